Background: an optimization exercise with open tools, aiming at small area and a short achievable clock period. Do not read the settings as production practice. In this exercise RTL edits were held to simulation tests only and were not proved equivalent to the original. The runs stand in the order in which they began. Some may have run side by side, so a run need not build on the results above it, and the first need not be the original design. Some runs may be left out. An edit can pass the tests and still lose a function that they never use. Power is estimated from default activity; no workload was simulated.

<file path="design/flow/constraint.sdc">
create_clock -name core_clock -period 12.0 [get_ports {clk}]
set_input_delay 2.4000 -clock core_clock [delete_from_list [all_inputs] [get_ports {clk}]]
set_output_delay 2.4000 -clock core_clock [all_outputs]
set_load 0.01 [all_outputs]
</file>
<file path="design/flow/run.sh">
#!/bin/bash
# synth_recipe.tcl (not shown) runs the flow's synth.tcl, then flattens the netlist and writes it again
# the make line also repeats each setting of config.mk as NAME=value (left out here)
make -C /OpenROAD-flow-scripts/flow DESIGN_CONFIG=/design/flow/config.mk WORK_HOME=/design/flow/orfs CLKGATE_MAP_FILE= SYNTH_SCRIPT=/design/flow/synth_recipe.tcl finish
</file>
<file path="design/flow/design.v">
module top_32bit(
    input                           clk,                             
    input                           we,                              
    input                           reset,                           
    input       [31:0]              data,                            
    input       [1:0]               p_sel,
    input       [31:0]              P0,
    input       [31:0]              P1,
    output      [31:0]              P0_out,
    output      [31:0]              P1_out,
    output      [31:0]              data_out
  );
  wire          [4:0]               addr,addr_reg;
  wire          [31:0]              instr,instr_reg;
  wire          [3:0]               op;
  wire          [2:0]               rs,rA,rB;
  wire                              jz;
  wire          [4:0]               start,end_addr;
  wire          [31:0]              out_ALU,out_A,out_B;
  AddrGen  U1(
             .clk(clk),
             .reset(reset),
             .jz(1'b0),
             .start(5'd0),
             .end_addr(5'd31),
             .count(addr)
           );
  register_5bit  U2 (
                   .clk(clk),
                   .rst(reset),
                   .din(addr),
                   .en(1'b1),
                   .dout(addr_reg)
                 );
  ProgramMem  U3(
                .clk(clk),
                .we(we),
                .data(data),
                .addr(addr_reg),
                .data_out(instr)
              );
  register_32bit  U4 (
                    .clk(clk),
                    .reset(reset),
                    .enable(1'b1),
                    .data_in(instr),
                    .data_out(instr_reg)
                  );
  inst_fetch  U5 (
                .instr(instr_reg),
                .op(op),
                .rs(rs),
                .rA(rA),
                .rB(rB),
                .jz(jz),
                .start(start),
                .end_addr(end_addr)
              );
  RegBank  U7 (
             .clk(clk),
             .reset(reset),
             .data_in(out_ALU),
             .p_sel(p_sel),
             .sel(rs),
             .sel_A(rA),
             .sel_B(rB),
             .P0(P0),
             .P1(P1),
             .out_A(out_A),
             .out_B(out_B),
             .P0_out(P0_out),
             .P1_out(P1_out)
           );
  ALU_32bit  U6 (
               .A(out_A),
               .B(out_B),
               .opcode(op),
               .result(out_ALU)
             );
  assign data_out = out_ALU;
endmodule
module ProgramMem (
    input                           clk,                             
    input                           we,                              
    input [31:0]                    data,                            
    input [4:0]                     addr,                            
    output [31:0]                   data_out                         
  );
  reg [31:0] memory [31:0];                                          
  reg [4:0] addr_reg;
  always @(posedge clk)
  begin
    if(we)
      memory[addr] <= data;
    addr_reg <= addr;
  end
  assign data_out = memory[addr_reg];
endmodule
module AddrGen (
    input clk,                                                       
    input reset,                                                     
    input jz,
    input [4:0]start,
    input [4:0]end_addr,
    output [4:0] count                                               
  );
  reg [4:0] counter;
  reg [4:0] R0;
  reg [4:0] R1;
  always @(posedge clk)
  begin
    if (reset)
      counter <= 5'b00000;
    else
      counter <= counter + 5'd1;
    if (reset)
    begin
      R0 <= end_addr;
      R1 <= start;
    end
    else if(jz)
    begin
      counter <= start;
      R0 <= end_addr;
      R1 <= counter;
    end
    if(counter == R0)
    begin
      counter <= R1;
    end
  end
  assign count = counter;
endmodule
module register_5bit(
    input clk,        
    input rst,        
    input [4:0] din,  
    input en,         
    output [4:0] dout  
  );
  reg [4:0] reg_data;
  always @(posedge clk or posedge rst)
  begin
    if (rst)
    begin
      reg_data <= 5'd0;  
    end
    else if (en)
    begin
      reg_data <= din;  
    end
  end
  assign dout = reg_data;
endmodule
module register_32bit (
    input wire clk,          
    input wire reset,        
    input wire enable,       
    input wire [31:0] data_in,  
    output [31:0] data_out  
  );
  reg [31:0] reg_data;
  always @(posedge clk or posedge reset)
  begin
    if (reset)
    begin
      reg_data <= 32'b0;
    end
    else if (enable)
    begin
      reg_data <= data_in;
    end
  end
  assign data_out = reg_data;
endmodule
module inst_fetch(
    input [31:0] instr,
    output [3:0] op,
    output [2:0] rs, rA, rB,
    output jz,
    output [4:0] start, end_addr
  );
  assign op = instr[31:28];
  assign rs = instr[27:25];
  assign rA = instr[24:22];
  assign rB = instr[21:19];
  assign jz = instr[0];
  assign start = instr[5:1];
  assign end_addr = instr[10:6];
endmodule
module ALU_32bit(
    input [31:0] A,                
    input [31:0] B,                
    input [3:0] opcode,
    output reg [31:0] result
  );
  wire [31:0] w2;
  vedic_multiplier_16bit n0(
              .A(A[15:0]),
              .B(B[15:0]),
              .product(w2)
  );
  always @(*)
  begin
    case(opcode)
      4'b0000:
        result = A + B;
      4'b0001:
        result = A - B;
      4'b0010:
        result = w2;
      4'b0011:
        result = A & B;
      4'b0100:
        result = A | B;
      4'b0101:
        result = A ^ B;
      4'b0110:
        result = (A>B)?1:0;
      4'b0111:
        result = (A<B)?1:0;
      4'b1001:
        result = A;
      default:
        result = 32'd0;
    endcase
  end
endmodule
module RegBank(
    input clk,
    input reset,
    input [31:0] data_in,     
    input [1:0] p_sel,
    input [2:0] sel,
    input [2:0] sel_A,
    input [2:0] sel_B,
    input [31:0] P0,
    input [31:0] P1,
    output [31:0] out_A,      
    output [31:0] out_B,      
    output [31:0] P0_out,    
    output [31:0] P1_out    
  );
  wire [31:0]w0,w1,w2,w3,w4,w5,w6,w7,w0_p0,w1_p1;   
  wire [7:
        0]Reg_EN;
  decoder_3to8  decoder_3to8_inst (
                  .input_A(sel),
                  .y(Reg_EN)
                );
  assign w0_p0 = p_sel[0] ? data_in : P0;
  assign w1_p1 = p_sel[1] ? data_in : P1;
  register_32bit  R0 (
                    .clk(clk),
                    .reset(reset),
                    .enable(Reg_EN[0]),
                    .data_in(w0_p0),
                    .data_out(w0)
                  );
  register_32bit  R1 (
                    .clk(clk),
                    .reset(reset),
                    .enable(Reg_EN[1]),
                    .data_in(w1_p1),
                    .data_out(w1)
                  );
  register_32bit  R2 (
                    .clk(clk),
                    .reset(reset),
                    .enable(Reg_EN[2]),
                    .data_in(data_in),
                    .data_out(w2)
                  );
  register_32bit  R3 (
                    .clk(clk),
                    .reset(reset),
                    .enable(Reg_EN[3]),
                    .data_in(data_in),
                    .data_out(w3)
                  );
  register_32bit  R4 (
                    .clk(clk),
                    .reset(reset),
                    .enable(Reg_EN[4]),
                    .data_in(data_in),
                    .data_out(w4)
                  );
  register_32bit  R5 (
                    .clk(clk),
                    .reset(reset),
                    .enable(Reg_EN[5]),
                    .data_in(data_in),
                    .data_out(w5)
                  );
  register_32bit  R6 (
                    .clk(clk),
                    .reset(reset),
                    .enable(Reg_EN[6]),
                    .data_in(data_in),
                    .data_out(w6)
                  );
  register_32bit  R7 (
                    .clk(clk),
                    .reset(reset),
                    .enable(Reg_EN[7]),
                    .data_in(data_in),
                    .data_out(w7)
                  );
  mux_8to1  U0 (
              .input_0(w0),
              .input_1(w1),
              .input_2(w2),
              .input_3(w3),
              .input_4(w4),
              .input_5(w5),
              .input_6(w6),
              .input_7(w7),
              .select(sel_A),
              .output_Y(out_A)
            );
  mux_8to1  U1 (
              .input_0(w0),
              .input_1(w1),
              .input_2(w2),
              .input_3(w3),
              .input_4(w4),
              .input_5(w5),
              .input_6(w6),
              .input_7(w7),
              .select(sel_B),
              .output_Y(out_B)
            );
  assign P0_out = w0;
  assign P1_out = w1;
endmodule
module mux_8to1 (
    input [31:0] input_0,
    input [31:0] input_1,
    input [31:0] input_2,
    input [31:0] input_3,
    input [31:0] input_4,
    input [31:0] input_5,
    input [31:0] input_6,
    input [31:0] input_7,
    input [2:0] select,
    output reg [31:0] output_Y
  );
  always @*
  begin
    case(select)
      3'b000:
        output_Y = input_0;
      3'b001:
        output_Y = input_1;
      3'b010:
        output_Y = input_2;
      3'b011:
        output_Y = input_3;
      3'b100:
        output_Y = input_4;
      3'b101:
        output_Y = input_5;
      3'b110:
        output_Y = input_6;
      3'b111:
        output_Y = input_7;
      default:
        output_Y = 8'b0;
    endcase
  end
endmodule
module decoder_3to8 (
    input wire [2:0] input_A,          
    output reg [7:0] y                 
  );
  always @*
  begin
    case(input_A)
      3'b000:
        y = 8'b00000001;
      3'b001:
        y = 8'b00000010;
      3'b010:
        y = 8'b00000100;
      3'b011:
        y = 8'b00001000;
      3'b100:
        y = 8'b00010000;
      3'b101:
        y = 8'b00100000;
      3'b110:
        y = 8'b01000000;
      3'b111:
        y = 8'b10000000;
      default:
        y = 8'b00000000;  
    endcase
  end
endmodule
module Reg_16_bit (
    input clk,                       
    input reset,                     
    input enable,                    
    input [15:0] data_in,            
    output [15:0] data_out           
  );
  reg [15:
       0] reg_data;               
  always @(posedge clk or posedge reset)
  begin
    if (reset)
      reg_data <= 16'd0;   
    else if (enable)
      reg_data <= data_in;
  end
  assign data_out = reg_data;
endmodule
module vedic_multiplier_16bit(
    input [15:0] A,  
    input [15:0] B,  
    output [31:0] product  
);
    wire [15:0] p0, p1, p2, p3;
    wire [7:0] A1, A0, B1, B0;
    assign A1 = A[15:8];
    assign A0 = A[7:0];
    assign B1 = B[15:8];
    assign B0 = B[7:0];
    vedic_multiplier_8bit VM0 (.A(A0), .B(B0), .product(p0));
    vedic_multiplier_8bit VM1 (.A(A1), .B(B0), .product(p1));
    vedic_multiplier_8bit VM2 (.A(A0), .B(B1), .product(p2));
    vedic_multiplier_8bit VM3 (.A(A1), .B(B1), .product(p3));
    wire [31:0] sum1, sum2, sum3;
    assign sum1 = {8'b0, p0[15:0]};
    assign sum2 = {p1[15:0], 8'b0} + {p2[15:0], 8'b0};
    assign sum3 = {p3[15:0], 16'b0};
    assign product = sum1 + sum2 + sum3;
endmodule
module vedic_multiplier_8bit(
    input [7:0] A,  
    input [7:0] B,  
    output [15:0] product  
);
    wire [7:0] p0, p1, p2, p3;
    wire [3:0] A1, A0, B1, B0;
    assign A1 = A[7:4];
    assign A0 = A[3:0];
    assign B1 = B[7:4];
    assign B0 = B[3:0];
    vedic_multiplier_4bit VM0 (.A(A0), .B(B0), .product(p0));
    vedic_multiplier_4bit VM1 (.A(A1), .B(B0), .product(p1));
    vedic_multiplier_4bit VM2 (.A(A0), .B(B1), .product(p2));
    vedic_multiplier_4bit VM3 (.A(A1), .B(B1), .product(p3));
    wire [15:0] sum1, sum2, sum3;
    assign sum1 = {4'b0, p0[7:0]};
    assign sum2 = {p1[7:0], 4'b0} + {p2[7:0], 4'b0};
    assign sum3 = {p3[7:0], 8'b0};
    assign product = sum1 + sum2 + sum3;
endmodule
module vedic_multiplier_4bit(
    input [3:0] A,  
    input [3:0] B,  
    output [7:0] product  
);
    wire [3:0] p0, p1, p2, p3;
    wire [1:0] A1, A0, B1, B0;
    assign A1 = A[3:2];
    assign A0 = A[1:0];
    assign B1 = B[3:2];
    assign B0 = B[1:0];
    vedic_multiplier_2bit VM0 (.A(A0), .B(B0), .product(p0));
    vedic_multiplier_2bit VM1 (.A(A1), .B(B0), .product(p1));
    vedic_multiplier_2bit VM2 (.A(A0), .B(B1), .product(p2));
    vedic_multiplier_2bit VM3 (.A(A1), .B(B1), .product(p3));
    wire [7:0] sum1, sum2, sum3;
    assign sum1 = {2'b0, p0[3:0]};
    assign sum2 = {p1[3:0], 2'b0} + {p2[3:0], 2'b0};
    assign sum3 = {p3[3:0], 4'b0};
    assign product = sum1 + sum2 + sum3;
endmodule
module vedic_multiplier_2bit(
    input [1:0] A,  
    input [1:0] B,  
    output [3:0] product  
);
    assign product = A * B;  
endmodule
</file>
<file path="design/flow/config.mk">
export PLATFORM = sky130hd
export DESIGN_NAME = top_32bit
export DESIGN_NICKNAME = top_32bit
export VERILOG_FILES = /design/flow/design.v
export SDC_FILE = /design/flow/constraint.sdc
export NUM_CORES = 4
export LEC_CHECK = 0
export CAP_MARGIN = 20
export CORE_MARGIN = 2
export CORE_UTILIZATION = 40
export SLEW_MARGIN = 20
</file>
==> results.toml, run 1 <==
[critical_path]
crit_type = "flip-flop to output port"
reg2reg_slack_ns = 3.01
cp_common_cell = "inv_1"
crit_fanout = 8
worst_setup_path_end_kind = "output port"
critPathArrivalTime_ns = 9.45
crit_slowest_cell = "dfrtp_4"
startpoint_type = "flip-flop"
critPathMaxStageDelay_ns = 0.58
worstPathRequired_ns = 9.60

[cells_and_area]
largest_register_ffs = 416
regMostFlops = "U3.memory"
instances_no_fill = 6379
drive_gt1_share_pct = 17.8
fillers = 10700
area_growth_pct = 18.7
layout.nets = 5398

[grt]
grt_antenna_before_repair = 3
grt_overflow = 0
grt_pass1_vias = 35600
grt_pass1_wl_mm = 231
grt_max_degree = 175
globalRouteTotalUtil_pct = 25.3

[route]
wl_per_cell_um = 24.6
drcViolationCount = 0
drt_iter0_drc = 3652
routed_wl_mm = 157
drt-pass1-iter-count = 6
via_count = 36900
antenna_left = 0
avgViaCountPerCell = 5.79

[clock_network]
numCtsBuffers = 74
cts_tree = "yes"
path_clk_slew_ns = 0.06
clk_path_buf_depth = 3
htreeDepth = 3
clock_latency_ns = 0.67
cts_root_buf = "clkbuf_16"
cts-hold-fix-buffers = 0
clock-sinks = 700

[floorplan]
dieArea_um2 = 121000
die_y_um = 348
io_pins = 197
die_x_um = 348
initial_core_util_pct = 40.2
rows = 126
coreArea_um2 = 118000

[timing]
hold_viol_final = 0
post-route-period-util_pct = 98.7
max_slew_margin_pct = 21.3
fmax_ghz = 0.0844
finalClockSkew_ns = 0.0593
rsz0062_at_grt = "yes"
worstMarginPinSlew_ns = 1.18
slew_violations = 0
min_period_ns = 11.85
setup_viol = 0

[logic_synthesis]
ys_ff_latch = 700
synthesis.area_um2 = 47400
yosys.area.top_type = "edfxtp_1"
yosysSeqAreaShare_pct = 41.3
yosysUniqueCellTypes = 94
yosys_warnings = 7
synthTopCellsByArea = "edfxtp_1, dfrtp_1, ha_1"
async_flop_share_pct = 39.1
synth_common_cells = "nor2_1, inv_1, edfxtp_1"
synthFlopType = "edfxtp_1"
synth_top_area_share_pct = 26.4
yosysMostFrequentCell = "nor2_1"
synth_edf_count = 416
syn_area_per_cell_um2 = 10.6
syn_inst = 4487

[worst_hold_path]
hold_class = "flip-flop to flip-flop"

[place]
dpl.hpwl_mm = 111
placed_cells = 6156
port-buffer-count = 177
gp_congestion = 0.974

[run]
cap_violations = 0

[outcome]
outcome = "finished clean"
-- kinds of logic after synthesis --
| logic type | Yosys count | synth area share (%) |
|---|---|---|
| flip-flops | 700 | 41.3 |
| buffers and inverters | 738 | 5.99 |
| XOR/XNOR | 124 | 2.29 |
| multiplexers | 273 | 10.3 |
| AND/OR/NAND/NOR | 1029 | 9.67 |
| AO/OA/AOI/OAI | 1110 | 15.0 |
| adder cells (fa/ha/maj) | 513 | 15.5 |
-- path summary, 6_finish.rpt --
kind                                  from                 end  depth (start not counted)
setup / recovery           U4.reg_data[21]        data_out[26]                         44
hold / removal               U1.counter[4]      U2.reg_data[4]                          0
setup reg to reg           U4.reg_data[21]  U7.R5.reg_data[29]                         43
hold reg to reg              U1.counter[4]      U2.reg_data[4]                          0
max in group asynchronous            reset     U4.reg_data[19]                          3
min in group asynchronous            reset      U2.reg_data[3]                          2
-- critical path: cells and delay by family, from the launching register on --
family	cells	cell delay (ns)
adder cells (fa/ha/maj)	10	3.21
buffers and inverters	15	1.86
AO/OA/AOI/OAI	9	1.66
AND/OR/NAND/NOR	7	0.96
flip-flops	1	0.58
XOR/XNOR	3	0.55
-- per-layer routing --
| metal | part of all wire (%) | vias to the layer above | track usage (%) |
|---|---|---|---|
| li1 | - | 16700 | - |
| met1 | 44 | 18500 | 36.4 |
| met4 | 3.7 | 2 | 9.04 |
| met2 | 45 | 1472 | 38.8 |
| met5 | 0.0083 | - | 0 |
| met3 | 7.5 | 264 | 3.58 |
-- cell type report --
type	instances	area, um^2	share of cell area (%)
diodes	1	2.50	0.00445
flip-flops and latches	700	19600	34.8
inverters	480	1820	3.23
clock buffers	96	1990	3.55
well taps	1536	1920	3.42
clock inverters	38	470	0.836
repair buffers	479	4510	8.02
multi-input cells	3049	25900	46.1
-- placed cells by master (no fill, tap or decap), drive strengths merged, types with 44 or more instances in the layout --
master,instances
xor2,44
nand2,276
fa,123
a21o,69
edfxtp,416
mux4,167
a21oi,310
a211oi,46
ha,390
mux2i,75
dfrtp,274
clkdlybuf4s50,153
inv,477
nor2,488
buf,307
xnor2,80
clkbuf,102
o21ai,313
-- through the flow --
step / utilization (%) / hold WS, ns / TNS, ns / area, um^2 / setup WS (ns)
floorplan: - / 0.336 / 0 / 47400 / 0.563
global placement: 44.2 / 0.346 / -0.0802 / 52000 / -0.0802
detailed placement: 44.2 / 0.350 / -0.209 / 52000 / -0.0975
CTS: 47.0 / 0.359 / 0 / 55400 / 0.0102
global route: 47.8 / 0.365 / -0.511 / 56200 / -0.169
finish: 47.8 / 0.359 / 0 / 56200 / 0.151
-- timing repair --
item                       in CTS  in global routing
cloned                          3                  3
pin swaps                      23                 50
setup buffers                  34                 46
gates resized for setup       112                120
setup endpoints to repair      16                 16
Power of run 1 is not shown: default switching activity piles up to over one toggle a cycle in this logic, so the estimate is an artifact.
==> run 2, diff against run 1 <==
==> design/flow/design.v (replaced) <==
module top_32bit(
    input               clk,
    input               we,
    input               reset,
    input      [31:0]   data,
    input      [1:0]    p_sel,
    input      [31:0]   P0,
    input      [31:0]   P1,
    output     [31:0]   P0_out,
    output     [31:0]   P1_out,
    output     [31:0]   data_out
  );
  localparam [2:0] OP_ADD = 3'd0, OP_SUB = 3'd1, OP_MUL = 3'd2, OP_AND = 3'd3,
                   OP_OR  = 3'd4, OP_XOR = 3'd5, OP_LT  = 3'd6;
  reg  [4:0]  a1;
  reg         first;
  always @(posedge clk or posedge reset)
    if (reset) a1 <= 5'd0;
    else       a1 <= first ? 5'd0 : a1 + 5'd1;
  always @(posedge clk)
    first <= reset;
  wire [3:0] d_op = data[31:28];
  wire [2:0] d_rs = data[27:25];
  wire [2:0] d_rA = data[24:22];
  wire [2:0] d_rB = data[21:19];
  reg  [2:0] e_op, e_A, e_B;
  always @* begin
    e_A = d_rA;
    e_B = d_rB;
    case (d_op)
      4'b0000: e_op = OP_ADD;
      4'b0001: e_op = OP_SUB;
      4'b0010: e_op = OP_MUL;
      4'b0011: e_op = OP_AND;
      4'b0100: e_op = OP_OR;
      4'b0101: e_op = OP_XOR;
      4'b0110: begin e_op = OP_LT; e_A = d_rB; e_B = d_rA; end
      4'b0111: e_op = OP_LT;
      4'b1001: begin e_op = OP_AND; e_B = d_rA; end
      default: begin e_op = OP_XOR; e_B = d_rA; end
    endcase
  end
  wire [11:0] enc = {e_op, d_rs, e_A, e_B};
  reg  [11:0] mem [0:31];
  always @(posedge clk)
    if (we) mem[a1] <= enc;
  reg  [11:0] J;
  always @(posedge clk)
    J <= we ? enc : mem[a1];
  wire [2:0] j_op = J[11:9];
  wire [2:0] j_rs = J[8:6];
  wire [2:0] j_A  = J[5:3];
  wire [2:0] j_B  = J[2:0];
  reg  [255:0] R;
  reg  [2:0]   rs_cur;    
  reg  [31:0]  Y;         
  wire [31:0] wb0 = p_sel[0] ? Y : P0;
  wire [31:0] wb1 = p_sel[1] ? Y : P1;
  wire [31:0] wb  = (rs_cur == 3'd0) ? wb0 : (rs_cur == 3'd1) ? wb1 : Y;
  genvar k;
  generate
    for (k = 0; k < 8; k = k + 1) begin : g_reg
      always @(posedge clk or posedge reset)
        if (reset)
          R[32*k +: 32] <= 32'd0;
        else if (rs_cur == k)
          R[32*k +: 32] <= (k == 0) ? wb0 : (k == 1) ? wb1 : Y;
    end
  endgenerate
  wire [31:0] rA_val = R[32*j_A +: 32];
  wire [31:0] rB_val = R[32*j_B +: 32];
  wire [31:0] A = (j_A == rs_cur) ? wb : rA_val;
  wire [31:0] B = (j_B == rs_cur) ? wb : rB_val;
  wire        sub  = (j_op == OP_SUB) | (j_op == OP_LT);
  wire [32:0] sum  = {1'b0, A} + {1'b0, B ^ {32{sub}}} + {32'd0, sub};
  wire [31:0] prod;
  mul16 u_mul (.a(A[15:0]), .b(B[15:0]), .p(prod));
  reg  [31:0] alu;
  always @* begin
    case (j_op)
      OP_ADD, OP_SUB: alu = sum[31:0];
      OP_MUL:         alu = prod;
      OP_OR:          alu = A | B;
      OP_XOR:         alu = A ^ B;
      OP_LT:          alu = {31'd0, ~sum[32]};
      default:        alu = A & B;
    endcase
  end
  always @(posedge clk or posedge reset)
    if (reset) begin
      Y      <= 32'd0;
      rs_cur <= 3'd0;
    end else begin
      Y      <= alu;
      rs_cur <= j_rs;
    end
  assign P0_out   = R[31:0];
  assign P1_out   = R[63:32];
  assign data_out = Y;
endmodule
module mul16(input [15:0] a, input [15:0] b, output [31:0] p);
  wire one1;
  wire two2;
  wire neg3;
  wire pp4;
  wire pp5;
  wire pp6;
  wire pp7;
  wire pp8;
  wire pp9;
  wire pp10;
  wire pp11;
  wire pp12;
  wire pp13;
  wire pp14;
  wire pp15;
  wire pp16;
  wire pp17;
  wire pp18;
  wire pp19;
  wire pp20;
  wire ns21;
  wire one22;
  wire two23;
  wire neg24;
  wire pp25;
  wire pp26;
  wire pp27;
  wire pp28;
  wire pp29;
  wire pp30;
  wire pp31;
  wire pp32;
  wire pp33;
  wire pp34;
  wire pp35;
  wire pp36;
  wire pp37;
  wire pp38;
  wire pp39;
  wire pp40;
  wire pp41;
  wire ns42;
  wire one43;
  wire two44;
  wire neg45;
  wire pp46;
  wire pp47;
  wire pp48;
  wire pp49;
  wire pp50;
  wire pp51;
  wire pp52;
  wire pp53;
  wire pp54;
  wire pp55;
  wire pp56;
  wire pp57;
  wire pp58;
  wire pp59;
  wire pp60;
  wire pp61;
  wire pp62;
  wire ns63;
  wire one64;
  wire two65;
  wire neg66;
  wire pp67;
  wire pp68;
  wire pp69;
  wire pp70;
  wire pp71;
  wire pp72;
  wire pp73;
  wire pp74;
  wire pp75;
  wire pp76;
  wire pp77;
  wire pp78;
  wire pp79;
  wire pp80;
  wire pp81;
  wire pp82;
  wire pp83;
  wire ns84;
  wire one85;
  wire two86;
  wire neg87;
  wire pp88;
  wire pp89;
  wire pp90;
  wire pp91;
  wire pp92;
  wire pp93;
  wire pp94;
  wire pp95;
  wire pp96;
  wire pp97;
  wire pp98;
  wire pp99;
  wire pp100;
  wire pp101;
  wire pp102;
  wire pp103;
  wire pp104;
  wire ns105;
  wire one106;
  wire two107;
  wire neg108;
  wire pp109;
  wire pp110;
  wire pp111;
  wire pp112;
  wire pp113;
  wire pp114;
  wire pp115;
  wire pp116;
  wire pp117;
  wire pp118;
  wire pp119;
  wire pp120;
  wire pp121;
  wire pp122;
  wire pp123;
  wire pp124;
  wire pp125;
  wire ns126;
  wire one127;
  wire two128;
  wire neg129;
  wire pp130;
  wire pp131;
  wire pp132;
  wire pp133;
  wire pp134;
  wire pp135;
  wire pp136;
  wire pp137;
  wire pp138;
  wire pp139;
  wire pp140;
  wire pp141;
  wire pp142;
  wire pp143;
  wire pp144;
  wire pp145;
  wire pp146;
  wire ns147;
  wire one148;
  wire two149;
  wire neg150;
  wire pp151;
  wire pp152;
  wire pp153;
  wire pp154;
  wire pp155;
  wire pp156;
  wire pp157;
  wire pp158;
  wire pp159;
  wire pp160;
  wire pp161;
  wire pp162;
  wire pp163;
  wire pp164;
  wire pp165;
  wire pp166;
  wire pp167;
  wire ns168;
  wire one169;
  wire two170;
  wire neg171;
  wire pp172;
  wire pp173;
  wire pp174;
  wire pp175;
  wire pp176;
  wire pp177;
  wire pp178;
  wire pp179;
  wire pp180;
  wire pp181;
  wire pp182;
  wire pp183;
  wire pp184;
  wire pp185;
  wire pp186;
  wire pp187;
  wire s188;
  wire c189;
  wire s190;
  wire c191;
  wire s192;
  wire c193;
  wire s194;
  wire c195;
  wire s196;
  wire c197;
  wire s198;
  wire c199;
  wire s200;
  wire c201;
  wire s202;
  wire c203;
  wire s204;
  wire c205;
  wire s206;
  wire c207;
  wire s208;
  wire c209;
  wire s210;
  wire c211;
  wire s212;
  wire c213;
  wire s214;
  wire c215;
  wire s216;
  wire c217;
  wire s218;
  wire c219;
  wire s220;
  wire c221;
  wire s222;
  wire c223;
  wire s224;
  wire c225;
  wire s226;
  wire c227;
  wire s228;
  wire c229;
  wire s230;
  wire c231;
  wire s232;
  wire c233;
  wire s234;
  wire c235;
  wire s236;
  wire c237;
  wire s238;
  wire c239;
  wire s240;
  wire c241;
  wire s242;
  wire c243;
  wire s244;
  wire c245;
  wire s246;
  wire c247;
  wire s248;
  wire c249;
  wire s250;
  wire c251;
  wire s252;
  wire c253;
  wire s254;
  wire c255;
  wire s256;
  wire c257;
  wire s258;
  wire c259;
  wire s260;
  wire c261;
  wire s262;
  wire c263;
  wire s264;
  wire c265;
  wire s266;
  wire c267;
  wire s268;
  wire c269;
  wire s270;
  wire c271;
  wire s272;
  wire c273;
  wire s274;
  wire c275;
  wire s276;
  wire c277;
  wire s278;
  wire c279;
  wire s280;
  wire c281;
  wire s282;
  wire c283;
  wire s284;
  wire c285;
  wire s286;
  wire c287;
  wire s288;
  wire c289;
  wire s290;
  wire c291;
  wire s292;
  wire c293;
  wire s294;
  wire c295;
  wire s296;
  wire c297;
  wire s298;
  wire c299;
  wire s300;
  wire c301;
  wire s302;
  wire c303;
  wire s304;
  wire c305;
  wire s306;
  wire c307;
  wire s308;
  wire c309;
  wire s310;
  wire c311;
  wire s312;
  wire c313;
  wire s314;
  wire c315;
  wire s316;
  wire c317;
  wire s318;
  wire c319;
  wire s320;
  wire c321;
  wire s322;
  wire c323;
  wire s324;
  wire c325;
  wire s326;
  wire c327;
  wire s328;
  wire c329;
  wire s330;
  wire c331;
  wire s332;
  wire c333;
  wire s334;
  wire c335;
  wire s336;
  wire c337;
  wire s338;
  wire c339;
  wire s340;
  wire c341;
  wire s342;
  wire c343;
  wire s344;
  wire c345;
  wire s346;
  wire c347;
  wire s348;
  wire c349;
  wire s350;
  wire c351;
  wire s352;
  wire c353;
  wire s354;
  wire c355;
  wire s356;
  wire c357;
  wire s358;
  wire c359;
  wire s360;
  wire c361;
  wire s362;
  wire c363;
  wire s364;
  wire c365;
  wire s366;
  wire c367;
  wire s368;
  wire c369;
  wire s370;
  wire c371;
  wire s372;
  wire c373;
  wire s374;
  wire c375;
  wire s376;
  wire c377;
  wire s378;
  wire c379;
  wire s380;
  wire c381;
  wire s382;
  wire c383;
  wire s384;
  wire c385;
  wire s386;
  wire c387;
  wire s388;
  wire c389;
  wire s390;
  wire c391;
  wire s392;
  wire c393;
  wire s394;
  wire c395;
  wire s396;
  wire c397;
  wire s398;
  wire c399;
  wire s400;
  wire c401;
  wire s402;
  wire c403;
  wire s404;
  wire c405;
  wire s406;
  wire c407;
  wire s408;
  wire c409;
  wire s410;
  wire c411;
  wire s412;
  wire c413;
  wire s414;
  wire c415;
  wire s416;
  wire c417;
  wire s418;
  wire c419;
  wire s420;
  wire c421;
  wire s422;
  wire c423;
  wire s424;
  wire c425;
  wire s426;
  wire c427;
  wire s428;
  wire c429;
  wire s430;
  wire c431;
  wire s432;
  wire c433;
  wire s434;
  wire c435;
  wire s436;
  wire c437;
  wire s438;
  wire c439;
  wire s440;
  wire c441;
  wire s442;
  wire c443;
  wire s444;
  wire c445;
  wire s446;
  wire c447;
  wire s448;
  wire c449;
  wire s450;
  wire c451;
  assign one1 = b[0] ^ 1'b0;
  assign two2 = (b[1] & ~b[0] & ~1'b0) | (~b[1] & b[0] & 1'b0);
  assign neg3 = b[1];
  assign pp4 = ((one1 & a[0]) | (two2 & 1'b0)) ^ neg3;
  assign pp5 = ((one1 & a[1]) | (two2 & a[0])) ^ neg3;
  assign pp6 = ((one1 & a[2]) | (two2 & a[1])) ^ neg3;
  assign pp7 = ((one1 & a[3]) | (two2 & a[2])) ^ neg3;
  assign pp8 = ((one1 & a[4]) | (two2 & a[3])) ^ neg3;
  assign pp9 = ((one1 & a[5]) | (two2 & a[4])) ^ neg3;
  assign pp10 = ((one1 & a[6]) | (two2 & a[5])) ^ neg3;
  assign pp11 = ((one1 & a[7]) | (two2 & a[6])) ^ neg3;
  assign pp12 = ((one1 & a[8]) | (two2 & a[7])) ^ neg3;
  assign pp13 = ((one1 & a[9]) | (two2 & a[8])) ^ neg3;
  assign pp14 = ((one1 & a[10]) | (two2 & a[9])) ^ neg3;
  assign pp15 = ((one1 & a[11]) | (two2 & a[10])) ^ neg3;
  assign pp16 = ((one1 & a[12]) | (two2 & a[11])) ^ neg3;
  assign pp17 = ((one1 & a[13]) | (two2 & a[12])) ^ neg3;
  assign pp18 = ((one1 & a[14]) | (two2 & a[13])) ^ neg3;
  assign pp19 = ((one1 & a[15]) | (two2 & a[14])) ^ neg3;
  assign pp20 = ((one1 & 1'b0) | (two2 & a[15])) ^ neg3;
  assign ns21 = ~neg3;
  assign one22 = b[2] ^ b[1];
  assign two23 = (b[3] & ~b[2] & ~b[1]) | (~b[3] & b[2] & b[1]);
  assign neg24 = b[3];
  assign pp25 = ((one22 & a[0]) | (two23 & 1'b0)) ^ neg24;
  assign pp26 = ((one22 & a[1]) | (two23 & a[0])) ^ neg24;
  assign pp27 = ((one22 & a[2]) | (two23 & a[1])) ^ neg24;
  assign pp28 = ((one22 & a[3]) | (two23 & a[2])) ^ neg24;
  assign pp29 = ((one22 & a[4]) | (two23 & a[3])) ^ neg24;
  assign pp30 = ((one22 & a[5]) | (two23 & a[4])) ^ neg24;
  assign pp31 = ((one22 & a[6]) | (two23 & a[5])) ^ neg24;
  assign pp32 = ((one22 & a[7]) | (two23 & a[6])) ^ neg24;
  assign pp33 = ((one22 & a[8]) | (two23 & a[7])) ^ neg24;
  assign pp34 = ((one22 & a[9]) | (two23 & a[8])) ^ neg24;
  assign pp35 = ((one22 & a[10]) | (two23 & a[9])) ^ neg24;
  assign pp36 = ((one22 & a[11]) | (two23 & a[10])) ^ neg24;
  assign pp37 = ((one22 & a[12]) | (two23 & a[11])) ^ neg24;
  assign pp38 = ((one22 & a[13]) | (two23 & a[12])) ^ neg24;
  assign pp39 = ((one22 & a[14]) | (two23 & a[13])) ^ neg24;
  assign pp40 = ((one22 & a[15]) | (two23 & a[14])) ^ neg24;
  assign pp41 = ((one22 & 1'b0) | (two23 & a[15])) ^ neg24;
  assign ns42 = ~neg24;
  assign one43 = b[4] ^ b[3];
  assign two44 = (b[5] & ~b[4] & ~b[3]) | (~b[5] & b[4] & b[3]);
  assign neg45 = b[5];
  assign pp46 = ((one43 & a[0]) | (two44 & 1'b0)) ^ neg45;
  assign pp47 = ((one43 & a[1]) | (two44 & a[0])) ^ neg45;
  assign pp48 = ((one43 & a[2]) | (two44 & a[1])) ^ neg45;
  assign pp49 = ((one43 & a[3]) | (two44 & a[2])) ^ neg45;
  assign pp50 = ((one43 & a[4]) | (two44 & a[3])) ^ neg45;
  assign pp51 = ((one43 & a[5]) | (two44 & a[4])) ^ neg45;
  assign pp52 = ((one43 & a[6]) | (two44 & a[5])) ^ neg45;
  assign pp53 = ((one43 & a[7]) | (two44 & a[6])) ^ neg45;
  assign pp54 = ((one43 & a[8]) | (two44 & a[7])) ^ neg45;
  assign pp55 = ((one43 & a[9]) | (two44 & a[8])) ^ neg45;
  assign pp56 = ((one43 & a[10]) | (two44 & a[9])) ^ neg45;
  assign pp57 = ((one43 & a[11]) | (two44 & a[10])) ^ neg45;
  assign pp58 = ((one43 & a[12]) | (two44 & a[11])) ^ neg45;
  assign pp59 = ((one43 & a[13]) | (two44 & a[12])) ^ neg45;
  assign pp60 = ((one43 & a[14]) | (two44 & a[13])) ^ neg45;
  assign pp61 = ((one43 & a[15]) | (two44 & a[14])) ^ neg45;
  assign pp62 = ((one43 & 1'b0) | (two44 & a[15])) ^ neg45;
  assign ns63 = ~neg45;
  assign one64 = b[6] ^ b[5];
  assign two65 = (b[7] & ~b[6] & ~b[5]) | (~b[7] & b[6] & b[5]);
  assign neg66 = b[7];
  assign pp67 = ((one64 & a[0]) | (two65 & 1'b0)) ^ neg66;
  assign pp68 = ((one64 & a[1]) | (two65 & a[0])) ^ neg66;
  assign pp69 = ((one64 & a[2]) | (two65 & a[1])) ^ neg66;
  assign pp70 = ((one64 & a[3]) | (two65 & a[2])) ^ neg66;
  assign pp71 = ((one64 & a[4]) | (two65 & a[3])) ^ neg66;
  assign pp72 = ((one64 & a[5]) | (two65 & a[4])) ^ neg66;
  assign pp73 = ((one64 & a[6]) | (two65 & a[5])) ^ neg66;
  assign pp74 = ((one64 & a[7]) | (two65 & a[6])) ^ neg66;
  assign pp75 = ((one64 & a[8]) | (two65 & a[7])) ^ neg66;
  assign pp76 = ((one64 & a[9]) | (two65 & a[8])) ^ neg66;
  assign pp77 = ((one64 & a[10]) | (two65 & a[9])) ^ neg66;
  assign pp78 = ((one64 & a[11]) | (two65 & a[10])) ^ neg66;
  assign pp79 = ((one64 & a[12]) | (two65 & a[11])) ^ neg66;
  assign pp80 = ((one64 & a[13]) | (two65 & a[12])) ^ neg66;
  assign pp81 = ((one64 & a[14]) | (two65 & a[13])) ^ neg66;
  assign pp82 = ((one64 & a[15]) | (two65 & a[14])) ^ neg66;
  assign pp83 = ((one64 & 1'b0) | (two65 & a[15])) ^ neg66;
  assign ns84 = ~neg66;
  assign one85 = b[8] ^ b[7];
  assign two86 = (b[9] & ~b[8] & ~b[7]) | (~b[9] & b[8] & b[7]);
  assign neg87 = b[9];
  assign pp88 = ((one85 & a[0]) | (two86 & 1'b0)) ^ neg87;
  assign pp89 = ((one85 & a[1]) | (two86 & a[0])) ^ neg87;
  assign pp90 = ((one85 & a[2]) | (two86 & a[1])) ^ neg87;
  assign pp91 = ((one85 & a[3]) | (two86 & a[2])) ^ neg87;
  assign pp92 = ((one85 & a[4]) | (two86 & a[3])) ^ neg87;
  assign pp93 = ((one85 & a[5]) | (two86 & a[4])) ^ neg87;
  assign pp94 = ((one85 & a[6]) | (two86 & a[5])) ^ neg87;
  assign pp95 = ((one85 & a[7]) | (two86 & a[6])) ^ neg87;
  assign pp96 = ((one85 & a[8]) | (two86 & a[7])) ^ neg87;
  assign pp97 = ((one85 & a[9]) | (two86 & a[8])) ^ neg87;
  assign pp98 = ((one85 & a[10]) | (two86 & a[9])) ^ neg87;
  assign pp99 = ((one85 & a[11]) | (two86 & a[10])) ^ neg87;
  assign pp100 = ((one85 & a[12]) | (two86 & a[11])) ^ neg87;
  assign pp101 = ((one85 & a[13]) | (two86 & a[12])) ^ neg87;
  assign pp102 = ((one85 & a[14]) | (two86 & a[13])) ^ neg87;
  assign pp103 = ((one85 & a[15]) | (two86 & a[14])) ^ neg87;
  assign pp104 = ((one85 & 1'b0) | (two86 & a[15])) ^ neg87;
  assign ns105 = ~neg87;
  assign one106 = b[10] ^ b[9];
  assign two107 = (b[11] & ~b[10] & ~b[9]) | (~b[11] & b[10] & b[9]);
  assign neg108 = b[11];
  assign pp109 = ((one106 & a[0]) | (two107 & 1'b0)) ^ neg108;
  assign pp110 = ((one106 & a[1]) | (two107 & a[0])) ^ neg108;
  assign pp111 = ((one106 & a[2]) | (two107 & a[1])) ^ neg108;
  assign pp112 = ((one106 & a[3]) | (two107 & a[2])) ^ neg108;
  assign pp113 = ((one106 & a[4]) | (two107 & a[3])) ^ neg108;
  assign pp114 = ((one106 & a[5]) | (two107 & a[4])) ^ neg108;
  assign pp115 = ((one106 & a[6]) | (two107 & a[5])) ^ neg108;
  assign pp116 = ((one106 & a[7]) | (two107 & a[6])) ^ neg108;
  assign pp117 = ((one106 & a[8]) | (two107 & a[7])) ^ neg108;
  assign pp118 = ((one106 & a[9]) | (two107 & a[8])) ^ neg108;
  assign pp119 = ((one106 & a[10]) | (two107 & a[9])) ^ neg108;
  assign pp120 = ((one106 & a[11]) | (two107 & a[10])) ^ neg108;
  assign pp121 = ((one106 & a[12]) | (two107 & a[11])) ^ neg108;
  assign pp122 = ((one106 & a[13]) | (two107 & a[12])) ^ neg108;
  assign pp123 = ((one106 & a[14]) | (two107 & a[13])) ^ neg108;
  assign pp124 = ((one106 & a[15]) | (two107 & a[14])) ^ neg108;
  assign pp125 = ((one106 & 1'b0) | (two107 & a[15])) ^ neg108;
  assign ns126 = ~neg108;
  assign one127 = b[12] ^ b[11];
  assign two128 = (b[13] & ~b[12] & ~b[11]) | (~b[13] & b[12] & b[11]);
  assign neg129 = b[13];
  assign pp130 = ((one127 & a[0]) | (two128 & 1'b0)) ^ neg129;
  assign pp131 = ((one127 & a[1]) | (two128 & a[0])) ^ neg129;
  assign pp132 = ((one127 & a[2]) | (two128 & a[1])) ^ neg129;
  assign pp133 = ((one127 & a[3]) | (two128 & a[2])) ^ neg129;
  assign pp134 = ((one127 & a[4]) | (two128 & a[3])) ^ neg129;
  assign pp135 = ((one127 & a[5]) | (two128 & a[4])) ^ neg129;
  assign pp136 = ((one127 & a[6]) | (two128 & a[5])) ^ neg129;
  assign pp137 = ((one127 & a[7]) | (two128 & a[6])) ^ neg129;
  assign pp138 = ((one127 & a[8]) | (two128 & a[7])) ^ neg129;
  assign pp139 = ((one127 & a[9]) | (two128 & a[8])) ^ neg129;
  assign pp140 = ((one127 & a[10]) | (two128 & a[9])) ^ neg129;
  assign pp141 = ((one127 & a[11]) | (two128 & a[10])) ^ neg129;
  assign pp142 = ((one127 & a[12]) | (two128 & a[11])) ^ neg129;
  assign pp143 = ((one127 & a[13]) | (two128 & a[12])) ^ neg129;
  assign pp144 = ((one127 & a[14]) | (two128 & a[13])) ^ neg129;
  assign pp145 = ((one127 & a[15]) | (two128 & a[14])) ^ neg129;
  assign pp146 = ((one127 & 1'b0) | (two128 & a[15])) ^ neg129;
  assign ns147 = ~neg129;
  assign one148 = b[14] ^ b[13];
  assign two149 = (b[15] & ~b[14] & ~b[13]) | (~b[15] & b[14] & b[13]);
  assign neg150 = b[15];
  assign pp151 = ((one148 & a[0]) | (two149 & 1'b0)) ^ neg150;
  assign pp152 = ((one148 & a[1]) | (two149 & a[0])) ^ neg150;
  assign pp153 = ((one148 & a[2]) | (two149 & a[1])) ^ neg150;
  assign pp154 = ((one148 & a[3]) | (two149 & a[2])) ^ neg150;
  assign pp155 = ((one148 & a[4]) | (two149 & a[3])) ^ neg150;
  assign pp156 = ((one148 & a[5]) | (two149 & a[4])) ^ neg150;
  assign pp157 = ((one148 & a[6]) | (two149 & a[5])) ^ neg150;
  assign pp158 = ((one148 & a[7]) | (two149 & a[6])) ^ neg150;
  assign pp159 = ((one148 & a[8]) | (two149 & a[7])) ^ neg150;
  assign pp160 = ((one148 & a[9]) | (two149 & a[8])) ^ neg150;
  assign pp161 = ((one148 & a[10]) | (two149 & a[9])) ^ neg150;
  assign pp162 = ((one148 & a[11]) | (two149 & a[10])) ^ neg150;
  assign pp163 = ((one148 & a[12]) | (two149 & a[11])) ^ neg150;
  assign pp164 = ((one148 & a[13]) | (two149 & a[12])) ^ neg150;
  assign pp165 = ((one148 & a[14]) | (two149 & a[13])) ^ neg150;
  assign pp166 = ((one148 & a[15]) | (two149 & a[14])) ^ neg150;
  assign pp167 = ((one148 & 1'b0) | (two149 & a[15])) ^ neg150;
  assign ns168 = ~neg150;
  assign one169 = 1'b0 ^ b[15];
  assign two170 = (1'b0 & ~1'b0 & ~b[15]) | (~1'b0 & 1'b0 & b[15]);
  assign neg171 = 1'b0;
  assign pp172 = one169 & a[0];
  assign pp173 = one169 & a[1];
  assign pp174 = one169 & a[2];
  assign pp175 = one169 & a[3];
  assign pp176 = one169 & a[4];
  assign pp177 = one169 & a[5];
  assign pp178 = one169 & a[6];
  assign pp179 = one169 & a[7];
  assign pp180 = one169 & a[8];
  assign pp181 = one169 & a[9];
  assign pp182 = one169 & a[10];
  assign pp183 = one169 & a[11];
  assign pp184 = one169 & a[12];
  assign pp185 = one169 & a[13];
  assign pp186 = one169 & a[14];
  assign pp187 = one169 & a[15];
  assign {c189,s188} = pp14 + pp33;
  assign {c191,s190} = pp15 + pp34;
  assign {c193,s192} = pp16 + pp35 + pp54;
  assign {c195,s194} = pp73 + pp92;
  assign {c197,s196} = pp17 + pp36 + pp55;
  assign {c199,s198} = pp74 + pp93;
  assign {c201,s200} = pp18 + pp37 + pp56;
  assign {c203,s202} = pp75 + pp94 + pp113;
  assign {c205,s204} = pp132 + pp151;
  assign {c207,s206} = pp19 + pp38 + pp57;
  assign {c209,s208} = pp76 + pp95 + pp114;
  assign {c211,s210} = pp133 + pp152;
  assign {c213,s212} = pp20 + pp39 + pp58;
  assign {c215,s214} = pp77 + pp96 + pp115;
  assign {c217,s216} = pp134 + pp153 + pp172;
  assign {c219,s218} = neg3 + pp40 + pp59;
  assign {c221,s220} = pp78 + pp97 + pp116;
  assign {c223,s222} = pp135 + pp154 + pp173;
  assign {c225,s224} = neg3 + pp41 + pp60;
  assign {c227,s226} = pp79 + pp98 + pp117;
  assign {c229,s228} = pp136 + pp155 + pp174;
  assign {c231,s230} = ns21 + ns42 + pp61;
  assign {c233,s232} = pp80 + pp99 + pp118;
  assign {c235,s234} = pp137 + pp156 + pp175;
  assign {c237,s236} = 1'b1 + pp62 + pp81;
  assign {c239,s238} = pp100 + pp119 + pp138;
  assign {c241,s240} = pp157 + pp176;
  assign {c243,s242} = ns63 + pp82 + pp101;
  assign {c245,s244} = pp120 + pp139 + pp158;
  assign {c247,s246} = 1'b1 + pp83 + pp102;
  assign {c249,s248} = pp121 + pp140;
  assign {c251,s250} = ns84 + pp103 + pp122;
  assign {c253,s252} = 1'b1 + pp104;
  assign {c255,s254} = pp10 + pp29;
  assign {c257,s256} = pp11 + pp30;
  assign {c259,s258} = pp12 + pp31 + pp50;
  assign {c261,s260} = pp69 + pp88;
  assign {c263,s262} = pp13 + pp32 + pp51;
  assign {c265,s264} = pp70 + pp89;
  assign {c267,s266} = s188 + pp52 + pp71;
  assign {c269,s268} = pp90 + pp109 + neg108;
  assign {c271,s270} = c189 + s190 + pp53;
  assign {c273,s272} = pp72 + pp91 + pp110;
  assign {c275,s274} = c191 + s192 + s194;
  assign {c277,s276} = pp111 + pp130 + neg129;
  assign {c279,s278} = c193 + c195 + s196;
  assign {c281,s280} = s198 + pp112 + pp131;
  assign {c283,s282} = c197 + c199 + s200;
  assign {c285,s284} = s202 + s204 + neg150;
  assign {c287,s286} = c201 + c203 + c205;
  assign {c289,s288} = s206 + s208 + s210;
  assign {c291,s290} = c207 + c209 + c211;
  assign {c293,s292} = s212 + s214 + s216;
  assign {c295,s294} = c213 + c215 + c217;
  assign {c297,s296} = s218 + s220 + s222;
  assign {c299,s298} = c219 + c221 + c223;
  assign {c301,s300} = s224 + s226 + s228;
  assign {c303,s302} = c225 + c227 + c229;
  assign {c305,s304} = s230 + s232 + s234;
  assign {c307,s306} = c231 + c233 + c235;
  assign {c309,s308} = s236 + s238 + s240;
  assign {c311,s310} = c237 + c239 + c241;
  assign {c313,s312} = s242 + s244 + pp177;
  assign {c315,s314} = c243 + c245 + s246;
  assign {c317,s316} = s248 + pp159 + pp178;
  assign {c319,s318} = c247 + c249 + s250;
  assign {c321,s320} = pp141 + pp160 + pp179;
  assign {c323,s322} = c251 + s252 + pp123;
  assign {c325,s324} = pp142 + pp161 + pp180;
  assign {c327,s326} = c253 + ns105 + pp124;
  assign {c329,s328} = pp143 + pp162 + pp181;
  assign {c331,s330} = 1'b1 + pp125 + pp144;
  assign {c333,s332} = pp163 + pp182;
  assign {c335,s334} = ns126 + pp145 + pp164;
  assign {c337,s336} = 1'b1 + pp146;
  assign {c339,s338} = pp8 + pp27;
  assign {c341,s340} = pp9 + pp28;
  assign {c343,s342} = s254 + pp48 + pp67;
  assign {c345,s344} = c255 + s256 + pp49;
  assign {c347,s346} = c257 + s258 + s260;
  assign {c349,s348} = c259 + c261 + s262;
  assign {c351,s350} = c263 + c265 + s266;
  assign {c353,s352} = c267 + c269 + s270;
  assign {c355,s354} = c271 + c273 + s274;
  assign {c357,s356} = c275 + c277 + s278;
  assign {c359,s358} = c279 + c281 + s282;
  assign {c361,s360} = c283 + c285 + s286;
  assign {c363,s362} = c287 + c289 + s290;
  assign {c365,s364} = c291 + c293 + s294;
  assign {c367,s366} = c295 + c297 + s298;
  assign {c369,s368} = c299 + c301 + s302;
  assign {c371,s370} = c303 + c305 + s306;
  assign {c373,s372} = c307 + c309 + s310;
  assign {c375,s374} = c311 + c313 + s314;
  assign {c377,s376} = c315 + c317 + s318;
  assign {c379,s378} = c319 + c321 + s322;
  assign {c381,s380} = c323 + c325 + s326;
  assign {c383,s382} = c327 + c329 + s330;
  assign {c385,s384} = c331 + c333 + s334;
  assign {c387,s386} = c335 + s336 + pp165;
  assign {c389,s388} = c337 + ns147 + pp166;
  assign {c391,s390} = 1'b1 + pp167;
  assign {c393,s392} = pp6 + pp25;
  assign {c395,s394} = pp7 + pp26;
  assign {c397,s396} = s338 + pp46 + neg45;
  assign {c399,s398} = c339 + s340 + pp47;
  assign {c401,s400} = c341 + s342 + neg66;
  assign {c403,s402} = c343 + s344 + pp68;
  assign {c405,s404} = c345 + s346 + neg87;
  assign {c407,s406} = c347 + s348 + s264;
  assign {c409,s408} = c349 + s350 + s268;
  assign {c411,s410} = c351 + s352 + s272;
  assign {c413,s412} = c353 + s354 + s276;
  assign {c415,s414} = c355 + s356 + s280;
  assign {c417,s416} = c357 + s358 + s284;
  assign {c419,s418} = c359 + s360 + s288;
  assign {c421,s420} = c361 + s362 + s292;
  assign {c423,s422} = c363 + s364 + s296;
  assign {c425,s424} = c365 + s366 + s300;
  assign {c427,s426} = c367 + s368 + s304;
  assign {c429,s428} = c369 + s370 + s308;
  assign {c431,s430} = c371 + s372 + s312;
  assign {c433,s432} = c373 + s374 + s316;
  assign {c435,s434} = c375 + s376 + s320;
  assign {c437,s436} = c377 + s378 + s324;
  assign {c439,s438} = c379 + s380 + s328;
  assign {c441,s440} = c381 + s382 + s332;
  assign {c443,s442} = c383 + s384 + pp183;
  assign {c445,s444} = c385 + s386 + pp184;
  assign {c447,s446} = c387 + s388 + pp185;
  assign {c449,s448} = c389 + s390 + pp186;
  assign {c451,s450} = c391 + ns168 + pp187;
  wire [31:0] ra = {c449, c447, c445, c443, c441, c439, c437, c435, c433, c431, c429, c427, c425, c423, c421, c419, c417, c415, c413, c411, c409, c407, c405, c403, c401, c399, c397, c395, c393, s392, pp5, pp4};
  wire [31:0] rb = {s450, s448, s446, s444, s442, s440, s438, s436, s434, s432, s430, s428, s426, s424, s422, s420, s418, s416, s414, s412, s410, s408, s406, s404, s402, s400, s398, s396, s394, neg24, 1'b0, neg3};
  assign p = ra + rb;
endmodule
==> run 2 against run 1 <==
Against the previous run: still clean; utilization shrank 2.8 points; synthesized area down 4.7%; critical path depth decreased by 10; sequential cell count is 14 lower; fmax increased by 14%; die area shrank 4.7%; global-route usage rose by 0.52 points; non-clock buffer count shrank 136; worst setup slack better by 1.4 ns; hold slack gained 0.10 ns; cell area is 10% lower; cell count is 4.7% lower; critical path type is now flip-flop to flip-flop; critical endpoint is now Y[26]; highest routed layer unchanged.
==> results.toml, run 2 <==
[logic_synthesis]
synthTopCellsByArea = "edfxtp_1, dfrtp_1, nand2_1"
synthesis.area_um2 = 45100
synth_simple_gate_area_share_pct = 13.3
yosys_warnings = 1
synth_xor_xnor_area_share_pct = 2.08
synthFlopType = "edfxtp_1"
async_flop_share_pct = 43.1
synth_common_cells = "nand2_1, edfxtp_1, nor2_1"
yosysSeqAreaShare_pct = 42.2
synthMuxAreaShare_pct = 12.5
synth_top_family_by_area = "compound AO/OA/AOI/OAI gates"
yosysUniqueCellTypes = 88
synth_compound_gate_area_share_pct = 14.8
yosysMostFrequentCell = "nand2_1"
ys_ff_latch = 686
synth_top_area_share_pct = 25.5
yosys.area.top_type = "edfxtp_1"
syn_inst = 4568
syn_area_per_cell_um2 = 9.88
synth_edf_count = 384
synthAdderAreaFrac_pct = 8.87

[cells_and_area]
largest_register_ffs = 384
instances_no_fill = 6078
layout_commonest_cell = "nand2_1"
fillers = 10500
regMostFlops = "mem"
final_cell_mix = "nand2_1, edfxtp_1, nor2_1"
final_util_pct = 44.9
diodes = 0
largestRegisters = "mem: 384 flops, R: 256 flops, Y: 32 flops"
layout.nets = 4884
area_growth_pct = 11.7
drive_gt1_share_pct = 13.7

[place]
gp_congestion = 0.952
dpl.hpwl_mm = 101
placed_cells = 5954
port-buffer-count = 177

[floorplan]
die_x_um = 340
rows = 123
coreArea_um2 = 112000
dieArea_um2 = 116000
die_y_um = 340
initial_core_util_pct = 40.2
io_pins = 197

[run]
cap_violations = 0

[clock_network]
cts_root_buf = "clkbuf_16"
clock_latency_ns = 0.65
cts_tree = "yes"
path_clk_slew_ns = 0.06
clock-sinks = 686
numCtsBuffers = 72
cts-hold-fix-buffers = 0
htreeDepth = 3
cts_setup_buffers = 0
cts-resized-gates = 0
clk_path_buf_depth = 3

[timing]
rsz0062_at_grt = "no"
max_slew_margin_pct = 19.9
setup_viol = 0
post-route-period-util_pct = 86.9
hold_viol_final = 0
min_period_ns = 10.43
finalClockSkew_ns = 0.0273
fmax_ghz = 0.0959
slew_violations = 0
worstMarginPinSlew_ns = 1.20
finalSetupTns_ns = 0

[grt]
globalRouteTotalUtil_pct = 25.8
grt_pass1_wl_mm = 227
grt_overflow = 0
grt_pass1_vias = 34600
grt_max_degree = 143
grt_antenna_before_repair = 1

[critical_path]
crit_type = "flip-flop to flip-flop"
worstPathRequired_ns = 12.53
critPathArrivalTime_ns = 10.96
worst_setup_path_end_kind = "flip-flop"
startpoint_type = "flip-flop"
crit_fanout = 52
critPathMaxStageDelay_ns = 0.74
crit_slowest_cell = "a211oi_1"

[route]
wl_per_cell_um = 25.1
antenna_left = 0
via_count = 36400
avgViaCountPerCell = 5.99
drt-pass1-iter-count = 9
drt_iter0_drc = 3893
routed_wl_mm = 152
drcViolationCount = 0

[worst_hold_path]
hold_class = "flip-flop to flip-flop"

[outcome]
outcome = "finished clean"
[run 2: changes by cell type after synthesis, sizes merged, moves of 68 or more]
cell	before	now
o22ai	37	120
o21ai	313	245
clkbuf	194	311
buf	64	146
nand3	19	278
inv	475	184
mux2	31	211
nor2	488	324
nand2	276	650
mux4	167	92
ha	390	151
[run 2: cell families (layout without fill, tap and decap cells)]
logic type | after synthesis | after routing
fa+ha+maj | 258 | 258
flops | 686 | 686
xor+xnor | 107 | 107
simple gates | 1390 | 1390
compound gates | 1066 | 1066
mux | 416 | 416
buf+inv | 645 | 655
[run 2: cell type report]
cell class / instances / area, um^2 / area share, %
inverter: 188 / 713 / 1.41
clock inverter: 23 / 303 / 0.601
tap: 1500 / 1880 / 3.72
timing repair buffer: 343 / 3040 / 6.04
sequential: 686 / 19100 / 37.8
multi-input combinational: 3237 / 23400 / 46.4
clock buffer: 101 / 2000 / 3.97
[run 2: path summary, 6_finish.rpt]
path / from / slack [ns] / endpoint / cells after the start
worst max-delay path: flip-flop / 1.57 / Y[26] / 34
worst min-delay path: a1[1] / 0.46 / flip-flop / 0
worst max register to register: flip-flop / 1.57 / Y[26] / 34
worst min register to register: a1[1] / 0.46 / flip-flop / 0
max in group asynchronous: reset / 8.29 / Y[18] / 3
min in group asynchronous: reset / 2.32 / R[1] / 2
[run 2: critical path, delay by kind of cell (launching register included)]
family | cells | cell delay (ns)
and+or+nand+nor | 8 | 2.11
xor gates and xnor gates | 1 | 0.18
DFF | 1 | 0.48
buffers and inverters | 5 | 1.02
adders and majority gates | 5 | 2.51
AOI/OAI and AO/OA | 15 | 3.97
[run 2: layer usage]
layer | routed length [um] | vias up | GRT usage, % | part of all wire [%]
li1 | - | 16300 | - | -
met1 | 61200 | 17900 | 34.5 | 40
met5 | 10 | - | 0 | 0.0066
met4 | 6960 | 2 | 10.7 | 4.6
met3 | 14600 | 314 | 5.59 | 9.6
met2 | 69700 | 1853 | 40.6 | 46
[run 2: metrics by stage]
| stage | setup slack [ns] | instance area, um^2 | hold WS (ns) |
|---|---|---|---|
| after CTS | 1.65 | 50400 | 0.451 |
| after floorplan | 1.42 | 45100 | 0.345 |
| after global placement | 1.23 | 48100 | 0.434 |
| after global routing | 1.00 | 50400 | 0.475 |
| after detailed placement | 1.19 | 48100 | 0.437 |
| final | 1.57 | 50400 | 0.460 |
Power of run 2 is left out for the same reason.
==> run 3, diff against run 2 <==
--- a/design/flow/config.mk
+++ b/design/flow/config.mk
@@ -5,7 +5,9 @@
 export SDC_FILE = /design/flow/constraint.sdc
 export NUM_CORES = 4
 export LEC_CHECK = 0
+export ABC_CLOCK_PERIOD_IN_PS = 6000
 export CAP_MARGIN = 20
 export CORE_MARGIN = 2
 export CORE_UTILIZATION = 40
+export SETUP_SLACK_MARGIN = 5
 export SLEW_MARGIN = 20
==> run 3 against run 2 <==
Against the previous run: critical path type is now primary input to flip-flop; critical path depth is the same; cell count grew 5.1%; highest routed layer unchanged; first-iteration DRC count grew 27%; synthesized area is the same; hold slack gained 0.016 ns; critical endpoint is now Y[30]; worst setup slack gained 2.1 ns; utilization grew 5.1 points; register-to-register slack gained 2.1 ns; sequential share of layout area shrank 3.9 points; still clean on timing, DRC and antenna; fmax grew 25%.
==> results.toml, run 3 <==
[outcome]
outcome = "finished clean"

[critical_path]
critPathTopFamily = "compound AO/OA/AOI/OAI gates"
worstPathRequired_ns = 12.52
r2r_cells = 39
startpoint_type = "primary input"
critPathMaxStageDelay_ns = 0.60
reg2reg_slack_ns = 3.68
crit_fanout = 16
critPathArrivalTime_ns = 8.88
critical_path.n_buffers_inverters = 8
worst_setup_path_end_kind = "flip-flop"
crit_type = "primary input to flip-flop"
r2r_end = "Y[30]"
crit_slowest_cell = "fa_1"

[clock_network]
numCtsBuffers = 72
htreeDepth = 3
clock_latency_ns = 0.66
cts_tree = "yes"
clk_path_buf_depth = 3
clock-sinks = 686
path_clk_slew_ns = 0.06
cts_root_buf = "clkbuf_16"

[cells_and_area]
multi_input_area_um2 = 25400
area_growth_pct = 24.4
layout_commonest_cell = "nand2_1"
regMostFlops = "mem"
largest_register_ffs = 384
largestRegisters = "mem: 384 flops, R: 256 flops, Y: 32 flops"
fillers = 9887
area.sequential_um2 = 19100
final_cell_mix = "nand2_1, edfxtp_1, buf_4"
layout.nets = 5190
drive_gt1_share_pct = 25.3

[timing]
post-route-period-util_pct = 69.7
hold_viol_final = 0
finalClockSkew_ns = 0.0328
finalSetupTns_ns = 0
max_slew_margin_pct = 30.2
slew_violations = 0
min_period_ns = 8.37
worstMarginPinSlew_ns = 1.04
setup_viol = 0
rsz0062_at_grt = "yes"
fmax_ghz = 0.120

[grt]
grt_antenna_before_repair = 5
grt_overflow = 0
grt_pass1_vias = 37700
grt_max_degree = 61
globalRouteTotalUtil_pct = 28.8
grt_pass1_wl_mm = 251

[logic_synthesis]
yosys_warnings = 1
synth_edf_count = 384
async_flop_share_pct = 43.1
synthesis.area_um2 = 45100
synth_common_cells = "nand2_1, edfxtp_1, nor2_1"
syn_inst = 4568
synthTopCellsByArea = "edfxtp_1, dfrtp_1, nand2_1"
ys_ff_latch = 686
synth_top_area_share_pct = 25.5
yosysMostFrequentCell = "nand2_1"
yosys.area.top_type = "edfxtp_1"
synthFlopType = "edfxtp_1"
yosysUniqueCellTypes = 88
yosysSeqAreaShare_pct = 42.2
syn_area_per_cell_um2 = 9.88

[route]
antenna_left = 0
highest_layer = "met5"
avgViaCountPerCell = 6.17
drcViolationCount = 0
via_count = 39400
wl_met3_mm = 18.1
wl_met1_mm = 65.9
drt_iter0_drc = 4951
wl_met2_mm = 77.7
drt-pass1-iter-count = 6
wl_per_cell_um = 27.0
routed_wl_mm = 173

[floorplan]
io_pins = 197
initial_core_util_pct = 40.2
rows = 123
dieArea_um2 = 116000
die_y_um = 340
coreArea_um2 = 112000
die_x_um = 340

[run]
cap_violations = 0

[place]
port-buffer-count = 177
dpl.hpwl_mm = 104
gp_congestion = 0.970

[worst_hold_path]
hold_depth = 0
hold_path_startpoint = "a1[1]"
hold_class = "flip-flop to flip-flop"
[run 3: changes by cell type in the layout (fill, tap and decap cells not counted), sizes merged]
cell,before,now
clkinv,17,15
a31o,2,3
inv,189,173
nand2,650,651
clkinvlp,2,18
dlygate4sd2,0,1
or4,4,12
diode,0,2
nor2b,10,11
bufbuf,0,12
clkbuf,101,113
bufinv,3,4
clkdlybuf4s50,172,171
buf,171,445
[run 3: how the worst max path moves through the flow]
stage,slack [ns],cells past startpoint,end,from
after floorplan,3.72,31,Y[26],p_sel[1]
after global placement,1.91,30,Y[26],flip-flop
after detailed placement,1.89,30,Y[26],flip-flop
after CTS,3.83,33,Y[26],p_sel[0]
after global routing,3.49,39,Y[30],flip-flop
final,3.63,34,Y[30],p_sel[1]
[run 3: worst reg2reg max path, delay by kind of cell, from the launching register on]
family / cells / cell delay [ns]
compound gates: 13 / 2.18
xor+xnor: 3 / 0.56
fa+ha+maj: 5 / 2.25
buf+inv: 11 / 1.47
flops: 1 / 0.42
mux: 1 / 0.55
simple gates: 6 / 0.77
[run 3: layout make-up]
| type | count | area share [%] |
|---|---|---|
| inverters | 188 | 1.40 |
| multi-input cells | 3248 | 45.3 |
| flip-flops and latches | 686 | 34.0 |
| repair buffers | 635 | 11.8 |
| clock inverters | 19 | 0.506 |
| repair inverters | 3 | 0.0356 |
| well taps | 1500 | 3.34 |
| diodes | 2 | 0.00891 |
| clock buffers | 107 | 3.66 |
[run 3: layer usage]
metal / vias up / GRT usage [%]
li1: 17000 / -
met1: 19400 / 37.6
met2: 2450 / 45.0
met3: 540 / 6.28
met4: 6 / 14.9
met5: - / 0
[run 3: cell families after synthesis]
family | count (synthesis) | share of synthesized area, %
buffers and inverters | 645 | 6.26
AO/OA/AOI/OAI | 1066 | 14.8
flip-flops | 686 | 42.2
XOR/XNOR | 107 | 2.08
multiplexers | 416 | 12.5
adder cells (fa/ha/maj) | 258 | 8.87
AND/OR/NAND/NOR | 1390 | 13.3
[run 3: timing repair]
| action | in CTS | in global routing |
|---|---|---|
| setup endpoints to repair | 30 | 27 |
| cloned | 29 | 8 |
| pin swaps | 116 | 113 |
| resized for setup | 433 | 145 |
| hold buffers | 0 | 0 |
| setup buffers | 210 | 66 |
[run 3: stage by stage]
| stage | area, um^2 | utilization (%) | cells | hold slack [ns] | setup slack [ns] |
|---|---|---|---|---|---|
| 6_report | 56200 | 50.1 | 6388 | 0.475 | 3.63 |
| 5_1_grt | 56200 | 50.1 | 6386 | 0.515 | 3.49 |
| 4_1_cts | 54800 | 48.9 | 6310 | 0.474 | 3.83 |
| 3_5_place_dp | 48200 | 43.0 | 5945 | 0.461 | 1.89 |
| 3_3_place_gp | 48200 | 43.0 | 5945 | 0.445 | 1.91 |
| 2_1_floorplan | 45500 | - | 4568 | 0.345 | 3.72 |
Power of run 3 is left out for the same reason.
--- run 4: outline of the changes from run 3 ---
design/flow/design.v: 875 -> 1133 lines; modules unchanged: 0
  top_32bit: edited, 100 -> 239 lines, not shown
  mulfront: new, 712 lines, shown in part
  csaback: new, 182 lines, not shown
  removed: mul16
==> module mulfront as of run 4, first 130 of 712 lines <==
module mulfront(input [15:0] a, input [15:0] b, output [114:0] t);
  wire one1;
  wire two2;
  wire neg3;
  wire pp4;
  wire pp5;
  wire pp6;
  wire pp7;
  wire pp8;
  wire pp9;
  wire pp10;
  wire pp11;
  wire pp12;
  wire pp13;
  wire pp14;
  wire pp15;
  wire pp16;
  wire pp17;
  wire pp18;
  wire pp19;
  wire pp20;
  wire ns21;
  wire one22;
  wire two23;
  wire neg24;
  wire pp25;
  wire pp26;
  wire pp27;
  wire pp28;
  wire pp29;
  wire pp30;
  wire pp31;
  wire pp32;
  wire pp33;
  wire pp34;
  wire pp35;
  wire pp36;
  wire pp37;
  wire pp38;
  wire pp39;
  wire pp40;
  wire pp41;
  wire ns42;
  wire one43;
  wire two44;
  wire neg45;
  wire pp46;
  wire pp47;
  wire pp48;
  wire pp49;
  wire pp50;
  wire pp51;
  wire pp52;
  wire pp53;
  wire pp54;
  wire pp55;
  wire pp56;
  wire pp57;
  wire pp58;
  wire pp59;
  wire pp60;
  wire pp61;
  wire pp62;
  wire ns63;
  wire one64;
  wire two65;
  wire neg66;
  wire pp67;
  wire pp68;
  wire pp69;
  wire pp70;
  wire pp71;
  wire pp72;
  wire pp73;
  wire pp74;
  wire pp75;
  wire pp76;
  wire pp77;
  wire pp78;
  wire pp79;
  wire pp80;
  wire pp81;
  wire pp82;
  wire pp83;
  wire ns84;
  wire one85;
  wire two86;
  wire neg87;
  wire pp88;
  wire pp89;
  wire pp90;
  wire pp91;
  wire pp92;
  wire pp93;
  wire pp94;
  wire pp95;
  wire pp96;
  wire pp97;
  wire pp98;
  wire pp99;
  wire pp100;
  wire pp101;
  wire pp102;
  wire pp103;
  wire pp104;
  wire ns105;
  wire one106;
  wire two107;
  wire neg108;
  wire pp109;
  wire pp110;
  wire pp111;
  wire pp112;
  wire pp113;
  wire pp114;
  wire pp115;
  wire pp116;
  wire pp117;
  wire pp118;
  wire pp119;
  wire pp120;
  wire pp121;
  wire pp122;
  wire pp123;
  wire pp124;
  wire pp125;
  wire ns126;
  wire one127;
  wire two128;
  wire neg129;
--- a/design/flow/config.mk
+++ b/design/flow/config.mk
@@ -5,9 +5,9 @@
 export SDC_FILE = /design/flow/constraint.sdc
 export NUM_CORES = 4
 export LEC_CHECK = 0
-export ABC_CLOCK_PERIOD_IN_PS = 6000
 export CAP_MARGIN = 20
 export CORE_MARGIN = 2
 export CORE_UTILIZATION = 40
 export SETUP_SLACK_MARGIN = 5
 export SLEW_MARGIN = 20
+export SYNTH_HIERARCHICAL = 1
==> run 4 against run 3 <==
Against the previous run: still clean; hold slack worse by 0.022 ns; register-to-register slack better by 1.5 ns; routed wire length down 17%; die area up 5.1%; non-clock buffer count down 285; first-iteration DRC count down 39%; clock skew up 0.030 ns; fmax up 20%; utilization down 4.3 points; clock-buffer cell count up 15; worst setup slack better by 1.4 ns; synthesized cell count down 11%; critical endpoint is now data_out[24]; largest cell class unchanged; highest routed layer is now met4.
==> results.toml, run 4 <==
[grt]
grt_pass1_vias = 32300
grt_max_degree = 154
globalRouteTotalUtil_pct = 22.8
grt_pass1_wl_mm = 210
grt_overflow = 0
grt_antenna_before_repair = 1

[logic_synthesis]
async_flop_share_pct = 25.2
yosys_warnings = 7
yosysSeqAreaShare_pct = 47.0
synthAdderAreaFrac_pct = 8.65
yosysUniqueCellTypes = 86
synth_xor_xnor_area_share_pct = 1.88
yosysMostFrequentCell = "edfxtp_1"
synth_compound_gate_area_share_pct = 14.7
synth_edf_count = 576
syn_area_per_cell_um2 = 11.6
synth_simple_gate_area_share_pct = 6.85
synthTopCellsByArea = "edfxtp_1, dfrtp_1, mux2i_1"
synthesis.area_um2 = 47400
synth_common_cells = "edfxtp_1, a21oi_1, nor2_1"
ys_ff_latch = 778
synthFlopType = "edfxtp_1"
synth_top_family_by_area = "compound AO/OA/AOI/OAI gates"
synth_top_area_share_pct = 36.5
yosys.area.top_type = "edfxtp_1"
syn_inst = 4083
synthMuxAreaShare_pct = 14.5

[cells_and_area]
layout_commonest_cell = "edfxtp_1"
layout.nets = 4443
multi_input_area_um2 = 22700
largest_register_ffs = 384
largestRegisters = "mem: 384 flops, Rh: 192 flops, mid: 118 flops"
drive_gt1_share_pct = 19.3
final_cell_mix = "edfxtp_1, a21oi_1, nor2_1"
regMostFlops = "mem"
area.sequential_um2 = 22300
fillers = 10600
area_growth_pct = 13.7

[timing]
rsz0062_at_grt = "yes"
slew_violations = 0
setup_viol = 0
hold_viol_final = 0
finalClockSkew_ns = 0.0631
max_slew_margin_pct = 26.8
worstMarginPinSlew_ns = 1.10
fmax_ghz = 0.144
min_period_ns = 6.95
finalSetupTns_ns = 0
post-route-period-util_pct = 57.9

[floorplan]
io_pins = 197
dieArea_um2 = 121000
die_x_um = 348
rows = 126
die_y_um = 348
coreArea_um2 = 118000
initial_core_util_pct = 40.2

[outcome]
outcome = "finished clean"

[clock_network]
clock_latency_ns = 0.71
clk_path_buf_depth = 3
clock-sinks = 778
cts-hold-fix-buffers = 0
numCtsBuffers = 87
htreeDepth = 3
cts_tree = "yes"
path_clk_slew_ns = 0.06
cts_root_buf = "clkbuf_16"

[critical_path]
reg2reg_slack_ns = 5.22
crit_fanout = 4
worstPathRequired_ns = 9.60
critPathArrivalTime_ns = 4.55
crit_type = "flip-flop to output port"
worst_setup_path_end_kind = "output port"
startpoint_type = "flip-flop"

[route]
drcViolationCount = 0
routed_wl_mm = 143
drt_iter0_drc = 3029
via_count = 33300
avgViaCountPerCell = 5.85
drt-pass1-iter-count = 5
wl_per_cell_um = 25.1
antenna_left = 0

[place]
port-buffer-count = 177
dpl.hpwl_mm = 91.7
gp_congestion = 0.926

[worst_hold_path]
hold_class = "flip-flop to flip-flop"

[run]
cap_violations = 0
## run 4: cell count changes after synthesis, moves of 115 or more
cell,before,now
nand2_1,650,193
nand3_1,278,22
edfxtp_1,384,576
mux2i_1,113,254
o21ai_0,237,106
clkbuf_1,311,182
a21oi_1,319,434
## run 4: worst paths after layout
kind                       startpoint           end  cells after the start
max reg2reg                 flip-flop       mid[69]                     22
min in group asynchronous       reset         a1[1]                      2
max in group asynchronous       reset       mid[80]                      4
max                           mid[18]  data_out[24]                     15
min                             a1[1]     flip-flop                      0
min reg2reg                     a1[1]     flip-flop                      0
## run 4: cell families after synthesis
group	Yosys count
simple gates	733
xor+xnor	102
flops	778
buf+inv	603
compound gates	1075
mux	527
fa+ha+maj	265
## run 4: area by class of cell
| type | instances | share of cell area [%] |
|---|---|---|
| Inverter | 162 | 1.20 |
| Timing Repair inverter | 2 | 0.0186 |
| Timing Repair Buffer | 350 | 6.24 |
| Clock inverter | 36 | 0.972 |
| Antenna cell | 2 | 0.00928 |
| Clock buffer | 122 | 4.54 |
| Sequential cell | 778 | 41.4 |
| Tap cell | 1536 | 3.56 |
| Multi-Input combinational cell | 2702 | 42.1 |
## run 4: critical path: stages, from the launching register on
cell and delay (ns):
dfrtp_1 0.38, fa_1 0.56, inv_2 0.06, fa_1 0.49, inv_2 0.05, ha_4 0.23, a21o_1 0.18, a21oi_4 0.25
o21ai_4 0.15, a21oi_4 0.22, a31oi_4 0.14, a31oi_4 0.21, buf_4 0.14, xnor2_1 0.10, buf_4 0.16, clkdlybuf4s50_1 0.54
## run 4: stage by stage
step | instances | instance area, um^2 | utilization, % | hold WS, ns | worst slack, ns
2_1_floorplan | 4083 | 47400 | - | 0.345 | 5.38
3_3_place_gp | 5470 | 49900 | 42.3 | 0.440 | 3.73
3_5_place_dp | 5470 | 49900 | 42.3 | 0.444 | 3.63
4_1_cts | 5646 | 53300 | 45.2 | 0.458 | 4.90
5_1_grt | 5689 | 53900 | 45.7 | 0.471 | 4.90
6_report | 5690 | 53900 | 45.7 | 0.453 | 5.05
## run 4: repair_timing
| item | 4_1_cts | 5_1_grt |
|---|---|---|
| endpoints found under the setup margin | 107 | 58 |
| gates cloned | 1 | 4 |
| resized for setup | 73 | 73 |
| setup buffers | 17 | 38 |
| pin swaps | 11 | 14 |
## run 4: routing by layer
metal | GRT usage [%] | share of wire (%) | vias up
met1 | 30.1 | 42 | 16700
met3 | 3.26 | 6.1 | 248
met5 | 0 | 0 | -
met2 | 38.2 | 48 | 1297
li1 | - | - | 15000
met4 | 8.65 | 3.7 | 0
## run 4: per-module statistics from Yosys (local to each module, per instance)
module | cells | area (um^2)
mulfront | 986 | 6520
csaback | 301 | 2810
top_32bit | 2796 | 38100
Power of run 4 is not shown: the default activity estimate is doubtful for this run.
==> run 5, diff against run 4 <==
--- a/design/flow/config.mk
+++ b/design/flow/config.mk
@@ -10,4 +10,3 @@
 export CORE_UTILIZATION = 40
 export SETUP_SLACK_MARGIN = 5
 export SLEW_MARGIN = 20
-export SYNTH_HIERARCHICAL = 1
==> run 5 against run 4 <==
Against the previous run: still clean; synthesized cell count down 2.3%; fmax is 2.5% lower; via count grew 6.0%; non-clock buffer count rose by 41.
==> results.toml, run 5 <==
[logic_synthesis]
synth_common_cells = "edfxtp_1, mux2i_1, o21ai_0"
synth_top_family_by_area = "multiplexers"
synth_simple_gate_area_share_pct = 6.68
yosysUniqueCellTypes = 96
synth_top_area_share_pct = 37.0
synthAdderAreaFrac_pct = 8.98
synthFlopType = "edfxtp_1"
syn_inst = 3988
ys_ff_latch = 778
synthesis.area_um2 = 46800
yosys_warnings = 1
yosysMostFrequentCell = "edfxtp_1"
synthTopCellsByArea = "edfxtp_1, dfrtp_1, mux2i_1"
syn_area_per_cell_um2 = 11.7
synth_compound_gate_area_share_pct = 15.0
synthMuxAreaShare_pct = 15.3
yosysSeqAreaShare_pct = 47.7
async_flop_share_pct = 25.2
synth_xor_xnor_area_share_pct = 1.16
yosys.area.top_type = "edfxtp_1"
synth_edf_count = 576

[grt]
grt_max_degree = 70
grt_antenna_before_repair = 4
grt_overflow = 0
grt_pass1_wl_mm = 238
grt_pass1_vias = 34000
globalRouteTotalUtil_pct = 26.9

[critical_path]
critPathArrivalTime_ns = 4.72
cp_cell_sequence = "fa_1, fa_1, ha_4, and3_1, nand4_1, o21ai_4, and3_4, o211ai_1, buf_4, a2111oi_2, or3_4, clkinvlp_4, buf_6"
crit_fanout = 9
worstPathRequired_ns = 9.60
worst_setup_path_end_kind = "output port"
crit_type = "flip-flop to output port"
cp_common_cell = "fa_1"
critPathMaxStageDelay_ns = 0.56
crit_slowest_cell = "fa_1"
startpoint_type = "flip-flop"

[worst_hold_path]
hold_class = "flip-flop to flip-flop"

[clock_network]
numCtsBuffers = 82
htreeDepth = 3
clk_path_buf_depth = 3
clock_latency_ns = 0.69
clock-sinks = 778
cts-hold-fix-buffers = 0
cts_tree = "yes"
path_clk_slew_ns = 0.07
cts_root_buf = "clkbuf_16"

[route]
drt_iter0_drc = 4500
avgViaCountPerCell = 6.21
via_count = 35300
routed_wl_mm = 166
antenna_left = 0
wl_per_cell_um = 29.2
drcViolationCount = 0
drt-pass1-iter-count = 7

[floorplan]
coreArea_um2 = 116000
dieArea_um2 = 120000
rows = 125
die_y_um = 346
initial_core_util_pct = 40.3
io_pins = 197
die_x_um = 346

[timing]
slew_violations = 0
post-route-period-util_pct = 59.4
fmax_ghz = 0.140
worstMarginPinSlew_ns = 1.12
rsz0062_at_grt = "yes"
max_slew_margin_pct = 24.8
min_period_ns = 7.12
finalSetupTns_ns = 0
hold_viol_final = 0
setup_viol = 0
finalClockSkew_ns = 0.0491

[outcome]
outcome = "finished clean"

[cells_and_area]
largest_register_ffs = 384
layout.nets = 4451
largestRegisters = "mem: 384 flops, Rh: 192 flops, mid: 118 flops"
area_growth_pct = 15.5
regMostFlops = "mem"
layout_commonest_cell = "edfxtp_1"
drive_gt1_share_pct = 17.6
final_cell_mix = "edfxtp_1, mux2i_1, o21ai_0"

[place]
port-buffer-count = 177
dpl.hpwl_mm = 109
gp_congestion = 0.946

[run]
cap_violations = 0
run 5: cell count changes after synthesis, sizes merged, moves of 33 or more:
cell	previous run	this run
a21oi	437	258
mux2i	258	407
o21ai	154	273
nor2	346	251
mux2	160	90
buf	259	207
nand2	193	236
and3	54	14
a211oi	78	39
nand3	23	57
a22oi	55	88
run 5: worst max-delay path, delay by kind of cell (launching register included):
family	cells	cell delay (ns)
buffers and inverters	3	0.60
AOI/OAI and AO/OA	3	0.74
and+or+nand+nor	4	0.92
DFF	1	0.38
adders and majority gates	3	1.42
run 5: final timing paths:
kind                       cells after the start      endpoint    start  slack [ns]
min in group asynchronous                      2         a1[3]    reset        2.07
setup / recovery                              13  data_out[31]  mid[37]        4.88
hold reg to reg                                0     flip-flop    a1[1]        0.46
hold / removal                                 0     flip-flop    a1[1]        0.46
setup reg to reg                              25       mid[66]  mid[17]        4.99
max in group asynchronous                      4      mid[109]    reset        7.82
run 5: area by class of cell:
cell class	instances	area (um^2)
Timing Repair Buffer	391	3580
Fill cell	10400	62000
Multi-Input combinational cell	2693	22800
Inverter	136	558
Antenna cell	2	5.00
Clock inverter	46	551
Timing Repair inverter	8	45.0
Clock buffer	104	2190
Tap cell	1524	1910
Sequential cell	778	22300
run 5: metrics by stage:
step | util [%] | hold WS [ns] | instances | instance area [um^2] | setup slack (ns)
3_3_place_gp | 42.9 | 0.453 | 5447 | 49800 | 3.73
4_1_cts | 46.1 | 0.472 | 5640 | 53500 | 4.76
6_report | 46.5 | 0.458 | 5682 | 54000 | 4.88
3_5_place_dp | 42.9 | 0.450 | 5447 | 49800 | 3.76
2_1_floorplan | - | 0.345 | 3988 | 46800 | 5.77
5_1_grt | 46.5 | 0.508 | 5680 | 54000 | 4.78
run 5: repair_timing:
action                     in CTS  in global routing
pin swaps                      25                 27
setup buffers                  35                 35
setup endpoints to repair      95                 69
gates cloned                    8                  5
gates resized for setup       157                 61
run 5: cells by family (layout without fill, tap and decap cells):
logic type / after synthesis / in the layout
compound gates: 1064 / 1064
flops: 778 / 778
simple gates: 704 / 704
mux: 587 / 589
buf+inv: 519 / 685
fa+ha+maj: 274 / 274
xor+xnor: 62 / 62
other cells: 0 / 2
run 5: metal layers:
layer,wire [um],vias to the layer above,GRT usage [%]
met5,30,-,0
met4,7490,6,10.7
met3,16500,376,6.11
met2,76000,1940,42.8
met1,65700,17700,35.4
li1,-,15200,-
Power of run 5 is not shown: the default activity estimate is doubtful for this run.
==> run 6, diff against run 5 <==
==> design/flow/flow/run.sh (new file) <==
#!/bin/bash
set -euo pipefail
bash standard.sh SETUP_SLACK_MARGIN=7 finish > layout_make.log 2>&1
==> design/flow/standard.sh (new file) <==
#!/bin/bash
# synth_recipe.tcl (not shown) runs the flow's synth.tcl, then flattens the netlist and writes it again
# the make line also repeats each setting of config.mk as NAME=value (left out here)
make -C /OpenROAD-flow-scripts/flow DESIGN_CONFIG=/design/flow/config.mk WORK_HOME=/design/flow/orfs CLKGATE_MAP_FILE= SYNTH_SCRIPT=/design/flow/synth_recipe.tcl "${@:-finish}"
--- a/design/flow/config.mk
+++ b/design/flow/config.mk
@@ -8,5 +8,5 @@
 export CAP_MARGIN = 20
 export CORE_MARGIN = 2
 export CORE_UTILIZATION = 40
-export SETUP_SLACK_MARGIN = 5
 export SLEW_MARGIN = 20
+export SYNTH_HIERARCHICAL = 1
removed: design/flow/run.sh
==> run 6 against run 5 <==
Against the previous run: still clean; die area increased by 1.5%; first-iteration DRC count decreased by 11%; clock-buffer cell count increased by 19; cell area increased by 11%; sequential share of layout area decreased by 4.2 points; via count increased by 1.9%; cell count increased by 4.7%; non-clock buffer count increased by 206; synthesized cell count increased by 2.4%; routed wire length decreased by 0.50%; hold slack about the same; register-to-register slack improved by 0.21 ns; critical path type unchanged; largest cell class unchanged; highest routed layer unchanged.
==> results.toml, run 6 <==
[place]
dpl.hpwl_mm = 93.7
port-buffer-count = 177
gp_congestion = 0.906

[clock_network]
htreeDepth = 3
clk_path_buf_depth = 3
cts_root_buf = "clkbuf_16"
numCtsBuffers = 87
cts_tree = "yes"
clock_latency_ns = 0.70
cts-hold-fix-buffers = 0
path_clk_slew_ns = 0.06
clock-sinks = 778

[timing]
setup_viol = 0
post-route-period-util_pct = 57.1
min_period_ns = 6.85
finalClockSkew_ns = 0.0543
rsz0062_at_grt = "yes"
max_slew_margin_pct = 27.2
worstMarginPinSlew_ns = 1.09
fmax_ghz = 0.146
finalSetupTns_ns = 0
slew_violations = 0
hold_viol_final = 0

[grt]
grt_pass1_wl_mm = 234
grt_overflow = 0
grt_antenna_before_repair = 5
grt_pass1_vias = 34300
grt_util_met3_pct = 4.27
grt_busiest_layer = "met2"
use_met2_pct = 43.5
grt_max_degree = 153
met1_usage_pct = 34.1
globalRouteTotalUtil_pct = 26.0

[route]
drt_iter0_drc = 4025
via_count = 35900
wl_per_cell_um = 27.7
antenna_left = 0
drt-pass1-iter-count = 6
routed_wl_mm = 165
drcViolationCount = 0
avgViaCountPerCell = 6.04

[logic_synthesis]
ys_ff_latch = 778
synth_edf_count = 576
syn_area_per_cell_um2 = 11.6
yosysUniqueCellTypes = 86
yosysMostFrequentCell = "edfxtp_1"
yosys_warnings = 7
yosysSeqAreaShare_pct = 47.0
synth_top_area_share_pct = 36.5
yosys.area.top_type = "edfxtp_1"
synthFlopType = "edfxtp_1"
synthTopCellsByArea = "edfxtp_1, dfrtp_1, mux2i_1"
async_flop_share_pct = 25.2
syn_inst = 4083
synth_common_cells = "edfxtp_1, a21oi_1, nor2_1"
synthesis.area_um2 = 47400

[critical_path]
r2r_end = "mid[85]"
critical_path.n_buffers_inverters = 3
cp_cell_sequence = "fa_1, fa_1, ha_2, a21oi_4, o21bai_1, a21o_1, and3_1, a31oi_4, buf_6, nor4b_4, nor4_4, xnor2_4, buf_12, buf_6"
critPathMaxStageDelay_ns = 0.57
critPathTopFamily = "adder cells"
timing.rr.start = "mid[17]"
crit_fanout = 6
worst_setup_path_end_kind = "output port"
reg2reg_slack_ns = 5.20
crit_slowest_cell = "fa_1"
worstPathRequired_ns = 9.60
crit_type = "flip-flop to output port"
startpoint_type = "flip-flop"
r2r_cells = 38
critPathArrivalTime_ns = 4.45

[floorplan]
die_y_um = 348
rows = 126
coreArea_um2 = 118000
io_pins = 197
dieArea_um2 = 121000
initial_core_util_pct = 40.2
die_x_um = 348

[worst_hold_path]
hold_path_startpoint = "a1[1]"
hold_depth = 0
hold_class = "flip-flop to flip-flop"

[cells_and_area]
largestRegisters = "mem: 384 flops, Rh: 192 flops, mid: 118 flops"
layout_commonest_cell = "edfxtp_1"
regMostFlops = "mem"
drive_gt1_share_pct = 32.4
final_cell_mix = "edfxtp_1, a21oi_1, nor2_1"
layout.nets = 4694
fillers = 10000
largest_register_ffs = 384
area_growth_pct = 26.6

[run]
cap_violations = 0

[outcome]
outcome = "finished clean"
## run 6: changes by cell type after synthesis, sizes merged, moves of 40 or more
| cell | before | now |
|---|---|---|
| mux2 | 90 | 160 |
| o21ai | 273 | 154 |
| mux2i | 407 | 258 |
| a21oi | 258 | 437 |
| nand2 | 236 | 193 |
| and3 | 14 | 54 |
| buf | 207 | 259 |
| nor2 | 251 | 346 |
## run 6: repair_timing
action | CTS | global route
gates resized for setup | 529 | 231
cloned | 34 | 10
endpoints found under the setup margin | 148 | 135
setup buffers | 237 | 62
pin swaps | 129 | 118
## run 6: worst max path at each step
stage	start	to	slack [ns]	depth (start not counted)
floorplan	p_sel[0]	mid[56]	6.11	16
detailed placement	flip-flop	mid[0]	3.66	20
CTS	mid[19]	data_out[30]	5.06	16
global route	mid[17]	mid[85]	5.01	38
global placement	flip-flop	mid[0]	3.69	20
finish	mid[37]	data_out[30]	5.15	14
## run 6: cell type report
type / count / area [um^2] / area share [%]
Timing Repair inverter: 5 / 42.5 / 0.0708
Tap cell: 1536 / 1920 / 3.20
Timing Repair Buffer: 597 / 6900 / 11.5
Antenna cell: 2 / 5.00 / 0.00833
Clock inverter: 41 / 594 / 0.989
Inverter: 162 / 726 / 1.21
Multi-Input combinational cell: 2703 / 25100 / 41.8
Clock buffer: 123 / 2420 / 4.03
Sequential cell: 778 / 22300 / 37.2
## run 6: per-stage QoR
step / hold WS, ns / cells / util [%] / setup WS (ns) / instance area [um^2]
after floorplan: 0.345 / 4083 / - / 6.11 / 48700
after global placement: 0.439 / 5438 / 42.9 / 3.69 / 50600
after detailed placement: 0.444 / 5438 / 42.9 / 3.66 / 50600
after CTS: 0.458 / 5873 / 49.5 / 5.06 / 58400
after global routing: 0.482 / 5945 / 50.9 / 5.01 / 60100
final: 0.458 / 5947 / 51.0 / 5.15 / 60100
## run 6: per-module statistics from Yosys (local to each module, per instance)
module	flops+latches	area, um^2
csaback	0	2810
mulfront	0	6520
top_32bit	778	38100
## run 6: worst register-to-register path, delay by kind of cell (launching register included)
family	cells	cell delay [ns]
flip-flops	1	0.38
AND/OR/NAND/NOR	4	0.59
AO/OA/AOI/OAI	11	1.46
adder cells (fa/ha/maj)	5	2.11
XOR/XNOR	1	0.15
buffers and inverters	16	1.82
multiplexers	1	0.12
## run 6: metal layers
layer / up-vias / part of all wire, % / wire length [um]
li1: 15600 / - / -
met1: 18200 / 40 / 65400
met2: 1745 / 47 / 78300
met3: 419 / 8.1 / 13300
met4: 2 / 4.8 / 7860
met5: - / 0.012 / 20
## run 6: logic make-up after synthesis
family | Yosys count | synth area share [%]
flops | 778 | 47.0
mux | 527 | 14.5
compound gates | 1075 | 14.7
fa+ha+maj | 265 | 8.65
simple gates | 733 | 6.85
buf+inv | 603 | 6.36
xor+xnor | 102 | 1.88
Power of run 6 is left out: the tool's default activity adds up to more than one toggle a clock period on the data nets, which glitch-free logic cannot reach.
==> run 7: too many edits to list; what changed since run 6 <==
design/flow/design.v: 1133 -> 1429 lines; modules unchanged: 0
  top_32bit: edited, 239 -> 119 lines, not shown
  opmux: new, 4 lines
  ltcmp: new, 3 lines
  mulfront: edited, 712 -> 941 lines, shown in part
  csaback: edited, 182 -> 359 lines, not shown
  xo2: new, 3 lines
==> module opmux as of run 7 <==
module opmux(input [31:0] alu, input [31:0] p0, input [31:0] p1, input [31:0] r,
             input gy, input gp0, input gp1, output [31:0] y);
  assign y = ({32{gy}} & alu) | ({32{gp0}} & p0) | ({32{gp1}} & p1) | r;
endmodule
==> module ltcmp as of run 7 <==
module ltcmp(input [31:0] a, input [31:0] b, output lt);
  assign lt = a < b;
endmodule
==> module mulfront, changes in run 7, first 115 of 883 lines <==
@@ -1,4 +1,5 @@
-module mulfront(input [15:0] a, input [15:0] b, output [114:0] t);
+module mulfront(input [15:0] a, input [15:0] b, input is_mul, input [31:0] ox,
+                input [31:0] oy, input ocin, output [117:0] m);
   wire one1;
   wire two2;
   wire neg3;
@@ -186,154 +187,229 @@
   wire pp185;
   wire s186;
   wire c187;
-  wire s188;
-  wire c189;
-  wire s190;
-  wire c191;
-  wire s192;
-  wire c193;
-  wire s194;
-  wire c195;
-  wire s196;
-  wire c197;
-  wire s198;
-  wire c199;
-  wire s200;
-  wire c201;
-  wire s202;
-  wire c203;
-  wire s204;
-  wire c205;
-  wire s206;
-  wire c207;
+  wire x188;
+  wire s189;
+  wire c190;
+  wire x191;
+  wire x192;
+  wire s193;
+  wire c194;
+  wire s195;
+  wire c196;
+  wire x197;
+  wire x198;
+  wire s199;
+  wire c200;
+  wire s201;
+  wire c202;
+  wire x203;
+  wire x204;
+  wire s205;
+  wire c206;
+  wire x207;
   wire s208;
   wire c209;
   wire s210;
   wire c211;
-  wire s212;
-  wire c213;
+  wire x212;
+  wire x213;
   wire s214;
   wire c215;
-  wire s216;
-  wire c217;
-  wire s218;
-  wire c219;
-  wire s220;
-  wire c221;
-  wire s222;
-  wire c223;
-  wire s224;
-  wire c225;
+  wire x216;
+  wire s217;
+  wire c218;
+  wire s219;
+  wire c220;
+  wire x221;
+  wire x222;
+  wire s223;
+  wire c224;
+  wire x225;
   wire s226;
   wire c227;
-  wire s228;
-  wire c229;
-  wire s230;
-  wire c231;
-  wire s232;
-  wire c233;
-  wire s234;
-  wire c235;
-  wire s236;
-  wire c237;
+  wire x228;
+  wire s229;
+  wire c230;
+  wire s231;
+  wire c232;
+  wire x233;
+  wire x234;
+  wire s235;
+  wire c236;
+  wire x237;
   wire s238;
   wire c239;
-  wire s240;
-  wire c241;
-  wire s242;
-  wire c243;
-  wire s244;
-  wire c245;
-  wire s246;
-  wire c247;
-  wire s248;
-  wire c249;
==> module xo2 as of run 7 <==
module xo2(input a, input b, output y);
  assign y = a ^ b;
endmodule
removed: design/flow/flow/run.sh
removed: design/flow/standard.sh
==> design/flow/run.sh (new file) <==
#!/bin/bash
# synth_recipe.tcl (not shown) runs the flow's synth.tcl, then flattens the netlist and writes it again
# the make line also repeats each setting of config.mk as NAME=value (left out here)
make -C /OpenROAD-flow-scripts/flow DESIGN_CONFIG=/design/flow/config.mk WORK_HOME=/design/flow/orfs CLKGATE_MAP_FILE= SYNTH_SCRIPT=/design/flow/synth_recipe.tcl finish
--- a/design/flow/config.mk
+++ b/design/flow/config.mk
@@ -8,5 +8,6 @@
 export CAP_MARGIN = 20
 export CORE_MARGIN = 2
 export CORE_UTILIZATION = 40
+export SETUP_SLACK_MARGIN = 5
 export SLEW_MARGIN = 20
 export SYNTH_HIERARCHICAL = 1
==> run 7 against run 6 <==
Against the previous run: cell area decreased by 3.9%; global-route usage increased by 0.73 points; via count increased by 12%; clock-buffer cell count decreased by 11; register-to-register slack got worse by 0.05 ns; critical endpoint unchanged; still clean; non-clock buffer count decreased by 217; largest cell class unchanged; sequential cell count unchanged.
==> results.toml, run 7 <==
[logic_synthesis]
synthFlopType = "edfxtp_1"
synth_common_cells = "edfxtp_1, nor2_1, nand2_1"
synth_top_area_share_pct = 34.3
yosys_warnings = 7
synth_edf_count = 576
async_flop_share_pct = 9.64
synthesis.area_um2 = 50500
yosysMostFrequentCell = "edfxtp_1"
synthTopCellsByArea = "edfxtp_1, dfxtp_1, mux4_2"
yosysSeqAreaShare_pct = 43.0
syn_area_per_cell_um2 = 10.7
yosysUniqueCellTypes = 112
syn_inst = 4724
yosys.area.top_type = "edfxtp_1"
ys_ff_latch = 778

[timing]
max_slew_margin_pct = 23.8
fmax_ghz = 0.144
min_period_ns = 6.94
worstMarginPinSlew_ns = 1.14
rsz0062_at_grt = "yes"
post-route-period-util_pct = 57.8
finalClockSkew_ns = 0.0513
slew_violations = 0
finalSetupTns_ns = 0
hold_viol_final = 0
setup_viol = 0

[floorplan]
dieArea_um2 = 129000
coreArea_um2 = 125000
initial_core_util_pct = 40.3
die_x_um = 359
die_y_um = 359
io_pins = 197
rows = 130

[cells_and_area]
regMostFlops = "mem"
area_growth_pct = 14.3
fillers = 11400
diodes = 0
final_cell_mix = "edfxtp_1, nor2_1, nand2_1, o211ai_1, a21oi_1"
layout.nets = 4922
largest_register_ffs = 384
largestRegisters = "mem: 384 flops, Rh: 192 flops, mid: 118 flops"
layout_commonest_cell = "edfxtp_1"
drive_gt1_share_pct = 20.1

[grt]
grt_antenna_before_repair = 5
grt_overflow = 0
grt_pass1_vias = 38300
grt_max_degree = 126
met1_usage_pct = 35.7
grt_busiest_layer = "met2"
grt_util_met3_pct = 6.40
grt_pass1_wl_mm = 259
globalRouteTotalUtil_pct = 26.7
use_met2_pct = 41.5

[worst_hold_path]
hold_depth = 1
hold_path_startpoint = "valid[7]"
whs_endpoint = "valid[7]"
hold_class = "flip-flop to flip-flop"

[critical_path]
crit_fanout = 7
worst_setup_path_end_kind = "output port"
startpoint = "mid[14]"
crit_type = "flip-flop to output port"
r2r_cells = 22
critPathArrivalTime_ns = 4.54
crit_slowest_cell = "clkdlybuf4s50_1"
critPathMaxStageDelay_ns = 0.55
reg2reg_slack_ns = 5.15
startpoint_type = "flip-flop"
cp_cell_sequence = "xor2_2, mux2_2, xor2_2, nor2_1, a21oi_1, ha_4, a211o_2, a21oi_2, o21a_4, a21oi_4, a21oi_2, xnor2_1, buf_4, clkdlybuf4s50_1"
critical_path.n_buffers_inverters = 2
critPathTopFamily = "compound AO/OA/AOI/OAI gates"
crit_cells = 14
worstPathRequired_ns = 9.60
r2r_end = "mid[58]"

[place]
gp_congestion = 0.935
dpl.hpwl_mm = 112
port-buffer-count = 177

[clock_network]
clock-sinks = 778
path_clk_slew_ns = 0.06
clock_latency_ns = 0.73
cts_tree = "yes"
numCtsBuffers = 88
clk_path_buf_depth = 3
htreeDepth = 3
cts-hold-fix-buffers = 0
cts_root_buf = "clkbuf_16"

[route]
wl_per_cell_um = 27.8
routed_wl_mm = 178
avgViaCountPerCell = 6.29
via_count = 40300
drt_iter0_drc = 5262
drt-pass1-iter-count = 6
antenna_left = 0
drcViolationCount = 0

[run]
cap_violations = 0

[outcome]
outcome = "finished clean"
run 7: changes by cell type in the layout (fill, tap and decap cells not counted), moves of 111 or more:
cell,before,now
xor2_1,13,138
dfrtp_1,196,75
nand2_1,165,276
dfxtp_1,2,119
inv_1,91,209
o211ai_1,21,276
mux2i_1,248,88
o41ai_1,0,132
run 7: kinds of logic after synthesis:
| family | count (synthesis) | share of synthesized area [%] |
|---|---|---|
| compound gates | 1402 | 20.6 |
| xor+xnor | 305 | 5.32 |
| fa+ha+maj | 180 | 4.23 |
| buf+inv | 731 | 7.10 |
| flops | 778 | 43.0 |
| mux | 384 | 10.9 |
| simple gates | 944 | 8.91 |
run 7: worst max path at each step:
stage                   end  slack (ns)
6_report       data_out[30]        5.06
5_1_grt        data_out[31]        4.90
4_1_cts        data_out[23]        5.00
3_5_place_dp        mid[83]        3.27
3_3_place_gp        mid[83]        3.33
2_1_floorplan       mid[83]        5.40
run 7: Yosys stat by module, one instance, submodules excluded:
module     area [um^2]  times used  flip-flops and latches
ltcmp              798           1                       0
mulfront          8220           1                       0
top_32bit        36000           1                     778
xo2               8.76         134                       0
opmux              603           2                       0
csaback           3140           1                       0
run 7: cell type report:
| class | instances | area, um^2 | area share (%) |
|---|---|---|---|
| clock buffers | 112 | 2410 | 4.18 |
| clock inverters | 50 | 597 | 1.03 |
| inverters | 222 | 846 | 1.47 |
| multi-input cells | 3220 | 26300 | 45.6 |
| flip-flops and latches | 778 | 21700 | 37.7 |
| well taps | 1650 | 2060 | 3.58 |
| repair buffers | 380 | 3720 | 6.45 |
run 7: worst register-to-register path, delay by kind of cell, from the launching register on:
family	cells	cell delay [ns]
AOI/OAI and AO/OA	9	1.94
buffers and inverters	6	1.77
and+or+nand+nor	3	1.23
xor gates and xnor gates	3	0.92
DFF	1	0.49
muxes	1	0.32
run 7: per-layer routing:
layer / up-vias / wire length, um
met5: - / 35
met4: 6 / 8110
met3: 407 / 18200
met2: 2137 / 79500
met1: 20000 / 72100
li1: 17800 / -
run 7: per-stage QoR:
step | hold slack (ns) | cell area (um^2) | utilization [%] | setup WS [ns] | instances
after floorplan | 0.345 | 50500 | - | 5.40 | 4724
after detailed placement | 0.458 | 53100 | 42.4 | 3.27 | 6203
after global placement | 0.446 | 53100 | 42.4 | 3.33 | 6203
final | 0.485 | 57700 | 46.0 | 5.06 | 6412
after global routing | 0.480 | 57700 | 46.0 | 4.90 | 6412
after CTS | 0.473 | 57100 | 45.5 | 5.00 | 6396
run 7: timing repair:
| action | 4_1_cts | 5_1_grt |
|---|---|---|
| buffers inserted | 23 | 15 |
| gates cloned | 8 | 0 |
| setup endpoints to repair | 122 | 49 |
| pin swaps | 21 | 21 |
| resized for setup | 116 | 93 |
Power of run 7 is not shown: the default activity estimate is doubtful for this run.
==> run 8, diff against run 7 <==
==> design/flow/flow/run.sh (new file) <==
#!/bin/bash
set -euo pipefail
bash standard.sh SETUP_SLACK_MARGIN=6.5 finish > layout_make.log 2>&1
==> design/flow/standard.sh (new file) <==
#!/bin/bash
# synth_recipe.tcl (not shown) runs the flow's synth.tcl, then flattens the netlist and writes it again
# the make line also repeats each setting of config.mk as NAME=value (left out here)
make -C /OpenROAD-flow-scripts/flow DESIGN_CONFIG=/design/flow/config.mk WORK_HOME=/design/flow/orfs CLKGATE_MAP_FILE= SYNTH_SCRIPT=/design/flow/synth_recipe.tcl "${@:-finish}"
--- a/design/flow/config.mk
+++ b/design/flow/config.mk
@@ -8,6 +8,5 @@
 export CAP_MARGIN = 20
 export CORE_MARGIN = 2
 export CORE_UTILIZATION = 40
-export SETUP_SLACK_MARGIN = 5
 export SLEW_MARGIN = 20
 export SYNTH_HIERARCHICAL = 1
removed: design/flow/run.sh
==> run 8 against run 7 <==
Against the previous run: clock-buffer cell count grew 5; cell count grew 9.1%; synthesized area is the same; non-clock buffer count grew 575; worst setup slack gained 0.32 ns; first-iteration DRC count grew 24%; routed wire length grew 20%; largest cell class unchanged.
==> results.toml, run 8 <==
[outcome]
outcome = "finished clean"

[cells_and_area]
layout_commonest_cell = "edfxtp_1"
largest_register_ffs = 384
regMostFlops = "mem"
area_growth_pct = 35.7
multi_input_area_um2 = 29800
fin_area_um2 = 68500
instances_no_fill = 6995
area.sequential_um2 = 21800
layout.nets = 5501
fillers = 10000
largestRegisters = "mem: 384 flops, Rh: 192 flops, mid: 118 flops"
final_cell_mix = "edfxtp_1, buf_4, nor2_1"
drive_gt1_share_pct = 37.1

[worst_hold_path]
hold_class = "flip-flop to flip-flop"

[timing]
fmax_ghz = 0.151
max_slew_margin_pct = 20.0
finalSetupTns_ns = 0
setup_viol = 0
rsz0062_at_grt = "yes"
post-route-period-util_pct = 55.2
hold_viol_final = 0
finalClockSkew_ns = 0.0553
slew_violations = 0
worstMarginPinSlew_ns = 1.20
min_period_ns = 6.62

[floorplan]
die_x_um = 359
die_y_um = 359
io_pins = 197
initial_core_util_pct = 40.3
dieArea_um2 = 129000
coreArea_um2 = 125000
rows = 130

[route]
routed_wl_mm = 213
drt_iter0_drc = 6500
antenna_left = 0
drt-pass1-iter-count = 6
wl_per_cell_um = 30.5
drcViolationCount = 0
via_count = 45500
avgViaCountPerCell = 6.50

[critical_path]
critical_path.n_buffers_inverters = 5
crit_fanout = 4
worstPathRequired_ns = 9.60
worst_setup_path_end_kind = "output port"
critPathTopFamily = "XOR/XNOR gates"
cp_cell_sequence = "xor2_2, xnor2_1, a21oi_2, ha_4, buf_4, buf_6, and3_4, o211ai_1, a21o_1, buf_4, o21ai_2, xor2_2, buf_6, clkdlybuf4s15_2"
critPathMaxStageDelay_ns = 0.63
crit_type = "flip-flop to output port"
startpoint_type = "flip-flop"
critPathArrivalTime_ns = 4.22
crit_slowest_cell = "xnor2_1"

[grt]
grt_pass1_vias = 42100
grt_pass1_wl_mm = 291
grt_overflow = 0
grt_antenna_before_repair = 7
grt_max_degree = 87
globalRouteTotalUtil_pct = 30.3

[logic_synthesis]
synthTopCellsByArea = "edfxtp_1, dfxtp_1, mux4_2"
async_flop_share_pct = 9.64
synthFlopType = "edfxtp_1"
syn_inst = 4724
ys_ff_latch = 778
yosysMostFrequentCell = "edfxtp_1"
synthesis.area_um2 = 50500
syn_area_per_cell_um2 = 10.7
yosys_warnings = 7
yosysSeqAreaShare_pct = 43.0
synth_edf_count = 576
synth_top_area_share_pct = 34.3
synth_common_cells = "edfxtp_1, nor2_1, nand2_1"
yosysUniqueCellTypes = 112
yosys.area.top_type = "edfxtp_1"

[place]
placed_cells = 6197
port-buffer-count = 177
gp_congestion = 0.930
dpl.hpwl_mm = 111
postPlaceCellArea_um2 = 53200

[clock_network]
clock-sinks = 778
clk_path_buf_depth = 3
cts_tree = "yes"
htreeDepth = 3
cts-hold-fix-buffers = 0
cts_root_buf = "clkbuf_16"
path_clk_slew_ns = 0.06
clock_latency_ns = 0.73
numCtsBuffers = 86

[run]
cap_violations = 0
-- run 8: cell type report --
type / count / share of cell area [%]
multi-input combinational: 3226 / 43.5
inverter: 222 / 1.31
tap: 1650 / 3.01
timing repair buffer: 955 / 16.1
clock buffer: 117 / 3.52
clock inverter: 45 / 0.827
antenna: 2 / 0.00731
sequential: 778 / 31.8
-- run 8: final timing paths --
check	depth (start not counted)	to	slack, ns	from
max	14	data_out[29]	5.38	mid[22]
min	1	a1[0]	0.49	first
max reg2reg	27	mid[0]	5.96	mid[22]
min reg2reg	1	a1[0]	0.49	first
max in group asynchronous	3	R0[23]	8.26	reset
min in group asynchronous	2	R1[5]	2.49	reset
-- run 8: per-module statistics from Yosys, one instance, submodules excluded --
module	cells	flip-flops and latches	area [um^2]
ltcmp	110	0	798
mulfront	1353	0	8220
top_32bit	2483	778	36000
opmux	105	0	603
xo2	1	0	8.76
csaback	434	0	3140
-- run 8: logic make-up after synthesis --
| logic type | Yosys count | share of synthesized area [%] |
|---|---|---|
| buffers and inverters | 731 | 7.10 |
| muxes | 384 | 10.9 |
| AOI/OAI and AO/OA | 1402 | 20.6 |
| and+or+nand+nor | 944 | 8.91 |
| xor gates and xnor gates | 305 | 5.32 |
| DFF | 778 | 43.0 |
| adders and majority gates | 180 | 4.23 |
-- run 8: through the flow --
stage / util (%) / hold WS (ns) / setup WS, ns
final: 54.6 / 0.490 / 5.38
after global routing: 54.6 / 0.493 / 5.34
after CTS: 51.8 / 0.470 / 5.52
after detailed placement: 42.4 / 0.454 / 3.15
after global placement: 42.4 / 0.454 / 3.22
after floorplan: - / 0.345 / 6.22
-- run 8: routing by layer --
metal / GRT usage, % / routed length (um) / share of wire, % / vias to the layer above
met5: 0 / 68 / 0.032 / -
met4: 18.2 / 17100 / 8.0 / 10
met3: 9.41 / 27800 / 13 / 922
met2: 45.4 / 91300 / 43 / 3387
met1: 38.3 / 76800 / 36 / 22200
li1: - / - / - / 19000
-- run 8: repair_timing --
item / in CTS / in global routing
setup endpoints to repair: 145 / 99
pin swaps: 254 / 275
cloned: 58 / 20
setup buffers: 386 / 170
gates resized for setup: 921 / 384
Power of run 8 is not shown: the default activity estimate is doubtful for this run.
==> run 9, diff against run 8 <==
==> design/flow/design.v: back to that of run 4 <==
==> design/flow/run.sh (new file) <==
#!/bin/bash
# synth_recipe.tcl (not shown) runs the flow's synth.tcl, then flattens the netlist and writes it again
# the make line also repeats each setting of config.mk as NAME=value (left out here)
make -C /OpenROAD-flow-scripts/flow DESIGN_CONFIG=/design/flow/config.mk WORK_HOME=/design/flow/orfs CLKGATE_MAP_FILE= SYNTH_SCRIPT=/design/flow/synth_recipe.tcl finish
--- a/design/flow/config.mk
+++ b/design/flow/config.mk
@@ -7,6 +7,7 @@
 export LEC_CHECK = 0
 export CAP_MARGIN = 20
 export CORE_MARGIN = 2
-export CORE_UTILIZATION = 40
+export CORE_UTILIZATION = 60
+export SETUP_SLACK_MARGIN = 5
 export SLEW_MARGIN = 20
 export SYNTH_HIERARCHICAL = 1
removed: design/flow/flow/run.sh
removed: design/flow/standard.sh
==> run 9 against run 8 <==
Against the previous run: synthesized cell count down 14%; cell count fell by 26%; synthesized area down 6.0%; cell area is 23% lower; worst setup slack got worse by 0.28 ns; clock skew decreased by 0.013 ns.
==> results.toml, run 9 <==
[cells_and_area]
final_cell_mix = "edfxtp_1, a21oi_1, nor2_1"
final_util_pct = 67.2
layout.nets = 4426
largest_register_ffs = 384
diodes = 0
drive_gt1_share_pct = 18.3
largestRegisters = "mem: 384 flops, Rh: 192 flops, mid: 118 flops"
regMostFlops = "mem"
layout_commonest_cell = "edfxtp_1"
area_growth_pct = 11.4

[clock_network]
cts_tree = "yes"
clk_path_buf_depth = 3
htreeDepth = 3
clock-sinks = 778
cts_root_buf = "clkbuf_16"
path_clk_slew_ns = 0.06
clock_latency_ns = 0.66
numCtsBuffers = 86

[timing]
fmax_ghz = 0.145
setup_viol = 0
slew_violations = 0
finalSetupTns_ns = 0
hold_viol_final = 0
rsz0062_at_grt = "yes"
min_period_ns = 6.90
finalClockSkew_ns = 0.0421
post-route-period-util_pct = 57.5
max_slew_margin_pct = 31.7
worstMarginPinSlew_ns = 1.02

[grt]
grt_max_degree = 89
grt_pass1_wl_mm = 214
globalRouteTotalUtil_pct = 35.1
grt_overflow = 0
grt_antenna_before_repair = 2
grt_pass1_vias = 33900

[logic_synthesis]
synth_common_cells = "edfxtp_1, a21oi_1, nor2_1"
synthFlopType = "edfxtp_1"
yosysMostFrequentCell = "edfxtp_1"
synth_top_family_by_area = "compound AO/OA/AOI/OAI gates"
synthesis.area_um2 = 47400
synth_edf_count = 576
synth_xor_xnor_area_share_pct = 1.88
yosysSeqAreaShare_pct = 47.0
yosys.area.top_type = "edfxtp_1"
synth_simple_gate_area_share_pct = 6.85
yosys_warnings = 7
async_flop_share_pct = 25.2
synthTopCellsByArea = "edfxtp_1, dfrtp_1, mux2i_1"
synth_compound_gate_area_share_pct = 14.7
yosysUniqueCellTypes = 86
syn_area_per_cell_um2 = 11.6
synthMuxAreaShare_pct = 14.5
ys_ff_latch = 778
syn_inst = 4083
synth_top_area_share_pct = 36.5
synthAdderAreaFrac_pct = 8.65

[worst_hold_path]
hold_path_startpoint = "a1[1]"
hold_depth = 0
hold_class = "flip-flop to flip-flop"

[floorplan]
die_x_um = 285
rows = 103
initial_core_util_pct = 60.4
dieArea_um2 = 81300
coreArea_um2 = 78600
io_pins = 197
die_y_um = 285

[outcome]
outcome = "finished clean"

[route]
routed_wl_mm = 144
via_count = 34600
drt_iter0_drc = 4251
antenna_left = 0
avgViaCountPerCell = 6.66
drcViolationCount = 0
wl_per_cell_um = 27.8
drt-pass1-iter-count = 6

[critical_path]
worst_setup_path_end_kind = "output port"
worstPathRequired_ns = 9.60
r2r_end = "mid[77]"
startpoint_type = "flip-flop"
timing.rr.start = "mid[17]"
reg2reg_slack_ns = 5.21
r2r_cells = 31
critPathArrivalTime_ns = 4.50
crit_type = "flip-flop to output port"
crit_fanout = 10

[place]
port-buffer-count = 177
dpl.hpwl_mm = 92.8
gp_congestion = 0.881

[run]
cap_violations = 0
[run 9: worst max path at each step]
| stage | startpoint | endpoint | slack, ns |
|---|---|---|---|
| floorplan | p_sel[0] | mid[53] | 5.38 |
| global placement | flip-flop | mid[49] | 3.02 |
| detailed placement | flip-flop | mid[49] | 2.89 |
| CTS | mid[17] | data_out[25] | 4.88 |
| global route | mid[17] | mid[77] | 4.96 |
| finish | mid[17] | data_out[31] | 5.10 |
[run 9: per-stage QoR]
stage          setup WS (ns)  cells  instance area (um^2)  hold WS, ns
2_1_floorplan           5.38   4083                 47400        0.345
5_1_grt                 4.96   5187                 52900        0.484
4_1_cts                 4.88   5169                 52500        0.466
6_report                5.10   5187                 52900        0.466
3_3_place_gp            3.02   4987                 49200        0.431
3_5_place_dp            2.89   4987                 49200        0.453
[run 9: worst max-delay path: stages (launching register included)]
cell and delay, ns:
dfrtp_1 0.38, fa_1 0.55, inv_1 0.05, fa_1 0.48, inv_1 0.07, ha_4 0.29
a21o_1 0.13, a21oi_2 0.07, buf_4 0.14, o21ai_1 0.17, a21oi_2 0.08, buf_4 0.18
a211oi_4 0.30, o22ai_2 0.13, o31ai_2 0.24, xnor2_1 0.15, buf_4 0.22, clkbuf_2 0.19
[run 9: what timing repair did]
action | in CTS | in global routing
pin swaps | 13 | 8
gates cloned | 4 | 1
gates resized for setup | 77 | 42
hold buffers | 0 | 0
endpoints found under the setup margin | 121 | 54
buffers inserted | 19 | 17
[run 9: area by class of cell]
| type | instances | area [um^2] |
|---|---|---|
| repair buffers | 334 | 3180 |
| multi-input cells | 2702 | 22600 |
| flip-flops and latches | 778 | 22300 |
| repair inverters | 2 | 10.0 |
| well taps | 1050 | 1310 |
| clock buffers | 108 | 2260 |
| clock inverters | 51 | 500 |
| inverters | 162 | 643 |
| fillers | 5733 | 25800 |
[run 9: logic make-up (layout without fill, tap and decap cells)]
| group | count (synthesis) | count (layout) |
|---|---|---|
| buffers and inverters | 603 | 657 |
| AO/OA/AOI/OAI | 1075 | 1075 |
| adder cells (fa/ha/maj) | 265 | 265 |
| XOR/XNOR | 102 | 102 |
| AND/OR/NAND/NOR | 733 | 733 |
| multiplexers | 527 | 527 |
| flip-flops | 778 | 778 |
[run 9: layer usage]
layer	wire, um	track usage (%)	up-vias
met5	25	0	-
met4	3870	10.6	4
met3	14400	5.84	271
met2	65000	53.7	1941
met1	60700	51.8	17400
li1	-	-	15000
[run 9: per-module statistics from Yosys (local to each module, per instance)]
| module | copies in the design | cells | flops+latches |
|---|---|---|---|
| mulfront | 1 | 986 | 0 |
| top_32bit | 1 | 2796 | 778 |
| csaback | 1 | 301 | 0 |
Power of run 9 is not shown: the default activity estimate is doubtful for this run.
==> run 10, diff against run 9 <==
--- a/design/flow/design.v
+++ b/design/flow/design.v
@@ -80,164 +80,52 @@
   wire        fwdB = (j_B == rs_cur);
   wire [31:0] rA_val = Rall[32*j_A +: 32];
   wire [31:0] rB_val = Rall[32*j_B +: 32];
-  wire [31:0] A_reg = vall[j_A] ? rA_val : 32'd0;
-  wire [31:0] B_reg = vall[j_B] ? rB_val : 32'd0;
+  wire [31:0] A_reg = (~fwdA & vall[j_A]) ? rA_val : 32'd0;
+  wire [31:0] B_reg = (~fwdB & vall[j_B]) ? rB_val : 32'd0;
   wire        sP0 = (rs_cur == 3'd0) & ~p_sel[0];
   wire        sP1 = (rs_cur == 3'd1) & ~p_sel[1];
-  wire [31:0] wbv = sP0 ? P0 : sP1 ? P1 : alu;
-  wire [31:0] A = fwdA ? wbv : A_reg;
-  wire [31:0] B = fwdB ? wbv : B_reg;
-  wire        is_mul = (j_op == OP_MUL);
-  wire        is_add = (j_op == OP_ADD);
-  wire        is_sub = (j_op == OP_SUB);
-  reg  [31:0] ox;
-  always @* begin
-    case (j_op)
-      OP_ADD, OP_SUB: ox = A;
-      OP_OR:          ox = A | B;
-      OP_XOR:         ox = A ^ B;
-      OP_LT:          ox = {31'd0, A < B};
-      default:        ox = A & B;
-    endcase
-  end
-  wire [31:0] oy   = is_add ? B : is_sub ? ~B : 32'd0;
-  wire        ocin = is_sub;
+  wire [31:0] A, B;
+  opmux u_opA (.alu(alu), .p0(P0), .p1(P1), .r(A_reg),
+               .gy(fwdA & ~sP0 & ~sP1), .gp0(fwdA & sP0), .gp1(fwdA & sP1), .y(A));
+  opmux u_opB (.alu(alu), .p0(P0), .p1(P1), .r(B_reg),
+               .gy(fwdB & ~sP0 & ~sP1), .gp0(fwdB & sP0), .gp1(fwdB & sP1), .y(B));
+  wire        nr    = ~reset;
+  wire        s_mul = nr & (j_op == OP_MUL);
+  wire        s_add = nr & (j_op == OP_ADD);
+  wire        s_sub = nr & (j_op == OP_SUB);
+  wire        s_or  = nr & (j_op == OP_OR);
+  wire        s_xor = nr & (j_op == OP_XOR);
+  wire        s_lt  = nr & (j_op == OP_LT);
+  wire        s_and = nr & (j_op == OP_AND | j_op == 3'd7);
+  wire        lt;
+  ltcmp u_lt (.a(A), .b(B), .lt(lt));
+  wire [31:0] ox = ({32{s_add | s_sub}} & A) | ({32{s_or}} & (A | B)) |
+                   ({32{s_xor}} & (A ^ B)) | ({32{s_and}} & (A & B)) |
+                   {31'd0, s_lt & lt};
+  wire [31:0] oy = ({32{s_add}} & B) | ({32{s_sub}} & ~B);
+  wire        ocin = s_sub;
   wire [117:0] mid_next;
   reg  [117:0] mid;
-  wire [114:0] t;
-  assign mid_next[0] = is_mul ? t[0] : ox[0];
-  assign mid_next[1] = is_mul ? t[1] : oy[0];
-  assign mid_next[2] = is_mul ? 1'b0 : ocin;
-  assign mid_next[3] = is_mul ? t[2] : ox[1];
-  assign mid_next[4] = is_mul ? 1'b0 : oy[1];
-  assign mid_next[5] = is_mul ? t[3] : ox[2];
-  assign mid_next[6] = is_mul ? t[4] : oy[2];
-  assign mid_next[7] = is_mul ? t[5] : 1'b0;
-  assign mid_next[8] = is_mul ? t[6] : ox[3];
-  assign mid_next[9] = is_mul ? t[7] : oy[3];
-  assign mid_next[10] = is_mul ? t[8] : ox[4];
-  assign mid_next[11] = is_mul ? t[9] : oy[4];
-  assign mid_next[12] = is_mul ? t[10] : 1'b0;
-  assign mid_next[13] = is_mul ? t[11] : 1'b0;
-  assign mid_next[14] = is_mul ? t[12] : ox[5];
-  assign mid_next[15] = is_mul ? t[13] : oy[5];
-  assign mid_next[16] = is_mul ? t[14] : 1'b0;
-  assign mid_next[17] = is_mul ? t[15] : ox[6];
-  assign mid_next[18] = is_mul ? t[16] : oy[6];
-  assign mid_next[19] = is_mul ? t[17] : 1'b0;
-  assign mid_next[20] = is_mul ? t[18] : 1'b0;
-  assign mid_next[21] = is_mul ? t[19] : ox[7];
-  assign mid_next[22] = is_mul ? t[20] : oy[7];
-  assign mid_next[23] = is_mul ? t[21] : 1'b0;
-  assign mid_next[24] = is_mul ? t[22] : 1'b0;
-  assign mid_next[25] = is_mul ? t[23] : ox[8];
-  assign mid_next[26] = is_mul ? t[24] : oy[8];
-  assign mid_next[27] = is_mul ? t[25] : 1'b0;
-  assign mid_next[28] = is_mul ? t[26] : 1'b0;
-  assign mid_next[29] = is_mul ? t[27] : ox[9];
-  assign mid_next[30] = is_mul ? t[28] : oy[9];
-  assign mid_next[31] = is_mul ? t[29] : 1'b0;
-  assign mid_next[32] = is_mul ? t[30] : 1'b0;
-  assign mid_next[33] = is_mul ? t[31] : ox[10];
-  assign mid_next[34] = is_mul ? t[32] : oy[10];
-  assign mid_next[35] = is_mul ? t[33] : 1'b0;
-  assign mid_next[36] = is_mul ? t[34] : 1'b0;
-  assign mid_next[37] = is_mul ? t[35] : ox[11];
-  assign mid_next[38] = is_mul ? t[36] : oy[11];
-  assign mid_next[39] = is_mul ? t[37] : 1'b0;
-  assign mid_next[40] = is_mul ? t[38] : 1'b0;
-  assign mid_next[41] = is_mul ? t[39] : ox[12];
-  assign mid_next[42] = is_mul ? t[40] : oy[12];
-  assign mid_next[43] = is_mul ? t[41] : 1'b0;
-  assign mid_next[44] = is_mul ? t[42] : 1'b0;
-  assign mid_next[45] = is_mul ? t[43] : ox[13];
-  assign mid_next[46] = is_mul ? t[44] : oy[13];
-  assign mid_next[47] = is_mul ? t[45] : 1'b0;
-  assign mid_next[48] = is_mul ? t[46] : 1'b0;
-  assign mid_next[49] = is_mul ? t[47] : ox[14];
-  assign mid_next[50] = is_mul ? t[48] : oy[14];
-  assign mid_next[51] = is_mul ? t[49] : 1'b0;
-  assign mid_next[52] = is_mul ? t[50] : 1'b0;
-  assign mid_next[53] = is_mul ? t[51] : ox[15];
-  assign mid_next[54] = is_mul ? t[52] : oy[15];
-  assign mid_next[55] = is_mul ? t[53] : 1'b0;
-  assign mid_next[56] = is_mul ? t[54] : 1'b0;
-  assign mid_next[57] = is_mul ? t[55] : ox[16];
-  assign mid_next[58] = is_mul ? t[56] : oy[16];
-  assign mid_next[59] = is_mul ? t[57] : 1'b0;
-  assign mid_next[60] = is_mul ? t[58] : 1'b0;
-  assign mid_next[61] = is_mul ? t[59] : ox[17];
-  assign mid_next[62] = is_mul ? t[60] : oy[17];
-  assign mid_next[63] = is_mul ? t[61] : 1'b0;
-  assign mid_next[64] = is_mul ? t[62] : 1'b0;
-  assign mid_next[65] = is_mul ? t[63] : ox[18];
-  assign mid_next[66] = is_mul ? t[64] : oy[18];
-  assign mid_next[67] = is_mul ? t[65] : 1'b0;
-  assign mid_next[68] = is_mul ? t[66] : 1'b0;
-  assign mid_next[69] = is_mul ? t[67] : ox[19];
-  assign mid_next[70] = is_mul ? t[68] : oy[19];
-  assign mid_next[71] = is_mul ? t[69] : 1'b0;
-  assign mid_next[72] = is_mul ? t[70] : 1'b0;
-  assign mid_next[73] = is_mul ? t[71] : ox[20];
-  assign mid_next[74] = is_mul ? t[72] : oy[20];
-  assign mid_next[75] = is_mul ? t[73] : 1'b0;
-  assign mid_next[76] = is_mul ? t[74] : 1'b0;
-  assign mid_next[77] = is_mul ? t[75] : ox[21];
-  assign mid_next[78] = is_mul ? t[76] : oy[21];
-  assign mid_next[79] = is_mul ? t[77] : 1'b0;
-  assign mid_next[80] = is_mul ? t[78] : 1'b0;
-  assign mid_next[81] = is_mul ? t[79] : ox[22];
-  assign mid_next[82] = is_mul ? t[80] : oy[22];
-  assign mid_next[83] = is_mul ? t[81] : 1'b0;
-  assign mid_next[84] = is_mul ? t[82] : 1'b0;
-  assign mid_next[85] = is_mul ? t[83] : ox[23];
-  assign mid_next[86] = is_mul ? t[84] : oy[23];
-  assign mid_next[87] = is_mul ? t[85] : 1'b0;
-  assign mid_next[88] = is_mul ? t[86] : 1'b0;
-  assign mid_next[89] = is_mul ? t[87] : ox[24];
-  assign mid_next[90] = is_mul ? t[88] : oy[24];
-  assign mid_next[91] = is_mul ? t[89] : 1'b0;
-  assign mid_next[92] = is_mul ? t[90] : 1'b0;
-  assign mid_next[93] = is_mul ? t[91] : ox[25];
-  assign mid_next[94] = is_mul ? t[92] : oy[25];
-  assign mid_next[95] = is_mul ? t[93] : 1'b0;
-  assign mid_next[96] = is_mul ? t[94] : 1'b0;
-  assign mid_next[97] = is_mul ? t[95] : ox[26];
-  assign mid_next[98] = is_mul ? t[96] : oy[26];
-  assign mid_next[99] = is_mul ? t[97] : 1'b0;
-  assign mid_next[100] = is_mul ? t[98] : 1'b0;
-  assign mid_next[101] = is_mul ? t[99] : ox[27];
-  assign mid_next[102] = is_mul ? t[100] : oy[27];
-  assign mid_next[103] = is_mul ? t[101] : 1'b0;
-  assign mid_next[104] = is_mul ? t[102] : 1'b0;
-  assign mid_next[105] = is_mul ? t[103] : ox[28];
-  assign mid_next[106] = is_mul ? t[104] : oy[28];
-  assign mid_next[107] = is_mul ? t[105] : 1'b0;
-  assign mid_next[108] = is_mul ? t[106] : 1'b0;
-  assign mid_next[109] = is_mul ? t[107] : ox[29];
-  assign mid_next[110] = is_mul ? t[108] : oy[29];
-  assign mid_next[111] = is_mul ? t[109] : 1'b0;
-  assign mid_next[112] = is_mul ? t[110] : 1'b0;
-  assign mid_next[113] = is_mul ? 1'b1 : ox[30];
-  assign mid_next[114] = is_mul ? t[111] : oy[30];
-  assign mid_next[115] = is_mul ? t[112] : 1'b0;
-  assign mid_next[116] = is_mul ? t[113] : ox[31];
-  assign mid_next[117] = is_mul ? t[114] : oy[31];
-  mulfront u_front (.a(A[15:0]), .b(B[15:0]), .t(t));
-  always @(posedge clk or posedge reset)
-    if (reset) begin
-      mid    <= 0;
-      rs_cur <= 3'd0;
-    end else begin
-      mid    <= mid_next;
-      rs_cur <= j_rs;
-    end
+  mulfront u_front (.a(A[15:0]), .b(B[15:0]), .is_mul(s_mul), .ox(ox), .oy(oy),
+                    .ocin(ocin), .m(mid_next));
+  always @(posedge clk) begin
+    mid    <= mid_next;
+    rs_cur <= reset ? 3'd0 : j_rs;
+  end
   csaback u_back (.m(mid), .s(alu));
   assign P0_out   = R0;
   assign P1_out   = R1;
   assign data_out = alu;
 endmodule
-module mulfront(input [15:0] a, input [15:0] b, output [114:0] t);
+module opmux(input [31:0] alu, input [31:0] p0, input [31:0] p1, input [31:0] r,
+             input gy, input gp0, input gp1, output [31:0] y);
+  assign y = ({32{gy}} & alu) | ({32{gp0}} & p0) | ({32{gp1}} & p1) | r;
+endmodule
+module ltcmp(input [31:0] a, input [31:0] b, output lt);
+  assign lt = a < b;
+endmodule
+module mulfront(input [15:0] a, input [15:0] b, input is_mul, input [31:0] ox,
+                input [31:0] oy, input ocin, output [117:0] m);
   wire one1;
   wire two2;
   wire neg3;
@@ -758,196 +646,199 @@
   assign pp183 = one169 & a[13];
   assign pp184 = one169 & a[14];
   assign pp185 = one169 & a[15];
-  assign {c187,s186} = pp14 + pp33;
-  assign {c189,s188} = pp15 + pp34;
-  assign {c191,s190} = pp16 + pp35 + pp54;
-  assign {c193,s192} = pp73 + pp92;
-  assign {c195,s194} = pp17 + pp36 + pp55;
-  assign {c197,s196} = pp74 + pp93;
-  assign {c199,s198} = pp18 + pp37 + pp56;
-  assign {c201,s200} = pp75 + pp94 + pp113;
-  assign {c203,s202} = pp132 + pp151;
-  assign {c205,s204} = pp19 + pp38 + pp57;
-  assign {c207,s206} = pp76 + pp95 + pp114;
-  assign {c209,s208} = pp133 + pp152;
-  assign {c211,s210} = pp20 + pp39 + pp58;
-  assign {c213,s212} = pp77 + pp96 + pp115;
-  assign {c215,s214} = pp134 + pp153 + pp170;
-  assign {c217,s216} = neg3 + pp40 + pp59;
-  assign {c219,s218} = pp78 + pp97 + pp116;
-  assign {c221,s220} = pp135 + pp154 + pp171;
-  assign {c223,s222} = neg3 + pp41 + pp60;
-  assign {c225,s224} = pp79 + pp98 + pp117;
-  assign {c227,s226} = pp136 + pp155 + pp172;
-  assign {c229,s228} = ns21 + ns42 + pp61;
-  assign {c231,s230} = pp80 + pp99 + pp118;
-  assign {c233,s232} = pp137 + pp156 + pp173;
-  assign {c235,s234} = 1'b1 + pp62 + pp81;
-  assign {c237,s236} = pp100 + pp119 + pp138;
-  assign {c239,s238} = pp157 + pp174;
-  assign {c241,s240} = ns63 + pp82 + pp101;
-  assign {c243,s242} = pp120 + pp139 + pp158;
-  assign {c245,s244} = 1'b1 + pp83 + pp102;
-  assign {c247,s246} = pp121 + pp140;
-  assign {c249,s248} = ns84 + pp103 + pp122;
-  assign {c251,s250} = 1'b1 + pp104;
-  assign {c253,s252} = pp10 + pp29;
-  assign {c255,s254} = pp11 + pp30;
-  assign {c257,s256} = pp12 + pp31 + pp50;
-  assign {c259,s258} = pp69 + pp88;
-  assign {c261,s260} = pp13 + pp32 + pp51;
-  assign {c263,s262} = pp70 + pp89;
-  assign {c265,s264} = s186 + pp52 + pp71;
-  assign {c267,s266} = pp90 + pp109 + neg108;
-  assign {c269,s268} = c187 + s188 + pp53;
-  assign {c271,s270} = pp72 + pp91 + pp110;
-  assign {c273,s272} = c189 + s190 + s192;
-  assign {c275,s274} = pp111 + pp130 + neg129;
-  assign {c277,s276} = c191 + c193 + s194;
-  assign {c279,s278} = s196 + pp112 + pp131;
-  assign {c281,s280} = c195 + c197 + s198;
-  assign {c283,s282} = s200 + s202 + neg150;
-  assign {c285,s284} = c199 + c201 + c203;
-  assign {c287,s286} = s204 + s206 + s208;
-  assign {c289,s288} = c205 + c207 + c209;
-  assign {c291,s290} = s210 + s212 + s214;
-  assign {c293,s292} = c211 + c213 + c215;
-  assign {c295,s294} = s216 + s218 + s220;
-  assign {c297,s296} = c217 + c219 + c221;
-  assign {c299,s298} = s222 + s224 + s226;
-  assign {c301,s300} = c223 + c225 + c227;
-  assign {c303,s302} = s228 + s230 + s232;
-  assign {c305,s304} = c229 + c231 + c233;
-  assign {c307,s306} = s234 + s236 + s238;
-  assign {c309,s308} = c235 + c237 + c239;
-  assign {c311,s310} = s240 + s242 + pp175;
-  assign {c313,s312} = c241 + c243 + s244;
-  assign {c315,s314} = s246 + pp159 + pp176;
-  assign {c317,s316} = c245 + c247 + s248;
-  assign {c319,s318} = pp141 + pp160 + pp177;
-  assign {c321,s320} = c249 + s250 + pp123;
-  assign {c323,s322} = pp142 + pp161 + pp178;
-  assign {c325,s324} = c251 + ns105 + pp124;
-  assign {c327,s326} = pp143 + pp162 + pp179;
-  assign {c329,s328} = 1'b1 + pp125 + pp144;
+  assign {c187,s186} = neg66 + pp10;
+  assign {c189,s188} = pp11 + pp30;
+  assign {c191,s190} = neg87 + pp12 + pp31;
+  assign {c193,s192} = pp50 + pp69;
+  assign {c195,s194} = pp13 + pp32 + pp51;
+  assign {c197,s196} = pp70 + pp89;
+  assign {c199,s198} = neg108 + pp14 + pp33;
+  assign {c201,s200} = pp52 + pp71 + pp90;
+  assign {c203,s202} = pp109 + c197;
+  assign {c205,s204} = pp15 + pp34 + pp53;
+  assign {c207,s206} = pp72 + pp91 + pp110;
+  assign {c209,s208} = c199 + c201;
+  assign {c211,s210} = neg129 + pp16 + pp35;
+  assign {c213,s212} = pp54 + pp73 + pp92;
+  assign {c215,s214} = pp111 + pp130 + c205;
+  assign {c217,s216} = c207 + s210;
+  assign {c219,s218} = pp17 + pp36 + pp55;
+  assign {c221,s220} = pp74 + pp93 + pp112;
+  assign {c223,s222} = pp131 + c211 + c213;
+  assign {c225,s224} = s218 + s220;
+  assign {c227,s226} = neg150 + pp18 + pp37;
+  assign {c229,s228} = pp56 + pp75 + pp94;
+  assign {c231,s230} = pp113 + pp132 + pp151;
+  assign {c233,s232} = c219 + c221 + s226;
+  assign {c235,s234} = s228 + s230;
+  assign {c237,s236} = pp19 + pp38 + pp57;
+  assign {c239,s238} = pp76 + pp95 + pp114;
+  assign {c241,s240} = pp133 + pp152 + c227;
+  assign {c243,s242} = c229 + c231 + s236;
+  assign {c245,s244} = s238 + c235;
+  assign {c247,s246} = pp20 + pp39 + pp58;
+  assign {c249,s248} = pp77 + pp96 + pp115;
+  assign {c251,s250} = pp134 + pp153 + pp170;
+  assign {c253,s252} = c237 + c239 + s246;
+  assign {c255,s254} = s248 + s250 + c241;
+  assign {c257,s256} = neg3 + pp40 + pp59;
+  assign {c259,s258} = pp78 + pp97 + pp116;
+  assign {c261,s260} = pp135 + pp154 + pp171;
+  assign {c263,s262} = c247 + c249 + c251;
+  assign {c265,s264} = s256 + s258 + s260;
+  assign {c267,s266} = neg3 + pp41 + pp60;
+  assign {c269,s268} = pp79 + pp98 + pp117;
+  assign {c271,s270} = pp136 + pp155 + pp172;
+  assign {c273,s272} = c257 + c259 + c261;
+  assign {c275,s274} = s266 + s268 + s270;
+  assign {c277,s276} = ns21 + ns42 + pp61;
+  assign {c279,s278} = pp80 + pp99 + pp118;
+  assign {c281,s280} = pp137 + pp156 + pp173;
+  assign {c283,s282} = c267 + c269 + c271;
+  assign {c285,s284} = s276 + s278 + s280;
+  assign {c287,s286} = pp62 + pp81 + 1'b1;
+  assign {c289,s288} = pp100 + pp119 + pp138;
+  assign {c291,s290} = pp157 + pp174 + c277;
+  assign {c293,s292} = c279 + c281 + s286;
+  assign {c295,s294} = s288 + c283;
+  assign {c297,s296} = ns63 + pp82 + pp101;
+  assign {c299,s298} = pp120 + pp139 + pp158;
+  assign {c301,s300} = pp175 + c287 + c289;
+  assign {c303,s302} = s296 + s298 + c291;
+  assign {c305,s304} = pp83 + pp102 + 1'b1;
+  assign {c307,s306} = pp121 + pp140 + pp159;
+  assign {c309,s308} = pp176 + c297 + c299;
+  assign {c311,s310} = s304 + s306;
+  assign {c313,s312} = ns84 + pp103 + pp122;
+  assign {c315,s314} = pp141 + pp160 + pp177;
+  assign {c317,s316} = c305 + c307 + s312;
+  assign {c319,s318} = pp104 + pp123 + 1'b1;
+  assign {c321,s320} = pp142 + pp161 + pp178;
+  assign {c323,s322} = c313 + c315;
+  assign {c325,s324} = ns105 + pp124 + pp143;
+  assign {c327,s326} = pp162 + pp179 + c319;
+  assign {c329,s328} = pp125 + pp144 + 1'b1;
   assign {c331,s330} = pp163 + pp180;
   assign {c333,s332} = ns126 + pp145 + pp164;
-  assign {c335,s334} = 1'b1 + pp146;
-  assign t[0] = pp4;
-  assign t[1] = neg3;
-  assign t[2] = pp5;
-  assign t[3] = pp6;
-  assign t[4] = pp25;
-  assign t[5] = neg24;
-  assign t[6] = pp7;
-  assign t[7] = pp26;
-  assign t[8] = pp8;
-  assign t[9] = pp27;
-  assign t[10] = pp46;
-  assign t[11] = neg45;
-  assign t[12] = pp9;
-  assign t[13] = pp28;
-  assign t[14] = pp47;
-  assign t[15] = s252;
-  assign t[16] = pp48;
-  assign t[17] = pp67;
-  assign t[18] = neg66;
-  assign t[19] = c253;
-  assign t[20] = s254;
-  assign t[21] = pp49;
-  assign t[22] = pp68;
-  assign t[23] = c255;
-  assign t[24] = s256;
-  assign t[25] = s258;
-  assign t[26] = neg87;
-  assign t[27] = c257;
-  assign t[28] = c259;
-  assign t[29] = s260;
-  assign t[30] = s262;
-  assign t[31] = c261;
-  assign t[32] = c263;
-  assign t[33] = s264;
-  assign t[34] = s266;
-  assign t[35] = c265;
-  assign t[36] = c267;
-  assign t[37] = s268;
-  assign t[38] = s270;
-  assign t[39] = c269;
-  assign t[40] = c271;
-  assign t[41] = s272;
-  assign t[42] = s274;
-  assign t[43] = c273;
-  assign t[44] = c275;
-  assign t[45] = s276;
-  assign t[46] = s278;
-  assign t[47] = c277;
-  assign t[48] = c279;
-  assign t[49] = s280;
-  assign t[50] = s282;
-  assign t[51] = c281;
-  assign t[52] = c283;
-  assign t[53] = s284;
-  assign t[54] = s286;
-  assign t[55] = c285;
-  assign t[56] = c287;
-  assign t[57] = s288;
-  assign t[58] = s290;
-  assign t[59] = c289;
-  assign t[60] = c291;
-  assign t[61] = s292;
-  assign t[62] = s294;
-  assign t[63] = c293;
-  assign t[64] = c295;
-  assign t[65] = s296;
-  assign t[66] = s298;
-  assign t[67] = c297;
-  assign t[68] = c299;
-  assign t[69] = s300;
-  assign t[70] = s302;
-  assign t[71] = c301;
-  assign t[72] = c303;
-  assign t[73] = s304;
-  assign t[74] = s306;
-  assign t[75] = c305;
-  assign t[76] = c307;
-  assign t[77] = s308;
-  assign t[78] = s310;
-  assign t[79] = c309;
-  assign t[80] = c311;
-  assign t[81] = s312;
-  assign t[82] = s314;
-  assign t[83] = c313;
-  assign t[84] = c315;
-  assign t[85] = s316;
-  assign t[86] = s318;
-  assign t[87] = c317;
-  assign t[88] = c319;
-  assign t[89] = s320;
-  assign t[90] = s322;
-  assign t[91] = c321;
-  assign t[92] = c323;
-  assign t[93] = s324;
-  assign t[94] = s326;
-  assign t[95] = c325;
-  assign t[96] = c327;
-  assign t[97] = s328;
-  assign t[98] = s330;
-  assign t[99] = c329;
-  assign t[100] = c331;
-  assign t[101] = s332;
-  assign t[102] = pp181;
-  assign t[103] = c333;
-  assign t[104] = s334;
-  assign t[105] = pp165;
-  assign t[106] = pp182;
-  assign t[107] = c335;
-  assign t[108] = ns147;
-  assign t[109] = pp166;
-  assign t[110] = pp183;
-  assign t[111] = pp167;
-  assign t[112] = pp184;
-  assign t[113] = ns168;
-  assign t[114] = pp185;
+  assign {c335,s334} = pp146 + pp165;
+  assign m[0] = is_mul ? pp4 : ox[0];
+  assign m[1] = is_mul ? neg3 : oy[0];
+  assign m[2] = ~is_mul & ocin;
+  assign m[3] = is_mul ? pp5 : ox[1];
+  assign m[4] = ~is_mul & oy[1];
+  assign m[5] = is_mul ? pp6 : ox[2];
+  assign m[6] = is_mul ? pp25 : oy[2];
+  assign m[7] = is_mul & neg24;
+  assign m[8] = is_mul ? pp7 : ox[3];
+  assign m[9] = is_mul ? pp26 : oy[3];
+  assign m[10] = is_mul ? pp8 : ox[4];
+  assign m[11] = is_mul ? pp27 : oy[4];
+  assign m[12] = is_mul & pp46;
+  assign m[13] = is_mul & neg45;
+  assign m[14] = is_mul ? pp9 : ox[5];
+  assign m[15] = is_mul ? pp28 : oy[5];
+  assign m[16] = is_mul & pp47;
+  assign m[17] = is_mul ? pp29 : ox[6];
+  assign m[18] = is_mul ? pp48 : oy[6];
+  assign m[19] = is_mul & pp67;
+  assign m[20] = is_mul & s186;
+  assign m[21] = is_mul ? pp49 : ox[7];
+  assign m[22] = is_mul ? pp68 : oy[7];
+  assign m[23] = is_mul & c187;
+  assign m[24] = is_mul & s188;
+  assign m[25] = is_mul ? pp88 : ox[8];
+  assign m[26] = is_mul ? c189 : oy[8];
+  assign m[27] = is_mul & s190;
+  assign m[28] = is_mul & s192;
+  assign m[29] = is_mul ? c193 : ox[9];
+  assign m[30] = is_mul ? c191 : oy[9];
+  assign m[31] = is_mul & s194;
+  assign m[32] = is_mul & s196;
+  assign m[33] = is_mul ? c195 : ox[10];
+  assign m[34] = is_mul ? s198 : oy[10];
+  assign m[35] = is_mul & s200;
+  assign m[36] = is_mul & s202;
+  assign m[37] = is_mul ? s204 : ox[11];
+  assign m[38] = is_mul ? s206 : oy[11];
+  assign m[39] = is_mul & c203;
+  assign m[40] = is_mul & s208;
+  assign m[41] = is_mul ? s212 : ox[12];
+  assign m[42] = is_mul ? c209 : oy[12];
+  assign m[43] = is_mul & s214;
+  assign m[44] = is_mul & s216;
+  assign m[45] = is_mul ? c217 : ox[13];
+  assign m[46] = is_mul ? c215 : oy[13];
+  assign m[47] = is_mul & s222;
+  assign m[48] = is_mul & s224;
+  assign m[49] = is_mul ? c225 : ox[14];
+  assign m[50] = is_mul ? c223 : oy[14];
+  assign m[51] = is_mul & s232;
+  assign m[52] = is_mul & s234;
+  assign m[53] = is_mul ? c233 : ox[15];
+  assign m[54] = is_mul ? s240 : oy[15];
+  assign m[55] = is_mul & s242;
+  assign m[56] = is_mul & s244;
+  assign m[57] = is_mul ? c243 : ox[16];
+  assign m[58] = is_mul ? s252 : oy[16];
+  assign m[59] = is_mul & c245;
+  assign m[60] = is_mul & s254;
+  assign m[61] = is_mul ? c253 : ox[17];
+  assign m[62] = is_mul ? s262 : oy[17];
+  assign m[63] = is_mul & c255;
+  assign m[64] = is_mul & s264;
+  assign m[65] = is_mul ? c263 : ox[18];
+  assign m[66] = is_mul ? c265 : oy[18];
+  assign m[67] = is_mul & s272;
+  assign m[68] = is_mul & s274;
+  assign m[69] = is_mul ? c273 : ox[19];
+  assign m[70] = is_mul ? c275 : oy[19];
+  assign m[71] = is_mul & s282;
+  assign m[72] = is_mul & s284;
+  assign m[73] = is_mul ? c285 : ox[20];
+  assign m[74] = is_mul ? s290 : oy[20];
+  assign m[75] = is_mul & s292;
+  assign m[76] = is_mul & s294;
+  assign m[77] = is_mul ? c293 : ox[21];
+  assign m[78] = is_mul ? s300 : oy[21];
+  assign m[79] = is_mul & c295;
+  assign m[80] = is_mul & s302;
+  assign m[81] = is_mul ? c301 : ox[22];
+  assign m[82] = is_mul ? s308 : oy[22];
+  assign m[83] = is_mul & c303;
+  assign m[84] = is_mul & s310;
+  assign m[85] = is_mul ? s314 : ox[23];
+  assign m[86] = is_mul ? c311 : oy[23];
+  assign m[87] = is_mul & c309;
+  assign m[88] = is_mul & s316;
+  assign m[89] = is_mul ? s318 : ox[24];
+  assign m[90] = is_mul ? s320 : oy[24];
+  assign m[91] = is_mul & c317;
+  assign m[92] = is_mul & s322;
+  assign m[93] = is_mul ? c321 : ox[25];
+  assign m[94] = is_mul ? s324 : oy[25];
+  assign m[95] = is_mul & c323;
+  assign m[96] = is_mul & s326;
+  assign m[97] = is_mul ? c325 : ox[26];
+  assign m[98] = is_mul ? s328 : oy[26];
+  assign m[99] = is_mul & c327;
+  assign m[100] = is_mul & s330;
+  assign m[101] = is_mul ? pp181 : ox[27];
+  assign m[102] = is_mul ? c331 : oy[27];
+  assign m[103] = is_mul & c329;
+  assign m[104] = is_mul & s332;
+  assign m[105] = is_mul ? 1'b1 : ox[28];
+  assign m[106] = is_mul ? pp182 : oy[28];
+  assign m[107] = is_mul & c333;
+  assign m[108] = is_mul & s334;
+  assign m[109] = is_mul ? ns147 : ox[29];
+  assign m[110] = is_mul ? pp166 : oy[29];
+  assign m[111] = is_mul & pp183;
+  assign m[112] = is_mul & c335;
+  assign m[113] = is_mul ? pp167 : ox[30];
+  assign m[114] = is_mul ? pp184 : oy[30];
+  assign m[115] = is_mul & 1'b1;
+  assign m[116] = is_mul ? ns168 : ox[31];
+  assign m[117] = is_mul ? pp185 : oy[31];
 endmodule
 module csaback(input [117:0] m, output [31:0] s);
   wire s1;
@@ -1068,66 +959,69 @@
   wire c116;
   wire s117;
   wire c118;
-  assign {c2,s1} = m[10] + m[11];
-  assign {c4,s3} = m[14] + m[15];
-  assign {c6,s5} = m[17] + m[18] + m[19];
-  assign {c8,s7} = m[21] + m[22] + m[23];
-  assign {c10,s9} = m[25] + m[26] + m[27];
-  assign {c12,s11} = m[29] + m[30] + m[31];
-  assign {c14,s13} = m[33] + m[34] + m[35];
-  assign {c16,s15} = m[37] + m[38] + m[39];
-  assign {c18,s17} = m[41] + m[42] + m[43];
-  assign {c20,s19} = m[45] + m[46] + m[47];
-  assign {c22,s21} = m[49] + m[50] + m[51];
-  assign {c24,s23} = m[53] + m[54] + m[55];
-  assign {c26,s25} = m[57] + m[58] + m[59];
-  assign {c28,s27} = m[61] + m[62] + m[63];
-  assign {c30,s29} = m[65] + m[66] + m[67];
-  assign {c32,s31} = m[69] + m[70] + m[71];
-  assign {c34,s33} = m[73] + m[74] + m[75];
-  assign {c36,s35} = m[77] + m[78] + m[79];
-  assign {c38,s37} = m[81] + m[82] + m[83];
-  assign {c40,s39} = m[85] + m[86] + m[87];
-  assign {c42,s41} = m[89] + m[90] + m[91];
-  assign {c44,s43} = m[93] + m[94] + m[95];
-  assign {c46,s45} = m[97] + m[98] + m[99];
-  assign {c48,s47} = m[101] + m[102] + m[103];
-  assign {c50,s49} = m[105] + m[106] + m[107];
-  assign {c52,s51} = m[109] + m[110] + m[111];
-  assign {c54,s53} = m[113] + m[114];
-  assign {c56,s55} = m[0] + m[1];
-  assign {c58,s57} = m[3] + m[4];
-  assign {c60,s59} = m[5] + m[6] + m[7];
-  assign {c62,s61} = m[8] + m[9];
-  assign {c64,s63} = s1 + m[12] + m[13];
-  assign {c66,s65} = c2 + s3 + m[16];
-  assign {c68,s67} = c4 + s5 + m[20];
-  assign {c70,s69} = c6 + s7 + m[24];
-  assign {c72,s71} = c8 + s9 + m[28];
-  assign {c74,s73} = c10 + s11 + m[32];
-  assign {c76,s75} = c12 + s13 + m[36];
-  assign {c78,s77} = c14 + s15 + m[40];
-  assign {c80,s79} = c16 + s17 + m[44];
-  assign {c82,s81} = c18 + s19 + m[48];
-  assign {c84,s83} = c20 + s21 + m[52];
-  assign {c86,s85} = c22 + s23 + m[56];
-  assign {c88,s87} = c24 + s25 + m[60];
-  assign {c90,s89} = c26 + s27 + m[64];
-  assign {c92,s91} = c28 + s29 + m[68];
-  assign {c94,s93} = c30 + s31 + m[72];
-  assign {c96,s95} = c32 + s33 + m[76];
-  assign {c98,s97} = c34 + s35 + m[80];
-  assign {c100,s99} = c36 + s37 + m[84];
-  assign {c102,s101} = c38 + s39 + m[88];
-  assign {c104,s103} = c40 + s41 + m[92];
-  assign {c106,s105} = c42 + s43 + m[96];
-  assign {c108,s107} = c44 + s45 + m[100];
-  assign {c110,s109} = c46 + s47 + m[104];
-  assign {c112,s111} = c48 + s49 + m[108];
-  assign {c114,s113} = c50 + s51 + m[112];
-  assign {c116,s115} = c52 + s53 + m[115];
-  assign {c118,s117} = c54 + m[116] + m[117];
-  wire [31:0] ra = {c116, c114, c112, c110, c108, c106, c104, c102, c100, c98, c96, c94, c92, c90, c88, c86, c84, c82, c80, c78, c76, c74, c72, c70, c68, c66, c64, c62, c60, c58, c56, s55};
-  wire [31:0] rb = {s117, s115, s113, s111, s109, s107, s105, s103, s101, s99, s97, s95, s93, s91, s89, s87, s85, s83, s81, s79, s77, s75, s73, s71, s69, s67, s65, s63, s61, s59, s57, m[2]};
+  assign {c2,s1} = m[0] + m[1];
+  assign {c4,s3} = m[3] + m[4];
+  assign {c6,s5} = m[5] + m[6] + m[7];
+  assign {c8,s7} = m[8] + m[9];
+  assign {c10,s9} = m[10] + m[11] + m[12];
+  assign {c12,s11} = m[13] + c8;
+  assign {c14,s13} = m[14] + m[15] + m[16];
+  assign {c16,s15} = c10 + s13;
+  assign {c18,s17} = m[17] + m[18] + m[19];
+  assign {c20,s19} = m[20] + c14 + s17;
+  assign {c22,s21} = m[21] + m[22] + m[23];
+  assign {c24,s23} = m[24] + c18 + s21;
+  assign {c26,s25} = m[25] + m[26] + m[27];
+  assign {c28,s27} = m[28] + c22 + s25;
+  assign {c30,s29} = m[29] + m[30] + m[31];
+  assign {c32,s31} = m[32] + c26 + s29;
+  assign {c34,s33} = m[33] + m[34] + m[35];
+  assign {c36,s35} = m[36] + c30 + s33;
+  assign {c38,s37} = m[37] + m[38] + m[39];
+  assign {c40,s39} = m[40] + c34 + s37;
+  assign {c42,s41} = m[41] + m[42] + m[43];
+  assign {c44,s43} = m[44] + c38 + s41;
+  assign {c46,s45} = m[45] + m[46] + m[47];
+  assign {c48,s47} = m[48] + c42 + s45;
+  assign {c50,s49} = m[49] + m[50] + m[51];
+  assign {c52,s51} = m[52] + c46 + s49;
+  assign {c54,s53} = m[53] + m[54] + m[55];
+  assign {c56,s55} = m[56] + c50 + s53;
+  assign {c58,s57} = m[57] + m[58] + m[59];
+  assign {c60,s59} = m[60] + c54 + s57;
+  assign {c62,s61} = m[61] + m[62] + m[63];
+  assign {c64,s63} = m[64] + c58 + s61;
+  assign {c66,s65} = m[65] + m[66] + m[67];
+  assign {c68,s67} = m[68] + c62 + s65;
+  assign {c70,s69} = m[69] + m[70] + m[71];
+  assign {c72,s71} = m[72] + c66 + s69;
+  assign {c74,s73} = m[73] + m[74] + m[75];
+  assign {c76,s75} = m[76] + c70 + s73;
+  assign {c78,s77} = m[77] + m[78] + m[79];
+  assign {c80,s79} = m[80] + c74 + s77;
+  assign {c82,s81} = m[81] + m[82] + m[83];
+  assign {c84,s83} = m[84] + c78 + s81;
+  assign {c86,s85} = m[85] + m[86] + m[87];
+  assign {c88,s87} = m[88] + c82 + s85;
+  assign {c90,s89} = m[89] + m[90] + m[91];
+  assign {c92,s91} = m[92] + c86 + s89;
+  assign {c94,s93} = m[93] + m[94] + m[95];
+  assign {c96,s95} = m[96] + c90 + s93;
+  assign {c98,s97} = m[97] + m[98] + m[99];
+  assign {c100,s99} = m[100] + c94 + s97;
+  assign {c102,s101} = m[101] + m[102] + m[103];
+  assign {c104,s103} = m[104] + c98 + s101;
+  assign {c106,s105} = m[105] + m[106] + m[107];
+  assign {c108,s107} = m[108] + c102 + s105;
+  assign {c110,s109} = m[109] + m[110] + m[111];
+  assign {c112,s111} = m[112] + c106 + s109;
+  assign {c114,s113} = m[113] + m[114] + m[115];
+  assign {c116,s115} = c110 + s113;
+  assign {c118,s117} = m[116] + m[117] + c114;
+  wire [31:0] ra = {c116, c112, c108, c104, c100, c96, c92, c88, c84, c80, c76, c72, c68, c64, c60, c56, c52, c48, c44, c40, c36, c32, c28, c24, c20, c16, c12, s9, c6, c4, c2, m[2]};
+  wire [31:0] rb = {s117, s115, s111, s107, s103, s99, s95, s91, s87, s83, s79, s75, s71, s67, s63, s59, s55, s51, s47, s43, s39, s35, s31, s27, s23, s19, s15, s11, s7, s5, s3, s1};
   assign s = ra + rb;
 endmodule
+module xo2(input a, input b, output y);
+  assign y = a ^ b;
+endmodule
==> run 10 against run 9 <==
Against the previous run: now fails the layout checks on antenna violations; first-iteration DRC count up 16%; synthesized area up 4.3%; worst setup slack worse by 0.086 ns; critical path type unchanged; critical endpoint unchanged; largest cell class unchanged; highest routed layer unchanged.
==> results.toml, run 10 <==
[critical_path]
startpoint_type = "flip-flop"
worst_setup_path_end_kind = "output port"
crit_type = "flip-flop to output port"
critPathArrivalTime_ns = 4.58
reg2reg_slack_ns = 5.22
crit_fanout = 11
worstPathRequired_ns = 9.60

[cells_and_area]
final_cell_mix = "edfxtp_1, nand2_1, o211ai_1"
largest_register_ffs = 384
regMostFlops = "mem"
layout_commonest_cell = "edfxtp_1"
largestRegisters = "mem: 384 flops, Rh: 192 flops, mid: 118 flops"
layout.nets = 4708
area_growth_pct = 11.3
drive_gt1_share_pct = 19.6

[logic_synthesis]
async_flop_share_pct = 9.64
ys_ff_latch = 778
syn_area_per_cell_um2 = 11.3
yosysSeqAreaShare_pct = 43.9
synthTopCellsByArea = "edfxtp_1, dfxtp_1, mux4_2"
yosys.area.top_type = "edfxtp_1"
synthesis.area_um2 = 49500
synthFlopType = "edfxtp_1"
yosys_warnings = 7
yosysMostFrequentCell = "edfxtp_1"
synth_edf_count = 576
yosysUniqueCellTypes = 101
synth_top_area_share_pct = 35.0
synth_common_cells = "edfxtp_1, nand2_1, nor2_1, o211ai_1, inv_1"
syn_inst = 4374

[timing]
slew_violations = 0
setup_ws_ns = 5.02
finalSetupTns_ns = 0
finalClockSkew_ns = 0.0397
fmax_ghz = 0.143
min_period_ns = 6.98
hold_viol_final = 0
setup_viol = 0
max_slew_margin_pct = 28.3
post-route-period-util_pct = 58.2
worstMarginPinSlew_ns = 1.08
rsz0062_at_grt = "yes"

[power_and_ir_drop]
p_per_area_nw_per_um2 = 255
ir_drop_mv = 0.147
p_leak_nw = 19.7

[clock_network]
clk_path_buf_depth = 3
numCtsBuffers = 85
htreeDepth = 3
clock_latency_ns = 0.66
clock-sinks = 778
cts_root_buf = "clkbuf_16"
path_clk_slew_ns = 0.06
cts_tree = "yes"

[outcome]
outcome = "failed layout checks"
so.violations = "antenna violations"

[place]
port-buffer-count = 177
dp_worst_setup_slack_ns = 3.39
gp_congestion = 0.935
dpl.hpwl_mm = 105

[floorplan]
io_pins = 197
initial_core_util_pct = 60.5
dieArea_um2 = 84800
coreArea_um2 = 81800
die_y_um = 291
rows = 105
die_x_um = 291

[grt]
grt_pass1_wl_mm = 243
globalRouteTotalUtil_pct = 38.2
grt_max_degree = 130
grt_pass1_vias = 36300
grt_overflow = 0
grt_antenna_before_repair = 4

[route]
antenna_left = 1
avgViaCountPerCell = 7.01
wl_per_cell_um = 30.2
via_count = 38500
routed_wl_mm = 166
drt-pass1-iter-count = 6
drcViolationCount = 0
drt_iter0_drc = 4929

[worst_hold_path]
hold_class = "flip-flop to flip-flop"

[run]
cap_violations = 0
run 10: cell count changes after synthesis, sizes merged, moves of 38 or more:
cell,previous run,this run
buf,259,307
inv,160,240
mux2i,258,80
nor2,346,240
o41ai,0,134
dfrtp,196,75
o22a,40,2
nand2,193,289
maj3,6,49
o211ai,23,267
a21oi,437,232
a2111oi,1,65
dfxtp,6,127
run 10: routing by layer:
layer  vias to the layer above  routed length (um)  track usage (%)
met2                      2506               75100             59.2
met3                       489               18100             8.49
met4                         8                7590             15.6
met5                         -                  54                0
li1                      16600                   -                -
met1                     18900               64700             52.3
run 10: worst max-delay path: stages, from the launching register on:
cell	delay [ns]
dfxtp_1	0.32
fa_1	0.61
inv_1	0.08
fa_1	0.39
inv_1	0.07
ha_2	0.32
and4_1	0.27
and3_4	0.18
a211o_4	0.35
nor3_4	0.24
o311a_2	0.46
clkdlybuf4s50_1	0.62
run 10: path summary, 6_finish.rpt:
path                       depth (start not counted)           end  startpoint
max reg2reg                                       24        mid[0]   flip-flop
min in group asynchronous                          2         a1[4]       reset
max                                               11  data_out[31]     mid[33]
min reg2reg                                        0     flip-flop       a1[1]
min                                                0     flip-flop       a1[1]
max in group asynchronous                          3        R0[16]       reset
run 10: cell type report:
| class | count | area, um^2 |
|---|---|---|
| Timing Repair inverter | 1 | 5.00 |
| Inverter | 241 | 913 |
| Clock inverter | 48 | 504 |
| Multi-Input combinational cell | 2862 | 24900 |
| Clock buffer | 103 | 2210 |
| Timing Repair Buffer | 374 | 3460 |
| Sequential cell | 778 | 21700 |
| Fill cell | 6261 | 26800 |
| Antenna cell | 6 | 15.0 |
| Tap cell | 1070 | 1340 |
run 10: logic make-up after synthesis:
logic type / share of synthesized area, %
flops: 43.9
simple gates: 7.49
fa+ha+maj: 9.33
buf+inv: 7.28
xor+xnor: 1.52
mux: 10.7
compound gates: 19.8
run 10: power breakdown:
group | internal (W) | switching, W
clock network | 0.00146 | 0.00113
registers | 0.00337 | 0.000240
logic | 0.00295 | 0.00487
run 10: metrics by stage:
step / std cells / area [um^2] / total power (W) / utilization, % / hold slack (ns)
floorplan: 4374 / 49500 / 0.00846 / - / 0.345
global placement: 5290 / 51400 / 0.0109 / 62.8 / 0.448
detailed placement: 5290 / 51400 / 0.0110 / 62.8 / 0.451
CTS: 5454 / 54600 / 0.0137 / 66.7 / 0.478
global route: 5477 / 55000 / 0.0148 / 67.2 / 0.509
finish: 5483 / 55100 / 0.0140 / 67.3 / 0.478
run 10: timing repair:
action / 4_1_cts / 5_1_grt
setup endpoints to repair: 121 / 63
gates cloned: 2 / 2
resized for setup: 77 / 65
hold buffers: 0 / 0
setup buffers: 11 / 21
endpoints found under the hold margin: 0 / 0
pin swaps: 5 / 7
run 10: Yosys stat by module (local to each module, per instance):
module | flops+latches | cells
top_32bit | 778 | 2486
ltcmp | 0 | 110
csaback | 0 | 345
opmux | 0 | 105
mulfront | 0 | 1223
## Run 11: large edit since run 10, in outline
design/flow/design.v: 1027 -> 1440 lines; modules unchanged: 2
  top_32bit: edited, 119 -> 138 lines, not shown
  opmux: edited, 4 -> 4 lines
  mulfront: edited, 716 -> 925 lines, shown in part
  csaback: edited, 182 -> 359 lines, not shown
  benc: new, 5 lines
  bsel: new, 3 lines
==> module opmux as of run 11 <==
module opmux(input [31:0] wb0, input [31:0] wb1, input [31:0] alu, input [31:0] r,
             input g0, input g1, input gy, output [31:0] y);
  assign y = ({32{g0}} & wb0) | ({32{g1}} & wb1) | ({32{gy}} & alu) | r;
endmodule
==> module mulfront, changes in run 11, first 127 of 1134 lines <==
@@ -187,321 +187,380 @@
   wire pp185;
   wire s186;
   wire c187;
-  wire s188;
-  wire c189;
-  wire s190;
-  wire c191;
-  wire s192;
-  wire c193;
-  wire s194;
-  wire c195;
-  wire s196;
-  wire c197;
-  wire s198;
-  wire c199;
-  wire s200;
-  wire c201;
-  wire s202;
-  wire c203;
-  wire s204;
-  wire c205;
-  wire s206;
-  wire c207;
+  wire x188;
+  wire s189;
+  wire c190;
+  wire x191;
+  wire x192;
+  wire s193;
+  wire c194;
+  wire s195;
+  wire c196;
+  wire x197;
+  wire x198;
+  wire s199;
+  wire c200;
+  wire s201;
+  wire c202;
+  wire x203;
+  wire x204;
+  wire s205;
+  wire c206;
+  wire x207;
   wire s208;
   wire c209;
   wire s210;
   wire c211;
-  wire s212;
-  wire c213;
+  wire x212;
+  wire x213;
   wire s214;
   wire c215;
-  wire s216;
-  wire c217;
-  wire s218;
-  wire c219;
-  wire s220;
-  wire c221;
-  wire s222;
-  wire c223;
-  wire s224;
-  wire c225;
+  wire x216;
+  wire s217;
+  wire c218;
+  wire s219;
+  wire c220;
+  wire x221;
+  wire x222;
+  wire s223;
+  wire c224;
+  wire x225;
   wire s226;
   wire c227;
-  wire s228;
-  wire c229;
-  wire s230;
-  wire c231;
-  wire s232;
-  wire c233;
-  wire s234;
-  wire c235;
-  wire s236;
-  wire c237;
+  wire x228;
+  wire s229;
+  wire c230;
+  wire s231;
+  wire c232;
+  wire x233;
+  wire x234;
+  wire s235;
+  wire c236;
+  wire x237;
   wire s238;
   wire c239;
-  wire s240;
-  wire c241;
-  wire s242;
-  wire c243;
-  wire s244;
-  wire c245;
-  wire s246;
-  wire c247;
-  wire s248;
-  wire c249;
+  wire x240;
+  wire s241;
+  wire c242;
+  wire s243;
+  wire c244;
+  wire x245;
+  wire x246;
+  wire s247;
+  wire c248;
+  wire x249;
   wire s250;
   wire c251;
-  wire s252;
-  wire c253;
-  wire s254;
-  wire c255;
+  wire x252;
+  wire s253;
+  wire c254;
==> module benc as of run 11 <==
module benc(input x2, input x1, input x0, output one, output two, output neg);
  assign one = x1 ^ x0;
  assign two = (x2 & ~x1 & ~x0) | (~x2 & x1 & x0);
  assign neg = x2;
endmodule
==> module bsel as of run 11 <==
module bsel(input one, input two, input neg, input a1, input a0, output pp);
  assign pp = ((one & a1) | (two & a0)) ^ neg;
endmodule
removed: design/flow/run.sh
==> design/flow/flow/run.sh (new file) <==
#!/bin/bash
set -euo pipefail
bash standard.sh SETUP_SLACK_MARGIN=6.5 finish > layout_make.log 2>&1
==> design/flow/standard.sh (new file) <==
#!/bin/bash
# synth_recipe.tcl (not shown) runs the flow's synth.tcl, then flattens the netlist and writes it again
# the make line also repeats each setting of config.mk as NAME=value (left out here)
make -C /OpenROAD-flow-scripts/flow DESIGN_CONFIG=/design/flow/config.mk WORK_HOME=/design/flow/orfs CLKGATE_MAP_FILE= SYNTH_SCRIPT=/design/flow/synth_recipe.tcl "${@:-finish}"
--- a/design/flow/config.mk
+++ b/design/flow/config.mk
@@ -8,6 +8,5 @@
 export CAP_MARGIN = 20
 export CORE_MARGIN = 2
 export CORE_UTILIZATION = 60
-export SETUP_SLACK_MARGIN = 5
 export SLEW_MARGIN = 20
 export SYNTH_HIERARCHICAL = 1
==> run 11 against run 10 <==
Against the previous run: now clean on timing, DRC and antenna; cell area is 3.0% higher; hold slack worse by 0.025 ns; critical path depth is 4 higher; clock power is 6% higher; sequential power is 6.1% higher; routed wire length is 0.56% lower; combinational power is 29% higher; sequential share of layout area is 0.28 points lower; power is 19% higher; global-route usage is 2.9 points higher; die area is 8.5% lower; synthesized area is 8.7% lower; critical path type unchanged; critical endpoint is now data_out[27].
==> results.toml, run 11 <==
[route]
avgViaCountPerCell = 6.95
drcViolationCount = 0
antenna_left = 0
via_count = 36000
drt_iter0_drc = 4912
wl_per_cell_um = 31.8
routed_wl_mm = 165
drt-pass1-iter-count = 9

[logic_synthesis]
async_flop_share_pct = 9.36
syn_area_per_cell_um2 = 12.1
syn_inst = 3724
yosysSeqAreaShare_pct = 49.1
synthFlopType = "edfxtp_1"
yosys.area.top_type = "edfxtp_1"
yosysMostFrequentCell = "edfxtp_1"
synth_common_cells = "edfxtp_1, a22oi_1, xnor2_1"
synth_edf_count = 576
synthTopCellsByArea = "edfxtp_1, dfxtp_1, a22oi_1"
synth_top_area_share_pct = 38.3
yosysUniqueCellTypes = 113
yosys_warnings = 7
ys_ff_latch = 801
synthesis.area_um2 = 45200

[critical_path]
timing.rr.start = "mid[17]"
startpoint_type = "flip-flop"
worst_setup_path_end_kind = "output port"
crit_type = "flip-flop to output port"
critPathMaxStageDelay_ns = 0.45
worstPathRequired_ns = 9.60
crit_fanout = 3
critPathTopFamily = "compound AO/OA/AOI/OAI gates"
critical_path.n_buffers_inverters = 3
r2r_end = "mid[62]"
reg2reg_slack_ns = 5.55
critPathArrivalTime_ns = 4.23
cp_cell_sequence = "xor2_2, mux2_4, xor2_4, nor2_2, a21oi_2, ha_4, a21o_1, a21o_1, a221o_2, buf_6, o211ai_1, buf_4, a21oi_2, a211oi_4, buf_2"
r2r_cells = 30
crit_slowest_cell = "a221o_2"

[grt]
grt_pass1_wl_mm = 233
grt_antenna_before_repair = 3
globalRouteTotalUtil_pct = 41.1
grt_pass1_vias = 35400
grt_overflow = 0
grt_max_degree = 66

[floorplan]
initial_core_util_pct = 60.6
coreArea_um2 = 74600
dieArea_um2 = 77500
die_x_um = 278
die_y_um = 278
rows = 100
io_pins = 197

[power_and_ir_drop]
switchingPower_w = 0.00717
swShare_pct = 43.0
p_total_w = 0.0167
p_leak_nw = 20.6
p_per_area_nw_per_um2 = 294
ir_drop_mv = 0.201
combPwrFrac_pct = 60.5
p_int_w = 0.00949
p_clk_share_pct = 16.5
power_frac_seq_pct = 23.0

[cells_and_area]
fillers = 4644
instances_no_fill = 5175
layout_commonest_cell = "edfxtp_1"
layout.nets = 4369
largest_register_ffs = 384
regMostFlops = "mem"
area_growth_pct = 25.4
final_cell_mix = "edfxtp_1, a22oi_1, buf_4"
drive_gt1_share_pct = 34.8
diodes = 0
largestRegisters = "mem: 384 flops, Rh: 192 flops, mid: 118 flops"

[clock_network]
cts_root_buf = "clkbuf_16"
cts-hold-fix-buffers = 0
numCtsBuffers = 84
clock_latency_ns = 0.68
path_clk_slew_ns = 0.06
htreeDepth = 3
clock-sinks = 801
clk_path_buf_depth = 3
cts_tree = "yes"

[timing]
worstMarginPinSlew_ns = 1.20
slew_violations = 0
finalSetupTns_ns = 0
max_slew_margin_pct = 19.7
min_period_ns = 6.63
rsz0062_at_grt = "yes"
finalClockSkew_ns = 0.0396
fmax_ghz = 0.151
hold_viol_final = 0
setup_viol = 0
post-route-period-util_pct = 55.2

[worst_hold_path]
hold_class = "flip-flop to flip-flop"
hold_depth = 1
hold_path_startpoint = "valid[2]"
whs_endpoint = "valid[2]"

[place]
gp_congestion = 0.931
port-buffer-count = 177
dpl.hpwl_mm = 97.5
placed_cells = 4752

[run]
cap_violations = 0

[outcome]
outcome = "finished clean"
==> run 11: final cells by class <==
class / instances / area [um^2] / share of cell area [%]
clock inverter: 39 / 562 / 0.991
tap: 969 / 1210 / 2.14
clock buffer: 116 / 2350 / 4.15
sequential: 801 / 22200 / 39.2
timing repair buffer: 554 / 5160 / 9.11
multi-input combinational: 2551 / 24600 / 43.4
inverter: 145 / 548 / 0.967
==> run 11: how the worst max path moves through the flow <==
stage | from | to | slack (ns) | cells past startpoint
after floorplan | p_sel[0] | mid[74] | 6.32 | 16
after global placement | mid[14] | mid[58] | 4.75 | 22
after CTS | mid[17] | data_out[12] | 5.49 | 12
after detailed placement | mid[14] | mid[58] | 4.60 | 22
after global routing | mid[17] | data_out[27] | 5.24 | 15
final | mid[17] | data_out[27] | 5.37 | 15
==> run 11: per-module statistics from Yosys (local to each module, per instance) <==
module,flops+latches,area (um^2),times used
bsel,0,21.3,136
opmux,0,603,2
mulfront,0,2370,1
top_32bit,801,33300,1
csaback,0,3140,1
benc,0,38.8,8
xo2,0,8.76,134
ltcmp,0,798,1
==> run 11: logic make-up after synthesis <==
kind of cell,share of synthesized area [%]
and+or+nand+nor,7.71
buffers and inverters,4.61
adders and majority gates,3.64
other,0.00830
muxes,10.4
xor gates and xnor gates,8.50
AOI/OAI and AO/OA,16.1
DFF,49.1
==> run 11: metal layers <==
metal	wire length [um]	global-route usage [%]	part of all wire, %	up-vias
met5	0	0	0	-
met4	12700	25.9	7.7	0
met3	19700	10.1	12	624
met2	73500	63.5	45	2665
met1	58800	52.3	36	17800
li1	-	-	-	14900
==> run 11: what timing repair did <==
action,4_1_cts,5_1_grt
endpoints found under the hold margin,0,0
pin swaps,135,170
gates cloned,8,0
endpoints found under the setup margin,106,100
gates resized for setup,480,259
buffers inserted,177,83
==> run 11: worst reg2reg max path, delay by kind of cell, from the launching register on <==
kind,cells,cell delay (ns)
AND/OR/NAND/NOR,4,0.66
AO/OA/AOI/OAI,8,1.81
flip-flops,1,0.34
adder cells (fa/ha/maj),1,0.25
multiplexers,2,0.64
XOR/XNOR,8,1.72
buffers and inverters,7,0.93
==> run 11: power by group through the flow <==
stage / sequential [W] / combinational (W) / clock, W
2_1_floorplan: 0.00373 / 0.00470 / 0
4_1_cts: 0.00381 / 0.00860 / 0.00275
6_report: 0.00383 / 0.0101 / 0.00275
3_3_place_gp: 0.00383 / 0.00677 / 0
5_1_grt: 0.00385 / 0.0104 / 0.00286
3_5_place_dp: 0.00385 / 0.00694 / 0
==> run 11: metrics by stage <==
stage	hold slack, ns	worst slack (ns)	util [%]	area, um^2
after detailed placement	0.431	4.60	64.7	48300
final	0.454	5.37	76.0	56700
after floorplan	0.416	6.32	-	46000
after global placement	0.430	4.75	64.7	48200
after CTS	0.460	5.49	73.5	54800
after global routing	0.470	5.24	76.0	56700
==> run 12: too many edits to list; what changed since run 11 <==
design/flow/design.v: 1440 -> 1339 lines; modules unchanged: 4
  top_32bit: edited, 138 -> 142 lines
  opmux: edited, 4 -> 4 lines
  mulfront: edited, 925 -> 700 lines, shown in part
  csaback: edited, 359 -> 182 lines, not shown
  cpa32: new, 294 lines, not shown
  ao21: new, 3 lines
==> module top_32bit, changes in run 12 <==
@@ -106,8 +106,12 @@
     end
   end
   wire [31:0] A, B;
-  opmux u_opA (.wb0(wb0), .wb1(wb1), .alu(alu), .r(A_reg), .g0(gA0), .g1(gA1), .gy(gAY), .y(A));
-  opmux u_opB (.wb0(wb0), .wb1(wb1), .alu(alu), .r(B_reg), .g0(gB0), .g1(gB1), .gy(gBY), .y(B));
+  opmux u_opA (.alu(alu), .p0(P0), .p1(P1), .r(A_reg),
+               .ga(gAY | (gA0 & p_sel[0]) | (gA1 & p_sel[1])),
+               .gp0(gA0 & ~p_sel[0]), .gp1(gA1 & ~p_sel[1]), .y(A));
+  opmux u_opB (.alu(alu), .p0(P0), .p1(P1), .r(B_reg),
+               .ga(gBY | (gB0 & p_sel[0]) | (gB1 & p_sel[1])),
+               .gp0(gB0 & ~p_sel[0]), .gp1(gB1 & ~p_sel[1]), .y(B));
   wire        nr    = ~reset;
   wire        s_mul = nr & (j_op == OP_MUL);
   wire        s_add = nr & (j_op == OP_ADD);
==> module opmux as of run 12 <==
module opmux(input [31:0] alu, input [31:0] p0, input [31:0] p1, input [31:0] r,
             input ga, input gp0, input gp1, output [31:0] y);
  assign y = ({32{ga}} & alu) | ({32{gp0}} & p0) | ({32{gp1}} & p1) | r;
endmodule
==> module mulfront, changes in run 12, first 127 of 879 lines <==
@@ -187,229 +187,154 @@
   wire pp185;
   wire s186;
   wire c187;
-  wire x188;
-  wire s189;
-  wire c190;
-  wire x191;
-  wire x192;
-  wire s193;
-  wire c194;
-  wire s195;
-  wire c196;
-  wire x197;
-  wire x198;
-  wire s199;
-  wire c200;
-  wire s201;
-  wire c202;
-  wire x203;
-  wire x204;
-  wire s205;
-  wire c206;
-  wire x207;
+  wire s188;
+  wire c189;
+  wire s190;
+  wire c191;
+  wire s192;
+  wire c193;
+  wire s194;
+  wire c195;
+  wire s196;
+  wire c197;
+  wire s198;
+  wire c199;
+  wire s200;
+  wire c201;
+  wire s202;
+  wire c203;
+  wire s204;
+  wire c205;
+  wire s206;
+  wire c207;
   wire s208;
   wire c209;
   wire s210;
   wire c211;
-  wire x212;
-  wire x213;
+  wire s212;
+  wire c213;
   wire s214;
   wire c215;
-  wire x216;
-  wire s217;
-  wire c218;
-  wire s219;
-  wire c220;
-  wire x221;
-  wire x222;
-  wire s223;
-  wire c224;
-  wire x225;
+  wire s216;
+  wire c217;
+  wire s218;
+  wire c219;
+  wire s220;
+  wire c221;
+  wire s222;
+  wire c223;
+  wire s224;
+  wire c225;
   wire s226;
   wire c227;
-  wire x228;
-  wire s229;
-  wire c230;
-  wire s231;
-  wire c232;
-  wire x233;
-  wire x234;
-  wire s235;
-  wire c236;
-  wire x237;
+  wire s228;
+  wire c229;
+  wire s230;
+  wire c231;
+  wire s232;
+  wire c233;
+  wire s234;
+  wire c235;
+  wire s236;
+  wire c237;
   wire s238;
   wire c239;
-  wire x240;
-  wire s241;
-  wire c242;
-  wire s243;
-  wire c244;
-  wire x245;
-  wire x246;
-  wire s247;
-  wire c248;
-  wire x249;
+  wire s240;
+  wire c241;
+  wire s242;
+  wire c243;
+  wire s244;
+  wire c245;
+  wire s246;
+  wire c247;
+  wire s248;
+  wire c249;
   wire s250;
   wire c251;
-  wire x252;
-  wire s253;
-  wire c254;
-  wire x255;
+  wire s252;
+  wire c253;
+  wire s254;
==> module ao21 as of run 12 <==
module ao21(input a, input b, input c, output y);
  assign y = (a & b) | c;
endmodule
==> run 12 against run 11 <==
Against the previous run: synthesized area fell by 2.2%; fmax rose by 0.50%; register-to-register slack improved by 0.39 ns; critical path depth fell by 3; non-clock buffer count fell by 63; sequential share of layout area rose by 1.8 points; clock-buffer cell count fell by 1; routed wire length fell by 6.3%; cell count fell by 3.2%; largest cell class is now sequential cells.
==> results.toml, run 12 <==
[clock_network]
clk_path_buf_depth = 3
cts_tree = "yes"
clock-sinks = 801
numCtsBuffers = 85
clock_latency_ns = 0.68
path_clk_slew_ns = 0.06
cts_root_buf = "clkbuf_16"
cts-hold-fix-buffers = 0
htreeDepth = 3

[critical_path]
timing.rr.start = "mid[27]"
critPathMaxStageDelay_ns = 0.60
worst_setup_path_end_kind = "output port"
startpoint = "mid[39]"
startpoint_type = "flip-flop"
cp_common_cell = "fa_1"
crit_type = "flip-flop to output port"
crit_fanout = 4
critPathArrivalTime_ns = 4.19
worstPathRequired_ns = 9.60
crit_slowest_cell = "fa_1"
cp_cell_sequence = "fa_1, fa_1, ha_4, and3_4, nand4_1, o221a_4, o21ai_4, a41oi_4, buf_6, o21bai_4, xor2_4, buf_2"
critical_path.n_buffers_inverters = 2
reg2reg_slack_ns = 5.94
critPathTopFamily = "adder cells"

[cells_and_area]
largestRegisters = "mem: 384 flops, Rh: 192 flops, mid: 118 flops"
regMostFlops = "mem"
multi_input_area_um2 = 22200
area.sequential_um2 = 22200
area_growth_pct = 22.6
layout_commonest_cell = "edfxtp_1"
largest_register_ffs = 384
fillers = 4662
final_cell_mix = "edfxtp_1, a22oi_1, inv_1"
layout.nets = 4342
instances_no_fill = 5011
fin_area_um2 = 54200
drive_gt1_share_pct = 25.4

[logic_synthesis]
syn_inst = 3555
synthesis.area_um2 = 44200
yosysSeqAreaShare_pct = 50.2
yosysUniqueCellTypes = 99
syn_area_per_cell_um2 = 12.4
yosysMostFrequentCell = "edfxtp_1"
yosys_warnings = 7
synthFlopType = "edfxtp_1"
synthTopCellsByArea = "edfxtp_1, dfxtp_1, a22oi_1"
ys_ff_latch = 801
synth_top_area_share_pct = 39.1
async_flop_share_pct = 9.36
synth_common_cells = "edfxtp_1, a22oi_1, inv_1"
synth_edf_count = 576
yosys.area.top_type = "edfxtp_1"

[floorplan]
coreArea_um2 = 73000
io_pins = 197
dieArea_um2 = 75900
initial_core_util_pct = 60.6
rows = 99
die_x_um = 275
die_y_um = 275

[worst_hold_path]
hold_path_startpoint = "valid[3]"
hold_class = "flip-flop to flip-flop"

[timing]
max_slew_margin_pct = 30.1
hold_viol_final = 0
rsz0062_at_grt = "yes"
slew_violations = 0
finalClockSkew_ns = 0.0795
worst_hold_slack_ns = 0.455
worstMarginPinSlew_ns = 1.05
setup_viol = 0
post-route-period-util_pct = 54.9
min_period_ns = 6.59
fmax_ghz = 0.152
finalSetupTns_ns = 0

[run]
cap_violations = 0

[route]
drcViolationCount = 0
routed_wl_mm = 154
drt-pass1-iter-count = 6
wl_per_cell_um = 30.8
avgViaCountPerCell = 6.74
antenna_left = 0
via_count = 33800
drt_iter0_drc = 3952

[place]
port-buffer-count = 177
dpl.hpwl_mm = 90.7
gp_congestion = 0.955
placed_cells = 4621
postPlaceCellArea_um2 = 47500

[grt]
grt_max_degree = 77
grt_pass1_vias = 34100
globalRouteTotalUtil_pct = 40.2
grt_overflow = 0
grt_antenna_before_repair = 7
grt_pass1_wl_mm = 221

[outcome]
outcome = "finished clean"
run 12: cell types whose count changed after synthesis, sizes merged, moves of 63 or more:
cell,delta
xor2,-168
a21o,+121
mux2i,+63
inv,+109
mux2,-209
fa,+108
run 12: routing by layer:
layer  global-route usage, %  part of all wire [%]  vias up
met5                       0                 0.031        -
met4                    26.4                   7.3        8
met3                    8.60                    10      622
met2                    65.4                    47     2229
met1                    48.8                    35    16800
li1                        -                     -    14100
run 12: final timing paths:
check                                to  cells after the start
min                            valid[3]                      2
max in group asynchronous         R0[7]                      4
min in group asynchronous         R0[3]                      3
max                        data_out[30]                     12
max reg2reg                     mid[64]                     29
min reg2reg                    valid[3]                      2
run 12: worst reg2reg max path: cells and delay by family, from the launching register on:
family,cells,cell delay (ns)
buf+inv,13,1.48
fa+ha+maj,5,2.34
compound gates,8,1.42
flops,1,0.32
xor+xnor,2,0.31
simple gates,1,0.07
run 12: kinds of logic (layout without fill, tap and decap cells):
| family | after synthesis | count (layout) | synth area share, % |
|---|---|---|---|
| muxes | 207 | 207 | 6.86 |
| adders and majority gates | 264 | 264 | 9.32 |
| AOI/OAI and AO/OA | 968 | 968 | 17.2 |
| and+or+nand+nor | 613 | 622 | 6.90 |
| DFF | 801 | 801 | 50.2 |
| xor gates and xnor gates | 212 | 212 | 4.23 |
| other | 1 | 75 | 0.00848 |
| buffers and inverters | 489 | 903 | 5.30 |
run 12: area by class of cell:
class,count,area share [%]
diodes,4,0.0185
multi-input cells,2344,40.9
inverters,254,1.78
repair buffers,491,8.84
flip-flops and latches,801,40.9
clock buffers,115,4.34
clock inverters,43,0.963
well taps,959,2.21
run 12: Yosys stat by module (local to each module, per instance), a selection:
module,copies in the design,cell area (um^2),flip-flops and latches,cells inside
ltcmp,1,798,0,110
ao21,114,7.51,0,1
bsel,136,21.3,0,2
csaback,1,1180,0,69
cpa32,1,1740,0,242
opmux,2,603,0,105
benc,8,38.8,0,5
top_32bit,1,33300,801,2274
run 12: metrics by stage:
stage	util [%]	setup WS, ns
after detailed placement	65.2	4.27
final	74.3	5.41
after floorplan	-	6.22
after global placement	65.1	4.30
after global routing	74.3	5.41
after CTS	73.1	5.43
run 12: what timing repair did:
| action | CTS | global route |
|---|---|---|
| setup endpoints to repair | 129 | 82 |
| pin swaps | 119 | 84 |
| buffers inserted | 161 | 54 |
| resized for setup | 365 | 113 |
| cloned | 11 | 1 |
Power of run 12 is not shown: the default activity estimate is doubtful for this run.
==> run 13: too many edits to list; what changed since run 12 <==
design/flow/design.v: 1339 -> 1741 lines; modules unchanged: 8
  mulfront: edited, 700 -> 925 lines, shown in part
  csaback: edited, 182 -> 359 lines, not shown
==> module mulfront, changes in run 13, first 127 of 823 lines <==
@@ -187,154 +187,229 @@
   wire pp185;
   wire s186;
   wire c187;
-  wire s188;
-  wire c189;
-  wire s190;
-  wire c191;
-  wire s192;
-  wire c193;
-  wire s194;
-  wire c195;
-  wire s196;
-  wire c197;
-  wire s198;
-  wire c199;
-  wire s200;
-  wire c201;
-  wire s202;
-  wire c203;
-  wire s204;
-  wire c205;
-  wire s206;
-  wire c207;
+  wire x188;
+  wire s189;
+  wire c190;
+  wire x191;
+  wire x192;
+  wire s193;
+  wire c194;
+  wire s195;
+  wire c196;
+  wire x197;
+  wire x198;
+  wire s199;
+  wire c200;
+  wire s201;
+  wire c202;
+  wire x203;
+  wire x204;
+  wire s205;
+  wire c206;
+  wire x207;
   wire s208;
   wire c209;
   wire s210;
   wire c211;
-  wire s212;
-  wire c213;
+  wire x212;
+  wire x213;
   wire s214;
   wire c215;
-  wire s216;
-  wire c217;
-  wire s218;
-  wire c219;
-  wire s220;
-  wire c221;
-  wire s222;
-  wire c223;
-  wire s224;
-  wire c225;
+  wire x216;
+  wire s217;
+  wire c218;
+  wire s219;
+  wire c220;
+  wire x221;
+  wire x222;
+  wire s223;
+  wire c224;
+  wire x225;
   wire s226;
   wire c227;
-  wire s228;
-  wire c229;
-  wire s230;
-  wire c231;
-  wire s232;
-  wire c233;
-  wire s234;
-  wire c235;
-  wire s236;
-  wire c237;
+  wire x228;
+  wire s229;
+  wire c230;
+  wire s231;
+  wire c232;
+  wire x233;
+  wire x234;
+  wire s235;
+  wire c236;
+  wire x237;
   wire s238;
   wire c239;
-  wire s240;
-  wire c241;
-  wire s242;
-  wire c243;
-  wire s244;
-  wire c245;
-  wire s246;
-  wire c247;
-  wire s248;
-  wire c249;
+  wire x240;
+  wire s241;
+  wire c242;
+  wire s243;
+  wire c244;
+  wire x245;
+  wire x246;
+  wire s247;
+  wire c248;
+  wire x249;
   wire s250;
   wire c251;
-  wire s252;
-  wire c253;
-  wire s254;
-  wire c255;
+  wire x252;
+  wire s253;
+  wire c254;
==> run 13 against run 12 <==
Against the previous run: non-clock buffer count up 65; hold slack gained 0.020 ns; fmax shrank 2.4%; synthesized cell count up 2.9%; global-route usage up 1.0 points; clock-buffer cell count is 11 lower; via count is 6.3% higher; utilization up 2.7 points; routed wire length grew 7.9%; sequential cell count stayed put; highest routed layer unchanged; first-iteration DRC count up 21%; critical path depth grew 2.
==> results.toml, run 13 <==
[floorplan]
initial_core_util_pct = 60.7
rows = 99
die_y_um = 276
coreArea_um2 = 73000
die_x_um = 276
io_pins = 197
dieArea_um2 = 76000

[cells_and_area]
layout.nets = 4375
largest_register_ffs = 384
layout_commonest_cell = "edfxtp_1"
regMostFlops = "mem"
final_util_pct = 77.0
drive_gt1_share_pct = 31.2
final_cell_mix = "edfxtp_1, a22oi_1, buf_4"
area_growth_pct = 26.9
largestRegisters = "mem: 384 flops, Rh: 192 flops, mid: 118 flops"

[clock_network]
clock_latency_ns = 0.69
numCtsBuffers = 86
clock-sinks = 801
cts_tree = "yes"
htreeDepth = 3
clk_path_buf_depth = 3
path_clk_slew_ns = 0.06
cts_root_buf = "clkbuf_16"

[logic_synthesis]
ys_ff_latch = 801
synthFlopType = "edfxtp_1"
yosys_warnings = 7
syn_inst = 3657
synth_common_cells = "edfxtp_1, a22oi_1, xnor2_1"
yosysSeqAreaShare_pct = 50.1
synth_edf_count = 576
synth_top_area_share_pct = 39.1
syn_area_per_cell_um2 = 12.1
yosysMostFrequentCell = "edfxtp_1"
synthTopCellsByArea = "edfxtp_1, dfxtp_1, a22oi_1"
async_flop_share_pct = 9.36
synthesis.area_um2 = 44300
yosysUniqueCellTypes = 107
yosys.area.top_type = "edfxtp_1"

[worst_hold_path]
hold_class = "flip-flop to flip-flop"

[grt]
grt_overflow = 0
grt_max_degree = 71
globalRouteTotalUtil_pct = 41.3
grt_antenna_before_repair = 8
grt_pass1_vias = 34800
grt_pass1_wl_mm = 228

[route]
wl_per_cell_um = 32.2
antenna_left = 0
avgViaCountPerCell = 6.95
drcViolationCount = 0
routed_wl_mm = 166
via_count = 35900
drt-pass1-iter-count = 10
drt_iter0_drc = 4785

[timing]
rsz0062_at_grt = "yes"
fmax_ghz = 0.148
max_slew_margin_pct = 26.8
min_period_ns = 6.75
slew_violations = 0
post-route-period-util_pct = 56.3
hold_viol_final = 0
setup_viol = 0
worstMarginPinSlew_ns = 1.10
finalSetupTns_ns = 0
finalClockSkew_ns = 0.0669

[place]
port-buffer-count = 177
gp_congestion = 0.941
dpl.hpwl_mm = 93.0

[outcome]
outcome = "finished clean"

[critical_path]
crit_type = "flip-flop to output port"
crit_fanout = 7
startpoint_type = "flip-flop"
worstPathRequired_ns = 9.60
worst_setup_path_end_kind = "output port"
critPathArrivalTime_ns = 4.35

[run]
cap_violations = 0
==> run 13: repair_timing <==
item                       in CTS  in global routing
resized for setup             392                280
setup endpoints to repair     108                 81
hold buffers                    0                  0
cloned                          9                  2
buffers inserted              155                124
pin swaps                     118                162
==> run 13: cell families after synthesis <==
kind of cell               Yosys count  synth area share (%)
muxes                              250                  7.96
DFF                                801                  50.1
xor gates and xnor gates           454                  9.00
and+or+nand+nor                    610                  6.77
AOI/OAI and AO/OA                 1036                  18.2
buffers and inverters              374                  4.32
other                                1               0.00847
adders and majority gates          131                  3.72
==> run 13: path summary, 6_finish.rpt <==
check	start	to	slack (ns)	depth (start not counted)
setup / recovery	mid[49]	data_out[27]	5.25	14
hold / removal	valid[2]	valid[2]	0.48	2
setup reg to reg	mid[49]	mid[0]	6.05	28
hold reg to reg	valid[2]	valid[2]	0.48	2
max in group asynchronous	reset	a1[1]	8.01	3
min in group asynchronous	reset	R1[11]	2.70	2
==> run 13: final cells by class <==
type | instances | area, um^2
Antenna cell | 2 | 5.00
Clock buffer | 104 | 2320
Clock inverter | 52 | 523
Fill cell | 4446 | 16800
Inverter | 135 | 509
Multi-Input combinational cell | 2563 | 24300
Sequential cell | 801 | 22200
Tap cell | 959 | 1200
Timing Repair Buffer | 556 | 5080
==> run 13: worst max-delay path, cell delays in order (launching register included) <==
cell,delay (ns)
dfxtp_1,0.39
xor2_2,0.21
mux2_4,0.36
xor2_4,0.26
xnor2_2,0.15
ha_4,0.36
nand4_1,0.19
nor2_2,0.23
nand3_2,0.17
nor4_4,0.29
a21oi_4,0.15
buf_4,0.17
o31ai_4,0.31
xor2_4,0.32
buf_6,0.15
==> run 13: through the flow <==
step           cell area [um^2]  std cells  hold slack, ns  setup slack (ns)
6_report                  56200       5172           0.475              5.25
5_1_grt                   56200       5170           0.498              5.18
4_1_cts                   53700       5043           0.479              5.35
3_5_place_dp              47800       4723           0.462              4.67
3_3_place_gp              47800       4722           0.457              4.79
2_1_floorplan             45500       3727           0.422              6.23
==> run 13: routing by layer <==
metal / global-route usage [%] / routed length (um) / part of all wire (%)
met5: 0 / 100 / 0.060
met4: 27.9 / 13800 / 8.3
met3: 11.1 / 20100 / 12
met2: 65.5 / 76200 / 46
met1: 49.5 / 56100 / 34
==> run 13: modules after synthesis, one instance, submodules excluded <==
| module | area (um^2) | cells | times used |
|---|---|---|---|
| bsel | 21.3 | 2 | 136 |
| mulfront | 1400 | 206 | 1 |
| csaback | 1040 | 135 | 1 |
| benc | 38.8 | 5 | 8 |
| cpa32 | 1620 | 219 | 1 |
| ltcmp | 798 | 110 | 1 |
| xo2 | 8.76 | 1 | 134 |
| opmux | 603 | 105 | 2 |
| ao21 | 7.51 | 1 | 114 |
| top_32bit | 33000 | 2217 | 1 |
Power of run 13 is not shown: default switching activity piles up to over one toggle a cycle in this logic, so the estimate is an artifact.
## Run 14: large edit since run 13, in outline
design/flow/design.v: 1741 -> 1792 lines; modules unchanged: 6
  top_32bit: edited, 142 -> 143 lines
  mulfront: edited, 925 -> 700 lines, shown in part
  csaback: edited, 359 -> 182 lines, not shown
  cpa32: edited, 294 -> 728 lines, not shown
  nd2: new, 3 lines
  nr2: new, 3 lines
  xn2: new, 3 lines
  iv: new, 3 lines
  aoi21: new, 3 lines
  oai21: new, 3 lines
==> module top_32bit, changes in run 14 <==
@@ -57,8 +57,9 @@
   reg  [7:2]   valid;
   reg  [2:0]   rs_cur;     
   wire [31:0]  alu;        
-  wire [31:0]  wb0 = p_sel[0] ? alu : P0;
-  wire [31:0]  wb1 = p_sel[1] ? alu : P1;
+  wire [31:0]  alu_rf;     
+  wire [31:0]  wb0 = p_sel[0] ? alu_rf : P0;
+  wire [31:0]  wb1 = p_sel[1] ? alu_rf : P1;
   always @(posedge clk or posedge reset)
     if (reset) begin
       R0 <= 32'd0;
@@ -71,7 +72,7 @@
   generate
     for (k = 2; k < 8; k = k + 1) begin : g_reg
       always @(posedge clk)
-        if (rs_cur == k) Rh[32*(k-2) +: 32] <= alu;
+        if (rs_cur == k) Rh[32*(k-2) +: 32] <= alu_rf;
       always @(posedge clk or posedge reset)
         if (reset)             valid[k] <= 1'b0;
         else if (rs_cur == k)  valid[k] <= 1'b1;
@@ -135,7 +136,7 @@
     mid    <= mid_next;
     rs_cur <= reset ? 3'd0 : j_rs;
   end
-  csaback u_back (.m(mid), .s(alu));
+  csaback u_back (.m(mid), .s(alu), .s2(alu_rf));
   assign P0_out   = R0;
   assign P1_out   = R1;
   assign data_out = alu;
==> module mulfront, changes in run 14, first 109 of 823 lines <==
@@ -187,229 +187,154 @@
   wire pp185;
   wire s186;
   wire c187;
-  wire x188;
-  wire s189;
-  wire c190;
-  wire x191;
-  wire x192;
-  wire s193;
-  wire c194;
-  wire s195;
-  wire c196;
-  wire x197;
-  wire x198;
-  wire s199;
-  wire c200;
-  wire s201;
-  wire c202;
-  wire x203;
-  wire x204;
-  wire s205;
-  wire c206;
-  wire x207;
+  wire s188;
+  wire c189;
+  wire s190;
+  wire c191;
+  wire s192;
+  wire c193;
+  wire s194;
+  wire c195;
+  wire s196;
+  wire c197;
+  wire s198;
+  wire c199;
+  wire s200;
+  wire c201;
+  wire s202;
+  wire c203;
+  wire s204;
+  wire c205;
+  wire s206;
+  wire c207;
   wire s208;
   wire c209;
   wire s210;
   wire c211;
-  wire x212;
-  wire x213;
+  wire s212;
+  wire c213;
   wire s214;
   wire c215;
-  wire x216;
-  wire s217;
-  wire c218;
-  wire s219;
-  wire c220;
-  wire x221;
-  wire x222;
-  wire s223;
-  wire c224;
-  wire x225;
+  wire s216;
+  wire c217;
+  wire s218;
+  wire c219;
+  wire s220;
+  wire c221;
+  wire s222;
+  wire c223;
+  wire s224;
+  wire c225;
   wire s226;
   wire c227;
-  wire x228;
-  wire s229;
-  wire c230;
-  wire s231;
-  wire c232;
-  wire x233;
-  wire x234;
-  wire s235;
-  wire c236;
-  wire x237;
+  wire s228;
+  wire c229;
+  wire s230;
+  wire c231;
+  wire s232;
+  wire c233;
+  wire s234;
+  wire c235;
+  wire s236;
+  wire c237;
   wire s238;
   wire c239;
-  wire x240;
-  wire s241;
-  wire c242;
-  wire s243;
-  wire c244;
-  wire x245;
-  wire x246;
-  wire s247;
-  wire c248;
-  wire x249;
+  wire s240;
==> module nd2 as of run 14 <==
module nd2(input a, input b, output y);
  assign y = ~(a & b);
endmodule
==> module nr2 as of run 14 <==
module nr2(input a, input b, output y);
  assign y = ~(a | b);
endmodule
==> module xn2 as of run 14 <==
module xn2(input a, input b, output y);
  assign y = ~(a ^ b);
endmodule
==> module iv as of run 14 <==
module iv(input a, output y);
  assign y = ~a;
endmodule
==> module aoi21 as of run 14 <==
module aoi21(input a, input b, input c, output y);
  assign y = ~(a | (b & c));
endmodule
==> module oai21 as of run 14 <==
module oai21(input a, input b, input c, output y);
  assign y = ~(a & (b | c));
endmodule
==> run 14 against run 13 <==
Against the previous run: global-route usage shrank 1.5 points; worst setup slack gained 0.77 ns; still clean; highest routed layer unchanged; routed wire length shrank 1.7%; critical endpoint is now data_out[29]; cell count shrank 1.5%; synthesized cell count is the same; sequential share of layout area grew 1.1 points.
==> results.toml, run 14 <==
[floorplan]
io_pins = 197
initial_core_util_pct = 60.8
dieArea_um2 = 76400
die_y_um = 276
die_x_um = 276
rows = 99
coreArea_um2 = 73200

[grt]
grt_pass1_wl_mm = 223
grt_overflow = 0
grt_max_degree = 75
grt_antenna_before_repair = 7
grt_pass1_vias = 34700
globalRouteTotalUtil_pct = 39.7

[timing]
rsz0062_at_grt = "yes"
finalSetupTns_ns = 0
hold_viol_final = 0
finalClockSkew_ns = 0.0532
slew_violations = 0
fmax_ghz = 0.167
max_slew_margin_pct = 20.7
post-route-period-util_pct = 49.9
setup_viol = 0
worstMarginPinSlew_ns = 1.19
min_period_ns = 5.99

[cells_and_area]
largest_register_ffs = 384
layout_commonest_cell = "edfxtp_1"
fillers = 4711
area.sequential_um2 = 22200
fin_area_um2 = 54600
regMostFlops = "mem"
layout.nets = 4393
largestRegisters = "mem: 384 flops, Rh: 192 flops, mid: 118 flops"
multi_input_area_um2 = 23000
final_cell_mix = "edfxtp_1, a22oi_1, inv_1"
drive_gt1_share_pct = 26.8
area_growth_pct = 22.7

[worst_hold_path]
hold_class = "flip-flop to flip-flop"
hold_path_startpoint = "valid[3]"
hold_depth = 2
whs_endpoint = "valid[3]"

[logic_synthesis]
yosysMostFrequentCell = "edfxtp_1"
syn_inst = 3657
async_flop_share_pct = 9.36
synthesis.area_um2 = 44500
yosys.area.top_type = "edfxtp_1"
yosys_warnings = 7
synth_top_area_share_pct = 38.8
synth_edf_count = 576
ys_ff_latch = 801
synth_common_cells = "edfxtp_1, a22oi_1, inv_1"
yosysUniqueCellTypes = 88
syn_area_per_cell_um2 = 12.2
synthFlopType = "edfxtp_1"
yosysSeqAreaShare_pct = 49.8
synthTopCellsByArea = "edfxtp_1, dfxtp_1, a22oi_1"

[clock_network]
cts_root_buf = "clkbuf_16"
numCtsBuffers = 83
clk_path_buf_depth = 3
clock-sinks = 801
path_clk_slew_ns = 0.07
htreeDepth = 3
cts-hold-fix-buffers = 0
clock_latency_ns = 0.68
cts_tree = "yes"

[critical_path]
crit_type = "flip-flop to output port"
timing.rr.start = "mid[21]"
crit_fanout = 3
reg2reg_slack_ns = 6.55
r2r_cells = 23
worst_setup_path_end_kind = "output port"
worstPathRequired_ns = 9.60
critPathArrivalTime_ns = 3.59
startpoint_type = "flip-flop"
r2r_end = "mid[0]"

[route]
drt_iter0_drc = 4634
drt-pass1-iter-count = 8
avgViaCountPerCell = 6.79
antenna_left = 0
wl_per_cell_um = 32.1
drcViolationCount = 0
routed_wl_mm = 164
via_count = 34600

[place]
port-buffer-count = 177
dpl.hpwl_mm = 97.4
gp_congestion = 1.01
postPlaceCellArea_um2 = 47500

[run]
cap_violations = 0

[outcome]
outcome = "finished clean"
run 14: cell count changes after synthesis, moves of 14 or more:
cell	change
inv_1	+136
fa_1	+107
xor2_1	-107
o21ai_1	+72
xnor2_1	-68
a21oi_1	-67
a21oi_2	+49
mux2_2	-45
nand2_1	+41
nor2_1	+37
o21ai_0	-20
nand3_1	-17
a22oi_1	-14
and2_1	-14
run 14: layout make-up:
cell class                      count  area share, %
Inverter                          268           1.85
Clock buffer                      104           4.08
Timing Repair Buffer              461           7.91
Tap cell                          959           2.20
Timing Repair inverter              1        0.00916
Clock inverter                     51           1.22
Multi-Input combinational cell   2444           42.1
Antenna cell                        3         0.0137
Sequential cell                   801           40.6
run 14: cells by family after synthesis:
logic type      Yosys count  share of synthesized area, %
xor+xnor                279                          5.52
compound gates         1003                          17.6
simple gates            636                          6.84
mux                     204                          6.58
fa+ha+maj               232                          8.34
flops                   801                          49.8
buf+inv                 501                          5.34
other cells               1                       0.00842
run 14: worst max path at each step:
stage | startpoint | to | slack, ns | cells after the start
floorplan | p_sel[0] | mid[60] | 6.23 | 16
global placement | p_sel[0] | mid[60] | 4.68 | 16
detailed placement | p_sel[0] | mid[60] | 4.64 | 16
CTS | mid[85] | data_out[29] | 6.08 | 11
global route | mid[105] | data_out[29] | 5.97 | 10
finish | mid[21] | data_out[29] | 6.01 | 10
run 14: worst max-delay path, cell delays in order (launching register included):
cell and delay (ns):
dfxtp_2 0.33, fa_1 0.50, fa_2 0.62, nor2_4 0.09
nor2_4 0.20, nand2_2 0.16, nor2_4 0.17, a21oi_4 0.09
o21ai_4 0.28, xor2_4 0.22, clkdlybuf4s15_2 0.25
run 14: metrics by stage:
step | hold WS (ns) | utilization (%) | cells | setup slack [ns]
after floorplan | 0.428 | - | 3727 | 6.23
after global placement | 0.441 | 64.8 | 4698 | 4.68
after detailed placement | 0.449 | 64.9 | 4698 | 4.64
after CTS | 0.466 | 72.5 | 4992 | 6.08
after global routing | 0.485 | 74.6 | 5089 | 5.97
final | 0.472 | 74.6 | 5092 | 6.01
run 14: routing by layer:
layer  global-route usage [%]  up-vias  share of wire (%)
met5                        0        -              0.015
met4                     29.5        4                 10
met3                     8.02      735                 11
met2                     64.1     2478                 46
met1                     47.5    17000                 33
li1                         -    14300                  -
run 14: per-module statistics from Yosys (local to each module, per instance), excerpt:
module,flip-flops and latches,times used,cells inside,cell area [um^2]
iv,0,8,1,3.75
nr2,0,82,1,3.75
xo2,0,72,1,8.76
nd2,0,73,1,3.75
top_32bit,801,1,2235,33100
ltcmp,0,1,110,798
bsel,0,136,2,21.3
benc,0,8,5,38.8
mulfront,0,1,224,1970
csaback,0,1,69,1180
opmux,0,2,105,603
aoi21,0,52,1,8.76
run 14: what timing repair did:
item / 4_1_cts / 5_1_grt
setup buffers: 133 / 78
pin swaps: 114 / 86
gates resized for setup: 441 / 122
gates cloned: 6 / 18
setup endpoints to repair: 116 / 68
Power of run 14 is not shown: the default activity estimate is doubtful for this run.
==> run 15, diff against run 14 <==
==> design/flow/run.sh (new file) <==
#!/bin/bash
# synth_recipe.tcl (not shown) runs the flow's synth.tcl, then flattens the netlist and writes it again
# the make line also repeats each setting of config.mk as NAME=value (left out here)
make -C /OpenROAD-flow-scripts/flow DESIGN_CONFIG=/design/flow/config.mk WORK_HOME=/design/flow/orfs CLKGATE_MAP_FILE= SYNTH_SCRIPT=/design/flow/synth_recipe.tcl finish
--- a/design/flow/config.mk
+++ b/design/flow/config.mk
@@ -7,6 +7,7 @@
 export LEC_CHECK = 0
 export CAP_MARGIN = 20
 export CORE_MARGIN = 2
-export CORE_UTILIZATION = 60
+export CORE_UTILIZATION = 55
+export SETUP_SLACK_MARGIN = 5
 export SLEW_MARGIN = 20
 export SYNTH_HIERARCHICAL = 1
removed: design/flow/flow/run.sh
removed: design/flow/standard.sh
==> run 15 against run 14 <==
Against the previous run: global-route usage decreased by 3.5 points; synthesized area unchanged; die area increased by 9.0%; hold slack got worse by 0.0094 ns; utilization decreased by 12 points; clock-buffer cell count increased by 3; via count decreased by 7.0%; register-to-register slack got worse by 1.0 ns; sequential share of layout area increased by 3.2 points; critical endpoint is now data_out[24]; largest cell class is now sequential cells.
==> results.toml, run 15 <==
[timing]
min_period_ns = 6.95
max_slew_margin_pct = 23.0
fmax_ghz = 0.144
setup_viol = 0
rsz0062_at_grt = "yes"
finalSetupTns_ns = 0
hold_viol_final = 0
slew_violations = 0
worstMarginPinSlew_ns = 1.15
post-route-period-util_pct = 57.9
finalClockSkew_ns = 0.0331

[logic_synthesis]
synth_xor_xnor_area_share_pct = 5.52
syn_area_per_cell_um2 = 12.2
synth_edf_count = 576
synth_simple_gate_area_share_pct = 6.84
yosysMostFrequentCell = "edfxtp_1"
synthMuxAreaShare_pct = 6.58
ys_ff_latch = 801
yosysUniqueCellTypes = 88
yosysSeqAreaShare_pct = 49.8
synth_top_area_share_pct = 38.8
synthAdderAreaFrac_pct = 8.34
synthTopCellsByArea = "edfxtp_1, dfxtp_1, a22oi_1"
synth_top_family_by_area = "compound AO/OA/AOI/OAI gates"
synthesis.area_um2 = 44500
syn_inst = 3657
yosys_warnings = 7
synth_common_cells = "edfxtp_1, a22oi_1, inv_1"
synth_compound_gate_area_share_pct = 17.6
async_flop_share_pct = 9.36
yosys.area.top_type = "edfxtp_1"
synthFlopType = "edfxtp_1"

[floorplan]
rows = 104
coreArea_um2 = 80400
die_y_um = 289
initial_core_util_pct = 55.4
dieArea_um2 = 83300
die_x_um = 289
io_pins = 197

[cells_and_area]
final_cell_mix = "edfxtp_1, a22oi_1, inv_1"
regMostFlops = "mem"
layout_commonest_cell = "edfxtp_1"
largestRegisters = "mem: 384 flops, Rh: 192 flops, mid: 118 flops"
drive_gt1_share_pct = 15.6
area_growth_pct = 13.6
largest_register_ffs = 384
layout.nets = 4192
final_util_pct = 62.9

[place]
dpl.hpwl_mm = 100
port-buffer-count = 177
gp_congestion = 0.972

[clock_network]
numCtsBuffers = 87
htreeDepth = 3
cts_tree = "yes"
path_clk_slew_ns = 0.06
cts_root_buf = "clkbuf_16"
cts-hold-fix-buffers = 0
clock-sinks = 801
clk_path_buf_depth = 3
clock_latency_ns = 0.67

[critical_path]
crit_type = "flip-flop to output port"
worstPathRequired_ns = 9.60
startpoint = "mid[17]"
crit_fanout = 4
worst_setup_path_end_kind = "output port"
critPathArrivalTime_ns = 4.55
startpoint_type = "flip-flop"
timing.rr.start = "mid[17]"

[route]
wl_met1_mm = 55.4
routed_wl_mm = 152
highest_layer = "met5"
drcViolationCount = 0
antenna_left = 0
wl_met3_mm = 13.8
wl_met2_mm = 72.1
via_count = 32100
wl_per_cell_um = 30.4
avgViaCountPerCell = 6.43
drt-pass1-iter-count = 8
drt_iter0_drc = 3438

[worst_hold_path]
hold_class = "flip-flop to flip-flop"
hold_path_startpoint = "valid[3]"

[grt]
grt_pass1_vias = 32400
grt_pass1_wl_mm = 217
grt_max_degree = 75
grt_antenna_before_repair = 7
grt_overflow = 0
globalRouteTotalUtil_pct = 36.2

[run]
cap_violations = 0

[outcome]
outcome = "finished clean"
[run 15: through the flow]
stage               setup slack [ns]  std cells  cell area, um^2  hold slack, ns
global route                    4.98       4994            50600           0.492
floorplan                       5.05       3727            44800           0.428
detailed placement              4.62       4825            47400           0.453
global placement                4.53       4825            47400           0.443
CTS                             4.92       4988            50400           0.468
finish                          5.05       4997            50600           0.462
[run 15: layout make-up]
type | instances | area (um^2)
Tap cell | 1060 | 1330
Multi-Input combinational cell | 2425 | 20600
Fill cell | 6200 | 29800
Clock inverter | 56 | 619
Inverter | 268 | 1010
Timing Repair Buffer | 276 | 2530
Antenna cell | 4 | 10.0
Sequential cell | 801 | 22200
Clock buffer | 107 | 2310
[run 15: per-module statistics from Yosys, one instance, submodules excluded]
module     area, um^2  flops+latches  times used
ao21             7.51              0         114
oai21            5.00              0          72
xo2              8.76              0          72
cpa32            15.0              0           1
bsel             21.3              0         136
aoi21            8.76              0          52
nr2              3.75              0          82
top_32bit       33100            801           1
iv               3.75              0           8
opmux             603              0           2
ltcmp             798              0           1
mulfront         1970              0           1
csaback          1180              0           1
benc             38.8              0           8
nd2              3.75              0          73
xn2              8.76              0          22
[run 15: critical path, cell delays in order (launching register included)]
cell and delay, ns:
dfxtp_1 0.31, fa_1 0.56, fa_1 0.62, nor2_1 0.10
nor2_1 0.22, nand2_1 0.14, o21ai_2 0.34, inv_1 0.07
o21ai_1 0.41, xor2_2 0.47, clkdlybuf4s50_1 0.64
[run 15: path summary, 6_finish.rpt]
check / cells after the start / endpoint / slack (ns)
worst max-delay path: 10 / data_out[24] / 5.05
worst min-delay path: 2 / valid[3] / 0.46
worst max register to register: 20 / mid[68] / 5.54
worst min register to register: 2 / valid[3] / 0.46
max in group asynchronous: 3 / R0[25] / 8.09
min in group asynchronous: 2 / a1[2] / 2.51
[run 15: metal layers]
layer	vias to the layer above	track usage [%]
li1	13900	-
met1	16000	44.4
met2	1785	59.3
met3	454	7.20
met4	2	22.2
met5	-	0
[run 15: cell families after synthesis]
logic type,count (synthesis)
AO/OA/AOI/OAI,1003
XOR/XNOR,279
adder cells (fa/ha/maj),232
buffers and inverters,501
flip-flops,801
multiplexers,204
other,1
AND/OR/NAND/NOR,636
[run 15: timing repair]
item / CTS / global route
hold endpoints to repair: 0 / 0
gates resized for setup: 8 / 10
endpoints found under the setup margin: 8 / 13
pin swaps: 0 / 1
buffers inserted: 0 / 1
Power of run 15 is not shown: the default activity estimate is doubtful for this run.
==> run 16, diff against run 15 <==
--- a/design/flow/design.v
+++ b/design/flow/design.v
@@ -128,8 +128,8 @@
                    {31'd0, s_lt & lt};
   wire [31:0] oy = ({32{s_add}} & B) | ({32{s_sub}} & ~B);
   wire        ocin = s_sub;
-  wire [117:0] mid_next;
-  reg  [117:0] mid;
+  wire [93:0] mid_next;
+  reg  [93:0] mid;
   mulfront u_front (.a(A[15:0]), .b(B[15:0]), .is_mul(s_mul), .ox(ox), .oy(oy),
                     .ocin(ocin), .m(mid_next));
   always @(posedge clk) begin
@@ -149,7 +149,7 @@
   assign lt = a < b;
 endmodule
 module mulfront(input [15:0] a, input [15:0] b, input is_mul, input [31:0] ox,
-                input [31:0] oy, input ocin, output [117:0] m);
+                input [31:0] oy, input ocin, output [93:0] m);
   wire one1;
   wire two2;
   wire neg3;
@@ -485,6 +485,60 @@
   wire c333;
   wire s334;
   wire c335;
+  wire s336;
+  wire c337;
+  wire s338;
+  wire c339;
+  wire s340;
+  wire c341;
+  wire s342;
+  wire c343;
+  wire s344;
+  wire c345;
+  wire s346;
+  wire c347;
+  wire s348;
+  wire c349;
+  wire s350;
+  wire c351;
+  wire s352;
+  wire c353;
+  wire s354;
+  wire c355;
+  wire s356;
+  wire c357;
+  wire s358;
+  wire c359;
+  wire s360;
+  wire c361;
+  wire s362;
+  wire c363;
+  wire s364;
+  wire c365;
+  wire s366;
+  wire c367;
+  wire s368;
+  wire c369;
+  wire s370;
+  wire c371;
+  wire s372;
+  wire c373;
+  wire s374;
+  wire c375;
+  wire s376;
+  wire c377;
+  wire s378;
+  wire c379;
+  wire s380;
+  wire c381;
+  wire s382;
+  wire c383;
+  wire s384;
+  wire c385;
+  wire s386;
+  wire c387;
+  wire s388;
+  wire c389;
   benc u_e0 (.x2(b[1]), .x1(b[0]), .x0(1'b0), .one(one1), .two(two2), .neg(neg3));
   bsel u_s0_0 (.one(one1), .two(two2), .neg(neg3), .a1(a[0]), .a0(1'b0), .pp(pp4));
   bsel u_s0_1 (.one(one1), .two(two2), .neg(neg3), .a1(a[1]), .a0(a[0]), .pp(pp5));
@@ -654,81 +708,108 @@
   assign pp183 = one169 & a[13];
   assign pp184 = one169 & a[14];
   assign pp185 = one169 & a[15];
-  assign {c187,s186} = neg66 + pp10;
-  assign {c189,s188} = pp11 + pp30;
-  assign {c191,s190} = neg87 + pp12 + pp31;
-  assign {c193,s192} = pp50 + pp69;
-  assign {c195,s194} = pp13 + pp32 + pp51;
-  assign {c197,s196} = pp70 + pp89;
-  assign {c199,s198} = neg108 + pp14 + pp33;
-  assign {c201,s200} = pp52 + pp71 + pp90;
-  assign {c203,s202} = pp109 + c197;
-  assign {c205,s204} = pp15 + pp34 + pp53;
-  assign {c207,s206} = pp72 + pp91 + pp110;
-  assign {c209,s208} = c199 + c201;
-  assign {c211,s210} = neg129 + pp16 + pp35;
-  assign {c213,s212} = pp54 + pp73 + pp92;
-  assign {c215,s214} = pp111 + pp130 + c205;
-  assign {c217,s216} = c207 + s210;
-  assign {c219,s218} = pp17 + pp36 + pp55;
-  assign {c221,s220} = pp74 + pp93 + pp112;
-  assign {c223,s222} = pp131 + c211 + c213;
-  assign {c225,s224} = s218 + s220;
-  assign {c227,s226} = neg150 + pp18 + pp37;
-  assign {c229,s228} = pp56 + pp75 + pp94;
-  assign {c231,s230} = pp113 + pp132 + pp151;
-  assign {c233,s232} = c219 + c221 + s226;
-  assign {c235,s234} = s228 + s230;
-  assign {c237,s236} = pp19 + pp38 + pp57;
-  assign {c239,s238} = pp76 + pp95 + pp114;
-  assign {c241,s240} = pp133 + pp152 + c227;
-  assign {c243,s242} = c229 + c231 + s236;
-  assign {c245,s244} = s238 + c235;
-  assign {c247,s246} = pp20 + pp39 + pp58;
-  assign {c249,s248} = pp77 + pp96 + pp115;
-  assign {c251,s250} = pp134 + pp153 + pp170;
+  assign {c187,s186} = neg45 + pp8;
+  assign {c189,s188} = pp9 + pp28;
+  assign {c191,s190} = neg66 + pp10 + pp29;
+  assign {c193,s192} = pp48 + pp67;
+  assign {c195,s194} = pp11 + pp30 + pp49;
+  assign {c197,s196} = pp68 + c193;
+  assign {c199,s198} = neg87 + pp12 + pp31;
+  assign {c201,s200} = pp50 + pp69 + pp88;
+  assign {c203,s202} = c195 + s198;
+  assign {c205,s204} = pp13 + pp32 + pp51;
+  assign {c207,s206} = pp70 + pp89 + c199;
+  assign {c209,s208} = c201 + s204;
+  assign {c211,s210} = neg108 + pp14 + pp33;
+  assign {c213,s212} = pp52 + pp71 + pp90;
+  assign {c215,s214} = pp109 + c205 + s210;
+  assign {c217,s216} = s212 + c209;
+  assign {c219,s218} = pp15 + pp34 + pp53;
+  assign {c221,s220} = pp72 + pp91 + pp110;
+  assign {c223,s222} = c211 + c213 + s218;
+  assign {c225,s224} = s220 + c215;
+  assign {c227,s226} = neg129 + pp16 + pp35;
+  assign {c229,s228} = pp54 + pp73 + pp92;
+  assign {c231,s230} = pp111 + pp130 + c219;
+  assign {c233,s232} = c221 + s226 + s228;
+  assign {c235,s234} = c223 + s230;
+  assign {c237,s236} = pp17 + pp36 + pp55;
+  assign {c239,s238} = pp74 + pp93 + pp112;
+  assign {c241,s240} = pp131 + c227 + c229;
+  assign {c243,s242} = s236 + s238 + c231;
+  assign {c245,s244} = c233 + s240;
+  assign {c247,s246} = neg150 + pp18 + pp37;
+  assign {c249,s248} = pp56 + pp75 + pp94;
+  assign {c251,s250} = pp113 + pp132 + pp151;
   assign {c253,s252} = c237 + c239 + s246;
   assign {c255,s254} = s248 + s250 + c241;
-  assign {c257,s256} = neg3 + pp40 + pp59;
-  assign {c259,s258} = pp78 + pp97 + pp116;
-  assign {c261,s260} = pp135 + pp154 + pp171;
-  assign {c263,s262} = c247 + c249 + c251;
-  assign {c265,s264} = s256 + s258 + s260;
-  assign {c267,s266} = neg3 + pp41 + pp60;
-  assign {c269,s268} = pp79 + pp98 + pp117;
-  assign {c271,s270} = pp136 + pp155 + pp172;
-  assign {c273,s272} = c257 + c259 + c261;
-  assign {c275,s274} = s266 + s268 + s270;
-  assign {c277,s276} = ns21 + ns42 + pp61;
-  assign {c279,s278} = pp80 + pp99 + pp118;
-  assign {c281,s280} = pp137 + pp156 + pp173;
-  assign {c283,s282} = c267 + c269 + c271;
-  assign {c285,s284} = s276 + s278 + s280;
-  assign {c287,s286} = pp62 + pp81 + 1'b1;
-  assign {c289,s288} = pp100 + pp119 + pp138;
-  assign {c291,s290} = pp157 + pp174 + c277;
-  assign {c293,s292} = c279 + c281 + s286;
-  assign {c295,s294} = s288 + c283;
-  assign {c297,s296} = ns63 + pp82 + pp101;
-  assign {c299,s298} = pp120 + pp139 + pp158;
-  assign {c301,s300} = pp175 + c287 + c289;
-  assign {c303,s302} = s296 + s298 + c291;
-  assign {c305,s304} = pp83 + pp102 + 1'b1;
-  assign {c307,s306} = pp121 + pp140 + pp159;
-  assign {c309,s308} = pp176 + c297 + c299;
-  assign {c311,s310} = s304 + s306;
-  assign {c313,s312} = ns84 + pp103 + pp122;
-  assign {c315,s314} = pp141 + pp160 + pp177;
-  assign {c317,s316} = c305 + c307 + s312;
-  assign {c319,s318} = pp104 + pp123 + 1'b1;
-  assign {c321,s320} = pp142 + pp161 + pp178;
-  assign {c323,s322} = c313 + c315;
-  assign {c325,s324} = ns105 + pp124 + pp143;
-  assign {c327,s326} = pp162 + pp179 + c319;
-  assign {c329,s328} = pp125 + pp144 + 1'b1;
-  assign {c331,s330} = pp163 + pp180;
-  assign {c333,s332} = ns126 + pp145 + pp164;
-  assign {c335,s334} = pp146 + pp165;
+  assign {c257,s256} = s252 + c245;
+  assign {c259,s258} = pp19 + pp38 + pp57;
+  assign {c261,s260} = pp76 + pp95 + pp114;
+  assign {c263,s262} = pp133 + pp152 + c247;
+  assign {c265,s264} = c249 + c251 + s258;
+  assign {c267,s266} = s260 + c253 + s262;
+  assign {c269,s268} = s264 + c255;
+  assign {c271,s270} = pp20 + pp39 + pp58;
+  assign {c273,s272} = pp77 + pp96 + pp115;
+  assign {c275,s274} = pp134 + pp153 + pp170;
+  assign {c277,s276} = c259 + c261 + s270;
+  assign {c279,s278} = s272 + s274 + c263;
+  assign {c281,s280} = c265 + s276 + c267;
+  assign {c283,s282} = neg3 + pp40 + pp59;
+  assign {c285,s284} = pp78 + pp97 + pp116;
+  assign {c287,s286} = pp135 + pp154 + pp171;
+  assign {c289,s288} = c271 + c273 + c275;
+  assign {c291,s290} = s282 + s284 + s286;
+  assign {c293,s292} = c277 + s288 + s290;
+  assign {c295,s294} = neg3 + pp41 + pp60;
+  assign {c297,s296} = pp79 + pp98 + pp117;
+  assign {c299,s298} = pp136 + pp155 + pp172;
+  assign {c301,s300} = c283 + c285 + c287;
+  assign {c303,s302} = s294 + s296 + s298;
+  assign {c305,s304} = c289 + c291 + s300;
+  assign {c307,s306} = ns21 + ns42 + pp61;
+  assign {c309,s308} = pp80 + pp99 + pp118;
+  assign {c311,s310} = pp137 + pp156 + pp173;
+  assign {c313,s312} = c295 + c297 + c299;
+  assign {c315,s314} = s306 + s308 + s310;
+  assign {c317,s316} = c301 + c303 + s312;
+  assign {c319,s318} = pp62 + pp81 + 1'b1;
+  assign {c321,s320} = pp100 + pp119 + pp138;
+  assign {c323,s322} = pp157 + pp174 + c307;
+  assign {c325,s324} = c309 + c311 + s318;
+  assign {c327,s326} = s320 + c313 + c315;
+  assign {c329,s328} = s322 + s324;
+  assign {c331,s330} = ns63 + pp82 + pp101;
+  assign {c333,s332} = pp120 + pp139 + pp158;
+  assign {c335,s334} = pp175 + c319 + c321;
+  assign {c337,s336} = s330 + s332 + c323;
+  assign {c339,s338} = c325 + s334 + c329;
+  assign {c341,s340} = pp83 + pp102 + 1'b1;
+  assign {c343,s342} = pp121 + pp140 + pp159;
+  assign {c345,s344} = pp176 + c331 + c333;
+  assign {c347,s346} = s340 + s342 + c335;
+  assign {c349,s348} = s344 + c337;
+  assign {c351,s350} = ns84 + pp103 + pp122;
+  assign {c353,s352} = pp141 + pp160 + pp177;
+  assign {c355,s354} = c341 + c343 + s350;
+  assign {c357,s356} = s352 + c345 + s354;
+  assign {c359,s358} = pp104 + pp123 + 1'b1;
+  assign {c361,s360} = pp142 + pp161 + pp178;
+  assign {c363,s362} = c351 + c353 + s358;
+  assign {c365,s364} = s360 + c355;
+  assign {c367,s366} = ns105 + pp124 + pp143;
+  assign {c369,s368} = pp162 + pp179 + c359;
+  assign {c371,s370} = c361 + s366 + c363;
+  assign {c373,s372} = pp125 + pp144 + 1'b1;
+  assign {c375,s374} = pp163 + pp180 + c367;
+  assign {c377,s376} = s372 + c369;
+  assign {c379,s378} = ns126 + pp145 + pp164;
+  assign {c381,s380} = pp181 + c373 + s378;
+  assign {c383,s382} = pp146 + pp165 + 1'b1;
+  assign {c385,s384} = pp182 + c379;
+  assign {c387,s386} = ns147 + pp166 + pp183;
+  assign {c389,s388} = pp167 + pp184;
   ao21 u_m0 (.a(is_mul), .b(pp4), .c(ox[0]), .y(m[0]));
   ao21 u_m1 (.a(is_mul), .b(neg3), .c(oy[0]), .y(m[1]));
   assign m[2] = ocin;
@@ -739,116 +820,92 @@
   ao21 u_m7 (.a(is_mul), .b(neg24), .c(1'b0), .y(m[7]));
   ao21 u_m8 (.a(is_mul), .b(pp7), .c(ox[3]), .y(m[8]));
   ao21 u_m9 (.a(is_mul), .b(pp26), .c(oy[3]), .y(m[9]));
-  ao21 u_m10 (.a(is_mul), .b(pp8), .c(ox[4]), .y(m[10]));
-  ao21 u_m11 (.a(is_mul), .b(pp27), .c(oy[4]), .y(m[11]));
-  ao21 u_m12 (.a(is_mul), .b(pp46), .c(1'b0), .y(m[12]));
-  ao21 u_m13 (.a(is_mul), .b(neg45), .c(1'b0), .y(m[13]));
-  ao21 u_m14 (.a(is_mul), .b(pp9), .c(ox[5]), .y(m[14]));
-  ao21 u_m15 (.a(is_mul), .b(pp28), .c(oy[5]), .y(m[15]));
-  ao21 u_m16 (.a(is_mul), .b(pp47), .c(1'b0), .y(m[16]));
-  ao21 u_m17 (.a(is_mul), .b(pp29), .c(ox[6]), .y(m[17]));
-  ao21 u_m18 (.a(is_mul), .b(pp48), .c(oy[6]), .y(m[18]));
-  ao21 u_m19 (.a(is_mul), .b(pp67), .c(1'b0), .y(m[19]));
-  ao21 u_m20 (.a(is_mul), .b(s186), .c(1'b0), .y(m[20]));
-  ao21 u_m21 (.a(is_mul), .b(pp49), .c(ox[7]), .y(m[21]));
-  ao21 u_m22 (.a(is_mul), .b(pp68), .c(oy[7]), .y(m[22]));
-  ao21 u_m23 (.a(is_mul), .b(c187), .c(1'b0), .y(m[23]));
-  ao21 u_m24 (.a(is_mul), .b(s188), .c(1'b0), .y(m[24]));
-  ao21 u_m25 (.a(is_mul), .b(pp88), .c(ox[8]), .y(m[25]));
-  ao21 u_m26 (.a(is_mul), .b(c189), .c(oy[8]), .y(m[26]));
-  ao21 u_m27 (.a(is_mul), .b(s190), .c(1'b0), .y(m[27]));
-  ao21 u_m28 (.a(is_mul), .b(s192), .c(1'b0), .y(m[28]));
-  ao21 u_m29 (.a(is_mul), .b(c193), .c(ox[9]), .y(m[29]));
-  ao21 u_m30 (.a(is_mul), .b(c191), .c(oy[9]), .y(m[30]));
-  ao21 u_m31 (.a(is_mul), .b(s194), .c(1'b0), .y(m[31]));
-  ao21 u_m32 (.a(is_mul), .b(s196), .c(1'b0), .y(m[32]));
-  ao21 u_m33 (.a(is_mul), .b(c195), .c(ox[10]), .y(m[33]));
-  ao21 u_m34 (.a(is_mul), .b(s198), .c(oy[10]), .y(m[34]));
-  ao21 u_m35 (.a(is_mul), .b(s200), .c(1'b0), .y(m[35]));
-  ao21 u_m36 (.a(is_mul), .b(s202), .c(1'b0), .y(m[36]));
-  ao21 u_m37 (.a(is_mul), .b(s204), .c(ox[11]), .y(m[37]));
-  ao21 u_m38 (.a(is_mul), .b(s206), .c(oy[11]), .y(m[38]));
-  ao21 u_m39 (.a(is_mul), .b(c203), .c(1'b0), .y(m[39]));
-  ao21 u_m40 (.a(is_mul), .b(s208), .c(1'b0), .y(m[40]));
-  ao21 u_m41 (.a(is_mul), .b(s212), .c(ox[12]), .y(m[41]));
-  ao21 u_m42 (.a(is_mul), .b(c209), .c(oy[12]), .y(m[42]));
-  ao21 u_m43 (.a(is_mul), .b(s214), .c(1'b0), .y(m[43]));
-  ao21 u_m44 (.a(is_mul), .b(s216), .c(1'b0), .y(m[44]));
-  ao21 u_m45 (.a(is_mul), .b(c217), .c(ox[13]), .y(m[45]));
-  ao21 u_m46 (.a(is_mul), .b(c215), .c(oy[13]), .y(m[46]));
-  ao21 u_m47 (.a(is_mul), .b(s222), .c(1'b0), .y(m[47]));
-  ao21 u_m48 (.a(is_mul), .b(s224), .c(1'b0), .y(m[48]));
-  ao21 u_m49 (.a(is_mul), .b(c225), .c(ox[14]), .y(m[49]));
-  ao21 u_m50 (.a(is_mul), .b(c223), .c(oy[14]), .y(m[50]));
-  ao21 u_m51 (.a(is_mul), .b(s232), .c(1'b0), .y(m[51]));
-  ao21 u_m52 (.a(is_mul), .b(s234), .c(1'b0), .y(m[52]));
-  ao21 u_m53 (.a(is_mul), .b(c233), .c(ox[15]), .y(m[53]));
-  ao21 u_m54 (.a(is_mul), .b(s240), .c(oy[15]), .y(m[54]));
-  ao21 u_m55 (.a(is_mul), .b(s242), .c(1'b0), .y(m[55]));
-  ao21 u_m56 (.a(is_mul), .b(s244), .c(1'b0), .y(m[56]));
-  ao21 u_m57 (.a(is_mul), .b(c243), .c(ox[16]), .y(m[57]));
-  ao21 u_m58 (.a(is_mul), .b(s252), .c(oy[16]), .y(m[58]));
-  ao21 u_m59 (.a(is_mul), .b(c245), .c(1'b0), .y(m[59]));
-  ao21 u_m60 (.a(is_mul), .b(s254), .c(1'b0), .y(m[60]));
-  ao21 u_m61 (.a(is_mul), .b(c253), .c(ox[17]), .y(m[61]));
-  ao21 u_m62 (.a(is_mul), .b(s262), .c(oy[17]), .y(m[62]));
-  ao21 u_m63 (.a(is_mul), .b(c255), .c(1'b0), .y(m[63]));
-  ao21 u_m64 (.a(is_mul), .b(s264), .c(1'b0), .y(m[64]));
-  ao21 u_m65 (.a(is_mul), .b(c263), .c(ox[18]), .y(m[65]));
-  ao21 u_m66 (.a(is_mul), .b(c265), .c(oy[18]), .y(m[66]));
-  ao21 u_m67 (.a(is_mul), .b(s272), .c(1'b0), .y(m[67]));
-  ao21 u_m68 (.a(is_mul), .b(s274), .c(1'b0), .y(m[68]));
-  ao21 u_m69 (.a(is_mul), .b(c273), .c(ox[19]), .y(m[69]));
-  ao21 u_m70 (.a(is_mul), .b(c275), .c(oy[19]), .y(m[70]));
-  ao21 u_m71 (.a(is_mul), .b(s282), .c(1'b0), .y(m[71]));
-  ao21 u_m72 (.a(is_mul), .b(s284), .c(1'b0), .y(m[72]));
-  ao21 u_m73 (.a(is_mul), .b(c285), .c(ox[20]), .y(m[73]));
-  ao21 u_m74 (.a(is_mul), .b(s290), .c(oy[20]), .y(m[74]));
-  ao21 u_m75 (.a(is_mul), .b(s292), .c(1'b0), .y(m[75]));
-  ao21 u_m76 (.a(is_mul), .b(s294), .c(1'b0), .y(m[76]));
-  ao21 u_m77 (.a(is_mul), .b(c293), .c(ox[21]), .y(m[77]));
-  ao21 u_m78 (.a(is_mul), .b(s300), .c(oy[21]), .y(m[78]));
-  ao21 u_m79 (.a(is_mul), .b(c295), .c(1'b0), .y(m[79]));
-  ao21 u_m80 (.a(is_mul), .b(s302), .c(1'b0), .y(m[80]));
-  ao21 u_m81 (.a(is_mul), .b(c301), .c(ox[22]), .y(m[81]));
-  ao21 u_m82 (.a(is_mul), .b(s308), .c(oy[22]), .y(m[82]));
-  ao21 u_m83 (.a(is_mul), .b(c303), .c(1'b0), .y(m[83]));
-  ao21 u_m84 (.a(is_mul), .b(s310), .c(1'b0), .y(m[84]));
-  ao21 u_m85 (.a(is_mul), .b(s314), .c(ox[23]), .y(m[85]));
-  ao21 u_m86 (.a(is_mul), .b(c311), .c(oy[23]), .y(m[86]));
-  ao21 u_m87 (.a(is_mul), .b(c309), .c(1'b0), .y(m[87]));
-  ao21 u_m88 (.a(is_mul), .b(s316), .c(1'b0), .y(m[88]));
-  ao21 u_m89 (.a(is_mul), .b(s318), .c(ox[24]), .y(m[89]));
-  ao21 u_m90 (.a(is_mul), .b(s320), .c(oy[24]), .y(m[90]));
-  ao21 u_m91 (.a(is_mul), .b(c317), .c(1'b0), .y(m[91]));
-  ao21 u_m92 (.a(is_mul), .b(s322), .c(1'b0), .y(m[92]));
-  ao21 u_m93 (.a(is_mul), .b(c321), .c(ox[25]), .y(m[93]));
-  ao21 u_m94 (.a(is_mul), .b(s324), .c(oy[25]), .y(m[94]));
-  ao21 u_m95 (.a(is_mul), .b(c323), .c(1'b0), .y(m[95]));
-  ao21 u_m96 (.a(is_mul), .b(s326), .c(1'b0), .y(m[96]));
-  ao21 u_m97 (.a(is_mul), .b(c325), .c(ox[26]), .y(m[97]));
-  ao21 u_m98 (.a(is_mul), .b(s328), .c(oy[26]), .y(m[98]));
-  ao21 u_m99 (.a(is_mul), .b(c327), .c(1'b0), .y(m[99]));
-  ao21 u_m100 (.a(is_mul), .b(s330), .c(1'b0), .y(m[100]));
-  ao21 u_m101 (.a(is_mul), .b(pp181), .c(ox[27]), .y(m[101]));
-  ao21 u_m102 (.a(is_mul), .b(c331), .c(oy[27]), .y(m[102]));
-  ao21 u_m103 (.a(is_mul), .b(c329), .c(1'b0), .y(m[103]));
-  ao21 u_m104 (.a(is_mul), .b(s332), .c(1'b0), .y(m[104]));
-  assign m[105] = is_mul | ox[28];
-  ao21 u_m106 (.a(is_mul), .b(pp182), .c(oy[28]), .y(m[106]));
-  ao21 u_m107 (.a(is_mul), .b(c333), .c(1'b0), .y(m[107]));
-  ao21 u_m108 (.a(is_mul), .b(s334), .c(1'b0), .y(m[108]));
-  ao21 u_m109 (.a(is_mul), .b(ns147), .c(ox[29]), .y(m[109]));
-  ao21 u_m110 (.a(is_mul), .b(pp166), .c(oy[29]), .y(m[110]));
-  ao21 u_m111 (.a(is_mul), .b(pp183), .c(1'b0), .y(m[111]));
-  ao21 u_m112 (.a(is_mul), .b(c335), .c(1'b0), .y(m[112]));
-  ao21 u_m113 (.a(is_mul), .b(pp167), .c(ox[30]), .y(m[113]));
-  ao21 u_m114 (.a(is_mul), .b(pp184), .c(oy[30]), .y(m[114]));
-  assign m[115] = is_mul | 1'b0;
-  ao21 u_m116 (.a(is_mul), .b(ns168), .c(ox[31]), .y(m[116]));
-  ao21 u_m117 (.a(is_mul), .b(pp185), .c(oy[31]), .y(m[117]));
+  ao21 u_m10 (.a(is_mul), .b(pp27), .c(ox[4]), .y(m[10]));
+  ao21 u_m11 (.a(is_mul), .b(pp46), .c(oy[4]), .y(m[11]));
+  ao21 u_m12 (.a(is_mul), .b(s186), .c(1'b0), .y(m[12]));
+  ao21 u_m13 (.a(is_mul), .b(pp47), .c(ox[5]), .y(m[13]));
+  ao21 u_m14 (.a(is_mul), .b(c187), .c(oy[5]), .y(m[14]));
+  ao21 u_m15 (.a(is_mul), .b(s188), .c(1'b0), .y(m[15]));
+  ao21 u_m16 (.a(is_mul), .b(c189), .c(ox[6]), .y(m[16]));
+  ao21 u_m17 (.a(is_mul), .b(s190), .c(oy[6]), .y(m[17]));
+  ao21 u_m18 (.a(is_mul), .b(s192), .c(1'b0), .y(m[18]));
+  ao21 u_m19 (.a(is_mul), .b(c191), .c(ox[7]), .y(m[19]));
+  ao21 u_m20 (.a(is_mul), .b(s194), .c(oy[7]), .y(m[20]));
+  ao21 u_m21 (.a(is_mul), .b(s196), .c(1'b0), .y(m[21]));
+  ao21 u_m22 (.a(is_mul), .b(s200), .c(ox[8]), .y(m[22]));
+  ao21 u_m23 (.a(is_mul), .b(c197), .c(oy[8]), .y(m[23]));
+  ao21 u_m24 (.a(is_mul), .b(s202), .c(1'b0), .y(m[24]));
+  ao21 u_m25 (.a(is_mul), .b(c203), .c(ox[9]), .y(m[25]));
+  ao21 u_m26 (.a(is_mul), .b(s206), .c(oy[9]), .y(m[26]));
+  ao21 u_m27 (.a(is_mul), .b(s208), .c(1'b0), .y(m[27]));
+  ao21 u_m28 (.a(is_mul), .b(c207), .c(ox[10]), .y(m[28]));
+  ao21 u_m29 (.a(is_mul), .b(s214), .c(oy[10]), .y(m[29]));
+  ao21 u_m30 (.a(is_mul), .b(s216), .c(1'b0), .y(m[30]));
+  ao21 u_m31 (.a(is_mul), .b(s222), .c(ox[11]), .y(m[31]));
+  ao21 u_m32 (.a(is_mul), .b(c217), .c(oy[11]), .y(m[32]));
+  ao21 u_m33 (.a(is_mul), .b(s224), .c(1'b0), .y(m[33]));
+  ao21 u_m34 (.a(is_mul), .b(s232), .c(ox[12]), .y(m[34]));
+  ao21 u_m35 (.a(is_mul), .b(c225), .c(oy[12]), .y(m[35]));
+  ao21 u_m36 (.a(is_mul), .b(s234), .c(1'b0), .y(m[36]));
+  ao21 u_m37 (.a(is_mul), .b(c235), .c(ox[13]), .y(m[37]));
+  ao21 u_m38 (.a(is_mul), .b(s242), .c(oy[13]), .y(m[38]));
+  ao21 u_m39 (.a(is_mul), .b(s244), .c(1'b0), .y(m[39]));
+  ao21 u_m40 (.a(is_mul), .b(c243), .c(ox[14]), .y(m[40]));
+  ao21 u_m41 (.a(is_mul), .b(s254), .c(oy[14]), .y(m[41]));
+  ao21 u_m42 (.a(is_mul), .b(s256), .c(1'b0), .y(m[42]));
+  ao21 u_m43 (.a(is_mul), .b(s266), .c(ox[15]), .y(m[43]));
+  ao21 u_m44 (.a(is_mul), .b(c257), .c(oy[15]), .y(m[44]));
+  ao21 u_m45 (.a(is_mul), .b(s268), .c(1'b0), .y(m[45]));
+  ao21 u_m46 (.a(is_mul), .b(s278), .c(ox[16]), .y(m[46]));
+  ao21 u_m47 (.a(is_mul), .b(c269), .c(oy[16]), .y(m[47]));
+  ao21 u_m48 (.a(is_mul), .b(s280), .c(1'b0), .y(m[48]));
+  ao21 u_m49 (.a(is_mul), .b(c279), .c(ox[17]), .y(m[49]));
+  ao21 u_m50 (.a(is_mul), .b(c281), .c(oy[17]), .y(m[50]));
+  ao21 u_m51 (.a(is_mul), .b(s292), .c(1'b0), .y(m[51]));
+  ao21 u_m52 (.a(is_mul), .b(s302), .c(ox[18]), .y(m[52]));
+  ao21 u_m53 (.a(is_mul), .b(c293), .c(oy[18]), .y(m[53]));
+  ao21 u_m54 (.a(is_mul), .b(s304), .c(1'b0), .y(m[54]));
+  ao21 u_m55 (.a(is_mul), .b(s314), .c(ox[19]), .y(m[55]));
+  ao21 u_m56 (.a(is_mul), .b(c305), .c(oy[19]), .y(m[56]));
+  ao21 u_m57 (.a(is_mul), .b(s316), .c(1'b0), .y(m[57]));
+  ao21 u_m58 (.a(is_mul), .b(c317), .c(ox[20]), .y(m[58]));
+  ao21 u_m59 (.a(is_mul), .b(s326), .c(oy[20]), .y(m[59]));
+  ao21 u_m60 (.a(is_mul), .b(s328), .c(1'b0), .y(m[60]));
+  ao21 u_m61 (.a(is_mul), .b(c327), .c(ox[21]), .y(m[61]));
+  ao21 u_m62 (.a(is_mul), .b(s336), .c(oy[21]), .y(m[62]));
+  ao21 u_m63 (.a(is_mul), .b(s338), .c(1'b0), .y(m[63]));
+  ao21 u_m64 (.a(is_mul), .b(s346), .c(ox[22]), .y(m[64]));
+  ao21 u_m65 (.a(is_mul), .b(c339), .c(oy[22]), .y(m[65]));
+  ao21 u_m66 (.a(is_mul), .b(s348), .c(1'b0), .y(m[66]));
+  ao21 u_m67 (.a(is_mul), .b(c347), .c(ox[23]), .y(m[67]));
+  ao21 u_m68 (.a(is_mul), .b(c349), .c(oy[23]), .y(m[68]));
+  ao21 u_m69 (.a(is_mul), .b(s356), .c(1'b0), .y(m[69]));
+  ao21 u_m70 (.a(is_mul), .b(s362), .c(ox[24]), .y(m[70]));
+  ao21 u_m71 (.a(is_mul), .b(c357), .c(oy[24]), .y(m[71]));
+  ao21 u_m72 (.a(is_mul), .b(s364), .c(1'b0), .y(m[72]));
+  ao21 u_m73 (.a(is_mul), .b(s368), .c(ox[25]), .y(m[73]));
+  ao21 u_m74 (.a(is_mul), .b(c365), .c(oy[25]), .y(m[74]));
+  ao21 u_m75 (.a(is_mul), .b(s370), .c(1'b0), .y(m[75]));
+  ao21 u_m76 (.a(is_mul), .b(s374), .c(ox[26]), .y(m[76]));
+  ao21 u_m77 (.a(is_mul), .b(c371), .c(oy[26]), .y(m[77]));
+  ao21 u_m78 (.a(is_mul), .b(s376), .c(1'b0), .y(m[78]));
+  ao21 u_m79 (.a(is_mul), .b(c375), .c(ox[27]), .y(m[79]));
+  ao21 u_m80 (.a(is_mul), .b(c377), .c(oy[27]), .y(m[80]));
+  ao21 u_m81 (.a(is_mul), .b(s380), .c(1'b0), .y(m[81]));
+  ao21 u_m82 (.a(is_mul), .b(s382), .c(ox[28]), .y(m[82]));
+  ao21 u_m83 (.a(is_mul), .b(c381), .c(oy[28]), .y(m[83]));
+  ao21 u_m84 (.a(is_mul), .b(s384), .c(1'b0), .y(m[84]));
+  ao21 u_m85 (.a(is_mul), .b(c383), .c(ox[29]), .y(m[85]));
+  ao21 u_m86 (.a(is_mul), .b(c385), .c(oy[29]), .y(m[86]));
+  ao21 u_m87 (.a(is_mul), .b(s386), .c(1'b0), .y(m[87]));
+  assign m[88] = is_mul | ox[30];
+  ao21 u_m89 (.a(is_mul), .b(c387), .c(oy[30]), .y(m[89]));
+  ao21 u_m90 (.a(is_mul), .b(s388), .c(1'b0), .y(m[90]));
+  ao21 u_m91 (.a(is_mul), .b(ns168), .c(ox[31]), .y(m[91]));
+  ao21 u_m92 (.a(is_mul), .b(pp185), .c(oy[31]), .y(m[92]));
+  ao21 u_m93 (.a(is_mul), .b(c389), .c(1'b0), .y(m[93]));
 endmodule
-module csaback(input [117:0] m, output [31:0] s, output [31:0] s2);
+module csaback(input [93:0] m, output [31:0] s, output [31:0] s2);
   wire s1;
   wire c2;
   wire s3;
@@ -913,121 +970,40 @@
   wire c62;
   wire s63;
   wire c64;
-  wire s65;
-  wire c66;
-  wire s67;
-  wire c68;
-  wire s69;
-  wire c70;
-  wire s71;
-  wire c72;
-  wire s73;
-  wire c74;
-  wire s75;
-  wire c76;
-  wire s77;
-  wire c78;
-  wire s79;
-  wire c80;
-  wire s81;
-  wire c82;
-  wire s83;
-  wire c84;
-  wire s85;
-  wire c86;
-  wire s87;
-  wire c88;
-  wire s89;
-  wire c90;
-  wire s91;
-  wire c92;
-  wire s93;
-  wire c94;
-  wire s95;
-  wire c96;
-  wire s97;
-  wire c98;
-  wire s99;
-  wire c100;
-  wire s101;
-  wire c102;
-  wire s103;
-  wire c104;
-  wire s105;
-  wire c106;
-  wire s107;
-  wire c108;
-  wire s109;
-  wire c110;
-  wire s111;
-  wire c112;
-  wire s113;
-  wire c114;
-  wire s115;
-  wire c116;
-  wire s117;
-  wire c118;
   assign {c2,s1} = m[0] + m[1];
   assign {c4,s3} = m[3] + m[4];
   assign {c6,s5} = m[5] + m[6] + m[7];
   assign {c8,s7} = m[8] + m[9];
   assign {c10,s9} = m[10] + m[11] + m[12];
-  assign {c12,s11} = m[13] + c8;
-  assign {c14,s13} = m[14] + m[15] + m[16];
-  assign {c16,s15} = c10 + s13;
-  assign {c18,s17} = m[17] + m[18] + m[19];
-  assign {c20,s19} = m[20] + c14 + s17;
-  assign {c22,s21} = m[21] + m[22] + m[23];
-  assign {c24,s23} = m[24] + c18 + s21;
-  assign {c26,s25} = m[25] + m[26] + m[27];
-  assign {c28,s27} = m[28] + c22 + s25;
-  assign {c30,s29} = m[29] + m[30] + m[31];
-  assign {c32,s31} = m[32] + c26 + s29;
-  assign {c34,s33} = m[33] + m[34] + m[35];
-  assign {c36,s35} = m[36] + c30 + s33;
-  assign {c38,s37} = m[37] + m[38] + m[39];
-  assign {c40,s39} = m[40] + c34 + s37;
-  assign {c42,s41} = m[41] + m[42] + m[43];
-  assign {c44,s43} = m[44] + c38 + s41;
-  assign {c46,s45} = m[45] + m[46] + m[47];
-  assign {c48,s47} = m[48] + c42 + s45;
-  assign {c50,s49} = m[49] + m[50] + m[51];
-  assign {c52,s51} = m[52] + c46 + s49;
-  assign {c54,s53} = m[53] + m[54] + m[55];
-  assign {c56,s55} = m[56] + c50 + s53;
-  assign {c58,s57} = m[57] + m[58] + m[59];
-  assign {c60,s59} = m[60] + c54 + s57;
-  assign {c62,s61} = m[61] + m[62] + m[63];
-  assign {c64,s63} = m[64] + c58 + s61;
-  assign {c66,s65} = m[65] + m[66] + m[67];
-  assign {c68,s67} = m[68] + c62 + s65;
-  assign {c70,s69} = m[69] + m[70] + m[71];
-  assign {c72,s71} = m[72] + c66 + s69;
-  assign {c74,s73} = m[73] + m[74] + m[75];
-  assign {c76,s75} = m[76] + c70 + s73;
-  assign {c78,s77} = m[77] + m[78] + m[79];
-  assign {c80,s79} = m[80] + c74 + s77;
-  assign {c82,s81} = m[81] + m[82] + m[83];
-  assign {c84,s83} = m[84] + c78 + s81;
-  assign {c86,s85} = m[85] + m[86] + m[87];
-  assign {c88,s87} = m[88] + c82 + s85;
-  assign {c90,s89} = m[89] + m[90] + m[91];
-  assign {c92,s91} = m[92] + c86 + s89;
-  assign {c94,s93} = m[93] + m[94] + m[95];
-  assign {c96,s95} = m[96] + c90 + s93;
-  assign {c98,s97} = m[97] + m[98] + m[99];
-  assign {c100,s99} = m[100] + c94 + s97;
-  assign {c102,s101} = m[101] + m[102] + m[103];
-  assign {c104,s103} = m[104] + c98 + s101;
-  assign {c106,s105} = m[105] + m[106] + m[107];
-  assign {c108,s107} = m[108] + c102 + s105;
-  assign {c110,s109} = m[109] + m[110] + m[111];
-  assign {c112,s111} = m[112] + c106 + s109;
-  assign {c114,s113} = m[113] + m[114] + m[115];
-  assign {c116,s115} = c110 + s113;
-  assign {c118,s117} = m[116] + m[117] + c114;
-  wire [31:0] ra = {c116, c112, c108, c104, c100, c96, c92, c88, c84, c80, c76, c72, c68, c64, c60, c56, c52, c48, c44, c40, c36, c32, c28, c24, c20, c16, c12, s9, c6, c4, c2, m[2]};
-  wire [31:0] rb = {s117, s115, s111, s107, s103, s99, s95, s91, s87, s83, s79, s75, s71, s67, s63, s59, s55, s51, s47, s43, s39, s35, s31, s27, s23, s19, s15, s11, s7, s5, s3, s1};
+  assign {c12,s11} = m[13] + m[14] + m[15];
+  assign {c14,s13} = m[16] + m[17] + m[18];
+  assign {c16,s15} = m[19] + m[20] + m[21];
+  assign {c18,s17} = m[22] + m[23] + m[24];
+  assign {c20,s19} = m[25] + m[26] + m[27];
+  assign {c22,s21} = m[28] + m[29] + m[30];
+  assign {c24,s23} = m[31] + m[32] + m[33];
+  assign {c26,s25} = m[34] + m[35] + m[36];
+  assign {c28,s27} = m[37] + m[38] + m[39];
+  assign {c30,s29} = m[40] + m[41] + m[42];
+  assign {c32,s31} = m[43] + m[44] + m[45];
+  assign {c34,s33} = m[46] + m[47] + m[48];
+  assign {c36,s35} = m[49] + m[50] + m[51];
+  assign {c38,s37} = m[52] + m[53] + m[54];
+  assign {c40,s39} = m[55] + m[56] + m[57];
+  assign {c42,s41} = m[58] + m[59] + m[60];
+  assign {c44,s43} = m[61] + m[62] + m[63];
+  assign {c46,s45} = m[64] + m[65] + m[66];
+  assign {c48,s47} = m[67] + m[68] + m[69];
+  assign {c50,s49} = m[70] + m[71] + m[72];
+  assign {c52,s51} = m[73] + m[74] + m[75];
+  assign {c54,s53} = m[76] + m[77] + m[78];
+  assign {c56,s55} = m[79] + m[80] + m[81];
+  assign {c58,s57} = m[82] + m[83] + m[84];
+  assign {c60,s59} = m[85] + m[86] + m[87];
+  assign {c62,s61} = m[88] + m[89] + m[90];
+  assign {c64,s63} = m[91] + m[92] + m[93];
+  wire [31:0] ra = {c62, c60, c58, c56, c54, c52, c50, c48, c46, c44, c42, c40, c38, c36, c34, c32, c30, c28, c26, c24, c22, c20, c18, c16, c14, c12, c10, c8, c6, c4, c2, m[2]};
+  wire [31:0] rb = {s63, s61, s59, s57, s55, s53, s51, s49, s47, s45, s43, s41, s39, s37, s35, s33, s31, s29, s27, s25, s23, s21, s19, s17, s15, s13, s11, s9, s7, s5, s3, s1};
   cpa32 u_cpa (.a(ra), .b(rb), .s(s), .s2(s2));
 endmodule
 module cpa32(input [31:0] a, input [31:0] b, output [31:0] s, output [31:0] s2);
==> run 16 against run 15 <==
Against the previous run: still clean; worst setup slack improved by 0.069 ns; global-route usage about the same; synthesized area decreased by 1.9%; first-iteration DRC count decreased by 1.9%; sequential share of layout area decreased by 0.36 points; synthesized cell count decreased by 2.3%; critical endpoint unchanged.
==> results.toml, run 16 <==
[outcome]
outcome = "finished clean"

[timing]
hold_viol_final = 0
finalClockSkew_ns = 0.0598
setup_viol = 0
min_period_ns = 6.88
worstMarginPinSlew_ns = 1.11
post-route-period-util_pct = 57.3
finalSetupTns_ns = 0
slew_violations = 0
rsz0062_at_grt = "no"
fmax_ghz = 0.145
setup_ws_ns = 5.12
max_slew_margin_pct = 26.0

[grt]
globalRouteTotalUtil_pct = 36.2
grt_overflow = 0
grt_pass1_wl_mm = 216
grt_pass1_vias = 32900
grt_max_degree = 79
grt_antenna_before_repair = 1

[place]
dpl.hpwl_mm = 98.1
port-buffer-count = 177
dp_worst_setup_slack_ns = 3.98
gp_congestion = 0.965

[clock_network]
clock-sinks = 777
cts_root_buf = "clkbuf_16"
numCtsBuffers = 84
path_clk_slew_ns = 0.06
clk_path_buf_depth = 3
cts_tree = "yes"
clock_latency_ns = 0.67
htreeDepth = 3

[critical_path]
crit_fanout = 6
critPathArrivalTime_ns = 4.48
startpoint_type = "flip-flop"
worstPathRequired_ns = 9.60
worst_setup_path_end_kind = "output port"
crit_type = "flip-flop to output port"

[cells_and_area]
multi_input_area_um2 = 20200
area_growth_pct = 14.2
area.sequential_um2 = 21700
regMostFlops = "mem"
fillers = 6071
final_cell_mix = "edfxtp_1, a22oi_1, nor2_1"
layout.nets = 4124
drive_gt1_share_pct = 15.5
largestRegisters = "mem: 384 flops, Rh: 192 flops, mid: 94 flops"
layout_commonest_cell = "edfxtp_1"
diodes = 0
final_util_pct = 63.3
largest_register_ffs = 384

[logic_synthesis]
synth_common_cells = "edfxtp_1, a22oi_1, nor2_1"
ys_ff_latch = 777
yosysSeqAreaShare_pct = 49.6
synth_edf_count = 576
synthTopCellsByArea = "edfxtp_1, dfxtp_1, a22oi_1"
yosysMostFrequentCell = "edfxtp_1"
async_flop_share_pct = 9.65
syn_area_per_cell_um2 = 12.2
synthFlopType = "edfxtp_1"
synth_top_area_share_pct = 39.6
syn_inst = 3573
synthesis.area_um2 = 43700
yosys.area.top_type = "edfxtp_1"
yosys_warnings = 7
yosysUniqueCellTypes = 84

[floorplan]
coreArea_um2 = 78900
die_y_um = 286
io_pins = 197
dieArea_um2 = 81700
die_x_um = 286
initial_core_util_pct = 55.4
rows = 103

[route]
avgViaCountPerCell = 6.56
drcViolationCount = 0
antenna_left = 0
drt_iter0_drc = 3372
drt-pass1-iter-count = 8
routed_wl_mm = 149
wl_per_cell_um = 30.4
via_count = 32200

[power_and_ir_drop]
ir_drop_mv = 0.170
p_per_area_nw_per_um2 = 270
p_leak_nw = 18.3

[run]
cap_violations = 0

[worst_hold_path]
hold_class = "flip-flop to flip-flop"
[run 16: cell types whose count changed after synthesis, sizes merged, moves of 6 or more]
| cell | previous run | this run |
|---|---|---|
| inv | 267 | 232 |
| a21o | 120 | 95 |
| nand3 | 8 | 16 |
| mux2i | 122 | 140 |
| clkbuf | 99 | 90 |
| nor2b | 18 | 11 |
| nor2 | 242 | 236 |
| mux2 | 13 | 4 |
| nand2 | 189 | 197 |
| dfxtp | 150 | 126 |
[run 16: critical path: stages (launching register included)]
cell	delay, ns
dfxtp_1	0.30
ha_1	0.31
nand2_1	0.17
o21ai_1	0.58
a21oi_2	0.23
o21ai_1	0.53
inv_1	0.09
o21ai_1	0.40
xor2_1	0.53
clkdlybuf4s50_1	0.65
[run 16: what timing repair did]
| action | 4_1_cts | 5_1_grt |
|---|---|---|
| setup buffers | 9 | 9 |
| gates resized for setup | 2 | 5 |
| hold buffers | 0 | 0 |
| pin swaps | 2 | 1 |
| setup endpoints to repair | 21 | 10 |
[run 16: worst paths after layout]
check / endpoint / from / slack (ns) / cells past startpoint
min in group asynchronous: valid[7] / reset / 2.40 / 3
min reg2reg: valid[3] / valid[3] / 0.47 / 2
max: data_out[24] / mid[0] / 5.12 / 9
min: valid[3] / valid[3] / 0.47 / 2
max in group asynchronous: R0[13] / reset / 8.36 / 4
max reg2reg: mid[48] / mid[16] / 5.82 / 21
[run 16: per-layer routing]
| metal | vias to the layer above | part of all wire (%) | track usage [%] | wire length (um) |
|---|---|---|---|---|
| met5 | - | 0 | 0 | 0 |
| met4 | 0 | 6.9 | 22.1 | 10400 |
| met1 | 16100 | 36 | 44.5 | 54000 |
| li1 | 13700 | - | - | - |
| met3 | 506 | 9.3 | 7.13 | 13800 |
| met2 | 1927 | 48 | 59.3 | 71000 |
[run 16: modules after synthesis (local to each module, per instance), a selection]
module	copies in the design	flip-flops and latches	cells inside
benc	8	0	5
iv	8	0	1
aoi21	52	0	1
xo2	72	0	1
opmux	2	0	105
xn2	22	0	1
csaback	1	0	32
cpa32	1	0	2
ao21	91	0	1
top_32bit	1	777	2201
[run 16: cells by family (layout without fill, tap and decap cells)]
logic type	after synthesis	count (layout)	share of synthesized area, %
mux	213	213	6.91
fa+ha+maj	232	232	8.48
buf+inv	459	702	5.12
flops	777	777	49.6
compound gates	980	980	17.5
simple gates	634	634	6.73
xor+xnor	277	277	5.60
other cells	1	48	0.00858
[run 16: report_power, final]
group / switching, W / total [W] / internal (W)
registers: 0.000274 / 0.00368 / 0.00341
logic: 0.00438 / 0.00698 / 0.00260
clock network: 0.00114 / 0.00279 / 0.00166
total: 0.00579 / 0.0135 / 0.00767
[run 16: stage by stage]
step / total power, W / area [um^2] / hold slack, ns / cells
after floorplan: 0.00799 / 44000 / 0.427 / 3620
after global placement: 0.0104 / 46700 / 0.446 / 4735
after detailed placement: 0.0106 / 46700 / 0.447 / 4735
after CTS: 0.0134 / 49800 / 0.462 / 4902
after global routing: 0.0142 / 49900 / 0.476 / 4913
final: 0.0135 / 49900 / 0.468 / 4913
[run 16: final cells by class]
class	instances	area share (%)
multi-input combinational	2384	40.4
clock buffer	110	4.70
timing repair buffer	312	5.67
inverter	232	1.75
sequential	777	43.5
clock inverter	48	1.37
tap	1050	2.63
==> run 17, diff against run 16 <==
--- a/design/flow/design.v
+++ b/design/flow/design.v
@@ -145,9 +145,6 @@
              input ga, input gp0, input gp1, output [31:0] y);
   assign y = ({32{ga}} & alu) | ({32{gp0}} & p0) | ({32{gp1}} & p1) | r;
 endmodule
-module ltcmp(input [31:0] a, input [31:0] b, output lt);
-  assign lt = a < b;
-endmodule
 module mulfront(input [15:0] a, input [15:0] b, input is_mul, input [31:0] ox,
                 input [31:0] oy, input ocin, output [93:0] m);
   wire one1;
@@ -1752,6 +1749,262 @@
 module oai21(input a, input b, input c, output y);
   assign y = ~(a & (b | c));
 endmodule
+module ltcmp(input [31:0] a, input [31:0] b, output lt);
+  wire [31:0] nb = ~b;
+  wire w1;
+  nd2 u_l1 (.a(a[0]), .b(nb[0]), .y(w1));
+  wire w2;
+  nr2 u_l2 (.a(a[0]), .b(nb[0]), .y(w2));
+  wire w3;
+  nd2 u_l3 (.a(a[1]), .b(nb[1]), .y(w3));
+  wire w4;
+  nr2 u_l4 (.a(a[1]), .b(nb[1]), .y(w4));
+  wire w5;
+  nd2 u_l5 (.a(a[2]), .b(nb[2]), .y(w5));
+  wire w6;
+  nr2 u_l6 (.a(a[2]), .b(nb[2]), .y(w6));
+  wire w7;
+  nd2 u_l7 (.a(a[3]), .b(nb[3]), .y(w7));
+  wire w8;
+  nr2 u_l8 (.a(a[3]), .b(nb[3]), .y(w8));
+  wire w9;
+  nd2 u_l9 (.a(a[4]), .b(nb[4]), .y(w9));
+  wire w10;
+  nr2 u_l10 (.a(a[4]), .b(nb[4]), .y(w10));
+  wire w11;
+  nd2 u_l11 (.a(a[5]), .b(nb[5]), .y(w11));
+  wire w12;
+  nr2 u_l12 (.a(a[5]), .b(nb[5]), .y(w12));
+  wire w13;
+  nd2 u_l13 (.a(a[6]), .b(nb[6]), .y(w13));
+  wire w14;
+  nr2 u_l14 (.a(a[6]), .b(nb[6]), .y(w14));
+  wire w15;
+  nd2 u_l15 (.a(a[7]), .b(nb[7]), .y(w15));
+  wire w16;
+  nr2 u_l16 (.a(a[7]), .b(nb[7]), .y(w16));
+  wire w17;
+  nd2 u_l17 (.a(a[8]), .b(nb[8]), .y(w17));
+  wire w18;
+  nr2 u_l18 (.a(a[8]), .b(nb[8]), .y(w18));
+  wire w19;
+  nd2 u_l19 (.a(a[9]), .b(nb[9]), .y(w19));
+  wire w20;
+  nr2 u_l20 (.a(a[9]), .b(nb[9]), .y(w20));
+  wire w21;
+  nd2 u_l21 (.a(a[10]), .b(nb[10]), .y(w21));
+  wire w22;
+  nr2 u_l22 (.a(a[10]), .b(nb[10]), .y(w22));
+  wire w23;
+  nd2 u_l23 (.a(a[11]), .b(nb[11]), .y(w23));
+  wire w24;
+  nr2 u_l24 (.a(a[11]), .b(nb[11]), .y(w24));
+  wire w25;
+  nd2 u_l25 (.a(a[12]), .b(nb[12]), .y(w25));
+  wire w26;
+  nr2 u_l26 (.a(a[12]), .b(nb[12]), .y(w26));
+  wire w27;
+  nd2 u_l27 (.a(a[13]), .b(nb[13]), .y(w27));
+  wire w28;
+  nr2 u_l28 (.a(a[13]), .b(nb[13]), .y(w28));
+  wire w29;
+  nd2 u_l29 (.a(a[14]), .b(nb[14]), .y(w29));
+  wire w30;
+  nr2 u_l30 (.a(a[14]), .b(nb[14]), .y(w30));
+  wire w31;
+  nd2 u_l31 (.a(a[15]), .b(nb[15]), .y(w31));
+  wire w32;
+  nr2 u_l32 (.a(a[15]), .b(nb[15]), .y(w32));
+  wire w33;
+  nd2 u_l33 (.a(a[16]), .b(nb[16]), .y(w33));
+  wire w34;
+  nr2 u_l34 (.a(a[16]), .b(nb[16]), .y(w34));
+  wire w35;
+  nd2 u_l35 (.a(a[17]), .b(nb[17]), .y(w35));
+  wire w36;
+  nr2 u_l36 (.a(a[17]), .b(nb[17]), .y(w36));
+  wire w37;
+  nd2 u_l37 (.a(a[18]), .b(nb[18]), .y(w37));
+  wire w38;
+  nr2 u_l38 (.a(a[18]), .b(nb[18]), .y(w38));
+  wire w39;
+  nd2 u_l39 (.a(a[19]), .b(nb[19]), .y(w39));
+  wire w40;
+  nr2 u_l40 (.a(a[19]), .b(nb[19]), .y(w40));
+  wire w41;
+  nd2 u_l41 (.a(a[20]), .b(nb[20]), .y(w41));
+  wire w42;
+  nr2 u_l42 (.a(a[20]), .b(nb[20]), .y(w42));
+  wire w43;
+  nd2 u_l43 (.a(a[21]), .b(nb[21]), .y(w43));
+  wire w44;
+  nr2 u_l44 (.a(a[21]), .b(nb[21]), .y(w44));
+  wire w45;
+  nd2 u_l45 (.a(a[22]), .b(nb[22]), .y(w45));
+  wire w46;
+  nr2 u_l46 (.a(a[22]), .b(nb[22]), .y(w46));
+  wire w47;
+  nd2 u_l47 (.a(a[23]), .b(nb[23]), .y(w47));
+  wire w48;
+  nr2 u_l48 (.a(a[23]), .b(nb[23]), .y(w48));
+  wire w49;
+  nd2 u_l49 (.a(a[24]), .b(nb[24]), .y(w49));
+  wire w50;
+  nr2 u_l50 (.a(a[24]), .b(nb[24]), .y(w50));
+  wire w51;
+  nd2 u_l51 (.a(a[25]), .b(nb[25]), .y(w51));
+  wire w52;
+  nr2 u_l52 (.a(a[25]), .b(nb[25]), .y(w52));
+  wire w53;
+  nd2 u_l53 (.a(a[26]), .b(nb[26]), .y(w53));
+  wire w54;
+  nr2 u_l54 (.a(a[26]), .b(nb[26]), .y(w54));
+  wire w55;
+  nd2 u_l55 (.a(a[27]), .b(nb[27]), .y(w55));
+  wire w56;
+  nr2 u_l56 (.a(a[27]), .b(nb[27]), .y(w56));
+  wire w57;
+  nd2 u_l57 (.a(a[28]), .b(nb[28]), .y(w57));
+  wire w58;
+  nr2 u_l58 (.a(a[28]), .b(nb[28]), .y(w58));
+  wire w59;
+  nd2 u_l59 (.a(a[29]), .b(nb[29]), .y(w59));
+  wire w60;
+  nr2 u_l60 (.a(a[29]), .b(nb[29]), .y(w60));
+  wire w61;
+  nd2 u_l61 (.a(a[30]), .b(nb[30]), .y(w61));
+  wire w62;
+  nr2 u_l62 (.a(a[30]), .b(nb[30]), .y(w62));
+  wire w63;
+  nd2 u_l63 (.a(a[31]), .b(nb[31]), .y(w63));
+  wire w64;
+  nr2 u_l64 (.a(a[31]), .b(nb[31]), .y(w64));
+  wire w65;
+  oai21 u_l65 (.a(w3), .b(w4), .c(w1), .y(w65));
+  wire w66;
+  nr2 u_l66 (.a(w4), .b(w2), .y(w66));
+  wire w67;
+  oai21 u_l67 (.a(w7), .b(w8), .c(w5), .y(w67));
+  wire w68;
+  nr2 u_l68 (.a(w8), .b(w6), .y(w68));
+  wire w69;
+  oai21 u_l69 (.a(w11), .b(w12), .c(w9), .y(w69));
+  wire w70;
+  nr2 u_l70 (.a(w12), .b(w10), .y(w70));
+  wire w71;
+  oai21 u_l71 (.a(w15), .b(w16), .c(w13), .y(w71));
+  wire w72;
+  nr2 u_l72 (.a(w16), .b(w14), .y(w72));
+  wire w73;
+  oai21 u_l73 (.a(w19), .b(w20), .c(w17), .y(w73));
+  wire w74;
+  nr2 u_l74 (.a(w20), .b(w18), .y(w74));
+  wire w75;
+  oai21 u_l75 (.a(w23), .b(w24), .c(w21), .y(w75));
+  wire w76;
+  nr2 u_l76 (.a(w24), .b(w22), .y(w76));
+  wire w77;
+  oai21 u_l77 (.a(w27), .b(w28), .c(w25), .y(w77));
+  wire w78;
+  nr2 u_l78 (.a(w28), .b(w26), .y(w78));
+  wire w79;
+  oai21 u_l79 (.a(w31), .b(w32), .c(w29), .y(w79));
+  wire w80;
+  nr2 u_l80 (.a(w32), .b(w30), .y(w80));
+  wire w81;
+  oai21 u_l81 (.a(w35), .b(w36), .c(w33), .y(w81));
+  wire w82;
+  nr2 u_l82 (.a(w36), .b(w34), .y(w82));
+  wire w83;
+  oai21 u_l83 (.a(w39), .b(w40), .c(w37), .y(w83));
+  wire w84;
+  nr2 u_l84 (.a(w40), .b(w38), .y(w84));
+  wire w85;
+  oai21 u_l85 (.a(w43), .b(w44), .c(w41), .y(w85));
+  wire w86;
+  nr2 u_l86 (.a(w44), .b(w42), .y(w86));
+  wire w87;
+  oai21 u_l87 (.a(w47), .b(w48), .c(w45), .y(w87));
+  wire w88;
+  nr2 u_l88 (.a(w48), .b(w46), .y(w88));
+  wire w89;
+  oai21 u_l89 (.a(w51), .b(w52), .c(w49), .y(w89));
+  wire w90;
+  nr2 u_l90 (.a(w52), .b(w50), .y(w90));
+  wire w91;
+  oai21 u_l91 (.a(w55), .b(w56), .c(w53), .y(w91));
+  wire w92;
+  nr2 u_l92 (.a(w56), .b(w54), .y(w92));
+  wire w93;
+  oai21 u_l93 (.a(w59), .b(w60), .c(w57), .y(w93));
+  wire w94;
+  nr2 u_l94 (.a(w60), .b(w58), .y(w94));
+  wire w95;
+  oai21 u_l95 (.a(w63), .b(w64), .c(w61), .y(w95));
+  wire w96;
+  nr2 u_l96 (.a(w64), .b(w62), .y(w96));
+  wire w97;
+  aoi21 u_l97 (.a(w67), .b(w68), .c(w65), .y(w97));
+  wire w98;
+  nd2 u_l98 (.a(w68), .b(w66), .y(w98));
+  wire w99;
+  aoi21 u_l99 (.a(w71), .b(w72), .c(w69), .y(w99));
+  wire w100;
+  nd2 u_l100 (.a(w72), .b(w70), .y(w100));
+  wire w101;
+  aoi21 u_l101 (.a(w75), .b(w76), .c(w73), .y(w101));
+  wire w102;
+  nd2 u_l102 (.a(w76), .b(w74), .y(w102));
+  wire w103;
+  aoi21 u_l103 (.a(w79), .b(w80), .c(w77), .y(w103));
+  wire w104;
+  nd2 u_l104 (.a(w80), .b(w78), .y(w104));
+  wire w105;
+  aoi21 u_l105 (.a(w83), .b(w84), .c(w81), .y(w105));
+  wire w106;
+  nd2 u_l106 (.a(w84), .b(w82), .y(w106));
+  wire w107;
+  aoi21 u_l107 (.a(w87), .b(w88), .c(w85), .y(w107));
+  wire w108;
+  nd2 u_l108 (.a(w88), .b(w86), .y(w108));
+  wire w109;
+  aoi21 u_l109 (.a(w91), .b(w92), .c(w89), .y(w109));
+  wire w110;
+  nd2 u_l110 (.a(w92), .b(w90), .y(w110));
+  wire w111;
+  aoi21 u_l111 (.a(w95), .b(w96), .c(w93), .y(w111));
+  wire w112;
+  nd2 u_l112 (.a(w96), .b(w94), .y(w112));
+  wire w113;
+  oai21 u_l113 (.a(w99), .b(w100), .c(w97), .y(w113));
+  wire w114;
+  nr2 u_l114 (.a(w100), .b(w98), .y(w114));
+  wire w115;
+  oai21 u_l115 (.a(w103), .b(w104), .c(w101), .y(w115));
+  wire w116;
+  nr2 u_l116 (.a(w104), .b(w102), .y(w116));
+  wire w117;
+  oai21 u_l117 (.a(w107), .b(w108), .c(w105), .y(w117));
+  wire w118;
+  nr2 u_l118 (.a(w108), .b(w106), .y(w118));
+  wire w119;
+  oai21 u_l119 (.a(w111), .b(w112), .c(w109), .y(w119));
+  wire w120;
+  nr2 u_l120 (.a(w112), .b(w110), .y(w120));
+  wire w121;
+  aoi21 u_l121 (.a(w115), .b(w116), .c(w113), .y(w121));
+  wire w122;
+  nd2 u_l122 (.a(w116), .b(w114), .y(w122));
+  wire w123;
+  aoi21 u_l123 (.a(w119), .b(w120), .c(w117), .y(w123));
+  wire w124;
+  nd2 u_l124 (.a(w120), .b(w118), .y(w124));
+  wire w125;
+  oai21 u_l125 (.a(w123), .b(w124), .c(w121), .y(w125));
+  wire w126;
+  nr2 u_l126 (.a(w124), .b(w122), .y(w126));
+  nr2 u_lo (.a(w125), .b(w126), .y(lt));
+endmodule
 module benc(input x2, input x1, input x0, output one, output two, output neg);
   assign one = x1 ^ x0;
   assign two = (x2 & ~x1 & ~x0) | (~x2 & x1 & x0);
==> design/flow/flow/run.sh (new file) <==
#!/bin/bash
set -euo pipefail
bash standard.sh SETUP_SLACK_MARGIN=6.5 finish > layout_make.log 2>&1
==> design/flow/standard.sh (new file) <==
#!/bin/bash
# synth_recipe.tcl (not shown) runs the flow's synth.tcl, then flattens the netlist and writes it again
# the make line also repeats each setting of config.mk as NAME=value (left out here)
make -C /OpenROAD-flow-scripts/flow DESIGN_CONFIG=/design/flow/config.mk WORK_HOME=/design/flow/orfs CLKGATE_MAP_FILE= SYNTH_SCRIPT=/design/flow/synth_recipe.tcl "${@:-finish}"
--- a/design/flow/config.mk
+++ b/design/flow/config.mk
@@ -7,7 +7,6 @@
 export LEC_CHECK = 0
 export CAP_MARGIN = 20
 export CORE_MARGIN = 2
-export CORE_UTILIZATION = 55
-export SETUP_SLACK_MARGIN = 5
+export CORE_UTILIZATION = 60
 export SLEW_MARGIN = 20
 export SYNTH_HIERARCHICAL = 1
removed: design/flow/run.sh
==> run 17 against run 16 <==
Against the previous run: power is 16% higher; utilization up 12 points; routed wire length rose by 9.6%; cell area up 7.9%; synthesized cell count is 0.90% higher; die area decreased by 8.8%; critical path depth up 8; first-iteration DRC count up 47%; largest power group unchanged; global-route usage up 6.0 points; clock-buffer cell count fell by 1; critical endpoint is now mid[51]; combinational power grew 33%; register-to-register slack gained 0.78 ns.
==> results.toml, run 17 <==
[outcome]
outcome = "finished clean"

[critical_path]
startpoint = "p_sel[0]"
r2r_end = "mid[51]"
worst_setup_path_end_kind = "flip-flop"
critPathArrivalTime_ns = 6.17
startpoint_type = "primary input"
worstPathRequired_ns = 12.52
reg2reg_slack_ns = 6.60
timing.rr.start = "mid[13]"
r2r_cells = 22
crit_end = "mid[51]"
crit_fanout = 8
crit_type = "primary input to flip-flop"

[floorplan]
dieArea_um2 = 74500
rows = 98
coreArea_um2 = 71600
initial_core_util_pct = 60.6
io_pins = 197
die_x_um = 273
die_y_um = 273

[route]
wl_per_cell_um = 32.3
routed_wl_mm = 163
drt-pass1-iter-count = 12
antenna_left = 0
avgViaCountPerCell = 6.85
via_count = 34600
drcViolationCount = 0
drt_iter0_drc = 4940

[logic_synthesis]
syn_area_per_cell_um2 = 12.0
syn_inst = 3605
ys_ff_latch = 777
synth_edf_count = 576
yosys_warnings = 7
yosys.area.top_type = "edfxtp_1"
synth_common_cells = "edfxtp_1, a22oi_1, nor2_1"
yosysUniqueCellTypes = 74
yosysMostFrequentCell = "edfxtp_1"
synthesis.area_um2 = 43400
synthTopCellsByArea = "edfxtp_1, dfxtp_1, a22oi_1"
async_flop_share_pct = 9.65
synthFlopType = "edfxtp_1"
yosysSeqAreaShare_pct = 50.0
synth_top_area_share_pct = 39.8

[cells_and_area]
layout_commonest_cell = "edfxtp_1"
fillers = 4553
largest_register_ffs = 384
regMostFlops = "mem"
final_util_pct = 75.2
largestRegisters = "mem: 384 flops, Rh: 192 flops, mid: 94 flops"
final_cell_mix = "edfxtp_1, a22oi_1, buf_4"
area_growth_pct = 24.1
drive_gt1_share_pct = 28.4
layout.nets = 4332

[grt]
globalRouteTotalUtil_pct = 42.2
grt_pass1_vias = 33900
grt_overflow = 0
grt_max_degree = 93
grt_antenna_before_repair = 10
grt_pass1_wl_mm = 228

[timing]
finalSetupTns_ns = 0
finalClockSkew_ns = 0.0549
hold_viol_final = 0
worstMarginPinSlew_ns = 1.18
max_slew_margin_pct = 20.9
worst_hold_slack_ns = 0.459
fmax_ghz = 0.177
post-route-period-util_pct = 47.1
setup_viol = 0
rsz0062_at_grt = "yes"
min_period_ns = 5.65
slew_violations = 0

[power_and_ir_drop]
p_leak_nw = 20.0
ir_drop_mv = 0.277
p_total_w = 0.0156
p_per_area_nw_per_um2 = 289

[clock_network]
htreeDepth = 3
clock_latency_ns = 0.67
path_clk_slew_ns = 0.07
clock-sinks = 777
clk_path_buf_depth = 3
cts_root_buf = "clkbuf_16"
cts-hold-fix-buffers = 0
cts_tree = "yes"
numCtsBuffers = 81

[place]
gp_congestion = 1.02
port-buffer-count = 177
dpl.hpwl_mm = 99.8

[worst_hold_path]
hold_class = "flip-flop to flip-flop"

[run]
cap_violations = 0
[run 17: cell types whose count changed after synthesis, moves of 10 or more]
cell	delta
o22ai_1	-19
a22oi_1	+10
mux2i_1	-43
nand2_1	+39
mux2_2	+13
a21oi_2	+10
o21ai_1	+20
ha_1	-31
mux4_2	+16
nor2_1	+52
a21oi_1	-10
[run 17: repair_timing]
item | 4_1_cts | 5_1_grt
gates cloned | 11 | 7
gates resized for setup | 374 | 203
pin swaps | 92 | 116
setup endpoints to repair | 115 | 50
setup buffers | 159 | 75
[run 17: through the flow]
stage                     area (um^2)  setup slack (ns)  cells
after floorplan                 44000              5.66   3652
after global placement          46400              4.44   4642
after detailed placement        46400              4.36   4643
after CTS                       52300              6.24   4965
after global routing            53900              6.32   5049
final                           53900              6.35   5052
[run 17: metal layers]
metal  global-route usage, %  part of all wire, %  vias to the layer above
met5                       0                0.048                        -
met4                    31.5                  9.4                       14
met3                    8.49                   11                      750
met2                    66.4                   46                     2702
met1                    52.0                   34                    17000
li1                        -                    -                    14200
[run 17: final cells by class]
cell class                 count  area [um^2]  area share [%]
timing repair buffer         521         5100            9.46
clock buffer                 109         2170            4.03
antenna                        3         7.51          0.0139
tap                          950         1190            2.21
clock inverter                43          557            1.03
inverter                     234          883            1.64
timing repair inverter         1         5.00         0.00929
sequential                   777        21700            40.3
multi-input combinational   2414        22300            41.3
[run 17: worst max-delay path, cell delays in order]
cell and delay, ns:
buf_12 0.12, a221o_2 0.39, buf_6 0.13, buf_12 0.14, a21oi_4 0.15, nand2_4 0.14
nand2b_4 0.18, o22ai_4 0.27, buf_6 0.17, a22oi_2 0.07, xnor2_2 0.18, fa_1 0.55
inv_2 0.05, fa_2 0.57, inv_2 0.04, fa_2 0.43, a21o_1 0.16
[run 17: logic make-up after synthesis]
| kind of cell | count (synthesis) | synth area share, % |
|---|---|---|
| AO/OA/AOI/OAI | 992 | 17.8 |
| XOR/XNOR | 276 | 5.60 |
| adder cells (fa/ha/maj) | 201 | 7.64 |
| buffers and inverters | 464 | 5.04 |
| flip-flops | 777 | 50.0 |
| multiplexers | 194 | 6.83 |
| other | 1 | 0.00864 |
| AND/OR/NAND/NOR | 700 | 7.17 |
[run 17: where the power goes]
part           internal (W)  total, W  switching (W)
Clock               0.00145   0.00257        0.00112
Sequential          0.00345   0.00371       0.000261
Combinational       0.00376   0.00928        0.00552
[run 17: per-module statistics from Yosys, one instance, submodules excluded, excerpt]
module | area (um^2) | times used | cells | flops+latches
ao21 | 7.51 | 91 | 1 | 0
xn2 | 8.76 | 22 | 1 | 0
top_32bit | 32400 | 1 | 2184 | 777
cpa32 | 15.0 | 1 | 2 | 0
xo2 | 8.76 | 72 | 1 | 0
aoi21 | 8.76 | 62 | 1 | 0
mulfront | 2410 | 1 | 234 | 0
nr2 | 3.75 | 136 | 1 | 0
benc | 38.8 | 8 | 5 | 0
csaback | 622 | 1 | 32 | 0
opmux | 603 | 2 | 105 | 0
oai21 | 5.00 | 93 | 1 | 0
bsel | 21.3 | 136 | 2 | 0
iv | 3.75 | 8 | 1 | 0
nd2 | 3.75 | 115 | 1 | 0
[run 17: how the worst min path moves through the flow]
stage / startpoint / end / depth (start not counted)
floorplan: valid[4] / valid[4] / 2
global placement: valid[3] / valid[3] / 2
detailed placement: valid[3] / valid[3] / 2
CTS: valid[3] / valid[3] / 2
global route: valid[6] / valid[6] / 1
finish: valid[3] / valid[3] / 2
==> run 18, diff against run 17 <==
==> design/flow/flow/run.sh (replaced) <==
#!/bin/bash
set -euo pipefail
bash standard.sh SETUP_SLACK_MARGIN=7.5 finish > layout_make.log 2>&1
==> run 18 against run 17 <==
Against the previous run: critical path type unchanged; critical endpoint unchanged; clock-buffer cell count shrank 11; sequential power is essentially flat; non-clock buffer count grew 89; largest cell class unchanged; still clean on timing, DRC and antenna; cell count grew 1.9%; hold slack gained 0.011 ns; register-to-register slack lost 0.09 ns.
==> results.toml, run 18 <==
[route]
wl_per_cell_um = 33.8
antenna_left = 0
drt-pass1-iter-count = 9
drt_iter0_drc = 5595
drcViolationCount = 0
avgViaCountPerCell = 7.01
routed_wl_mm = 174
via_count = 36100

[clock_network]
clock-sinks = 777
numCtsBuffers = 81
clock_latency_ns = 0.68
cts-hold-fix-buffers = 0
clk_path_buf_depth = 3
htreeDepth = 3
cts_root_buf = "clkbuf_16"
cts_tree = "yes"
path_clk_slew_ns = 0.06

[timing]
finalClockSkew_ns = 0.0624
post-route-period-util_pct = 49.2
setup_viol = 0
max_slew_margin_pct = 20.5
setup_ws_ns = 6.10
finalSetupTns_ns = 0
fmax_ghz = 0.169
min_period_ns = 5.90
slew_violations = 0
hold_viol_final = 0
worstMarginPinSlew_ns = 1.19
worst_hold_slack_ns = 0.470
rsz0062_at_grt = "yes"

[logic_synthesis]
synthTopCellsByArea = "edfxtp_1, dfxtp_1, a22oi_1"
synthFlopType = "edfxtp_1"
yosysSeqAreaShare_pct = 50.0
yosysMostFrequentCell = "edfxtp_1"
ys_ff_latch = 777
yosysUniqueCellTypes = 74
syn_area_per_cell_um2 = 12.0
synth_top_area_share_pct = 39.8
synth_edf_count = 576
async_flop_share_pct = 9.65
yosys.area.top_type = "edfxtp_1"
synthesis.area_um2 = 43400
syn_inst = 3605
synth_common_cells = "edfxtp_1, a22oi_1, nor2_1"
yosys_warnings = 7

[critical_path]
crit_type = "primary input to flip-flop"
cp_common_cell = "fa_2"
worst_setup_path_end_kind = "flip-flop"
crit_slowest_cell = "a22oi_2"
critPathMaxStageDelay_ns = 0.58
worstPathRequired_ns = 12.56
crit_fanout = 32
critPathArrivalTime_ns = 6.46
startpoint_type = "primary input"
cp_cell_sequence = "buf_2, buf_12, nor2b_2, clkbuf_8, a22oi_2, nand2_4, a22oi_2, xnor2_2, fa_2, inv_2, fa_2, inv_2, fa_2, a21o_1"

[place]
gp_congestion = 1.03
postPlaceCellArea_um2 = 46500
dp_worst_setup_slack_ns = 4.19
port-buffer-count = 177
dpl.hpwl_mm = 99.6

[power_and_ir_drop]
p_leak_nw = 20.8
ir_drop_mv = 0.317
p_per_area_nw_per_um2 = 300

[floorplan]
die_y_um = 273
io_pins = 197
rows = 98
die_x_um = 273
coreArea_um2 = 71600
initial_core_util_pct = 60.6
dieArea_um2 = 74500

[cells_and_area]
largest_register_ffs = 384
layout_commonest_cell = "edfxtp_1"
final_cell_mix = "edfxtp_1, a22oi_1, buf_4"
fin_area_um2 = 55900
area_growth_pct = 28.7
final_util_pct = 78.0
drive_gt1_share_pct = 33.7
largestRegisters = "mem: 384 flops, Rh: 192 flops, mid: 94 flops"
regMostFlops = "mem"
layout.nets = 4433

[grt]
grt_overflow = 0
grt_pass1_wl_mm = 238
grt_antenna_before_repair = 9
grt_pass1_vias = 35300
globalRouteTotalUtil_pct = 44.4
grt_max_degree = 87

[run]
cap_violations = 0

[worst_hold_path]
hold_class = "flip-flop to flip-flop"

[outcome]
outcome = "finished clean"
==> run 18: area by class of cell <==
class,count,area [um^2]
Tap cell,950,1190
Sequential cell,777,21700
Clock buffer,98,2100
Antenna cell,2,5.00
Timing Repair inverter,3,22.5
Fill cell,4136,15700
Clock inverter,52,723
Inverter,234,895
Multi-Input combinational cell,2424,23100
Timing Repair Buffer,610,6140
==> run 18: final timing paths <==
kind	startpoint	to	slack, ns	cells after the start
worst max-delay path	p_sel[0]	mid[51]	6.10	14
max in group asynchronous	reset	R0[9]	9.18	2
worst min register to register	valid[3]	valid[3]	0.47	2
worst min-delay path	valid[3]	valid[3]	0.47	2
worst max register to register	mid[11]	mid[63]	6.51	26
min in group asynchronous	reset	a1[2]	2.17	2
==> run 18: what timing repair did <==
action | in CTS | in global routing
resized for setup | 709 | 185
pin swaps | 219 | 147
setup endpoints to repair | 143 | 134
buffers inserted | 258 | 68
gates cloned | 22 | 7
==> run 18: Yosys stat by module (local to each module, per instance), a selection <==
module / copies in the design / area [um^2] / cells inside
opmux: 2 / 603 / 105
xo2: 72 / 8.76 / 1
mulfront: 1 / 2410 / 234
bsel: 136 / 21.3 / 2
csaback: 1 / 622 / 32
ao21: 91 / 7.51 / 1
nd2: 115 / 3.75 / 1
cpa32: 1 / 15.0 / 2
aoi21: 62 / 8.76 / 1
top_32bit: 1 / 32400 / 2184
xn2: 22 / 8.76 / 1
iv: 8 / 3.75 / 1
==> run 18: routing by layer <==
layer,up-vias,global-route usage [%],wire length (um)
met2,3106,69.5,78000
met4,10,31.8,17100
met1,17700,54.3,57000
met5,-,0,69
met3,923,10.6,22000
li1,14400,-,-
==> run 18: power breakdown <==
group | leakage, nW | internal [W] | switching, W
Clock | 1.35 | 0.00153 | 0.00112
Sequential | 7.07 | 0.00345 | 0.000273
Combinational | 12.3 | 0.00427 | 0.00610
==> run 18: worst max-delay path: cells and delay by family <==
family | cells | cell delay, ns
AND/OR/NAND/NOR | 2 | 0.40
buffers and inverters | 5 | 0.80
AO/OA/AOI/OAI | 3 | 1.06
adder cells (fa/ha/maj) | 3 | 1.65
XOR/XNOR | 1 | 0.12
==> run 18: stage by stage <==
stage	power, W	cells
2_1_floorplan	0.00836	3652
3_3_place_gp	0.0108	4642
3_5_place_dp	0.0110	4643
4_1_cts	0.0157	5073
5_1_grt	0.0172	5149
6_report	0.0167	5150
==> run 18: cell families (layout without fill, tap and decap cells) <==
group           count (synthesis)  in the layout  share of synthesized area [%]
compound gates                992            992                           17.8
mux                           194            194                           6.83
buf+inv                       464            997                           5.04
flops                         777            777                           50.0
fa+ha+maj                     201            201                           7.64
simple gates                  700            713                           7.17
xor+xnor                      276            276                           5.60
other cells                     1             50                        0.00864
## Run 19: large edit since run 18, in outline
design/flow/design.v: 2021 -> 2411 lines; modules unchanged: 14
  mulfront: edited, 757 -> 1048 lines, shown in part
  csaback: edited, 101 -> 197 lines, not shown
  mj3: new, 3 lines
==> module mulfront, changes in run 19, first 127 of 1043 lines <==
@@ -187,208 +187,305 @@
   wire pp185;
   wire s186;
   wire c187;
-  wire s188;
-  wire c189;
-  wire s190;
-  wire c191;
-  wire s192;
-  wire c193;
-  wire s194;
-  wire c195;
-  wire s196;
-  wire c197;
-  wire s198;
-  wire c199;
-  wire s200;
-  wire c201;
-  wire s202;
-  wire c203;
-  wire s204;
-  wire c205;
-  wire s206;
-  wire c207;
-  wire s208;
+  wire x188;
+  wire s189;
+  wire c190;
+  wire x191;
+  wire x192;
+  wire x193;
+  wire c194;
+  wire s195;
+  wire c196;
+  wire x197;
+  wire x198;
+  wire x199;
+  wire c200;
+  wire s201;
+  wire c202;
+  wire x203;
+  wire x204;
+  wire x205;
+  wire c206;
+  wire x207;
+  wire x208;
   wire c209;
   wire s210;
   wire c211;
-  wire s212;
-  wire c213;
-  wire s214;
+  wire x212;
+  wire x213;
+  wire x214;
   wire c215;
-  wire s216;
-  wire c217;
-  wire s218;
-  wire c219;
-  wire s220;
-  wire c221;
-  wire s222;
-  wire c223;
-  wire s224;
-  wire c225;
-  wire s226;
+  wire x216;
+  wire x217;
+  wire c218;
+  wire s219;
+  wire c220;
+  wire x221;
+  wire x222;
+  wire x223;
+  wire c224;
+  wire x225;
+  wire x226;
   wire c227;
-  wire s228;
-  wire c229;
-  wire s230;
-  wire c231;
-  wire s232;
-  wire c233;
-  wire s234;
-  wire c235;
-  wire s236;
-  wire c237;
-  wire s238;
+  wire x228;
+  wire x229;
+  wire c230;
+  wire s231;
+  wire c232;
+  wire x233;
+  wire x234;
+  wire x235;
+  wire c236;
+  wire x237;
+  wire x238;
   wire c239;
-  wire s240;
-  wire c241;
-  wire s242;
-  wire c243;
-  wire s244;
-  wire c245;
-  wire s246;
-  wire c247;
-  wire s248;
-  wire c249;
-  wire s250;
+  wire x240;
+  wire x241;
+  wire c242;
+  wire s243;
+  wire c244;
+  wire x245;
+  wire x246;
+  wire x247;
+  wire c248;
+  wire x249;
+  wire x250;
   wire c251;
-  wire s252;
-  wire c253;
==> module mj3 as of run 19 <==
module mj3(input a, input b, input c, output y);
  assign y = (a & b) | (a & c) | (b & c);
endmodule
==> design/flow/flow/run.sh (replaced) <==
#!/bin/bash
set -euo pipefail
bash standard.sh SETUP_SLACK_MARGIN=6.5 finish > layout_make.log 2>&1
==> run 19 against run 18 <==
Against the previous run: critical path depth shrank 4; hold slack worse by 0.018 ns; first-iteration DRC count is 9.6% higher; still clean on timing, DRC and antenna.
==> results.toml, run 19 <==
[logic_synthesis]
synthFlopType = "edfxtp_1"
syn_inst = 3792
syn_area_per_cell_um2 = 11.7
synthesis.area_um2 = 44400
yosysMostFrequentCell = "edfxtp_1"
yosysSeqAreaShare_pct = 48.8
yosys.area.top_type = "edfxtp_1"
synth_common_cells = "edfxtp_1, a22oi_1, xor2_1"
yosys_warnings = 7
synth_top_area_share_pct = 38.9
synthTopCellsByArea = "edfxtp_1, xor2_1, dfxtp_1"
yosysUniqueCellTypes = 83
synth_edf_count = 576
async_flop_share_pct = 9.65
ys_ff_latch = 777

[clock_network]
path_clk_slew_ns = 0.06
clk_path_buf_depth = 3
clock_latency_ns = 0.66
clock-sinks = 777
cts_tree = "yes"
htreeDepth = 3
numCtsBuffers = 82
cts_root_buf = "clkbuf_16"

[route]
wl_met2_mm = 71.3
highest_layer = "met5"
drcViolationCount = 0
antenna_left = 0
wl_met1_mm = 61.2
wl_per_cell_um = 31.7
avgViaCountPerCell = 6.91
drt-pass1-iter-count = 6
via_count = 35900
drt_iter0_drc = 6133
wl_met3_mm = 22.1
routed_wl_mm = 165

[outcome]
outcome = "finished clean"

[critical_path]
critical_path.n_buffers_inverters = 1
r2r_end = "mid[50]"
critPathArrivalTime_ns = 3.41
crit_slowest_cell = "clkdlybuf4s50_1"
startpoint_type = "flip-flop"
r2r_cells = 23
timing.rr.start = "mid[10]"
cp_common_cell = "nor2_2"
worst_setup_path_end_kind = "output port"
crit_type = "flip-flop to output port"
cp_cell_sequence = "xor2_1, xor2_2, nor2_2, nor2_2, nand2_1, nor2_2, a21oi_4, o21ai_4, xor2_4, clkdlybuf4s50_1"
critPathMaxStageDelay_ns = 0.57
critPathTopFamily = "XOR/XNOR gates"
crit_cells = 10
worstPathRequired_ns = 9.60
reg2reg_slack_ns = 7.10
crit_fanout = 3

[grt]
grt_pass1_vias = 35300
grt_overflow = 0
globalRouteTotalUtil_pct = 41.2
grt_max_degree = 66
grt_antenna_before_repair = 3
grt_pass1_wl_mm = 233

[worst_hold_path]
hold_class = "flip-flop to flip-flop"
hold_path_startpoint = "valid[2]"
whs_endpoint = "valid[2]"
hold_depth = 2

[timing]
setup_viol = 0
rsz0062_at_grt = "yes"
min_period_ns = 5.81
finalClockSkew_ns = 0.0347
max_slew_margin_pct = 25.7
slew_violations = 0
finalSetupTns_ns = 0
post-route-period-util_pct = 48.4
hold_viol_final = 0
worstMarginPinSlew_ns = 1.11
fmax_ghz = 0.172

[floorplan]
coreArea_um2 = 73100
die_x_um = 276
rows = 99
initial_core_util_pct = 60.8
io_pins = 197
die_y_um = 276
dieArea_um2 = 76200

[cells_and_area]
final_cell_mix = "edfxtp_1, a22oi_1, xor2_1"
drive_gt1_share_pct = 27.8
regMostFlops = "mem"
largest_register_ffs = 384
area_growth_pct = 21.8
final_util_pct = 74.0
instances_no_fill = 5188
layout_commonest_cell = "edfxtp_1"
fillers = 4843
largestRegisters = "mem: 384 flops, Rh: 192 flops, mid: 94 flops"
layout.nets = 4333

[run]
cap_violations = 0

[place]
port-buffer-count = 177
gp_congestion = 1.01
dpl.hpwl_mm = 102
placed_cells = 4839
## run 19: cell types whose count changed in the layout (fill, tap and decap cells not counted), sizes merged, moves of 9 or more
cell,previous run,this run
xor2,80,319
buf,455,279
fa,107,0
maj3,0,107
inv,237,148
mux2i,97,123
ha,94,73
and2,14,33
dlygate4sd2,0,15
clkbuf,101,114
nand2,249,238
o22ai,10,21
mux4,80,70
clkdlybuf4s50,141,150
## run 19: stage by stage
stage	area (um^2)	setup slack, ns	hold WS [ns]
5_1_grt	54100	6.11	0.462
6_report	54100	6.19	0.452
3_3_place_gp	47600	4.42	0.431
4_1_cts	53000	6.23	0.449
2_1_floorplan	45400	6.17	0.416
3_5_place_dp	47600	4.37	0.437
## run 19: repair_timing
action | CTS | global route
setup buffers | 131 | 48
pin swaps | 88 | 54
endpoints found under the setup margin | 114 | 64
gates resized for setup | 281 | 119
hold endpoints to repair | 0 | 0
gates cloned | 5 | 10
hold buffers | 0 | 0
## run 19: worst register-to-register path, stage by stage (launching register included)
cell      delay (ns)
dfxtp_1         0.35
xor2_1          0.23
xor2_2          0.27
nor2_2          0.12
nor2_2          0.24
nand2_1         0.16
o21ai_4         0.21
a21oi_4         0.09
buf_4           0.17
xnor2_4         0.22
buf_4           0.19
a21oi_4         0.08
nand2_8         0.21
nand2b_4        0.13
o22ai_4         0.28
buf_4           0.18
a22oi_2         0.06
xnor2_1         0.28
xor2_1          0.20
xor2_1          0.28
xor2_1          0.22
xor2_1          0.12
maj3_2          0.36
a21o_1          0.16
## run 19: logic make-up (layout without fill, tap and decap cells)
family	after synthesis	count (layout)	synth area share [%]
other	1	51	0.00844
AO/OA/AOI/OAI	992	992	17.4
multiplexers	204	204	6.62
flip-flops	777	777	48.8
AND/OR/NAND/NOR	745	757	7.78
buffers and inverters	378	753	4.43
adder cells (fa/ha/maj)	180	180	4.77
XOR/XNOR	515	515	10.2
## run 19: how the worst max path moves through the flow
stage          slack (ns)           end  startpoint
2_1_floorplan        6.17       mid[65]    p_sel[0]
3_3_place_gp         4.42       mid[50]    p_sel[1]
3_5_place_dp         4.37       mid[50]    p_sel[1]
4_1_cts              6.23  data_out[20]     mid[38]
5_1_grt              6.11  data_out[30]     mid[83]
6_report             6.19  data_out[26]     mid[10]
## run 19: cell type report
class                      instances  area [um^2]  area share (%)
clock buffer                     109         2260            4.17
timing repair buffer             456         4290            7.92
multi-input combinational       2696        23600            43.7
inverter                         146          553            1.02
sequential                       777        21700            40.1
clock inverter                    42          452           0.835
antenna                            3         7.51          0.0139
tap                              959         1200            2.22
## run 19: metal layers
layer / global-route usage, % / up-vias
met4: 22.2 / 2
met1: 55.1 / 17700
li1: - / 14800
met3: 10.1 / 659
met2: 62.5 / 2768
met5: 0 / -
## run 19: modules after synthesis, one instance, submodules excluded, a selection
module	flops+latches	cell area (um^2)
xo2	0	8.76
csaback	0	18.8
nr2	0	3.75
ltcmp	0	120
bsel	0	21.3
benc	0	38.8
aoi21	0	8.76
nd2	0	3.75
oai21	0	5.00
cpa32	0	15.0
mj3	0	11.3
ao21	0	7.51
xn2	0	8.76
Power of run 19 is not shown: the default activity estimate is doubtful for this run.
==> run 20, diff against run 19 <==
--- a/design/flow/design.v
+++ b/design/flow/design.v
@@ -107,12 +107,19 @@
     end
   end
   wire [31:0] A, B;
-  opmux u_opA (.alu(alu), .p0(P0), .p1(P1), .r(A_reg),
-               .ga(gAY | (gA0 & p_sel[0]) | (gA1 & p_sel[1])),
-               .gp0(gA0 & ~p_sel[0]), .gp1(gA1 & ~p_sel[1]), .y(A));
-  opmux u_opB (.alu(alu), .p0(P0), .p1(P1), .r(B_reg),
-               .ga(gBY | (gB0 & p_sel[0]) | (gB1 & p_sel[1])),
-               .gp0(gB0 & ~p_sel[0]), .gp1(gB1 & ~p_sel[1]), .y(B));
+  wire [3:0]  ga, gp0, gp1;
+  opctl u_cA0 (.g0(gA0), .g1(gA1), .gy(gAY), .p_sel(p_sel), .ga(ga[0]), .gp0(gp0[0]), .gp1(gp1[0]));
+  opctl u_cA1 (.g0(gA0), .g1(gA1), .gy(gAY), .p_sel(p_sel), .ga(ga[1]), .gp0(gp0[1]), .gp1(gp1[1]));
+  opctl u_cB0 (.g0(gB0), .g1(gB1), .gy(gBY), .p_sel(p_sel), .ga(ga[2]), .gp0(gp0[2]), .gp1(gp1[2]));
+  opctl u_cB1 (.g0(gB0), .g1(gB1), .gy(gBY), .p_sel(p_sel), .ga(ga[3]), .gp0(gp0[3]), .gp1(gp1[3]));
+  opmux u_opA0 (.alu(alu[15:0]), .p0(P0[15:0]), .p1(P1[15:0]), .r(A_reg[15:0]),
+                .ga(ga[0]), .gp0(gp0[0]), .gp1(gp1[0]), .y(A[15:0]));
+  opmux u_opA1 (.alu(alu[31:16]), .p0(P0[31:16]), .p1(P1[31:16]), .r(A_reg[31:16]),
+                .ga(ga[1]), .gp0(gp0[1]), .gp1(gp1[1]), .y(A[31:16]));
+  opmux u_opB0 (.alu(alu[15:0]), .p0(P0[15:0]), .p1(P1[15:0]), .r(B_reg[15:0]),
+                .ga(ga[2]), .gp0(gp0[2]), .gp1(gp1[2]), .y(B[15:0]));
+  opmux u_opB1 (.alu(alu[31:16]), .p0(P0[31:16]), .p1(P1[31:16]), .r(B_reg[31:16]),
+                .ga(ga[3]), .gp0(gp0[3]), .gp1(gp1[3]), .y(B[31:16]));
   wire        nr    = ~reset;
   wire        s_mul = nr & (j_op == OP_MUL);
   wire        s_add = nr & (j_op == OP_ADD);
@@ -141,9 +148,15 @@
   assign P1_out   = R1;
   assign data_out = alu;
 endmodule
-module opmux(input [31:0] alu, input [31:0] p0, input [31:0] p1, input [31:0] r,
-             input ga, input gp0, input gp1, output [31:0] y);
-  assign y = ({32{ga}} & alu) | ({32{gp0}} & p0) | ({32{gp1}} & p1) | r;
+module opmux(input [15:0] alu, input [15:0] p0, input [15:0] p1, input [15:0] r,
+             input ga, input gp0, input gp1, output [15:0] y);
+  assign y = ({16{ga}} & alu) | ({16{gp0}} & p0) | ({16{gp1}} & p1) | r;
+endmodule
+module opctl(input g0, input g1, input gy, input [1:0] p_sel,
+             output ga, output gp0, output gp1);
+  assign ga  = gy | (g0 & p_sel[0]) | (g1 & p_sel[1]);
+  assign gp0 = g0 & ~p_sel[0];
+  assign gp1 = g1 & ~p_sel[1];
 endmodule
 module mulfront(input [15:0] a, input [15:0] b, input is_mul, input [31:0] ox,
                 input [31:0] oy, input ocin, output [93:0] m);
==> run 20 against run 19 <==
Against the previous run: still clean; synthesized cell count shrank 0.42%; utilization shrank 0.96 points; fmax grew 2.9%; hold slack gained 0.026 ns; sequential share of layout area is essentially flat; via count shrank 0.16%; synthesized area grew 0.69%; non-clock buffer count grew 10; register-to-register slack lost 0.19 ns; clock-buffer cell count shrank 5; largest cell class unchanged.
==> results.toml, run 20 <==
[logic_synthesis]
synthFlopType = "edfxtp_1"
synth_top_area_share_pct = 38.7
yosys_warnings = 7
synth_common_cells = "edfxtp_1, xor2_1, a22oi_1"
yosysMostFrequentCell = "edfxtp_1"
yosys.area.top_type = "edfxtp_1"
async_flop_share_pct = 9.65
ys_ff_latch = 777
synthesis.area_um2 = 44700
yosysSeqAreaShare_pct = 48.5
yosysUniqueCellTypes = 85
synthTopCellsByArea = "edfxtp_1, xor2_1, dfxtp_1"
syn_area_per_cell_um2 = 11.8
synth_edf_count = 576
syn_inst = 3776

[place]
dpl.hpwl_mm = 98.3
port-buffer-count = 177
gp_congestion = 0.985
postPlaceCellArea_um2 = 47500

[clock_network]
htreeDepth = 3
cts_tree = "yes"
path_clk_slew_ns = 0.07
cts_root_buf = "clkbuf_16"
numCtsBuffers = 81
clk_path_buf_depth = 3
clock-sinks = 777
cts-hold-fix-buffers = 0
clock_latency_ns = 0.66

[power_and_ir_drop]
p_per_area_nw_per_um2 = 292
p_leak_nw = 20.2
ir_drop_mv = 0.243

[cells_and_area]
largestRegisters = "mem: 384 flops, Rh: 192 flops, mid: 94 flops"
drive_gt1_share_pct = 29.4
final_util_pct = 73.1
fin_area_um2 = 54100
largest_register_ffs = 384
regMostFlops = "mem"
final_cell_mix = "edfxtp_1, a22oi_1, xor2_1"
layout_commonest_cell = "edfxtp_1"
layout.nets = 4309
area_growth_pct = 21.0

[route]
wl_per_cell_um = 30.9
drcViolationCount = 0
routed_wl_mm = 160
avgViaCountPerCell = 6.92
drt_iter0_drc = 5651
via_count = 35800
antenna_left = 0
drt-pass1-iter-count = 9

[run]
cap_violations = 0

[timing]
slew_violations = 0
post-route-period-util_pct = 47.1
fmax_ghz = 0.177
max_slew_margin_pct = 26.6
finalClockSkew_ns = 0.0325
finalSetupTns_ns = 0
min_period_ns = 5.65
hold_viol_final = 0
rsz0062_at_grt = "yes"
worstMarginPinSlew_ns = 1.10
setup_viol = 0

[floorplan]
die_y_um = 277
coreArea_um2 = 74100
dieArea_um2 = 76800
initial_core_util_pct = 60.4
rows = 100
io_pins = 197
die_x_um = 277

[outcome]
outcome = "finished clean"

[critical_path]
worst_setup_path_end_kind = "output port"
critPathArrivalTime_ns = 3.25
crit_fanout = 3
startpoint_type = "flip-flop"
crit_type = "flip-flop to output port"
worstPathRequired_ns = 9.60

[grt]
grt_pass1_wl_mm = 225
globalRouteTotalUtil_pct = 39.9
grt_overflow = 0
grt_max_degree = 58
grt_antenna_before_repair = 4
grt_pass1_vias = 34600

[worst_hold_path]
hold_class = "flip-flop to flip-flop"
[run 20: cell count changes after synthesis, moves of 9 or more]
| cell | before | now |
|---|---|---|
| a22oi_2 | 136 | 176 |
| mux2i_1 | 123 | 89 |
| nor2_1 | 295 | 285 |
| nand3_1 | 11 | 20 |
| a22oi_1 | 332 | 295 |
[run 20: per-stage QoR]
| step | cells | setup slack, ns | power, W | hold WS (ns) |
|---|---|---|---|---|
| 6_report | 5175 | 6.35 | 0.0158 | 0.478 |
| 4_1_cts | 5118 | 6.34 | 0.0151 | 0.475 |
| 3_3_place_gp | 4821 | 4.34 | 0.0114 | 0.455 |
| 5_1_grt | 5173 | 6.30 | 0.0164 | 0.489 |
| 2_1_floorplan | 3823 | 6.41 | 0.00932 | 0.430 |
| 3_5_place_dp | 4821 | 4.29 | 0.0116 | 0.458 |
[run 20: repair_timing]
action                     in CTS  in global routing
cloned                          4                  4
pin swaps                      92                 84
setup buffers                 143                 49
setup endpoints to repair     117                 61
resized for setup             291                162
[run 20: layout make-up]
class                      instances  area (um^2)
clock inverter                    46          561
timing repair buffer             466         4340
multi-input combinational       2659        23500
inverter                         150          564
sequential                       777        21700
tap                              969         1210
antenna                            4         10.0
clock buffer                     104         2200
fill                            4951        20000
[run 20: worst paths after layout]
path	start	to	slack [ns]	cells after the start
min in group asynchronous	reset	a1[1]	2.60	2
max in group asynchronous	reset	R0[9]	8.01	3
setup reg to reg	mid[16]	mid[50]	6.91	24
setup / recovery	mid[8]	data_out[23]	6.35	10
hold / removal	valid[4]	valid[4]	0.48	1
hold reg to reg	valid[4]	valid[4]	0.48	1
[run 20: kinds of logic (layout without fill, tap and decap cells)]
logic type / count (synthesis) / in the layout / share of synthesized area (%)
AOI/OAI and AO/OA: 989 / 989 / 17.7
xor gates and xnor gates: 514 / 514 / 10.1
adders and majority gates: 180 / 180 / 4.74
buffers and inverters: 391 / 766 / 4.77
DFF: 777 / 777 / 48.5
muxes: 188 / 188 / 6.61
other: 1 / 52 / 0.00838
and+or+nand+nor: 736 / 740 / 7.59
[run 20: critical path, cell delays in order (launching register included)]
cell and delay (ns):
dfxtp_1 0.39, xor2_2 0.37, nand2_1 0.27, o21ai_4 0.29, a21oi_4 0.12, buf_4 0.16
o21ai_4 0.08, inv_1 0.11, o21ai_4 0.28, xor2_2 0.23, dlygate4sd2_1 0.30
[run 20: per-layer routing]
layer | GRT usage [%] | part of all wire (%) | vias up
li1 | - | - | 14700
met1 | 57.2 | 38 | 17600
met2 | 57.8 | 43 | 2877
met3 | 10.6 | 15 | 586
met4 | 16.1 | 4.5 | 0
met5 | 0 | 0 | -
[run 20: per-module statistics from Yosys, one instance, submodules excluded, a selection]
module | flops+latches | cell area [um^2]
nr2 | 0 | 3.75
ao21 | 0 | 7.51
csaback | 0 | 18.8
oai21 | 0 | 5.00
mj3 | 0 | 11.3
benc | 0 | 38.8
bsel | 0 | 21.3
opmux | 0 | 380
[run 20: report_power, final]
part           switching, W  internal, W  total, W
Sequential         0.000306      0.00345   0.00375
Combinational       0.00566      0.00378   0.00944
Clock               0.00111      0.00151   0.00261
Total               0.00707      0.00873    0.0158
==> run 21, diff against run 20 <==
==> design/flow/design.v: back to that of run 17 <==
==> design/flow/flow/run.sh (replaced) <==
#!/bin/bash
# The standard layout (standard.sh, standard synthesis included) with:
#  - a clock tree of smaller buffers, larger sink clusters and no dummy loads;
#  - port buffers of buf_2 cells.
# make's own output goes to layout_make.log; each ORFS step logs under orfs/logs.
set -euo pipefail
bash standard.sh SETUP_SLACK_MARGIN=6.5 \
  'CTS_ARGS=-sink_clustering_enable -repair_clock_nets -dont_use_dummy_load -buf_list {sky130_fd_sc_hd__clkbuf_4 sky130_fd_sc_hd__clkbuf_8} -sink_clustering_size 16' \
  'BUFFER_PORTS_ARGS=-buffer_cell sky130_fd_sc_hd__buf_2' \
  finish > layout_make.log 2>&1
==> run 21 against run 20 <==
Against the previous run: sequential share of layout area grew 2.2 points; synthesized area shrank 2.9%; die area is 2.9% lower; non-clock buffer count rose by 11; synthesized cell count fell by 4.5%; clock skew up 0.050 ns; via count is 5.5% lower; register-to-register slack got worse by 0.07 ns; cell count down 3.5%; first-iteration DRC count fell by 16%; largest power group unchanged; power decreased by 10%; still clean.
==> results.toml, run 21 <==
[outcome]
outcome = "finished clean"

[clock_network]
clock-sinks = 777
clock_latency_ns = 0.79
htreeDepth = 4
path_clk_slew_ns = 0.05
numCtsBuffers = 130
clk_path_buf_depth = 3
cts-hold-fix-buffers = 0
cts_tree = "yes"
cts_root_buf = "clkbuf_8"

[logic_synthesis]
synthesis.area_um2 = 43400
synthAdderAreaFrac_pct = 7.64
synthFlopType = "edfxtp_1"
yosysMostFrequentCell = "edfxtp_1"
synthTopCellsByArea = "edfxtp_1, dfxtp_1, a22oi_1"
syn_inst = 3605
synth_top_area_share_pct = 39.8
yosys.area.top_type = "edfxtp_1"
synthMuxAreaShare_pct = 6.83
synth_top_family_by_area = "compound AO/OA/AOI/OAI gates"
ys_ff_latch = 777
synth_common_cells = "edfxtp_1, a22oi_1, nor2_1"
yosys_warnings = 7
synth_compound_gate_area_share_pct = 17.8
yosysSeqAreaShare_pct = 50.0
synth_simple_gate_area_share_pct = 7.17
async_flop_share_pct = 9.65
syn_area_per_cell_um2 = 12.0
yosysUniqueCellTypes = 74
synth_xor_xnor_area_share_pct = 5.60
synth_edf_count = 576

[cells_and_area]
largestRegisters = "mem: 384 flops, Rh: 192 flops, mid: 94 flops"
final_cell_mix = "edfxtp_1, a22oi_1, buf_4"
area_growth_pct = 18.1
fillers = 4924
multi_input_area_um2 = 21900
regMostFlops = "mem"
layout.nets = 4338
area.sequential_um2 = 21700
drive_gt1_share_pct = 30.7
largest_register_ffs = 384
layout_commonest_cell = "edfxtp_1"

[grt]
use_met2_pct = 64.7
grt_util_met3_pct = 8.89
globalRouteTotalUtil_pct = 40.8
grt_max_degree = 78
grt_busiest_layer = "met2"
grt_pass1_wl_mm = 219
grt_overflow = 0
met1_usage_pct = 50.2
grt_pass1_vias = 33000
grt_antenna_before_repair = 17

[timing]
finalClockSkew_ns = 0.0829
max_slew_margin_pct = 21.6
finalSetupTns_ns = 0
hold_viol_final = 0
rsz0062_at_grt = "yes"
min_period_ns = 5.59
worstMarginPinSlew_ns = 1.17
slew_violations = 0
fmax_ghz = 0.179
setup_viol = 0
post-route-period-util_pct = 46.6

[place]
dpl.hpwl_mm = 98.8
port-buffer-count = 177
gp_congestion = 1.02

[critical_path]
crit_type = "flip-flop to output port"
critPathArrivalTime_ns = 3.19
crit_fanout = 3
worstPathRequired_ns = 9.60
worst_setup_path_end_kind = "output port"
startpoint_type = "flip-flop"

[floorplan]
io_pins = 197
die_y_um = 273
coreArea_um2 = 71600
dieArea_um2 = 74500
initial_core_util_pct = 60.6
die_x_um = 273
rows = 98

[route]
via_count = 33900
wl_per_cell_um = 31.4
antenna_left = 0
routed_wl_mm = 157
drcViolationCount = 0
drt_iter0_drc = 4744
avgViaCountPerCell = 6.78
drt-pass1-iter-count = 9

[power_and_ir_drop]
p_total_w = 0.0142
p_per_area_nw_per_um2 = 277
p_leak_nw = 19.1
ir_drop_mv = 0.297

[run]
cap_violations = 0

[worst_hold_path]
hold_class = "flip-flop to flip-flop"
run 21: cell types whose count changed after synthesis, moves of 12 or more:
cell and change:
a22oi_1 +37, and2_2 -12, ha_1 +21, a22oi_2 -39, inv_1 +83, maj3_2 -107
fa_1 +107, xor2_1 -239
run 21: per-stage QoR:
stage          area (um^2)  cells  hold slack [ns]  utilization, %  worst slack [ns]
6_report             51300   4993            0.471            71.6              6.41
5_1_grt              51300   4984            0.469            71.6              6.36
4_1_cts              49400   4899            0.467            69.0              6.44
3_5_place_dp         45500   4642            0.456            63.6              3.86
3_3_place_gp         45500   4641            0.452            63.5              3.96
2_1_floorplan        44000   3652            0.425               -              5.66
run 21: power breakdown:
| group | internal, W | switching [W] |
|---|---|---|
| Sequential | 0.00345 | 0.000258 |
| Combinational | 0.00330 | 0.00528 |
| Clock | 0.000951 | 0.000953 |
run 21: final timing paths:
path	start	cells past startpoint	slack [ns]	to
max reg2reg	mid[21]	20	6.84	mid[51]
min	valid[2]	2	0.47	valid[2]
max	mid[22]	9	6.41	data_out[17]
min reg2reg	valid[2]	2	0.47	valid[2]
min in group asynchronous	reset	2	1.77	valid[2]
max in group asynchronous	reset	3	8.77	a1[1]
run 21: kinds of logic after synthesis:
logic type,Yosys count
AO/OA/AOI/OAI,992
XOR/XNOR,276
adder cells (fa/ha/maj),201
buffers and inverters,464
flip-flops,777
multiplexers,194
other,1
AND/OR/NAND/NOR,700
run 21: layout make-up:
cell class / instances / share of cell area [%]
clock buffers: 130 / 3.49
flip-flops and latches: 777 / 42.3
inverters: 234 / 1.72
well taps: 950 / 2.32
multi-input cells: 2416 / 42.8
diodes: 9 / 0.0439
repair buffers: 477 / 7.35
run 21: what timing repair did:
item,4_1_cts,5_1_grt
resized for setup,193,225
pin swaps,54,67
gates cloned,6,7
endpoints found under the setup margin,107,61
setup buffers,121,76
run 21: layer usage:
metal	share of wire, %	wire length, um	up-vias
met4	8.5	13300	20
met2	46	72400	2363
met5	0.079	124	-
met3	11	16800	672
li1	-	-	14100
met1	35	54200	16700
run 21: worst max-delay path: stages (launching register included):
cell and delay [ns]:
dfxtp_1 0.32, fa_2 0.67, nor2_4 0.09, nor2_4 0.16, nand2_2 0.13, nor2_2 0.23
nand2_1 0.10, o21ai_2 0.23, xor2_2 0.31, buf_2 0.21
run 21: per-module statistics from Yosys, one instance, submodules excluded, excerpt:
| module | flops+latches | times used | cells inside |
|---|---|---|---|
| nr2 | 0 | 136 | 1 |
| xn2 | 0 | 22 | 1 |
| cpa32 | 0 | 1 | 2 |
| nd2 | 0 | 115 | 1 |
| opmux | 0 | 2 | 105 |
| iv | 0 | 8 | 1 |
| benc | 0 | 8 | 5 |
| csaback | 0 | 1 | 32 |
| oai21 | 0 | 93 | 1 |
| ao21 | 0 | 91 | 1 |
| top_32bit | 777 | 1 | 2184 |
| aoi21 | 0 | 62 | 1 |
==> run 22, diff against run 21 <==
--- a/design/flow/config.mk
+++ b/design/flow/config.mk
@@ -5,6 +5,7 @@
 export SDC_FILE = /design/flow/constraint.sdc
 export NUM_CORES = 4
 export LEC_CHECK = 0
+export ABC_AREA = 1
 export CAP_MARGIN = 20
 export CORE_MARGIN = 2
 export CORE_UTILIZATION = 60
==> run 22 against run 21 <==
Against the previous run: first-iteration DRC count is 1.7% higher; routed wire length is 5.8% higher; via count is 29% higher; critical path depth is 11 higher; critical path type is now primary input to flip-flop; hold slack worse by 0.018 ns; clock skew is 0.028 ns higher; sequential share of layout area is 2.9 points lower; largest power group unchanged; non-clock buffer count is 60 lower; critical endpoint is now mid[51].
==> results.toml, run 22 <==
[floorplan]
rows = 103
die_y_um = 286
io_pins = 197
coreArea_um2 = 78700
dieArea_um2 = 81700
die_x_um = 286
initial_core_util_pct = 60.5

[cells_and_area]
drive_gt1_share_pct = 16.7
largestRegisters = "mem: 384 flops, Rh: 192 flops, mid: 94 flops"
largest_register_ffs = 384
final_cell_mix = "nand2_1, inv_1, edfxtp_1"
layout.nets = 6815
layout_commonest_cell = "nand2_1"
instances_no_fill = 7568
area_growth_pct = 15.6
regMostFlops = "mem"

[critical_path]
cp_cell_sequence = "buf_6, buf_12, buf_4, nor2_4, buf_4, a21oi_4, nand2_8, inv_1, nand3_4, nand2_8, nand2_1, nand3_1, nand2_1, fa_2, inv_1, fa_1, inv_1, fa_2, nand2_1, nand2_1"
startpoint_type = "primary input"
worst_setup_path_end_kind = "flip-flop"
cp_common_cell = "nand2_1"
crit_slowest_cell = "fa_2"
r2r_cells = 31
critPathArrivalTime_ns = 6.32
worstPathRequired_ns = 12.68
crit_fanout = 8
crit_type = "primary input to flip-flop"
critPathMaxStageDelay_ns = 0.56

[power_and_ir_drop]
power_frac_seq_pct = 28.5
combPwrFrac_pct = 55.5
p_per_area_nw_per_um2 = 222
swShare_pct = 45.9
switchingPower_w = 0.00560
p_leak_nw = 24.8
p_clk_share_pct = 16.0
ir_drop_mv = 0.125
p_int_w = 0.00660

[logic_synthesis]
yosysUniqueCellTypes = 44
synthesis.area_um2 = 47600
yosys.area.top_type = "edfxtp_1"
synth_top_area_share_pct = 36.3
ys_ff_latch = 777
syn_inst = 6163
syn_area_per_cell_um2 = 7.73
yosys_warnings = 7
yosysMostFrequentCell = "nand2_1"
yosysSeqAreaShare_pct = 45.5
synthFlopType = "edfxtp_1"
synthTopCellsByArea = "edfxtp_1, nand2_1, inv_1"
synth_common_cells = "nand2_1, inv_1, edfxtp_1"
async_flop_share_pct = 9.65
synth_edf_count = 576

[route]
avgViaCountPerCell = 5.77
routed_wl_mm = 166
via_count = 43700
drt_iter0_drc = 4827
drt-pass1-iter-count = 7
wl_per_cell_um = 21.9
antenna_left = 0
drcViolationCount = 0

[timing]
worstMarginPinSlew_ns = 1.15
max_slew_margin_pct = 23.1
finalSetupTns_ns = 0
setup_viol = 0
finalClockSkew_ns = 0.111
hold_viol_final = 0
post-route-period-util_pct = 47.0
fmax_ghz = 0.177
slew_violations = 0
min_period_ns = 5.64
rsz0062_at_grt = "yes"

[place]
port-buffer-count = 177
placed_cells = 7247
dpl.hpwl_mm = 102
gp_congestion = 1.00

[clock_network]
numCtsBuffers = 134
cts_root_buf = "clkbuf_8"
cts-hold-fix-buffers = 0
clock-sinks = 777
path_clk_slew_ns = 0.06
clk_path_buf_depth = 3
htreeDepth = 4
cts_tree = "yes"
clock_latency_ns = 0.84

[grt]
grt_busiest_layer = "met2"
grt_antenna_before_repair = 11
grt_util_met3_pct = 8.67
use_met2_pct = 63.2
globalRouteTotalUtil_pct = 39.5
grt_max_degree = 88
met1_usage_pct = 48.3
grt_overflow = 0
grt_pass1_wl_mm = 240
grt_pass1_vias = 40500

[worst_hold_path]
hold_depth = 1
hold_class = "flip-flop to flip-flop"

[run]
cap_violations = 0

[outcome]
outcome = "finished clean"
==> run 22: changes by cell type after synthesis, moves of 92 or more <==
cell and delta:
nand2_1 +2130, inv_1 +811, a22oi_1 -331, nand3_1 +262, xnor2_1 -195, o21ai_0 +179
a22oi_2 -137, mux2i_1 -97, a21o_1 -92
==> run 22: kinds of logic (layout without fill, tap and decap cells) <==
family,count (synthesis),after routing,share of synthesized area [%]
AO/OA/AOI/OAI,770,770,10.3
XOR/XNOR,9,9,0.165
adder cells (fa/ha/maj),201,201,6.96
buffers and inverters,1322,1608,11.5
AND/OR/NAND/NOR,3083,3098,25.5
flip-flops,777,777,45.5
other,1,55,0.00787
==> run 22: power by group through the flow <==
| stage | clock network [W] | logic, W | registers [W] |
|---|---|---|---|
| after global placement | 0 | 0.00534 | 0.00352 |
| after floorplan | 0 | 0.00383 | 0.00345 |
| after CTS | 0.00197 | 0.00610 | 0.00347 |
| after global routing | 0.00208 | 0.00733 | 0.00350 |
| after detailed placement | 0 | 0.00549 | 0.00352 |
| final | 0.00196 | 0.00677 | 0.00348 |
==> run 22: final timing paths <==
path	slack [ns]	startpoint	end
min in group asynchronous	1.88	reset	valid[2]
max in group asynchronous	8.96	reset	R1[29]
setup reg to reg	6.75	mid[26]	mid[51]
hold reg to reg	0.45	valid[2]	valid[2]
hold / removal	0.45	valid[2]	valid[2]
setup / recovery	6.36	p_sel[1]	mid[51]
==> run 22: per-layer routing <==
metal / routed length, um / vias to the layer above
met4: 13000 / 10
met3: 18700 / 664
met2: 75400 / 2627
met5: 75 / -
met1: 58700 / 20200
li1: - / 20200
==> run 22: repair_timing <==
| item | CTS | global route |
|---|---|---|
| pin swaps | 56 | 93 |
| resized for setup | 267 | 218 |
| setup endpoints to repair | 87 | 46 |
| cloned | 19 | 1 |
| buffers inserted | 101 | 58 |
==> run 22: worst max-delay path: cells and delay by family <==
| family | cells | cell delay (ns) |
|---|---|---|
| adder cells (fa/ha/maj) | 3 | 1.58 |
| AND/OR/NAND/NOR | 9 | 0.94 |
| buffers and inverters | 7 | 0.85 |
| AO/OA/AOI/OAI | 1 | 0.52 |
==> run 22: through the flow <==
stage / utilization [%] / setup WS, ns / hold WS, ns / total power, W / cell area, um^2
floorplan: - / 6.02 / 0.423 / 0.00728 / 48300
global route: 69.9 / 6.32 / 0.461 / 0.0129 / 55000
global placement: 62.9 / 4.56 / 0.434 / 0.00886 / 49500
detailed placement: 63.0 / 4.44 / 0.442 / 0.00902 / 49600
CTS: 68.2 / 6.48 / 0.454 / 0.0115 / 53700
finish: 69.9 / 6.36 / 0.453 / 0.0122 / 55100
==> run 22: layout make-up <==
type                    count  area [um^2]
repair buffers            417         3140
fillers                  6377        23700
multi-input cells        4126        23000
diodes                      7         17.5
flip-flops and latches    777        21700
inverters                1057         4000
well taps                1050         1310
clock buffers             134         1840
==> run 22: modules after synthesis, one instance, submodules excluded, excerpt <==
module     times used  cells inside
top_32bit           1          3264
iv                  8             1
bsel              136             7
benc                8             8
csaback             1            40
xn2                22             5
aoi21              62             1
oai21              93             1
==> run 23, diff against run 22 <==
==> design/flow/flow/run.sh (replaced) <==
#!/bin/bash
# The standard layout (standard.sh, standard synthesis included) with:
#  - a clock tree of smaller buffers, larger sink clusters and no dummy loads;
#  - port buffers of buf_2 cells.
# make's own output goes to layout_make.log; each ORFS step logs under orfs/logs.
set -euo pipefail
bash standard.sh SETUP_SLACK_MARGIN=6.5 \
  'CTS_ARGS=-sink_clustering_enable -repair_clock_nets -dont_use_dummy_load -buf_list {sky130_fd_sc_hd__clkbuf_4} -root_buf sky130_fd_sc_hd__clkbuf_16 -sink_clustering_size 12' \
  'BUFFER_PORTS_ARGS=-buffer_cell sky130_fd_sc_hd__buf_2' \
  finish > layout_make.log 2>&1
--- a/design/flow/config.mk
+++ b/design/flow/config.mk
@@ -5,7 +5,6 @@
 export SDC_FILE = /design/flow/constraint.sdc
 export NUM_CORES = 4
 export LEC_CHECK = 0
-export ABC_AREA = 1
 export CAP_MARGIN = 20
 export CORE_MARGIN = 2
 export CORE_UTILIZATION = 60
==> run 23 against run 22 <==
Against the previous run: die area decreased by 8.7%; fmax hardly changed; utilization is 0.63 points higher; non-clock buffer count is 36 higher; critical endpoint unchanged.
==> results.toml, run 23 <==
[power_and_ir_drop]
power_frac_seq_pct = 26.9
p_int_w = 0.00740
p_clk_share_pct = 12.1
switchingPower_w = 0.00640
ir_drop_mv = 0.262
p_leak_nw = 18.9
swShare_pct = 46.4
p_per_area_nw_per_um2 = 273
combPwrFrac_pct = 61.1

[logic_synthesis]
yosysUniqueCellTypes = 74
syn_area_per_cell_um2 = 12.0
synthFlopType = "edfxtp_1"
async_flop_share_pct = 9.65
yosys_warnings = 7
synth_top_area_share_pct = 39.8
synth_common_cells = "edfxtp_1, a22oi_1, nor2_1"
ys_ff_latch = 777
synth_edf_count = 576
synthesis.area_um2 = 43400
yosysSeqAreaShare_pct = 50.0
yosysMostFrequentCell = "edfxtp_1"
synthTopCellsByArea = "edfxtp_1, dfxtp_1, a22oi_1"
yosys.area.top_type = "edfxtp_1"
syn_inst = 3605

[timing]
max_slew_margin_pct = 22.1
worstMarginPinSlew_ns = 1.17
hold_viol_final = 0
slew_violations = 0
post-route-period-util_pct = 46.9
rsz0062_at_grt = "yes"
finalClockSkew_ns = 0.160
min_period_ns = 5.63
finalSetupTns_ns = 0
setup_viol = 0
fmax_ghz = 0.178

[cells_and_area]
largestRegisters = "mem: 384 flops, Rh: 192 flops, mid: 94 flops"
final_cell_mix = "edfxtp_1, a22oi_1, inv_1"
drive_gt1_share_pct = 30.4
area_growth_pct = 16.4
layout.nets = 4377
instances_no_fill = 5033
final_util_pct = 70.6
layout_commonest_cell = "edfxtp_1"
regMostFlops = "mem"
largest_register_ffs = 384

[clock_network]
clock-sinks = 777
path_clk_slew_ns = 0.07
clock_latency_ns = 0.79
cts_tree = "yes"
cts_root_buf = "clkbuf_16"
clk_path_buf_depth = 3
numCtsBuffers = 193
htreeDepth = 4

[critical_path]
crit_fanout = 22
worstPathRequired_ns = 12.54
reg2reg_slack_ns = 6.70
crit_type = "primary input to flip-flop"
startpoint_type = "primary input"
critPathArrivalTime_ns = 6.17
worst_setup_path_end_kind = "flip-flop"

[place]
port-buffer-count = 177
dpl.hpwl_mm = 98.8
placed_cells = 4642
gp_congestion = 1.02

[grt]
grt_pass1_vias = 33700
grt_max_degree = 78
grt_antenna_before_repair = 14
grt_pass1_wl_mm = 223
globalRouteTotalUtil_pct = 41.6
grt_overflow = 0

[floorplan]
dieArea_um2 = 74500
rows = 98
die_x_um = 273
die_y_um = 273
initial_core_util_pct = 60.6
io_pins = 197
coreArea_um2 = 71600

[run]
cap_violations = 0

[route]
drcViolationCount = 0
avgViaCountPerCell = 6.80
wl_per_cell_um = 31.3
via_count = 34200
drt_iter0_drc = 4805
antenna_left = 0
drt-pass1-iter-count = 10
routed_wl_mm = 157

[worst_hold_path]
hold_class = "flip-flop to flip-flop"

[outcome]
outcome = "finished clean"
[run 23: path summary, 6_finish.rpt]
kind	startpoint	depth (start not counted)	end
min in group asynchronous	reset	2	R1[1]
max in group asynchronous	reset	3	a1[1]
worst max register to register	mid[28]	19	mid[51]
worst min register to register	first	1	a1[0]
worst min-delay path	first	1	a1[0]
worst max-delay path	p_sel[1]	14	mid[51]
[run 23: Yosys stat by module, one instance, submodules excluded, a selection]
module,cells inside,flops+latches,area [um^2],copies in the design
top_32bit,2184,777,32400,1
csaback,32,0,622,1
nr2,1,0,3.75,136
benc,5,0,38.8,8
bsel,2,0,21.3,136
ltcmp,32,0,120,1
aoi21,1,0,8.76,62
mulfront,234,0,2410,1
ao21,1,0,7.51,91
xn2,1,0,8.76,22
xo2,1,0,8.76,72
nd2,1,0,3.75,115
iv,1,0,3.75,8
[run 23: area by class of cell]
class / instances / area, um^2
flip-flops and latches: 777 / 21700
multi-input cells: 2416 / 21700
fillers: 5084 / 21100
repair buffers: 453 / 3590
clock buffers: 193 / 1470
well taps: 950 / 1190
inverters: 234 / 880
diodes: 10 / 25.0
[run 23: kinds of logic after synthesis]
logic type      count (synthesis)  synth area share (%)
compound gates                992                  17.8
flops                         777                  50.0
simple gates                  700                  7.17
buf+inv                       464                  5.04
xor+xnor                      276                  5.60
fa+ha+maj                     201                  7.64
mux                           194                  6.83
other cells                     1               0.00864
[run 23: metal layers]
metal	vias up	track usage, %	routed length [um]
met2	2490	65.2	72300
met4	20	30.1	13700
met1	16800	50.5	54200
li1	14300	-	-
met5	-	0	126
met3	701	10.3	17100
[run 23: critical path, cell delays in order]
cell     delay [ns]
buf_8          0.13
buf_12         0.17
nor2b_4        0.58
a22oi_1        0.20
nand2_1        0.13
buf_4          0.39
a22oi_2        0.16
xnor2_1        0.18
fa_1           0.50
inv_1          0.07
fa_1           0.55
inv_2          0.04
fa_1           0.44
a21o_1         0.16
[run 23: power by group through the flow]
stage          sequential, W  combinational [W]  clock [W]
2_1_floorplan        0.00364            0.00469          0
3_3_place_gp         0.00373            0.00679          0
3_5_place_dp         0.00374            0.00694          0
4_1_cts              0.00369            0.00786    0.00169
5_1_grt              0.00373            0.00892    0.00182
6_report             0.00371            0.00842    0.00166
[run 23: stage by stage]
stage                     setup slack (ns)  area, um^2  power (W)  hold WS, ns
after floorplan                       5.66       44000    0.00833        0.425
after global placement                3.96       45500     0.0105        0.452
after detailed placement              3.86       45500     0.0107        0.456
after CTS                             6.45       49500     0.0132        0.446
after global routing                  6.35       50500     0.0145        0.455
final                                 6.37       50500     0.0138        0.426
[run 23: repair_timing]
item	in CTS	in global routing
hold buffers	0	0
pin swaps	84	40
endpoints found under the setup margin	110	51
endpoints found under the hold margin	0	0
gates cloned	12	1
buffers inserted	143	30
resized for setup	208	151
==> run 24, diff against run 23 <==
==> design/flow/flow/run.sh (replaced) <==
#!/bin/bash
# The standard layout (standard.sh, standard synthesis included) with:
#  - a clock tree of smaller buffers, larger sink clusters and no dummy loads;
#  - port buffers of buf_2 cells.
# make's own output goes to layout_make.log; each ORFS step logs under orfs/logs.
set -euo pipefail
bash standard.sh SETUP_SLACK_MARGIN=6.5 \
  'CTS_ARGS=-sink_clustering_enable -repair_clock_nets -dont_use_dummy_load -buf_list {sky130_fd_sc_hd__clkbuf_4 sky130_fd_sc_hd__clkbuf_8} -sink_clustering_size 16' \
  'BUFFER_PORTS_ARGS=-buffer_cell sky130_fd_sc_hd__buf_2' \
  finish > layout_make.log 2>&1
--- a/design/flow/config.mk
+++ b/design/flow/config.mk
@@ -7,6 +7,6 @@
 export LEC_CHECK = 0
 export CAP_MARGIN = 20
 export CORE_MARGIN = 2
-export CORE_UTILIZATION = 60
+export CORE_UTILIZATION = 70
 export SLEW_MARGIN = 20
 export SYNTH_HIERARCHICAL = 1
==> run 24 against run 23 <==
Against the previous run: the layout now fails its checks (max-capacitance violations, max-slew violations); cell area increased by 0.32%; synthesized area unchanged; sequential power about the same; via count increased by 9.6%; critical path depth increased by 5; cell count decreased by 4.5%; hold slack improved by 0.041 ns; non-clock buffer count increased by 8; synthesized cell count unchanged; largest cell class is now multi-input combinational cells; largest power group unchanged; highest routed layer unchanged.
==> results.toml, run 24 <==
[route]
drcViolationCount = 0
antenna_left = 0
routed_wl_mm = 180
via_count = 37500
drt_iter0_drc = 7677
avgViaCountPerCell = 7.81
wl_per_cell_um = 37.5
drt-pass1-iter-count = 17

[floorplan]
die_y_um = 253
initial_core_util_pct = 70.6
die_x_um = 253
coreArea_um2 = 61500
dieArea_um2 = 64000
io_pins = 197
rows = 91

[place]
dpl.hpwl_mm = 101
gp_congestion = 1.07
port-buffer-count = 177

[clock_network]
clock_latency_ns = 0.82
cts_root_buf = "clkbuf_8"
clk_path_buf_depth = 3
clock-sinks = 777
numCtsBuffers = 116
htreeDepth = 3
cts_tree = "yes"
cts-hold-fix-buffers = 0
path_clk_slew_ns = 0.07

[logic_synthesis]
synthTopCellsByArea = "edfxtp_1, dfxtp_1, a22oi_1"
syn_area_per_cell_um2 = 12.0
synthesis.area_um2 = 43400
yosys.area.top_type = "edfxtp_1"
synthFlopType = "edfxtp_1"
syn_inst = 3605
yosys_warnings = 7
synth_top_area_share_pct = 39.8
ys_ff_latch = 777
yosysMostFrequentCell = "edfxtp_1"
synth_common_cells = "edfxtp_1, a22oi_1, nor2_1"
async_flop_share_pct = 9.65
yosysUniqueCellTypes = 74
yosysSeqAreaShare_pct = 50.0
synth_edf_count = 576

[timing]
max_slew_margin_pct = -10.8
rsz0062_at_grt = "yes"
min_period_ns = 6.26
slew_violations = 4
post-route-period-util_pct = 52.2
finalSetupTns_ns = 0
worstMarginPinSlew_ns = 1.66
hold_viol_final = 0
fmax_ghz = 0.160
finalClockSkew_ns = 0.167
setup_viol = 0

[cells_and_area]
area_growth_pct = 16.7
multi_input_area_um2 = 21700
layout_commonest_cell = "edfxtp_1"
fillers = 3043
final_cell_mix = "edfxtp_1, a22oi_1, buf_4"
regMostFlops = "mem"
largest_register_ffs = 384
area.sequential_um2 = 21700
final_util_pct = 82.4
layout.nets = 4305
drive_gt1_share_pct = 29.9
largestRegisters = "mem: 384 flops, Rh: 192 flops, mid: 94 flops"

[grt]
grt_pass1_vias = 35100
use_met2_pct = 75.2
grt_max_degree = 92
grt_busiest_layer = "met2"
globalRouteTotalUtil_pct = 51.0
grt_pass1_wl_mm = 233
grt_overflow = 0
met1_usage_pct = 61.8
grt_util_met3_pct = 18.0
grt_antenna_before_repair = 31

[critical_path]
reg2reg_slack_ns = 5.90
critPathArrivalTime_ns = 6.97
crit_type = "primary input to flip-flop"
crit_fanout = 10
startpoint_type = "primary input"
worstPathRequired_ns = 12.71
worst_setup_path_end_kind = "flip-flop"

[run]
cap_violations = 1

[power_and_ir_drop]
p_per_area_nw_per_um2 = 295
p_leak_nw = 18.9
ir_drop_mv = 0.240

[outcome]
outcome = "failed layout checks"
so.violations = "max-capacitance violations, max-slew violations"

[worst_hold_path]
hold_class = "flip-flop to flip-flop"
[run 24: cell families (layout without fill, tap and decap cells)]
logic type,Yosys count,in the layout,synth area share (%)
mux,194,194,6.83
simple gates,700,702,7.17
other cells,1,64,0.00864
buf+inv,464,811,5.04
fa+ha+maj,201,201,7.64
xor+xnor,276,276,5.60
flops,777,777,50.0
compound gates,992,992,17.8
[run 24: final timing paths]
check | start | to | depth (start not counted)
max | p_sel[1] | mid[36] | 19
min reg2reg | valid[6] | valid[6] | 1
min | valid[6] | valid[6] | 1
min in group asynchronous | reset | a1[2] | 3
max reg2reg | mid[20] | mid[36] | 24
max in group asynchronous | reset | R1[19] | 4
[run 24: area by class of cell]
type,instances,share of cell area [%]
clock buffer,116,3.15
multi-input combinational,2413,42.9
antenna,16,0.0790
inverter,234,1.74
tap,790,1.95
timing repair buffer,461,7.37
sequential,777,42.8
[run 24: worst max-delay path: stages]
cell	delay (ns)
buf_16	0.13
a221o_2	0.44
buf_12	0.20
a21oi_4	0.19
nand2_8	0.14
nand2b_4	0.21
o22ai_4	0.33
clkbuf_16	0.25
buf_12	0.11
buf_4	0.11
buf_4	0.11
a22oi_2	0.06
xnor2_1	0.45
fa_1	0.71
inv_1	0.15
fa_1	0.43
inv_1	0.09
ha_1	0.24
a21o_1	0.16
[run 24: through the flow]
step	std cells	power, W	hold slack [ns]	worst slack [ns]	area, um^2
after global placement	4470	0.0104	0.451	4.52	45200
after global routing	4795	0.0152	0.494	5.84	50700
after floorplan	3652	0.00833	0.425	5.66	44000
after CTS	4704	0.0133	0.466	6.42	49000
after detailed placement	4471	0.0107	0.452	4.43	45200
final	4807	0.0150	0.468	5.74	50700
[run 24: metal layers]
| metal | wire, um | share of wire, % | vias up |
|---|---|---|---|
| li1 | - | - | 14000 |
| met1 | 53100 | 29 | 17400 |
| met2 | 74400 | 41 | 4475 |
| met3 | 31500 | 17 | 1559 |
| met4 | 20900 | 12 | 32 |
| met5 | 372 | 0.21 | - |
[run 24: modules after synthesis, one instance, submodules excluded, excerpt]
| module | cells inside | flops+latches |
|---|---|---|
| nd2 | 1 | 0 |
| iv | 1 | 0 |
| mulfront | 234 | 0 |
| ltcmp | 32 | 0 |
| cpa32 | 2 | 0 |
| benc | 5 | 0 |
| nr2 | 1 | 0 |
| top_32bit | 2184 | 777 |
| oai21 | 1 | 0 |
| aoi21 | 1 | 0 |
| csaback | 32 | 0 |
[run 24: where the power goes]
group          switching, W  leakage, nW  internal (W)
sequential         0.000275         7.07       0.00345
combinational       0.00599         11.0       0.00340
clock               0.00100        0.834      0.000846
total               0.00726         18.9       0.00770
[run 24: what timing repair did]
item	4_1_cts	5_1_grt
pin swaps	53	76
gates cloned	5	8
resized for setup	220	171
setup buffers	112	78
endpoints found under the setup margin	95	67
--- run 25: outline of the changes from run 24 ---
design/flow/design.v: 2021 -> 2053 lines; modules unchanged: 15
  mulfront: edited, 757 -> 789 lines, shown in part
==> module mulfront, changes in run 25, first 124 of 1023 lines <==
@@ -3,9 +3,9 @@
   wire one1;
   wire two2;
   wire neg3;
-  wire pp4;
-  wire pp5;
-  wire pp6;
+  wire one4;
+  wire two5;
+  wire neg6;
   wire pp7;
   wire pp8;
   wire pp9;
@@ -20,16 +20,16 @@
   wire pp18;
   wire pp19;
   wire pp20;
-  wire ns21;
-  wire one22;
-  wire two23;
-  wire neg24;
-  wire pp25;
-  wire pp26;
-  wire pp27;
-  wire pp28;
-  wire pp29;
-  wire pp30;
+  wire pp21;
+  wire pp22;
+  wire pp23;
+  wire ns24;
+  wire one25;
+  wire two26;
+  wire neg27;
+  wire one28;
+  wire two29;
+  wire neg30;
   wire pp31;
   wire pp32;
   wire pp33;
@@ -41,19 +41,19 @@
   wire pp39;
   wire pp40;
   wire pp41;
-  wire ns42;
-  wire one43;
-  wire two44;
-  wire neg45;
+  wire pp42;
+  wire pp43;
+  wire pp44;
+  wire pp45;
   wire pp46;
   wire pp47;
-  wire pp48;
-  wire pp49;
-  wire pp50;
-  wire pp51;
-  wire pp52;
-  wire pp53;
-  wire pp54;
+  wire ns48;
+  wire one49;
+  wire two50;
+  wire neg51;
+  wire one52;
+  wire two53;
+  wire neg54;
   wire pp55;
   wire pp56;
   wire pp57;
@@ -62,31 +62,31 @@
   wire pp60;
   wire pp61;
   wire pp62;
-  wire ns63;
-  wire one64;
-  wire two65;
-  wire neg66;
+  wire pp63;
+  wire pp64;
+  wire pp65;
+  wire pp66;
   wire pp67;
   wire pp68;
   wire pp69;
   wire pp70;
   wire pp71;
-  wire pp72;
-  wire pp73;
-  wire pp74;
-  wire pp75;
-  wire pp76;
-  wire pp77;
-  wire pp78;
+  wire ns72;
+  wire one73;
+  wire two74;
+  wire neg75;
+  wire one76;
+  wire two77;
+  wire neg78;
   wire pp79;
   wire pp80;
   wire pp81;
   wire pp82;
   wire pp83;
-  wire ns84;
-  wire one85;
-  wire two86;
-  wire neg87;
+  wire pp84;
+  wire pp85;
+  wire pp86;
+  wire pp87;
   wire pp88;
   wire pp89;
   wire pp90;
@@ -95,19 +95,19 @@
   wire pp93;
   wire pp94;
   wire pp95;
-  wire pp96;
-  wire pp97;
--- a/design/flow/config.mk
+++ b/design/flow/config.mk
@@ -7,6 +7,6 @@
 export LEC_CHECK = 0
 export CAP_MARGIN = 20
 export CORE_MARGIN = 2
-export CORE_UTILIZATION = 70
+export CORE_UTILIZATION = 60
 export SLEW_MARGIN = 20
 export SYNTH_HIERARCHICAL = 1
==> run 25 against run 24 <==
Against the previous run: now clean on timing, DRC and antenna; synthesized area is 0.71% higher; combinational power increased by 0.9%; critical path depth is 2 lower; sequential share of layout area decreased by 1.5 points; worst setup slack improved by 0.55 ns; first-iteration DRC count fell by 27%; clock skew shrank 0.040 ns; sequential power about the same; sequential cell count did not move; utilization decreased by 9.4 points; routed wire length down 7.1%; critical path type unchanged; largest power group unchanged.
==> results.toml, run 25 <==
[outcome]
outcome = "finished clean"

[clock_network]
cts_root_buf = "clkbuf_8"
clk_path_buf_depth = 3
numCtsBuffers = 118
path_clk_slew_ns = 0.06
cts_tree = "yes"
clock-sinks = 777
clock_latency_ns = 0.80
htreeDepth = 3

[timing]
finalSetupTns_ns = 0
post-route-period-util_pct = 47.6
finalClockSkew_ns = 0.127
hold_viol_final = 0
rsz0062_at_grt = "yes"
worstMarginPinSlew_ns = 1.22
fmax_ghz = 0.175
min_period_ns = 5.71
worst_hold_slack_ns = 0.468
max_slew_margin_pct = 18.6
slew_violations = 0
setup_viol = 0

[logic_synthesis]
ys_ff_latch = 777
yosys_warnings = 7
synthesis.area_um2 = 43700
yosysUniqueCellTypes = 74
async_flop_share_pct = 9.65
yosysSeqAreaShare_pct = 49.6
synth_edf_count = 576
synth_top_area_share_pct = 39.6
yosys.area.top_type = "edfxtp_1"
syn_inst = 3645
yosysMostFrequentCell = "edfxtp_1"
synth_common_cells = "edfxtp_1, a22oi_1, nor2_1"
syn_area_per_cell_um2 = 12.0
synthFlopType = "edfxtp_1"
synthTopCellsByArea = "edfxtp_1, dfxtp_1, a22oi_1"

[route]
antenna_left = 0
wl_met2_mm = 73.2
via_count = 35100
drt-pass1-iter-count = 8
wl_met3_mm = 21.4
wl_met1_mm = 60.3
drcViolationCount = 0
drt_iter0_drc = 5634
highest_layer = "met5"
avgViaCountPerCell = 6.97
wl_per_cell_um = 33.3
routed_wl_mm = 168

[cells_and_area]
instances_no_fill = 5030
final_cell_mix = "edfxtp_1, a22oi_1, buf_4"
layout.nets = 4374
layout_commonest_cell = "edfxtp_1"
fillers = 4814
fin_area_um2 = 52500
regMostFlops = "mem"
area_growth_pct = 20.1
largest_register_ffs = 384
largestRegisters = "mem: 384 flops, Rh: 192 flops, mid: 94 flops"
drive_gt1_share_pct = 32.9
final_util_pct = 73.1

[critical_path]
crit_fanout = 8
worstPathRequired_ns = 12.60
r2r_end = "mid[48]"
worst_setup_path_end_kind = "flip-flop"
crit_type = "primary input to flip-flop"
reg2reg_slack_ns = 6.60
timing.rr.start = "mid[10]"
startpoint_type = "primary input"
critPathArrivalTime_ns = 6.31
r2r_cells = 24

[grt]
grt_antenna_before_repair = 16
grt_max_degree = 87
globalRouteTotalUtil_pct = 43.0
grt_pass1_wl_mm = 230
grt_overflow = 0
grt_pass1_vias = 33300

[place]
placed_cells = 4655
port-buffer-count = 177
gp_congestion = 1.01
postPlaceCellArea_um2 = 46100
dpl.hpwl_mm = 103

[run]
cap_violations = 0

[worst_hold_path]
whs_endpoint = "valid[5]"
hold_path_startpoint = "valid[5]"
hold_class = "flip-flop to flip-flop"
hold_depth = 1

[floorplan]
rows = 98
initial_core_util_pct = 60.9
dieArea_um2 = 75100
die_x_um = 274
io_pins = 197
coreArea_um2 = 71900
die_y_um = 274

[power_and_ir_drop]
p_leak_nw = 19.5
p_per_area_nw_per_um2 = 285
ir_drop_mv = 0.383
[run 25: worst max-delay path, stage by stage]
cell      delay, ns
buf_8          0.10
buf_12         0.13
a221o_2        0.43
buf_12         0.20
a21oi_4        0.15
nand2_4        0.15
nand2b_4       0.20
o22ai_4        0.26
buf_4          0.17
a22oi_2        0.07
xnor2_1        0.25
inv_1          0.12
fa_2           0.57
inv_1          0.06
fa_2           0.36
fa_2           0.48
a21o_1         0.17
[run 25: area by class of cell]
type	count	area, um^2	area share (%)
clock buffers	118	1620	3.09
well taps	950	1190	2.26
multi-input cells	2458	23100	44.0
flip-flops and latches	777	21700	41.3
diodes	10	25.0	0.0476
inverters	234	883	1.68
repair buffers	483	3960	7.55
[run 25: kinds of logic (layout without fill, tap and decap cells)]
family | count (synthesis) | after routing | share of synthesized area [%]
compound gates | 1000 | 1000 | 17.9
xor+xnor | 284 | 284 | 5.72
fa+ha+maj | 201 | 201 | 7.59
buf+inv | 472 | 835 | 5.14
flops | 777 | 777 | 49.6
mux | 194 | 194 | 6.78
other cells | 1 | 61 | 0.00857
simple gates | 716 | 728 | 7.30
[run 25: per-stage QoR]
stage                     total power (W)  setup slack [ns]
final                              0.0150              6.29
after global routing               0.0155              6.27
after detailed placement           0.0110              4.27
after global placement             0.0108              4.32
after floorplan                   0.00860              5.87
after CTS                          0.0139              6.38
[run 25: Yosys stat by module (local to each module, per instance), excerpt]
module / times used / cells inside
bsel: 136 / 2
ltcmp: 1 / 32
oai21: 93 / 1
opmux: 2 / 105
top_32bit: 1 / 2184
xo2: 72 / 1
[run 25: repair_timing]
item                       in CTS  in global routing
setup endpoints to repair     107                 60
setup buffers                 165                 57
gates cloned                   13                  6
hold buffers                    0                  0
gates resized for setup       296                156
pin swaps                     131                117
[run 25: worst max-delay path by stage]
stage,to,startpoint,cells after the start,slack (ns)
after detailed placement,mid[51],p_sel[1],16,4.27
final,mid[48],p_sel[1],17,6.29
after CTS,data_out[24],mid[21],9,6.38
after global routing,data_out[25],mid[21],9,6.27
after floorplan,mid[51],p_sel[0],15,5.87
after global placement,mid[51],p_sel[1],16,4.32
[run 25: report_power, final]
part | internal (W) | switching (W) | total (W)
Combinational | 0.00366 | 0.00581 | 0.00947
Clock | 0.000859 | 0.000923 | 0.00178
Sequential | 0.00345 | 0.000265 | 0.00371
Total | 0.00797 | 0.00700 | 0.0150
[run 25: routing by layer]
| metal | up-vias | global-route usage [%] |
|---|---|---|
| met5 | - | 0 |
| li1 | 14300 | - |
| met1 | 17300 | 57.7 |
| met2 | 2857 | 64.0 |
| met3 | 671 | 10.6 |
| met4 | 18 | 24.8 |
==> run 26, diff against run 25 <==
==> design/flow/design.v: back to that of run 17 <==
--- a/design/flow/flow/run.sh
+++ b/design/flow/flow/run.sh
@@ -4,7 +4,7 @@
 #  - port buffers of buf_2 cells.
 # make's own output goes to layout_make.log; each ORFS step logs under orfs/logs.
 set -euo pipefail
-bash standard.sh SETUP_SLACK_MARGIN=6.5 \
+bash standard.sh SETUP_SLACK_MARGIN=7.0 \
   'CTS_ARGS=-sink_clustering_enable -repair_clock_nets -dont_use_dummy_load -buf_list {sky130_fd_sc_hd__clkbuf_4 sky130_fd_sc_hd__clkbuf_8} -sink_clustering_size 16' \
   'BUFFER_PORTS_ARGS=-buffer_cell sky130_fd_sc_hd__buf_2' \
   finish > layout_make.log 2>&1
==> run 26 against run 25 <==
Against the previous run: still clean on timing, DRC and antenna; fmax increased by 1.7%; combinational power increased by 6%; cell area up 1.6%; sequential cell count unchanged; non-clock buffer count grew 67; routed wire length fell by 1.7%; clock power rose by 7%; global-route usage is 0.088 points higher; largest cell class unchanged.
==> results.toml, run 26 <==
[grt]
grt_overflow = 0
grt_pass1_vias = 34800
globalRouteTotalUtil_pct = 43.1
grt_pass1_wl_mm = 230
grt_max_degree = 93
grt_antenna_before_repair = 15

[logic_synthesis]
yosys_warnings = 7
synthFlopType = "edfxtp_1"
synthTopCellsByArea = "edfxtp_1, dfxtp_1, a22oi_1"
yosysUniqueCellTypes = 74
ys_ff_latch = 777
syn_area_per_cell_um2 = 12.0
async_flop_share_pct = 9.65
synth_common_cells = "edfxtp_1, a22oi_1, nor2_1"
yosys.area.top_type = "edfxtp_1"
syn_inst = 3605
yosysSeqAreaShare_pct = 50.0
synth_edf_count = 576
synth_top_area_share_pct = 39.8
yosysMostFrequentCell = "edfxtp_1"
synthesis.area_um2 = 43400

[route]
wl_met2_mm = 74.8
wl_per_cell_um = 32.5
avgViaCountPerCell = 6.93
wl_met3_mm = 20.4
routed_wl_mm = 165
antenna_left = 0
drt_iter0_drc = 4894
drcViolationCount = 0
highest_layer = "met5"
wl_met1_mm = 55.3
via_count = 35100
drt-pass1-iter-count = 11

[timing]
hold_viol_final = 0
setup_viol = 0
worstMarginPinSlew_ns = 1.20
post-route-period-util_pct = 46.8
slew_violations = 0
finalSetupTns_ns = 0
rsz0062_at_grt = "yes"
min_period_ns = 5.62
fmax_ghz = 0.178
max_slew_margin_pct = 19.4
finalClockSkew_ns = 0.0988

[power_and_ir_drop]
ir_drop_mv = 0.265
p_leak_nw = 19.9
p_per_area_nw_per_um2 = 293

[critical_path]
crit_type = "flip-flop to output port"
critPathArrivalTime_ns = 3.22
startpoint_type = "flip-flop"
worst_setup_path_end_kind = "output port"
crit_slowest_cell = "fa_2"
cp_cell_sequence = "fa_2, nor2_4, nor2_4, nand2_2, o21ai_2, buf_4, a21oi_2, o21ai_2, xor2_2, buf_2"
worstPathRequired_ns = 9.60
crit_fanout = 3
critPathMaxStageDelay_ns = 0.69

[clock_network]
cts_root_buf = "clkbuf_8"
path_clk_slew_ns = 0.05
clock_latency_ns = 0.82
cts_tree = "yes"
numCtsBuffers = 130
clock-sinks = 777
htreeDepth = 4
clk_path_buf_depth = 3
cts-hold-fix-buffers = 0

[cells_and_area]
instances_no_fill = 5072
fillers = 4557
layout_commonest_cell = "edfxtp_1"
largest_register_ffs = 384
largestRegisters = "mem: 384 flops, Rh: 192 flops, mid: 94 flops"
final_util_pct = 74.5
regMostFlops = "mem"
layout.nets = 4416
drive_gt1_share_pct = 36.4
final_cell_mix = "edfxtp_1, a22oi_1, buf_4"
area_growth_pct = 22.9

[floorplan]
die_y_um = 273
rows = 98
dieArea_um2 = 74500
initial_core_util_pct = 60.6
coreArea_um2 = 71600
io_pins = 197
die_x_um = 273

[place]
gp_congestion = 1.04
port-buffer-count = 177
dpl.hpwl_mm = 98.8
placed_cells = 4638

[worst_hold_path]
hold_class = "flip-flop to flip-flop"

[outcome]
outcome = "finished clean"

[run]
cap_violations = 0
## run 26: changes by cell type after synthesis
| cell | previous run | this run |
|---|---|---|
| nand2_1 | 244 | 236 |
| nand2b_1 | 20 | 12 |
| buf_4 | 90 | 82 |
| o22ai_2 | 16 | 8 |
| xor2_1 | 88 | 80 |
## run 26: cell type report
| class | instances | area [um^2] | area share (%) |
|---|---|---|---|
| antenna | 10 | 25.0 | 0.0469 |
| timing repair inverter | 1 | 5.00 | 0.00938 |
| sequential | 777 | 21700 | 40.7 |
| clock buffer | 130 | 1790 | 3.35 |
| inverter | 234 | 896 | 1.68 |
| tap | 950 | 1190 | 2.23 |
| timing repair buffer | 550 | 4820 | 9.03 |
| multi-input combinational | 2420 | 22900 | 43.0 |
## run 26: modules after synthesis (local to each module, per instance)
module	cell area (um^2)	flops+latches	copies in the design	cells inside
top_32bit	32400	777	1	2184
mulfront	2410	0	1	234
csaback	622	0	1	32
opmux	603	0	2	105
ltcmp	120	0	1	32
benc	38.8	0	8	5
bsel	21.3	0	136	2
cpa32	15.0	0	1	2
aoi21	8.76	0	62	1
xn2	8.76	0	22	1
xo2	8.76	0	72	1
ao21	7.51	0	91	1
oai21	5.00	0	93	1
iv	3.75	0	8	1
nd2	3.75	0	115	1
nr2	3.75	0	136	1
## run 26: final timing paths
check / depth (start not counted) / slack [ns] / to / from
worst min register to register: 2 / 0.48 / valid[3] / valid[3]
max in group asynchronous: 2 / 9.35 / a1[1] / reset
worst max-delay path: 10 / 6.38 / data_out[17] / mid[23]
min in group asynchronous: 2 / 1.98 / valid[2] / reset
worst min-delay path: 2 / 0.48 / valid[3] / valid[3]
worst max register to register: 20 / 6.57 / mid[48] / mid[20]
## run 26: critical path: cells and delay by family, from the launching register on
kind	cells	cell delay, ns
fa+ha+maj	1	0.69
compound gates	3	0.37
simple gates	3	0.36
buf+inv	2	0.36
xor+xnor	1	0.34
flops	1	0.32
## run 26: kinds of logic after synthesis
kind of cell | Yosys count | synth area share [%]
buffers and inverters | 464 | 5.04
muxes | 194 | 6.83
and+or+nand+nor | 700 | 7.17
DFF | 777 | 50.0
xor gates and xnor gates | 276 | 5.60
other | 1 | 0.00864
AOI/OAI and AO/OA | 992 | 17.8
adders and majority gates | 201 | 7.64
## run 26: metrics by stage
step	total power [W]	hold slack, ns	worst slack [ns]	cell area [um^2]
3_5_place_dp	0.0107	0.461	4.27	45600
2_1_floorplan	0.00836	0.425	5.71	44100
6_report	0.0156	0.475	6.38	53400
5_1_grt	0.0162	0.487	6.35	53300
3_3_place_gp	0.0105	0.451	4.33	45500
4_1_cts	0.0144	0.476	6.48	51900
## run 26: metal layers
metal | GRT usage, % | vias up
li1 | - | 14300
met1 | 52.0 | 17200
met2 | 67.1 | 2762
met3 | 12.1 | 840
met4 | 30.1 | 8
met5 | 0 | -
## run 26: where the power goes
| part | switching (W) | internal, W | leakage [nW] | total [W] |
|---|---|---|---|---|
| clock | 0.000951 | 0.000952 | 0.935 | 0.00190 |
| combinational | 0.00596 | 0.00405 | 11.9 | 0.0100 |
| sequential | 0.000258 | 0.00345 | 7.07 | 0.00371 |
## run 26: repair_timing
item,4_1_cts,5_1_grt
endpoints found under the setup margin,126,99
cloned,21,2
pin swaps,171,166
resized for setup,491,196
setup buffers,209,59
==> run 27, diff against run 26 <==
--- a/design/flow/design.v
+++ b/design/flow/design.v
@@ -107,12 +107,27 @@
     end
   end
   wire [31:0] A, B;
-  opmux u_opA (.alu(alu), .p0(P0), .p1(P1), .r(A_reg),
-               .ga(gAY | (gA0 & p_sel[0]) | (gA1 & p_sel[1])),
-               .gp0(gA0 & ~p_sel[0]), .gp1(gA1 & ~p_sel[1]), .y(A));
-  opmux u_opB (.alu(alu), .p0(P0), .p1(P1), .r(B_reg),
-               .ga(gBY | (gB0 & p_sel[0]) | (gB1 & p_sel[1])),
-               .gp0(gB0 & ~p_sel[0]), .gp1(gB1 & ~p_sel[1]), .y(B));
+  wire [3:0]  ga, gp0, gp1;
+  opctl u_cA0 (.g0(gA0), .g1(gA1), .gy(gAY), .p_sel(p_sel), .ga(ga[0]), .gp0(gp0[0]), .gp1(gp1[0]));
+  opctl u_cA1 (.g0(gA0), .g1(gA1), .gy(gAY), .p_sel(p_sel), .ga(ga[1]), .gp0(gp0[1]), .gp1(gp1[1]));
+  opctl u_cB0 (.g0(gB0), .g1(gB1), .gy(gBY), .p_sel(p_sel), .ga(ga[2]), .gp0(gp0[2]), .gp1(gp1[2]));
+  opctl u_cB1 (.g0(gB0), .g1(gB1), .gy(gBY), .p_sel(p_sel), .ga(ga[3]), .gp0(gp0[3]), .gp1(gp1[3]));
+  opmux u_opA0 (.alu(alu[15:0]), .p0(P0[15:0]), .p1(P1[15:0]), .r(A_reg[15:0]),
+                .ga(ga[0]), .gp0(gp0[0]), .gp1(gp1[0]), .y(A[15:0]));
+  opmux u_opA1 (.alu(alu[31:16]), .p0(P0[31:16]), .p1(P1[31:16]), .r(A_reg[31:16]),
+                .ga(ga[1]), .gp0(gp0[1]), .gp1(gp1[1]), .y(A[31:16]));
+  opmux u_opB0 (.alu(alu[15:0]), .p0(P0[15:0]), .p1(P1[15:0]), .r(B_reg[15:0]),
+                .ga(ga[2]), .gp0(gp0[2]), .gp1(gp1[2]), .y(B[15:0]));
+  opmux u_opB1 (.alu(alu[31:16]), .p0(P0[31:16]), .p1(P1[31:16]), .r(B_reg[31:16]),
+                .ga(ga[3]), .gp0(gp0[3]), .gp1(gp1[3]), .y(B[31:16]));
+  wire [15:0] Am, Bm;
+  wire [1:0]  gam, gp0m, gp1m;
+  opctl u_cAm (.g0(gA0), .g1(gA1), .gy(gAY), .p_sel(p_sel), .ga(gam[0]), .gp0(gp0m[0]), .gp1(gp1m[0]));
+  opctl u_cBm (.g0(gB0), .g1(gB1), .gy(gBY), .p_sel(p_sel), .ga(gam[1]), .gp0(gp0m[1]), .gp1(gp1m[1]));
+  opmux u_opAm (.alu(alu[15:0]), .p0(P0[15:0]), .p1(P1[15:0]), .r(A_reg[15:0]),
+                .ga(gam[0]), .gp0(gp0m[0]), .gp1(gp1m[0]), .y(Am));
+  opmux u_opBm (.alu(alu[15:0]), .p0(P0[15:0]), .p1(P1[15:0]), .r(B_reg[15:0]),
+                .ga(gam[1]), .gp0(gp0m[1]), .gp1(gp1m[1]), .y(Bm));
   wire        nr    = ~reset;
   wire        s_mul = nr & (j_op == OP_MUL);
   wire        s_add = nr & (j_op == OP_ADD);
@@ -130,7 +145,7 @@
   wire        ocin = s_sub;
   wire [93:0] mid_next;
   reg  [93:0] mid;
-  mulfront u_front (.a(A[15:0]), .b(B[15:0]), .is_mul(s_mul), .ox(ox), .oy(oy),
+  mulfront u_front (.a(Am), .b(Bm), .is_mul(s_mul), .ox(ox), .oy(oy),
                     .ocin(ocin), .m(mid_next));
   always @(posedge clk) begin
     mid    <= mid_next;
@@ -141,9 +156,15 @@
   assign P1_out   = R1;
   assign data_out = alu;
 endmodule
-module opmux(input [31:0] alu, input [31:0] p0, input [31:0] p1, input [31:0] r,
-             input ga, input gp0, input gp1, output [31:0] y);
-  assign y = ({32{ga}} & alu) | ({32{gp0}} & p0) | ({32{gp1}} & p1) | r;
+module opmux(input [15:0] alu, input [15:0] p0, input [15:0] p1, input [15:0] r,
+             input ga, input gp0, input gp1, output [15:0] y);
+  assign y = ({16{ga}} & alu) | ({16{gp0}} & p0) | ({16{gp1}} & p1) | r;
+endmodule
+module opctl(input g0, input g1, input gy, input [1:0] p_sel,
+             output ga, output gp0, output gp1);
+  assign ga  = gy | (g0 & p_sel[0]) | (g1 & p_sel[1]);
+  assign gp0 = g0 & ~p_sel[0];
+  assign gp1 = g1 & ~p_sel[1];
 endmodule
 module mulfront(input [15:0] a, input [15:0] b, input is_mul, input [31:0] ox,
                 input [31:0] oy, input ocin, output [93:0] m);
--- a/design/flow/flow/run.sh
+++ b/design/flow/flow/run.sh
@@ -4,7 +4,7 @@
 #  - port buffers of buf_2 cells.
 # make's own output goes to layout_make.log; each ORFS step logs under orfs/logs.
 set -euo pipefail
-bash standard.sh SETUP_SLACK_MARGIN=7.0 \
+bash standard.sh SETUP_SLACK_MARGIN=6.5 \
   'CTS_ARGS=-sink_clustering_enable -repair_clock_nets -dont_use_dummy_load -buf_list {sky130_fd_sc_hd__clkbuf_4 sky130_fd_sc_hd__clkbuf_8} -sink_clustering_size 16' \
   'BUFFER_PORTS_ARGS=-buffer_cell sky130_fd_sc_hd__buf_2' \
   finish > layout_make.log 2>&1
==> run 27 against run 26 <==
Against the previous run: largest power group unchanged; combinational power fell by 7%; synthesized cell count increased by 6.0%; worst setup slack better by 0.054 ns; clock power is 7% lower; sequential share of layout area is 1.0 points higher; register-to-register slack improved by 0.11 ns; die area rose by 3.7%; cell area fell by 2.5%; fmax rose by 0.97%; hold slack lost 0.042 ns; non-clock buffer count shrank 114.
==> results.toml, run 27 <==
[outcome]
outcome = "finished clean"

[floorplan]
initial_core_util_pct = 60.5
io_pins = 197
dieArea_um2 = 77300
die_x_um = 278
die_y_um = 278
coreArea_um2 = 74400
rows = 100

[route]
avgViaCountPerCell = 6.78
via_count = 35000
drt-pass1-iter-count = 6
drt_iter0_drc = 3907
routed_wl_mm = 160
wl_per_cell_um = 31.0
drcViolationCount = 0
antenna_left = 0

[grt]
grt_overflow = 0
globalRouteTotalUtil_pct = 40.4
grt_pass1_vias = 34500
grt_antenna_before_repair = 23
grt_pass1_wl_mm = 228
grt_max_degree = 93

[cells_and_area]
regMostFlops = "mem"
fin_area_um2 = 52000
layout_commonest_cell = "edfxtp_1"
fillers = 5355
area_growth_pct = 15.4
largest_register_ffs = 384
largestRegisters = "mem: 384 flops, Rh: 192 flops, mid: 94 flops"
layout.nets = 4485
drive_gt1_share_pct = 29.4
final_cell_mix = "edfxtp_1, a22oi_1, nand2_1"

[critical_path]
crit_fanout = 8
worstPathRequired_ns = 12.57
critPathArrivalTime_ns = 6.13
crit_type = "primary input to flip-flop"
startpoint_type = "primary input"
worst_setup_path_end_kind = "flip-flop"

[place]
dpl.hpwl_mm = 105
port-buffer-count = 177
postPlaceCellArea_um2 = 46900
gp_congestion = 0.992

[timing]
max_slew_margin_pct = 23.9
finalSetupTns_ns = 0
worstMarginPinSlew_ns = 1.14
hold_viol_final = 0
finalClockSkew_ns = 0.150
setup_viol = 0
min_period_ns = 5.56
rsz0062_at_grt = "yes"
worst_hold_slack_ns = 0.433
slew_violations = 0
fmax_ghz = 0.180
post-route-period-util_pct = 46.3

[logic_synthesis]
yosysSeqAreaShare_pct = 48.1
synthMuxAreaShare_pct = 6.58
yosys_warnings = 7
synth_edf_count = 576
synth_simple_gate_area_share_pct = 8.18
yosysMostFrequentCell = "edfxtp_1"
synthTopCellsByArea = "edfxtp_1, dfxtp_1, a22oi_2"
synth_compound_gate_area_share_pct = 18.7
yosysUniqueCellTypes = 87
synth_common_cells = "edfxtp_1, nor2_1, a22oi_1"
synth_top_family_by_area = "compound AO/OA/AOI/OAI gates"
synth_xor_xnor_area_share_pct = 5.47
synthAdderAreaFrac_pct = 7.36
ys_ff_latch = 777
synth_top_area_share_pct = 38.4
synthFlopType = "edfxtp_1"
syn_area_per_cell_um2 = 11.8
synthesis.area_um2 = 45100
yosys.area.top_type = "edfxtp_1"
syn_inst = 3823
async_flop_share_pct = 9.65

[clock_network]
numCtsBuffers = 119
path_clk_slew_ns = 0.06
cts_root_buf = "clkbuf_8"
clock-sinks = 777
clk_path_buf_depth = 3
clock_latency_ns = 0.79
cts_tree = "yes"
htreeDepth = 3

[run]
cap_violations = 0

[power_and_ir_drop]
p_per_area_nw_per_um2 = 285
ir_drop_mv = 0.179
p_leak_nw = 19.3

[worst_hold_path]
hold_class = "flip-flop to flip-flop"
run 27: cell count changes in the layout (fill, tap and decap cells not counted), sizes merged, moves of 19 or more:
| cell | before | now |
|---|---|---|
| a21oi | 202 | 234 |
| a221o | 2 | 40 |
| a22oi | 469 | 490 |
| buf | 539 | 430 |
| nand2 | 245 | 287 |
| a222oi | 31 | 0 |
| mux2i | 97 | 145 |
| mux4 | 80 | 61 |
run 27: routing by layer:
metal,global-route usage (%),vias to the layer above,share of wire [%]
met2,66.1,2363,47
met1,48.9,17200,35
li1,-,14700,-
met5,0,-,0.091
met4,25.9,24,8.1
met3,8.74,640,10
run 27: path summary, 6_finish.rpt:
| path | start | end | slack (ns) | cells after the start |
|---|---|---|---|---|
| worst min register to register | first | a1[0] | 0.43 | 1 |
| worst max register to register | mid[18] | mid[63] | 6.68 | 24 |
| worst min-delay path | first | a1[0] | 0.43 | 1 |
| worst max-delay path | p_sel[0] | mid[48] | 6.44 | 18 |
| max in group asynchronous | reset | R1[14] | 9.18 | 3 |
| min in group asynchronous | reset | a1[3] | 1.79 | 2 |
run 27: critical path, stage by stage:
cell      delay (ns)
buf_12          0.10
buf_12          0.13
a221o_4         0.47
buf_6           0.17
a21oi_4         0.14
nand2_4         0.10
nand2b_4        0.16
o22ai_4         0.18
buf_12          0.17
buf_8           0.14
a22oi_2         0.07
xnor2_1         0.17
fa_2            0.52
inv_1           0.05
fa_1            0.50
inv_1           0.06
fa_1            0.43
a21o_1          0.16
run 27: what timing repair did:
item                                    in CTS  in global routing
resized for setup                          208                149
hold buffers                                 0                  0
buffers inserted                           137                 27
pin swaps                                   75                 67
endpoints found under the setup margin     114                 50
gates cloned                                11                  2
run 27: per-stage QoR:
step / setup slack [ns] / power, W / instances / util, %
2_1_floorplan: 6.04 / 0.00885 / 3870 / -
3_3_place_gp: 3.99 / 0.0112 / 4850 / 62.9
3_5_place_dp: 3.93 / 0.0114 / 4851 / 63.0
4_1_cts: 6.43 / 0.0141 / 5118 / 68.5
5_1_grt: 6.39 / 0.0155 / 5153 / 69.8
6_report: 6.44 / 0.0148 / 5162 / 69.9
run 27: modules after synthesis, one instance, submodules excluded, excerpt:
module / cells / area [um^2]
top_32bit: 2270 / 32800
mulfront: 234 / 2410
csaback: 32 / 622
opmux: 54 / 380
ltcmp: 32 / 120
opctl: 3 / 25.0
bsel: 2 / 21.3
cpa32: 2 / 15.0
xn2: 1 / 8.76
aoi21: 1 / 8.76
xo2: 1 / 8.76
ao21: 1 / 7.51
oai21: 1 / 5.00
nr2: 1 / 3.75
iv: 1 / 3.75
nd2: 1 / 3.75
run 27: power breakdown:
| group | switching, W | internal (W) |
|---|---|---|
| logic | 0.00572 | 0.00354 |
| registers | 0.000276 | 0.00350 |
| clock network | 0.000909 | 0.000865 |
run 27: final cells by class:
type	instances	area [um^2]	area share, %
Sequential cell	777	21700	41.7
Multi-Input combinational cell	2614	23100	44.4
Tap cell	969	1210	2.33
Inverter	235	886	1.70
Clock buffer	119	1640	3.15
Antenna cell	12	30.0	0.0577
Timing Repair Buffer	436	3450	6.63
run 27: logic make-up after synthesis:
family | count (synthesis)
and+or+nand+nor | 807
xor gates and xnor gates | 279
adders and majority gates | 201
AOI/OAI and AO/OA | 1057
DFF | 777
muxes | 218
buffers and inverters | 483
other | 1
==> run 28, diff against run 27 <==
==> design/flow/design.v: back to that of run 17 <==
--- a/design/flow/flow/run.sh
+++ b/design/flow/flow/run.sh
@@ -4,7 +4,7 @@
 #  - port buffers of buf_2 cells.
 # make's own output goes to layout_make.log; each ORFS step logs under orfs/logs.
 set -euo pipefail
-bash standard.sh SETUP_SLACK_MARGIN=6.5 \
+bash standard.sh SETUP_SLACK_MARGIN=6.0 \
   'CTS_ARGS=-sink_clustering_enable -repair_clock_nets -dont_use_dummy_load -buf_list {sky130_fd_sc_hd__clkbuf_4 sky130_fd_sc_hd__clkbuf_8} -sink_clustering_size 16' \
   'BUFFER_PORTS_ARGS=-buffer_cell sky130_fd_sc_hd__buf_2' \
   finish > layout_make.log 2>&1
==> run 28 against run 27 <==
Against the previous run: still clean on timing, DRC and antenna; sequential share of layout area up 2.7 points; cell area down 6.2%; synthesized area down 3.7%; power down 10%; combinational power down 17%; clock power up 7%; clock-buffer cell count up 12; non-clock buffer count down 82; critical path type unchanged; critical endpoint is now mid[69]; largest cell class is now sequential cells.
==> results.toml, run 28 <==
[outcome]
outcome = "finished clean"

[cells_and_area]
largest_register_ffs = 384
layout_commonest_cell = "edfxtp_1"
drive_gt1_share_pct = 23.9
regMostFlops = "mem"
area_growth_pct = 12.4
layout.nets = 4217
fin_area_um2 = 48800
largestRegisters = "mem: 384 flops, Rh: 192 flops, mid: 94 flops"
final_cell_mix = "edfxtp_1, a22oi_1, nor2_1"

[floorplan]
dieArea_um2 = 74500
io_pins = 197
die_x_um = 273
die_y_um = 273
rows = 98
coreArea_um2 = 71600
initial_core_util_pct = 60.6

[route]
avgViaCountPerCell = 6.79
routed_wl_mm = 153
drt_iter0_drc = 4571
wl_per_cell_um = 31.3
drt-pass1-iter-count = 8
antenna_left = 0
via_count = 33100
drcViolationCount = 0

[logic_synthesis]
synth_compound_gate_area_share_pct = 17.8
synthAdderAreaFrac_pct = 7.64
synth_edf_count = 576
yosys_warnings = 7
synthTopCellsByArea = "edfxtp_1, dfxtp_1, a22oi_1"
synth_common_cells = "edfxtp_1, a22oi_1, nor2_1"
synthFlopType = "edfxtp_1"
synthesis.area_um2 = 43400
synthMuxAreaShare_pct = 6.83
synth_top_family_by_area = "compound AO/OA/AOI/OAI gates"
async_flop_share_pct = 9.65
syn_inst = 3605
yosysSeqAreaShare_pct = 50.0
yosys.area.top_type = "edfxtp_1"
ys_ff_latch = 777
synth_simple_gate_area_share_pct = 7.17
synth_top_area_share_pct = 39.8
syn_area_per_cell_um2 = 12.0
synth_xor_xnor_area_share_pct = 5.60
yosysMostFrequentCell = "edfxtp_1"
yosysUniqueCellTypes = 74

[critical_path]
crit_type = "primary input to flip-flop"
critPathArrivalTime_ns = 6.62
critPathMaxStageDelay_ns = 0.52
timing.rr.start = "mid[13]"
worstPathRequired_ns = 12.64
r2r_cells = 22
cp_cell_sequence = "buf_2, buf_6, a221o_4, buf_4, buf_4, a21oi_1, nand2_4, buf_4, xor2_4, buf_12, a22oi_2, xnor2_1, inv_1, fa_1, fa_1, fa_1, inv_1, a21o_1"
reg2reg_slack_ns = 6.29
r2r_end = "mid[83]"
worst_setup_path_end_kind = "flip-flop"
startpoint_type = "primary input"
crit_slowest_cell = "fa_1"
startpoint = "p_sel[0]"
crit_end = "mid[69]"
crit_fanout = 20

[clock_network]
cts-hold-fix-buffers = 0
path_clk_slew_ns = 0.05
clock-sinks = 777
clock_latency_ns = 0.78
clk_path_buf_depth = 3
htreeDepth = 4
numCtsBuffers = 131
cts_tree = "yes"
cts_root_buf = "clkbuf_8"

[place]
dp_worst_setup_slack_ns = 4.20
port-buffer-count = 177
postPlaceCellArea_um2 = 45500
dpl.hpwl_mm = 99.8
gp_congestion = 1.02

[grt]
globalRouteTotalUtil_pct = 40.8
grt_pass1_wl_mm = 219
grt_pass1_vias = 33000
grt_antenna_before_repair = 13
grt_max_degree = 87
grt_overflow = 0

[timing]
finalClockSkew_ns = 0.0780
fmax_ghz = 0.167
finalSetupTns_ns = 0
setup_viol = 0
worst_hold_slack_ns = 0.472
rsz0062_at_grt = "yes"
hold_viol_final = 0
max_slew_margin_pct = 16.5
post-route-period-util_pct = 49.8
setup_ws_ns = 6.02
slew_violations = 0
worstMarginPinSlew_ns = 1.24
min_period_ns = 5.98

[power_and_ir_drop]
ir_drop_mv = 0.230
p_per_area_nw_per_um2 = 273
p_leak_nw = 18.1

[worst_hold_path]
hold_class = "flip-flop to flip-flop"

[run]
cap_violations = 0
[run 28: changes by cell type after synthesis, sizes merged, moves of 12 or more]
cell and change:
nor2b -12, buf -18, o22ai -15, a22oi -21, nor2 -18, a222oi +31, nand2 -48, a221o -37
a21oi -32, mux4 +19, mux2i -48
[run 28: modules after synthesis (local to each module, per instance), excerpt]
module | cells | copies in the design | cell area [um^2] | flops+latches
csaback | 32 | 1 | 622 | 0
ltcmp | 32 | 1 | 120 | 0
benc | 5 | 8 | 38.8 | 0
bsel | 2 | 136 | 21.3 | 0
cpa32 | 2 | 1 | 15.0 | 0
xo2 | 1 | 72 | 8.76 | 0
xn2 | 1 | 22 | 8.76 | 0
aoi21 | 1 | 62 | 8.76 | 0
ao21 | 1 | 91 | 7.51 | 0
oai21 | 1 | 93 | 5.00 | 0
nd2 | 1 | 115 | 3.75 | 0
nr2 | 1 | 136 | 3.75 | 0
[run 28: layout make-up]
class | instances | area (um^2)
Clock buffer | 131 | 1800
Timing Repair Buffer | 354 | 2480
Tap cell | 950 | 1190
Antenna cell | 10 | 25.0
Sequential cell | 777 | 21700
Multi-Input combinational cell | 2417 | 20700
Fill cell | 5255 | 22800
Inverter | 234 | 880
[run 28: how the worst min path moves through the flow]
| stage | cells past startpoint | startpoint | end | slack (ns) |
|---|---|---|---|---|
| global placement | 1 | valid[7] | valid[7] | 0.45 |
| detailed placement | 2 | valid[3] | valid[3] | 0.46 |
| global route | 1 | valid[5] | valid[5] | 0.50 |
| finish | 2 | valid[3] | valid[3] | 0.47 |
| CTS | 1 | valid[5] | valid[5] | 0.47 |
| floorplan | 2 | valid[4] | valid[4] | 0.42 |
[run 28: per-layer routing]
layer	vias to the layer above	routed length [um]	GRT usage, %	share of wire, %
met2	2323	70100	63.9	46
met4	12	12100	28.5	7.9
met3	621	16700	10.4	11
met1	16300	53600	49.7	35
met5	-	77	0	0.050
li1	13900	-	-	-
[run 28: what timing repair did]
| item | 4_1_cts | 5_1_grt |
|---|---|---|
| setup endpoints to repair | 74 | 50 |
| pin swaps | 21 | 10 |
| gates resized for setup | 38 | 43 |
| buffers inserted | 74 | 20 |
| cloned | 6 | 0 |
[run 28: metrics by stage]
| stage | std cells | utilization (%) | total power (W) |
|---|---|---|---|
| finish | 4873 | 68.2 | 0.0133 |
| global route | 4866 | 68.1 | 0.0140 |
| CTS | 4840 | 67.4 | 0.0130 |
| detailed placement | 4629 | 63.5 | 0.0107 |
| global placement | 4629 | 63.5 | 0.0105 |
| floorplan | 3652 | - | 0.00837 |
[run 28: where the power goes]
| group | internal, W | switching (W) | leakage (nW) |
|---|---|---|---|
| sequential | 0.00345 | 0.000264 | 7.07 |
| clock | 0.000958 | 0.000945 | 0.942 |
| combinational | 0.00279 | 0.00490 | 10.1 |
| total | 0.00720 | 0.00610 | 18.1 |
[run 28: cells by family after synthesis]
| kind of cell | Yosys count |
|---|---|
| xor+xnor | 276 |
| buf+inv | 464 |
| mux | 194 |
| other cells | 1 |
| flops | 777 |
| fa+ha+maj | 201 |
| compound gates | 992 |
| simple gates | 700 |
[run 28: worst max-delay path, delay by kind of cell]
family / cells / cell delay, ns
buf+inv: 8 / 1.17
xor+xnor: 2 / 0.29
fa+ha+maj: 3 / 1.49
compound gates: 4 / 1.03
simple gates: 1 / 0.17
==> run 29, diff against run 28 <==
--- a/design/flow/flow/run.sh
+++ b/design/flow/flow/run.sh
@@ -4,7 +4,7 @@
 #  - port buffers of buf_2 cells.
 # make's own output goes to layout_make.log; each ORFS step logs under orfs/logs.
 set -euo pipefail
-bash standard.sh SETUP_SLACK_MARGIN=6.0 \
+bash standard.sh SETUP_SLACK_MARGIN=6.5 \
   'CTS_ARGS=-sink_clustering_enable -repair_clock_nets -dont_use_dummy_load -buf_list {sky130_fd_sc_hd__clkbuf_4 sky130_fd_sc_hd__clkbuf_8} -sink_clustering_size 16' \
   'BUFFER_PORTS_ARGS=-buffer_cell sky130_fd_sc_hd__buf_2' \
   finish > layout_make.log 2>&1
--- a/design/flow/config.mk
+++ b/design/flow/config.mk
@@ -7,6 +7,6 @@
 export LEC_CHECK = 0
 export CAP_MARGIN = 20
 export CORE_MARGIN = 2
-export CORE_UTILIZATION = 60
+export CORE_UTILIZATION = 65
 export SLEW_MARGIN = 20
 export SYNTH_HIERARCHICAL = 1
==> run 29 against run 28 <==
Against the previous run: register-to-register slack gained 0.49 ns; synthesized cell count is the same; clock skew up 0.022 ns; clock power hardly changed; die area down 7.6%; largest power group unchanged; highest routed layer unchanged.
==> results.toml, run 29 <==
[outcome]
outcome = "finished clean"

[power_and_ir_drop]
swShare_pct = 46.2
ir_drop_mv = 0.203
p_leak_nw = 19.1
combPwrFrac_pct = 61.4
p_per_area_nw_per_um2 = 284
power_frac_seq_pct = 25.5
p_int_w = 0.00782
p_clk_share_pct = 13.2
switchingPower_w = 0.00673

[logic_synthesis]
yosys_warnings = 7
synth_common_cells = "edfxtp_1, a22oi_1, nor2_1"
synthTopCellsByArea = "edfxtp_1, dfxtp_1, a22oi_1"
async_flop_share_pct = 9.65
yosysUniqueCellTypes = 74
synthFlopType = "edfxtp_1"
synth_edf_count = 576
syn_inst = 3605
ys_ff_latch = 777
yosysSeqAreaShare_pct = 50.0
synth_top_area_share_pct = 39.8
synthesis.area_um2 = 43400
yosys.area.top_type = "edfxtp_1"
syn_area_per_cell_um2 = 12.0
yosysMostFrequentCell = "edfxtp_1"

[clock_network]
numCtsBuffers = 130
cts_tree = "yes"
clock_latency_ns = 0.81
htreeDepth = 4
path_clk_slew_ns = 0.05
cts_root_buf = "clkbuf_8"
clock-sinks = 777
clk_path_buf_depth = 3

[timing]
rsz0062_at_grt = "yes"
post-route-period-util_pct = 47.4
slew_violations = 0
setup_viol = 0
fmax_ghz = 0.176
max_slew_margin_pct = 17.8
worstMarginPinSlew_ns = 1.23
finalClockSkew_ns = 0.0996
finalSetupTns_ns = 0
hold_viol_final = 0
min_period_ns = 5.69

[route]
wl_met1_mm = 51.9
drcViolationCount = 0
highest_layer = "met5"
drt_iter0_drc = 5324
wl_per_cell_um = 32.3
antenna_left = 0
routed_wl_mm = 158
via_count = 35000
avgViaCountPerCell = 7.13
wl_met3_mm = 20.2
drt-pass1-iter-count = 10
wl_met2_mm = 71.2

[cells_and_area]
layout.nets = 4339
drive_gt1_share_pct = 31.7
area_growth_pct = 18.1
regMostFlops = "mem"
layout_commonest_cell = "edfxtp_1"
instances_no_fill = 4905
fillers = 3988
largest_register_ffs = 384
final_cell_mix = "edfxtp_1, a22oi_1, buf_4"
largestRegisters = "mem: 384 flops, Rh: 192 flops, mid: 94 flops"

[critical_path]
worst_setup_path_end_kind = "flip-flop"
reg2reg_slack_ns = 6.78
startpoint_type = "primary input"
worstPathRequired_ns = 12.62
critPathArrivalTime_ns = 6.31
r2r_cells = 23
r2r_end = "mid[57]"
crit_type = "primary input to flip-flop"
timing.rr.start = "mid[6]"
crit_fanout = 8

[grt]
globalRouteTotalUtil_pct = 43.9
grt_max_degree = 93
grt_antenna_before_repair = 14
grt_pass1_wl_mm = 221
grt_pass1_vias = 34300
grt_overflow = 0

[worst_hold_path]
whs_endpoint = "valid[3]"
hold_path_startpoint = "valid[3]"
hold_class = "flip-flop to flip-flop"
hold_depth = 2

[place]
port-buffer-count = 177
dpl.hpwl_mm = 99.0
placed_cells = 4553
gp_congestion = 1.03

[floorplan]
coreArea_um2 = 66000
io_pins = 197
die_y_um = 262
die_x_um = 262
rows = 94
initial_core_util_pct = 65.8
dieArea_um2 = 68900

[run]
cap_violations = 0
## run 29: cell counts after synthesis
Identical to the previous run, type by type.
## run 29: through the flow
stage	total power (W)	util, %	hold slack (ns)	worst slack (ns)	area, um^2
after floorplan	0.00833	-	0.425	5.66	44000
after global placement	0.0105	68.7	0.445	4.10	45300
after detailed placement	0.0107	68.8	0.450	4.08	45400
after CTS	0.0135	75.0	0.464	6.42	49500
after global routing	0.0150	77.7	0.488	6.28	51300
final	0.0145	77.7	0.469	6.31	51300
## run 29: modules after synthesis (local to each module, per instance), a selection
module / flip-flops and latches / copies in the design / cell area [um^2] / cells inside
iv: 0 / 8 / 3.75 / 1
ao21: 0 / 91 / 7.51 / 1
ltcmp: 0 / 1 / 120 / 32
cpa32: 0 / 1 / 15.0 / 2
bsel: 0 / 136 / 21.3 / 2
nr2: 0 / 136 / 3.75 / 1
oai21: 0 / 93 / 5.00 / 1
nd2: 0 / 115 / 3.75 / 1
mulfront: 0 / 1 / 2410 / 234
## run 29: repair_timing
action	in CTS	in global routing
gates cloned	8	5
endpoints found under the setup margin	106	68
hold buffers	0	0
resized for setup	221	227
buffers inserted	123	79
pin swaps	68	118
## run 29: cell families (layout without fill, tap and decap cells)
family | count (synthesis) | count (layout) | synth area share [%]
XOR/XNOR | 276 | 276 | 5.60
adder cells (fa/ha/maj) | 201 | 201 | 7.64
flip-flops | 777 | 777 | 50.0
multiplexers | 194 | 194 | 6.83
other | 1 | 54 | 0.00864
buffers and inverters | 464 | 844 | 5.04
AND/OR/NAND/NOR | 700 | 703 | 7.17
AO/OA/AOI/OAI | 992 | 992 | 17.8
## run 29: layout make-up
cell class,instances,area (um^2),area share [%]
diodes,6,15.0,0.0293
clock buffers,130,1790,3.49
inverters,234,883,1.72
multi-input cells,2414,22000,42.9
flip-flops and latches,777,21700,42.3
well taps,864,1080,2.11
repair buffers,480,3800,7.41
## run 29: worst max-delay path, stage by stage
cell and delay, ns:
buf_12 0.11, buf_12 0.12, a221o_2 0.46, buf_16 0.20, a21oi_4 0.23, nand2_8 0.13, xor2_4 0.43, a22oi_2 0.17
xnor2_2 0.18, fa_2 0.57, inv_1 0.06, fa_2 0.36, inv_2 0.08, fa_2 0.21, fa_2 0.43, a21o_1 0.15
## run 29: power groups by stage
stage | clock network [W] | logic, W | registers (W)
after floorplan | 0 | 0.00469 | 0.00364
after global placement | 0 | 0.00674 | 0.00372
after detailed placement | 0 | 0.00694 | 0.00374
after CTS | 0.00191 | 0.00785 | 0.00369
after global routing | 0.00201 | 0.00930 | 0.00373
final | 0.00191 | 0.00893 | 0.00371
## run 29: worst max path at each step
stage,start,to,slack [ns]
global route,p_sel[0],mid[48],6.28
detailed placement,p_sel[1],mid[48],4.08
floorplan,p_sel[0],mid[48],5.66
global placement,p_sel[1],mid[48],4.10
CTS,mid[19],data_out[18],6.42
finish,p_sel[0],mid[48],6.31
## run 29: metal layers
layer / up-vias / GRT usage (%)
li1: 14100 / -
met1: 17000 / 53.4
met2: 2963 / 68.5
met3: 878 / 11.5
met4: 14 / 31.7
met5: - / 0
==> run 30, diff against run 29 <==
--- a/design/flow/design.v
+++ b/design/flow/design.v
@@ -705,202 +705,202 @@
   assign pp183 = one169 & a[13];
   assign pp184 = one169 & a[14];
   assign pp185 = one169 & a[15];
-  assign {c187,s186} = neg45 + pp8;
-  assign {c189,s188} = pp9 + pp28;
-  assign {c191,s190} = neg66 + pp10 + pp29;
-  assign {c193,s192} = pp48 + pp67;
-  assign {c195,s194} = pp11 + pp30 + pp49;
-  assign {c197,s196} = pp68 + c193;
-  assign {c199,s198} = neg87 + pp12 + pp31;
-  assign {c201,s200} = pp50 + pp69 + pp88;
-  assign {c203,s202} = c195 + s198;
-  assign {c205,s204} = pp13 + pp32 + pp51;
-  assign {c207,s206} = pp70 + pp89 + c199;
-  assign {c209,s208} = c201 + s204;
-  assign {c211,s210} = neg108 + pp14 + pp33;
-  assign {c213,s212} = pp52 + pp71 + pp90;
-  assign {c215,s214} = pp109 + c205 + s210;
-  assign {c217,s216} = s212 + c209;
-  assign {c219,s218} = pp15 + pp34 + pp53;
-  assign {c221,s220} = pp72 + pp91 + pp110;
-  assign {c223,s222} = c211 + c213 + s218;
-  assign {c225,s224} = s220 + c215;
-  assign {c227,s226} = neg129 + pp16 + pp35;
-  assign {c229,s228} = pp54 + pp73 + pp92;
-  assign {c231,s230} = pp111 + pp130 + c219;
-  assign {c233,s232} = c221 + s226 + s228;
-  assign {c235,s234} = c223 + s230;
-  assign {c237,s236} = pp17 + pp36 + pp55;
-  assign {c239,s238} = pp74 + pp93 + pp112;
-  assign {c241,s240} = pp131 + c227 + c229;
-  assign {c243,s242} = s236 + s238 + c231;
-  assign {c245,s244} = c233 + s240;
-  assign {c247,s246} = neg150 + pp18 + pp37;
-  assign {c249,s248} = pp56 + pp75 + pp94;
-  assign {c251,s250} = pp113 + pp132 + pp151;
-  assign {c253,s252} = c237 + c239 + s246;
-  assign {c255,s254} = s248 + s250 + c241;
-  assign {c257,s256} = s252 + c245;
-  assign {c259,s258} = pp19 + pp38 + pp57;
-  assign {c261,s260} = pp76 + pp95 + pp114;
-  assign {c263,s262} = pp133 + pp152 + c247;
-  assign {c265,s264} = c249 + c251 + s258;
-  assign {c267,s266} = s260 + c253 + s262;
-  assign {c269,s268} = s264 + c255;
-  assign {c271,s270} = pp20 + pp39 + pp58;
-  assign {c273,s272} = pp77 + pp96 + pp115;
-  assign {c275,s274} = pp134 + pp153 + pp170;
-  assign {c277,s276} = c259 + c261 + s270;
-  assign {c279,s278} = s272 + s274 + c263;
-  assign {c281,s280} = c265 + s276 + c267;
-  assign {c283,s282} = neg3 + pp40 + pp59;
-  assign {c285,s284} = pp78 + pp97 + pp116;
-  assign {c287,s286} = pp135 + pp154 + pp171;
-  assign {c289,s288} = c271 + c273 + c275;
-  assign {c291,s290} = s282 + s284 + s286;
-  assign {c293,s292} = c277 + s288 + s290;
-  assign {c295,s294} = neg3 + pp41 + pp60;
-  assign {c297,s296} = pp79 + pp98 + pp117;
-  assign {c299,s298} = pp136 + pp155 + pp172;
-  assign {c301,s300} = c283 + c285 + c287;
-  assign {c303,s302} = s294 + s296 + s298;
-  assign {c305,s304} = c289 + c291 + s300;
-  assign {c307,s306} = ns21 + ns42 + pp61;
-  assign {c309,s308} = pp80 + pp99 + pp118;
-  assign {c311,s310} = pp137 + pp156 + pp173;
-  assign {c313,s312} = c295 + c297 + c299;
-  assign {c315,s314} = s306 + s308 + s310;
-  assign {c317,s316} = c301 + c303 + s312;
-  assign {c319,s318} = pp62 + pp81 + 1'b1;
-  assign {c321,s320} = pp100 + pp119 + pp138;
-  assign {c323,s322} = pp157 + pp174 + c307;
-  assign {c325,s324} = c309 + c311 + s318;
-  assign {c327,s326} = s320 + c313 + c315;
-  assign {c329,s328} = s322 + s324;
-  assign {c331,s330} = ns63 + pp82 + pp101;
-  assign {c333,s332} = pp120 + pp139 + pp158;
-  assign {c335,s334} = pp175 + c319 + c321;
-  assign {c337,s336} = s330 + s332 + c323;
-  assign {c339,s338} = c325 + s334 + c329;
-  assign {c341,s340} = pp83 + pp102 + 1'b1;
-  assign {c343,s342} = pp121 + pp140 + pp159;
-  assign {c345,s344} = pp176 + c331 + c333;
-  assign {c347,s346} = s340 + s342 + c335;
-  assign {c349,s348} = s344 + c337;
-  assign {c351,s350} = ns84 + pp103 + pp122;
-  assign {c353,s352} = pp141 + pp160 + pp177;
-  assign {c355,s354} = c341 + c343 + s350;
-  assign {c357,s356} = s352 + c345 + s354;
-  assign {c359,s358} = pp104 + pp123 + 1'b1;
-  assign {c361,s360} = pp142 + pp161 + pp178;
-  assign {c363,s362} = c351 + c353 + s358;
-  assign {c365,s364} = s360 + c355;
-  assign {c367,s366} = ns105 + pp124 + pp143;
-  assign {c369,s368} = pp162 + pp179 + c359;
-  assign {c371,s370} = c361 + s366 + c363;
-  assign {c373,s372} = pp125 + pp144 + 1'b1;
-  assign {c375,s374} = pp163 + pp180 + c367;
-  assign {c377,s376} = s372 + c369;
-  assign {c379,s378} = ns126 + pp145 + pp164;
-  assign {c381,s380} = pp181 + c373 + s378;
-  assign {c383,s382} = pp146 + pp165 + 1'b1;
-  assign {c385,s384} = pp182 + c379;
+  assign {c187,s186} = neg108 + pp14;
+  assign {c189,s188} = pp15 + pp34;
+  assign {c191,s190} = neg129 + pp16 + pp35;
+  assign {c193,s192} = pp54 + pp73;
+  assign {c195,s194} = pp17 + pp36 + pp55;
+  assign {c197,s196} = pp74 + pp93;
+  assign {c199,s198} = neg150 + pp18 + pp37;
+  assign {c201,s200} = pp56 + pp75 + pp94;
+  assign {c203,s202} = pp113 + pp132;
+  assign {c205,s204} = pp19 + pp38 + pp57;
+  assign {c207,s206} = pp76 + pp95 + pp114;
+  assign {c209,s208} = pp133 + pp152;
+  assign {c211,s210} = pp20 + pp39 + pp58;
+  assign {c213,s212} = pp77 + pp96 + pp115;
+  assign {c215,s214} = pp134 + pp153 + pp170;
+  assign {c217,s216} = neg3 + pp40 + pp59;
+  assign {c219,s218} = pp78 + pp97 + pp116;
+  assign {c221,s220} = pp135 + pp154 + pp171;
+  assign {c223,s222} = neg3 + pp41 + pp60;
+  assign {c225,s224} = pp79 + pp98 + pp117;
+  assign {c227,s226} = pp136 + pp155 + pp172;
+  assign {c229,s228} = ns21 + ns42 + pp61;
+  assign {c231,s230} = pp80 + pp99 + pp118;
+  assign {c233,s232} = pp137 + pp156 + pp173;
+  assign {c235,s234} = pp62 + pp81 + 1'b1;
+  assign {c237,s236} = pp100 + pp119 + pp138;
+  assign {c239,s238} = pp157 + pp174;
+  assign {c241,s240} = ns63 + pp82 + pp101;
+  assign {c243,s242} = pp120 + pp139 + pp158;
+  assign {c245,s244} = pp83 + pp102 + 1'b1;
+  assign {c247,s246} = pp121 + pp140;
+  assign {c249,s248} = ns84 + pp103 + pp122;
+  assign {c251,s250} = pp104 + pp123;
+  assign {c253,s252} = neg66 + pp10;
+  assign {c255,s254} = pp11 + pp30;
+  assign {c257,s256} = neg87 + pp12 + pp31;
+  assign {c259,s258} = pp50 + pp69;
+  assign {c261,s260} = pp13 + pp32 + pp51;
+  assign {c263,s262} = pp70 + pp89;
+  assign {c265,s264} = pp33 + pp52 + pp71;
+  assign {c267,s266} = pp90 + pp109 + s186;
+  assign {c269,s268} = pp53 + pp72 + pp91;
+  assign {c271,s270} = pp110 + c187 + s188;
+  assign {c273,s272} = pp92 + pp111 + pp130;
+  assign {c275,s274} = c189 + s192 + s190;
+  assign {c277,s276} = pp112 + pp131 + c193;
+  assign {c279,s278} = s196 + c191 + s194;
+  assign {c281,s280} = pp151 + c197 + s202;
+  assign {c283,s282} = c195 + s198 + s200;
+  assign {c285,s284} = c203 + s208 + c199;
+  assign {c287,s286} = c201 + s204 + s206;
+  assign {c289,s288} = c209 + c205 + c207;
+  assign {c291,s290} = s210 + s212 + s214;
+  assign {c293,s292} = c211 + c213 + c215;
+  assign {c295,s294} = s216 + s218 + s220;
+  assign {c297,s296} = c217 + c219 + c221;
+  assign {c299,s298} = s222 + s224 + s226;
+  assign {c301,s300} = c223 + c225 + c227;
+  assign {c303,s302} = s228 + s230 + s232;
+  assign {c305,s304} = s238 + c229 + c231;
+  assign {c307,s306} = c233 + s234 + s236;
+  assign {c309,s308} = pp175 + c239 + c235;
+  assign {c311,s310} = c237 + s240 + s242;
+  assign {c313,s312} = pp159 + pp176 + s246;
+  assign {c315,s314} = c241 + c243 + s244;
+  assign {c317,s316} = pp141 + pp160 + pp177;
+  assign {c319,s318} = c247 + c245 + s248;
+  assign {c321,s320} = pp142 + pp161 + 1'b1;
+  assign {c323,s322} = pp178 + s250 + c249;
+  assign {c325,s324} = ns105 + pp124 + pp143;
+  assign {c327,s326} = pp162 + pp179 + c251;
+  assign {c329,s328} = pp125 + pp144 + 1'b1;
+  assign {c331,s330} = pp163 + pp180;
+  assign {c333,s332} = ns126 + pp145 + pp164;
+  assign {c335,s334} = pp146 + pp165;
+  assign {c337,s336} = neg45 + pp8;
+  assign {c339,s338} = pp9 + pp28;
+  assign {c341,s340} = pp29 + pp48 + pp67;
+  assign {c343,s342} = pp49 + pp68 + c253;
+  assign {c345,s344} = pp88 + c255 + s258;
+  assign {c347,s346} = c259 + s262 + c257;
+  assign {c349,s348} = c263 + c261 + s264;
+  assign {c351,s350} = c265 + s268 + c267;
+  assign {c353,s352} = c269 + s272 + c271;
+  assign {c355,s354} = c273 + s276 + c275;
+  assign {c357,s356} = c277 + s280 + c279;
+  assign {c359,s358} = c281 + c283 + s284;
+  assign {c361,s360} = c285 + c287 + s288;
+  assign {c363,s362} = c289 + c291 + s292;
+  assign {c365,s364} = c293 + c295 + s296;
+  assign {c367,s366} = c297 + c299 + s300;
+  assign {c369,s368} = c301 + c303 + s304;
+  assign {c371,s370} = c305 + c307 + s308;
+  assign {c373,s372} = s312 + c309 + c311;
+  assign {c375,s374} = s316 + c313 + c315;
+  assign {c377,s376} = c317 + s320 + c319;
+  assign {c379,s378} = c321 + s324 + s326;
+  assign {c381,s380} = s330 + c325 + s328;
+  assign {c383,s382} = pp181 + c331 + c329;
+  assign {c385,s384} = pp182 + s334 + 1'b1;
   assign {c387,s386} = ns147 + pp166 + pp183;
   assign {c389,s388} = pp167 + pp184;
-  ao21 u_m0 (.a(is_mul), .b(pp4), .c(ox[0]), .y(m[0]));
-  ao21 u_m1 (.a(is_mul), .b(neg3), .c(oy[0]), .y(m[1]));
+  ao21 u_m0 (.a(is_mul), .b(neg3), .c(ox[0]), .y(m[0]));
+  ao21 u_m1 (.a(is_mul), .b(pp4), .c(oy[0]), .y(m[1]));
   assign m[2] = ocin;
   ao21 u_m3 (.a(is_mul), .b(pp5), .c(ox[1]), .y(m[3]));
   assign m[4] = oy[1];
-  ao21 u_m5 (.a(is_mul), .b(pp6), .c(ox[2]), .y(m[5]));
-  ao21 u_m6 (.a(is_mul), .b(pp25), .c(oy[2]), .y(m[6]));
-  ao21 u_m7 (.a(is_mul), .b(neg24), .c(1'b0), .y(m[7]));
+  ao21 u_m5 (.a(is_mul), .b(neg24), .c(ox[2]), .y(m[5]));
+  ao21 u_m6 (.a(is_mul), .b(pp6), .c(oy[2]), .y(m[6]));
+  ao21 u_m7 (.a(is_mul), .b(pp25), .c(1'b0), .y(m[7]));
   ao21 u_m8 (.a(is_mul), .b(pp7), .c(ox[3]), .y(m[8]));
   ao21 u_m9 (.a(is_mul), .b(pp26), .c(oy[3]), .y(m[9]));
-  ao21 u_m10 (.a(is_mul), .b(pp27), .c(ox[4]), .y(m[10]));
-  ao21 u_m11 (.a(is_mul), .b(pp46), .c(oy[4]), .y(m[11]));
-  ao21 u_m12 (.a(is_mul), .b(s186), .c(1'b0), .y(m[12]));
-  ao21 u_m13 (.a(is_mul), .b(pp47), .c(ox[5]), .y(m[13]));
-  ao21 u_m14 (.a(is_mul), .b(c187), .c(oy[5]), .y(m[14]));
-  ao21 u_m15 (.a(is_mul), .b(s188), .c(1'b0), .y(m[15]));
-  ao21 u_m16 (.a(is_mul), .b(c189), .c(ox[6]), .y(m[16]));
-  ao21 u_m17 (.a(is_mul), .b(s190), .c(oy[6]), .y(m[17]));
-  ao21 u_m18 (.a(is_mul), .b(s192), .c(1'b0), .y(m[18]));
-  ao21 u_m19 (.a(is_mul), .b(c191), .c(ox[7]), .y(m[19]));
-  ao21 u_m20 (.a(is_mul), .b(s194), .c(oy[7]), .y(m[20]));
-  ao21 u_m21 (.a(is_mul), .b(s196), .c(1'b0), .y(m[21]));
-  ao21 u_m22 (.a(is_mul), .b(s200), .c(ox[8]), .y(m[22]));
-  ao21 u_m23 (.a(is_mul), .b(c197), .c(oy[8]), .y(m[23]));
-  ao21 u_m24 (.a(is_mul), .b(s202), .c(1'b0), .y(m[24]));
-  ao21 u_m25 (.a(is_mul), .b(c203), .c(ox[9]), .y(m[25]));
-  ao21 u_m26 (.a(is_mul), .b(s206), .c(oy[9]), .y(m[26]));
-  ao21 u_m27 (.a(is_mul), .b(s208), .c(1'b0), .y(m[27]));
-  ao21 u_m28 (.a(is_mul), .b(c207), .c(ox[10]), .y(m[28]));
-  ao21 u_m29 (.a(is_mul), .b(s214), .c(oy[10]), .y(m[29]));
-  ao21 u_m30 (.a(is_mul), .b(s216), .c(1'b0), .y(m[30]));
-  ao21 u_m31 (.a(is_mul), .b(s222), .c(ox[11]), .y(m[31]));
-  ao21 u_m32 (.a(is_mul), .b(c217), .c(oy[11]), .y(m[32]));
-  ao21 u_m33 (.a(is_mul), .b(s224), .c(1'b0), .y(m[33]));
-  ao21 u_m34 (.a(is_mul), .b(s232), .c(ox[12]), .y(m[34]));
-  ao21 u_m35 (.a(is_mul), .b(c225), .c(oy[12]), .y(m[35]));
-  ao21 u_m36 (.a(is_mul), .b(s234), .c(1'b0), .y(m[36]));
-  ao21 u_m37 (.a(is_mul), .b(c235), .c(ox[13]), .y(m[37]));
-  ao21 u_m38 (.a(is_mul), .b(s242), .c(oy[13]), .y(m[38]));
-  ao21 u_m39 (.a(is_mul), .b(s244), .c(1'b0), .y(m[39]));
-  ao21 u_m40 (.a(is_mul), .b(c243), .c(ox[14]), .y(m[40]));
-  ao21 u_m41 (.a(is_mul), .b(s254), .c(oy[14]), .y(m[41]));
-  ao21 u_m42 (.a(is_mul), .b(s256), .c(1'b0), .y(m[42]));
-  ao21 u_m43 (.a(is_mul), .b(s266), .c(ox[15]), .y(m[43]));
-  ao21 u_m44 (.a(is_mul), .b(c257), .c(oy[15]), .y(m[44]));
-  ao21 u_m45 (.a(is_mul), .b(s268), .c(1'b0), .y(m[45]));
-  ao21 u_m46 (.a(is_mul), .b(s278), .c(ox[16]), .y(m[46]));
-  ao21 u_m47 (.a(is_mul), .b(c269), .c(oy[16]), .y(m[47]));
-  ao21 u_m48 (.a(is_mul), .b(s280), .c(1'b0), .y(m[48]));
-  ao21 u_m49 (.a(is_mul), .b(c279), .c(ox[17]), .y(m[49]));
-  ao21 u_m50 (.a(is_mul), .b(c281), .c(oy[17]), .y(m[50]));
-  ao21 u_m51 (.a(is_mul), .b(s292), .c(1'b0), .y(m[51]));
-  ao21 u_m52 (.a(is_mul), .b(s302), .c(ox[18]), .y(m[52]));
-  ao21 u_m53 (.a(is_mul), .b(c293), .c(oy[18]), .y(m[53]));
-  ao21 u_m54 (.a(is_mul), .b(s304), .c(1'b0), .y(m[54]));
-  ao21 u_m55 (.a(is_mul), .b(s314), .c(ox[19]), .y(m[55]));
-  ao21 u_m56 (.a(is_mul), .b(c305), .c(oy[19]), .y(m[56]));
-  ao21 u_m57 (.a(is_mul), .b(s316), .c(1'b0), .y(m[57]));
-  ao21 u_m58 (.a(is_mul), .b(c317), .c(ox[20]), .y(m[58]));
-  ao21 u_m59 (.a(is_mul), .b(s326), .c(oy[20]), .y(m[59]));
-  ao21 u_m60 (.a(is_mul), .b(s328), .c(1'b0), .y(m[60]));
-  ao21 u_m61 (.a(is_mul), .b(c327), .c(ox[21]), .y(m[61]));
-  ao21 u_m62 (.a(is_mul), .b(s336), .c(oy[21]), .y(m[62]));
-  ao21 u_m63 (.a(is_mul), .b(s338), .c(1'b0), .y(m[63]));
-  ao21 u_m64 (.a(is_mul), .b(s346), .c(ox[22]), .y(m[64]));
-  ao21 u_m65 (.a(is_mul), .b(c339), .c(oy[22]), .y(m[65]));
-  ao21 u_m66 (.a(is_mul), .b(s348), .c(1'b0), .y(m[66]));
-  ao21 u_m67 (.a(is_mul), .b(c347), .c(ox[23]), .y(m[67]));
-  ao21 u_m68 (.a(is_mul), .b(c349), .c(oy[23]), .y(m[68]));
-  ao21 u_m69 (.a(is_mul), .b(s356), .c(1'b0), .y(m[69]));
-  ao21 u_m70 (.a(is_mul), .b(s362), .c(ox[24]), .y(m[70]));
-  ao21 u_m71 (.a(is_mul), .b(c357), .c(oy[24]), .y(m[71]));
-  ao21 u_m72 (.a(is_mul), .b(s364), .c(1'b0), .y(m[72]));
-  ao21 u_m73 (.a(is_mul), .b(s368), .c(ox[25]), .y(m[73]));
-  ao21 u_m74 (.a(is_mul), .b(c365), .c(oy[25]), .y(m[74]));
-  ao21 u_m75 (.a(is_mul), .b(s370), .c(1'b0), .y(m[75]));
-  ao21 u_m76 (.a(is_mul), .b(s374), .c(ox[26]), .y(m[76]));
-  ao21 u_m77 (.a(is_mul), .b(c371), .c(oy[26]), .y(m[77]));
-  ao21 u_m78 (.a(is_mul), .b(s376), .c(1'b0), .y(m[78]));
-  ao21 u_m79 (.a(is_mul), .b(c375), .c(ox[27]), .y(m[79]));
-  ao21 u_m80 (.a(is_mul), .b(c377), .c(oy[27]), .y(m[80]));
-  ao21 u_m81 (.a(is_mul), .b(s380), .c(1'b0), .y(m[81]));
-  ao21 u_m82 (.a(is_mul), .b(s382), .c(ox[28]), .y(m[82]));
-  ao21 u_m83 (.a(is_mul), .b(c381), .c(oy[28]), .y(m[83]));
-  ao21 u_m84 (.a(is_mul), .b(s384), .c(1'b0), .y(m[84]));
-  ao21 u_m85 (.a(is_mul), .b(c383), .c(ox[29]), .y(m[85]));
-  ao21 u_m86 (.a(is_mul), .b(c385), .c(oy[29]), .y(m[86]));
-  ao21 u_m87 (.a(is_mul), .b(s386), .c(1'b0), .y(m[87]));
-  assign m[88] = is_mul | ox[30];
-  ao21 u_m89 (.a(is_mul), .b(c387), .c(oy[30]), .y(m[89]));
-  ao21 u_m90 (.a(is_mul), .b(s388), .c(1'b0), .y(m[90]));
-  ao21 u_m91 (.a(is_mul), .b(ns168), .c(ox[31]), .y(m[91]));
-  ao21 u_m92 (.a(is_mul), .b(pp185), .c(oy[31]), .y(m[92]));
-  ao21 u_m93 (.a(is_mul), .b(c389), .c(1'b0), .y(m[93]));
+  ao21 u_m10 (.a(is_mul), .b(s336), .c(ox[4]), .y(m[10]));
+  ao21 u_m11 (.a(is_mul), .b(pp27), .c(oy[4]), .y(m[11]));
+  ao21 u_m12 (.a(is_mul), .b(pp46), .c(1'b0), .y(m[12]));
+  ao21 u_m13 (.a(is_mul), .b(c337), .c(ox[5]), .y(m[13]));
+  ao21 u_m14 (.a(is_mul), .b(s338), .c(oy[5]), .y(m[14]));
+  ao21 u_m15 (.a(is_mul), .b(pp47), .c(1'b0), .y(m[15]));
+  ao21 u_m16 (.a(is_mul), .b(c339), .c(ox[6]), .y(m[16]));
+  ao21 u_m17 (.a(is_mul), .b(s340), .c(oy[6]), .y(m[17]));
+  ao21 u_m18 (.a(is_mul), .b(s252), .c(1'b0), .y(m[18]));
+  ao21 u_m19 (.a(is_mul), .b(c341), .c(ox[7]), .y(m[19]));
+  ao21 u_m20 (.a(is_mul), .b(s342), .c(oy[7]), .y(m[20]));
+  ao21 u_m21 (.a(is_mul), .b(s254), .c(1'b0), .y(m[21]));
+  ao21 u_m22 (.a(is_mul), .b(c343), .c(ox[8]), .y(m[22]));
+  ao21 u_m23 (.a(is_mul), .b(s344), .c(oy[8]), .y(m[23]));
+  ao21 u_m24 (.a(is_mul), .b(s256), .c(1'b0), .y(m[24]));
+  ao21 u_m25 (.a(is_mul), .b(c345), .c(ox[9]), .y(m[25]));
+  ao21 u_m26 (.a(is_mul), .b(s346), .c(oy[9]), .y(m[26]));
+  ao21 u_m27 (.a(is_mul), .b(s260), .c(1'b0), .y(m[27]));
+  ao21 u_m28 (.a(is_mul), .b(c347), .c(ox[10]), .y(m[28]));
+  ao21 u_m29 (.a(is_mul), .b(s348), .c(oy[10]), .y(m[29]));
+  ao21 u_m30 (.a(is_mul), .b(s266), .c(1'b0), .y(m[30]));
+  ao21 u_m31 (.a(is_mul), .b(c349), .c(ox[11]), .y(m[31]));
+  ao21 u_m32 (.a(is_mul), .b(s350), .c(oy[11]), .y(m[32]));
+  ao21 u_m33 (.a(is_mul), .b(s270), .c(1'b0), .y(m[33]));
+  ao21 u_m34 (.a(is_mul), .b(c351), .c(ox[12]), .y(m[34]));
+  ao21 u_m35 (.a(is_mul), .b(s352), .c(oy[12]), .y(m[35]));
+  ao21 u_m36 (.a(is_mul), .b(s274), .c(1'b0), .y(m[36]));
+  ao21 u_m37 (.a(is_mul), .b(c353), .c(ox[13]), .y(m[37]));
+  ao21 u_m38 (.a(is_mul), .b(s354), .c(oy[13]), .y(m[38]));
+  ao21 u_m39 (.a(is_mul), .b(s278), .c(1'b0), .y(m[39]));
+  ao21 u_m40 (.a(is_mul), .b(c355), .c(ox[14]), .y(m[40]));
+  ao21 u_m41 (.a(is_mul), .b(s356), .c(oy[14]), .y(m[41]));
+  ao21 u_m42 (.a(is_mul), .b(s282), .c(1'b0), .y(m[42]));
+  ao21 u_m43 (.a(is_mul), .b(c357), .c(ox[15]), .y(m[43]));
+  ao21 u_m44 (.a(is_mul), .b(s358), .c(oy[15]), .y(m[44]));
+  ao21 u_m45 (.a(is_mul), .b(s286), .c(1'b0), .y(m[45]));
+  ao21 u_m46 (.a(is_mul), .b(c359), .c(ox[16]), .y(m[46]));
+  ao21 u_m47 (.a(is_mul), .b(s360), .c(oy[16]), .y(m[47]));
+  ao21 u_m48 (.a(is_mul), .b(s290), .c(1'b0), .y(m[48]));
+  ao21 u_m49 (.a(is_mul), .b(c361), .c(ox[17]), .y(m[49]));
+  ao21 u_m50 (.a(is_mul), .b(s362), .c(oy[17]), .y(m[50]));
+  ao21 u_m51 (.a(is_mul), .b(s294), .c(1'b0), .y(m[51]));
+  ao21 u_m52 (.a(is_mul), .b(c363), .c(ox[18]), .y(m[52]));
+  ao21 u_m53 (.a(is_mul), .b(s364), .c(oy[18]), .y(m[53]));
+  ao21 u_m54 (.a(is_mul), .b(s298), .c(1'b0), .y(m[54]));
+  ao21 u_m55 (.a(is_mul), .b(c365), .c(ox[19]), .y(m[55]));
+  ao21 u_m56 (.a(is_mul), .b(s366), .c(oy[19]), .y(m[56]));
+  ao21 u_m57 (.a(is_mul), .b(s302), .c(1'b0), .y(m[57]));
+  ao21 u_m58 (.a(is_mul), .b(c367), .c(ox[20]), .y(m[58]));
+  ao21 u_m59 (.a(is_mul), .b(s368), .c(oy[20]), .y(m[59]));
+  ao21 u_m60 (.a(is_mul), .b(s306), .c(1'b0), .y(m[60]));
+  ao21 u_m61 (.a(is_mul), .b(c369), .c(ox[21]), .y(m[61]));
+  ao21 u_m62 (.a(is_mul), .b(s370), .c(oy[21]), .y(m[62]));
+  ao21 u_m63 (.a(is_mul), .b(s310), .c(1'b0), .y(m[63]));
+  ao21 u_m64 (.a(is_mul), .b(c371), .c(ox[22]), .y(m[64]));
+  ao21 u_m65 (.a(is_mul), .b(s372), .c(oy[22]), .y(m[65]));
+  ao21 u_m66 (.a(is_mul), .b(s314), .c(1'b0), .y(m[66]));
+  ao21 u_m67 (.a(is_mul), .b(c373), .c(ox[23]), .y(m[67]));
+  ao21 u_m68 (.a(is_mul), .b(s374), .c(oy[23]), .y(m[68]));
+  ao21 u_m69 (.a(is_mul), .b(s318), .c(1'b0), .y(m[69]));
+  ao21 u_m70 (.a(is_mul), .b(c375), .c(ox[24]), .y(m[70]));
+  ao21 u_m71 (.a(is_mul), .b(s376), .c(oy[24]), .y(m[71]));
+  ao21 u_m72 (.a(is_mul), .b(s322), .c(1'b0), .y(m[72]));
+  ao21 u_m73 (.a(is_mul), .b(c377), .c(ox[25]), .y(m[73]));
+  ao21 u_m74 (.a(is_mul), .b(s378), .c(oy[25]), .y(m[74]));
+  ao21 u_m75 (.a(is_mul), .b(c323), .c(1'b0), .y(m[75]));
+  ao21 u_m76 (.a(is_mul), .b(c379), .c(ox[26]), .y(m[76]));
+  ao21 u_m77 (.a(is_mul), .b(s380), .c(oy[26]), .y(m[77]));
+  ao21 u_m78 (.a(is_mul), .b(c327), .c(1'b0), .y(m[78]));
+  ao21 u_m79 (.a(is_mul), .b(c381), .c(ox[27]), .y(m[79]));
+  ao21 u_m80 (.a(is_mul), .b(s382), .c(oy[27]), .y(m[80]));
+  ao21 u_m81 (.a(is_mul), .b(s332), .c(1'b0), .y(m[81]));
+  ao21 u_m82 (.a(is_mul), .b(c383), .c(ox[28]), .y(m[82]));
+  ao21 u_m83 (.a(is_mul), .b(s384), .c(oy[28]), .y(m[83]));
+  ao21 u_m84 (.a(is_mul), .b(c333), .c(1'b0), .y(m[84]));
+  ao21 u_m85 (.a(is_mul), .b(c385), .c(ox[29]), .y(m[85]));
+  ao21 u_m86 (.a(is_mul), .b(s386), .c(oy[29]), .y(m[86]));
+  ao21 u_m87 (.a(is_mul), .b(c335), .c(1'b0), .y(m[87]));
+  ao21 u_m88 (.a(is_mul), .b(c387), .c(ox[30]), .y(m[88]));
+  ao21 u_m89 (.a(is_mul), .b(s388), .c(oy[30]), .y(m[89]));
+  assign m[90] = is_mul | 1'b0;
+  ao21 u_m91 (.a(is_mul), .b(c389), .c(ox[31]), .y(m[91]));
+  ao21 u_m92 (.a(is_mul), .b(ns168), .c(oy[31]), .y(m[92]));
+  ao21 u_m93 (.a(is_mul), .b(pp185), .c(1'b0), .y(m[93]));
 endmodule
 module csaback(input [93:0] m, output [31:0] s, output [31:0] s2);
   wire s1;
@@ -999,8 +999,8 @@
   assign {c60,s59} = m[85] + m[86] + m[87];
   assign {c62,s61} = m[88] + m[89] + m[90];
   assign {c64,s63} = m[91] + m[92] + m[93];
-  wire [31:0] ra = {c62, c60, c58, c56, c54, c52, c50, c48, c46, c44, c42, c40, c38, c36, c34, c32, c30, c28, c26, c24, c22, c20, c18, c16, c14, c12, c10, c8, c6, c4, c2, m[2]};
-  wire [31:0] rb = {s63, s61, s59, s57, s55, s53, s51, s49, s47, s45, s43, s41, s39, s37, s35, s33, s31, s29, s27, s25, s23, s21, s19, s17, s15, s13, s11, s9, s7, s5, s3, s1};
+  wire [31:0] ra = {c62, c60, c58, c56, c54, c52, c50, c48, c46, c44, c42, c40, c38, c36, c34, c32, c30, c28, c26, c24, c22, c20, c18, c16, c14, c12, c10, c8, c6, c4, c2, s1};
+  wire [31:0] rb = {s63, s61, s59, s57, s55, s53, s51, s49, s47, s45, s43, s41, s39, s37, s35, s33, s31, s29, s27, s25, s23, s21, s19, s17, s15, s13, s11, s9, s7, s5, s3, m[2]};
   cpa32 u_cpa (.a(ra), .b(rb), .s(s), .s2(s2));
 endmodule
 module cpa32(input [31:0] a, input [31:0] b, output [31:0] s, output [31:0] s2);
--- a/design/flow/config.mk
+++ b/design/flow/config.mk
@@ -7,6 +7,6 @@
 export LEC_CHECK = 0
 export CAP_MARGIN = 20
 export CORE_MARGIN = 2
-export CORE_UTILIZATION = 65
+export CORE_UTILIZATION = 60
 export SLEW_MARGIN = 20
 export SYNTH_HIERARCHICAL = 1
==> run 30 against run 29 <==
Against the previous run: first-iteration DRC count shrank 22%; synthesized cell count is 1.5% higher; utilization down 6.9 points; clock skew is 0.0012 ns lower.
==> results.toml, run 30 <==
[floorplan]
coreArea_um2 = 71700
dieArea_um2 = 74900
io_pins = 197
initial_core_util_pct = 60.8
die_x_um = 274
rows = 98
die_y_um = 274

[power_and_ir_drop]
p_total_w = 0.0136
p_leak_nw = 18.7
p_per_area_nw_per_um2 = 267
ir_drop_mv = 0.297

[route]
via_count = 33900
antenna_left = 0
avgViaCountPerCell = 6.80
drt-pass1-iter-count = 8
drt_iter0_drc = 4147
wl_per_cell_um = 31.2
routed_wl_mm = 155
drcViolationCount = 0

[timing]
finalSetupTns_ns = 0
hold_viol_final = 0
rsz0062_at_grt = "yes"
fmax_ghz = 0.178
post-route-period-util_pct = 46.9
slew_violations = 0
max_slew_margin_pct = 20.9
worst_hold_slack_ns = 0.471
worstMarginPinSlew_ns = 1.19
setup_viol = 0
min_period_ns = 5.63
finalClockSkew_ns = 0.0984

[logic_synthesis]
yosysMostFrequentCell = "edfxtp_1"
syn_inst = 3658
synthTopCellsByArea = "edfxtp_1, dfxtp_1, a22oi_1"
yosysUniqueCellTypes = 78
async_flop_share_pct = 9.65
yosys.area.top_type = "edfxtp_1"
synthesis.area_um2 = 43600
synth_edf_count = 576
syn_area_per_cell_um2 = 11.9
synth_top_area_share_pct = 39.6
yosysSeqAreaShare_pct = 49.7
synth_common_cells = "edfxtp_1, a22oi_1, nor2_1"
ys_ff_latch = 777
synthFlopType = "edfxtp_1"
yosys_warnings = 7

[place]
dpl.hpwl_mm = 98.9
gp_congestion = 1.05
port-buffer-count = 177

[critical_path]
crit_type = "primary input to flip-flop"
crit_slowest_cell = "fa_2"
worst_setup_path_end_kind = "flip-flop"
worstPathRequired_ns = 12.61
cp_common_cell = "buf_12"
critPathArrivalTime_ns = 6.25
cp_cell_sequence = "buf_12, buf_12, a221o_2, buf_12, a21oi_4, nand2_4, nand2b_4, o22ai_4, buf_6, buf_6, a22oi_2, xnor2_1, fa_2, fa_2, fa_1, a21o_1"
startpoint_type = "primary input"
crit_fanout = 8
critPathMaxStageDelay_ns = 0.53

[worst_hold_path]
hold_class = "flip-flop to flip-flop"

[grt]
grt_max_degree = 93
grt_overflow = 0
grt_pass1_wl_mm = 219
grt_antenna_before_repair = 24
globalRouteTotalUtil_pct = 40.6
grt_pass1_vias = 33200

[clock_network]
clock_latency_ns = 0.78
path_clk_slew_ns = 0.05
numCtsBuffers = 121
cts_root_buf = "clkbuf_8"
cts-hold-fix-buffers = 0
htreeDepth = 3
clk_path_buf_depth = 3
cts_tree = "yes"
clock-sinks = 777

[cells_and_area]
largestRegisters = "mem: 384 flops, Rh: 192 flops, mid: 94 flops"
largest_register_ffs = 384
regMostFlops = "mem"
drive_gt1_share_pct = 29.6
layout.nets = 4327
layout_commonest_cell = "edfxtp_1"
area_growth_pct = 16.4
final_cell_mix = "edfxtp_1, a22oi_1, inv_1"

[outcome]
outcome = "finished clean"

[run]
cap_violations = 0
[run 30: worst max-delay path: cells and delay by family]
family	cells	cell delay [ns]
xor+xnor	1	0.35
compound gates	5	1.16
fa+ha+maj	3	1.35
simple gates	2	0.32
buf+inv	5	0.66
[run 30: Yosys stat by module, one instance, submodules excluded, a selection]
module     flip-flops and latches  copies in the design
ltcmp                           0                     1
cpa32                           0                     1
bsel                            0                   136
iv                              0                     8
xo2                             0                    72
csaback                         0                     1
nr2                             0                   136
aoi21                           0                    62
ao21                            0                    91
benc                            0                     8
mulfront                        0                     1
xn2                             0                    22
top_32bit                     777                     1
[run 30: metrics by stage]
| step | cells | setup slack [ns] | utilization [%] | instance area (um^2) |
|---|---|---|---|---|
| final | 4986 | 6.37 | 70.8 | 50800 |
| after global routing | 4978 | 6.37 | 70.8 | 50800 |
| after CTS | 4906 | 6.41 | 68.8 | 49300 |
| after detailed placement | 4668 | 4.48 | 63.6 | 45700 |
| after global placement | 4665 | 4.49 | 63.6 | 45600 |
| after floorplan | 3704 | 5.81 | - | 44300 |
[run 30: cell type report]
class / instances / area, um^2
well taps: 950 / 1190
clock buffers: 121 / 1670
multi-input cells: 2469 / 22000
inverters: 230 / 865
fillers: 5066 / 20900
diodes: 13 / 32.5
repair buffers: 426 / 3380
flip-flops and latches: 777 / 21700
[run 30: path summary, 6_finish.rpt]
path | cells past startpoint | start | slack, ns | to
setup / recovery | 16 | p_sel[0] | 6.37 | mid[50]
hold / removal | 1 | valid[2] | 0.47 | valid[2]
setup reg to reg | 20 | mid[16] | 6.91 | mid[65]
hold reg to reg | 1 | valid[2] | 0.47 | valid[2]
max in group asynchronous | 3 | reset | 8.82 | R0[25]
min in group asynchronous | 2 | reset | 1.79 | R1[2]
[run 30: repair_timing]
action,CTS,global route
setup buffers,109,60
resized for setup,164,183
endpoints found under the hold margin,0,0
pin swaps,50,81
endpoints found under the setup margin,100,55
gates cloned,8,6
[run 30: power by group]
group | switching [W] | internal (W) | leakage (nW) | total (W)
Sequential | 0.000257 | 0.00344 | 7.07 | 0.00369
Combinational | 0.00498 | 0.00309 | 10.8 | 0.00807
Clock | 0.000939 | 0.000880 | 0.870 | 0.00182
[run 30: cells by family after synthesis]
group / share of synthesized area, %
multiplexers: 6.65
other: 0.00859
adder cells (fa/ha/maj): 7.60
AND/OR/NAND/NOR: 7.63
flip-flops: 49.7
XOR/XNOR: 5.57
AO/OA/AOI/OAI: 17.8
buffers and inverters: 5.06
[run 30: per-layer routing]
metal  vias up  wire length (um)  GRT usage (%)
met5         -               127              0
met4        20             12500           26.4
met3       636             17600           10.7
met2      2390             71600           64.7
met1     16700             53500           48.9
li1      14200                 -              -
==> run 31, diff against run 30 <==
--- a/design/flow/design.v
+++ b/design/flow/design.v
@@ -128,8 +128,8 @@
                    {31'd0, s_lt & lt};
   wire [31:0] oy = ({32{s_add}} & B) | ({32{s_sub}} & ~B);
   wire        ocin = s_sub;
-  wire [93:0] mid_next;
-  reg  [93:0] mid;
+  wire [64:0] mid_next;
+  reg  [64:0] mid;
   mulfront u_front (.a(A[15:0]), .b(B[15:0]), .is_mul(s_mul), .ox(ox), .oy(oy),
                     .ocin(ocin), .m(mid_next));
   always @(posedge clk) begin
@@ -146,7 +146,7 @@
   assign y = ({32{ga}} & alu) | ({32{gp0}} & p0) | ({32{gp1}} & p1) | r;
 endmodule
 module mulfront(input [15:0] a, input [15:0] b, input is_mul, input [31:0] ox,
-                input [31:0] oy, input ocin, output [93:0] m);
+                input [31:0] oy, input ocin, output [64:0] m);
   wire one1;
   wire two2;
   wire neg3;
@@ -536,6 +536,66 @@
   wire c387;
   wire s388;
   wire c389;
+  wire s390;
+  wire c391;
+  wire s392;
+  wire c393;
+  wire s394;
+  wire c395;
+  wire s396;
+  wire c397;
+  wire s398;
+  wire c399;
+  wire s400;
+  wire c401;
+  wire s402;
+  wire c403;
+  wire s404;
+  wire c405;
+  wire s406;
+  wire c407;
+  wire s408;
+  wire c409;
+  wire s410;
+  wire c411;
+  wire s412;
+  wire c413;
+  wire s414;
+  wire c415;
+  wire s416;
+  wire c417;
+  wire s418;
+  wire c419;
+  wire s420;
+  wire c421;
+  wire s422;
+  wire c423;
+  wire s424;
+  wire c425;
+  wire s426;
+  wire c427;
+  wire s428;
+  wire c429;
+  wire s430;
+  wire c431;
+  wire s432;
+  wire c433;
+  wire s434;
+  wire c435;
+  wire s436;
+  wire c437;
+  wire s438;
+  wire c439;
+  wire s440;
+  wire c441;
+  wire s442;
+  wire c443;
+  wire s444;
+  wire c445;
+  wire s446;
+  wire c447;
+  wire s448;
+  wire c449;
   benc u_e0 (.x2(b[1]), .x1(b[0]), .x0(1'b0), .one(one1), .two(two2), .neg(neg3));
   bsel u_s0_0 (.one(one1), .two(two2), .neg(neg3), .a1(a[0]), .a0(1'b0), .pp(pp4));
   bsel u_s0_1 (.one(one1), .two(two2), .neg(neg3), .a1(a[1]), .a0(a[0]), .pp(pp5));
@@ -807,102 +867,103 @@
   assign {c385,s384} = pp182 + s334 + 1'b1;
   assign {c387,s386} = ns147 + pp166 + pp183;
   assign {c389,s388} = pp167 + pp184;
+  assign {c391,s390} = neg24 + pp6;
+  assign {c393,s392} = pp7 + pp26;
+  assign {c395,s394} = pp27 + pp46 + s336;
+  assign {c397,s396} = pp47 + c337 + s338;
+  assign {c399,s398} = c339 + s252 + s340;
+  assign {c401,s400} = s254 + c341 + s342;
+  assign {c403,s402} = s256 + c343 + s344;
+  assign {c405,s404} = s260 + c345 + s346;
+  assign {c407,s406} = s266 + c347 + s348;
+  assign {c409,s408} = s270 + c349 + s350;
+  assign {c411,s410} = s274 + c351 + s352;
+  assign {c413,s412} = s278 + c353 + s354;
+  assign {c415,s414} = s282 + c355 + s356;
+  assign {c417,s416} = s286 + c357 + s358;
+  assign {c419,s418} = s290 + c359 + s360;
+  assign {c421,s420} = s294 + c361 + s362;
+  assign {c423,s422} = s298 + c363 + s364;
+  assign {c425,s424} = s302 + c365 + s366;
+  assign {c427,s426} = s306 + c367 + s368;
+  assign {c429,s428} = s310 + c369 + s370;
+  assign {c431,s430} = s314 + c371 + s372;
+  assign {c433,s432} = s318 + c373 + s374;
+  assign {c435,s434} = s322 + c375 + s376;
+  assign {c437,s436} = c323 + s378 + c377;
+  assign {c439,s438} = c327 + s380 + c379;
+  assign {c441,s440} = s332 + c381 + s382;
+  assign {c443,s442} = c333 + s384 + c383;
+  assign {c445,s444} = c335 + s386 + c385;
+  assign {c447,s446} = s388 + c387 + 1'b1;
+  assign {c449,s448} = ns168 + pp185 + c389;
   ao21 u_m0 (.a(is_mul), .b(neg3), .c(ox[0]), .y(m[0]));
   ao21 u_m1 (.a(is_mul), .b(pp4), .c(oy[0]), .y(m[1]));
   assign m[2] = ocin;
   ao21 u_m3 (.a(is_mul), .b(pp5), .c(ox[1]), .y(m[3]));
   assign m[4] = oy[1];
-  ao21 u_m5 (.a(is_mul), .b(neg24), .c(ox[2]), .y(m[5]));
-  ao21 u_m6 (.a(is_mul), .b(pp6), .c(oy[2]), .y(m[6]));
-  ao21 u_m7 (.a(is_mul), .b(pp25), .c(1'b0), .y(m[7]));
-  ao21 u_m8 (.a(is_mul), .b(pp7), .c(ox[3]), .y(m[8]));
-  ao21 u_m9 (.a(is_mul), .b(pp26), .c(oy[3]), .y(m[9]));
-  ao21 u_m10 (.a(is_mul), .b(s336), .c(ox[4]), .y(m[10]));
-  ao21 u_m11 (.a(is_mul), .b(pp27), .c(oy[4]), .y(m[11]));
-  ao21 u_m12 (.a(is_mul), .b(pp46), .c(1'b0), .y(m[12]));
-  ao21 u_m13 (.a(is_mul), .b(c337), .c(ox[5]), .y(m[13]));
-  ao21 u_m14 (.a(is_mul), .b(s338), .c(oy[5]), .y(m[14]));
-  ao21 u_m15 (.a(is_mul), .b(pp47), .c(1'b0), .y(m[15]));
-  ao21 u_m16 (.a(is_mul), .b(c339), .c(ox[6]), .y(m[16]));
-  ao21 u_m17 (.a(is_mul), .b(s340), .c(oy[6]), .y(m[17]));
-  ao21 u_m18 (.a(is_mul), .b(s252), .c(1'b0), .y(m[18]));
-  ao21 u_m19 (.a(is_mul), .b(c341), .c(ox[7]), .y(m[19]));
-  ao21 u_m20 (.a(is_mul), .b(s342), .c(oy[7]), .y(m[20]));
-  ao21 u_m21 (.a(is_mul), .b(s254), .c(1'b0), .y(m[21]));
-  ao21 u_m22 (.a(is_mul), .b(c343), .c(ox[8]), .y(m[22]));
-  ao21 u_m23 (.a(is_mul), .b(s344), .c(oy[8]), .y(m[23]));
-  ao21 u_m24 (.a(is_mul), .b(s256), .c(1'b0), .y(m[24]));
-  ao21 u_m25 (.a(is_mul), .b(c345), .c(ox[9]), .y(m[25]));
-  ao21 u_m26 (.a(is_mul), .b(s346), .c(oy[9]), .y(m[26]));
-  ao21 u_m27 (.a(is_mul), .b(s260), .c(1'b0), .y(m[27]));
-  ao21 u_m28 (.a(is_mul), .b(c347), .c(ox[10]), .y(m[28]));
-  ao21 u_m29 (.a(is_mul), .b(s348), .c(oy[10]), .y(m[29]));
-  ao21 u_m30 (.a(is_mul), .b(s266), .c(1'b0), .y(m[30]));
-  ao21 u_m31 (.a(is_mul), .b(c349), .c(ox[11]), .y(m[31]));
-  ao21 u_m32 (.a(is_mul), .b(s350), .c(oy[11]), .y(m[32]));
-  ao21 u_m33 (.a(is_mul), .b(s270), .c(1'b0), .y(m[33]));
-  ao21 u_m34 (.a(is_mul), .b(c351), .c(ox[12]), .y(m[34]));
-  ao21 u_m35 (.a(is_mul), .b(s352), .c(oy[12]), .y(m[35]));
-  ao21 u_m36 (.a(is_mul), .b(s274), .c(1'b0), .y(m[36]));
-  ao21 u_m37 (.a(is_mul), .b(c353), .c(ox[13]), .y(m[37]));
-  ao21 u_m38 (.a(is_mul), .b(s354), .c(oy[13]), .y(m[38]));
-  ao21 u_m39 (.a(is_mul), .b(s278), .c(1'b0), .y(m[39]));
-  ao21 u_m40 (.a(is_mul), .b(c355), .c(ox[14]), .y(m[40]));
-  ao21 u_m41 (.a(is_mul), .b(s356), .c(oy[14]), .y(m[41]));
-  ao21 u_m42 (.a(is_mul), .b(s282), .c(1'b0), .y(m[42]));
-  ao21 u_m43 (.a(is_mul), .b(c357), .c(ox[15]), .y(m[43]));
-  ao21 u_m44 (.a(is_mul), .b(s358), .c(oy[15]), .y(m[44]));
-  ao21 u_m45 (.a(is_mul), .b(s286), .c(1'b0), .y(m[45]));
-  ao21 u_m46 (.a(is_mul), .b(c359), .c(ox[16]), .y(m[46]));
-  ao21 u_m47 (.a(is_mul), .b(s360), .c(oy[16]), .y(m[47]));
-  ao21 u_m48 (.a(is_mul), .b(s290), .c(1'b0), .y(m[48]));
-  ao21 u_m49 (.a(is_mul), .b(c361), .c(ox[17]), .y(m[49]));
-  ao21 u_m50 (.a(is_mul), .b(s362), .c(oy[17]), .y(m[50]));
-  ao21 u_m51 (.a(is_mul), .b(s294), .c(1'b0), .y(m[51]));
-  ao21 u_m52 (.a(is_mul), .b(c363), .c(ox[18]), .y(m[52]));
-  ao21 u_m53 (.a(is_mul), .b(s364), .c(oy[18]), .y(m[53]));
-  ao21 u_m54 (.a(is_mul), .b(s298), .c(1'b0), .y(m[54]));
-  ao21 u_m55 (.a(is_mul), .b(c365), .c(ox[19]), .y(m[55]));
-  ao21 u_m56 (.a(is_mul), .b(s366), .c(oy[19]), .y(m[56]));
-  ao21 u_m57 (.a(is_mul), .b(s302), .c(1'b0), .y(m[57]));
-  ao21 u_m58 (.a(is_mul), .b(c367), .c(ox[20]), .y(m[58]));
-  ao21 u_m59 (.a(is_mul), .b(s368), .c(oy[20]), .y(m[59]));
-  ao21 u_m60 (.a(is_mul), .b(s306), .c(1'b0), .y(m[60]));
-  ao21 u_m61 (.a(is_mul), .b(c369), .c(ox[21]), .y(m[61]));
-  ao21 u_m62 (.a(is_mul), .b(s370), .c(oy[21]), .y(m[62]));
-  ao21 u_m63 (.a(is_mul), .b(s310), .c(1'b0), .y(m[63]));
-  ao21 u_m64 (.a(is_mul), .b(c371), .c(ox[22]), .y(m[64]));
-  ao21 u_m65 (.a(is_mul), .b(s372), .c(oy[22]), .y(m[65]));
-  ao21 u_m66 (.a(is_mul), .b(s314), .c(1'b0), .y(m[66]));
-  ao21 u_m67 (.a(is_mul), .b(c373), .c(ox[23]), .y(m[67]));
-  ao21 u_m68 (.a(is_mul), .b(s374), .c(oy[23]), .y(m[68]));
-  ao21 u_m69 (.a(is_mul), .b(s318), .c(1'b0), .y(m[69]));
-  ao21 u_m70 (.a(is_mul), .b(c375), .c(ox[24]), .y(m[70]));
-  ao21 u_m71 (.a(is_mul), .b(s376), .c(oy[24]), .y(m[71]));
-  ao21 u_m72 (.a(is_mul), .b(s322), .c(1'b0), .y(m[72]));
-  ao21 u_m73 (.a(is_mul), .b(c377), .c(ox[25]), .y(m[73]));
-  ao21 u_m74 (.a(is_mul), .b(s378), .c(oy[25]), .y(m[74]));
-  ao21 u_m75 (.a(is_mul), .b(c323), .c(1'b0), .y(m[75]));
-  ao21 u_m76 (.a(is_mul), .b(c379), .c(ox[26]), .y(m[76]));
-  ao21 u_m77 (.a(is_mul), .b(s380), .c(oy[26]), .y(m[77]));
-  ao21 u_m78 (.a(is_mul), .b(c327), .c(1'b0), .y(m[78]));
-  ao21 u_m79 (.a(is_mul), .b(c381), .c(ox[27]), .y(m[79]));
-  ao21 u_m80 (.a(is_mul), .b(s382), .c(oy[27]), .y(m[80]));
-  ao21 u_m81 (.a(is_mul), .b(s332), .c(1'b0), .y(m[81]));
-  ao21 u_m82 (.a(is_mul), .b(c383), .c(ox[28]), .y(m[82]));
-  ao21 u_m83 (.a(is_mul), .b(s384), .c(oy[28]), .y(m[83]));
-  ao21 u_m84 (.a(is_mul), .b(c333), .c(1'b0), .y(m[84]));
-  ao21 u_m85 (.a(is_mul), .b(c385), .c(ox[29]), .y(m[85]));
-  ao21 u_m86 (.a(is_mul), .b(s386), .c(oy[29]), .y(m[86]));
-  ao21 u_m87 (.a(is_mul), .b(c335), .c(1'b0), .y(m[87]));
-  ao21 u_m88 (.a(is_mul), .b(c387), .c(ox[30]), .y(m[88]));
-  ao21 u_m89 (.a(is_mul), .b(s388), .c(oy[30]), .y(m[89]));
-  assign m[90] = is_mul | 1'b0;
-  ao21 u_m91 (.a(is_mul), .b(c389), .c(ox[31]), .y(m[91]));
-  ao21 u_m92 (.a(is_mul), .b(ns168), .c(oy[31]), .y(m[92]));
-  ao21 u_m93 (.a(is_mul), .b(pp185), .c(1'b0), .y(m[93]));
+  ao21 u_m5 (.a(is_mul), .b(s390), .c(ox[2]), .y(m[5]));
+  ao21 u_m6 (.a(is_mul), .b(pp25), .c(oy[2]), .y(m[6]));
+  ao21 u_m7 (.a(is_mul), .b(c391), .c(ox[3]), .y(m[7]));
+  ao21 u_m8 (.a(is_mul), .b(s392), .c(oy[3]), .y(m[8]));
+  ao21 u_m9 (.a(is_mul), .b(c393), .c(ox[4]), .y(m[9]));
+  ao21 u_m10 (.a(is_mul), .b(s394), .c(oy[4]), .y(m[10]));
+  ao21 u_m11 (.a(is_mul), .b(c395), .c(ox[5]), .y(m[11]));
+  ao21 u_m12 (.a(is_mul), .b(s396), .c(oy[5]), .y(m[12]));
+  ao21 u_m13 (.a(is_mul), .b(c397), .c(ox[6]), .y(m[13]));
+  ao21 u_m14 (.a(is_mul), .b(s398), .c(oy[6]), .y(m[14]));
+  ao21 u_m15 (.a(is_mul), .b(c399), .c(ox[7]), .y(m[15]));
+  ao21 u_m16 (.a(is_mul), .b(s400), .c(oy[7]), .y(m[16]));
+  ao21 u_m17 (.a(is_mul), .b(c401), .c(ox[8]), .y(m[17]));
+  ao21 u_m18 (.a(is_mul), .b(s402), .c(oy[8]), .y(m[18]));
+  ao21 u_m19 (.a(is_mul), .b(c403), .c(ox[9]), .y(m[19]));
+  ao21 u_m20 (.a(is_mul), .b(s404), .c(oy[9]), .y(m[20]));
+  ao21 u_m21 (.a(is_mul), .b(c405), .c(ox[10]), .y(m[21]));
+  ao21 u_m22 (.a(is_mul), .b(s406), .c(oy[10]), .y(m[22]));
+  ao21 u_m23 (.a(is_mul), .b(c407), .c(ox[11]), .y(m[23]));
+  ao21 u_m24 (.a(is_mul), .b(s408), .c(oy[11]), .y(m[24]));
+  ao21 u_m25 (.a(is_mul), .b(c409), .c(ox[12]), .y(m[25]));
+  ao21 u_m26 (.a(is_mul), .b(s410), .c(oy[12]), .y(m[26]));
+  ao21 u_m27 (.a(is_mul), .b(c411), .c(ox[13]), .y(m[27]));
+  ao21 u_m28 (.a(is_mul), .b(s412), .c(oy[13]), .y(m[28]));
+  ao21 u_m29 (.a(is_mul), .b(c413), .c(ox[14]), .y(m[29]));
+  ao21 u_m30 (.a(is_mul), .b(s414), .c(oy[14]), .y(m[30]));
+  ao21 u_m31 (.a(is_mul), .b(c415), .c(ox[15]), .y(m[31]));
+  ao21 u_m32 (.a(is_mul), .b(s416), .c(oy[15]), .y(m[32]));
+  ao21 u_m33 (.a(is_mul), .b(c417), .c(ox[16]), .y(m[33]));
+  ao21 u_m34 (.a(is_mul), .b(s418), .c(oy[16]), .y(m[34]));
+  ao21 u_m35 (.a(is_mul), .b(c419), .c(ox[17]), .y(m[35]));
+  ao21 u_m36 (.a(is_mul), .b(s420), .c(oy[17]), .y(m[36]));
+  ao21 u_m37 (.a(is_mul), .b(c421), .c(ox[18]), .y(m[37]));
+  ao21 u_m38 (.a(is_mul), .b(s422), .c(oy[18]), .y(m[38]));
+  ao21 u_m39 (.a(is_mul), .b(c423), .c(ox[19]), .y(m[39]));
+  ao21 u_m40 (.a(is_mul), .b(s424), .c(oy[19]), .y(m[40]));
+  ao21 u_m41 (.a(is_mul), .b(c425), .c(ox[20]), .y(m[41]));
+  ao21 u_m42 (.a(is_mul), .b(s426), .c(oy[20]), .y(m[42]));
+  ao21 u_m43 (.a(is_mul), .b(c427), .c(ox[21]), .y(m[43]));
+  ao21 u_m44 (.a(is_mul), .b(s428), .c(oy[21]), .y(m[44]));
+  ao21 u_m45 (.a(is_mul), .b(c429), .c(ox[22]), .y(m[45]));
+  ao21 u_m46 (.a(is_mul), .b(s430), .c(oy[22]), .y(m[46]));
+  ao21 u_m47 (.a(is_mul), .b(c431), .c(ox[23]), .y(m[47]));
+  ao21 u_m48 (.a(is_mul), .b(s432), .c(oy[23]), .y(m[48]));
+  ao21 u_m49 (.a(is_mul), .b(c433), .c(ox[24]), .y(m[49]));
+  ao21 u_m50 (.a(is_mul), .b(s434), .c(oy[24]), .y(m[50]));
+  ao21 u_m51 (.a(is_mul), .b(c435), .c(ox[25]), .y(m[51]));
+  ao21 u_m52 (.a(is_mul), .b(s436), .c(oy[25]), .y(m[52]));
+  ao21 u_m53 (.a(is_mul), .b(c437), .c(ox[26]), .y(m[53]));
+  ao21 u_m54 (.a(is_mul), .b(s438), .c(oy[26]), .y(m[54]));
+  ao21 u_m55 (.a(is_mul), .b(c439), .c(ox[27]), .y(m[55]));
+  ao21 u_m56 (.a(is_mul), .b(s440), .c(oy[27]), .y(m[56]));
+  ao21 u_m57 (.a(is_mul), .b(c441), .c(ox[28]), .y(m[57]));
+  ao21 u_m58 (.a(is_mul), .b(s442), .c(oy[28]), .y(m[58]));
+  ao21 u_m59 (.a(is_mul), .b(c443), .c(ox[29]), .y(m[59]));
+  ao21 u_m60 (.a(is_mul), .b(s444), .c(oy[29]), .y(m[60]));
+  ao21 u_m61 (.a(is_mul), .b(c445), .c(ox[30]), .y(m[61]));
+  ao21 u_m62 (.a(is_mul), .b(s446), .c(oy[30]), .y(m[62]));
+  ao21 u_m63 (.a(is_mul), .b(c447), .c(ox[31]), .y(m[63]));
+  ao21 u_m64 (.a(is_mul), .b(s448), .c(oy[31]), .y(m[64]));
 endmodule
-module csaback(input [93:0] m, output [31:0] s, output [31:0] s2);
+module csaback(input [64:0] m, output [31:0] s, output [31:0] s2);
   wire s1;
   wire c2;
   wire s3;
@@ -969,36 +1030,36 @@
   wire c64;
   assign {c2,s1} = m[0] + m[1];
   assign {c4,s3} = m[3] + m[4];
-  assign {c6,s5} = m[5] + m[6] + m[7];
-  assign {c8,s7} = m[8] + m[9];
-  assign {c10,s9} = m[10] + m[11] + m[12];
-  assign {c12,s11} = m[13] + m[14] + m[15];
-  assign {c14,s13} = m[16] + m[17] + m[18];
-  assign {c16,s15} = m[19] + m[20] + m[21];
-  assign {c18,s17} = m[22] + m[23] + m[24];
-  assign {c20,s19} = m[25] + m[26] + m[27];
-  assign {c22,s21} = m[28] + m[29] + m[30];
-  assign {c24,s23} = m[31] + m[32] + m[33];
-  assign {c26,s25} = m[34] + m[35] + m[36];
-  assign {c28,s27} = m[37] + m[38] + m[39];
-  assign {c30,s29} = m[40] + m[41] + m[42];
-  assign {c32,s31} = m[43] + m[44] + m[45];
-  assign {c34,s33} = m[46] + m[47] + m[48];
-  assign {c36,s35} = m[49] + m[50] + m[51];
-  assign {c38,s37} = m[52] + m[53] + m[54];
-  assign {c40,s39} = m[55] + m[56] + m[57];
-  assign {c42,s41} = m[58] + m[59] + m[60];
-  assign {c44,s43} = m[61] + m[62] + m[63];
-  assign {c46,s45} = m[64] + m[65] + m[66];
-  assign {c48,s47} = m[67] + m[68] + m[69];
-  assign {c50,s49} = m[70] + m[71] + m[72];
-  assign {c52,s51} = m[73] + m[74] + m[75];
-  assign {c54,s53} = m[76] + m[77] + m[78];
-  assign {c56,s55} = m[79] + m[80] + m[81];
-  assign {c58,s57} = m[82] + m[83] + m[84];
-  assign {c60,s59} = m[85] + m[86] + m[87];
-  assign {c62,s61} = m[88] + m[89] + m[90];
-  assign {c64,s63} = m[91] + m[92] + m[93];
+  assign {c6,s5} = m[5] + m[6];
+  assign {c8,s7} = m[7] + m[8];
+  assign {c10,s9} = m[9] + m[10];
+  assign {c12,s11} = m[11] + m[12];
+  assign {c14,s13} = m[13] + m[14];
+  assign {c16,s15} = m[15] + m[16];
+  assign {c18,s17} = m[17] + m[18];
+  assign {c20,s19} = m[19] + m[20];
+  assign {c22,s21} = m[21] + m[22];
+  assign {c24,s23} = m[23] + m[24];
+  assign {c26,s25} = m[25] + m[26];
+  assign {c28,s27} = m[27] + m[28];
+  assign {c30,s29} = m[29] + m[30];
+  assign {c32,s31} = m[31] + m[32];
+  assign {c34,s33} = m[33] + m[34];
+  assign {c36,s35} = m[35] + m[36];
+  assign {c38,s37} = m[37] + m[38];
+  assign {c40,s39} = m[39] + m[40];
+  assign {c42,s41} = m[41] + m[42];
+  assign {c44,s43} = m[43] + m[44];
+  assign {c46,s45} = m[45] + m[46];
+  assign {c48,s47} = m[47] + m[48];
+  assign {c50,s49} = m[49] + m[50];
+  assign {c52,s51} = m[51] + m[52];
+  assign {c54,s53} = m[53] + m[54];
+  assign {c56,s55} = m[55] + m[56];
+  assign {c58,s57} = m[57] + m[58];
+  assign {c60,s59} = m[59] + m[60];
+  assign {c62,s61} = m[61] + m[62];
+  assign {c64,s63} = m[63] + m[64];
   wire [31:0] ra = {c62, c60, c58, c56, c54, c52, c50, c48, c46, c44, c42, c40, c38, c36, c34, c32, c30, c28, c26, c24, c22, c20, c18, c16, c14, c12, c10, c8, c6, c4, c2, s1};
   wire [31:0] rb = {s63, s61, s59, s57, s55, s53, s51, s49, s47, s45, s43, s41, s39, s37, s35, s33, s31, s29, s27, s25, s23, s21, s19, s17, s15, s13, s11, s9, s7, s5, s3, m[2]};
   cpa32 u_cpa (.a(ra), .b(rb), .s(s), .s2(s2));
==> run 31 against run 30 <==
Against the previous run: fmax down 4.6%; critical path depth unchanged; clock power is 3% lower; synthesized area is 0.66% lower.
==> results.toml, run 31 <==
[grt]
globalRouteTotalUtil_pct = 40.2
grt_max_degree = 65
grt_overflow = 0
grt_antenna_before_repair = 29
grt_pass1_vias = 32800
grt_pass1_wl_mm = 217

[timing]
fmax_ghz = 0.169
min_period_ns = 5.90
finalSetupTns_ns = 0
hold_viol_final = 0
max_slew_margin_pct = 23.9
slew_violations = 0
rsz0062_at_grt = "yes"
post-route-period-util_pct = 49.2
setup_viol = 0
worstMarginPinSlew_ns = 1.13
setup_ws_ns = 6.10
finalClockSkew_ns = 0.124

[cells_and_area]
fillers = 5040
final_cell_mix = "edfxtp_1, a22oi_1, inv_1"
largest_register_ffs = 384
layout_commonest_cell = "edfxtp_1"
area_growth_pct = 14.6
drive_gt1_share_pct = 27.7
largestRegisters = "mem: 384 flops, Rh: 192 flops, mid: 65 flops"
layout.nets = 4309
regMostFlops = "mem"

[critical_path]
crit_slowest_cell = "fa_2"
worstPathRequired_ns = 12.59
worst_setup_path_end_kind = "flip-flop"
critical_path.n_buffers_inverters = 4
critPathArrivalTime_ns = 6.49
reg2reg_slack_ns = 6.61
critPathMaxStageDelay_ns = 0.54
startpoint_type = "primary input"
crit_type = "primary input to flip-flop"
critPathTopFamily = "adder cells"
cp_cell_sequence = "buf_6, a221o_4, a21oi_4, nand2_4, nand2b_4, o22ai_4, buf_12, a22oi_2, xnor2_1, fa_1, fa_2, inv_2, fa_1, fa_2, inv_1, a21o_1"
crit_fanout = 8

[place]
gp_congestion = 0.988
dp_worst_setup_slack_ns = 4.34
port-buffer-count = 177
dpl.hpwl_mm = 99.0

[clock_network]
htreeDepth = 3
cts_tree = "yes"
clock_latency_ns = 0.82
clock-sinks = 748
cts_root_buf = "clkbuf_8"
numCtsBuffers = 117
clk_path_buf_depth = 3
path_clk_slew_ns = 0.07

[floorplan]
dieArea_um2 = 74400
die_x_um = 273
io_pins = 197
initial_core_util_pct = 60.6
die_y_um = 273
coreArea_um2 = 71500
rows = 98

[route]
routed_wl_mm = 153
avgViaCountPerCell = 6.73
drt-pass1-iter-count = 8
via_count = 33200
antenna_left = 0
drcViolationCount = 0
wl_per_cell_um = 31.0
drt_iter0_drc = 4095

[logic_synthesis]
synthFlopType = "edfxtp_1"
synthTopCellsByArea = "edfxtp_1, a22oi_1, fa_1"
async_flop_share_pct = 10.0
synth_common_cells = "edfxtp_1, a22oi_1, inv_1"
yosysSeqAreaShare_pct = 48.7
syn_area_per_cell_um2 = 11.8
synth_edf_count = 576
synthesis.area_um2 = 43400
yosysUniqueCellTypes = 78
ys_ff_latch = 748
synth_top_area_share_pct = 39.9
yosysMostFrequentCell = "edfxtp_1"
syn_inst = 3676
yosys.area.top_type = "edfxtp_1"
yosys_warnings = 7

[power_and_ir_drop]
p_leak_nw = 18.4
p_int_w = 0.00722
p_clk_share_pct = 13.4
ir_drop_mv = 0.518
switchingPower_w = 0.00591
power_frac_seq_pct = 26.0
combPwrFrac_pct = 60.6
swShare_pct = 45.0
p_per_area_nw_per_um2 = 264

[worst_hold_path]
hold_class = "flip-flop to flip-flop"

[run]
cap_violations = 0

[outcome]
outcome = "finished clean"
run 31: cell count changes after synthesis, moves of 12 or more:
cell	delta
inv_1	+70
a22oi_1	+37
o21ai_0	-35
o211ai_1	+32
ha_1	+31
a222oi_1	-30
a21o_1	-29
dfxtp_1	-29
nand2_1	+13
mux2i_1	-12
run 31: routing by layer:
metal	track usage (%)	share of wire [%]
met1	47.9	35
met4	25.3	7.4
met3	10.6	11
met5	0	0.13
met2	65.3	47
run 31: modules after synthesis (local to each module, per instance), excerpt:
module / flops+latches / cells inside
iv: 0 / 1
xn2: 0 / 1
nr2: 0 / 1
mulfront: 0 / 326
aoi21: 0 / 1
nd2: 0 / 1
opmux: 0 / 105
cpa32: 0 / 2
oai21: 0 / 1
ltcmp: 0 / 32
bsel: 0 / 2
run 31: cell type report:
type / instances / area [um^2] / share of cell area (%)
Inverter: 298 / 1120 / 2.26
Antenna cell: 13 / 32.5 / 0.0655
Clock buffer: 117 / 1610 / 3.24
Tap cell: 950 / 1190 / 2.39
Multi-Input combinational cell: 2432 / 21500 / 43.3
Timing Repair Buffer: 381 / 3100 / 6.24
Sequential cell: 748 / 21100 / 42.5
run 31: worst paths after layout:
check                               from  endpoint  depth (start not counted)
min in group asynchronous          reset     R1[2]                          2
worst max-delay path            p_sel[1]   mid[44]                         16
worst min-delay path            valid[2]  valid[2]                          1
max in group asynchronous          reset     a1[0]                          3
worst min register to register  valid[2]  valid[2]                          1
worst max register to register    mid[6]   mid[44]                         21
run 31: cells by family (layout without fill, tap and decap cells):
group	Yosys count	in the layout	synth area share (%)
AOI/OAI and AO/OA	957	959	17.2
DFF	748	748	48.7
and+or+nand+nor	738	747	7.67
buffers and inverters	525	796	5.60
xor gates and xnor gates	278	278	5.62
adders and majority gates	230	230	8.46
muxes	199	199	6.76
other	1	32	0.00865
run 31: power groups by stage:
| stage | sequential (W) | combinational (W) | clock (W) |
|---|---|---|---|
| 4_1_cts | 0.00340 | 0.00764 | 0.00177 |
| 5_1_grt | 0.00342 | 0.00859 | 0.00186 |
| 3_5_place_dp | 0.00345 | 0.00694 | 0 |
| 6_report | 0.00341 | 0.00796 | 0.00176 |
| 3_3_place_gp | 0.00343 | 0.00678 | 0 |
| 2_1_floorplan | 0.00335 | 0.00485 | 0 |
run 31: per-stage QoR:
step / instances / instance area, um^2 / hold slack [ns] / power [W] / util (%)
2_1_floorplan: 3694 / 44000 / 0.424 / 0.00819 / -
3_3_place_gp: 4664 / 45300 / 0.439 / 0.0102 / 63.4
3_5_place_dp: 4666 / 45400 / 0.453 / 0.0104 / 63.5
4_1_cts: 4888 / 48800 / 0.466 / 0.0128 / 68.3
5_1_grt: 4930 / 49700 / 0.488 / 0.0139 / 69.5
6_report: 4939 / 49700 / 0.468 / 0.0131 / 69.5
run 31: what timing repair did:
item                       in CTS  in global routing
hold buffers                    0                  0
setup endpoints to repair      72                 65
resized for setup             156                 96
setup buffers                  90                 32
gates cloned                   15                  3
pin swaps                     105                 50
==> run 32, diff against run 31 <==
==> design/flow/design.v: back to that of run 30 <==
--- a/design/flow/flow/run.sh
+++ b/design/flow/flow/run.sh
@@ -4,7 +4,7 @@
 #  - port buffers of buf_2 cells.
 # make's own output goes to layout_make.log; each ORFS step logs under orfs/logs.
 set -euo pipefail
-bash standard.sh SETUP_SLACK_MARGIN=6.5 \
+bash standard.sh SETUP_SLACK_MARGIN=7.0 \
   'CTS_ARGS=-sink_clustering_enable -repair_clock_nets -dont_use_dummy_load -buf_list {sky130_fd_sc_hd__clkbuf_4 sky130_fd_sc_hd__clkbuf_8} -sink_clustering_size 16' \
   'BUFFER_PORTS_ARGS=-buffer_cell sky130_fd_sc_hd__buf_2' \
   finish > layout_make.log 2>&1
==> run 32 against run 31 <==
Against the previous run: sequential power up 8.8%; first-iteration DRC count up 8.8%; critical path type is now flip-flop to output port; combinational power is 12% higher; synthesized area up 0.66%; utilization is 3.6 points higher; die area increased by 0.65%; sequential cell count up 29; critical endpoint is now data_out[21]; clock skew is 0.028 ns higher; synthesized cell count down 0.49%; global-route usage increased by 1.7 points; fmax is 6.6% higher; hold slack got worse by 0.0098 ns.
==> results.toml, run 32 <==
[outcome]
outcome = "finished clean"

[clock_network]
htreeDepth = 3
clock-sinks = 777
clock_latency_ns = 0.79
clk_path_buf_depth = 3
numCtsBuffers = 121
cts_root_buf = "clkbuf_8"
path_clk_slew_ns = 0.06
cts_tree = "yes"

[logic_synthesis]
syn_area_per_cell_um2 = 11.9
synthesis.area_um2 = 43600
async_flop_share_pct = 9.65
yosysMostFrequentCell = "edfxtp_1"
synthFlopType = "edfxtp_1"
synth_common_cells = "edfxtp_1, a22oi_1, nor2_1"
yosysSeqAreaShare_pct = 49.7
synth_edf_count = 576
ys_ff_latch = 777
yosys_warnings = 7
yosysUniqueCellTypes = 78
yosys.area.top_type = "edfxtp_1"
syn_inst = 3658
synthTopCellsByArea = "edfxtp_1, dfxtp_1, a22oi_1"
synth_top_area_share_pct = 39.6

[cells_and_area]
layout.nets = 4406
fin_area_um2 = 52400
regMostFlops = "mem"
instances_no_fill = 5061
drive_gt1_share_pct = 34.0
area_growth_pct = 20.1
largestRegisters = "mem: 384 flops, Rh: 192 flops, mid: 94 flops"
final_cell_mix = "edfxtp_1, a22oi_1, buf_4"
layout_commonest_cell = "edfxtp_1"
final_util_pct = 73.1
largest_register_ffs = 384

[power_and_ir_drop]
p_per_area_nw_per_um2 = 276
p_total_w = 0.0144
swShare_pct = 45.3
p_int_w = 0.00789
p_clk_share_pct = 12.5
ir_drop_mv = 0.255
combPwrFrac_pct = 61.8
power_frac_seq_pct = 25.7
switchingPower_w = 0.00655
p_leak_nw = 19.4

[grt]
grt_overflow = 0
grt_antenna_before_repair = 19
globalRouteTotalUtil_pct = 41.9
grt_pass1_vias = 34600
grt_pass1_wl_mm = 227
grt_max_degree = 93

[timing]
hold_viol_final = 0
rsz0062_at_grt = "yes"
finalSetupTns_ns = 0
finalClockSkew_ns = 0.153
worstMarginPinSlew_ns = 1.16
setup_viol = 0
max_slew_margin_pct = 22.4
post-route-period-util_pct = 46.1
fmax_ghz = 0.181
slew_violations = 0
min_period_ns = 5.54

[floorplan]
die_x_um = 274
coreArea_um2 = 71700
initial_core_util_pct = 60.8
rows = 98
die_y_um = 274
io_pins = 197
dieArea_um2 = 74900

[route]
routed_wl_mm = 162
wl_per_cell_um = 31.9
drcViolationCount = 0
avgViaCountPerCell = 6.86
antenna_left = 0
via_count = 34700
drt_iter0_drc = 4457
drt-pass1-iter-count = 10

[critical_path]
critPathArrivalTime_ns = 3.14
startpoint_type = "flip-flop"
crit_fanout = 3
worst_setup_path_end_kind = "output port"
crit_type = "flip-flop to output port"
worstPathRequired_ns = 9.60

[place]
port-buffer-count = 177
gp_congestion = 1.03
postPlaceCellArea_um2 = 45800
placed_cells = 4670
dpl.hpwl_mm = 101

[run]
cap_violations = 0

[worst_hold_path]
hold_class = "flip-flop to flip-flop"
[run 32: worst max-delay path: stages, from the launching register on]
cell and delay (ns):
dfxtp_2 0.32, fa_2 0.68, nor2_4 0.10, nor2_4 0.21, nand2_4 0.13, nor2_4 0.17, nand2_2 0.08, o21ai_4 0.21
xor2_2 0.28, buf_2 0.20
[run 32: logic make-up after synthesis]
group                    share of synthesized area (%)
multiplexers                                      6.65
AND/OR/NAND/NOR                                   7.63
XOR/XNOR                                          5.57
AO/OA/AOI/OAI                                     17.8
adder cells (fa/ha/maj)                           7.60
other                                          0.00859
buffers and inverters                             5.06
flip-flops                                        49.7
[run 32: path summary, 6_finish.rpt]
path	start	slack (ns)	depth (start not counted)	end
max	mid[19]	6.46	9	data_out[21]
min in group asynchronous	reset	1.88	2	R0[4]
min	valid[3]	0.46	2	valid[3]
max in group asynchronous	reset	8.75	3	R1[15]
min reg2reg	valid[3]	0.46	2	valid[3]
max reg2reg	mid[14]	6.79	21	mid[56]
[run 32: per-module statistics from Yosys, one instance, submodules excluded, excerpt]
module     flops+latches  cells  copies in the design
top_32bit            777   2238                     1
cpa32                  0      2                     1
nd2                    0      1                   115
xo2                    0      1                    72
opmux                  0    105                     2
mulfront               0    233                     1
csaback                0     32                     1
nr2                    0      1                   136
benc                   0      5                     8
xn2                    0      1                    22
[run 32: per-layer routing]
layer  vias to the layer above  GRT usage (%)  routed length [um]
met3                       738           11.3               18600
met1                     17100           49.4               54400
met4                        20           32.2               14600
met5                         -              0                 126
li1                      14300              -                   -
met2                      2544           65.6               73900
[run 32: what timing repair did]
action	4_1_cts	5_1_grt
buffers inserted	167	78
hold buffers	0	0
endpoints found under the hold margin	0	0
setup endpoints to repair	117	88
pin swaps	164	157
gates cloned	11	4
resized for setup	416	152
[run 32: metrics by stage]
| stage | worst slack (ns) | hold slack (ns) |
|---|---|---|
| global route | 6.43 | 0.482 |
| floorplan | 5.88 | 0.425 |
| CTS | 6.54 | 0.460 |
| detailed placement | 4.38 | 0.445 |
| global placement | 4.45 | 0.442 |
| finish | 6.46 | 0.459 |
[run 32: power by group through the flow]
stage               clock (W)  combinational, W  sequential (W)
finish                0.00181           0.00892         0.00371
global route          0.00193           0.00937         0.00374
CTS                   0.00181           0.00807         0.00370
detailed placement          0           0.00669         0.00375
global placement            0           0.00655         0.00373
floorplan                   0           0.00459         0.00363
[run 32: layout make-up]
class | count | area, um^2
diodes | 9 | 22.5
multi-input cells | 2471 | 22800
clock buffers | 121 | 1670
repair buffers | 503 | 4140
flip-flops and latches | 777 | 21700
well taps | 950 | 1190
inverters | 230 | 865
fillers | 4776 | 19300

static timing again, ports no longer ideal:
The flow's constraints put no driver on any port. The routed layouts listed below were extracted and timed again, unchanged, in two steps.
Step 1 (the two cells are an assumption about what drives the block):
set clk [get_ports {clk}]
set_driving_cell -lib_cell sky130_fd_sc_hd__clkbuf_16 $clk
set_driving_cell -lib_cell sky130_fd_sc_hd__buf_2 [delete_from_list [all_inputs] $clk]
Step 2 adds t to the input delays and takes it off the output delays; t is the mean of the earliest and latest rising clock arrival at the registers after step 1. Input paths then give back, and output paths get back, about the clock's delay inside the block.
Slacks: ideal / step 1 / step 2; pairs: ideal / step 1.
| run | shift t [ns] | setup slack, ns | worst setup path after step 2 | cell pins on the clock port's net |
|---|---|---|---|---|
| run 1 | 0.693 | 0.151 / 0.095 / 0.788 | register to output | 1 |
| run 2 | 0.699 | 1.569 / 1.569 / 1.005 | input to register | 1 |
| run 3 | 0.710 | 3.635 / 3.673 / 2.963 | input to register | 1 |
| run 4 | 0.746 | 5.054 / 4.984 / 4.719 | input to register | 1 |
| run 5 | 0.732 | 4.878 / 4.808 / 4.435 | input to register | 1 |
| run 6 | 0.742 | 5.149 / 5.078 / 5.203 | register to register | 1 |
| run 7 | 0.776 | 5.064 / 4.992 / 4.722 | input to register | 1 |
| run 8 | 0.772 | 5.380 / 5.309 / 5.385 | input to register | 1 |
| run 9 | 0.712 | 5.104 / 5.034 / 4.596 | input to register | 1 |
| run 10 | 0.714 | 5.018 / 4.946 / 4.656 | input to register | 1 |
| run 11 | 0.734 | 5.374 / 5.301 / 5.353 | input to register | 1 |
| run 12 | 0.717 | 5.407 / 5.338 / 5.513 | input to register | 1 |
| run 13 | 0.734 | 5.246 / 5.174 / 5.498 | input to register | 1 |
| run 14 | 0.719 | 6.013 / 5.945 / 5.742 | input to register | 1 |
| run 15 | 0.728 | 5.052 / 4.978 / 4.548 | input to register | 1 |
| run 16 | 0.722 | 5.121 / 5.047 / 4.511 | input to register | 1 |
| run 17 | 0.716 | 6.351 / 6.329 / 5.652 | input to register | 1 |
| run 18 | 0.716 | 6.097 / 6.131 / 5.415 | input to register | 1 |
| run 19 | 0.708 | 6.186 / 6.119 / 5.776 | input to register | 1 |
| run 20 | 0.710 | 6.349 / 6.280 / 5.842 | input to register | 1 |
| run 21 | 0.814 | 6.413 / 6.351 / 5.624 | input to register | 1 |
| run 22 | 0.845 | 6.365 / 6.304 / 5.541 | input to register | 1 |
| run 23 | 0.771 | 6.370 / 6.373 / 5.608 | input to register | 1 |
| run 24 | 0.803 | 5.740 / 5.743 / 4.940 | input to register | 1 |
| run 25 | 0.796 | 6.289 / 6.261 / 5.515 | input to register | 1 |
| run 26 | 0.839 | 6.384 / 6.316 / 5.623 | input to register | 1 |
| run 27 | 0.789 | 6.438 / 6.384 / 5.663 | input to register | 1 |
| run 28 | 0.818 | 6.020 / 6.032 / 5.248 | input to register | 1 |
| run 29 | 0.825 | 6.312 / 6.247 / 5.422 | input to register | 1 |
| run 30 | 0.797 | 6.367 / 6.379 / 5.582 | input to register | 1 |
| run 31 | 0.812 | 6.097 / 6.119 / 5.306 | input to register | 1 |
| run 32 | 0.771 | 6.463 / 6.400 / 5.720 | input to register | 1 |
The setup slack of run 29, which loses most, moves by -0.065 ns with the drivers and by -0.890 ns with both steps.
